Context: an optimization exercise on an open-source flow, tuned for a short achievable clock period and few clock cycles. The choices shown serve that exercise and are no tape-out recipe.
RTL that was checked went through simulation tests only; none was proved equivalent to the original.
Runs are listed by start time; runs that overlapped did not see each other's results, and the first one shown may already differ from the original design.
The series may have gaps, and a smaller design here may also do less where the tests do not look.
Only the layout flow was run in run 1; the RTL was not checked for function there.

==> flow/design.v <==
module sirv_gnrl_dfflr_init # (
  parameter DW = 32,
  parameter rst_value = 0
) (
  input               lden, 
  input      [DW-1:0] dnxt,
  output     [DW-1:0] qout,
  input               clk,
  input               rst_n
);
reg [DW-1:0] qout_r;
always @(posedge clk or negedge rst_n)
begin : DFFLRS_PROC
  if (rst_n == 1'b0)
    qout_r <= rst_value;
  else if (lden == 1'b1)
    qout_r <=   dnxt;
end
assign qout = qout_r;
endmodule
module sirv_gnrl_dfflrs # (
  parameter DW = 32
) (
  input               lden, 
  input      [DW-1:0] dnxt,
  output     [DW-1:0] qout,
  input               clk,
  input               rst_n
);
reg [DW-1:0] qout_r;
always @(posedge clk or negedge rst_n)
begin : DFFLRS_PROC
  if (rst_n == 1'b0)
    qout_r <= {DW{1'b1}};
  else if (lden == 1'b1)
    qout_r <=   dnxt;
end
assign qout = qout_r;
endmodule
module sirv_gnrl_dfflr # (
  parameter DW = 32
) (
  input               lden, 
  input      [DW-1:0] dnxt,
  output     [DW-1:0] qout,
  input               clk,
  input               rst_n
);
reg [DW-1:0] qout_r;
always @(posedge clk or negedge rst_n)
begin : DFFLR_PROC
  if (rst_n == 1'b0)
    qout_r <= {DW{1'b0}};
  else if (lden == 1'b1)
    qout_r <=   dnxt;
end
assign qout = qout_r;
endmodule
module sirv_gnrl_dffl # (
  parameter DW = 32
) (
  input               lden, 
  input      [DW-1:0] dnxt,
  output     [DW-1:0] qout,
  input               clk 
);
reg [DW-1:0] qout_r;
always @(posedge clk)
begin : DFFL_PROC
  if (lden == 1'b1)
    qout_r <=   dnxt;
end
assign qout = qout_r;
endmodule
module sirv_gnrl_dffrs # (
  parameter DW = 32
) (
  input      [DW-1:0] dnxt,
  output     [DW-1:0] qout,
  input               clk,
  input               rst_n
);
reg [DW-1:0] qout_r;
always @(posedge clk or negedge rst_n)
begin : DFFRS_PROC
  if (rst_n == 1'b0)
    qout_r <= {DW{1'b1}};
  else                  
    qout_r <=   dnxt;
end
assign qout = qout_r;
endmodule
module sirv_gnrl_dffr # (
  parameter DW = 32
) (
  input      [DW-1:0] dnxt,
  output     [DW-1:0] qout,
  input               clk,
  input               rst_n
);
reg [DW-1:0] qout_r;
always @(posedge clk or negedge rst_n)
begin : DFFR_PROC
  if (rst_n == 1'b0)
    qout_r <= {DW{1'b0}};
  else                  
    qout_r <=   dnxt;
end
assign qout = qout_r;
endmodule
module sirv_gnrl_ltch # (
  parameter DW = 32
) (
  input               lden, 
  input      [DW-1:0] dnxt,
  output     [DW-1:0] qout
);
reg [DW-1:0] qout_r;
always @ * 
begin : LTCH_PROC
  if (lden == 1'b1)
    qout_r <= dnxt;
end
assign qout = qout_r;
endmodule
module booth_mul33 (
  input  [32:0] x,
  input  [32:0] y,
  output [65:0] p
);
  wire [34:0] ye = {y[32], y, 1'b0};
  wire b0_2 = ye[2], b0_1 = ye[1], b0_0 = ye[0];
  wire one0 = b0_1 ^ b0_0;
  wire two0 = (b0_2 & ~b0_1 & ~b0_0) | (~b0_2 & b0_1 & b0_0);
  wire neg0 = b0_2 & ~(b0_1 & b0_0);
  wire [33:0] sel0 = ({34{one0}} & {x[32], x}) | ({34{two0}} & {x, 1'b0});
  wire [33:0] sx0 = sel0 ^ {34{neg0}};
  wire b1_2 = ye[4], b1_1 = ye[3], b1_0 = ye[2];
  wire one1 = b1_1 ^ b1_0;
  wire two1 = (b1_2 & ~b1_1 & ~b1_0) | (~b1_2 & b1_1 & b1_0);
  wire neg1 = b1_2 & ~(b1_1 & b1_0);
  wire [33:0] sel1 = ({34{one1}} & {x[32], x}) | ({34{two1}} & {x, 1'b0});
  wire [33:0] sx1 = sel1 ^ {34{neg1}};
  wire b2_2 = ye[6], b2_1 = ye[5], b2_0 = ye[4];
  wire one2 = b2_1 ^ b2_0;
  wire two2 = (b2_2 & ~b2_1 & ~b2_0) | (~b2_2 & b2_1 & b2_0);
  wire neg2 = b2_2 & ~(b2_1 & b2_0);
  wire [33:0] sel2 = ({34{one2}} & {x[32], x}) | ({34{two2}} & {x, 1'b0});
  wire [33:0] sx2 = sel2 ^ {34{neg2}};
  wire b3_2 = ye[8], b3_1 = ye[7], b3_0 = ye[6];
  wire one3 = b3_1 ^ b3_0;
  wire two3 = (b3_2 & ~b3_1 & ~b3_0) | (~b3_2 & b3_1 & b3_0);
  wire neg3 = b3_2 & ~(b3_1 & b3_0);
  wire [33:0] sel3 = ({34{one3}} & {x[32], x}) | ({34{two3}} & {x, 1'b0});
  wire [33:0] sx3 = sel3 ^ {34{neg3}};
  wire b4_2 = ye[10], b4_1 = ye[9], b4_0 = ye[8];
  wire one4 = b4_1 ^ b4_0;
  wire two4 = (b4_2 & ~b4_1 & ~b4_0) | (~b4_2 & b4_1 & b4_0);
  wire neg4 = b4_2 & ~(b4_1 & b4_0);
  wire [33:0] sel4 = ({34{one4}} & {x[32], x}) | ({34{two4}} & {x, 1'b0});
  wire [33:0] sx4 = sel4 ^ {34{neg4}};
  wire b5_2 = ye[12], b5_1 = ye[11], b5_0 = ye[10];
  wire one5 = b5_1 ^ b5_0;
  wire two5 = (b5_2 & ~b5_1 & ~b5_0) | (~b5_2 & b5_1 & b5_0);
  wire neg5 = b5_2 & ~(b5_1 & b5_0);
  wire [33:0] sel5 = ({34{one5}} & {x[32], x}) | ({34{two5}} & {x, 1'b0});
  wire [33:0] sx5 = sel5 ^ {34{neg5}};
  wire b6_2 = ye[14], b6_1 = ye[13], b6_0 = ye[12];
  wire one6 = b6_1 ^ b6_0;
  wire two6 = (b6_2 & ~b6_1 & ~b6_0) | (~b6_2 & b6_1 & b6_0);
  wire neg6 = b6_2 & ~(b6_1 & b6_0);
  wire [33:0] sel6 = ({34{one6}} & {x[32], x}) | ({34{two6}} & {x, 1'b0});
  wire [33:0] sx6 = sel6 ^ {34{neg6}};
  wire b7_2 = ye[16], b7_1 = ye[15], b7_0 = ye[14];
  wire one7 = b7_1 ^ b7_0;
  wire two7 = (b7_2 & ~b7_1 & ~b7_0) | (~b7_2 & b7_1 & b7_0);
  wire neg7 = b7_2 & ~(b7_1 & b7_0);
  wire [33:0] sel7 = ({34{one7}} & {x[32], x}) | ({34{two7}} & {x, 1'b0});
  wire [33:0] sx7 = sel7 ^ {34{neg7}};
  wire b8_2 = ye[18], b8_1 = ye[17], b8_0 = ye[16];
  wire one8 = b8_1 ^ b8_0;
  wire two8 = (b8_2 & ~b8_1 & ~b8_0) | (~b8_2 & b8_1 & b8_0);
  wire neg8 = b8_2 & ~(b8_1 & b8_0);
  wire [33:0] sel8 = ({34{one8}} & {x[32], x}) | ({34{two8}} & {x, 1'b0});
  wire [33:0] sx8 = sel8 ^ {34{neg8}};
  wire b9_2 = ye[20], b9_1 = ye[19], b9_0 = ye[18];
  wire one9 = b9_1 ^ b9_0;
  wire two9 = (b9_2 & ~b9_1 & ~b9_0) | (~b9_2 & b9_1 & b9_0);
  wire neg9 = b9_2 & ~(b9_1 & b9_0);
  wire [33:0] sel9 = ({34{one9}} & {x[32], x}) | ({34{two9}} & {x, 1'b0});
  wire [33:0] sx9 = sel9 ^ {34{neg9}};
  wire b10_2 = ye[22], b10_1 = ye[21], b10_0 = ye[20];
  wire one10 = b10_1 ^ b10_0;
  wire two10 = (b10_2 & ~b10_1 & ~b10_0) | (~b10_2 & b10_1 & b10_0);
  wire neg10 = b10_2 & ~(b10_1 & b10_0);
  wire [33:0] sel10 = ({34{one10}} & {x[32], x}) | ({34{two10}} & {x, 1'b0});
  wire [33:0] sx10 = sel10 ^ {34{neg10}};
  wire b11_2 = ye[24], b11_1 = ye[23], b11_0 = ye[22];
  wire one11 = b11_1 ^ b11_0;
  wire two11 = (b11_2 & ~b11_1 & ~b11_0) | (~b11_2 & b11_1 & b11_0);
  wire neg11 = b11_2 & ~(b11_1 & b11_0);
  wire [33:0] sel11 = ({34{one11}} & {x[32], x}) | ({34{two11}} & {x, 1'b0});
  wire [33:0] sx11 = sel11 ^ {34{neg11}};
  wire b12_2 = ye[26], b12_1 = ye[25], b12_0 = ye[24];
  wire one12 = b12_1 ^ b12_0;
  wire two12 = (b12_2 & ~b12_1 & ~b12_0) | (~b12_2 & b12_1 & b12_0);
  wire neg12 = b12_2 & ~(b12_1 & b12_0);
  wire [33:0] sel12 = ({34{one12}} & {x[32], x}) | ({34{two12}} & {x, 1'b0});
  wire [33:0] sx12 = sel12 ^ {34{neg12}};
  wire b13_2 = ye[28], b13_1 = ye[27], b13_0 = ye[26];
  wire one13 = b13_1 ^ b13_0;
  wire two13 = (b13_2 & ~b13_1 & ~b13_0) | (~b13_2 & b13_1 & b13_0);
  wire neg13 = b13_2 & ~(b13_1 & b13_0);
  wire [33:0] sel13 = ({34{one13}} & {x[32], x}) | ({34{two13}} & {x, 1'b0});
  wire [33:0] sx13 = sel13 ^ {34{neg13}};
  wire b14_2 = ye[30], b14_1 = ye[29], b14_0 = ye[28];
  wire one14 = b14_1 ^ b14_0;
  wire two14 = (b14_2 & ~b14_1 & ~b14_0) | (~b14_2 & b14_1 & b14_0);
  wire neg14 = b14_2 & ~(b14_1 & b14_0);
  wire [33:0] sel14 = ({34{one14}} & {x[32], x}) | ({34{two14}} & {x, 1'b0});
  wire [33:0] sx14 = sel14 ^ {34{neg14}};
  wire b15_2 = ye[32], b15_1 = ye[31], b15_0 = ye[30];
  wire one15 = b15_1 ^ b15_0;
  wire two15 = (b15_2 & ~b15_1 & ~b15_0) | (~b15_2 & b15_1 & b15_0);
  wire neg15 = b15_2 & ~(b15_1 & b15_0);
  wire [33:0] sel15 = ({34{one15}} & {x[32], x}) | ({34{two15}} & {x, 1'b0});
  wire [33:0] sx15 = sel15 ^ {34{neg15}};
  wire b16_2 = ye[34], b16_1 = ye[33], b16_0 = ye[32];
  wire one16 = b16_1 ^ b16_0;
  wire two16 = (b16_2 & ~b16_1 & ~b16_0) | (~b16_2 & b16_1 & b16_0);
  wire neg16 = b16_2 & ~(b16_1 & b16_0);
  wire [33:0] sel16 = ({34{one16}} & {x[32], x}) | ({34{two16}} & {x, 1'b0});
  wire [33:0] sx16 = sel16 ^ {34{neg16}};
  wire mt1 = sx0[24] ^ sx1[22];
  wire mt2 = sx0[24] & sx1[22];
  wire mt3 = sx0[25] ^ sx1[23];
  wire mt4 = sx0[25] & sx1[23];
  wire mt5 = sx0[26] ^ sx1[24] ^ sx2[22];
  wire mt6 = (sx0[26] & sx1[24]) | (sx0[26] & sx2[22]) | (sx1[24] & sx2[22]);
  wire mt7 = sx3[20] ^ sx4[18];
  wire mt8 = sx3[20] & sx4[18];
  wire mt9 = sx0[27] ^ sx1[25] ^ sx2[23];
  wire mt10 = (sx0[27] & sx1[25]) | (sx0[27] & sx2[23]) | (sx1[25] & sx2[23]);
  wire mt11 = sx3[21] ^ sx4[19];
  wire mt12 = sx3[21] & sx4[19];
  wire mt13 = sx0[28] ^ sx1[26] ^ sx2[24];
  wire mt14 = (sx0[28] & sx1[26]) | (sx0[28] & sx2[24]) | (sx1[26] & sx2[24]);
  wire mt15 = sx3[22] ^ sx4[20] ^ sx5[18];
  wire mt16 = (sx3[22] & sx4[20]) | (sx3[22] & sx5[18]) | (sx4[20] & sx5[18]);
  wire mt17 = sx6[16] ^ sx7[14];
  wire mt18 = sx6[16] & sx7[14];
  wire mt19 = sx0[29] ^ sx1[27] ^ sx2[25];
  wire mt20 = (sx0[29] & sx1[27]) | (sx0[29] & sx2[25]) | (sx1[27] & sx2[25]);
  wire mt21 = sx3[23] ^ sx4[21] ^ sx5[19];
  wire mt22 = (sx3[23] & sx4[21]) | (sx3[23] & sx5[19]) | (sx4[21] & sx5[19]);
  wire mt23 = sx6[17] ^ sx7[15];
  wire mt24 = sx6[17] & sx7[15];
  wire mt25 = sx0[30] ^ sx1[28] ^ sx2[26];
  wire mt26 = (sx0[30] & sx1[28]) | (sx0[30] & sx2[26]) | (sx1[28] & sx2[26]);
  wire mt27 = sx3[24] ^ sx4[22] ^ sx5[20];
  wire mt28 = (sx3[24] & sx4[22]) | (sx3[24] & sx5[20]) | (sx4[22] & sx5[20]);
  wire mt29 = sx6[18] ^ sx7[16] ^ sx8[14];
  wire mt30 = (sx6[18] & sx7[16]) | (sx6[18] & sx8[14]) | (sx7[16] & sx8[14]);
  wire mt31 = sx9[12] ^ sx10[10];
  wire mt32 = sx9[12] & sx10[10];
  wire mt33 = sx0[31] ^ sx1[29] ^ sx2[27];
  wire mt34 = (sx0[31] & sx1[29]) | (sx0[31] & sx2[27]) | (sx1[29] & sx2[27]);
  wire mt35 = sx3[25] ^ sx4[23] ^ sx5[21];
  wire mt36 = (sx3[25] & sx4[23]) | (sx3[25] & sx5[21]) | (sx4[23] & sx5[21]);
  wire mt37 = sx6[19] ^ sx7[17] ^ sx8[15];
  wire mt38 = (sx6[19] & sx7[17]) | (sx6[19] & sx8[15]) | (sx7[17] & sx8[15]);
  wire mt39 = sx9[13] ^ sx10[11];
  wire mt40 = sx9[13] & sx10[11];
  wire mt41 = sx0[32] ^ sx1[30] ^ sx2[28];
  wire mt42 = (sx0[32] & sx1[30]) | (sx0[32] & sx2[28]) | (sx1[30] & sx2[28]);
  wire mt43 = sx3[26] ^ sx4[24] ^ sx5[22];
  wire mt44 = (sx3[26] & sx4[24]) | (sx3[26] & sx5[22]) | (sx4[24] & sx5[22]);
  wire mt45 = sx6[20] ^ sx7[18] ^ sx8[16];
  wire mt46 = (sx6[20] & sx7[18]) | (sx6[20] & sx8[16]) | (sx7[18] & sx8[16]);
  wire mt47 = sx9[14] ^ sx10[12] ^ sx11[10];
  wire mt48 = (sx9[14] & sx10[12]) | (sx9[14] & sx11[10]) | (sx10[12] & sx11[10]);
  wire mt49 = sx12[8] ^ sx13[6];
  wire mt50 = sx12[8] & sx13[6];
  wire mt51 = ~sx0[33] ^ sx1[31] ^ sx2[29];
  wire mt52 = (~sx0[33] & sx1[31]) | (~sx0[33] & sx2[29]) | (sx1[31] & sx2[29]);
  wire mt53 = sx3[27] ^ sx4[25] ^ sx5[23];
  wire mt54 = (sx3[27] & sx4[25]) | (sx3[27] & sx5[23]) | (sx4[25] & sx5[23]);
  wire mt55 = sx6[21] ^ sx7[19] ^ sx8[17];
  wire mt56 = (sx6[21] & sx7[19]) | (sx6[21] & sx8[17]) | (sx7[19] & sx8[17]);
  wire mt57 = sx9[15] ^ sx10[13] ^ sx11[11];
  wire mt58 = (sx9[15] & sx10[13]) | (sx9[15] & sx11[11]) | (sx10[13] & sx11[11]);
  wire mt59 = sx12[9] ^ sx13[7] ^ sx14[5];
  wire mt60 = (sx12[9] & sx13[7]) | (sx12[9] & sx14[5]) | (sx13[7] & sx14[5]);
  wire mt61 = sx1[32] ^ sx2[30] ^ sx3[28];
  wire mt62 = (sx1[32] & sx2[30]) | (sx1[32] & sx3[28]) | (sx2[30] & sx3[28]);
  wire mt63 = sx4[26] ^ sx5[24] ^ sx6[22];
  wire mt64 = (sx4[26] & sx5[24]) | (sx4[26] & sx6[22]) | (sx5[24] & sx6[22]);
  wire mt65 = sx7[20] ^ sx8[18] ^ sx9[16];
  wire mt66 = (sx7[20] & sx8[18]) | (sx7[20] & sx9[16]) | (sx8[18] & sx9[16]);
  wire mt67 = sx10[14] ^ sx11[12] ^ sx12[10];
  wire mt68 = (sx10[14] & sx11[12]) | (sx10[14] & sx12[10]) | (sx11[12] & sx12[10]);
  wire mt69 = sx13[8] ^ sx14[6];
  wire mt70 = sx13[8] & sx14[6];
  wire mt71 = ~sx1[33] ^ sx2[31] ^ sx3[29];
  wire mt72 = (~sx1[33] & sx2[31]) | (~sx1[33] & sx3[29]) | (sx2[31] & sx3[29]);
  wire mt73 = sx4[27] ^ sx5[25] ^ sx6[23];
  wire mt74 = (sx4[27] & sx5[25]) | (sx4[27] & sx6[23]) | (sx5[25] & sx6[23]);
  wire mt75 = sx7[21] ^ sx8[19] ^ sx9[17];
  wire mt76 = (sx7[21] & sx8[19]) | (sx7[21] & sx9[17]) | (sx8[19] & sx9[17]);
  wire mt77 = sx10[15] ^ sx11[13] ^ sx12[11];
  wire mt78 = (sx10[15] & sx11[13]) | (sx10[15] & sx12[11]) | (sx11[13] & sx12[11]);
  wire mt79 = sx2[32] ^ sx3[30] ^ sx4[28];
  wire mt80 = (sx2[32] & sx3[30]) | (sx2[32] & sx4[28]) | (sx3[30] & sx4[28]);
  wire mt81 = sx5[26] ^ sx6[24] ^ sx7[22];
  wire mt82 = (sx5[26] & sx6[24]) | (sx5[26] & sx7[22]) | (sx6[24] & sx7[22]);
  wire mt83 = sx8[20] ^ sx9[18] ^ sx10[16];
  wire mt84 = (sx8[20] & sx9[18]) | (sx8[20] & sx10[16]) | (sx9[18] & sx10[16]);
  wire mt85 = sx11[14] ^ sx12[12];
  wire mt86 = sx11[14] & sx12[12];
  wire mt87 = ~sx2[33] ^ sx3[31] ^ sx4[29];
  wire mt88 = (~sx2[33] & sx3[31]) | (~sx2[33] & sx4[29]) | (sx3[31] & sx4[29]);
  wire mt89 = sx5[27] ^ sx6[25] ^ sx7[23];
  wire mt90 = (sx5[27] & sx6[25]) | (sx5[27] & sx7[23]) | (sx6[25] & sx7[23]);
  wire mt91 = sx8[21] ^ sx9[19] ^ sx10[17];
  wire mt92 = (sx8[21] & sx9[19]) | (sx8[21] & sx10[17]) | (sx9[19] & sx10[17]);
  wire mt93 = sx3[32] ^ sx4[30] ^ sx5[28];
  wire mt94 = (sx3[32] & sx4[30]) | (sx3[32] & sx5[28]) | (sx4[30] & sx5[28]);
  wire mt95 = sx6[26] ^ sx7[24] ^ sx8[22];
  wire mt96 = (sx6[26] & sx7[24]) | (sx6[26] & sx8[22]) | (sx7[24] & sx8[22]);
  wire mt97 = sx9[20] ^ sx10[18];
  wire mt98 = sx9[20] & sx10[18];
  wire mt99 = ~sx3[33] ^ sx4[31] ^ sx5[29];
  wire mt100 = (~sx3[33] & sx4[31]) | (~sx3[33] & sx5[29]) | (sx4[31] & sx5[29]);
  wire mt101 = sx6[27] ^ sx7[25] ^ sx8[23];
  wire mt102 = (sx6[27] & sx7[25]) | (sx6[27] & sx8[23]) | (sx7[25] & sx8[23]);
  wire mt103 = sx4[32] ^ sx5[30] ^ sx6[28];
  wire mt104 = (sx4[32] & sx5[30]) | (sx4[32] & sx6[28]) | (sx5[30] & sx6[28]);
  wire mt105 = sx7[26] ^ sx8[24];
  wire mt106 = sx7[26] & sx8[24];
  wire mt107 = ~sx4[33] ^ sx5[31] ^ sx6[29];
  wire mt108 = (~sx4[33] & sx5[31]) | (~sx4[33] & sx6[29]) | (sx5[31] & sx6[29]);
  wire mt109 = sx5[32] ^ sx6[30];
  wire mt110 = sx5[32] & sx6[30];
  wire mt111 = sx0[16] ^ sx1[14];
  wire mt112 = sx0[16] & sx1[14];
  wire mt113 = sx0[17] ^ sx1[15];
  wire mt114 = sx0[17] & sx1[15];
  wire mt115 = sx0[18] ^ sx1[16] ^ sx2[14];
  wire mt116 = (sx0[18] & sx1[16]) | (sx0[18] & sx2[14]) | (sx1[16] & sx2[14]);
  wire mt117 = sx3[12] ^ sx4[10];
  wire mt118 = sx3[12] & sx4[10];
  wire mt119 = sx0[19] ^ sx1[17] ^ sx2[15];
  wire mt120 = (sx0[19] & sx1[17]) | (sx0[19] & sx2[15]) | (sx1[17] & sx2[15]);
  wire mt121 = sx3[13] ^ sx4[11];
  wire mt122 = sx3[13] & sx4[11];
  wire mt123 = sx0[20] ^ sx1[18] ^ sx2[16];
  wire mt124 = (sx0[20] & sx1[18]) | (sx0[20] & sx2[16]) | (sx1[18] & sx2[16]);
  wire mt125 = sx3[14] ^ sx4[12] ^ sx5[10];
  wire mt126 = (sx3[14] & sx4[12]) | (sx3[14] & sx5[10]) | (sx4[12] & sx5[10]);
  wire mt127 = sx6[8] ^ sx7[6];
  wire mt128 = sx6[8] & sx7[6];
  wire mt129 = sx0[21] ^ sx1[19] ^ sx2[17];
  wire mt130 = (sx0[21] & sx1[19]) | (sx0[21] & sx2[17]) | (sx1[19] & sx2[17]);
  wire mt131 = sx3[15] ^ sx4[13] ^ sx5[11];
  wire mt132 = (sx3[15] & sx4[13]) | (sx3[15] & sx5[11]) | (sx4[13] & sx5[11]);
  wire mt133 = sx6[9] ^ sx7[7];
  wire mt134 = sx6[9] & sx7[7];
  wire mt135 = sx0[22] ^ sx1[20] ^ sx2[18];
  wire mt136 = (sx0[22] & sx1[20]) | (sx0[22] & sx2[18]) | (sx1[20] & sx2[18]);
  wire mt137 = sx3[16] ^ sx4[14] ^ sx5[12];
  wire mt138 = (sx3[16] & sx4[14]) | (sx3[16] & sx5[12]) | (sx4[14] & sx5[12]);
  wire mt139 = sx6[10] ^ sx7[8] ^ sx8[6];
  wire mt140 = (sx6[10] & sx7[8]) | (sx6[10] & sx8[6]) | (sx7[8] & sx8[6]);
  wire mt141 = sx9[4] ^ sx10[2];
  wire mt142 = sx9[4] & sx10[2];
  wire mt143 = sx0[23] ^ sx1[21] ^ sx2[19];
  wire mt144 = (sx0[23] & sx1[21]) | (sx0[23] & sx2[19]) | (sx1[21] & sx2[19]);
  wire mt145 = sx3[17] ^ sx4[15] ^ sx5[13];
  wire mt146 = (sx3[17] & sx4[15]) | (sx3[17] & sx5[13]) | (sx4[15] & sx5[13]);
  wire mt147 = sx6[11] ^ sx7[9] ^ sx8[7];
  wire mt148 = (sx6[11] & sx7[9]) | (sx6[11] & sx8[7]) | (sx7[9] & sx8[7]);
  wire mt149 = sx9[5] ^ sx10[3];
  wire mt150 = sx9[5] & sx10[3];
  wire mt151 = mt1 ^ sx2[20] ^ sx3[18];
  wire mt152 = (mt1 & sx2[20]) | (mt1 & sx3[18]) | (sx2[20] & sx3[18]);
  wire mt153 = sx4[16] ^ sx5[14] ^ sx6[12];
  wire mt154 = (sx4[16] & sx5[14]) | (sx4[16] & sx6[12]) | (sx5[14] & sx6[12]);
  wire mt155 = sx7[10] ^ sx8[8] ^ sx9[6];
  wire mt156 = (sx7[10] & sx8[8]) | (sx7[10] & sx9[6]) | (sx8[8] & sx9[6]);
  wire mt157 = sx10[4] ^ sx11[2] ^ sx12[0];
  wire mt158 = (sx10[4] & sx11[2]) | (sx10[4] & sx12[0]) | (sx11[2] & sx12[0]);
  wire mt159 = mt2 ^ mt3 ^ sx2[21];
  wire mt160 = (mt2 & mt3) | (mt2 & sx2[21]) | (mt3 & sx2[21]);
  wire mt161 = sx3[19] ^ sx4[17] ^ sx5[15];
  wire mt162 = (sx3[19] & sx4[17]) | (sx3[19] & sx5[15]) | (sx4[17] & sx5[15]);
  wire mt163 = sx6[13] ^ sx7[11] ^ sx8[9];
  wire mt164 = (sx6[13] & sx7[11]) | (sx6[13] & sx8[9]) | (sx7[11] & sx8[9]);
  wire mt165 = sx9[7] ^ sx10[5] ^ sx11[3];
  wire mt166 = (sx9[7] & sx10[5]) | (sx9[7] & sx11[3]) | (sx10[5] & sx11[3]);
  wire mt167 = mt4 ^ mt5 ^ mt7;
  wire mt168 = (mt4 & mt5) | (mt4 & mt7) | (mt5 & mt7);
  wire mt169 = sx5[16] ^ sx6[14] ^ sx7[12];
  wire mt170 = (sx5[16] & sx6[14]) | (sx5[16] & sx7[12]) | (sx6[14] & sx7[12]);
  wire mt171 = sx8[10] ^ sx9[8] ^ sx10[6];
  wire mt172 = (sx8[10] & sx9[8]) | (sx8[10] & sx10[6]) | (sx9[8] & sx10[6]);
  wire mt173 = sx11[4] ^ sx12[2] ^ sx13[0];
  wire mt174 = (sx11[4] & sx12[2]) | (sx11[4] & sx13[0]) | (sx12[2] & sx13[0]);
  wire mt175 = mt6 ^ mt8 ^ mt9;
  wire mt176 = (mt6 & mt8) | (mt6 & mt9) | (mt8 & mt9);
  wire mt177 = mt11 ^ sx5[17] ^ sx6[15];
  wire mt178 = (mt11 & sx5[17]) | (mt11 & sx6[15]) | (sx5[17] & sx6[15]);
  wire mt179 = sx7[13] ^ sx8[11] ^ sx9[9];
  wire mt180 = (sx7[13] & sx8[11]) | (sx7[13] & sx9[9]) | (sx8[11] & sx9[9]);
  wire mt181 = sx10[7] ^ sx11[5] ^ sx12[3];
  wire mt182 = (sx10[7] & sx11[5]) | (sx10[7] & sx12[3]) | (sx11[5] & sx12[3]);
  wire mt183 = mt10 ^ mt12 ^ mt13;
  wire mt184 = (mt10 & mt12) | (mt10 & mt13) | (mt12 & mt13);
  wire mt185 = mt15 ^ mt17 ^ sx8[12];
  wire mt186 = (mt15 & mt17) | (mt15 & sx8[12]) | (mt17 & sx8[12]);
  wire mt187 = sx9[10] ^ sx10[8] ^ sx11[6];
  wire mt188 = (sx9[10] & sx10[8]) | (sx9[10] & sx11[6]) | (sx10[8] & sx11[6]);
  wire mt189 = sx12[4] ^ sx13[2] ^ sx14[0];
  wire mt190 = (sx12[4] & sx13[2]) | (sx12[4] & sx14[0]) | (sx13[2] & sx14[0]);
  wire mt191 = mt14 ^ mt16 ^ mt18;
  wire mt192 = (mt14 & mt16) | (mt14 & mt18) | (mt16 & mt18);
  wire mt193 = mt19 ^ mt21 ^ mt23;
  wire mt194 = (mt19 & mt21) | (mt19 & mt23) | (mt21 & mt23);
  wire mt195 = sx8[13] ^ sx9[11] ^ sx10[9];
  wire mt196 = (sx8[13] & sx9[11]) | (sx8[13] & sx10[9]) | (sx9[11] & sx10[9]);
  wire mt197 = sx11[7] ^ sx12[5] ^ sx13[3];
  wire mt198 = (sx11[7] & sx12[5]) | (sx11[7] & sx13[3]) | (sx12[5] & sx13[3]);
  wire mt199 = mt20 ^ mt22 ^ mt24;
  wire mt200 = (mt20 & mt22) | (mt20 & mt24) | (mt22 & mt24);
  wire mt201 = mt25 ^ mt27 ^ mt29;
  wire mt202 = (mt25 & mt27) | (mt25 & mt29) | (mt27 & mt29);
  wire mt203 = mt31 ^ sx11[8] ^ sx12[6];
  wire mt204 = (mt31 & sx11[8]) | (mt31 & sx12[6]) | (sx11[8] & sx12[6]);
  wire mt205 = sx13[4] ^ sx14[2] ^ sx15[0];
  wire mt206 = (sx13[4] & sx14[2]) | (sx13[4] & sx15[0]) | (sx14[2] & sx15[0]);
  wire mt207 = mt26 ^ mt28 ^ mt30;
  wire mt208 = (mt26 & mt28) | (mt26 & mt30) | (mt28 & mt30);
  wire mt209 = mt32 ^ mt33 ^ mt35;
  wire mt210 = (mt32 & mt33) | (mt32 & mt35) | (mt33 & mt35);
  wire mt211 = mt37 ^ mt39 ^ sx11[9];
  wire mt212 = (mt37 & mt39) | (mt37 & sx11[9]) | (mt39 & sx11[9]);
  wire mt213 = sx12[7] ^ sx13[5] ^ sx14[3];
  wire mt214 = (sx12[7] & sx13[5]) | (sx12[7] & sx14[3]) | (sx13[5] & sx14[3]);
  wire mt215 = mt34 ^ mt36 ^ mt38;
  wire mt216 = (mt34 & mt36) | (mt34 & mt38) | (mt36 & mt38);
  wire mt217 = mt40 ^ mt41 ^ mt43;
  wire mt218 = (mt40 & mt41) | (mt40 & mt43) | (mt41 & mt43);
  wire mt219 = mt45 ^ mt47 ^ mt49;
  wire mt220 = (mt45 & mt47) | (mt45 & mt49) | (mt47 & mt49);
  wire mt221 = sx14[4] ^ sx15[2] ^ sx16[0];
  wire mt222 = (sx14[4] & sx15[2]) | (sx14[4] & sx16[0]) | (sx15[2] & sx16[0]);
  wire mt223 = mt42 ^ mt44 ^ mt46;
  wire mt224 = (mt42 & mt44) | (mt42 & mt46) | (mt44 & mt46);
  wire mt225 = mt48 ^ mt50 ^ mt51;
  wire mt226 = (mt48 & mt50) | (mt48 & mt51) | (mt50 & mt51);
  wire mt227 = mt53 ^ mt55 ^ mt57;
  wire mt228 = (mt53 & mt55) | (mt53 & mt57) | (mt55 & mt57);
  wire mt229 = mt59 ^ sx15[3] ^ sx16[1];
  wire mt230 = (mt59 & sx15[3]) | (mt59 & sx16[1]) | (sx15[3] & sx16[1]);
  wire mt231 = mt52 ^ mt54 ^ mt56;
  wire mt232 = (mt52 & mt54) | (mt52 & mt56) | (mt54 & mt56);
  wire mt233 = mt58 ^ mt60 ^ mt61;
  wire mt234 = (mt58 & mt60) | (mt58 & mt61) | (mt60 & mt61);
  wire mt235 = mt63 ^ mt65 ^ mt67;
  wire mt236 = (mt63 & mt65) | (mt63 & mt67) | (mt65 & mt67);
  wire mt237 = mt69 ^ sx15[4] ^ sx16[2];
  wire mt238 = (mt69 & sx15[4]) | (mt69 & sx16[2]) | (sx15[4] & sx16[2]);
  wire mt239 = mt62 ^ mt64 ^ mt66;
  wire mt240 = (mt62 & mt64) | (mt62 & mt66) | (mt64 & mt66);
  wire mt241 = mt68 ^ mt70 ^ mt71;
  wire mt242 = (mt68 & mt70) | (mt68 & mt71) | (mt70 & mt71);
  wire mt243 = mt73 ^ mt75 ^ mt77;
  wire mt244 = (mt73 & mt75) | (mt73 & mt77) | (mt75 & mt77);
  wire mt245 = sx13[9] ^ sx14[7] ^ sx15[5];
  wire mt246 = (sx13[9] & sx14[7]) | (sx13[9] & sx15[5]) | (sx14[7] & sx15[5]);
  wire mt247 = mt72 ^ mt74 ^ mt76;
  wire mt248 = (mt72 & mt74) | (mt72 & mt76) | (mt74 & mt76);
  wire mt249 = mt78 ^ mt79 ^ mt81;
  wire mt250 = (mt78 & mt79) | (mt78 & mt81) | (mt79 & mt81);
  wire mt251 = mt83 ^ mt85 ^ sx13[10];
  wire mt252 = (mt83 & mt85) | (mt83 & sx13[10]) | (mt85 & sx13[10]);
  wire mt253 = sx14[8] ^ sx15[6] ^ sx16[4];
  wire mt254 = (sx14[8] & sx15[6]) | (sx14[8] & sx16[4]) | (sx15[6] & sx16[4]);
  wire mt255 = mt80 ^ mt82 ^ mt84;
  wire mt256 = (mt80 & mt82) | (mt80 & mt84) | (mt82 & mt84);
  wire mt257 = mt86 ^ mt87 ^ mt89;
  wire mt258 = (mt86 & mt87) | (mt86 & mt89) | (mt87 & mt89);
  wire mt259 = mt91 ^ sx11[15] ^ sx12[13];
  wire mt260 = (mt91 & sx11[15]) | (mt91 & sx12[13]) | (sx11[15] & sx12[13]);
  wire mt261 = sx13[11] ^ sx14[9] ^ sx15[7];
  wire mt262 = (sx13[11] & sx14[9]) | (sx13[11] & sx15[7]) | (sx14[9] & sx15[7]);
  wire mt263 = mt88 ^ mt90 ^ mt92;
  wire mt264 = (mt88 & mt90) | (mt88 & mt92) | (mt90 & mt92);
  wire mt265 = mt93 ^ mt95 ^ mt97;
  wire mt266 = (mt93 & mt95) | (mt93 & mt97) | (mt95 & mt97);
  wire mt267 = sx11[16] ^ sx12[14] ^ sx13[12];
  wire mt268 = (sx11[16] & sx12[14]) | (sx11[16] & sx13[12]) | (sx12[14] & sx13[12]);
  wire mt269 = sx14[10] ^ sx15[8] ^ sx16[6];
  wire mt270 = (sx14[10] & sx15[8]) | (sx14[10] & sx16[6]) | (sx15[8] & sx16[6]);
  wire mt271 = mt94 ^ mt96 ^ mt98;
  wire mt272 = (mt94 & mt96) | (mt94 & mt98) | (mt96 & mt98);
  wire mt273 = mt99 ^ mt101 ^ sx9[21];
  wire mt274 = (mt99 & mt101) | (mt99 & sx9[21]) | (mt101 & sx9[21]);
  wire mt275 = sx10[19] ^ sx11[17] ^ sx12[15];
  wire mt276 = (sx10[19] & sx11[17]) | (sx10[19] & sx12[15]) | (sx11[17] & sx12[15]);
  wire mt277 = sx13[13] ^ sx14[11] ^ sx15[9];
  wire mt278 = (sx13[13] & sx14[11]) | (sx13[13] & sx15[9]) | (sx14[11] & sx15[9]);
  wire mt279 = mt100 ^ mt102 ^ mt103;
  wire mt280 = (mt100 & mt102) | (mt100 & mt103) | (mt102 & mt103);
  wire mt281 = mt105 ^ sx9[22] ^ sx10[20];
  wire mt282 = (mt105 & sx9[22]) | (mt105 & sx10[20]) | (sx9[22] & sx10[20]);
  wire mt283 = sx11[18] ^ sx12[16] ^ sx13[14];
  wire mt284 = (sx11[18] & sx12[16]) | (sx11[18] & sx13[14]) | (sx12[16] & sx13[14]);
  wire mt285 = sx14[12] ^ sx15[10] ^ sx16[8];
  wire mt286 = (sx14[12] & sx15[10]) | (sx14[12] & sx16[8]) | (sx15[10] & sx16[8]);
  wire mt287 = mt104 ^ mt106 ^ mt107;
  wire mt288 = (mt104 & mt106) | (mt104 & mt107) | (mt106 & mt107);
  wire mt289 = sx7[27] ^ sx8[25] ^ sx9[23];
  wire mt290 = (sx7[27] & sx8[25]) | (sx7[27] & sx9[23]) | (sx8[25] & sx9[23]);
  wire mt291 = sx10[21] ^ sx11[19] ^ sx12[17];
  wire mt292 = (sx10[21] & sx11[19]) | (sx10[21] & sx12[17]) | (sx11[19] & sx12[17]);
  wire mt293 = sx13[15] ^ sx14[13] ^ sx15[11];
  wire mt294 = (sx13[15] & sx14[13]) | (sx13[15] & sx15[11]) | (sx14[13] & sx15[11]);
  wire mt295 = mt108 ^ mt109 ^ sx7[28];
  wire mt296 = (mt108 & mt109) | (mt108 & sx7[28]) | (mt109 & sx7[28]);
  wire mt297 = sx8[26] ^ sx9[24] ^ sx10[22];
  wire mt298 = (sx8[26] & sx9[24]) | (sx8[26] & sx10[22]) | (sx9[24] & sx10[22]);
  wire mt299 = sx11[20] ^ sx12[18] ^ sx13[16];
  wire mt300 = (sx11[20] & sx12[18]) | (sx11[20] & sx13[16]) | (sx12[18] & sx13[16]);
  wire mt301 = sx14[14] ^ sx15[12] ^ sx16[10];
  wire mt302 = (sx14[14] & sx15[12]) | (sx14[14] & sx16[10]) | (sx15[12] & sx16[10]);
  wire mt303 = mt110 ^ ~sx5[33] ^ sx6[31];
  wire mt304 = (mt110 & ~sx5[33]) | (mt110 & sx6[31]) | (~sx5[33] & sx6[31]);
  wire mt305 = sx7[29] ^ sx8[27] ^ sx9[25];
  wire mt306 = (sx7[29] & sx8[27]) | (sx7[29] & sx9[25]) | (sx8[27] & sx9[25]);
  wire mt307 = sx10[23] ^ sx11[21] ^ sx12[19];
  wire mt308 = (sx10[23] & sx11[21]) | (sx10[23] & sx12[19]) | (sx11[21] & sx12[19]);
  wire mt309 = sx13[17] ^ sx14[15] ^ sx15[13];
  wire mt310 = (sx13[17] & sx14[15]) | (sx13[17] & sx15[13]) | (sx14[15] & sx15[13]);
  wire mt311 = sx6[32] ^ sx7[30] ^ sx8[28];
  wire mt312 = (sx6[32] & sx7[30]) | (sx6[32] & sx8[28]) | (sx7[30] & sx8[28]);
  wire mt313 = sx9[26] ^ sx10[24] ^ sx11[22];
  wire mt314 = (sx9[26] & sx10[24]) | (sx9[26] & sx11[22]) | (sx10[24] & sx11[22]);
  wire mt315 = sx12[20] ^ sx13[18] ^ sx14[16];
  wire mt316 = (sx12[20] & sx13[18]) | (sx12[20] & sx14[16]) | (sx13[18] & sx14[16]);
  wire mt317 = sx15[14] ^ sx16[12];
  wire mt318 = sx15[14] & sx16[12];
  wire mt319 = ~sx6[33] ^ sx7[31] ^ sx8[29];
  wire mt320 = (~sx6[33] & sx7[31]) | (~sx6[33] & sx8[29]) | (sx7[31] & sx8[29]);
  wire mt321 = sx9[27] ^ sx10[25] ^ sx11[23];
  wire mt322 = (sx9[27] & sx10[25]) | (sx9[27] & sx11[23]) | (sx10[25] & sx11[23]);
  wire mt323 = sx12[21] ^ sx13[19] ^ sx14[17];
  wire mt324 = (sx12[21] & sx13[19]) | (sx12[21] & sx14[17]) | (sx13[19] & sx14[17]);
  wire mt325 = sx7[32] ^ sx8[30] ^ sx9[28];
  wire mt326 = (sx7[32] & sx8[30]) | (sx7[32] & sx9[28]) | (sx8[30] & sx9[28]);
  wire mt327 = sx10[26] ^ sx11[24] ^ sx12[22];
  wire mt328 = (sx10[26] & sx11[24]) | (sx10[26] & sx12[22]) | (sx11[24] & sx12[22]);
  wire mt329 = sx13[20] ^ sx14[18];
  wire mt330 = sx13[20] & sx14[18];
  wire mt331 = ~sx7[33] ^ sx8[31] ^ sx9[29];
  wire mt332 = (~sx7[33] & sx8[31]) | (~sx7[33] & sx9[29]) | (sx8[31] & sx9[29]);
  wire mt333 = sx10[27] ^ sx11[25] ^ sx12[23];
  wire mt334 = (sx10[27] & sx11[25]) | (sx10[27] & sx12[23]) | (sx11[25] & sx12[23]);
  wire mt335 = sx8[32] ^ sx9[30] ^ sx10[28];
  wire mt336 = (sx8[32] & sx9[30]) | (sx8[32] & sx10[28]) | (sx9[30] & sx10[28]);
  wire mt337 = sx11[26] ^ sx12[24];
  wire mt338 = sx11[26] & sx12[24];
  wire mt339 = ~sx8[33] ^ sx9[31] ^ sx10[29];
  wire mt340 = (~sx8[33] & sx9[31]) | (~sx8[33] & sx10[29]) | (sx9[31] & sx10[29]);
  wire mt341 = sx9[32] ^ sx10[30];
  wire mt342 = sx9[32] & sx10[30];
  wire mt343 = sx0[10] ^ sx1[8];
  wire mt344 = sx0[10] & sx1[8];
  wire mt345 = sx0[11] ^ sx1[9];
  wire mt346 = sx0[11] & sx1[9];
  wire mt347 = sx0[12] ^ sx1[10] ^ sx2[8];
  wire mt348 = (sx0[12] & sx1[10]) | (sx0[12] & sx2[8]) | (sx1[10] & sx2[8]);
  wire mt349 = sx3[6] ^ sx4[4];
  wire mt350 = sx3[6] & sx4[4];
  wire mt351 = sx0[13] ^ sx1[11] ^ sx2[9];
  wire mt352 = (sx0[13] & sx1[11]) | (sx0[13] & sx2[9]) | (sx1[11] & sx2[9]);
  wire mt353 = sx3[7] ^ sx4[5];
  wire mt354 = sx3[7] & sx4[5];
  wire mt355 = sx0[14] ^ sx1[12] ^ sx2[10];
  wire mt356 = (sx0[14] & sx1[12]) | (sx0[14] & sx2[10]) | (sx1[12] & sx2[10]);
  wire mt357 = sx3[8] ^ sx4[6] ^ sx5[4];
  wire mt358 = (sx3[8] & sx4[6]) | (sx3[8] & sx5[4]) | (sx4[6] & sx5[4]);
  wire mt359 = sx6[2] ^ sx7[0];
  wire mt360 = sx6[2] & sx7[0];
  wire mt361 = sx0[15] ^ sx1[13] ^ sx2[11];
  wire mt362 = (sx0[15] & sx1[13]) | (sx0[15] & sx2[11]) | (sx1[13] & sx2[11]);
  wire mt363 = sx3[9] ^ sx4[7] ^ sx5[5];
  wire mt364 = (sx3[9] & sx4[7]) | (sx3[9] & sx5[5]) | (sx4[7] & sx5[5]);
  wire mt365 = sx6[3] ^ sx7[1];
  wire mt366 = sx6[3] & sx7[1];
  wire mt367 = mt111 ^ sx2[12] ^ sx3[10];
  wire mt368 = (mt111 & sx2[12]) | (mt111 & sx3[10]) | (sx2[12] & sx3[10]);
  wire mt369 = sx4[8] ^ sx5[6] ^ sx6[4];
  wire mt370 = (sx4[8] & sx5[6]) | (sx4[8] & sx6[4]) | (sx5[6] & sx6[4]);
  wire mt371 = sx7[2] ^ sx8[0] ^ neg8;
  wire mt372 = (sx7[2] & sx8[0]) | (sx7[2] & neg8) | (sx8[0] & neg8);
  wire mt373 = mt112 ^ mt113 ^ sx2[13];
  wire mt374 = (mt112 & mt113) | (mt112 & sx2[13]) | (mt113 & sx2[13]);
  wire mt375 = sx3[11] ^ sx4[9] ^ sx5[7];
  wire mt376 = (sx3[11] & sx4[9]) | (sx3[11] & sx5[7]) | (sx4[9] & sx5[7]);
  wire mt377 = sx6[5] ^ sx7[3] ^ sx8[1];
  wire mt378 = (sx6[5] & sx7[3]) | (sx6[5] & sx8[1]) | (sx7[3] & sx8[1]);
  wire mt379 = mt114 ^ mt115 ^ mt117;
  wire mt380 = (mt114 & mt115) | (mt114 & mt117) | (mt115 & mt117);
  wire mt381 = sx5[8] ^ sx6[6] ^ sx7[4];
  wire mt382 = (sx5[8] & sx6[6]) | (sx5[8] & sx7[4]) | (sx6[6] & sx7[4]);
  wire mt383 = sx8[2] ^ sx9[0] ^ neg9;
  wire mt384 = (sx8[2] & sx9[0]) | (sx8[2] & neg9) | (sx9[0] & neg9);
  wire mt385 = mt116 ^ mt118 ^ mt119;
  wire mt386 = (mt116 & mt118) | (mt116 & mt119) | (mt118 & mt119);
  wire mt387 = mt121 ^ sx5[9] ^ sx6[7];
  wire mt388 = (mt121 & sx5[9]) | (mt121 & sx6[7]) | (sx5[9] & sx6[7]);
  wire mt389 = sx7[5] ^ sx8[3] ^ sx9[1];
  wire mt390 = (sx7[5] & sx8[3]) | (sx7[5] & sx9[1]) | (sx8[3] & sx9[1]);
  wire mt391 = mt120 ^ mt122 ^ mt123;
  wire mt392 = (mt120 & mt122) | (mt120 & mt123) | (mt122 & mt123);
  wire mt393 = mt125 ^ mt127 ^ sx8[4];
  wire mt394 = (mt125 & mt127) | (mt125 & sx8[4]) | (mt127 & sx8[4]);
  wire mt395 = sx9[2] ^ sx10[0] ^ neg10;
  wire mt396 = (sx9[2] & sx10[0]) | (sx9[2] & neg10) | (sx10[0] & neg10);
  wire mt397 = mt124 ^ mt126 ^ mt128;
  wire mt398 = (mt124 & mt126) | (mt124 & mt128) | (mt126 & mt128);
  wire mt399 = mt129 ^ mt131 ^ mt133;
  wire mt400 = (mt129 & mt131) | (mt129 & mt133) | (mt131 & mt133);
  wire mt401 = sx8[5] ^ sx9[3] ^ sx10[1];
  wire mt402 = (sx8[5] & sx9[3]) | (sx8[5] & sx10[1]) | (sx9[3] & sx10[1]);
  wire mt403 = mt130 ^ mt132 ^ mt134;
  wire mt404 = (mt130 & mt132) | (mt130 & mt134) | (mt132 & mt134);
  wire mt405 = mt135 ^ mt137 ^ mt139;
  wire mt406 = (mt135 & mt137) | (mt135 & mt139) | (mt137 & mt139);
  wire mt407 = mt141 ^ sx11[0] ^ neg11;
  wire mt408 = (mt141 & sx11[0]) | (mt141 & neg11) | (sx11[0] & neg11);
  wire mt409 = mt136 ^ mt138 ^ mt140;
  wire mt410 = (mt136 & mt138) | (mt136 & mt140) | (mt138 & mt140);
  wire mt411 = mt142 ^ mt143 ^ mt145;
  wire mt412 = (mt142 & mt143) | (mt142 & mt145) | (mt143 & mt145);
  wire mt413 = mt147 ^ mt149 ^ sx11[1];
  wire mt414 = (mt147 & mt149) | (mt147 & sx11[1]) | (mt149 & sx11[1]);
  wire mt415 = mt144 ^ mt146 ^ mt148;
  wire mt416 = (mt144 & mt146) | (mt144 & mt148) | (mt146 & mt148);
  wire mt417 = mt150 ^ mt151 ^ mt153;
  wire mt418 = (mt150 & mt151) | (mt150 & mt153) | (mt151 & mt153);
  wire mt419 = mt155 ^ mt157 ^ neg12;
  wire mt420 = (mt155 & mt157) | (mt155 & neg12) | (mt157 & neg12);
  wire mt421 = mt152 ^ mt154 ^ mt156;
  wire mt422 = (mt152 & mt154) | (mt152 & mt156) | (mt154 & mt156);
  wire mt423 = mt158 ^ mt159 ^ mt161;
  wire mt424 = (mt158 & mt159) | (mt158 & mt161) | (mt159 & mt161);
  wire mt425 = mt163 ^ mt165 ^ sx12[1];
  wire mt426 = (mt163 & mt165) | (mt163 & sx12[1]) | (mt165 & sx12[1]);
  wire mt427 = mt160 ^ mt162 ^ mt164;
  wire mt428 = (mt160 & mt162) | (mt160 & mt164) | (mt162 & mt164);
  wire mt429 = mt166 ^ mt167 ^ mt169;
  wire mt430 = (mt166 & mt167) | (mt166 & mt169) | (mt167 & mt169);
  wire mt431 = mt171 ^ mt173 ^ neg13;
  wire mt432 = (mt171 & mt173) | (mt171 & neg13) | (mt173 & neg13);
  wire mt433 = mt168 ^ mt170 ^ mt172;
  wire mt434 = (mt168 & mt170) | (mt168 & mt172) | (mt170 & mt172);
  wire mt435 = mt174 ^ mt175 ^ mt177;
  wire mt436 = (mt174 & mt175) | (mt174 & mt177) | (mt175 & mt177);
  wire mt437 = mt179 ^ mt181 ^ sx13[1];
  wire mt438 = (mt179 & mt181) | (mt179 & sx13[1]) | (mt181 & sx13[1]);
  wire mt439 = mt176 ^ mt178 ^ mt180;
  wire mt440 = (mt176 & mt178) | (mt176 & mt180) | (mt178 & mt180);
  wire mt441 = mt182 ^ mt183 ^ mt185;
  wire mt442 = (mt182 & mt183) | (mt182 & mt185) | (mt183 & mt185);
  wire mt443 = mt187 ^ mt189 ^ neg14;
  wire mt444 = (mt187 & mt189) | (mt187 & neg14) | (mt189 & neg14);
  wire mt445 = mt184 ^ mt186 ^ mt188;
  wire mt446 = (mt184 & mt186) | (mt184 & mt188) | (mt186 & mt188);
  wire mt447 = mt190 ^ mt191 ^ mt193;
  wire mt448 = (mt190 & mt191) | (mt190 & mt193) | (mt191 & mt193);
  wire mt449 = mt195 ^ mt197 ^ sx14[1];
  wire mt450 = (mt195 & mt197) | (mt195 & sx14[1]) | (mt197 & sx14[1]);
  wire mt451 = mt192 ^ mt194 ^ mt196;
  wire mt452 = (mt192 & mt194) | (mt192 & mt196) | (mt194 & mt196);
  wire mt453 = mt198 ^ mt199 ^ mt201;
  wire mt454 = (mt198 & mt199) | (mt198 & mt201) | (mt199 & mt201);
  wire mt455 = mt203 ^ mt205 ^ neg15;
  wire mt456 = (mt203 & mt205) | (mt203 & neg15) | (mt205 & neg15);
  wire mt457 = mt200 ^ mt202 ^ mt204;
  wire mt458 = (mt200 & mt202) | (mt200 & mt204) | (mt202 & mt204);
  wire mt459 = mt206 ^ mt207 ^ mt209;
  wire mt460 = (mt206 & mt207) | (mt206 & mt209) | (mt207 & mt209);
  wire mt461 = mt211 ^ mt213 ^ sx15[1];
  wire mt462 = (mt211 & mt213) | (mt211 & sx15[1]) | (mt213 & sx15[1]);
  wire mt463 = mt208 ^ mt210 ^ mt212;
  wire mt464 = (mt208 & mt210) | (mt208 & mt212) | (mt210 & mt212);
  wire mt465 = mt214 ^ mt215 ^ mt217;
  wire mt466 = (mt214 & mt215) | (mt214 & mt217) | (mt215 & mt217);
  wire mt467 = mt219 ^ mt221 ^ neg16;
  wire mt468 = (mt219 & mt221) | (mt219 & neg16) | (mt221 & neg16);
  wire mt469 = mt216 ^ mt218 ^ mt220;
  wire mt470 = (mt216 & mt218) | (mt216 & mt220) | (mt218 & mt220);
  wire mt471 = mt222 ^ mt223 ^ mt225;
  wire mt472 = (mt222 & mt223) | (mt222 & mt225) | (mt223 & mt225);
  wire mt473 = mt227 ^ mt229 ^ 1'b1;
  wire mt474 = (mt227 & mt229) | (mt227 & 1'b1) | (mt229 & 1'b1);
  wire mt475 = mt224 ^ mt226 ^ mt228;
  wire mt476 = (mt224 & mt226) | (mt224 & mt228) | (mt226 & mt228);
  wire mt477 = mt230 ^ mt231 ^ mt233;
  wire mt478 = (mt230 & mt231) | (mt230 & mt233) | (mt231 & mt233);
  wire mt479 = mt235 ^ mt237 ^ 1'b1;
  wire mt480 = (mt235 & mt237) | (mt235 & 1'b1) | (mt237 & 1'b1);
  wire mt481 = mt232 ^ mt234 ^ mt236;
  wire mt482 = (mt232 & mt234) | (mt232 & mt236) | (mt234 & mt236);
  wire mt483 = mt238 ^ mt239 ^ mt241;
  wire mt484 = (mt238 & mt239) | (mt238 & mt241) | (mt239 & mt241);
  wire mt485 = mt243 ^ mt245 ^ sx16[3];
  wire mt486 = (mt243 & mt245) | (mt243 & sx16[3]) | (mt245 & sx16[3]);
  wire mt487 = mt240 ^ mt242 ^ mt244;
  wire mt488 = (mt240 & mt242) | (mt240 & mt244) | (mt242 & mt244);
  wire mt489 = mt246 ^ mt247 ^ mt249;
  wire mt490 = (mt246 & mt247) | (mt246 & mt249) | (mt247 & mt249);
  wire mt491 = mt251 ^ mt253 ^ 1'b1;
  wire mt492 = (mt251 & mt253) | (mt251 & 1'b1) | (mt253 & 1'b1);
  wire mt493 = mt248 ^ mt250 ^ mt252;
  wire mt494 = (mt248 & mt250) | (mt248 & mt252) | (mt250 & mt252);
  wire mt495 = mt254 ^ mt255 ^ mt257;
  wire mt496 = (mt254 & mt255) | (mt254 & mt257) | (mt255 & mt257);
  wire mt497 = mt259 ^ mt261 ^ sx16[5];
  wire mt498 = (mt259 & mt261) | (mt259 & sx16[5]) | (mt261 & sx16[5]);
  wire mt499 = mt256 ^ mt258 ^ mt260;
  wire mt500 = (mt256 & mt258) | (mt256 & mt260) | (mt258 & mt260);
  wire mt501 = mt262 ^ mt263 ^ mt265;
  wire mt502 = (mt262 & mt263) | (mt262 & mt265) | (mt263 & mt265);
  wire mt503 = mt267 ^ mt269 ^ 1'b1;
  wire mt504 = (mt267 & mt269) | (mt267 & 1'b1) | (mt269 & 1'b1);
  wire mt505 = mt264 ^ mt266 ^ mt268;
  wire mt506 = (mt264 & mt266) | (mt264 & mt268) | (mt266 & mt268);
  wire mt507 = mt270 ^ mt271 ^ mt273;
  wire mt508 = (mt270 & mt271) | (mt270 & mt273) | (mt271 & mt273);
  wire mt509 = mt275 ^ mt277 ^ sx16[7];
  wire mt510 = (mt275 & mt277) | (mt275 & sx16[7]) | (mt277 & sx16[7]);
  wire mt511 = mt272 ^ mt274 ^ mt276;
  wire mt512 = (mt272 & mt274) | (mt272 & mt276) | (mt274 & mt276);
  wire mt513 = mt278 ^ mt279 ^ mt281;
  wire mt514 = (mt278 & mt279) | (mt278 & mt281) | (mt279 & mt281);
  wire mt515 = mt283 ^ mt285 ^ 1'b1;
  wire mt516 = (mt283 & mt285) | (mt283 & 1'b1) | (mt285 & 1'b1);
  wire mt517 = mt280 ^ mt282 ^ mt284;
  wire mt518 = (mt280 & mt282) | (mt280 & mt284) | (mt282 & mt284);
  wire mt519 = mt286 ^ mt287 ^ mt289;
  wire mt520 = (mt286 & mt287) | (mt286 & mt289) | (mt287 & mt289);
  wire mt521 = mt291 ^ mt293 ^ sx16[9];
  wire mt522 = (mt291 & mt293) | (mt291 & sx16[9]) | (mt293 & sx16[9]);
  wire mt523 = mt288 ^ mt290 ^ mt292;
  wire mt524 = (mt288 & mt290) | (mt288 & mt292) | (mt290 & mt292);
  wire mt525 = mt294 ^ mt295 ^ mt297;
  wire mt526 = (mt294 & mt295) | (mt294 & mt297) | (mt295 & mt297);
  wire mt527 = mt299 ^ mt301 ^ 1'b1;
  wire mt528 = (mt299 & mt301) | (mt299 & 1'b1) | (mt301 & 1'b1);
  wire mt529 = mt296 ^ mt298 ^ mt300;
  wire mt530 = (mt296 & mt298) | (mt296 & mt300) | (mt298 & mt300);
  wire mt531 = mt302 ^ mt303 ^ mt305;
  wire mt532 = (mt302 & mt303) | (mt302 & mt305) | (mt303 & mt305);
  wire mt533 = mt307 ^ mt309 ^ sx16[11];
  wire mt534 = (mt307 & mt309) | (mt307 & sx16[11]) | (mt309 & sx16[11]);
  wire mt535 = mt304 ^ mt306 ^ mt308;
  wire mt536 = (mt304 & mt306) | (mt304 & mt308) | (mt306 & mt308);
  wire mt537 = mt310 ^ mt311 ^ mt313;
  wire mt538 = (mt310 & mt311) | (mt310 & mt313) | (mt311 & mt313);
  wire mt539 = mt315 ^ mt317 ^ 1'b1;
  wire mt540 = (mt315 & mt317) | (mt315 & 1'b1) | (mt317 & 1'b1);
  wire mt541 = mt312 ^ mt314 ^ mt316;
  wire mt542 = (mt312 & mt314) | (mt312 & mt316) | (mt314 & mt316);
  wire mt543 = mt318 ^ mt319 ^ mt321;
  wire mt544 = (mt318 & mt319) | (mt318 & mt321) | (mt319 & mt321);
  wire mt545 = mt323 ^ sx15[15] ^ sx16[13];
  wire mt546 = (mt323 & sx15[15]) | (mt323 & sx16[13]) | (sx15[15] & sx16[13]);
  wire mt547 = mt320 ^ mt322 ^ mt324;
  wire mt548 = (mt320 & mt322) | (mt320 & mt324) | (mt322 & mt324);
  wire mt549 = mt325 ^ mt327 ^ mt329;
  wire mt550 = (mt325 & mt327) | (mt325 & mt329) | (mt327 & mt329);
  wire mt551 = sx15[16] ^ sx16[14] ^ 1'b1;
  wire mt552 = (sx15[16] & sx16[14]) | (sx15[16] & 1'b1) | (sx16[14] & 1'b1);
  wire mt553 = mt326 ^ mt328 ^ mt330;
  wire mt554 = (mt326 & mt328) | (mt326 & mt330) | (mt328 & mt330);
  wire mt555 = mt331 ^ mt333 ^ sx13[21];
  wire mt556 = (mt331 & mt333) | (mt331 & sx13[21]) | (mt333 & sx13[21]);
  wire mt557 = sx14[19] ^ sx15[17] ^ sx16[15];
  wire mt558 = (sx14[19] & sx15[17]) | (sx14[19] & sx16[15]) | (sx15[17] & sx16[15]);
  wire mt559 = mt332 ^ mt334 ^ mt335;
  wire mt560 = (mt332 & mt334) | (mt332 & mt335) | (mt334 & mt335);
  wire mt561 = mt337 ^ sx13[22] ^ sx14[20];
  wire mt562 = (mt337 & sx13[22]) | (mt337 & sx14[20]) | (sx13[22] & sx14[20]);
  wire mt563 = sx15[18] ^ sx16[16] ^ 1'b1;
  wire mt564 = (sx15[18] & sx16[16]) | (sx15[18] & 1'b1) | (sx16[16] & 1'b1);
  wire mt565 = mt336 ^ mt338 ^ mt339;
  wire mt566 = (mt336 & mt338) | (mt336 & mt339) | (mt338 & mt339);
  wire mt567 = sx11[27] ^ sx12[25] ^ sx13[23];
  wire mt568 = (sx11[27] & sx12[25]) | (sx11[27] & sx13[23]) | (sx12[25] & sx13[23]);
  wire mt569 = sx14[21] ^ sx15[19] ^ sx16[17];
  wire mt570 = (sx14[21] & sx15[19]) | (sx14[21] & sx16[17]) | (sx15[19] & sx16[17]);
  wire mt571 = mt340 ^ mt341 ^ sx11[28];
  wire mt572 = (mt340 & mt341) | (mt340 & sx11[28]) | (mt341 & sx11[28]);
  wire mt573 = sx12[26] ^ sx13[24] ^ sx14[22];
  wire mt574 = (sx12[26] & sx13[24]) | (sx12[26] & sx14[22]) | (sx13[24] & sx14[22]);
  wire mt575 = sx15[20] ^ sx16[18] ^ 1'b1;
  wire mt576 = (sx15[20] & sx16[18]) | (sx15[20] & 1'b1) | (sx16[18] & 1'b1);
  wire mt577 = mt342 ^ ~sx9[33] ^ sx10[31];
  wire mt578 = (mt342 & ~sx9[33]) | (mt342 & sx10[31]) | (~sx9[33] & sx10[31]);
  wire mt579 = sx11[29] ^ sx12[27] ^ sx13[25];
  wire mt580 = (sx11[29] & sx12[27]) | (sx11[29] & sx13[25]) | (sx12[27] & sx13[25]);
  wire mt581 = sx14[23] ^ sx15[21] ^ sx16[19];
  wire mt582 = (sx14[23] & sx15[21]) | (sx14[23] & sx16[19]) | (sx15[21] & sx16[19]);
  wire mt583 = sx10[32] ^ sx11[30] ^ sx12[28];
  wire mt584 = (sx10[32] & sx11[30]) | (sx10[32] & sx12[28]) | (sx11[30] & sx12[28]);
  wire mt585 = sx13[26] ^ sx14[24] ^ sx15[22];
  wire mt586 = (sx13[26] & sx14[24]) | (sx13[26] & sx15[22]) | (sx14[24] & sx15[22]);
  wire mt587 = sx16[20] ^ 1'b1;
  wire mt588 = sx16[20] & 1'b1;
  wire mt589 = ~sx10[33] ^ sx11[31] ^ sx12[29];
  wire mt590 = (~sx10[33] & sx11[31]) | (~sx10[33] & sx12[29]) | (sx11[31] & sx12[29]);
  wire mt591 = sx13[27] ^ sx14[25] ^ sx15[23];
  wire mt592 = (sx13[27] & sx14[25]) | (sx13[27] & sx15[23]) | (sx14[25] & sx15[23]);
  wire mt593 = sx11[32] ^ sx12[30] ^ sx13[28];
  wire mt594 = (sx11[32] & sx12[30]) | (sx11[32] & sx13[28]) | (sx12[30] & sx13[28]);
  wire mt595 = sx14[26] ^ sx15[24];
  wire mt596 = sx14[26] & sx15[24];
  wire mt597 = ~sx11[33] ^ sx12[31] ^ sx13[29];
  wire mt598 = (~sx11[33] & sx12[31]) | (~sx11[33] & sx13[29]) | (sx12[31] & sx13[29]);
  wire mt599 = sx12[32] ^ sx13[30];
  wire mt600 = sx12[32] & sx13[30];
  wire mt601 = sx0[6] ^ sx1[4];
  wire mt602 = sx0[6] & sx1[4];
  wire mt603 = sx0[7] ^ sx1[5];
  wire mt604 = sx0[7] & sx1[5];
  wire mt605 = sx0[8] ^ sx1[6] ^ sx2[4];
  wire mt606 = (sx0[8] & sx1[6]) | (sx0[8] & sx2[4]) | (sx1[6] & sx2[4]);
  wire mt607 = sx3[2] ^ sx4[0];
  wire mt608 = sx3[2] & sx4[0];
  wire mt609 = sx0[9] ^ sx1[7] ^ sx2[5];
  wire mt610 = (sx0[9] & sx1[7]) | (sx0[9] & sx2[5]) | (sx1[7] & sx2[5]);
  wire mt611 = sx3[3] ^ sx4[1];
  wire mt612 = sx3[3] & sx4[1];
  wire mt613 = mt343 ^ sx2[6] ^ sx3[4];
  wire mt614 = (mt343 & sx2[6]) | (mt343 & sx3[4]) | (sx2[6] & sx3[4]);
  wire mt615 = sx4[2] ^ sx5[0] ^ neg5;
  wire mt616 = (sx4[2] & sx5[0]) | (sx4[2] & neg5) | (sx5[0] & neg5);
  wire mt617 = mt344 ^ mt345 ^ sx2[7];
  wire mt618 = (mt344 & mt345) | (mt344 & sx2[7]) | (mt345 & sx2[7]);
  wire mt619 = sx3[5] ^ sx4[3] ^ sx5[1];
  wire mt620 = (sx3[5] & sx4[3]) | (sx3[5] & sx5[1]) | (sx4[3] & sx5[1]);
  wire mt621 = mt346 ^ mt347 ^ mt349;
  wire mt622 = (mt346 & mt347) | (mt346 & mt349) | (mt347 & mt349);
  wire mt623 = sx5[2] ^ sx6[0] ^ neg6;
  wire mt624 = (sx5[2] & sx6[0]) | (sx5[2] & neg6) | (sx6[0] & neg6);
  wire mt625 = mt348 ^ mt350 ^ mt351;
  wire mt626 = (mt348 & mt350) | (mt348 & mt351) | (mt350 & mt351);
  wire mt627 = mt353 ^ sx5[3] ^ sx6[1];
  wire mt628 = (mt353 & sx5[3]) | (mt353 & sx6[1]) | (sx5[3] & sx6[1]);
  wire mt629 = mt352 ^ mt354 ^ mt355;
  wire mt630 = (mt352 & mt354) | (mt352 & mt355) | (mt354 & mt355);
  wire mt631 = mt357 ^ mt359 ^ neg7;
  wire mt632 = (mt357 & mt359) | (mt357 & neg7) | (mt359 & neg7);
  wire mt633 = mt356 ^ mt358 ^ mt360;
  wire mt634 = (mt356 & mt358) | (mt356 & mt360) | (mt358 & mt360);
  wire mt635 = mt361 ^ mt363 ^ mt365;
  wire mt636 = (mt361 & mt363) | (mt361 & mt365) | (mt363 & mt365);
  wire mt637 = mt362 ^ mt364 ^ mt366;
  wire mt638 = (mt362 & mt364) | (mt362 & mt366) | (mt364 & mt366);
  wire mt639 = mt367 ^ mt369 ^ mt371;
  wire mt640 = (mt367 & mt369) | (mt367 & mt371) | (mt369 & mt371);
  wire mt641 = mt368 ^ mt370 ^ mt372;
  wire mt642 = (mt368 & mt370) | (mt368 & mt372) | (mt370 & mt372);
  wire mt643 = mt373 ^ mt375 ^ mt377;
  wire mt644 = (mt373 & mt375) | (mt373 & mt377) | (mt375 & mt377);
  wire mt645 = mt374 ^ mt376 ^ mt378;
  wire mt646 = (mt374 & mt376) | (mt374 & mt378) | (mt376 & mt378);
  wire mt647 = mt379 ^ mt381 ^ mt383;
  wire mt648 = (mt379 & mt381) | (mt379 & mt383) | (mt381 & mt383);
  wire mt649 = mt380 ^ mt382 ^ mt384;
  wire mt650 = (mt380 & mt382) | (mt380 & mt384) | (mt382 & mt384);
  wire mt651 = mt385 ^ mt387 ^ mt389;
  wire mt652 = (mt385 & mt387) | (mt385 & mt389) | (mt387 & mt389);
  wire mt653 = mt386 ^ mt388 ^ mt390;
  wire mt654 = (mt386 & mt388) | (mt386 & mt390) | (mt388 & mt390);
  wire mt655 = mt391 ^ mt393 ^ mt395;
  wire mt656 = (mt391 & mt393) | (mt391 & mt395) | (mt393 & mt395);
  wire mt657 = mt392 ^ mt394 ^ mt396;
  wire mt658 = (mt392 & mt394) | (mt392 & mt396) | (mt394 & mt396);
  wire mt659 = mt397 ^ mt399 ^ mt401;
  wire mt660 = (mt397 & mt399) | (mt397 & mt401) | (mt399 & mt401);
  wire mt661 = mt398 ^ mt400 ^ mt402;
  wire mt662 = (mt398 & mt400) | (mt398 & mt402) | (mt400 & mt402);
  wire mt663 = mt403 ^ mt405 ^ mt407;
  wire mt664 = (mt403 & mt405) | (mt403 & mt407) | (mt405 & mt407);
  wire mt665 = mt404 ^ mt406 ^ mt408;
  wire mt666 = (mt404 & mt406) | (mt404 & mt408) | (mt406 & mt408);
  wire mt667 = mt409 ^ mt411 ^ mt413;
  wire mt668 = (mt409 & mt411) | (mt409 & mt413) | (mt411 & mt413);
  wire mt669 = mt410 ^ mt412 ^ mt414;
  wire mt670 = (mt410 & mt412) | (mt410 & mt414) | (mt412 & mt414);
  wire mt671 = mt415 ^ mt417 ^ mt419;
  wire mt672 = (mt415 & mt417) | (mt415 & mt419) | (mt417 & mt419);
  wire mt673 = mt416 ^ mt418 ^ mt420;
  wire mt674 = (mt416 & mt418) | (mt416 & mt420) | (mt418 & mt420);
  wire mt675 = mt421 ^ mt423 ^ mt425;
  wire mt676 = (mt421 & mt423) | (mt421 & mt425) | (mt423 & mt425);
  wire mt677 = mt422 ^ mt424 ^ mt426;
  wire mt678 = (mt422 & mt424) | (mt422 & mt426) | (mt424 & mt426);
  wire mt679 = mt427 ^ mt429 ^ mt431;
  wire mt680 = (mt427 & mt429) | (mt427 & mt431) | (mt429 & mt431);
  wire mt681 = mt428 ^ mt430 ^ mt432;
  wire mt682 = (mt428 & mt430) | (mt428 & mt432) | (mt430 & mt432);
  wire mt683 = mt433 ^ mt435 ^ mt437;
  wire mt684 = (mt433 & mt435) | (mt433 & mt437) | (mt435 & mt437);
  wire mt685 = mt434 ^ mt436 ^ mt438;
  wire mt686 = (mt434 & mt436) | (mt434 & mt438) | (mt436 & mt438);
  wire mt687 = mt439 ^ mt441 ^ mt443;
  wire mt688 = (mt439 & mt441) | (mt439 & mt443) | (mt441 & mt443);
  wire mt689 = mt440 ^ mt442 ^ mt444;
  wire mt690 = (mt440 & mt442) | (mt440 & mt444) | (mt442 & mt444);
  wire mt691 = mt445 ^ mt447 ^ mt449;
  wire mt692 = (mt445 & mt447) | (mt445 & mt449) | (mt447 & mt449);
  wire mt693 = mt446 ^ mt448 ^ mt450;
  wire mt694 = (mt446 & mt448) | (mt446 & mt450) | (mt448 & mt450);
  wire mt695 = mt451 ^ mt453 ^ mt455;
  wire mt696 = (mt451 & mt453) | (mt451 & mt455) | (mt453 & mt455);
  wire mt697 = mt452 ^ mt454 ^ mt456;
  wire mt698 = (mt452 & mt454) | (mt452 & mt456) | (mt454 & mt456);
  wire mt699 = mt457 ^ mt459 ^ mt461;
  wire mt700 = (mt457 & mt459) | (mt457 & mt461) | (mt459 & mt461);
  wire mt701 = mt458 ^ mt460 ^ mt462;
  wire mt702 = (mt458 & mt460) | (mt458 & mt462) | (mt460 & mt462);
  wire mt703 = mt463 ^ mt465 ^ mt467;
  wire mt704 = (mt463 & mt465) | (mt463 & mt467) | (mt465 & mt467);
  wire mt705 = mt464 ^ mt466 ^ mt468;
  wire mt706 = (mt464 & mt466) | (mt464 & mt468) | (mt466 & mt468);
  wire mt707 = mt469 ^ mt471 ^ mt473;
  wire mt708 = (mt469 & mt471) | (mt469 & mt473) | (mt471 & mt473);
  wire mt709 = mt470 ^ mt472 ^ mt474;
  wire mt710 = (mt470 & mt472) | (mt470 & mt474) | (mt472 & mt474);
  wire mt711 = mt475 ^ mt477 ^ mt479;
  wire mt712 = (mt475 & mt477) | (mt475 & mt479) | (mt477 & mt479);
  wire mt713 = mt476 ^ mt478 ^ mt480;
  wire mt714 = (mt476 & mt478) | (mt476 & mt480) | (mt478 & mt480);
  wire mt715 = mt481 ^ mt483 ^ mt485;
  wire mt716 = (mt481 & mt483) | (mt481 & mt485) | (mt483 & mt485);
  wire mt717 = mt482 ^ mt484 ^ mt486;
  wire mt718 = (mt482 & mt484) | (mt482 & mt486) | (mt484 & mt486);
  wire mt719 = mt487 ^ mt489 ^ mt491;
  wire mt720 = (mt487 & mt489) | (mt487 & mt491) | (mt489 & mt491);
  wire mt721 = mt488 ^ mt490 ^ mt492;
  wire mt722 = (mt488 & mt490) | (mt488 & mt492) | (mt490 & mt492);
  wire mt723 = mt493 ^ mt495 ^ mt497;
  wire mt724 = (mt493 & mt495) | (mt493 & mt497) | (mt495 & mt497);
  wire mt725 = mt494 ^ mt496 ^ mt498;
  wire mt726 = (mt494 & mt496) | (mt494 & mt498) | (mt496 & mt498);
  wire mt727 = mt499 ^ mt501 ^ mt503;
  wire mt728 = (mt499 & mt501) | (mt499 & mt503) | (mt501 & mt503);
  wire mt729 = mt500 ^ mt502 ^ mt504;
  wire mt730 = (mt500 & mt502) | (mt500 & mt504) | (mt502 & mt504);
  wire mt731 = mt505 ^ mt507 ^ mt509;
  wire mt732 = (mt505 & mt507) | (mt505 & mt509) | (mt507 & mt509);
  wire mt733 = mt506 ^ mt508 ^ mt510;
  wire mt734 = (mt506 & mt508) | (mt506 & mt510) | (mt508 & mt510);
  wire mt735 = mt511 ^ mt513 ^ mt515;
  wire mt736 = (mt511 & mt513) | (mt511 & mt515) | (mt513 & mt515);
  wire mt737 = mt512 ^ mt514 ^ mt516;
  wire mt738 = (mt512 & mt514) | (mt512 & mt516) | (mt514 & mt516);
  wire mt739 = mt517 ^ mt519 ^ mt521;
  wire mt740 = (mt517 & mt519) | (mt517 & mt521) | (mt519 & mt521);
  wire mt741 = mt518 ^ mt520 ^ mt522;
  wire mt742 = (mt518 & mt520) | (mt518 & mt522) | (mt520 & mt522);
  wire mt743 = mt523 ^ mt525 ^ mt527;
  wire mt744 = (mt523 & mt525) | (mt523 & mt527) | (mt525 & mt527);
  wire mt745 = mt524 ^ mt526 ^ mt528;
  wire mt746 = (mt524 & mt526) | (mt524 & mt528) | (mt526 & mt528);
  wire mt747 = mt529 ^ mt531 ^ mt533;
  wire mt748 = (mt529 & mt531) | (mt529 & mt533) | (mt531 & mt533);
  wire mt749 = mt530 ^ mt532 ^ mt534;
  wire mt750 = (mt530 & mt532) | (mt530 & mt534) | (mt532 & mt534);
  wire mt751 = mt535 ^ mt537 ^ mt539;
  wire mt752 = (mt535 & mt537) | (mt535 & mt539) | (mt537 & mt539);
  wire mt753 = mt536 ^ mt538 ^ mt540;
  wire mt754 = (mt536 & mt538) | (mt536 & mt540) | (mt538 & mt540);
  wire mt755 = mt541 ^ mt543 ^ mt545;
  wire mt756 = (mt541 & mt543) | (mt541 & mt545) | (mt543 & mt545);
  wire mt757 = mt542 ^ mt544 ^ mt546;
  wire mt758 = (mt542 & mt544) | (mt542 & mt546) | (mt544 & mt546);
  wire mt759 = mt547 ^ mt549 ^ mt551;
  wire mt760 = (mt547 & mt549) | (mt547 & mt551) | (mt549 & mt551);
  wire mt761 = mt548 ^ mt550 ^ mt552;
  wire mt762 = (mt548 & mt550) | (mt548 & mt552) | (mt550 & mt552);
  wire mt763 = mt553 ^ mt555 ^ mt557;
  wire mt764 = (mt553 & mt555) | (mt553 & mt557) | (mt555 & mt557);
  wire mt765 = mt554 ^ mt556 ^ mt558;
  wire mt766 = (mt554 & mt556) | (mt554 & mt558) | (mt556 & mt558);
  wire mt767 = mt559 ^ mt561 ^ mt563;
  wire mt768 = (mt559 & mt561) | (mt559 & mt563) | (mt561 & mt563);
  wire mt769 = mt560 ^ mt562 ^ mt564;
  wire mt770 = (mt560 & mt562) | (mt560 & mt564) | (mt562 & mt564);
  wire mt771 = mt565 ^ mt567 ^ mt569;
  wire mt772 = (mt565 & mt567) | (mt565 & mt569) | (mt567 & mt569);
  wire mt773 = mt566 ^ mt568 ^ mt570;
  wire mt774 = (mt566 & mt568) | (mt566 & mt570) | (mt568 & mt570);
  wire mt775 = mt571 ^ mt573 ^ mt575;
  wire mt776 = (mt571 & mt573) | (mt571 & mt575) | (mt573 & mt575);
  wire mt777 = mt572 ^ mt574 ^ mt576;
  wire mt778 = (mt572 & mt574) | (mt572 & mt576) | (mt574 & mt576);
  wire mt779 = mt577 ^ mt579 ^ mt581;
  wire mt780 = (mt577 & mt579) | (mt577 & mt581) | (mt579 & mt581);
  wire mt781 = mt578 ^ mt580 ^ mt582;
  wire mt782 = (mt578 & mt580) | (mt578 & mt582) | (mt580 & mt582);
  wire mt783 = mt583 ^ mt585 ^ mt587;
  wire mt784 = (mt583 & mt585) | (mt583 & mt587) | (mt585 & mt587);
  wire mt785 = mt584 ^ mt586 ^ mt588;
  wire mt786 = (mt584 & mt586) | (mt584 & mt588) | (mt586 & mt588);
  wire mt787 = mt589 ^ mt591 ^ sx16[21];
  wire mt788 = (mt589 & mt591) | (mt589 & sx16[21]) | (mt591 & sx16[21]);
  wire mt789 = mt590 ^ mt592 ^ mt593;
  wire mt790 = (mt590 & mt592) | (mt590 & mt593) | (mt592 & mt593);
  wire mt791 = mt595 ^ sx16[22] ^ 1'b1;
  wire mt792 = (mt595 & sx16[22]) | (mt595 & 1'b1) | (sx16[22] & 1'b1);
  wire mt793 = mt594 ^ mt596 ^ mt597;
  wire mt794 = (mt594 & mt596) | (mt594 & mt597) | (mt596 & mt597);
  wire mt795 = sx14[27] ^ sx15[25] ^ sx16[23];
  wire mt796 = (sx14[27] & sx15[25]) | (sx14[27] & sx16[23]) | (sx15[25] & sx16[23]);
  wire mt797 = mt598 ^ mt599 ^ sx14[28];
  wire mt798 = (mt598 & mt599) | (mt598 & sx14[28]) | (mt599 & sx14[28]);
  wire mt799 = sx15[26] ^ sx16[24] ^ 1'b1;
  wire mt800 = (sx15[26] & sx16[24]) | (sx15[26] & 1'b1) | (sx16[24] & 1'b1);
  wire mt801 = mt600 ^ ~sx12[33] ^ sx13[31];
  wire mt802 = (mt600 & ~sx12[33]) | (mt600 & sx13[31]) | (~sx12[33] & sx13[31]);
  wire mt803 = sx14[29] ^ sx15[27] ^ sx16[25];
  wire mt804 = (sx14[29] & sx15[27]) | (sx14[29] & sx16[25]) | (sx15[27] & sx16[25]);
  wire mt805 = sx13[32] ^ sx14[30] ^ sx15[28];
  wire mt806 = (sx13[32] & sx14[30]) | (sx13[32] & sx15[28]) | (sx14[30] & sx15[28]);
  wire mt807 = sx16[26] ^ 1'b1;
  wire mt808 = sx16[26] & 1'b1;
  wire mt809 = ~sx13[33] ^ sx14[31] ^ sx15[29];
  wire mt810 = (~sx13[33] & sx14[31]) | (~sx13[33] & sx15[29]) | (sx14[31] & sx15[29]);
  wire mt811 = sx14[32] ^ sx15[30];
  wire mt812 = sx14[32] & sx15[30];
  wire mt813 = sx0[4] ^ sx1[2];
  wire mt814 = sx0[4] & sx1[2];
  wire mt815 = sx0[5] ^ sx1[3];
  wire mt816 = sx0[5] & sx1[3];
  wire mt817 = mt601 ^ sx2[2] ^ sx3[0];
  wire mt818 = (mt601 & sx2[2]) | (mt601 & sx3[0]) | (sx2[2] & sx3[0]);
  wire mt819 = mt602 ^ mt603 ^ sx2[3];
  wire mt820 = (mt602 & mt603) | (mt602 & sx2[3]) | (mt603 & sx2[3]);
  wire mt821 = mt604 ^ mt605 ^ mt607;
  wire mt822 = (mt604 & mt605) | (mt604 & mt607) | (mt605 & mt607);
  wire mt823 = mt606 ^ mt608 ^ mt609;
  wire mt824 = (mt606 & mt608) | (mt606 & mt609) | (mt608 & mt609);
  wire mt825 = mt610 ^ mt612 ^ mt613;
  wire mt826 = (mt610 & mt612) | (mt610 & mt613) | (mt612 & mt613);
  wire mt827 = mt614 ^ mt616 ^ mt617;
  wire mt828 = (mt614 & mt616) | (mt614 & mt617) | (mt616 & mt617);
  wire mt829 = mt618 ^ mt620 ^ mt621;
  wire mt830 = (mt618 & mt620) | (mt618 & mt621) | (mt620 & mt621);
  wire mt831 = mt622 ^ mt624 ^ mt625;
  wire mt832 = (mt622 & mt624) | (mt622 & mt625) | (mt624 & mt625);
  wire mt833 = mt626 ^ mt628 ^ mt629;
  wire mt834 = (mt626 & mt628) | (mt626 & mt629) | (mt628 & mt629);
  wire mt835 = mt630 ^ mt632 ^ mt633;
  wire mt836 = (mt630 & mt632) | (mt630 & mt633) | (mt632 & mt633);
  wire mt837 = mt634 ^ mt636 ^ mt637;
  wire mt838 = (mt634 & mt636) | (mt634 & mt637) | (mt636 & mt637);
  wire mt839 = mt638 ^ mt640 ^ mt641;
  wire mt840 = (mt638 & mt640) | (mt638 & mt641) | (mt640 & mt641);
  wire mt841 = mt642 ^ mt644 ^ mt645;
  wire mt842 = (mt642 & mt644) | (mt642 & mt645) | (mt644 & mt645);
  wire mt843 = mt646 ^ mt648 ^ mt649;
  wire mt844 = (mt646 & mt648) | (mt646 & mt649) | (mt648 & mt649);
  wire mt845 = mt650 ^ mt652 ^ mt653;
  wire mt846 = (mt650 & mt652) | (mt650 & mt653) | (mt652 & mt653);
  wire mt847 = mt654 ^ mt656 ^ mt657;
  wire mt848 = (mt654 & mt656) | (mt654 & mt657) | (mt656 & mt657);
  wire mt849 = mt658 ^ mt660 ^ mt661;
  wire mt850 = (mt658 & mt660) | (mt658 & mt661) | (mt660 & mt661);
  wire mt851 = mt662 ^ mt664 ^ mt665;
  wire mt852 = (mt662 & mt664) | (mt662 & mt665) | (mt664 & mt665);
  wire mt853 = mt666 ^ mt668 ^ mt669;
  wire mt854 = (mt666 & mt668) | (mt666 & mt669) | (mt668 & mt669);
  wire mt855 = mt670 ^ mt672 ^ mt673;
  wire mt856 = (mt670 & mt672) | (mt670 & mt673) | (mt672 & mt673);
  wire mt857 = mt674 ^ mt676 ^ mt677;
  wire mt858 = (mt674 & mt676) | (mt674 & mt677) | (mt676 & mt677);
  wire mt859 = mt678 ^ mt680 ^ mt681;
  wire mt860 = (mt678 & mt680) | (mt678 & mt681) | (mt680 & mt681);
  wire mt861 = mt682 ^ mt684 ^ mt685;
  wire mt862 = (mt682 & mt684) | (mt682 & mt685) | (mt684 & mt685);
  wire mt863 = mt686 ^ mt688 ^ mt689;
  wire mt864 = (mt686 & mt688) | (mt686 & mt689) | (mt688 & mt689);
  wire mt865 = mt690 ^ mt692 ^ mt693;
  wire mt866 = (mt690 & mt692) | (mt690 & mt693) | (mt692 & mt693);
  wire mt867 = mt694 ^ mt696 ^ mt697;
  wire mt868 = (mt694 & mt696) | (mt694 & mt697) | (mt696 & mt697);
  wire mt869 = mt698 ^ mt700 ^ mt701;
  wire mt870 = (mt698 & mt700) | (mt698 & mt701) | (mt700 & mt701);
  wire mt871 = mt702 ^ mt704 ^ mt705;
  wire mt872 = (mt702 & mt704) | (mt702 & mt705) | (mt704 & mt705);
  wire mt873 = mt706 ^ mt708 ^ mt709;
  wire mt874 = (mt706 & mt708) | (mt706 & mt709) | (mt708 & mt709);
  wire mt875 = mt710 ^ mt712 ^ mt713;
  wire mt876 = (mt710 & mt712) | (mt710 & mt713) | (mt712 & mt713);
  wire mt877 = mt714 ^ mt716 ^ mt717;
  wire mt878 = (mt714 & mt716) | (mt714 & mt717) | (mt716 & mt717);
  wire mt879 = mt718 ^ mt720 ^ mt721;
  wire mt880 = (mt718 & mt720) | (mt718 & mt721) | (mt720 & mt721);
  wire mt881 = mt722 ^ mt724 ^ mt725;
  wire mt882 = (mt722 & mt724) | (mt722 & mt725) | (mt724 & mt725);
  wire mt883 = mt726 ^ mt728 ^ mt729;
  wire mt884 = (mt726 & mt728) | (mt726 & mt729) | (mt728 & mt729);
  wire mt885 = mt730 ^ mt732 ^ mt733;
  wire mt886 = (mt730 & mt732) | (mt730 & mt733) | (mt732 & mt733);
  wire mt887 = mt734 ^ mt736 ^ mt737;
  wire mt888 = (mt734 & mt736) | (mt734 & mt737) | (mt736 & mt737);
  wire mt889 = mt738 ^ mt740 ^ mt741;
  wire mt890 = (mt738 & mt740) | (mt738 & mt741) | (mt740 & mt741);
  wire mt891 = mt742 ^ mt744 ^ mt745;
  wire mt892 = (mt742 & mt744) | (mt742 & mt745) | (mt744 & mt745);
  wire mt893 = mt746 ^ mt748 ^ mt749;
  wire mt894 = (mt746 & mt748) | (mt746 & mt749) | (mt748 & mt749);
  wire mt895 = mt750 ^ mt752 ^ mt753;
  wire mt896 = (mt750 & mt752) | (mt750 & mt753) | (mt752 & mt753);
  wire mt897 = mt754 ^ mt756 ^ mt757;
  wire mt898 = (mt754 & mt756) | (mt754 & mt757) | (mt756 & mt757);
  wire mt899 = mt758 ^ mt760 ^ mt761;
  wire mt900 = (mt758 & mt760) | (mt758 & mt761) | (mt760 & mt761);
  wire mt901 = mt762 ^ mt764 ^ mt765;
  wire mt902 = (mt762 & mt764) | (mt762 & mt765) | (mt764 & mt765);
  wire mt903 = mt766 ^ mt768 ^ mt769;
  wire mt904 = (mt766 & mt768) | (mt766 & mt769) | (mt768 & mt769);
  wire mt905 = mt770 ^ mt772 ^ mt773;
  wire mt906 = (mt770 & mt772) | (mt770 & mt773) | (mt772 & mt773);
  wire mt907 = mt774 ^ mt776 ^ mt777;
  wire mt908 = (mt774 & mt776) | (mt774 & mt777) | (mt776 & mt777);
  wire mt909 = mt778 ^ mt780 ^ mt781;
  wire mt910 = (mt778 & mt780) | (mt778 & mt781) | (mt780 & mt781);
  wire mt911 = mt782 ^ mt784 ^ mt785;
  wire mt912 = (mt782 & mt784) | (mt782 & mt785) | (mt784 & mt785);
  wire mt913 = mt786 ^ mt788 ^ mt789;
  wire mt914 = (mt786 & mt788) | (mt786 & mt789) | (mt788 & mt789);
  wire mt915 = mt790 ^ mt792 ^ mt793;
  wire mt916 = (mt790 & mt792) | (mt790 & mt793) | (mt792 & mt793);
  wire mt917 = mt794 ^ mt796 ^ mt797;
  wire mt918 = (mt794 & mt796) | (mt794 & mt797) | (mt796 & mt797);
  wire mt919 = mt798 ^ mt800 ^ mt801;
  wire mt920 = (mt798 & mt800) | (mt798 & mt801) | (mt800 & mt801);
  wire mt921 = mt802 ^ mt804 ^ mt805;
  wire mt922 = (mt802 & mt804) | (mt802 & mt805) | (mt804 & mt805);
  wire mt923 = mt806 ^ mt808 ^ mt809;
  wire mt924 = (mt806 & mt808) | (mt806 & mt809) | (mt808 & mt809);
  wire mt925 = mt810 ^ mt811 ^ sx16[28];
  wire mt926 = (mt810 & mt811) | (mt810 & sx16[28]) | (mt811 & sx16[28]);
  wire mt927 = mt812 ^ ~sx14[33] ^ sx15[31];
  wire mt928 = (mt812 & ~sx14[33]) | (mt812 & sx15[31]) | (~sx14[33] & sx15[31]);
  wire mt929 = sx15[32] ^ sx16[30];
  wire mt930 = sx15[32] & sx16[30];
  wire mt931 = sx0[2] ^ sx1[0];
  wire mt932 = sx0[2] & sx1[0];
  wire mt933 = sx0[3] ^ sx1[1];
  wire mt934 = sx0[3] & sx1[1];
  wire mt935 = mt813 ^ sx2[0] ^ neg2;
  wire mt936 = (mt813 & sx2[0]) | (mt813 & neg2) | (sx2[0] & neg2);
  wire mt937 = mt814 ^ mt815 ^ sx2[1];
  wire mt938 = (mt814 & mt815) | (mt814 & sx2[1]) | (mt815 & sx2[1]);
  wire mt939 = mt816 ^ mt817 ^ neg3;
  wire mt940 = (mt816 & mt817) | (mt816 & neg3) | (mt817 & neg3);
  wire mt941 = mt818 ^ mt819 ^ sx3[1];
  wire mt942 = (mt818 & mt819) | (mt818 & sx3[1]) | (mt819 & sx3[1]);
  wire mt943 = mt820 ^ mt821 ^ neg4;
  wire mt944 = (mt820 & mt821) | (mt820 & neg4) | (mt821 & neg4);
  wire mt945 = mt822 ^ mt823 ^ mt611;
  wire mt946 = (mt822 & mt823) | (mt822 & mt611) | (mt823 & mt611);
  wire mt947 = mt824 ^ mt825 ^ mt615;
  wire mt948 = (mt824 & mt825) | (mt824 & mt615) | (mt825 & mt615);
  wire mt949 = mt826 ^ mt827 ^ mt619;
  wire mt950 = (mt826 & mt827) | (mt826 & mt619) | (mt827 & mt619);
  wire mt951 = mt828 ^ mt829 ^ mt623;
  wire mt952 = (mt828 & mt829) | (mt828 & mt623) | (mt829 & mt623);
  wire mt953 = mt830 ^ mt831 ^ mt627;
  wire mt954 = (mt830 & mt831) | (mt830 & mt627) | (mt831 & mt627);
  wire mt955 = mt832 ^ mt833 ^ mt631;
  wire mt956 = (mt832 & mt833) | (mt832 & mt631) | (mt833 & mt631);
  wire mt957 = mt834 ^ mt835 ^ mt635;
  wire mt958 = (mt834 & mt835) | (mt834 & mt635) | (mt835 & mt635);
  wire mt959 = mt836 ^ mt837 ^ mt639;
  wire mt960 = (mt836 & mt837) | (mt836 & mt639) | (mt837 & mt639);
  wire mt961 = mt838 ^ mt839 ^ mt643;
  wire mt962 = (mt838 & mt839) | (mt838 & mt643) | (mt839 & mt643);
  wire mt963 = mt840 ^ mt841 ^ mt647;
  wire mt964 = (mt840 & mt841) | (mt840 & mt647) | (mt841 & mt647);
  wire mt965 = mt842 ^ mt843 ^ mt651;
  wire mt966 = (mt842 & mt843) | (mt842 & mt651) | (mt843 & mt651);
  wire mt967 = mt844 ^ mt845 ^ mt655;
  wire mt968 = (mt844 & mt845) | (mt844 & mt655) | (mt845 & mt655);
  wire mt969 = mt846 ^ mt847 ^ mt659;
  wire mt970 = (mt846 & mt847) | (mt846 & mt659) | (mt847 & mt659);
  wire mt971 = mt848 ^ mt849 ^ mt663;
  wire mt972 = (mt848 & mt849) | (mt848 & mt663) | (mt849 & mt663);
  wire mt973 = mt850 ^ mt851 ^ mt667;
  wire mt974 = (mt850 & mt851) | (mt850 & mt667) | (mt851 & mt667);
  wire mt975 = mt852 ^ mt853 ^ mt671;
  wire mt976 = (mt852 & mt853) | (mt852 & mt671) | (mt853 & mt671);
  wire mt977 = mt854 ^ mt855 ^ mt675;
  wire mt978 = (mt854 & mt855) | (mt854 & mt675) | (mt855 & mt675);
  wire mt979 = mt856 ^ mt857 ^ mt679;
  wire mt980 = (mt856 & mt857) | (mt856 & mt679) | (mt857 & mt679);
  wire mt981 = mt858 ^ mt859 ^ mt683;
  wire mt982 = (mt858 & mt859) | (mt858 & mt683) | (mt859 & mt683);
  wire mt983 = mt860 ^ mt861 ^ mt687;
  wire mt984 = (mt860 & mt861) | (mt860 & mt687) | (mt861 & mt687);
  wire mt985 = mt862 ^ mt863 ^ mt691;
  wire mt986 = (mt862 & mt863) | (mt862 & mt691) | (mt863 & mt691);
  wire mt987 = mt864 ^ mt865 ^ mt695;
  wire mt988 = (mt864 & mt865) | (mt864 & mt695) | (mt865 & mt695);
  wire mt989 = mt866 ^ mt867 ^ mt699;
  wire mt990 = (mt866 & mt867) | (mt866 & mt699) | (mt867 & mt699);
  wire mt991 = mt868 ^ mt869 ^ mt703;
  wire mt992 = (mt868 & mt869) | (mt868 & mt703) | (mt869 & mt703);
  wire mt993 = mt870 ^ mt871 ^ mt707;
  wire mt994 = (mt870 & mt871) | (mt870 & mt707) | (mt871 & mt707);
  wire mt995 = mt872 ^ mt873 ^ mt711;
  wire mt996 = (mt872 & mt873) | (mt872 & mt711) | (mt873 & mt711);
  wire mt997 = mt874 ^ mt875 ^ mt715;
  wire mt998 = (mt874 & mt875) | (mt874 & mt715) | (mt875 & mt715);
  wire mt999 = mt876 ^ mt877 ^ mt719;
  wire mt1000 = (mt876 & mt877) | (mt876 & mt719) | (mt877 & mt719);
  wire mt1001 = mt878 ^ mt879 ^ mt723;
  wire mt1002 = (mt878 & mt879) | (mt878 & mt723) | (mt879 & mt723);
  wire mt1003 = mt880 ^ mt881 ^ mt727;
  wire mt1004 = (mt880 & mt881) | (mt880 & mt727) | (mt881 & mt727);
  wire mt1005 = mt882 ^ mt883 ^ mt731;
  wire mt1006 = (mt882 & mt883) | (mt882 & mt731) | (mt883 & mt731);
  wire mt1007 = mt884 ^ mt885 ^ mt735;
  wire mt1008 = (mt884 & mt885) | (mt884 & mt735) | (mt885 & mt735);
  wire mt1009 = mt886 ^ mt887 ^ mt739;
  wire mt1010 = (mt886 & mt887) | (mt886 & mt739) | (mt887 & mt739);
  wire mt1011 = mt888 ^ mt889 ^ mt743;
  wire mt1012 = (mt888 & mt889) | (mt888 & mt743) | (mt889 & mt743);
  wire mt1013 = mt890 ^ mt891 ^ mt747;
  wire mt1014 = (mt890 & mt891) | (mt890 & mt747) | (mt891 & mt747);
  wire mt1015 = mt892 ^ mt893 ^ mt751;
  wire mt1016 = (mt892 & mt893) | (mt892 & mt751) | (mt893 & mt751);
  wire mt1017 = mt894 ^ mt895 ^ mt755;
  wire mt1018 = (mt894 & mt895) | (mt894 & mt755) | (mt895 & mt755);
  wire mt1019 = mt896 ^ mt897 ^ mt759;
  wire mt1020 = (mt896 & mt897) | (mt896 & mt759) | (mt897 & mt759);
  wire mt1021 = mt898 ^ mt899 ^ mt763;
  wire mt1022 = (mt898 & mt899) | (mt898 & mt763) | (mt899 & mt763);
  wire mt1023 = mt900 ^ mt901 ^ mt767;
  wire mt1024 = (mt900 & mt901) | (mt900 & mt767) | (mt901 & mt767);
  wire mt1025 = mt902 ^ mt903 ^ mt771;
  wire mt1026 = (mt902 & mt903) | (mt902 & mt771) | (mt903 & mt771);
  wire mt1027 = mt904 ^ mt905 ^ mt775;
  wire mt1028 = (mt904 & mt905) | (mt904 & mt775) | (mt905 & mt775);
  wire mt1029 = mt906 ^ mt907 ^ mt779;
  wire mt1030 = (mt906 & mt907) | (mt906 & mt779) | (mt907 & mt779);
  wire mt1031 = mt908 ^ mt909 ^ mt783;
  wire mt1032 = (mt908 & mt909) | (mt908 & mt783) | (mt909 & mt783);
  wire mt1033 = mt910 ^ mt911 ^ mt787;
  wire mt1034 = (mt910 & mt911) | (mt910 & mt787) | (mt911 & mt787);
  wire mt1035 = mt912 ^ mt913 ^ mt791;
  wire mt1036 = (mt912 & mt913) | (mt912 & mt791) | (mt913 & mt791);
  wire mt1037 = mt914 ^ mt915 ^ mt795;
  wire mt1038 = (mt914 & mt915) | (mt914 & mt795) | (mt915 & mt795);
  wire mt1039 = mt916 ^ mt917 ^ mt799;
  wire mt1040 = (mt916 & mt917) | (mt916 & mt799) | (mt917 & mt799);
  wire mt1041 = mt918 ^ mt919 ^ mt803;
  wire mt1042 = (mt918 & mt919) | (mt918 & mt803) | (mt919 & mt803);
  wire mt1043 = mt920 ^ mt921 ^ mt807;
  wire mt1044 = (mt920 & mt921) | (mt920 & mt807) | (mt921 & mt807);
  wire mt1045 = mt922 ^ mt923 ^ sx16[27];
  wire mt1046 = (mt922 & mt923) | (mt922 & sx16[27]) | (mt923 & sx16[27]);
  wire mt1047 = mt924 ^ mt925 ^ 1'b1;
  wire mt1048 = (mt924 & mt925) | (mt924 & 1'b1) | (mt925 & 1'b1);
  wire mt1049 = mt926 ^ mt927 ^ sx16[29];
  wire mt1050 = (mt926 & mt927) | (mt926 & sx16[29]) | (mt927 & sx16[29]);
  wire mt1051 = mt928 ^ mt929 ^ 1'b1;
  wire mt1052 = (mt928 & mt929) | (mt928 & 1'b1) | (mt929 & 1'b1);
  wire mt1053 = mt930 ^ ~sx15[33] ^ sx16[31];
  wire mt1054 = (mt930 & ~sx15[33]) | (mt930 & sx16[31]) | (~sx15[33] & sx16[31]);
  wire mt1055 = sx16[32] ^ 1'b1;
  wire mt1056 = sx16[32] & 1'b1;
  wire [65:0] r0 = {mt1056, mt1054, mt1052, mt1050, mt1048, mt1046, mt1044, mt1042, mt1040, mt1038, mt1036, mt1034, mt1032, mt1030, mt1028, mt1026, mt1024, mt1022, mt1020, mt1018, mt1016, mt1014, mt1012, mt1010, mt1008, mt1006, mt1004, mt1002, mt1000, mt998, mt996, mt994, mt992, mt990, mt988, mt986, mt984, mt982, mt980, mt978, mt976, mt974, mt972, mt970, mt968, mt966, mt964, mt962, mt960, mt958, mt956, mt954, mt952, mt950, mt948, mt946, mt944, mt942, mt940, mt938, mt936, mt934, mt932, mt931, sx0[1], sx0[0]};
  wire [65:0] r1 = {~sx16[33], mt1055, mt1053, mt1051, mt1049, mt1047, mt1045, mt1043, mt1041, mt1039, mt1037, mt1035, mt1033, mt1031, mt1029, mt1027, mt1025, mt1023, mt1021, mt1019, mt1017, mt1015, mt1013, mt1011, mt1009, mt1007, mt1005, mt1003, mt1001, mt999, mt997, mt995, mt993, mt991, mt989, mt987, mt985, mt983, mt981, mt979, mt977, mt975, mt973, mt971, mt969, mt967, mt965, mt963, mt961, mt959, mt957, mt955, mt953, mt951, mt949, mt947, mt945, mt943, mt941, mt939, mt937, mt935, mt933, neg1, 1'b0, neg0};
  assign p = r0 + r1;
endmodule
module div_fast (
  input  [31:0] a,
  input  [31:0] b,
  input         sgn,
  output        big,
  output [31:0] q,
  output [31:0] r
);
  wire sa = sgn & a[31];
  wire sb = sgn & b[31];
  wire sq = sa ^ sb;
  wire [32:0] bx = {sb, b};
  wire p1_1 = a[0] ^ ~bx[0];
  wire p1_2 = a[0] & ~bx[0];
  wire p1_3 = a[1] ^ ~bx[1];
  wire p1_4 = a[1] & ~bx[1];
  wire p1_5 = a[2] ^ ~bx[2];
  wire p1_6 = a[2] & ~bx[2];
  wire p1_7 = a[3] ^ ~bx[3];
  wire p1_8 = a[3] & ~bx[3];
  wire p1_9 = a[4] ^ ~bx[4];
  wire p1_10 = a[4] & ~bx[4];
  wire p1_11 = a[5] ^ ~bx[5];
  wire p1_12 = a[5] & ~bx[5];
  wire p1_13 = a[6] ^ ~bx[6];
  wire p1_14 = a[6] & ~bx[6];
  wire p1_15 = a[7] ^ ~bx[7];
  wire p1_16 = a[7] & ~bx[7];
  wire p1_17 = a[8] ^ ~bx[8];
  wire p1_18 = a[8] & ~bx[8];
  wire p1_19 = a[9] ^ ~bx[9];
  wire p1_20 = a[9] & ~bx[9];
  wire p1_21 = a[10] ^ ~bx[10];
  wire p1_22 = a[10] & ~bx[10];
  wire p1_23 = a[11] ^ ~bx[11];
  wire p1_24 = a[11] & ~bx[11];
  wire p1_25 = a[12] ^ ~bx[12];
  wire p1_26 = a[12] & ~bx[12];
  wire p1_27 = a[13] ^ ~bx[13];
  wire p1_28 = a[13] & ~bx[13];
  wire p1_29 = a[14] ^ ~bx[14];
  wire p1_30 = a[14] & ~bx[14];
  wire p1_31 = a[15] ^ ~bx[15];
  wire p1_32 = a[15] & ~bx[15];
  wire p1_33 = a[16] ^ ~bx[16];
  wire p1_34 = a[16] & ~bx[16];
  wire p1_35 = a[17] ^ ~bx[17];
  wire p1_36 = a[17] & ~bx[17];
  wire p1_37 = a[18] ^ ~bx[18];
  wire p1_38 = a[18] & ~bx[18];
  wire p1_39 = a[19] ^ ~bx[19];
  wire p1_40 = a[19] & ~bx[19];
  wire p1_41 = a[20] ^ ~bx[20];
  wire p1_42 = a[20] & ~bx[20];
  wire p1_43 = a[21] ^ ~bx[21];
  wire p1_44 = a[21] & ~bx[21];
  wire p1_45 = a[22] ^ ~bx[22];
  wire p1_46 = a[22] & ~bx[22];
  wire p1_47 = a[23] ^ ~bx[23];
  wire p1_48 = a[23] & ~bx[23];
  wire p1_49 = a[24] ^ ~bx[24];
  wire p1_50 = a[24] & ~bx[24];
  wire p1_51 = a[25] ^ ~bx[25];
  wire p1_52 = a[25] & ~bx[25];
  wire p1_53 = a[26] ^ ~bx[26];
  wire p1_54 = a[26] & ~bx[26];
  wire p1_55 = a[27] ^ ~bx[27];
  wire p1_56 = a[27] & ~bx[27];
  wire p1_57 = a[28] ^ ~bx[28];
  wire p1_58 = a[28] & ~bx[28];
  wire p1_59 = a[29] ^ ~bx[29];
  wire p1_60 = a[29] & ~bx[29];
  wire p1_61 = a[30] ^ ~bx[30];
  wire p1_62 = a[30] & ~bx[30];
  wire p1_63 = a[31] ^ ~bx[31];
  wire p1_64 = a[31] & ~bx[31];
  wire p1_65 = sa ^ ~bx[32];
  wire p1_66 = sa & ~bx[32];
  wire p1_67 = sa ^ ~bx[32];
  wire p1_68 = sa & ~bx[32];
  wire p1_69 = sa ^ ~bx[32];
  wire p1_70 = sa & ~bx[32];
  wire p1_71 = sa ^ ~bx[32];
  wire p1_72 = sa & ~bx[32];
  wire p1_73 = sa ^ ~bx[32];
  wire p1_74 = sa & ~bx[32];
  wire p1_75 = sa ^ ~bx[32];
  wire p1_76 = sa & ~bx[32];
  wire [37:0] p1_r0 = {p1_74, p1_72, p1_70, p1_68, p1_66, p1_64, p1_62, p1_60, p1_58, p1_56, p1_54, p1_52, p1_50, p1_48, p1_46, p1_44, p1_42, p1_40, p1_38, p1_36, p1_34, p1_32, p1_30, p1_28, p1_26, p1_24, p1_22, p1_20, p1_18, p1_16, p1_14, p1_12, p1_10, p1_8, p1_6, p1_4, p1_2, p1_1};
  wire [37:0] p1_r1 = {p1_75, p1_73, p1_71, p1_69, p1_67, p1_65, p1_63, p1_61, p1_59, p1_57, p1_55, p1_53, p1_51, p1_49, p1_47, p1_45, p1_43, p1_41, p1_39, p1_37, p1_35, p1_33, p1_31, p1_29, p1_27, p1_25, p1_23, p1_21, p1_19, p1_17, p1_15, p1_13, p1_11, p1_9, p1_7, p1_5, p1_3, 1'b1};
  wire [37:0] pv1 = p1_r0 + p1_r1;
  wire pz1 = ((p1_r0 ^ p1_r1) == {p1_r0[36:0] | p1_r1[36:0], 1'b0});
  wire pok1 = sa ? (pv1[37] | pz1) : ~pv1[37];
  wire p2_1 = a[1] ^ ~bx[0];
  wire p2_2 = a[1] & ~bx[0];
  wire p2_3 = a[2] ^ ~bx[1];
  wire p2_4 = a[2] & ~bx[1];
  wire p2_5 = a[3] ^ ~bx[2];
  wire p2_6 = a[3] & ~bx[2];
  wire p2_7 = a[4] ^ ~bx[3];
  wire p2_8 = a[4] & ~bx[3];
  wire p2_9 = a[5] ^ ~bx[4];
  wire p2_10 = a[5] & ~bx[4];
  wire p2_11 = a[6] ^ ~bx[5];
  wire p2_12 = a[6] & ~bx[5];
  wire p2_13 = a[7] ^ ~bx[6];
  wire p2_14 = a[7] & ~bx[6];
  wire p2_15 = a[8] ^ ~bx[7];
  wire p2_16 = a[8] & ~bx[7];
  wire p2_17 = a[9] ^ ~bx[8];
  wire p2_18 = a[9] & ~bx[8];
  wire p2_19 = a[10] ^ ~bx[9];
  wire p2_20 = a[10] & ~bx[9];
  wire p2_21 = a[11] ^ ~bx[10];
  wire p2_22 = a[11] & ~bx[10];
  wire p2_23 = a[12] ^ ~bx[11];
  wire p2_24 = a[12] & ~bx[11];
  wire p2_25 = a[13] ^ ~bx[12];
  wire p2_26 = a[13] & ~bx[12];
  wire p2_27 = a[14] ^ ~bx[13];
  wire p2_28 = a[14] & ~bx[13];
  wire p2_29 = a[15] ^ ~bx[14];
  wire p2_30 = a[15] & ~bx[14];
  wire p2_31 = a[16] ^ ~bx[15];
  wire p2_32 = a[16] & ~bx[15];
  wire p2_33 = a[17] ^ ~bx[16];
  wire p2_34 = a[17] & ~bx[16];
  wire p2_35 = a[18] ^ ~bx[17];
  wire p2_36 = a[18] & ~bx[17];
  wire p2_37 = a[19] ^ ~bx[18];
  wire p2_38 = a[19] & ~bx[18];
  wire p2_39 = a[20] ^ ~bx[19];
  wire p2_40 = a[20] & ~bx[19];
  wire p2_41 = a[21] ^ ~bx[20];
  wire p2_42 = a[21] & ~bx[20];
  wire p2_43 = a[22] ^ ~bx[21];
  wire p2_44 = a[22] & ~bx[21];
  wire p2_45 = a[23] ^ ~bx[22];
  wire p2_46 = a[23] & ~bx[22];
  wire p2_47 = a[24] ^ ~bx[23];
  wire p2_48 = a[24] & ~bx[23];
  wire p2_49 = a[25] ^ ~bx[24];
  wire p2_50 = a[25] & ~bx[24];
  wire p2_51 = a[26] ^ ~bx[25];
  wire p2_52 = a[26] & ~bx[25];
  wire p2_53 = a[27] ^ ~bx[26];
  wire p2_54 = a[27] & ~bx[26];
  wire p2_55 = a[28] ^ ~bx[27];
  wire p2_56 = a[28] & ~bx[27];
  wire p2_57 = a[29] ^ ~bx[28];
  wire p2_58 = a[29] & ~bx[28];
  wire p2_59 = a[30] ^ ~bx[29];
  wire p2_60 = a[30] & ~bx[29];
  wire p2_61 = a[31] ^ ~bx[30];
  wire p2_62 = a[31] & ~bx[30];
  wire p2_63 = sa ^ ~bx[31];
  wire p2_64 = sa & ~bx[31];
  wire p2_65 = sa ^ ~bx[32];
  wire p2_66 = sa & ~bx[32];
  wire p2_67 = sa ^ ~bx[32];
  wire p2_68 = sa & ~bx[32];
  wire p2_69 = sa ^ ~bx[32];
  wire p2_70 = sa & ~bx[32];
  wire p2_71 = sa ^ ~bx[32];
  wire p2_72 = sa & ~bx[32];
  wire p2_73 = sa ^ ~bx[32];
  wire p2_74 = sa & ~bx[32];
  wire [37:0] p2_r0 = {p2_72, p2_70, p2_68, p2_66, p2_64, p2_62, p2_60, p2_58, p2_56, p2_54, p2_52, p2_50, p2_48, p2_46, p2_44, p2_42, p2_40, p2_38, p2_36, p2_34, p2_32, p2_30, p2_28, p2_26, p2_24, p2_22, p2_20, p2_18, p2_16, p2_14, p2_12, p2_10, p2_8, p2_6, p2_4, p2_2, p2_1, a[0]};
  wire [37:0] p2_r1 = {p2_73, p2_71, p2_69, p2_67, p2_65, p2_63, p2_61, p2_59, p2_57, p2_55, p2_53, p2_51, p2_49, p2_47, p2_45, p2_43, p2_41, p2_39, p2_37, p2_35, p2_33, p2_31, p2_29, p2_27, p2_25, p2_23, p2_21, p2_19, p2_17, p2_15, p2_13, p2_11, p2_9, p2_7, p2_5, p2_3, 1'b1, 1'b0};
  wire [37:0] pv2 = p2_r0 + p2_r1;
  wire pz2 = ((p2_r0 ^ p2_r1) == {p2_r0[36:0] | p2_r1[36:0], 1'b0});
  wire pok2 = sa ? (pv2[37] | pz2) : ~pv2[37];
  wire p3_1 = a[2] ^ bx[2];
  wire p3_2 = a[2] & bx[2];
  wire p3_3 = a[3] ^ bx[3];
  wire p3_4 = a[3] & bx[3];
  wire p3_5 = a[4] ^ bx[4];
  wire p3_6 = a[4] & bx[4];
  wire p3_7 = a[5] ^ bx[5];
  wire p3_8 = a[5] & bx[5];
  wire p3_9 = a[6] ^ bx[6];
  wire p3_10 = a[6] & bx[6];
  wire p3_11 = a[7] ^ bx[7];
  wire p3_12 = a[7] & bx[7];
  wire p3_13 = a[8] ^ bx[8];
  wire p3_14 = a[8] & bx[8];
  wire p3_15 = a[9] ^ bx[9];
  wire p3_16 = a[9] & bx[9];
  wire p3_17 = a[10] ^ bx[10];
  wire p3_18 = a[10] & bx[10];
  wire p3_19 = a[11] ^ bx[11];
  wire p3_20 = a[11] & bx[11];
  wire p3_21 = a[12] ^ bx[12];
  wire p3_22 = a[12] & bx[12];
  wire p3_23 = a[13] ^ bx[13];
  wire p3_24 = a[13] & bx[13];
  wire p3_25 = a[14] ^ bx[14];
  wire p3_26 = a[14] & bx[14];
  wire p3_27 = a[15] ^ bx[15];
  wire p3_28 = a[15] & bx[15];
  wire p3_29 = a[16] ^ bx[16];
  wire p3_30 = a[16] & bx[16];
  wire p3_31 = a[17] ^ bx[17];
  wire p3_32 = a[17] & bx[17];
  wire p3_33 = a[18] ^ bx[18];
  wire p3_34 = a[18] & bx[18];
  wire p3_35 = a[19] ^ bx[19];
  wire p3_36 = a[19] & bx[19];
  wire p3_37 = a[20] ^ bx[20];
  wire p3_38 = a[20] & bx[20];
  wire p3_39 = a[21] ^ bx[21];
  wire p3_40 = a[21] & bx[21];
  wire p3_41 = a[22] ^ bx[22];
  wire p3_42 = a[22] & bx[22];
  wire p3_43 = a[23] ^ bx[23];
  wire p3_44 = a[23] & bx[23];
  wire p3_45 = a[24] ^ bx[24];
  wire p3_46 = a[24] & bx[24];
  wire p3_47 = a[25] ^ bx[25];
  wire p3_48 = a[25] & bx[25];
  wire p3_49 = a[26] ^ bx[26];
  wire p3_50 = a[26] & bx[26];
  wire p3_51 = a[27] ^ bx[27];
  wire p3_52 = a[27] & bx[27];
  wire p3_53 = a[28] ^ bx[28];
  wire p3_54 = a[28] & bx[28];
  wire p3_55 = a[29] ^ bx[29];
  wire p3_56 = a[29] & bx[29];
  wire p3_57 = a[30] ^ bx[30];
  wire p3_58 = a[30] & bx[30];
  wire p3_59 = a[31] ^ bx[31];
  wire p3_60 = a[31] & bx[31];
  wire p3_61 = sa ^ bx[32];
  wire p3_62 = sa & bx[32];
  wire p3_63 = sa ^ bx[32];
  wire p3_64 = sa & bx[32];
  wire p3_65 = sa ^ bx[32];
  wire p3_66 = sa & bx[32];
  wire p3_67 = sa ^ bx[32];
  wire p3_68 = sa & bx[32];
  wire p3_69 = sa ^ bx[32];
  wire p3_70 = sa & bx[32];
  wire p3_71 = sa ^ bx[32];
  wire p3_72 = sa & bx[32];
  wire p3_73 = p3_1 ^ ~bx[0];
  wire p3_74 = p3_1 & ~bx[0];
  wire p3_75 = p3_2 ^ p3_3 ^ ~bx[1];
  wire p3_76 = (p3_2 & p3_3) | (p3_2 & ~bx[1]) | (p3_3 & ~bx[1]);
  wire p3_77 = p3_4 ^ p3_5 ^ ~bx[2];
  wire p3_78 = (p3_4 & p3_5) | (p3_4 & ~bx[2]) | (p3_5 & ~bx[2]);
  wire p3_79 = p3_6 ^ p3_7 ^ ~bx[3];
  wire p3_80 = (p3_6 & p3_7) | (p3_6 & ~bx[3]) | (p3_7 & ~bx[3]);
  wire p3_81 = p3_8 ^ p3_9 ^ ~bx[4];
  wire p3_82 = (p3_8 & p3_9) | (p3_8 & ~bx[4]) | (p3_9 & ~bx[4]);
  wire p3_83 = p3_10 ^ p3_11 ^ ~bx[5];
  wire p3_84 = (p3_10 & p3_11) | (p3_10 & ~bx[5]) | (p3_11 & ~bx[5]);
  wire p3_85 = p3_12 ^ p3_13 ^ ~bx[6];
  wire p3_86 = (p3_12 & p3_13) | (p3_12 & ~bx[6]) | (p3_13 & ~bx[6]);
  wire p3_87 = p3_14 ^ p3_15 ^ ~bx[7];
  wire p3_88 = (p3_14 & p3_15) | (p3_14 & ~bx[7]) | (p3_15 & ~bx[7]);
  wire p3_89 = p3_16 ^ p3_17 ^ ~bx[8];
  wire p3_90 = (p3_16 & p3_17) | (p3_16 & ~bx[8]) | (p3_17 & ~bx[8]);
  wire p3_91 = p3_18 ^ p3_19 ^ ~bx[9];
  wire p3_92 = (p3_18 & p3_19) | (p3_18 & ~bx[9]) | (p3_19 & ~bx[9]);
  wire p3_93 = p3_20 ^ p3_21 ^ ~bx[10];
  wire p3_94 = (p3_20 & p3_21) | (p3_20 & ~bx[10]) | (p3_21 & ~bx[10]);
  wire p3_95 = p3_22 ^ p3_23 ^ ~bx[11];
  wire p3_96 = (p3_22 & p3_23) | (p3_22 & ~bx[11]) | (p3_23 & ~bx[11]);
  wire p3_97 = p3_24 ^ p3_25 ^ ~bx[12];
  wire p3_98 = (p3_24 & p3_25) | (p3_24 & ~bx[12]) | (p3_25 & ~bx[12]);
  wire p3_99 = p3_26 ^ p3_27 ^ ~bx[13];
  wire p3_100 = (p3_26 & p3_27) | (p3_26 & ~bx[13]) | (p3_27 & ~bx[13]);
  wire p3_101 = p3_28 ^ p3_29 ^ ~bx[14];
  wire p3_102 = (p3_28 & p3_29) | (p3_28 & ~bx[14]) | (p3_29 & ~bx[14]);
  wire p3_103 = p3_30 ^ p3_31 ^ ~bx[15];
  wire p3_104 = (p3_30 & p3_31) | (p3_30 & ~bx[15]) | (p3_31 & ~bx[15]);
  wire p3_105 = p3_32 ^ p3_33 ^ ~bx[16];
  wire p3_106 = (p3_32 & p3_33) | (p3_32 & ~bx[16]) | (p3_33 & ~bx[16]);
  wire p3_107 = p3_34 ^ p3_35 ^ ~bx[17];
  wire p3_108 = (p3_34 & p3_35) | (p3_34 & ~bx[17]) | (p3_35 & ~bx[17]);
  wire p3_109 = p3_36 ^ p3_37 ^ ~bx[18];
  wire p3_110 = (p3_36 & p3_37) | (p3_36 & ~bx[18]) | (p3_37 & ~bx[18]);
  wire p3_111 = p3_38 ^ p3_39 ^ ~bx[19];
  wire p3_112 = (p3_38 & p3_39) | (p3_38 & ~bx[19]) | (p3_39 & ~bx[19]);
  wire p3_113 = p3_40 ^ p3_41 ^ ~bx[20];
  wire p3_114 = (p3_40 & p3_41) | (p3_40 & ~bx[20]) | (p3_41 & ~bx[20]);
  wire p3_115 = p3_42 ^ p3_43 ^ ~bx[21];
  wire p3_116 = (p3_42 & p3_43) | (p3_42 & ~bx[21]) | (p3_43 & ~bx[21]);
  wire p3_117 = p3_44 ^ p3_45 ^ ~bx[22];
  wire p3_118 = (p3_44 & p3_45) | (p3_44 & ~bx[22]) | (p3_45 & ~bx[22]);
  wire p3_119 = p3_46 ^ p3_47 ^ ~bx[23];
  wire p3_120 = (p3_46 & p3_47) | (p3_46 & ~bx[23]) | (p3_47 & ~bx[23]);
  wire p3_121 = p3_48 ^ p3_49 ^ ~bx[24];
  wire p3_122 = (p3_48 & p3_49) | (p3_48 & ~bx[24]) | (p3_49 & ~bx[24]);
  wire p3_123 = p3_50 ^ p3_51 ^ ~bx[25];
  wire p3_124 = (p3_50 & p3_51) | (p3_50 & ~bx[25]) | (p3_51 & ~bx[25]);
  wire p3_125 = p3_52 ^ p3_53 ^ ~bx[26];
  wire p3_126 = (p3_52 & p3_53) | (p3_52 & ~bx[26]) | (p3_53 & ~bx[26]);
  wire p3_127 = p3_54 ^ p3_55 ^ ~bx[27];
  wire p3_128 = (p3_54 & p3_55) | (p3_54 & ~bx[27]) | (p3_55 & ~bx[27]);
  wire p3_129 = p3_56 ^ p3_57 ^ ~bx[28];
  wire p3_130 = (p3_56 & p3_57) | (p3_56 & ~bx[28]) | (p3_57 & ~bx[28]);
  wire p3_131 = p3_58 ^ p3_59 ^ ~bx[29];
  wire p3_132 = (p3_58 & p3_59) | (p3_58 & ~bx[29]) | (p3_59 & ~bx[29]);
  wire p3_133 = p3_60 ^ p3_61 ^ ~bx[30];
  wire p3_134 = (p3_60 & p3_61) | (p3_60 & ~bx[30]) | (p3_61 & ~bx[30]);
  wire p3_135 = p3_62 ^ p3_63 ^ ~bx[31];
  wire p3_136 = (p3_62 & p3_63) | (p3_62 & ~bx[31]) | (p3_63 & ~bx[31]);
  wire p3_137 = p3_64 ^ p3_65 ^ ~bx[32];
  wire p3_138 = (p3_64 & p3_65) | (p3_64 & ~bx[32]) | (p3_65 & ~bx[32]);
  wire p3_139 = p3_66 ^ p3_67 ^ ~bx[32];
  wire p3_140 = (p3_66 & p3_67) | (p3_66 & ~bx[32]) | (p3_67 & ~bx[32]);
  wire p3_141 = p3_68 ^ p3_69 ^ ~bx[32];
  wire p3_142 = (p3_68 & p3_69) | (p3_68 & ~bx[32]) | (p3_69 & ~bx[32]);
  wire p3_143 = p3_70 ^ p3_71 ^ ~bx[32];
  wire p3_144 = (p3_70 & p3_71) | (p3_70 & ~bx[32]) | (p3_71 & ~bx[32]);
  wire [37:0] p3_r0 = {p3_142, p3_140, p3_138, p3_136, p3_134, p3_132, p3_130, p3_128, p3_126, p3_124, p3_122, p3_120, p3_118, p3_116, p3_114, p3_112, p3_110, p3_108, p3_106, p3_104, p3_102, p3_100, p3_98, p3_96, p3_94, p3_92, p3_90, p3_88, p3_86, p3_84, p3_82, p3_80, p3_78, p3_76, p3_74, p3_73, a[1], a[0]};
  wire [37:0] p3_r1 = {p3_143, p3_141, p3_139, p3_137, p3_135, p3_133, p3_131, p3_129, p3_127, p3_125, p3_123, p3_121, p3_119, p3_117, p3_115, p3_113, p3_111, p3_109, p3_107, p3_105, p3_103, p3_101, p3_99, p3_97, p3_95, p3_93, p3_91, p3_89, p3_87, p3_85, p3_83, p3_81, p3_79, p3_77, p3_75, 1'b1, bx[1], bx[0]};
  wire [37:0] pv3 = p3_r0 + p3_r1;
  wire pz3 = ((p3_r0 ^ p3_r1) == {p3_r0[36:0] | p3_r1[36:0], 1'b0});
  wire pok3 = sa ? (pv3[37] | pz3) : ~pv3[37];
  wire p4_1 = a[2] ^ ~bx[0];
  wire p4_2 = a[2] & ~bx[0];
  wire p4_3 = a[3] ^ ~bx[1];
  wire p4_4 = a[3] & ~bx[1];
  wire p4_5 = a[4] ^ ~bx[2];
  wire p4_6 = a[4] & ~bx[2];
  wire p4_7 = a[5] ^ ~bx[3];
  wire p4_8 = a[5] & ~bx[3];
  wire p4_9 = a[6] ^ ~bx[4];
  wire p4_10 = a[6] & ~bx[4];
  wire p4_11 = a[7] ^ ~bx[5];
  wire p4_12 = a[7] & ~bx[5];
  wire p4_13 = a[8] ^ ~bx[6];
  wire p4_14 = a[8] & ~bx[6];
  wire p4_15 = a[9] ^ ~bx[7];
  wire p4_16 = a[9] & ~bx[7];
  wire p4_17 = a[10] ^ ~bx[8];
  wire p4_18 = a[10] & ~bx[8];
  wire p4_19 = a[11] ^ ~bx[9];
  wire p4_20 = a[11] & ~bx[9];
  wire p4_21 = a[12] ^ ~bx[10];
  wire p4_22 = a[12] & ~bx[10];
  wire p4_23 = a[13] ^ ~bx[11];
  wire p4_24 = a[13] & ~bx[11];
  wire p4_25 = a[14] ^ ~bx[12];
  wire p4_26 = a[14] & ~bx[12];
  wire p4_27 = a[15] ^ ~bx[13];
  wire p4_28 = a[15] & ~bx[13];
  wire p4_29 = a[16] ^ ~bx[14];
  wire p4_30 = a[16] & ~bx[14];
  wire p4_31 = a[17] ^ ~bx[15];
  wire p4_32 = a[17] & ~bx[15];
  wire p4_33 = a[18] ^ ~bx[16];
  wire p4_34 = a[18] & ~bx[16];
  wire p4_35 = a[19] ^ ~bx[17];
  wire p4_36 = a[19] & ~bx[17];
  wire p4_37 = a[20] ^ ~bx[18];
  wire p4_38 = a[20] & ~bx[18];
  wire p4_39 = a[21] ^ ~bx[19];
  wire p4_40 = a[21] & ~bx[19];
  wire p4_41 = a[22] ^ ~bx[20];
  wire p4_42 = a[22] & ~bx[20];
  wire p4_43 = a[23] ^ ~bx[21];
  wire p4_44 = a[23] & ~bx[21];
  wire p4_45 = a[24] ^ ~bx[22];
  wire p4_46 = a[24] & ~bx[22];
  wire p4_47 = a[25] ^ ~bx[23];
  wire p4_48 = a[25] & ~bx[23];
  wire p4_49 = a[26] ^ ~bx[24];
  wire p4_50 = a[26] & ~bx[24];
  wire p4_51 = a[27] ^ ~bx[25];
  wire p4_52 = a[27] & ~bx[25];
  wire p4_53 = a[28] ^ ~bx[26];
  wire p4_54 = a[28] & ~bx[26];
  wire p4_55 = a[29] ^ ~bx[27];
  wire p4_56 = a[29] & ~bx[27];
  wire p4_57 = a[30] ^ ~bx[28];
  wire p4_58 = a[30] & ~bx[28];
  wire p4_59 = a[31] ^ ~bx[29];
  wire p4_60 = a[31] & ~bx[29];
  wire p4_61 = sa ^ ~bx[30];
  wire p4_62 = sa & ~bx[30];
  wire p4_63 = sa ^ ~bx[31];
  wire p4_64 = sa & ~bx[31];
  wire p4_65 = sa ^ ~bx[32];
  wire p4_66 = sa & ~bx[32];
  wire p4_67 = sa ^ ~bx[32];
  wire p4_68 = sa & ~bx[32];
  wire p4_69 = sa ^ ~bx[32];
  wire p4_70 = sa & ~bx[32];
  wire p4_71 = sa ^ ~bx[32];
  wire p4_72 = sa & ~bx[32];
  wire [37:0] p4_r0 = {p4_70, p4_68, p4_66, p4_64, p4_62, p4_60, p4_58, p4_56, p4_54, p4_52, p4_50, p4_48, p4_46, p4_44, p4_42, p4_40, p4_38, p4_36, p4_34, p4_32, p4_30, p4_28, p4_26, p4_24, p4_22, p4_20, p4_18, p4_16, p4_14, p4_12, p4_10, p4_8, p4_6, p4_4, p4_2, p4_1, a[1], a[0]};
  wire [37:0] p4_r1 = {p4_71, p4_69, p4_67, p4_65, p4_63, p4_61, p4_59, p4_57, p4_55, p4_53, p4_51, p4_49, p4_47, p4_45, p4_43, p4_41, p4_39, p4_37, p4_35, p4_33, p4_31, p4_29, p4_27, p4_25, p4_23, p4_21, p4_19, p4_17, p4_15, p4_13, p4_11, p4_9, p4_7, p4_5, p4_3, 1'b1, 1'b0, 1'b0};
  wire [37:0] pv4 = p4_r0 + p4_r1;
  wire pz4 = ((p4_r0 ^ p4_r1) == {p4_r0[36:0] | p4_r1[36:0], 1'b0});
  wire pok4 = sa ? (pv4[37] | pz4) : ~pv4[37];
  wire p5_1 = a[2] ^ ~bx[2];
  wire p5_2 = a[2] & ~bx[2];
  wire p5_3 = a[3] ^ ~bx[3];
  wire p5_4 = a[3] & ~bx[3];
  wire p5_5 = a[4] ^ ~bx[4];
  wire p5_6 = a[4] & ~bx[4];
  wire p5_7 = a[5] ^ ~bx[5];
  wire p5_8 = a[5] & ~bx[5];
  wire p5_9 = a[6] ^ ~bx[6];
  wire p5_10 = a[6] & ~bx[6];
  wire p5_11 = a[7] ^ ~bx[7];
  wire p5_12 = a[7] & ~bx[7];
  wire p5_13 = a[8] ^ ~bx[8];
  wire p5_14 = a[8] & ~bx[8];
  wire p5_15 = a[9] ^ ~bx[9];
  wire p5_16 = a[9] & ~bx[9];
  wire p5_17 = a[10] ^ ~bx[10];
  wire p5_18 = a[10] & ~bx[10];
  wire p5_19 = a[11] ^ ~bx[11];
  wire p5_20 = a[11] & ~bx[11];
  wire p5_21 = a[12] ^ ~bx[12];
  wire p5_22 = a[12] & ~bx[12];
  wire p5_23 = a[13] ^ ~bx[13];
  wire p5_24 = a[13] & ~bx[13];
  wire p5_25 = a[14] ^ ~bx[14];
  wire p5_26 = a[14] & ~bx[14];
  wire p5_27 = a[15] ^ ~bx[15];
  wire p5_28 = a[15] & ~bx[15];
  wire p5_29 = a[16] ^ ~bx[16];
  wire p5_30 = a[16] & ~bx[16];
  wire p5_31 = a[17] ^ ~bx[17];
  wire p5_32 = a[17] & ~bx[17];
  wire p5_33 = a[18] ^ ~bx[18];
  wire p5_34 = a[18] & ~bx[18];
  wire p5_35 = a[19] ^ ~bx[19];
  wire p5_36 = a[19] & ~bx[19];
  wire p5_37 = a[20] ^ ~bx[20];
  wire p5_38 = a[20] & ~bx[20];
  wire p5_39 = a[21] ^ ~bx[21];
  wire p5_40 = a[21] & ~bx[21];
  wire p5_41 = a[22] ^ ~bx[22];
  wire p5_42 = a[22] & ~bx[22];
  wire p5_43 = a[23] ^ ~bx[23];
  wire p5_44 = a[23] & ~bx[23];
  wire p5_45 = a[24] ^ ~bx[24];
  wire p5_46 = a[24] & ~bx[24];
  wire p5_47 = a[25] ^ ~bx[25];
  wire p5_48 = a[25] & ~bx[25];
  wire p5_49 = a[26] ^ ~bx[26];
  wire p5_50 = a[26] & ~bx[26];
  wire p5_51 = a[27] ^ ~bx[27];
  wire p5_52 = a[27] & ~bx[27];
  wire p5_53 = a[28] ^ ~bx[28];
  wire p5_54 = a[28] & ~bx[28];
  wire p5_55 = a[29] ^ ~bx[29];
  wire p5_56 = a[29] & ~bx[29];
  wire p5_57 = a[30] ^ ~bx[30];
  wire p5_58 = a[30] & ~bx[30];
  wire p5_59 = a[31] ^ ~bx[31];
  wire p5_60 = a[31] & ~bx[31];
  wire p5_61 = sa ^ ~bx[32];
  wire p5_62 = sa & ~bx[32];
  wire p5_63 = sa ^ ~bx[32];
  wire p5_64 = sa & ~bx[32];
  wire p5_65 = sa ^ ~bx[32];
  wire p5_66 = sa & ~bx[32];
  wire p5_67 = sa ^ ~bx[32];
  wire p5_68 = sa & ~bx[32];
  wire p5_69 = sa ^ ~bx[32];
  wire p5_70 = sa & ~bx[32];
  wire p5_71 = sa ^ ~bx[32];
  wire p5_72 = sa & ~bx[32];
  wire p5_73 = a[0] ^ ~bx[0];
  wire p5_74 = a[0] & ~bx[0];
  wire p5_75 = a[1] ^ ~bx[1];
  wire p5_76 = a[1] & ~bx[1];
  wire p5_77 = p5_1 ^ ~bx[0] ^ 1'b1;
  wire p5_78 = (p5_1 & ~bx[0]) | (p5_1 & 1'b1) | (~bx[0] & 1'b1);
  wire p5_79 = p5_2 ^ p5_3 ^ ~bx[1];
  wire p5_80 = (p5_2 & p5_3) | (p5_2 & ~bx[1]) | (p5_3 & ~bx[1]);
  wire p5_81 = p5_4 ^ p5_5 ^ ~bx[2];
  wire p5_82 = (p5_4 & p5_5) | (p5_4 & ~bx[2]) | (p5_5 & ~bx[2]);
  wire p5_83 = p5_6 ^ p5_7 ^ ~bx[3];
  wire p5_84 = (p5_6 & p5_7) | (p5_6 & ~bx[3]) | (p5_7 & ~bx[3]);
  wire p5_85 = p5_8 ^ p5_9 ^ ~bx[4];
  wire p5_86 = (p5_8 & p5_9) | (p5_8 & ~bx[4]) | (p5_9 & ~bx[4]);
  wire p5_87 = p5_10 ^ p5_11 ^ ~bx[5];
  wire p5_88 = (p5_10 & p5_11) | (p5_10 & ~bx[5]) | (p5_11 & ~bx[5]);
  wire p5_89 = p5_12 ^ p5_13 ^ ~bx[6];
  wire p5_90 = (p5_12 & p5_13) | (p5_12 & ~bx[6]) | (p5_13 & ~bx[6]);
  wire p5_91 = p5_14 ^ p5_15 ^ ~bx[7];
  wire p5_92 = (p5_14 & p5_15) | (p5_14 & ~bx[7]) | (p5_15 & ~bx[7]);
  wire p5_93 = p5_16 ^ p5_17 ^ ~bx[8];
  wire p5_94 = (p5_16 & p5_17) | (p5_16 & ~bx[8]) | (p5_17 & ~bx[8]);
  wire p5_95 = p5_18 ^ p5_19 ^ ~bx[9];
  wire p5_96 = (p5_18 & p5_19) | (p5_18 & ~bx[9]) | (p5_19 & ~bx[9]);
  wire p5_97 = p5_20 ^ p5_21 ^ ~bx[10];
  wire p5_98 = (p5_20 & p5_21) | (p5_20 & ~bx[10]) | (p5_21 & ~bx[10]);
  wire p5_99 = p5_22 ^ p5_23 ^ ~bx[11];
  wire p5_100 = (p5_22 & p5_23) | (p5_22 & ~bx[11]) | (p5_23 & ~bx[11]);
  wire p5_101 = p5_24 ^ p5_25 ^ ~bx[12];
  wire p5_102 = (p5_24 & p5_25) | (p5_24 & ~bx[12]) | (p5_25 & ~bx[12]);
  wire p5_103 = p5_26 ^ p5_27 ^ ~bx[13];
  wire p5_104 = (p5_26 & p5_27) | (p5_26 & ~bx[13]) | (p5_27 & ~bx[13]);
  wire p5_105 = p5_28 ^ p5_29 ^ ~bx[14];
  wire p5_106 = (p5_28 & p5_29) | (p5_28 & ~bx[14]) | (p5_29 & ~bx[14]);
  wire p5_107 = p5_30 ^ p5_31 ^ ~bx[15];
  wire p5_108 = (p5_30 & p5_31) | (p5_30 & ~bx[15]) | (p5_31 & ~bx[15]);
  wire p5_109 = p5_32 ^ p5_33 ^ ~bx[16];
  wire p5_110 = (p5_32 & p5_33) | (p5_32 & ~bx[16]) | (p5_33 & ~bx[16]);
  wire p5_111 = p5_34 ^ p5_35 ^ ~bx[17];
  wire p5_112 = (p5_34 & p5_35) | (p5_34 & ~bx[17]) | (p5_35 & ~bx[17]);
  wire p5_113 = p5_36 ^ p5_37 ^ ~bx[18];
  wire p5_114 = (p5_36 & p5_37) | (p5_36 & ~bx[18]) | (p5_37 & ~bx[18]);
  wire p5_115 = p5_38 ^ p5_39 ^ ~bx[19];
  wire p5_116 = (p5_38 & p5_39) | (p5_38 & ~bx[19]) | (p5_39 & ~bx[19]);
  wire p5_117 = p5_40 ^ p5_41 ^ ~bx[20];
  wire p5_118 = (p5_40 & p5_41) | (p5_40 & ~bx[20]) | (p5_41 & ~bx[20]);
  wire p5_119 = p5_42 ^ p5_43 ^ ~bx[21];
  wire p5_120 = (p5_42 & p5_43) | (p5_42 & ~bx[21]) | (p5_43 & ~bx[21]);
  wire p5_121 = p5_44 ^ p5_45 ^ ~bx[22];
  wire p5_122 = (p5_44 & p5_45) | (p5_44 & ~bx[22]) | (p5_45 & ~bx[22]);
  wire p5_123 = p5_46 ^ p5_47 ^ ~bx[23];
  wire p5_124 = (p5_46 & p5_47) | (p5_46 & ~bx[23]) | (p5_47 & ~bx[23]);
  wire p5_125 = p5_48 ^ p5_49 ^ ~bx[24];
  wire p5_126 = (p5_48 & p5_49) | (p5_48 & ~bx[24]) | (p5_49 & ~bx[24]);
  wire p5_127 = p5_50 ^ p5_51 ^ ~bx[25];
  wire p5_128 = (p5_50 & p5_51) | (p5_50 & ~bx[25]) | (p5_51 & ~bx[25]);
  wire p5_129 = p5_52 ^ p5_53 ^ ~bx[26];
  wire p5_130 = (p5_52 & p5_53) | (p5_52 & ~bx[26]) | (p5_53 & ~bx[26]);
  wire p5_131 = p5_54 ^ p5_55 ^ ~bx[27];
  wire p5_132 = (p5_54 & p5_55) | (p5_54 & ~bx[27]) | (p5_55 & ~bx[27]);
  wire p5_133 = p5_56 ^ p5_57 ^ ~bx[28];
  wire p5_134 = (p5_56 & p5_57) | (p5_56 & ~bx[28]) | (p5_57 & ~bx[28]);
  wire p5_135 = p5_58 ^ p5_59 ^ ~bx[29];
  wire p5_136 = (p5_58 & p5_59) | (p5_58 & ~bx[29]) | (p5_59 & ~bx[29]);
  wire p5_137 = p5_60 ^ p5_61 ^ ~bx[30];
  wire p5_138 = (p5_60 & p5_61) | (p5_60 & ~bx[30]) | (p5_61 & ~bx[30]);
  wire p5_139 = p5_62 ^ p5_63 ^ ~bx[31];
  wire p5_140 = (p5_62 & p5_63) | (p5_62 & ~bx[31]) | (p5_63 & ~bx[31]);
  wire p5_141 = p5_64 ^ p5_65 ^ ~bx[32];
  wire p5_142 = (p5_64 & p5_65) | (p5_64 & ~bx[32]) | (p5_65 & ~bx[32]);
  wire p5_143 = p5_66 ^ p5_67 ^ ~bx[32];
  wire p5_144 = (p5_66 & p5_67) | (p5_66 & ~bx[32]) | (p5_67 & ~bx[32]);
  wire p5_145 = p5_68 ^ p5_69 ^ ~bx[32];
  wire p5_146 = (p5_68 & p5_69) | (p5_68 & ~bx[32]) | (p5_69 & ~bx[32]);
  wire p5_147 = p5_70 ^ p5_71 ^ ~bx[32];
  wire p5_148 = (p5_70 & p5_71) | (p5_70 & ~bx[32]) | (p5_71 & ~bx[32]);
  wire [37:0] p5_r0 = {p5_146, p5_144, p5_142, p5_140, p5_138, p5_136, p5_134, p5_132, p5_130, p5_128, p5_126, p5_124, p5_122, p5_120, p5_118, p5_116, p5_114, p5_112, p5_110, p5_108, p5_106, p5_104, p5_102, p5_100, p5_98, p5_96, p5_94, p5_92, p5_90, p5_88, p5_86, p5_84, p5_82, p5_80, p5_78, p5_76, p5_74, p5_73};
  wire [37:0] p5_r1 = {p5_147, p5_145, p5_143, p5_141, p5_139, p5_137, p5_135, p5_133, p5_131, p5_129, p5_127, p5_125, p5_123, p5_121, p5_119, p5_117, p5_115, p5_113, p5_111, p5_109, p5_107, p5_105, p5_103, p5_101, p5_99, p5_97, p5_95, p5_93, p5_91, p5_89, p5_87, p5_85, p5_83, p5_81, p5_79, p5_77, p5_75, 1'b1};
  wire [37:0] pv5 = p5_r0 + p5_r1;
  wire pz5 = ((p5_r0 ^ p5_r1) == {p5_r0[36:0] | p5_r1[36:0], 1'b0});
  wire pok5 = sa ? (pv5[37] | pz5) : ~pv5[37];
  wire p6_1 = a[3] ^ bx[2];
  wire p6_2 = a[3] & bx[2];
  wire p6_3 = a[4] ^ bx[3];
  wire p6_4 = a[4] & bx[3];
  wire p6_5 = a[5] ^ bx[4];
  wire p6_6 = a[5] & bx[4];
  wire p6_7 = a[6] ^ bx[5];
  wire p6_8 = a[6] & bx[5];
  wire p6_9 = a[7] ^ bx[6];
  wire p6_10 = a[7] & bx[6];
  wire p6_11 = a[8] ^ bx[7];
  wire p6_12 = a[8] & bx[7];
  wire p6_13 = a[9] ^ bx[8];
  wire p6_14 = a[9] & bx[8];
  wire p6_15 = a[10] ^ bx[9];
  wire p6_16 = a[10] & bx[9];
  wire p6_17 = a[11] ^ bx[10];
  wire p6_18 = a[11] & bx[10];
  wire p6_19 = a[12] ^ bx[11];
  wire p6_20 = a[12] & bx[11];
  wire p6_21 = a[13] ^ bx[12];
  wire p6_22 = a[13] & bx[12];
  wire p6_23 = a[14] ^ bx[13];
  wire p6_24 = a[14] & bx[13];
  wire p6_25 = a[15] ^ bx[14];
  wire p6_26 = a[15] & bx[14];
  wire p6_27 = a[16] ^ bx[15];
  wire p6_28 = a[16] & bx[15];
  wire p6_29 = a[17] ^ bx[16];
  wire p6_30 = a[17] & bx[16];
  wire p6_31 = a[18] ^ bx[17];
  wire p6_32 = a[18] & bx[17];
  wire p6_33 = a[19] ^ bx[18];
  wire p6_34 = a[19] & bx[18];
  wire p6_35 = a[20] ^ bx[19];
  wire p6_36 = a[20] & bx[19];
  wire p6_37 = a[21] ^ bx[20];
  wire p6_38 = a[21] & bx[20];
  wire p6_39 = a[22] ^ bx[21];
  wire p6_40 = a[22] & bx[21];
  wire p6_41 = a[23] ^ bx[22];
  wire p6_42 = a[23] & bx[22];
  wire p6_43 = a[24] ^ bx[23];
  wire p6_44 = a[24] & bx[23];
  wire p6_45 = a[25] ^ bx[24];
  wire p6_46 = a[25] & bx[24];
  wire p6_47 = a[26] ^ bx[25];
  wire p6_48 = a[26] & bx[25];
  wire p6_49 = a[27] ^ bx[26];
  wire p6_50 = a[27] & bx[26];
  wire p6_51 = a[28] ^ bx[27];
  wire p6_52 = a[28] & bx[27];
  wire p6_53 = a[29] ^ bx[28];
  wire p6_54 = a[29] & bx[28];
  wire p6_55 = a[30] ^ bx[29];
  wire p6_56 = a[30] & bx[29];
  wire p6_57 = a[31] ^ bx[30];
  wire p6_58 = a[31] & bx[30];
  wire p6_59 = sa ^ bx[31];
  wire p6_60 = sa & bx[31];
  wire p6_61 = sa ^ bx[32];
  wire p6_62 = sa & bx[32];
  wire p6_63 = sa ^ bx[32];
  wire p6_64 = sa & bx[32];
  wire p6_65 = sa ^ bx[32];
  wire p6_66 = sa & bx[32];
  wire p6_67 = sa ^ bx[32];
  wire p6_68 = sa & bx[32];
  wire p6_69 = sa ^ bx[32];
  wire p6_70 = sa & bx[32];
  wire p6_71 = p6_1 ^ ~bx[0];
  wire p6_72 = p6_1 & ~bx[0];
  wire p6_73 = p6_2 ^ p6_3 ^ ~bx[1];
  wire p6_74 = (p6_2 & p6_3) | (p6_2 & ~bx[1]) | (p6_3 & ~bx[1]);
  wire p6_75 = p6_4 ^ p6_5 ^ ~bx[2];
  wire p6_76 = (p6_4 & p6_5) | (p6_4 & ~bx[2]) | (p6_5 & ~bx[2]);
  wire p6_77 = p6_6 ^ p6_7 ^ ~bx[3];
  wire p6_78 = (p6_6 & p6_7) | (p6_6 & ~bx[3]) | (p6_7 & ~bx[3]);
  wire p6_79 = p6_8 ^ p6_9 ^ ~bx[4];
  wire p6_80 = (p6_8 & p6_9) | (p6_8 & ~bx[4]) | (p6_9 & ~bx[4]);
  wire p6_81 = p6_10 ^ p6_11 ^ ~bx[5];
  wire p6_82 = (p6_10 & p6_11) | (p6_10 & ~bx[5]) | (p6_11 & ~bx[5]);
  wire p6_83 = p6_12 ^ p6_13 ^ ~bx[6];
  wire p6_84 = (p6_12 & p6_13) | (p6_12 & ~bx[6]) | (p6_13 & ~bx[6]);
  wire p6_85 = p6_14 ^ p6_15 ^ ~bx[7];
  wire p6_86 = (p6_14 & p6_15) | (p6_14 & ~bx[7]) | (p6_15 & ~bx[7]);
  wire p6_87 = p6_16 ^ p6_17 ^ ~bx[8];
  wire p6_88 = (p6_16 & p6_17) | (p6_16 & ~bx[8]) | (p6_17 & ~bx[8]);
  wire p6_89 = p6_18 ^ p6_19 ^ ~bx[9];
  wire p6_90 = (p6_18 & p6_19) | (p6_18 & ~bx[9]) | (p6_19 & ~bx[9]);
  wire p6_91 = p6_20 ^ p6_21 ^ ~bx[10];
  wire p6_92 = (p6_20 & p6_21) | (p6_20 & ~bx[10]) | (p6_21 & ~bx[10]);
  wire p6_93 = p6_22 ^ p6_23 ^ ~bx[11];
  wire p6_94 = (p6_22 & p6_23) | (p6_22 & ~bx[11]) | (p6_23 & ~bx[11]);
  wire p6_95 = p6_24 ^ p6_25 ^ ~bx[12];
  wire p6_96 = (p6_24 & p6_25) | (p6_24 & ~bx[12]) | (p6_25 & ~bx[12]);
  wire p6_97 = p6_26 ^ p6_27 ^ ~bx[13];
  wire p6_98 = (p6_26 & p6_27) | (p6_26 & ~bx[13]) | (p6_27 & ~bx[13]);
  wire p6_99 = p6_28 ^ p6_29 ^ ~bx[14];
  wire p6_100 = (p6_28 & p6_29) | (p6_28 & ~bx[14]) | (p6_29 & ~bx[14]);
  wire p6_101 = p6_30 ^ p6_31 ^ ~bx[15];
  wire p6_102 = (p6_30 & p6_31) | (p6_30 & ~bx[15]) | (p6_31 & ~bx[15]);
  wire p6_103 = p6_32 ^ p6_33 ^ ~bx[16];
  wire p6_104 = (p6_32 & p6_33) | (p6_32 & ~bx[16]) | (p6_33 & ~bx[16]);
  wire p6_105 = p6_34 ^ p6_35 ^ ~bx[17];
  wire p6_106 = (p6_34 & p6_35) | (p6_34 & ~bx[17]) | (p6_35 & ~bx[17]);
  wire p6_107 = p6_36 ^ p6_37 ^ ~bx[18];
  wire p6_108 = (p6_36 & p6_37) | (p6_36 & ~bx[18]) | (p6_37 & ~bx[18]);
  wire p6_109 = p6_38 ^ p6_39 ^ ~bx[19];
  wire p6_110 = (p6_38 & p6_39) | (p6_38 & ~bx[19]) | (p6_39 & ~bx[19]);
  wire p6_111 = p6_40 ^ p6_41 ^ ~bx[20];
  wire p6_112 = (p6_40 & p6_41) | (p6_40 & ~bx[20]) | (p6_41 & ~bx[20]);
  wire p6_113 = p6_42 ^ p6_43 ^ ~bx[21];
  wire p6_114 = (p6_42 & p6_43) | (p6_42 & ~bx[21]) | (p6_43 & ~bx[21]);
  wire p6_115 = p6_44 ^ p6_45 ^ ~bx[22];
  wire p6_116 = (p6_44 & p6_45) | (p6_44 & ~bx[22]) | (p6_45 & ~bx[22]);
  wire p6_117 = p6_46 ^ p6_47 ^ ~bx[23];
  wire p6_118 = (p6_46 & p6_47) | (p6_46 & ~bx[23]) | (p6_47 & ~bx[23]);
  wire p6_119 = p6_48 ^ p6_49 ^ ~bx[24];
  wire p6_120 = (p6_48 & p6_49) | (p6_48 & ~bx[24]) | (p6_49 & ~bx[24]);
  wire p6_121 = p6_50 ^ p6_51 ^ ~bx[25];
  wire p6_122 = (p6_50 & p6_51) | (p6_50 & ~bx[25]) | (p6_51 & ~bx[25]);
  wire p6_123 = p6_52 ^ p6_53 ^ ~bx[26];
  wire p6_124 = (p6_52 & p6_53) | (p6_52 & ~bx[26]) | (p6_53 & ~bx[26]);
  wire p6_125 = p6_54 ^ p6_55 ^ ~bx[27];
  wire p6_126 = (p6_54 & p6_55) | (p6_54 & ~bx[27]) | (p6_55 & ~bx[27]);
  wire p6_127 = p6_56 ^ p6_57 ^ ~bx[28];
  wire p6_128 = (p6_56 & p6_57) | (p6_56 & ~bx[28]) | (p6_57 & ~bx[28]);
  wire p6_129 = p6_58 ^ p6_59 ^ ~bx[29];
  wire p6_130 = (p6_58 & p6_59) | (p6_58 & ~bx[29]) | (p6_59 & ~bx[29]);
  wire p6_131 = p6_60 ^ p6_61 ^ ~bx[30];
  wire p6_132 = (p6_60 & p6_61) | (p6_60 & ~bx[30]) | (p6_61 & ~bx[30]);
  wire p6_133 = p6_62 ^ p6_63 ^ ~bx[31];
  wire p6_134 = (p6_62 & p6_63) | (p6_62 & ~bx[31]) | (p6_63 & ~bx[31]);
  wire p6_135 = p6_64 ^ p6_65 ^ ~bx[32];
  wire p6_136 = (p6_64 & p6_65) | (p6_64 & ~bx[32]) | (p6_65 & ~bx[32]);
  wire p6_137 = p6_66 ^ p6_67 ^ ~bx[32];
  wire p6_138 = (p6_66 & p6_67) | (p6_66 & ~bx[32]) | (p6_67 & ~bx[32]);
  wire p6_139 = p6_68 ^ p6_69 ^ ~bx[32];
  wire p6_140 = (p6_68 & p6_69) | (p6_68 & ~bx[32]) | (p6_69 & ~bx[32]);
  wire [37:0] p6_r0 = {p6_138, p6_136, p6_134, p6_132, p6_130, p6_128, p6_126, p6_124, p6_122, p6_120, p6_118, p6_116, p6_114, p6_112, p6_110, p6_108, p6_106, p6_104, p6_102, p6_100, p6_98, p6_96, p6_94, p6_92, p6_90, p6_88, p6_86, p6_84, p6_82, p6_80, p6_78, p6_76, p6_74, p6_72, p6_71, a[2], a[1], a[0]};
  wire [37:0] p6_r1 = {p6_139, p6_137, p6_135, p6_133, p6_131, p6_129, p6_127, p6_125, p6_123, p6_121, p6_119, p6_117, p6_115, p6_113, p6_111, p6_109, p6_107, p6_105, p6_103, p6_101, p6_99, p6_97, p6_95, p6_93, p6_91, p6_89, p6_87, p6_85, p6_83, p6_81, p6_79, p6_77, p6_75, p6_73, 1'b1, bx[1], bx[0], 1'b0};
  wire [37:0] pv6 = p6_r0 + p6_r1;
  wire pz6 = ((p6_r0 ^ p6_r1) == {p6_r0[36:0] | p6_r1[36:0], 1'b0});
  wire pok6 = sa ? (pv6[37] | pz6) : ~pv6[37];
  wire p7_1 = a[3] ^ bx[3];
  wire p7_2 = a[3] & bx[3];
  wire p7_3 = a[4] ^ bx[4];
  wire p7_4 = a[4] & bx[4];
  wire p7_5 = a[5] ^ bx[5];
  wire p7_6 = a[5] & bx[5];
  wire p7_7 = a[6] ^ bx[6];
  wire p7_8 = a[6] & bx[6];
  wire p7_9 = a[7] ^ bx[7];
  wire p7_10 = a[7] & bx[7];
  wire p7_11 = a[8] ^ bx[8];
  wire p7_12 = a[8] & bx[8];
  wire p7_13 = a[9] ^ bx[9];
  wire p7_14 = a[9] & bx[9];
  wire p7_15 = a[10] ^ bx[10];
  wire p7_16 = a[10] & bx[10];
  wire p7_17 = a[11] ^ bx[11];
  wire p7_18 = a[11] & bx[11];
  wire p7_19 = a[12] ^ bx[12];
  wire p7_20 = a[12] & bx[12];
  wire p7_21 = a[13] ^ bx[13];
  wire p7_22 = a[13] & bx[13];
  wire p7_23 = a[14] ^ bx[14];
  wire p7_24 = a[14] & bx[14];
  wire p7_25 = a[15] ^ bx[15];
  wire p7_26 = a[15] & bx[15];
  wire p7_27 = a[16] ^ bx[16];
  wire p7_28 = a[16] & bx[16];
  wire p7_29 = a[17] ^ bx[17];
  wire p7_30 = a[17] & bx[17];
  wire p7_31 = a[18] ^ bx[18];
  wire p7_32 = a[18] & bx[18];
  wire p7_33 = a[19] ^ bx[19];
  wire p7_34 = a[19] & bx[19];
  wire p7_35 = a[20] ^ bx[20];
  wire p7_36 = a[20] & bx[20];
  wire p7_37 = a[21] ^ bx[21];
  wire p7_38 = a[21] & bx[21];
  wire p7_39 = a[22] ^ bx[22];
  wire p7_40 = a[22] & bx[22];
  wire p7_41 = a[23] ^ bx[23];
  wire p7_42 = a[23] & bx[23];
  wire p7_43 = a[24] ^ bx[24];
  wire p7_44 = a[24] & bx[24];
  wire p7_45 = a[25] ^ bx[25];
  wire p7_46 = a[25] & bx[25];
  wire p7_47 = a[26] ^ bx[26];
  wire p7_48 = a[26] & bx[26];
  wire p7_49 = a[27] ^ bx[27];
  wire p7_50 = a[27] & bx[27];
  wire p7_51 = a[28] ^ bx[28];
  wire p7_52 = a[28] & bx[28];
  wire p7_53 = a[29] ^ bx[29];
  wire p7_54 = a[29] & bx[29];
  wire p7_55 = a[30] ^ bx[30];
  wire p7_56 = a[30] & bx[30];
  wire p7_57 = a[31] ^ bx[31];
  wire p7_58 = a[31] & bx[31];
  wire p7_59 = sa ^ bx[32];
  wire p7_60 = sa & bx[32];
  wire p7_61 = sa ^ bx[32];
  wire p7_62 = sa & bx[32];
  wire p7_63 = sa ^ bx[32];
  wire p7_64 = sa & bx[32];
  wire p7_65 = sa ^ bx[32];
  wire p7_66 = sa & bx[32];
  wire p7_67 = sa ^ bx[32];
  wire p7_68 = sa & bx[32];
  wire p7_69 = sa ^ bx[32];
  wire p7_70 = sa & bx[32];
  wire p7_71 = p7_1 ^ ~bx[0];
  wire p7_72 = p7_1 & ~bx[0];
  wire p7_73 = p7_2 ^ p7_3 ^ ~bx[1];
  wire p7_74 = (p7_2 & p7_3) | (p7_2 & ~bx[1]) | (p7_3 & ~bx[1]);
  wire p7_75 = p7_4 ^ p7_5 ^ ~bx[2];
  wire p7_76 = (p7_4 & p7_5) | (p7_4 & ~bx[2]) | (p7_5 & ~bx[2]);
  wire p7_77 = p7_6 ^ p7_7 ^ ~bx[3];
  wire p7_78 = (p7_6 & p7_7) | (p7_6 & ~bx[3]) | (p7_7 & ~bx[3]);
  wire p7_79 = p7_8 ^ p7_9 ^ ~bx[4];
  wire p7_80 = (p7_8 & p7_9) | (p7_8 & ~bx[4]) | (p7_9 & ~bx[4]);
  wire p7_81 = p7_10 ^ p7_11 ^ ~bx[5];
  wire p7_82 = (p7_10 & p7_11) | (p7_10 & ~bx[5]) | (p7_11 & ~bx[5]);
  wire p7_83 = p7_12 ^ p7_13 ^ ~bx[6];
  wire p7_84 = (p7_12 & p7_13) | (p7_12 & ~bx[6]) | (p7_13 & ~bx[6]);
  wire p7_85 = p7_14 ^ p7_15 ^ ~bx[7];
  wire p7_86 = (p7_14 & p7_15) | (p7_14 & ~bx[7]) | (p7_15 & ~bx[7]);
  wire p7_87 = p7_16 ^ p7_17 ^ ~bx[8];
  wire p7_88 = (p7_16 & p7_17) | (p7_16 & ~bx[8]) | (p7_17 & ~bx[8]);
  wire p7_89 = p7_18 ^ p7_19 ^ ~bx[9];
  wire p7_90 = (p7_18 & p7_19) | (p7_18 & ~bx[9]) | (p7_19 & ~bx[9]);
  wire p7_91 = p7_20 ^ p7_21 ^ ~bx[10];
  wire p7_92 = (p7_20 & p7_21) | (p7_20 & ~bx[10]) | (p7_21 & ~bx[10]);
  wire p7_93 = p7_22 ^ p7_23 ^ ~bx[11];
  wire p7_94 = (p7_22 & p7_23) | (p7_22 & ~bx[11]) | (p7_23 & ~bx[11]);
  wire p7_95 = p7_24 ^ p7_25 ^ ~bx[12];
  wire p7_96 = (p7_24 & p7_25) | (p7_24 & ~bx[12]) | (p7_25 & ~bx[12]);
  wire p7_97 = p7_26 ^ p7_27 ^ ~bx[13];
  wire p7_98 = (p7_26 & p7_27) | (p7_26 & ~bx[13]) | (p7_27 & ~bx[13]);
  wire p7_99 = p7_28 ^ p7_29 ^ ~bx[14];
  wire p7_100 = (p7_28 & p7_29) | (p7_28 & ~bx[14]) | (p7_29 & ~bx[14]);
  wire p7_101 = p7_30 ^ p7_31 ^ ~bx[15];
  wire p7_102 = (p7_30 & p7_31) | (p7_30 & ~bx[15]) | (p7_31 & ~bx[15]);
  wire p7_103 = p7_32 ^ p7_33 ^ ~bx[16];
  wire p7_104 = (p7_32 & p7_33) | (p7_32 & ~bx[16]) | (p7_33 & ~bx[16]);
  wire p7_105 = p7_34 ^ p7_35 ^ ~bx[17];
  wire p7_106 = (p7_34 & p7_35) | (p7_34 & ~bx[17]) | (p7_35 & ~bx[17]);
  wire p7_107 = p7_36 ^ p7_37 ^ ~bx[18];
  wire p7_108 = (p7_36 & p7_37) | (p7_36 & ~bx[18]) | (p7_37 & ~bx[18]);
  wire p7_109 = p7_38 ^ p7_39 ^ ~bx[19];
  wire p7_110 = (p7_38 & p7_39) | (p7_38 & ~bx[19]) | (p7_39 & ~bx[19]);
  wire p7_111 = p7_40 ^ p7_41 ^ ~bx[20];
  wire p7_112 = (p7_40 & p7_41) | (p7_40 & ~bx[20]) | (p7_41 & ~bx[20]);
  wire p7_113 = p7_42 ^ p7_43 ^ ~bx[21];
  wire p7_114 = (p7_42 & p7_43) | (p7_42 & ~bx[21]) | (p7_43 & ~bx[21]);
  wire p7_115 = p7_44 ^ p7_45 ^ ~bx[22];
  wire p7_116 = (p7_44 & p7_45) | (p7_44 & ~bx[22]) | (p7_45 & ~bx[22]);
  wire p7_117 = p7_46 ^ p7_47 ^ ~bx[23];
  wire p7_118 = (p7_46 & p7_47) | (p7_46 & ~bx[23]) | (p7_47 & ~bx[23]);
  wire p7_119 = p7_48 ^ p7_49 ^ ~bx[24];
  wire p7_120 = (p7_48 & p7_49) | (p7_48 & ~bx[24]) | (p7_49 & ~bx[24]);
  wire p7_121 = p7_50 ^ p7_51 ^ ~bx[25];
  wire p7_122 = (p7_50 & p7_51) | (p7_50 & ~bx[25]) | (p7_51 & ~bx[25]);
  wire p7_123 = p7_52 ^ p7_53 ^ ~bx[26];
  wire p7_124 = (p7_52 & p7_53) | (p7_52 & ~bx[26]) | (p7_53 & ~bx[26]);
  wire p7_125 = p7_54 ^ p7_55 ^ ~bx[27];
  wire p7_126 = (p7_54 & p7_55) | (p7_54 & ~bx[27]) | (p7_55 & ~bx[27]);
  wire p7_127 = p7_56 ^ p7_57 ^ ~bx[28];
  wire p7_128 = (p7_56 & p7_57) | (p7_56 & ~bx[28]) | (p7_57 & ~bx[28]);
  wire p7_129 = p7_58 ^ p7_59 ^ ~bx[29];
  wire p7_130 = (p7_58 & p7_59) | (p7_58 & ~bx[29]) | (p7_59 & ~bx[29]);
  wire p7_131 = p7_60 ^ p7_61 ^ ~bx[30];
  wire p7_132 = (p7_60 & p7_61) | (p7_60 & ~bx[30]) | (p7_61 & ~bx[30]);
  wire p7_133 = p7_62 ^ p7_63 ^ ~bx[31];
  wire p7_134 = (p7_62 & p7_63) | (p7_62 & ~bx[31]) | (p7_63 & ~bx[31]);
  wire p7_135 = p7_64 ^ p7_65 ^ ~bx[32];
  wire p7_136 = (p7_64 & p7_65) | (p7_64 & ~bx[32]) | (p7_65 & ~bx[32]);
  wire p7_137 = p7_66 ^ p7_67 ^ ~bx[32];
  wire p7_138 = (p7_66 & p7_67) | (p7_66 & ~bx[32]) | (p7_67 & ~bx[32]);
  wire p7_139 = p7_68 ^ p7_69 ^ ~bx[32];
  wire p7_140 = (p7_68 & p7_69) | (p7_68 & ~bx[32]) | (p7_69 & ~bx[32]);
  wire [37:0] p7_r0 = {p7_138, p7_136, p7_134, p7_132, p7_130, p7_128, p7_126, p7_124, p7_122, p7_120, p7_118, p7_116, p7_114, p7_112, p7_110, p7_108, p7_106, p7_104, p7_102, p7_100, p7_98, p7_96, p7_94, p7_92, p7_90, p7_88, p7_86, p7_84, p7_82, p7_80, p7_78, p7_76, p7_74, p7_72, p7_71, a[2], a[1], a[0]};
  wire [37:0] p7_r1 = {p7_139, p7_137, p7_135, p7_133, p7_131, p7_129, p7_127, p7_125, p7_123, p7_121, p7_119, p7_117, p7_115, p7_113, p7_111, p7_109, p7_107, p7_105, p7_103, p7_101, p7_99, p7_97, p7_95, p7_93, p7_91, p7_89, p7_87, p7_85, p7_83, p7_81, p7_79, p7_77, p7_75, p7_73, 1'b1, bx[2], bx[1], bx[0]};
  wire [37:0] pv7 = p7_r0 + p7_r1;
  wire pz7 = ((p7_r0 ^ p7_r1) == {p7_r0[36:0] | p7_r1[36:0], 1'b0});
  wire pok7 = sa ? (pv7[37] | pz7) : ~pv7[37];
  wire p8_1 = a[3] ^ ~bx[0];
  wire p8_2 = a[3] & ~bx[0];
  wire p8_3 = a[4] ^ ~bx[1];
  wire p8_4 = a[4] & ~bx[1];
  wire p8_5 = a[5] ^ ~bx[2];
  wire p8_6 = a[5] & ~bx[2];
  wire p8_7 = a[6] ^ ~bx[3];
  wire p8_8 = a[6] & ~bx[3];
  wire p8_9 = a[7] ^ ~bx[4];
  wire p8_10 = a[7] & ~bx[4];
  wire p8_11 = a[8] ^ ~bx[5];
  wire p8_12 = a[8] & ~bx[5];
  wire p8_13 = a[9] ^ ~bx[6];
  wire p8_14 = a[9] & ~bx[6];
  wire p8_15 = a[10] ^ ~bx[7];
  wire p8_16 = a[10] & ~bx[7];
  wire p8_17 = a[11] ^ ~bx[8];
  wire p8_18 = a[11] & ~bx[8];
  wire p8_19 = a[12] ^ ~bx[9];
  wire p8_20 = a[12] & ~bx[9];
  wire p8_21 = a[13] ^ ~bx[10];
  wire p8_22 = a[13] & ~bx[10];
  wire p8_23 = a[14] ^ ~bx[11];
  wire p8_24 = a[14] & ~bx[11];
  wire p8_25 = a[15] ^ ~bx[12];
  wire p8_26 = a[15] & ~bx[12];
  wire p8_27 = a[16] ^ ~bx[13];
  wire p8_28 = a[16] & ~bx[13];
  wire p8_29 = a[17] ^ ~bx[14];
  wire p8_30 = a[17] & ~bx[14];
  wire p8_31 = a[18] ^ ~bx[15];
  wire p8_32 = a[18] & ~bx[15];
  wire p8_33 = a[19] ^ ~bx[16];
  wire p8_34 = a[19] & ~bx[16];
  wire p8_35 = a[20] ^ ~bx[17];
  wire p8_36 = a[20] & ~bx[17];
  wire p8_37 = a[21] ^ ~bx[18];
  wire p8_38 = a[21] & ~bx[18];
  wire p8_39 = a[22] ^ ~bx[19];
  wire p8_40 = a[22] & ~bx[19];
  wire p8_41 = a[23] ^ ~bx[20];
  wire p8_42 = a[23] & ~bx[20];
  wire p8_43 = a[24] ^ ~bx[21];
  wire p8_44 = a[24] & ~bx[21];
  wire p8_45 = a[25] ^ ~bx[22];
  wire p8_46 = a[25] & ~bx[22];
  wire p8_47 = a[26] ^ ~bx[23];
  wire p8_48 = a[26] & ~bx[23];
  wire p8_49 = a[27] ^ ~bx[24];
  wire p8_50 = a[27] & ~bx[24];
  wire p8_51 = a[28] ^ ~bx[25];
  wire p8_52 = a[28] & ~bx[25];
  wire p8_53 = a[29] ^ ~bx[26];
  wire p8_54 = a[29] & ~bx[26];
  wire p8_55 = a[30] ^ ~bx[27];
  wire p8_56 = a[30] & ~bx[27];
  wire p8_57 = a[31] ^ ~bx[28];
  wire p8_58 = a[31] & ~bx[28];
  wire p8_59 = sa ^ ~bx[29];
  wire p8_60 = sa & ~bx[29];
  wire p8_61 = sa ^ ~bx[30];
  wire p8_62 = sa & ~bx[30];
  wire p8_63 = sa ^ ~bx[31];
  wire p8_64 = sa & ~bx[31];
  wire p8_65 = sa ^ ~bx[32];
  wire p8_66 = sa & ~bx[32];
  wire p8_67 = sa ^ ~bx[32];
  wire p8_68 = sa & ~bx[32];
  wire p8_69 = sa ^ ~bx[32];
  wire p8_70 = sa & ~bx[32];
  wire [37:0] p8_r0 = {p8_68, p8_66, p8_64, p8_62, p8_60, p8_58, p8_56, p8_54, p8_52, p8_50, p8_48, p8_46, p8_44, p8_42, p8_40, p8_38, p8_36, p8_34, p8_32, p8_30, p8_28, p8_26, p8_24, p8_22, p8_20, p8_18, p8_16, p8_14, p8_12, p8_10, p8_8, p8_6, p8_4, p8_2, p8_1, a[2], a[1], a[0]};
  wire [37:0] p8_r1 = {p8_69, p8_67, p8_65, p8_63, p8_61, p8_59, p8_57, p8_55, p8_53, p8_51, p8_49, p8_47, p8_45, p8_43, p8_41, p8_39, p8_37, p8_35, p8_33, p8_31, p8_29, p8_27, p8_25, p8_23, p8_21, p8_19, p8_17, p8_15, p8_13, p8_11, p8_9, p8_7, p8_5, p8_3, 1'b1, 1'b0, 1'b0, 1'b0};
  wire [37:0] pv8 = p8_r0 + p8_r1;
  wire pz8 = ((p8_r0 ^ p8_r1) == {p8_r0[36:0] | p8_r1[36:0], 1'b0});
  wire pok8 = sa ? (pv8[37] | pz8) : ~pv8[37];
  wire p9_1 = a[3] ^ ~bx[3];
  wire p9_2 = a[3] & ~bx[3];
  wire p9_3 = a[4] ^ ~bx[4];
  wire p9_4 = a[4] & ~bx[4];
  wire p9_5 = a[5] ^ ~bx[5];
  wire p9_6 = a[5] & ~bx[5];
  wire p9_7 = a[6] ^ ~bx[6];
  wire p9_8 = a[6] & ~bx[6];
  wire p9_9 = a[7] ^ ~bx[7];
  wire p9_10 = a[7] & ~bx[7];
  wire p9_11 = a[8] ^ ~bx[8];
  wire p9_12 = a[8] & ~bx[8];
  wire p9_13 = a[9] ^ ~bx[9];
  wire p9_14 = a[9] & ~bx[9];
  wire p9_15 = a[10] ^ ~bx[10];
  wire p9_16 = a[10] & ~bx[10];
  wire p9_17 = a[11] ^ ~bx[11];
  wire p9_18 = a[11] & ~bx[11];
  wire p9_19 = a[12] ^ ~bx[12];
  wire p9_20 = a[12] & ~bx[12];
  wire p9_21 = a[13] ^ ~bx[13];
  wire p9_22 = a[13] & ~bx[13];
  wire p9_23 = a[14] ^ ~bx[14];
  wire p9_24 = a[14] & ~bx[14];
  wire p9_25 = a[15] ^ ~bx[15];
  wire p9_26 = a[15] & ~bx[15];
  wire p9_27 = a[16] ^ ~bx[16];
  wire p9_28 = a[16] & ~bx[16];
  wire p9_29 = a[17] ^ ~bx[17];
  wire p9_30 = a[17] & ~bx[17];
  wire p9_31 = a[18] ^ ~bx[18];
  wire p9_32 = a[18] & ~bx[18];
  wire p9_33 = a[19] ^ ~bx[19];
  wire p9_34 = a[19] & ~bx[19];
  wire p9_35 = a[20] ^ ~bx[20];
  wire p9_36 = a[20] & ~bx[20];
  wire p9_37 = a[21] ^ ~bx[21];
  wire p9_38 = a[21] & ~bx[21];
  wire p9_39 = a[22] ^ ~bx[22];
  wire p9_40 = a[22] & ~bx[22];
  wire p9_41 = a[23] ^ ~bx[23];
  wire p9_42 = a[23] & ~bx[23];
  wire p9_43 = a[24] ^ ~bx[24];
  wire p9_44 = a[24] & ~bx[24];
  wire p9_45 = a[25] ^ ~bx[25];
  wire p9_46 = a[25] & ~bx[25];
  wire p9_47 = a[26] ^ ~bx[26];
  wire p9_48 = a[26] & ~bx[26];
  wire p9_49 = a[27] ^ ~bx[27];
  wire p9_50 = a[27] & ~bx[27];
  wire p9_51 = a[28] ^ ~bx[28];
  wire p9_52 = a[28] & ~bx[28];
  wire p9_53 = a[29] ^ ~bx[29];
  wire p9_54 = a[29] & ~bx[29];
  wire p9_55 = a[30] ^ ~bx[30];
  wire p9_56 = a[30] & ~bx[30];
  wire p9_57 = a[31] ^ ~bx[31];
  wire p9_58 = a[31] & ~bx[31];
  wire p9_59 = sa ^ ~bx[32];
  wire p9_60 = sa & ~bx[32];
  wire p9_61 = sa ^ ~bx[32];
  wire p9_62 = sa & ~bx[32];
  wire p9_63 = sa ^ ~bx[32];
  wire p9_64 = sa & ~bx[32];
  wire p9_65 = sa ^ ~bx[32];
  wire p9_66 = sa & ~bx[32];
  wire p9_67 = sa ^ ~bx[32];
  wire p9_68 = sa & ~bx[32];
  wire p9_69 = sa ^ ~bx[32];
  wire p9_70 = sa & ~bx[32];
  wire p9_71 = a[0] ^ ~bx[0];
  wire p9_72 = a[0] & ~bx[0];
  wire p9_73 = a[1] ^ ~bx[1];
  wire p9_74 = a[1] & ~bx[1];
  wire p9_75 = a[2] ^ ~bx[2];
  wire p9_76 = a[2] & ~bx[2];
  wire p9_77 = p9_1 ^ ~bx[0] ^ 1'b1;
  wire p9_78 = (p9_1 & ~bx[0]) | (p9_1 & 1'b1) | (~bx[0] & 1'b1);
  wire p9_79 = p9_2 ^ p9_3 ^ ~bx[1];
  wire p9_80 = (p9_2 & p9_3) | (p9_2 & ~bx[1]) | (p9_3 & ~bx[1]);
  wire p9_81 = p9_4 ^ p9_5 ^ ~bx[2];
  wire p9_82 = (p9_4 & p9_5) | (p9_4 & ~bx[2]) | (p9_5 & ~bx[2]);
  wire p9_83 = p9_6 ^ p9_7 ^ ~bx[3];
  wire p9_84 = (p9_6 & p9_7) | (p9_6 & ~bx[3]) | (p9_7 & ~bx[3]);
  wire p9_85 = p9_8 ^ p9_9 ^ ~bx[4];
  wire p9_86 = (p9_8 & p9_9) | (p9_8 & ~bx[4]) | (p9_9 & ~bx[4]);
  wire p9_87 = p9_10 ^ p9_11 ^ ~bx[5];
  wire p9_88 = (p9_10 & p9_11) | (p9_10 & ~bx[5]) | (p9_11 & ~bx[5]);
  wire p9_89 = p9_12 ^ p9_13 ^ ~bx[6];
  wire p9_90 = (p9_12 & p9_13) | (p9_12 & ~bx[6]) | (p9_13 & ~bx[6]);
  wire p9_91 = p9_14 ^ p9_15 ^ ~bx[7];
  wire p9_92 = (p9_14 & p9_15) | (p9_14 & ~bx[7]) | (p9_15 & ~bx[7]);
  wire p9_93 = p9_16 ^ p9_17 ^ ~bx[8];
  wire p9_94 = (p9_16 & p9_17) | (p9_16 & ~bx[8]) | (p9_17 & ~bx[8]);
  wire p9_95 = p9_18 ^ p9_19 ^ ~bx[9];
  wire p9_96 = (p9_18 & p9_19) | (p9_18 & ~bx[9]) | (p9_19 & ~bx[9]);
  wire p9_97 = p9_20 ^ p9_21 ^ ~bx[10];
  wire p9_98 = (p9_20 & p9_21) | (p9_20 & ~bx[10]) | (p9_21 & ~bx[10]);
  wire p9_99 = p9_22 ^ p9_23 ^ ~bx[11];
  wire p9_100 = (p9_22 & p9_23) | (p9_22 & ~bx[11]) | (p9_23 & ~bx[11]);
  wire p9_101 = p9_24 ^ p9_25 ^ ~bx[12];
  wire p9_102 = (p9_24 & p9_25) | (p9_24 & ~bx[12]) | (p9_25 & ~bx[12]);
  wire p9_103 = p9_26 ^ p9_27 ^ ~bx[13];
  wire p9_104 = (p9_26 & p9_27) | (p9_26 & ~bx[13]) | (p9_27 & ~bx[13]);
  wire p9_105 = p9_28 ^ p9_29 ^ ~bx[14];
  wire p9_106 = (p9_28 & p9_29) | (p9_28 & ~bx[14]) | (p9_29 & ~bx[14]);
  wire p9_107 = p9_30 ^ p9_31 ^ ~bx[15];
  wire p9_108 = (p9_30 & p9_31) | (p9_30 & ~bx[15]) | (p9_31 & ~bx[15]);
  wire p9_109 = p9_32 ^ p9_33 ^ ~bx[16];
  wire p9_110 = (p9_32 & p9_33) | (p9_32 & ~bx[16]) | (p9_33 & ~bx[16]);
  wire p9_111 = p9_34 ^ p9_35 ^ ~bx[17];
  wire p9_112 = (p9_34 & p9_35) | (p9_34 & ~bx[17]) | (p9_35 & ~bx[17]);
  wire p9_113 = p9_36 ^ p9_37 ^ ~bx[18];
  wire p9_114 = (p9_36 & p9_37) | (p9_36 & ~bx[18]) | (p9_37 & ~bx[18]);
  wire p9_115 = p9_38 ^ p9_39 ^ ~bx[19];
  wire p9_116 = (p9_38 & p9_39) | (p9_38 & ~bx[19]) | (p9_39 & ~bx[19]);
  wire p9_117 = p9_40 ^ p9_41 ^ ~bx[20];
  wire p9_118 = (p9_40 & p9_41) | (p9_40 & ~bx[20]) | (p9_41 & ~bx[20]);
  wire p9_119 = p9_42 ^ p9_43 ^ ~bx[21];
  wire p9_120 = (p9_42 & p9_43) | (p9_42 & ~bx[21]) | (p9_43 & ~bx[21]);
  wire p9_121 = p9_44 ^ p9_45 ^ ~bx[22];
  wire p9_122 = (p9_44 & p9_45) | (p9_44 & ~bx[22]) | (p9_45 & ~bx[22]);
  wire p9_123 = p9_46 ^ p9_47 ^ ~bx[23];
  wire p9_124 = (p9_46 & p9_47) | (p9_46 & ~bx[23]) | (p9_47 & ~bx[23]);
  wire p9_125 = p9_48 ^ p9_49 ^ ~bx[24];
  wire p9_126 = (p9_48 & p9_49) | (p9_48 & ~bx[24]) | (p9_49 & ~bx[24]);
  wire p9_127 = p9_50 ^ p9_51 ^ ~bx[25];
  wire p9_128 = (p9_50 & p9_51) | (p9_50 & ~bx[25]) | (p9_51 & ~bx[25]);
  wire p9_129 = p9_52 ^ p9_53 ^ ~bx[26];
  wire p9_130 = (p9_52 & p9_53) | (p9_52 & ~bx[26]) | (p9_53 & ~bx[26]);
  wire p9_131 = p9_54 ^ p9_55 ^ ~bx[27];
  wire p9_132 = (p9_54 & p9_55) | (p9_54 & ~bx[27]) | (p9_55 & ~bx[27]);
  wire p9_133 = p9_56 ^ p9_57 ^ ~bx[28];
  wire p9_134 = (p9_56 & p9_57) | (p9_56 & ~bx[28]) | (p9_57 & ~bx[28]);
  wire p9_135 = p9_58 ^ p9_59 ^ ~bx[29];
  wire p9_136 = (p9_58 & p9_59) | (p9_58 & ~bx[29]) | (p9_59 & ~bx[29]);
  wire p9_137 = p9_60 ^ p9_61 ^ ~bx[30];
  wire p9_138 = (p9_60 & p9_61) | (p9_60 & ~bx[30]) | (p9_61 & ~bx[30]);
  wire p9_139 = p9_62 ^ p9_63 ^ ~bx[31];
  wire p9_140 = (p9_62 & p9_63) | (p9_62 & ~bx[31]) | (p9_63 & ~bx[31]);
  wire p9_141 = p9_64 ^ p9_65 ^ ~bx[32];
  wire p9_142 = (p9_64 & p9_65) | (p9_64 & ~bx[32]) | (p9_65 & ~bx[32]);
  wire p9_143 = p9_66 ^ p9_67 ^ ~bx[32];
  wire p9_144 = (p9_66 & p9_67) | (p9_66 & ~bx[32]) | (p9_67 & ~bx[32]);
  wire p9_145 = p9_68 ^ p9_69 ^ ~bx[32];
  wire p9_146 = (p9_68 & p9_69) | (p9_68 & ~bx[32]) | (p9_69 & ~bx[32]);
  wire [37:0] p9_r0 = {p9_144, p9_142, p9_140, p9_138, p9_136, p9_134, p9_132, p9_130, p9_128, p9_126, p9_124, p9_122, p9_120, p9_118, p9_116, p9_114, p9_112, p9_110, p9_108, p9_106, p9_104, p9_102, p9_100, p9_98, p9_96, p9_94, p9_92, p9_90, p9_88, p9_86, p9_84, p9_82, p9_80, p9_78, p9_76, p9_74, p9_72, p9_71};
  wire [37:0] p9_r1 = {p9_145, p9_143, p9_141, p9_139, p9_137, p9_135, p9_133, p9_131, p9_129, p9_127, p9_125, p9_123, p9_121, p9_119, p9_117, p9_115, p9_113, p9_111, p9_109, p9_107, p9_105, p9_103, p9_101, p9_99, p9_97, p9_95, p9_93, p9_91, p9_89, p9_87, p9_85, p9_83, p9_81, p9_79, p9_77, p9_75, p9_73, 1'b1};
  wire [37:0] pv9 = p9_r0 + p9_r1;
  wire pz9 = ((p9_r0 ^ p9_r1) == {p9_r0[36:0] | p9_r1[36:0], 1'b0});
  wire pok9 = sa ? (pv9[37] | pz9) : ~pv9[37];
  wire p10_1 = a[3] ^ ~bx[2];
  wire p10_2 = a[3] & ~bx[2];
  wire p10_3 = a[4] ^ ~bx[3];
  wire p10_4 = a[4] & ~bx[3];
  wire p10_5 = a[5] ^ ~bx[4];
  wire p10_6 = a[5] & ~bx[4];
  wire p10_7 = a[6] ^ ~bx[5];
  wire p10_8 = a[6] & ~bx[5];
  wire p10_9 = a[7] ^ ~bx[6];
  wire p10_10 = a[7] & ~bx[6];
  wire p10_11 = a[8] ^ ~bx[7];
  wire p10_12 = a[8] & ~bx[7];
  wire p10_13 = a[9] ^ ~bx[8];
  wire p10_14 = a[9] & ~bx[8];
  wire p10_15 = a[10] ^ ~bx[9];
  wire p10_16 = a[10] & ~bx[9];
  wire p10_17 = a[11] ^ ~bx[10];
  wire p10_18 = a[11] & ~bx[10];
  wire p10_19 = a[12] ^ ~bx[11];
  wire p10_20 = a[12] & ~bx[11];
  wire p10_21 = a[13] ^ ~bx[12];
  wire p10_22 = a[13] & ~bx[12];
  wire p10_23 = a[14] ^ ~bx[13];
  wire p10_24 = a[14] & ~bx[13];
  wire p10_25 = a[15] ^ ~bx[14];
  wire p10_26 = a[15] & ~bx[14];
  wire p10_27 = a[16] ^ ~bx[15];
  wire p10_28 = a[16] & ~bx[15];
  wire p10_29 = a[17] ^ ~bx[16];
  wire p10_30 = a[17] & ~bx[16];
  wire p10_31 = a[18] ^ ~bx[17];
  wire p10_32 = a[18] & ~bx[17];
  wire p10_33 = a[19] ^ ~bx[18];
  wire p10_34 = a[19] & ~bx[18];
  wire p10_35 = a[20] ^ ~bx[19];
  wire p10_36 = a[20] & ~bx[19];
  wire p10_37 = a[21] ^ ~bx[20];
  wire p10_38 = a[21] & ~bx[20];
  wire p10_39 = a[22] ^ ~bx[21];
  wire p10_40 = a[22] & ~bx[21];
  wire p10_41 = a[23] ^ ~bx[22];
  wire p10_42 = a[23] & ~bx[22];
  wire p10_43 = a[24] ^ ~bx[23];
  wire p10_44 = a[24] & ~bx[23];
  wire p10_45 = a[25] ^ ~bx[24];
  wire p10_46 = a[25] & ~bx[24];
  wire p10_47 = a[26] ^ ~bx[25];
  wire p10_48 = a[26] & ~bx[25];
  wire p10_49 = a[27] ^ ~bx[26];
  wire p10_50 = a[27] & ~bx[26];
  wire p10_51 = a[28] ^ ~bx[27];
  wire p10_52 = a[28] & ~bx[27];
  wire p10_53 = a[29] ^ ~bx[28];
  wire p10_54 = a[29] & ~bx[28];
  wire p10_55 = a[30] ^ ~bx[29];
  wire p10_56 = a[30] & ~bx[29];
  wire p10_57 = a[31] ^ ~bx[30];
  wire p10_58 = a[31] & ~bx[30];
  wire p10_59 = sa ^ ~bx[31];
  wire p10_60 = sa & ~bx[31];
  wire p10_61 = sa ^ ~bx[32];
  wire p10_62 = sa & ~bx[32];
  wire p10_63 = sa ^ ~bx[32];
  wire p10_64 = sa & ~bx[32];
  wire p10_65 = sa ^ ~bx[32];
  wire p10_66 = sa & ~bx[32];
  wire p10_67 = sa ^ ~bx[32];
  wire p10_68 = sa & ~bx[32];
  wire p10_69 = sa ^ ~bx[32];
  wire p10_70 = sa & ~bx[32];
  wire p10_71 = a[1] ^ ~bx[0];
  wire p10_72 = a[1] & ~bx[0];
  wire p10_73 = a[2] ^ ~bx[1];
  wire p10_74 = a[2] & ~bx[1];
  wire p10_75 = p10_1 ^ ~bx[0] ^ 1'b1;
  wire p10_76 = (p10_1 & ~bx[0]) | (p10_1 & 1'b1) | (~bx[0] & 1'b1);
  wire p10_77 = p10_2 ^ p10_3 ^ ~bx[1];
  wire p10_78 = (p10_2 & p10_3) | (p10_2 & ~bx[1]) | (p10_3 & ~bx[1]);
  wire p10_79 = p10_4 ^ p10_5 ^ ~bx[2];
  wire p10_80 = (p10_4 & p10_5) | (p10_4 & ~bx[2]) | (p10_5 & ~bx[2]);
  wire p10_81 = p10_6 ^ p10_7 ^ ~bx[3];
  wire p10_82 = (p10_6 & p10_7) | (p10_6 & ~bx[3]) | (p10_7 & ~bx[3]);
  wire p10_83 = p10_8 ^ p10_9 ^ ~bx[4];
  wire p10_84 = (p10_8 & p10_9) | (p10_8 & ~bx[4]) | (p10_9 & ~bx[4]);
  wire p10_85 = p10_10 ^ p10_11 ^ ~bx[5];
  wire p10_86 = (p10_10 & p10_11) | (p10_10 & ~bx[5]) | (p10_11 & ~bx[5]);
  wire p10_87 = p10_12 ^ p10_13 ^ ~bx[6];
  wire p10_88 = (p10_12 & p10_13) | (p10_12 & ~bx[6]) | (p10_13 & ~bx[6]);
  wire p10_89 = p10_14 ^ p10_15 ^ ~bx[7];
  wire p10_90 = (p10_14 & p10_15) | (p10_14 & ~bx[7]) | (p10_15 & ~bx[7]);
  wire p10_91 = p10_16 ^ p10_17 ^ ~bx[8];
  wire p10_92 = (p10_16 & p10_17) | (p10_16 & ~bx[8]) | (p10_17 & ~bx[8]);
  wire p10_93 = p10_18 ^ p10_19 ^ ~bx[9];
  wire p10_94 = (p10_18 & p10_19) | (p10_18 & ~bx[9]) | (p10_19 & ~bx[9]);
  wire p10_95 = p10_20 ^ p10_21 ^ ~bx[10];
  wire p10_96 = (p10_20 & p10_21) | (p10_20 & ~bx[10]) | (p10_21 & ~bx[10]);
  wire p10_97 = p10_22 ^ p10_23 ^ ~bx[11];
  wire p10_98 = (p10_22 & p10_23) | (p10_22 & ~bx[11]) | (p10_23 & ~bx[11]);
  wire p10_99 = p10_24 ^ p10_25 ^ ~bx[12];
  wire p10_100 = (p10_24 & p10_25) | (p10_24 & ~bx[12]) | (p10_25 & ~bx[12]);
  wire p10_101 = p10_26 ^ p10_27 ^ ~bx[13];
  wire p10_102 = (p10_26 & p10_27) | (p10_26 & ~bx[13]) | (p10_27 & ~bx[13]);
  wire p10_103 = p10_28 ^ p10_29 ^ ~bx[14];
  wire p10_104 = (p10_28 & p10_29) | (p10_28 & ~bx[14]) | (p10_29 & ~bx[14]);
  wire p10_105 = p10_30 ^ p10_31 ^ ~bx[15];
  wire p10_106 = (p10_30 & p10_31) | (p10_30 & ~bx[15]) | (p10_31 & ~bx[15]);
  wire p10_107 = p10_32 ^ p10_33 ^ ~bx[16];
  wire p10_108 = (p10_32 & p10_33) | (p10_32 & ~bx[16]) | (p10_33 & ~bx[16]);
  wire p10_109 = p10_34 ^ p10_35 ^ ~bx[17];
  wire p10_110 = (p10_34 & p10_35) | (p10_34 & ~bx[17]) | (p10_35 & ~bx[17]);
  wire p10_111 = p10_36 ^ p10_37 ^ ~bx[18];
  wire p10_112 = (p10_36 & p10_37) | (p10_36 & ~bx[18]) | (p10_37 & ~bx[18]);
  wire p10_113 = p10_38 ^ p10_39 ^ ~bx[19];
  wire p10_114 = (p10_38 & p10_39) | (p10_38 & ~bx[19]) | (p10_39 & ~bx[19]);
  wire p10_115 = p10_40 ^ p10_41 ^ ~bx[20];
  wire p10_116 = (p10_40 & p10_41) | (p10_40 & ~bx[20]) | (p10_41 & ~bx[20]);
  wire p10_117 = p10_42 ^ p10_43 ^ ~bx[21];
  wire p10_118 = (p10_42 & p10_43) | (p10_42 & ~bx[21]) | (p10_43 & ~bx[21]);
  wire p10_119 = p10_44 ^ p10_45 ^ ~bx[22];
  wire p10_120 = (p10_44 & p10_45) | (p10_44 & ~bx[22]) | (p10_45 & ~bx[22]);
  wire p10_121 = p10_46 ^ p10_47 ^ ~bx[23];
  wire p10_122 = (p10_46 & p10_47) | (p10_46 & ~bx[23]) | (p10_47 & ~bx[23]);
  wire p10_123 = p10_48 ^ p10_49 ^ ~bx[24];
  wire p10_124 = (p10_48 & p10_49) | (p10_48 & ~bx[24]) | (p10_49 & ~bx[24]);
  wire p10_125 = p10_50 ^ p10_51 ^ ~bx[25];
  wire p10_126 = (p10_50 & p10_51) | (p10_50 & ~bx[25]) | (p10_51 & ~bx[25]);
  wire p10_127 = p10_52 ^ p10_53 ^ ~bx[26];
  wire p10_128 = (p10_52 & p10_53) | (p10_52 & ~bx[26]) | (p10_53 & ~bx[26]);
  wire p10_129 = p10_54 ^ p10_55 ^ ~bx[27];
  wire p10_130 = (p10_54 & p10_55) | (p10_54 & ~bx[27]) | (p10_55 & ~bx[27]);
  wire p10_131 = p10_56 ^ p10_57 ^ ~bx[28];
  wire p10_132 = (p10_56 & p10_57) | (p10_56 & ~bx[28]) | (p10_57 & ~bx[28]);
  wire p10_133 = p10_58 ^ p10_59 ^ ~bx[29];
  wire p10_134 = (p10_58 & p10_59) | (p10_58 & ~bx[29]) | (p10_59 & ~bx[29]);
  wire p10_135 = p10_60 ^ p10_61 ^ ~bx[30];
  wire p10_136 = (p10_60 & p10_61) | (p10_60 & ~bx[30]) | (p10_61 & ~bx[30]);
  wire p10_137 = p10_62 ^ p10_63 ^ ~bx[31];
  wire p10_138 = (p10_62 & p10_63) | (p10_62 & ~bx[31]) | (p10_63 & ~bx[31]);
  wire p10_139 = p10_64 ^ p10_65 ^ ~bx[32];
  wire p10_140 = (p10_64 & p10_65) | (p10_64 & ~bx[32]) | (p10_65 & ~bx[32]);
  wire p10_141 = p10_66 ^ p10_67 ^ ~bx[32];
  wire p10_142 = (p10_66 & p10_67) | (p10_66 & ~bx[32]) | (p10_67 & ~bx[32]);
  wire p10_143 = p10_68 ^ p10_69 ^ ~bx[32];
  wire p10_144 = (p10_68 & p10_69) | (p10_68 & ~bx[32]) | (p10_69 & ~bx[32]);
  wire [37:0] p10_r0 = {p10_142, p10_140, p10_138, p10_136, p10_134, p10_132, p10_130, p10_128, p10_126, p10_124, p10_122, p10_120, p10_118, p10_116, p10_114, p10_112, p10_110, p10_108, p10_106, p10_104, p10_102, p10_100, p10_98, p10_96, p10_94, p10_92, p10_90, p10_88, p10_86, p10_84, p10_82, p10_80, p10_78, p10_76, p10_74, p10_72, p10_71, a[0]};
  wire [37:0] p10_r1 = {p10_143, p10_141, p10_139, p10_137, p10_135, p10_133, p10_131, p10_129, p10_127, p10_125, p10_123, p10_121, p10_119, p10_117, p10_115, p10_113, p10_111, p10_109, p10_107, p10_105, p10_103, p10_101, p10_99, p10_97, p10_95, p10_93, p10_91, p10_89, p10_87, p10_85, p10_83, p10_81, p10_79, p10_77, p10_75, p10_73, 1'b1, 1'b0};
  wire [37:0] pv10 = p10_r0 + p10_r1;
  wire pz10 = ((p10_r0 ^ p10_r1) == {p10_r0[36:0] | p10_r1[36:0], 1'b0});
  wire pok10 = sa ? (pv10[37] | pz10) : ~pv10[37];
  wire p11_1 = a[4] ^ bx[4];
  wire p11_2 = a[4] & bx[4];
  wire p11_3 = a[5] ^ bx[5];
  wire p11_4 = a[5] & bx[5];
  wire p11_5 = a[6] ^ bx[6];
  wire p11_6 = a[6] & bx[6];
  wire p11_7 = a[7] ^ bx[7];
  wire p11_8 = a[7] & bx[7];
  wire p11_9 = a[8] ^ bx[8];
  wire p11_10 = a[8] & bx[8];
  wire p11_11 = a[9] ^ bx[9];
  wire p11_12 = a[9] & bx[9];
  wire p11_13 = a[10] ^ bx[10];
  wire p11_14 = a[10] & bx[10];
  wire p11_15 = a[11] ^ bx[11];
  wire p11_16 = a[11] & bx[11];
  wire p11_17 = a[12] ^ bx[12];
  wire p11_18 = a[12] & bx[12];
  wire p11_19 = a[13] ^ bx[13];
  wire p11_20 = a[13] & bx[13];
  wire p11_21 = a[14] ^ bx[14];
  wire p11_22 = a[14] & bx[14];
  wire p11_23 = a[15] ^ bx[15];
  wire p11_24 = a[15] & bx[15];
  wire p11_25 = a[16] ^ bx[16];
  wire p11_26 = a[16] & bx[16];
  wire p11_27 = a[17] ^ bx[17];
  wire p11_28 = a[17] & bx[17];
  wire p11_29 = a[18] ^ bx[18];
  wire p11_30 = a[18] & bx[18];
  wire p11_31 = a[19] ^ bx[19];
  wire p11_32 = a[19] & bx[19];
  wire p11_33 = a[20] ^ bx[20];
  wire p11_34 = a[20] & bx[20];
  wire p11_35 = a[21] ^ bx[21];
  wire p11_36 = a[21] & bx[21];
  wire p11_37 = a[22] ^ bx[22];
  wire p11_38 = a[22] & bx[22];
  wire p11_39 = a[23] ^ bx[23];
  wire p11_40 = a[23] & bx[23];
  wire p11_41 = a[24] ^ bx[24];
  wire p11_42 = a[24] & bx[24];
  wire p11_43 = a[25] ^ bx[25];
  wire p11_44 = a[25] & bx[25];
  wire p11_45 = a[26] ^ bx[26];
  wire p11_46 = a[26] & bx[26];
  wire p11_47 = a[27] ^ bx[27];
  wire p11_48 = a[27] & bx[27];
  wire p11_49 = a[28] ^ bx[28];
  wire p11_50 = a[28] & bx[28];
  wire p11_51 = a[29] ^ bx[29];
  wire p11_52 = a[29] & bx[29];
  wire p11_53 = a[30] ^ bx[30];
  wire p11_54 = a[30] & bx[30];
  wire p11_55 = a[31] ^ bx[31];
  wire p11_56 = a[31] & bx[31];
  wire p11_57 = sa ^ bx[32];
  wire p11_58 = sa & bx[32];
  wire p11_59 = sa ^ bx[32];
  wire p11_60 = sa & bx[32];
  wire p11_61 = sa ^ bx[32];
  wire p11_62 = sa & bx[32];
  wire p11_63 = sa ^ bx[32];
  wire p11_64 = sa & bx[32];
  wire p11_65 = sa ^ bx[32];
  wire p11_66 = sa & bx[32];
  wire p11_67 = sa ^ bx[32];
  wire p11_68 = sa & bx[32];
  wire p11_69 = p11_1 ^ bx[2];
  wire p11_70 = p11_1 & bx[2];
  wire p11_71 = p11_2 ^ p11_3 ^ bx[3];
  wire p11_72 = (p11_2 & p11_3) | (p11_2 & bx[3]) | (p11_3 & bx[3]);
  wire p11_73 = p11_4 ^ p11_5 ^ bx[4];
  wire p11_74 = (p11_4 & p11_5) | (p11_4 & bx[4]) | (p11_5 & bx[4]);
  wire p11_75 = p11_6 ^ p11_7 ^ bx[5];
  wire p11_76 = (p11_6 & p11_7) | (p11_6 & bx[5]) | (p11_7 & bx[5]);
  wire p11_77 = p11_8 ^ p11_9 ^ bx[6];
  wire p11_78 = (p11_8 & p11_9) | (p11_8 & bx[6]) | (p11_9 & bx[6]);
  wire p11_79 = p11_10 ^ p11_11 ^ bx[7];
  wire p11_80 = (p11_10 & p11_11) | (p11_10 & bx[7]) | (p11_11 & bx[7]);
  wire p11_81 = p11_12 ^ p11_13 ^ bx[8];
  wire p11_82 = (p11_12 & p11_13) | (p11_12 & bx[8]) | (p11_13 & bx[8]);
  wire p11_83 = p11_14 ^ p11_15 ^ bx[9];
  wire p11_84 = (p11_14 & p11_15) | (p11_14 & bx[9]) | (p11_15 & bx[9]);
  wire p11_85 = p11_16 ^ p11_17 ^ bx[10];
  wire p11_86 = (p11_16 & p11_17) | (p11_16 & bx[10]) | (p11_17 & bx[10]);
  wire p11_87 = p11_18 ^ p11_19 ^ bx[11];
  wire p11_88 = (p11_18 & p11_19) | (p11_18 & bx[11]) | (p11_19 & bx[11]);
  wire p11_89 = p11_20 ^ p11_21 ^ bx[12];
  wire p11_90 = (p11_20 & p11_21) | (p11_20 & bx[12]) | (p11_21 & bx[12]);
  wire p11_91 = p11_22 ^ p11_23 ^ bx[13];
  wire p11_92 = (p11_22 & p11_23) | (p11_22 & bx[13]) | (p11_23 & bx[13]);
  wire p11_93 = p11_24 ^ p11_25 ^ bx[14];
  wire p11_94 = (p11_24 & p11_25) | (p11_24 & bx[14]) | (p11_25 & bx[14]);
  wire p11_95 = p11_26 ^ p11_27 ^ bx[15];
  wire p11_96 = (p11_26 & p11_27) | (p11_26 & bx[15]) | (p11_27 & bx[15]);
  wire p11_97 = p11_28 ^ p11_29 ^ bx[16];
  wire p11_98 = (p11_28 & p11_29) | (p11_28 & bx[16]) | (p11_29 & bx[16]);
  wire p11_99 = p11_30 ^ p11_31 ^ bx[17];
  wire p11_100 = (p11_30 & p11_31) | (p11_30 & bx[17]) | (p11_31 & bx[17]);
  wire p11_101 = p11_32 ^ p11_33 ^ bx[18];
  wire p11_102 = (p11_32 & p11_33) | (p11_32 & bx[18]) | (p11_33 & bx[18]);
  wire p11_103 = p11_34 ^ p11_35 ^ bx[19];
  wire p11_104 = (p11_34 & p11_35) | (p11_34 & bx[19]) | (p11_35 & bx[19]);
  wire p11_105 = p11_36 ^ p11_37 ^ bx[20];
  wire p11_106 = (p11_36 & p11_37) | (p11_36 & bx[20]) | (p11_37 & bx[20]);
  wire p11_107 = p11_38 ^ p11_39 ^ bx[21];
  wire p11_108 = (p11_38 & p11_39) | (p11_38 & bx[21]) | (p11_39 & bx[21]);
  wire p11_109 = p11_40 ^ p11_41 ^ bx[22];
  wire p11_110 = (p11_40 & p11_41) | (p11_40 & bx[22]) | (p11_41 & bx[22]);
  wire p11_111 = p11_42 ^ p11_43 ^ bx[23];
  wire p11_112 = (p11_42 & p11_43) | (p11_42 & bx[23]) | (p11_43 & bx[23]);
  wire p11_113 = p11_44 ^ p11_45 ^ bx[24];
  wire p11_114 = (p11_44 & p11_45) | (p11_44 & bx[24]) | (p11_45 & bx[24]);
  wire p11_115 = p11_46 ^ p11_47 ^ bx[25];
  wire p11_116 = (p11_46 & p11_47) | (p11_46 & bx[25]) | (p11_47 & bx[25]);
  wire p11_117 = p11_48 ^ p11_49 ^ bx[26];
  wire p11_118 = (p11_48 & p11_49) | (p11_48 & bx[26]) | (p11_49 & bx[26]);
  wire p11_119 = p11_50 ^ p11_51 ^ bx[27];
  wire p11_120 = (p11_50 & p11_51) | (p11_50 & bx[27]) | (p11_51 & bx[27]);
  wire p11_121 = p11_52 ^ p11_53 ^ bx[28];
  wire p11_122 = (p11_52 & p11_53) | (p11_52 & bx[28]) | (p11_53 & bx[28]);
  wire p11_123 = p11_54 ^ p11_55 ^ bx[29];
  wire p11_124 = (p11_54 & p11_55) | (p11_54 & bx[29]) | (p11_55 & bx[29]);
  wire p11_125 = p11_56 ^ p11_57 ^ bx[30];
  wire p11_126 = (p11_56 & p11_57) | (p11_56 & bx[30]) | (p11_57 & bx[30]);
  wire p11_127 = p11_58 ^ p11_59 ^ bx[31];
  wire p11_128 = (p11_58 & p11_59) | (p11_58 & bx[31]) | (p11_59 & bx[31]);
  wire p11_129 = p11_60 ^ p11_61 ^ bx[32];
  wire p11_130 = (p11_60 & p11_61) | (p11_60 & bx[32]) | (p11_61 & bx[32]);
  wire p11_131 = p11_62 ^ p11_63 ^ bx[32];
  wire p11_132 = (p11_62 & p11_63) | (p11_62 & bx[32]) | (p11_63 & bx[32]);
  wire p11_133 = p11_64 ^ p11_65 ^ bx[32];
  wire p11_134 = (p11_64 & p11_65) | (p11_64 & bx[32]) | (p11_65 & bx[32]);
  wire p11_135 = p11_66 ^ p11_67 ^ bx[32];
  wire p11_136 = (p11_66 & p11_67) | (p11_66 & bx[32]) | (p11_67 & bx[32]);
  wire p11_137 = a[2] ^ bx[2];
  wire p11_138 = a[2] & bx[2];
  wire p11_139 = a[3] ^ bx[3] ^ bx[1];
  wire p11_140 = (a[3] & bx[3]) | (a[3] & bx[1]) | (bx[3] & bx[1]);
  wire p11_141 = p11_69 ^ ~bx[0] ^ 1'b1;
  wire p11_142 = (p11_69 & ~bx[0]) | (p11_69 & 1'b1) | (~bx[0] & 1'b1);
  wire p11_143 = p11_70 ^ p11_71 ^ ~bx[1];
  wire p11_144 = (p11_70 & p11_71) | (p11_70 & ~bx[1]) | (p11_71 & ~bx[1]);
  wire p11_145 = p11_72 ^ p11_73 ^ ~bx[2];
  wire p11_146 = (p11_72 & p11_73) | (p11_72 & ~bx[2]) | (p11_73 & ~bx[2]);
  wire p11_147 = p11_74 ^ p11_75 ^ ~bx[3];
  wire p11_148 = (p11_74 & p11_75) | (p11_74 & ~bx[3]) | (p11_75 & ~bx[3]);
  wire p11_149 = p11_76 ^ p11_77 ^ ~bx[4];
  wire p11_150 = (p11_76 & p11_77) | (p11_76 & ~bx[4]) | (p11_77 & ~bx[4]);
  wire p11_151 = p11_78 ^ p11_79 ^ ~bx[5];
  wire p11_152 = (p11_78 & p11_79) | (p11_78 & ~bx[5]) | (p11_79 & ~bx[5]);
  wire p11_153 = p11_80 ^ p11_81 ^ ~bx[6];
  wire p11_154 = (p11_80 & p11_81) | (p11_80 & ~bx[6]) | (p11_81 & ~bx[6]);
  wire p11_155 = p11_82 ^ p11_83 ^ ~bx[7];
  wire p11_156 = (p11_82 & p11_83) | (p11_82 & ~bx[7]) | (p11_83 & ~bx[7]);
  wire p11_157 = p11_84 ^ p11_85 ^ ~bx[8];
  wire p11_158 = (p11_84 & p11_85) | (p11_84 & ~bx[8]) | (p11_85 & ~bx[8]);
  wire p11_159 = p11_86 ^ p11_87 ^ ~bx[9];
  wire p11_160 = (p11_86 & p11_87) | (p11_86 & ~bx[9]) | (p11_87 & ~bx[9]);
  wire p11_161 = p11_88 ^ p11_89 ^ ~bx[10];
  wire p11_162 = (p11_88 & p11_89) | (p11_88 & ~bx[10]) | (p11_89 & ~bx[10]);
  wire p11_163 = p11_90 ^ p11_91 ^ ~bx[11];
  wire p11_164 = (p11_90 & p11_91) | (p11_90 & ~bx[11]) | (p11_91 & ~bx[11]);
  wire p11_165 = p11_92 ^ p11_93 ^ ~bx[12];
  wire p11_166 = (p11_92 & p11_93) | (p11_92 & ~bx[12]) | (p11_93 & ~bx[12]);
  wire p11_167 = p11_94 ^ p11_95 ^ ~bx[13];
  wire p11_168 = (p11_94 & p11_95) | (p11_94 & ~bx[13]) | (p11_95 & ~bx[13]);
  wire p11_169 = p11_96 ^ p11_97 ^ ~bx[14];
  wire p11_170 = (p11_96 & p11_97) | (p11_96 & ~bx[14]) | (p11_97 & ~bx[14]);
  wire p11_171 = p11_98 ^ p11_99 ^ ~bx[15];
  wire p11_172 = (p11_98 & p11_99) | (p11_98 & ~bx[15]) | (p11_99 & ~bx[15]);
  wire p11_173 = p11_100 ^ p11_101 ^ ~bx[16];
  wire p11_174 = (p11_100 & p11_101) | (p11_100 & ~bx[16]) | (p11_101 & ~bx[16]);
  wire p11_175 = p11_102 ^ p11_103 ^ ~bx[17];
  wire p11_176 = (p11_102 & p11_103) | (p11_102 & ~bx[17]) | (p11_103 & ~bx[17]);
  wire p11_177 = p11_104 ^ p11_105 ^ ~bx[18];
  wire p11_178 = (p11_104 & p11_105) | (p11_104 & ~bx[18]) | (p11_105 & ~bx[18]);
  wire p11_179 = p11_106 ^ p11_107 ^ ~bx[19];
  wire p11_180 = (p11_106 & p11_107) | (p11_106 & ~bx[19]) | (p11_107 & ~bx[19]);
  wire p11_181 = p11_108 ^ p11_109 ^ ~bx[20];
  wire p11_182 = (p11_108 & p11_109) | (p11_108 & ~bx[20]) | (p11_109 & ~bx[20]);
  wire p11_183 = p11_110 ^ p11_111 ^ ~bx[21];
  wire p11_184 = (p11_110 & p11_111) | (p11_110 & ~bx[21]) | (p11_111 & ~bx[21]);
  wire p11_185 = p11_112 ^ p11_113 ^ ~bx[22];
  wire p11_186 = (p11_112 & p11_113) | (p11_112 & ~bx[22]) | (p11_113 & ~bx[22]);
  wire p11_187 = p11_114 ^ p11_115 ^ ~bx[23];
  wire p11_188 = (p11_114 & p11_115) | (p11_114 & ~bx[23]) | (p11_115 & ~bx[23]);
  wire p11_189 = p11_116 ^ p11_117 ^ ~bx[24];
  wire p11_190 = (p11_116 & p11_117) | (p11_116 & ~bx[24]) | (p11_117 & ~bx[24]);
  wire p11_191 = p11_118 ^ p11_119 ^ ~bx[25];
  wire p11_192 = (p11_118 & p11_119) | (p11_118 & ~bx[25]) | (p11_119 & ~bx[25]);
  wire p11_193 = p11_120 ^ p11_121 ^ ~bx[26];
  wire p11_194 = (p11_120 & p11_121) | (p11_120 & ~bx[26]) | (p11_121 & ~bx[26]);
  wire p11_195 = p11_122 ^ p11_123 ^ ~bx[27];
  wire p11_196 = (p11_122 & p11_123) | (p11_122 & ~bx[27]) | (p11_123 & ~bx[27]);
  wire p11_197 = p11_124 ^ p11_125 ^ ~bx[28];
  wire p11_198 = (p11_124 & p11_125) | (p11_124 & ~bx[28]) | (p11_125 & ~bx[28]);
  wire p11_199 = p11_126 ^ p11_127 ^ ~bx[29];
  wire p11_200 = (p11_126 & p11_127) | (p11_126 & ~bx[29]) | (p11_127 & ~bx[29]);
  wire p11_201 = p11_128 ^ p11_129 ^ ~bx[30];
  wire p11_202 = (p11_128 & p11_129) | (p11_128 & ~bx[30]) | (p11_129 & ~bx[30]);
  wire p11_203 = p11_130 ^ p11_131 ^ ~bx[31];
  wire p11_204 = (p11_130 & p11_131) | (p11_130 & ~bx[31]) | (p11_131 & ~bx[31]);
  wire p11_205 = p11_132 ^ p11_133 ^ ~bx[32];
  wire p11_206 = (p11_132 & p11_133) | (p11_132 & ~bx[32]) | (p11_133 & ~bx[32]);
  wire p11_207 = p11_134 ^ p11_135 ^ ~bx[32];
  wire p11_208 = (p11_134 & p11_135) | (p11_134 & ~bx[32]) | (p11_135 & ~bx[32]);
  wire [37:0] p11_r0 = {p11_206, p11_204, p11_202, p11_200, p11_198, p11_196, p11_194, p11_192, p11_190, p11_188, p11_186, p11_184, p11_182, p11_180, p11_178, p11_176, p11_174, p11_172, p11_170, p11_168, p11_166, p11_164, p11_162, p11_160, p11_158, p11_156, p11_154, p11_152, p11_150, p11_148, p11_146, p11_144, p11_142, p11_140, p11_138, p11_137, a[1], a[0]};
  wire [37:0] p11_r1 = {p11_207, p11_205, p11_203, p11_201, p11_199, p11_197, p11_195, p11_193, p11_191, p11_189, p11_187, p11_185, p11_183, p11_181, p11_179, p11_177, p11_175, p11_173, p11_171, p11_169, p11_167, p11_165, p11_163, p11_161, p11_159, p11_157, p11_155, p11_153, p11_151, p11_149, p11_147, p11_145, p11_143, p11_141, p11_139, bx[0], bx[1], bx[0]};
  wire [37:0] pv11 = p11_r0 + p11_r1;
  wire pz11 = ((p11_r0 ^ p11_r1) == {p11_r0[36:0] | p11_r1[36:0], 1'b0});
  wire pok11 = sa ? (pv11[37] | pz11) : ~pv11[37];
  wire p12_1 = a[4] ^ bx[2];
  wire p12_2 = a[4] & bx[2];
  wire p12_3 = a[5] ^ bx[3];
  wire p12_4 = a[5] & bx[3];
  wire p12_5 = a[6] ^ bx[4];
  wire p12_6 = a[6] & bx[4];
  wire p12_7 = a[7] ^ bx[5];
  wire p12_8 = a[7] & bx[5];
  wire p12_9 = a[8] ^ bx[6];
  wire p12_10 = a[8] & bx[6];
  wire p12_11 = a[9] ^ bx[7];
  wire p12_12 = a[9] & bx[7];
  wire p12_13 = a[10] ^ bx[8];
  wire p12_14 = a[10] & bx[8];
  wire p12_15 = a[11] ^ bx[9];
  wire p12_16 = a[11] & bx[9];
  wire p12_17 = a[12] ^ bx[10];
  wire p12_18 = a[12] & bx[10];
  wire p12_19 = a[13] ^ bx[11];
  wire p12_20 = a[13] & bx[11];
  wire p12_21 = a[14] ^ bx[12];
  wire p12_22 = a[14] & bx[12];
  wire p12_23 = a[15] ^ bx[13];
  wire p12_24 = a[15] & bx[13];
  wire p12_25 = a[16] ^ bx[14];
  wire p12_26 = a[16] & bx[14];
  wire p12_27 = a[17] ^ bx[15];
  wire p12_28 = a[17] & bx[15];
  wire p12_29 = a[18] ^ bx[16];
  wire p12_30 = a[18] & bx[16];
  wire p12_31 = a[19] ^ bx[17];
  wire p12_32 = a[19] & bx[17];
  wire p12_33 = a[20] ^ bx[18];
  wire p12_34 = a[20] & bx[18];
  wire p12_35 = a[21] ^ bx[19];
  wire p12_36 = a[21] & bx[19];
  wire p12_37 = a[22] ^ bx[20];
  wire p12_38 = a[22] & bx[20];
  wire p12_39 = a[23] ^ bx[21];
  wire p12_40 = a[23] & bx[21];
  wire p12_41 = a[24] ^ bx[22];
  wire p12_42 = a[24] & bx[22];
  wire p12_43 = a[25] ^ bx[23];
  wire p12_44 = a[25] & bx[23];
  wire p12_45 = a[26] ^ bx[24];
  wire p12_46 = a[26] & bx[24];
  wire p12_47 = a[27] ^ bx[25];
  wire p12_48 = a[27] & bx[25];
  wire p12_49 = a[28] ^ bx[26];
  wire p12_50 = a[28] & bx[26];
  wire p12_51 = a[29] ^ bx[27];
  wire p12_52 = a[29] & bx[27];
  wire p12_53 = a[30] ^ bx[28];
  wire p12_54 = a[30] & bx[28];
  wire p12_55 = a[31] ^ bx[29];
  wire p12_56 = a[31] & bx[29];
  wire p12_57 = sa ^ bx[30];
  wire p12_58 = sa & bx[30];
  wire p12_59 = sa ^ bx[31];
  wire p12_60 = sa & bx[31];
  wire p12_61 = sa ^ bx[32];
  wire p12_62 = sa & bx[32];
  wire p12_63 = sa ^ bx[32];
  wire p12_64 = sa & bx[32];
  wire p12_65 = sa ^ bx[32];
  wire p12_66 = sa & bx[32];
  wire p12_67 = sa ^ bx[32];
  wire p12_68 = sa & bx[32];
  wire p12_69 = p12_1 ^ ~bx[0];
  wire p12_70 = p12_1 & ~bx[0];
  wire p12_71 = p12_2 ^ p12_3 ^ ~bx[1];
  wire p12_72 = (p12_2 & p12_3) | (p12_2 & ~bx[1]) | (p12_3 & ~bx[1]);
  wire p12_73 = p12_4 ^ p12_5 ^ ~bx[2];
  wire p12_74 = (p12_4 & p12_5) | (p12_4 & ~bx[2]) | (p12_5 & ~bx[2]);
  wire p12_75 = p12_6 ^ p12_7 ^ ~bx[3];
  wire p12_76 = (p12_6 & p12_7) | (p12_6 & ~bx[3]) | (p12_7 & ~bx[3]);
  wire p12_77 = p12_8 ^ p12_9 ^ ~bx[4];
  wire p12_78 = (p12_8 & p12_9) | (p12_8 & ~bx[4]) | (p12_9 & ~bx[4]);
  wire p12_79 = p12_10 ^ p12_11 ^ ~bx[5];
  wire p12_80 = (p12_10 & p12_11) | (p12_10 & ~bx[5]) | (p12_11 & ~bx[5]);
  wire p12_81 = p12_12 ^ p12_13 ^ ~bx[6];
  wire p12_82 = (p12_12 & p12_13) | (p12_12 & ~bx[6]) | (p12_13 & ~bx[6]);
  wire p12_83 = p12_14 ^ p12_15 ^ ~bx[7];
  wire p12_84 = (p12_14 & p12_15) | (p12_14 & ~bx[7]) | (p12_15 & ~bx[7]);
  wire p12_85 = p12_16 ^ p12_17 ^ ~bx[8];
  wire p12_86 = (p12_16 & p12_17) | (p12_16 & ~bx[8]) | (p12_17 & ~bx[8]);
  wire p12_87 = p12_18 ^ p12_19 ^ ~bx[9];
  wire p12_88 = (p12_18 & p12_19) | (p12_18 & ~bx[9]) | (p12_19 & ~bx[9]);
  wire p12_89 = p12_20 ^ p12_21 ^ ~bx[10];
  wire p12_90 = (p12_20 & p12_21) | (p12_20 & ~bx[10]) | (p12_21 & ~bx[10]);
  wire p12_91 = p12_22 ^ p12_23 ^ ~bx[11];
  wire p12_92 = (p12_22 & p12_23) | (p12_22 & ~bx[11]) | (p12_23 & ~bx[11]);
  wire p12_93 = p12_24 ^ p12_25 ^ ~bx[12];
  wire p12_94 = (p12_24 & p12_25) | (p12_24 & ~bx[12]) | (p12_25 & ~bx[12]);
  wire p12_95 = p12_26 ^ p12_27 ^ ~bx[13];
  wire p12_96 = (p12_26 & p12_27) | (p12_26 & ~bx[13]) | (p12_27 & ~bx[13]);
  wire p12_97 = p12_28 ^ p12_29 ^ ~bx[14];
  wire p12_98 = (p12_28 & p12_29) | (p12_28 & ~bx[14]) | (p12_29 & ~bx[14]);
  wire p12_99 = p12_30 ^ p12_31 ^ ~bx[15];
  wire p12_100 = (p12_30 & p12_31) | (p12_30 & ~bx[15]) | (p12_31 & ~bx[15]);
  wire p12_101 = p12_32 ^ p12_33 ^ ~bx[16];
  wire p12_102 = (p12_32 & p12_33) | (p12_32 & ~bx[16]) | (p12_33 & ~bx[16]);
  wire p12_103 = p12_34 ^ p12_35 ^ ~bx[17];
  wire p12_104 = (p12_34 & p12_35) | (p12_34 & ~bx[17]) | (p12_35 & ~bx[17]);
  wire p12_105 = p12_36 ^ p12_37 ^ ~bx[18];
  wire p12_106 = (p12_36 & p12_37) | (p12_36 & ~bx[18]) | (p12_37 & ~bx[18]);
  wire p12_107 = p12_38 ^ p12_39 ^ ~bx[19];
  wire p12_108 = (p12_38 & p12_39) | (p12_38 & ~bx[19]) | (p12_39 & ~bx[19]);
  wire p12_109 = p12_40 ^ p12_41 ^ ~bx[20];
  wire p12_110 = (p12_40 & p12_41) | (p12_40 & ~bx[20]) | (p12_41 & ~bx[20]);
  wire p12_111 = p12_42 ^ p12_43 ^ ~bx[21];
  wire p12_112 = (p12_42 & p12_43) | (p12_42 & ~bx[21]) | (p12_43 & ~bx[21]);
  wire p12_113 = p12_44 ^ p12_45 ^ ~bx[22];
  wire p12_114 = (p12_44 & p12_45) | (p12_44 & ~bx[22]) | (p12_45 & ~bx[22]);
  wire p12_115 = p12_46 ^ p12_47 ^ ~bx[23];
  wire p12_116 = (p12_46 & p12_47) | (p12_46 & ~bx[23]) | (p12_47 & ~bx[23]);
  wire p12_117 = p12_48 ^ p12_49 ^ ~bx[24];
  wire p12_118 = (p12_48 & p12_49) | (p12_48 & ~bx[24]) | (p12_49 & ~bx[24]);
  wire p12_119 = p12_50 ^ p12_51 ^ ~bx[25];
  wire p12_120 = (p12_50 & p12_51) | (p12_50 & ~bx[25]) | (p12_51 & ~bx[25]);
  wire p12_121 = p12_52 ^ p12_53 ^ ~bx[26];
  wire p12_122 = (p12_52 & p12_53) | (p12_52 & ~bx[26]) | (p12_53 & ~bx[26]);
  wire p12_123 = p12_54 ^ p12_55 ^ ~bx[27];
  wire p12_124 = (p12_54 & p12_55) | (p12_54 & ~bx[27]) | (p12_55 & ~bx[27]);
  wire p12_125 = p12_56 ^ p12_57 ^ ~bx[28];
  wire p12_126 = (p12_56 & p12_57) | (p12_56 & ~bx[28]) | (p12_57 & ~bx[28]);
  wire p12_127 = p12_58 ^ p12_59 ^ ~bx[29];
  wire p12_128 = (p12_58 & p12_59) | (p12_58 & ~bx[29]) | (p12_59 & ~bx[29]);
  wire p12_129 = p12_60 ^ p12_61 ^ ~bx[30];
  wire p12_130 = (p12_60 & p12_61) | (p12_60 & ~bx[30]) | (p12_61 & ~bx[30]);
  wire p12_131 = p12_62 ^ p12_63 ^ ~bx[31];
  wire p12_132 = (p12_62 & p12_63) | (p12_62 & ~bx[31]) | (p12_63 & ~bx[31]);
  wire p12_133 = p12_64 ^ p12_65 ^ ~bx[32];
  wire p12_134 = (p12_64 & p12_65) | (p12_64 & ~bx[32]) | (p12_65 & ~bx[32]);
  wire p12_135 = p12_66 ^ p12_67 ^ ~bx[32];
  wire p12_136 = (p12_66 & p12_67) | (p12_66 & ~bx[32]) | (p12_67 & ~bx[32]);
  wire [37:0] p12_r0 = {p12_134, p12_132, p12_130, p12_128, p12_126, p12_124, p12_122, p12_120, p12_118, p12_116, p12_114, p12_112, p12_110, p12_108, p12_106, p12_104, p12_102, p12_100, p12_98, p12_96, p12_94, p12_92, p12_90, p12_88, p12_86, p12_84, p12_82, p12_80, p12_78, p12_76, p12_74, p12_72, p12_70, p12_69, a[3], a[2], a[1], a[0]};
  wire [37:0] p12_r1 = {p12_135, p12_133, p12_131, p12_129, p12_127, p12_125, p12_123, p12_121, p12_119, p12_117, p12_115, p12_113, p12_111, p12_109, p12_107, p12_105, p12_103, p12_101, p12_99, p12_97, p12_95, p12_93, p12_91, p12_89, p12_87, p12_85, p12_83, p12_81, p12_79, p12_77, p12_75, p12_73, p12_71, 1'b1, bx[1], bx[0], 1'b0, 1'b0};
  wire [37:0] pv12 = p12_r0 + p12_r1;
  wire pz12 = ((p12_r0 ^ p12_r1) == {p12_r0[36:0] | p12_r1[36:0], 1'b0});
  wire pok12 = sa ? (pv12[37] | pz12) : ~pv12[37];
  wire p13_1 = a[4] ^ ~bx[4];
  wire p13_2 = a[4] & ~bx[4];
  wire p13_3 = a[5] ^ ~bx[5];
  wire p13_4 = a[5] & ~bx[5];
  wire p13_5 = a[6] ^ ~bx[6];
  wire p13_6 = a[6] & ~bx[6];
  wire p13_7 = a[7] ^ ~bx[7];
  wire p13_8 = a[7] & ~bx[7];
  wire p13_9 = a[8] ^ ~bx[8];
  wire p13_10 = a[8] & ~bx[8];
  wire p13_11 = a[9] ^ ~bx[9];
  wire p13_12 = a[9] & ~bx[9];
  wire p13_13 = a[10] ^ ~bx[10];
  wire p13_14 = a[10] & ~bx[10];
  wire p13_15 = a[11] ^ ~bx[11];
  wire p13_16 = a[11] & ~bx[11];
  wire p13_17 = a[12] ^ ~bx[12];
  wire p13_18 = a[12] & ~bx[12];
  wire p13_19 = a[13] ^ ~bx[13];
  wire p13_20 = a[13] & ~bx[13];
  wire p13_21 = a[14] ^ ~bx[14];
  wire p13_22 = a[14] & ~bx[14];
  wire p13_23 = a[15] ^ ~bx[15];
  wire p13_24 = a[15] & ~bx[15];
  wire p13_25 = a[16] ^ ~bx[16];
  wire p13_26 = a[16] & ~bx[16];
  wire p13_27 = a[17] ^ ~bx[17];
  wire p13_28 = a[17] & ~bx[17];
  wire p13_29 = a[18] ^ ~bx[18];
  wire p13_30 = a[18] & ~bx[18];
  wire p13_31 = a[19] ^ ~bx[19];
  wire p13_32 = a[19] & ~bx[19];
  wire p13_33 = a[20] ^ ~bx[20];
  wire p13_34 = a[20] & ~bx[20];
  wire p13_35 = a[21] ^ ~bx[21];
  wire p13_36 = a[21] & ~bx[21];
  wire p13_37 = a[22] ^ ~bx[22];
  wire p13_38 = a[22] & ~bx[22];
  wire p13_39 = a[23] ^ ~bx[23];
  wire p13_40 = a[23] & ~bx[23];
  wire p13_41 = a[24] ^ ~bx[24];
  wire p13_42 = a[24] & ~bx[24];
  wire p13_43 = a[25] ^ ~bx[25];
  wire p13_44 = a[25] & ~bx[25];
  wire p13_45 = a[26] ^ ~bx[26];
  wire p13_46 = a[26] & ~bx[26];
  wire p13_47 = a[27] ^ ~bx[27];
  wire p13_48 = a[27] & ~bx[27];
  wire p13_49 = a[28] ^ ~bx[28];
  wire p13_50 = a[28] & ~bx[28];
  wire p13_51 = a[29] ^ ~bx[29];
  wire p13_52 = a[29] & ~bx[29];
  wire p13_53 = a[30] ^ ~bx[30];
  wire p13_54 = a[30] & ~bx[30];
  wire p13_55 = a[31] ^ ~bx[31];
  wire p13_56 = a[31] & ~bx[31];
  wire p13_57 = sa ^ ~bx[32];
  wire p13_58 = sa & ~bx[32];
  wire p13_59 = sa ^ ~bx[32];
  wire p13_60 = sa & ~bx[32];
  wire p13_61 = sa ^ ~bx[32];
  wire p13_62 = sa & ~bx[32];
  wire p13_63 = sa ^ ~bx[32];
  wire p13_64 = sa & ~bx[32];
  wire p13_65 = sa ^ ~bx[32];
  wire p13_66 = sa & ~bx[32];
  wire p13_67 = sa ^ ~bx[32];
  wire p13_68 = sa & ~bx[32];
  wire p13_69 = p13_1 ^ bx[2];
  wire p13_70 = p13_1 & bx[2];
  wire p13_71 = p13_2 ^ p13_3 ^ bx[3];
  wire p13_72 = (p13_2 & p13_3) | (p13_2 & bx[3]) | (p13_3 & bx[3]);
  wire p13_73 = p13_4 ^ p13_5 ^ bx[4];
  wire p13_74 = (p13_4 & p13_5) | (p13_4 & bx[4]) | (p13_5 & bx[4]);
  wire p13_75 = p13_6 ^ p13_7 ^ bx[5];
  wire p13_76 = (p13_6 & p13_7) | (p13_6 & bx[5]) | (p13_7 & bx[5]);
  wire p13_77 = p13_8 ^ p13_9 ^ bx[6];
  wire p13_78 = (p13_8 & p13_9) | (p13_8 & bx[6]) | (p13_9 & bx[6]);
  wire p13_79 = p13_10 ^ p13_11 ^ bx[7];
  wire p13_80 = (p13_10 & p13_11) | (p13_10 & bx[7]) | (p13_11 & bx[7]);
  wire p13_81 = p13_12 ^ p13_13 ^ bx[8];
  wire p13_82 = (p13_12 & p13_13) | (p13_12 & bx[8]) | (p13_13 & bx[8]);
  wire p13_83 = p13_14 ^ p13_15 ^ bx[9];
  wire p13_84 = (p13_14 & p13_15) | (p13_14 & bx[9]) | (p13_15 & bx[9]);
  wire p13_85 = p13_16 ^ p13_17 ^ bx[10];
  wire p13_86 = (p13_16 & p13_17) | (p13_16 & bx[10]) | (p13_17 & bx[10]);
  wire p13_87 = p13_18 ^ p13_19 ^ bx[11];
  wire p13_88 = (p13_18 & p13_19) | (p13_18 & bx[11]) | (p13_19 & bx[11]);
  wire p13_89 = p13_20 ^ p13_21 ^ bx[12];
  wire p13_90 = (p13_20 & p13_21) | (p13_20 & bx[12]) | (p13_21 & bx[12]);
  wire p13_91 = p13_22 ^ p13_23 ^ bx[13];
  wire p13_92 = (p13_22 & p13_23) | (p13_22 & bx[13]) | (p13_23 & bx[13]);
  wire p13_93 = p13_24 ^ p13_25 ^ bx[14];
  wire p13_94 = (p13_24 & p13_25) | (p13_24 & bx[14]) | (p13_25 & bx[14]);
  wire p13_95 = p13_26 ^ p13_27 ^ bx[15];
  wire p13_96 = (p13_26 & p13_27) | (p13_26 & bx[15]) | (p13_27 & bx[15]);
  wire p13_97 = p13_28 ^ p13_29 ^ bx[16];
  wire p13_98 = (p13_28 & p13_29) | (p13_28 & bx[16]) | (p13_29 & bx[16]);
  wire p13_99 = p13_30 ^ p13_31 ^ bx[17];
  wire p13_100 = (p13_30 & p13_31) | (p13_30 & bx[17]) | (p13_31 & bx[17]);
  wire p13_101 = p13_32 ^ p13_33 ^ bx[18];
  wire p13_102 = (p13_32 & p13_33) | (p13_32 & bx[18]) | (p13_33 & bx[18]);
  wire p13_103 = p13_34 ^ p13_35 ^ bx[19];
  wire p13_104 = (p13_34 & p13_35) | (p13_34 & bx[19]) | (p13_35 & bx[19]);
  wire p13_105 = p13_36 ^ p13_37 ^ bx[20];
  wire p13_106 = (p13_36 & p13_37) | (p13_36 & bx[20]) | (p13_37 & bx[20]);
  wire p13_107 = p13_38 ^ p13_39 ^ bx[21];
  wire p13_108 = (p13_38 & p13_39) | (p13_38 & bx[21]) | (p13_39 & bx[21]);
  wire p13_109 = p13_40 ^ p13_41 ^ bx[22];
  wire p13_110 = (p13_40 & p13_41) | (p13_40 & bx[22]) | (p13_41 & bx[22]);
  wire p13_111 = p13_42 ^ p13_43 ^ bx[23];
  wire p13_112 = (p13_42 & p13_43) | (p13_42 & bx[23]) | (p13_43 & bx[23]);
  wire p13_113 = p13_44 ^ p13_45 ^ bx[24];
  wire p13_114 = (p13_44 & p13_45) | (p13_44 & bx[24]) | (p13_45 & bx[24]);
  wire p13_115 = p13_46 ^ p13_47 ^ bx[25];
  wire p13_116 = (p13_46 & p13_47) | (p13_46 & bx[25]) | (p13_47 & bx[25]);
  wire p13_117 = p13_48 ^ p13_49 ^ bx[26];
  wire p13_118 = (p13_48 & p13_49) | (p13_48 & bx[26]) | (p13_49 & bx[26]);
  wire p13_119 = p13_50 ^ p13_51 ^ bx[27];
  wire p13_120 = (p13_50 & p13_51) | (p13_50 & bx[27]) | (p13_51 & bx[27]);
  wire p13_121 = p13_52 ^ p13_53 ^ bx[28];
  wire p13_122 = (p13_52 & p13_53) | (p13_52 & bx[28]) | (p13_53 & bx[28]);
  wire p13_123 = p13_54 ^ p13_55 ^ bx[29];
  wire p13_124 = (p13_54 & p13_55) | (p13_54 & bx[29]) | (p13_55 & bx[29]);
  wire p13_125 = p13_56 ^ p13_57 ^ bx[30];
  wire p13_126 = (p13_56 & p13_57) | (p13_56 & bx[30]) | (p13_57 & bx[30]);
  wire p13_127 = p13_58 ^ p13_59 ^ bx[31];
  wire p13_128 = (p13_58 & p13_59) | (p13_58 & bx[31]) | (p13_59 & bx[31]);
  wire p13_129 = p13_60 ^ p13_61 ^ bx[32];
  wire p13_130 = (p13_60 & p13_61) | (p13_60 & bx[32]) | (p13_61 & bx[32]);
  wire p13_131 = p13_62 ^ p13_63 ^ bx[32];
  wire p13_132 = (p13_62 & p13_63) | (p13_62 & bx[32]) | (p13_63 & bx[32]);
  wire p13_133 = p13_64 ^ p13_65 ^ bx[32];
  wire p13_134 = (p13_64 & p13_65) | (p13_64 & bx[32]) | (p13_65 & bx[32]);
  wire p13_135 = p13_66 ^ p13_67 ^ bx[32];
  wire p13_136 = (p13_66 & p13_67) | (p13_66 & bx[32]) | (p13_67 & bx[32]);
  wire p13_137 = a[0] ^ ~bx[0];
  wire p13_138 = a[0] & ~bx[0];
  wire p13_139 = a[1] ^ ~bx[1];
  wire p13_140 = a[1] & ~bx[1];
  wire p13_141 = a[2] ^ ~bx[2] ^ bx[0];
  wire p13_142 = (a[2] & ~bx[2]) | (a[2] & bx[0]) | (~bx[2] & bx[0]);
  wire p13_143 = a[3] ^ ~bx[3] ^ bx[1];
  wire p13_144 = (a[3] & ~bx[3]) | (a[3] & bx[1]) | (~bx[3] & bx[1]);
  wire p13_145 = p13_69 ^ ~bx[0] ^ 1'b1;
  wire p13_146 = (p13_69 & ~bx[0]) | (p13_69 & 1'b1) | (~bx[0] & 1'b1);
  wire p13_147 = p13_70 ^ p13_71 ^ ~bx[1];
  wire p13_148 = (p13_70 & p13_71) | (p13_70 & ~bx[1]) | (p13_71 & ~bx[1]);
  wire p13_149 = p13_72 ^ p13_73 ^ ~bx[2];
  wire p13_150 = (p13_72 & p13_73) | (p13_72 & ~bx[2]) | (p13_73 & ~bx[2]);
  wire p13_151 = p13_74 ^ p13_75 ^ ~bx[3];
  wire p13_152 = (p13_74 & p13_75) | (p13_74 & ~bx[3]) | (p13_75 & ~bx[3]);
  wire p13_153 = p13_76 ^ p13_77 ^ ~bx[4];
  wire p13_154 = (p13_76 & p13_77) | (p13_76 & ~bx[4]) | (p13_77 & ~bx[4]);
  wire p13_155 = p13_78 ^ p13_79 ^ ~bx[5];
  wire p13_156 = (p13_78 & p13_79) | (p13_78 & ~bx[5]) | (p13_79 & ~bx[5]);
  wire p13_157 = p13_80 ^ p13_81 ^ ~bx[6];
  wire p13_158 = (p13_80 & p13_81) | (p13_80 & ~bx[6]) | (p13_81 & ~bx[6]);
  wire p13_159 = p13_82 ^ p13_83 ^ ~bx[7];
  wire p13_160 = (p13_82 & p13_83) | (p13_82 & ~bx[7]) | (p13_83 & ~bx[7]);
  wire p13_161 = p13_84 ^ p13_85 ^ ~bx[8];
  wire p13_162 = (p13_84 & p13_85) | (p13_84 & ~bx[8]) | (p13_85 & ~bx[8]);
  wire p13_163 = p13_86 ^ p13_87 ^ ~bx[9];
  wire p13_164 = (p13_86 & p13_87) | (p13_86 & ~bx[9]) | (p13_87 & ~bx[9]);
  wire p13_165 = p13_88 ^ p13_89 ^ ~bx[10];
  wire p13_166 = (p13_88 & p13_89) | (p13_88 & ~bx[10]) | (p13_89 & ~bx[10]);
  wire p13_167 = p13_90 ^ p13_91 ^ ~bx[11];
  wire p13_168 = (p13_90 & p13_91) | (p13_90 & ~bx[11]) | (p13_91 & ~bx[11]);
  wire p13_169 = p13_92 ^ p13_93 ^ ~bx[12];
  wire p13_170 = (p13_92 & p13_93) | (p13_92 & ~bx[12]) | (p13_93 & ~bx[12]);
  wire p13_171 = p13_94 ^ p13_95 ^ ~bx[13];
  wire p13_172 = (p13_94 & p13_95) | (p13_94 & ~bx[13]) | (p13_95 & ~bx[13]);
  wire p13_173 = p13_96 ^ p13_97 ^ ~bx[14];
  wire p13_174 = (p13_96 & p13_97) | (p13_96 & ~bx[14]) | (p13_97 & ~bx[14]);
  wire p13_175 = p13_98 ^ p13_99 ^ ~bx[15];
  wire p13_176 = (p13_98 & p13_99) | (p13_98 & ~bx[15]) | (p13_99 & ~bx[15]);
  wire p13_177 = p13_100 ^ p13_101 ^ ~bx[16];
  wire p13_178 = (p13_100 & p13_101) | (p13_100 & ~bx[16]) | (p13_101 & ~bx[16]);
  wire p13_179 = p13_102 ^ p13_103 ^ ~bx[17];
  wire p13_180 = (p13_102 & p13_103) | (p13_102 & ~bx[17]) | (p13_103 & ~bx[17]);
  wire p13_181 = p13_104 ^ p13_105 ^ ~bx[18];
  wire p13_182 = (p13_104 & p13_105) | (p13_104 & ~bx[18]) | (p13_105 & ~bx[18]);
  wire p13_183 = p13_106 ^ p13_107 ^ ~bx[19];
  wire p13_184 = (p13_106 & p13_107) | (p13_106 & ~bx[19]) | (p13_107 & ~bx[19]);
  wire p13_185 = p13_108 ^ p13_109 ^ ~bx[20];
  wire p13_186 = (p13_108 & p13_109) | (p13_108 & ~bx[20]) | (p13_109 & ~bx[20]);
  wire p13_187 = p13_110 ^ p13_111 ^ ~bx[21];
  wire p13_188 = (p13_110 & p13_111) | (p13_110 & ~bx[21]) | (p13_111 & ~bx[21]);
  wire p13_189 = p13_112 ^ p13_113 ^ ~bx[22];
  wire p13_190 = (p13_112 & p13_113) | (p13_112 & ~bx[22]) | (p13_113 & ~bx[22]);
  wire p13_191 = p13_114 ^ p13_115 ^ ~bx[23];
  wire p13_192 = (p13_114 & p13_115) | (p13_114 & ~bx[23]) | (p13_115 & ~bx[23]);
  wire p13_193 = p13_116 ^ p13_117 ^ ~bx[24];
  wire p13_194 = (p13_116 & p13_117) | (p13_116 & ~bx[24]) | (p13_117 & ~bx[24]);
  wire p13_195 = p13_118 ^ p13_119 ^ ~bx[25];
  wire p13_196 = (p13_118 & p13_119) | (p13_118 & ~bx[25]) | (p13_119 & ~bx[25]);
  wire p13_197 = p13_120 ^ p13_121 ^ ~bx[26];
  wire p13_198 = (p13_120 & p13_121) | (p13_120 & ~bx[26]) | (p13_121 & ~bx[26]);
  wire p13_199 = p13_122 ^ p13_123 ^ ~bx[27];
  wire p13_200 = (p13_122 & p13_123) | (p13_122 & ~bx[27]) | (p13_123 & ~bx[27]);
  wire p13_201 = p13_124 ^ p13_125 ^ ~bx[28];
  wire p13_202 = (p13_124 & p13_125) | (p13_124 & ~bx[28]) | (p13_125 & ~bx[28]);
  wire p13_203 = p13_126 ^ p13_127 ^ ~bx[29];
  wire p13_204 = (p13_126 & p13_127) | (p13_126 & ~bx[29]) | (p13_127 & ~bx[29]);
  wire p13_205 = p13_128 ^ p13_129 ^ ~bx[30];
  wire p13_206 = (p13_128 & p13_129) | (p13_128 & ~bx[30]) | (p13_129 & ~bx[30]);
  wire p13_207 = p13_130 ^ p13_131 ^ ~bx[31];
  wire p13_208 = (p13_130 & p13_131) | (p13_130 & ~bx[31]) | (p13_131 & ~bx[31]);
  wire p13_209 = p13_132 ^ p13_133 ^ ~bx[32];
  wire p13_210 = (p13_132 & p13_133) | (p13_132 & ~bx[32]) | (p13_133 & ~bx[32]);
  wire p13_211 = p13_134 ^ p13_135 ^ ~bx[32];
  wire p13_212 = (p13_134 & p13_135) | (p13_134 & ~bx[32]) | (p13_135 & ~bx[32]);
  wire [37:0] p13_r0 = {p13_210, p13_208, p13_206, p13_204, p13_202, p13_200, p13_198, p13_196, p13_194, p13_192, p13_190, p13_188, p13_186, p13_184, p13_182, p13_180, p13_178, p13_176, p13_174, p13_172, p13_170, p13_168, p13_166, p13_164, p13_162, p13_160, p13_158, p13_156, p13_154, p13_152, p13_150, p13_148, p13_146, p13_144, p13_142, p13_140, p13_138, p13_137};
  wire [37:0] p13_r1 = {p13_211, p13_209, p13_207, p13_205, p13_203, p13_201, p13_199, p13_197, p13_195, p13_193, p13_191, p13_189, p13_187, p13_185, p13_183, p13_181, p13_179, p13_177, p13_175, p13_173, p13_171, p13_169, p13_167, p13_165, p13_163, p13_161, p13_159, p13_157, p13_155, p13_153, p13_151, p13_149, p13_147, p13_145, p13_143, p13_141, p13_139, 1'b1};
  wire [37:0] pv13 = p13_r0 + p13_r1;
  wire pz13 = ((p13_r0 ^ p13_r1) == {p13_r0[36:0] | p13_r1[36:0], 1'b0});
  wire pok13 = sa ? (pv13[37] | pz13) : ~pv13[37];
  wire p14_1 = a[4] ^ bx[3];
  wire p14_2 = a[4] & bx[3];
  wire p14_3 = a[5] ^ bx[4];
  wire p14_4 = a[5] & bx[4];
  wire p14_5 = a[6] ^ bx[5];
  wire p14_6 = a[6] & bx[5];
  wire p14_7 = a[7] ^ bx[6];
  wire p14_8 = a[7] & bx[6];
  wire p14_9 = a[8] ^ bx[7];
  wire p14_10 = a[8] & bx[7];
  wire p14_11 = a[9] ^ bx[8];
  wire p14_12 = a[9] & bx[8];
  wire p14_13 = a[10] ^ bx[9];
  wire p14_14 = a[10] & bx[9];
  wire p14_15 = a[11] ^ bx[10];
  wire p14_16 = a[11] & bx[10];
  wire p14_17 = a[12] ^ bx[11];
  wire p14_18 = a[12] & bx[11];
  wire p14_19 = a[13] ^ bx[12];
  wire p14_20 = a[13] & bx[12];
  wire p14_21 = a[14] ^ bx[13];
  wire p14_22 = a[14] & bx[13];
  wire p14_23 = a[15] ^ bx[14];
  wire p14_24 = a[15] & bx[14];
  wire p14_25 = a[16] ^ bx[15];
  wire p14_26 = a[16] & bx[15];
  wire p14_27 = a[17] ^ bx[16];
  wire p14_28 = a[17] & bx[16];
  wire p14_29 = a[18] ^ bx[17];
  wire p14_30 = a[18] & bx[17];
  wire p14_31 = a[19] ^ bx[18];
  wire p14_32 = a[19] & bx[18];
  wire p14_33 = a[20] ^ bx[19];
  wire p14_34 = a[20] & bx[19];
  wire p14_35 = a[21] ^ bx[20];
  wire p14_36 = a[21] & bx[20];
  wire p14_37 = a[22] ^ bx[21];
  wire p14_38 = a[22] & bx[21];
  wire p14_39 = a[23] ^ bx[22];
  wire p14_40 = a[23] & bx[22];
  wire p14_41 = a[24] ^ bx[23];
  wire p14_42 = a[24] & bx[23];
  wire p14_43 = a[25] ^ bx[24];
  wire p14_44 = a[25] & bx[24];
  wire p14_45 = a[26] ^ bx[25];
  wire p14_46 = a[26] & bx[25];
  wire p14_47 = a[27] ^ bx[26];
  wire p14_48 = a[27] & bx[26];
  wire p14_49 = a[28] ^ bx[27];
  wire p14_50 = a[28] & bx[27];
  wire p14_51 = a[29] ^ bx[28];
  wire p14_52 = a[29] & bx[28];
  wire p14_53 = a[30] ^ bx[29];
  wire p14_54 = a[30] & bx[29];
  wire p14_55 = a[31] ^ bx[30];
  wire p14_56 = a[31] & bx[30];
  wire p14_57 = sa ^ bx[31];
  wire p14_58 = sa & bx[31];
  wire p14_59 = sa ^ bx[32];
  wire p14_60 = sa & bx[32];
  wire p14_61 = sa ^ bx[32];
  wire p14_62 = sa & bx[32];
  wire p14_63 = sa ^ bx[32];
  wire p14_64 = sa & bx[32];
  wire p14_65 = sa ^ bx[32];
  wire p14_66 = sa & bx[32];
  wire p14_67 = sa ^ bx[32];
  wire p14_68 = sa & bx[32];
  wire p14_69 = p14_1 ^ ~bx[0];
  wire p14_70 = p14_1 & ~bx[0];
  wire p14_71 = p14_2 ^ p14_3 ^ ~bx[1];
  wire p14_72 = (p14_2 & p14_3) | (p14_2 & ~bx[1]) | (p14_3 & ~bx[1]);
  wire p14_73 = p14_4 ^ p14_5 ^ ~bx[2];
  wire p14_74 = (p14_4 & p14_5) | (p14_4 & ~bx[2]) | (p14_5 & ~bx[2]);
  wire p14_75 = p14_6 ^ p14_7 ^ ~bx[3];
  wire p14_76 = (p14_6 & p14_7) | (p14_6 & ~bx[3]) | (p14_7 & ~bx[3]);
  wire p14_77 = p14_8 ^ p14_9 ^ ~bx[4];
  wire p14_78 = (p14_8 & p14_9) | (p14_8 & ~bx[4]) | (p14_9 & ~bx[4]);
  wire p14_79 = p14_10 ^ p14_11 ^ ~bx[5];
  wire p14_80 = (p14_10 & p14_11) | (p14_10 & ~bx[5]) | (p14_11 & ~bx[5]);
  wire p14_81 = p14_12 ^ p14_13 ^ ~bx[6];
  wire p14_82 = (p14_12 & p14_13) | (p14_12 & ~bx[6]) | (p14_13 & ~bx[6]);
  wire p14_83 = p14_14 ^ p14_15 ^ ~bx[7];
  wire p14_84 = (p14_14 & p14_15) | (p14_14 & ~bx[7]) | (p14_15 & ~bx[7]);
  wire p14_85 = p14_16 ^ p14_17 ^ ~bx[8];
  wire p14_86 = (p14_16 & p14_17) | (p14_16 & ~bx[8]) | (p14_17 & ~bx[8]);
  wire p14_87 = p14_18 ^ p14_19 ^ ~bx[9];
  wire p14_88 = (p14_18 & p14_19) | (p14_18 & ~bx[9]) | (p14_19 & ~bx[9]);
  wire p14_89 = p14_20 ^ p14_21 ^ ~bx[10];
  wire p14_90 = (p14_20 & p14_21) | (p14_20 & ~bx[10]) | (p14_21 & ~bx[10]);
  wire p14_91 = p14_22 ^ p14_23 ^ ~bx[11];
  wire p14_92 = (p14_22 & p14_23) | (p14_22 & ~bx[11]) | (p14_23 & ~bx[11]);
  wire p14_93 = p14_24 ^ p14_25 ^ ~bx[12];
  wire p14_94 = (p14_24 & p14_25) | (p14_24 & ~bx[12]) | (p14_25 & ~bx[12]);
  wire p14_95 = p14_26 ^ p14_27 ^ ~bx[13];
  wire p14_96 = (p14_26 & p14_27) | (p14_26 & ~bx[13]) | (p14_27 & ~bx[13]);
  wire p14_97 = p14_28 ^ p14_29 ^ ~bx[14];
  wire p14_98 = (p14_28 & p14_29) | (p14_28 & ~bx[14]) | (p14_29 & ~bx[14]);
  wire p14_99 = p14_30 ^ p14_31 ^ ~bx[15];
  wire p14_100 = (p14_30 & p14_31) | (p14_30 & ~bx[15]) | (p14_31 & ~bx[15]);
  wire p14_101 = p14_32 ^ p14_33 ^ ~bx[16];
  wire p14_102 = (p14_32 & p14_33) | (p14_32 & ~bx[16]) | (p14_33 & ~bx[16]);
  wire p14_103 = p14_34 ^ p14_35 ^ ~bx[17];
  wire p14_104 = (p14_34 & p14_35) | (p14_34 & ~bx[17]) | (p14_35 & ~bx[17]);
  wire p14_105 = p14_36 ^ p14_37 ^ ~bx[18];
  wire p14_106 = (p14_36 & p14_37) | (p14_36 & ~bx[18]) | (p14_37 & ~bx[18]);
  wire p14_107 = p14_38 ^ p14_39 ^ ~bx[19];
  wire p14_108 = (p14_38 & p14_39) | (p14_38 & ~bx[19]) | (p14_39 & ~bx[19]);
  wire p14_109 = p14_40 ^ p14_41 ^ ~bx[20];
  wire p14_110 = (p14_40 & p14_41) | (p14_40 & ~bx[20]) | (p14_41 & ~bx[20]);
  wire p14_111 = p14_42 ^ p14_43 ^ ~bx[21];
  wire p14_112 = (p14_42 & p14_43) | (p14_42 & ~bx[21]) | (p14_43 & ~bx[21]);
  wire p14_113 = p14_44 ^ p14_45 ^ ~bx[22];
  wire p14_114 = (p14_44 & p14_45) | (p14_44 & ~bx[22]) | (p14_45 & ~bx[22]);
  wire p14_115 = p14_46 ^ p14_47 ^ ~bx[23];
  wire p14_116 = (p14_46 & p14_47) | (p14_46 & ~bx[23]) | (p14_47 & ~bx[23]);
  wire p14_117 = p14_48 ^ p14_49 ^ ~bx[24];
  wire p14_118 = (p14_48 & p14_49) | (p14_48 & ~bx[24]) | (p14_49 & ~bx[24]);
  wire p14_119 = p14_50 ^ p14_51 ^ ~bx[25];
  wire p14_120 = (p14_50 & p14_51) | (p14_50 & ~bx[25]) | (p14_51 & ~bx[25]);
  wire p14_121 = p14_52 ^ p14_53 ^ ~bx[26];
  wire p14_122 = (p14_52 & p14_53) | (p14_52 & ~bx[26]) | (p14_53 & ~bx[26]);
  wire p14_123 = p14_54 ^ p14_55 ^ ~bx[27];
  wire p14_124 = (p14_54 & p14_55) | (p14_54 & ~bx[27]) | (p14_55 & ~bx[27]);
  wire p14_125 = p14_56 ^ p14_57 ^ ~bx[28];
  wire p14_126 = (p14_56 & p14_57) | (p14_56 & ~bx[28]) | (p14_57 & ~bx[28]);
  wire p14_127 = p14_58 ^ p14_59 ^ ~bx[29];
  wire p14_128 = (p14_58 & p14_59) | (p14_58 & ~bx[29]) | (p14_59 & ~bx[29]);
  wire p14_129 = p14_60 ^ p14_61 ^ ~bx[30];
  wire p14_130 = (p14_60 & p14_61) | (p14_60 & ~bx[30]) | (p14_61 & ~bx[30]);
  wire p14_131 = p14_62 ^ p14_63 ^ ~bx[31];
  wire p14_132 = (p14_62 & p14_63) | (p14_62 & ~bx[31]) | (p14_63 & ~bx[31]);
  wire p14_133 = p14_64 ^ p14_65 ^ ~bx[32];
  wire p14_134 = (p14_64 & p14_65) | (p14_64 & ~bx[32]) | (p14_65 & ~bx[32]);
  wire p14_135 = p14_66 ^ p14_67 ^ ~bx[32];
  wire p14_136 = (p14_66 & p14_67) | (p14_66 & ~bx[32]) | (p14_67 & ~bx[32]);
  wire [37:0] p14_r0 = {p14_134, p14_132, p14_130, p14_128, p14_126, p14_124, p14_122, p14_120, p14_118, p14_116, p14_114, p14_112, p14_110, p14_108, p14_106, p14_104, p14_102, p14_100, p14_98, p14_96, p14_94, p14_92, p14_90, p14_88, p14_86, p14_84, p14_82, p14_80, p14_78, p14_76, p14_74, p14_72, p14_70, p14_69, a[3], a[2], a[1], a[0]};
  wire [37:0] p14_r1 = {p14_135, p14_133, p14_131, p14_129, p14_127, p14_125, p14_123, p14_121, p14_119, p14_117, p14_115, p14_113, p14_111, p14_109, p14_107, p14_105, p14_103, p14_101, p14_99, p14_97, p14_95, p14_93, p14_91, p14_89, p14_87, p14_85, p14_83, p14_81, p14_79, p14_77, p14_75, p14_73, p14_71, 1'b1, bx[2], bx[1], bx[0], 1'b0};
  wire [37:0] pv14 = p14_r0 + p14_r1;
  wire pz14 = ((p14_r0 ^ p14_r1) == {p14_r0[36:0] | p14_r1[36:0], 1'b0});
  wire pok14 = sa ? (pv14[37] | pz14) : ~pv14[37];
  wire p15_1 = a[4] ^ bx[4];
  wire p15_2 = a[4] & bx[4];
  wire p15_3 = a[5] ^ bx[5];
  wire p15_4 = a[5] & bx[5];
  wire p15_5 = a[6] ^ bx[6];
  wire p15_6 = a[6] & bx[6];
  wire p15_7 = a[7] ^ bx[7];
  wire p15_8 = a[7] & bx[7];
  wire p15_9 = a[8] ^ bx[8];
  wire p15_10 = a[8] & bx[8];
  wire p15_11 = a[9] ^ bx[9];
  wire p15_12 = a[9] & bx[9];
  wire p15_13 = a[10] ^ bx[10];
  wire p15_14 = a[10] & bx[10];
  wire p15_15 = a[11] ^ bx[11];
  wire p15_16 = a[11] & bx[11];
  wire p15_17 = a[12] ^ bx[12];
  wire p15_18 = a[12] & bx[12];
  wire p15_19 = a[13] ^ bx[13];
  wire p15_20 = a[13] & bx[13];
  wire p15_21 = a[14] ^ bx[14];
  wire p15_22 = a[14] & bx[14];
  wire p15_23 = a[15] ^ bx[15];
  wire p15_24 = a[15] & bx[15];
  wire p15_25 = a[16] ^ bx[16];
  wire p15_26 = a[16] & bx[16];
  wire p15_27 = a[17] ^ bx[17];
  wire p15_28 = a[17] & bx[17];
  wire p15_29 = a[18] ^ bx[18];
  wire p15_30 = a[18] & bx[18];
  wire p15_31 = a[19] ^ bx[19];
  wire p15_32 = a[19] & bx[19];
  wire p15_33 = a[20] ^ bx[20];
  wire p15_34 = a[20] & bx[20];
  wire p15_35 = a[21] ^ bx[21];
  wire p15_36 = a[21] & bx[21];
  wire p15_37 = a[22] ^ bx[22];
  wire p15_38 = a[22] & bx[22];
  wire p15_39 = a[23] ^ bx[23];
  wire p15_40 = a[23] & bx[23];
  wire p15_41 = a[24] ^ bx[24];
  wire p15_42 = a[24] & bx[24];
  wire p15_43 = a[25] ^ bx[25];
  wire p15_44 = a[25] & bx[25];
  wire p15_45 = a[26] ^ bx[26];
  wire p15_46 = a[26] & bx[26];
  wire p15_47 = a[27] ^ bx[27];
  wire p15_48 = a[27] & bx[27];
  wire p15_49 = a[28] ^ bx[28];
  wire p15_50 = a[28] & bx[28];
  wire p15_51 = a[29] ^ bx[29];
  wire p15_52 = a[29] & bx[29];
  wire p15_53 = a[30] ^ bx[30];
  wire p15_54 = a[30] & bx[30];
  wire p15_55 = a[31] ^ bx[31];
  wire p15_56 = a[31] & bx[31];
  wire p15_57 = sa ^ bx[32];
  wire p15_58 = sa & bx[32];
  wire p15_59 = sa ^ bx[32];
  wire p15_60 = sa & bx[32];
  wire p15_61 = sa ^ bx[32];
  wire p15_62 = sa & bx[32];
  wire p15_63 = sa ^ bx[32];
  wire p15_64 = sa & bx[32];
  wire p15_65 = sa ^ bx[32];
  wire p15_66 = sa & bx[32];
  wire p15_67 = sa ^ bx[32];
  wire p15_68 = sa & bx[32];
  wire p15_69 = p15_1 ^ ~bx[0];
  wire p15_70 = p15_1 & ~bx[0];
  wire p15_71 = p15_2 ^ p15_3 ^ ~bx[1];
  wire p15_72 = (p15_2 & p15_3) | (p15_2 & ~bx[1]) | (p15_3 & ~bx[1]);
  wire p15_73 = p15_4 ^ p15_5 ^ ~bx[2];
  wire p15_74 = (p15_4 & p15_5) | (p15_4 & ~bx[2]) | (p15_5 & ~bx[2]);
  wire p15_75 = p15_6 ^ p15_7 ^ ~bx[3];
  wire p15_76 = (p15_6 & p15_7) | (p15_6 & ~bx[3]) | (p15_7 & ~bx[3]);
  wire p15_77 = p15_8 ^ p15_9 ^ ~bx[4];
  wire p15_78 = (p15_8 & p15_9) | (p15_8 & ~bx[4]) | (p15_9 & ~bx[4]);
  wire p15_79 = p15_10 ^ p15_11 ^ ~bx[5];
  wire p15_80 = (p15_10 & p15_11) | (p15_10 & ~bx[5]) | (p15_11 & ~bx[5]);
  wire p15_81 = p15_12 ^ p15_13 ^ ~bx[6];
  wire p15_82 = (p15_12 & p15_13) | (p15_12 & ~bx[6]) | (p15_13 & ~bx[6]);
  wire p15_83 = p15_14 ^ p15_15 ^ ~bx[7];
  wire p15_84 = (p15_14 & p15_15) | (p15_14 & ~bx[7]) | (p15_15 & ~bx[7]);
  wire p15_85 = p15_16 ^ p15_17 ^ ~bx[8];
  wire p15_86 = (p15_16 & p15_17) | (p15_16 & ~bx[8]) | (p15_17 & ~bx[8]);
  wire p15_87 = p15_18 ^ p15_19 ^ ~bx[9];
  wire p15_88 = (p15_18 & p15_19) | (p15_18 & ~bx[9]) | (p15_19 & ~bx[9]);
  wire p15_89 = p15_20 ^ p15_21 ^ ~bx[10];
  wire p15_90 = (p15_20 & p15_21) | (p15_20 & ~bx[10]) | (p15_21 & ~bx[10]);
  wire p15_91 = p15_22 ^ p15_23 ^ ~bx[11];
  wire p15_92 = (p15_22 & p15_23) | (p15_22 & ~bx[11]) | (p15_23 & ~bx[11]);
  wire p15_93 = p15_24 ^ p15_25 ^ ~bx[12];
  wire p15_94 = (p15_24 & p15_25) | (p15_24 & ~bx[12]) | (p15_25 & ~bx[12]);
  wire p15_95 = p15_26 ^ p15_27 ^ ~bx[13];
  wire p15_96 = (p15_26 & p15_27) | (p15_26 & ~bx[13]) | (p15_27 & ~bx[13]);
  wire p15_97 = p15_28 ^ p15_29 ^ ~bx[14];
  wire p15_98 = (p15_28 & p15_29) | (p15_28 & ~bx[14]) | (p15_29 & ~bx[14]);
  wire p15_99 = p15_30 ^ p15_31 ^ ~bx[15];
  wire p15_100 = (p15_30 & p15_31) | (p15_30 & ~bx[15]) | (p15_31 & ~bx[15]);
  wire p15_101 = p15_32 ^ p15_33 ^ ~bx[16];
  wire p15_102 = (p15_32 & p15_33) | (p15_32 & ~bx[16]) | (p15_33 & ~bx[16]);
  wire p15_103 = p15_34 ^ p15_35 ^ ~bx[17];
  wire p15_104 = (p15_34 & p15_35) | (p15_34 & ~bx[17]) | (p15_35 & ~bx[17]);
  wire p15_105 = p15_36 ^ p15_37 ^ ~bx[18];
  wire p15_106 = (p15_36 & p15_37) | (p15_36 & ~bx[18]) | (p15_37 & ~bx[18]);
  wire p15_107 = p15_38 ^ p15_39 ^ ~bx[19];
  wire p15_108 = (p15_38 & p15_39) | (p15_38 & ~bx[19]) | (p15_39 & ~bx[19]);
  wire p15_109 = p15_40 ^ p15_41 ^ ~bx[20];
  wire p15_110 = (p15_40 & p15_41) | (p15_40 & ~bx[20]) | (p15_41 & ~bx[20]);
  wire p15_111 = p15_42 ^ p15_43 ^ ~bx[21];
  wire p15_112 = (p15_42 & p15_43) | (p15_42 & ~bx[21]) | (p15_43 & ~bx[21]);
  wire p15_113 = p15_44 ^ p15_45 ^ ~bx[22];
  wire p15_114 = (p15_44 & p15_45) | (p15_44 & ~bx[22]) | (p15_45 & ~bx[22]);
  wire p15_115 = p15_46 ^ p15_47 ^ ~bx[23];
  wire p15_116 = (p15_46 & p15_47) | (p15_46 & ~bx[23]) | (p15_47 & ~bx[23]);
  wire p15_117 = p15_48 ^ p15_49 ^ ~bx[24];
  wire p15_118 = (p15_48 & p15_49) | (p15_48 & ~bx[24]) | (p15_49 & ~bx[24]);
  wire p15_119 = p15_50 ^ p15_51 ^ ~bx[25];
  wire p15_120 = (p15_50 & p15_51) | (p15_50 & ~bx[25]) | (p15_51 & ~bx[25]);
  wire p15_121 = p15_52 ^ p15_53 ^ ~bx[26];
  wire p15_122 = (p15_52 & p15_53) | (p15_52 & ~bx[26]) | (p15_53 & ~bx[26]);
  wire p15_123 = p15_54 ^ p15_55 ^ ~bx[27];
  wire p15_124 = (p15_54 & p15_55) | (p15_54 & ~bx[27]) | (p15_55 & ~bx[27]);
  wire p15_125 = p15_56 ^ p15_57 ^ ~bx[28];
  wire p15_126 = (p15_56 & p15_57) | (p15_56 & ~bx[28]) | (p15_57 & ~bx[28]);
  wire p15_127 = p15_58 ^ p15_59 ^ ~bx[29];
  wire p15_128 = (p15_58 & p15_59) | (p15_58 & ~bx[29]) | (p15_59 & ~bx[29]);
  wire p15_129 = p15_60 ^ p15_61 ^ ~bx[30];
  wire p15_130 = (p15_60 & p15_61) | (p15_60 & ~bx[30]) | (p15_61 & ~bx[30]);
  wire p15_131 = p15_62 ^ p15_63 ^ ~bx[31];
  wire p15_132 = (p15_62 & p15_63) | (p15_62 & ~bx[31]) | (p15_63 & ~bx[31]);
  wire p15_133 = p15_64 ^ p15_65 ^ ~bx[32];
  wire p15_134 = (p15_64 & p15_65) | (p15_64 & ~bx[32]) | (p15_65 & ~bx[32]);
  wire p15_135 = p15_66 ^ p15_67 ^ ~bx[32];
  wire p15_136 = (p15_66 & p15_67) | (p15_66 & ~bx[32]) | (p15_67 & ~bx[32]);
  wire [37:0] p15_r0 = {p15_134, p15_132, p15_130, p15_128, p15_126, p15_124, p15_122, p15_120, p15_118, p15_116, p15_114, p15_112, p15_110, p15_108, p15_106, p15_104, p15_102, p15_100, p15_98, p15_96, p15_94, p15_92, p15_90, p15_88, p15_86, p15_84, p15_82, p15_80, p15_78, p15_76, p15_74, p15_72, p15_70, p15_69, a[3], a[2], a[1], a[0]};
  wire [37:0] p15_r1 = {p15_135, p15_133, p15_131, p15_129, p15_127, p15_125, p15_123, p15_121, p15_119, p15_117, p15_115, p15_113, p15_111, p15_109, p15_107, p15_105, p15_103, p15_101, p15_99, p15_97, p15_95, p15_93, p15_91, p15_89, p15_87, p15_85, p15_83, p15_81, p15_79, p15_77, p15_75, p15_73, p15_71, 1'b1, bx[3], bx[2], bx[1], bx[0]};
  wire [37:0] pv15 = p15_r0 + p15_r1;
  wire pz15 = ((p15_r0 ^ p15_r1) == {p15_r0[36:0] | p15_r1[36:0], 1'b0});
  wire pok15 = sa ? (pv15[37] | pz15) : ~pv15[37];
  wire p16_1 = a[4] ^ ~bx[0];
  wire p16_2 = a[4] & ~bx[0];
  wire p16_3 = a[5] ^ ~bx[1];
  wire p16_4 = a[5] & ~bx[1];
  wire p16_5 = a[6] ^ ~bx[2];
  wire p16_6 = a[6] & ~bx[2];
  wire p16_7 = a[7] ^ ~bx[3];
  wire p16_8 = a[7] & ~bx[3];
  wire p16_9 = a[8] ^ ~bx[4];
  wire p16_10 = a[8] & ~bx[4];
  wire p16_11 = a[9] ^ ~bx[5];
  wire p16_12 = a[9] & ~bx[5];
  wire p16_13 = a[10] ^ ~bx[6];
  wire p16_14 = a[10] & ~bx[6];
  wire p16_15 = a[11] ^ ~bx[7];
  wire p16_16 = a[11] & ~bx[7];
  wire p16_17 = a[12] ^ ~bx[8];
  wire p16_18 = a[12] & ~bx[8];
  wire p16_19 = a[13] ^ ~bx[9];
  wire p16_20 = a[13] & ~bx[9];
  wire p16_21 = a[14] ^ ~bx[10];
  wire p16_22 = a[14] & ~bx[10];
  wire p16_23 = a[15] ^ ~bx[11];
  wire p16_24 = a[15] & ~bx[11];
  wire p16_25 = a[16] ^ ~bx[12];
  wire p16_26 = a[16] & ~bx[12];
  wire p16_27 = a[17] ^ ~bx[13];
  wire p16_28 = a[17] & ~bx[13];
  wire p16_29 = a[18] ^ ~bx[14];
  wire p16_30 = a[18] & ~bx[14];
  wire p16_31 = a[19] ^ ~bx[15];
  wire p16_32 = a[19] & ~bx[15];
  wire p16_33 = a[20] ^ ~bx[16];
  wire p16_34 = a[20] & ~bx[16];
  wire p16_35 = a[21] ^ ~bx[17];
  wire p16_36 = a[21] & ~bx[17];
  wire p16_37 = a[22] ^ ~bx[18];
  wire p16_38 = a[22] & ~bx[18];
  wire p16_39 = a[23] ^ ~bx[19];
  wire p16_40 = a[23] & ~bx[19];
  wire p16_41 = a[24] ^ ~bx[20];
  wire p16_42 = a[24] & ~bx[20];
  wire p16_43 = a[25] ^ ~bx[21];
  wire p16_44 = a[25] & ~bx[21];
  wire p16_45 = a[26] ^ ~bx[22];
  wire p16_46 = a[26] & ~bx[22];
  wire p16_47 = a[27] ^ ~bx[23];
  wire p16_48 = a[27] & ~bx[23];
  wire p16_49 = a[28] ^ ~bx[24];
  wire p16_50 = a[28] & ~bx[24];
  wire p16_51 = a[29] ^ ~bx[25];
  wire p16_52 = a[29] & ~bx[25];
  wire p16_53 = a[30] ^ ~bx[26];
  wire p16_54 = a[30] & ~bx[26];
  wire p16_55 = a[31] ^ ~bx[27];
  wire p16_56 = a[31] & ~bx[27];
  wire p16_57 = sa ^ ~bx[28];
  wire p16_58 = sa & ~bx[28];
  wire p16_59 = sa ^ ~bx[29];
  wire p16_60 = sa & ~bx[29];
  wire p16_61 = sa ^ ~bx[30];
  wire p16_62 = sa & ~bx[30];
  wire p16_63 = sa ^ ~bx[31];
  wire p16_64 = sa & ~bx[31];
  wire p16_65 = sa ^ ~bx[32];
  wire p16_66 = sa & ~bx[32];
  wire p16_67 = sa ^ ~bx[32];
  wire p16_68 = sa & ~bx[32];
  wire [37:0] p16_r0 = {p16_66, p16_64, p16_62, p16_60, p16_58, p16_56, p16_54, p16_52, p16_50, p16_48, p16_46, p16_44, p16_42, p16_40, p16_38, p16_36, p16_34, p16_32, p16_30, p16_28, p16_26, p16_24, p16_22, p16_20, p16_18, p16_16, p16_14, p16_12, p16_10, p16_8, p16_6, p16_4, p16_2, p16_1, a[3], a[2], a[1], a[0]};
  wire [37:0] p16_r1 = {p16_67, p16_65, p16_63, p16_61, p16_59, p16_57, p16_55, p16_53, p16_51, p16_49, p16_47, p16_45, p16_43, p16_41, p16_39, p16_37, p16_35, p16_33, p16_31, p16_29, p16_27, p16_25, p16_23, p16_21, p16_19, p16_17, p16_15, p16_13, p16_11, p16_9, p16_7, p16_5, p16_3, 1'b1, 1'b0, 1'b0, 1'b0, 1'b0};
  wire [37:0] pv16 = p16_r0 + p16_r1;
  wire pz16 = ((p16_r0 ^ p16_r1) == {p16_r0[36:0] | p16_r1[36:0], 1'b0});
  wire pok16 = sa ? (pv16[37] | pz16) : ~pv16[37];
  wire [37:0] n1_r0 = {sa, sa, sa, sa, sa, sa, a[31], a[30], a[29], a[28], a[27], a[26], a[25], a[24], a[23], a[22], a[21], a[20], a[19], a[18], a[17], a[16], a[15], a[14], a[13], a[12], a[11], a[10], a[9], a[8], a[7], a[6], a[5], a[4], a[3], a[2], a[1], a[0]};
  wire [37:0] n1_r1 = {bx[32], bx[32], bx[32], bx[32], bx[32], bx[32], bx[31], bx[30], bx[29], bx[28], bx[27], bx[26], bx[25], bx[24], bx[23], bx[22], bx[21], bx[20], bx[19], bx[18], bx[17], bx[16], bx[15], bx[14], bx[13], bx[12], bx[11], bx[10], bx[9], bx[8], bx[7], bx[6], bx[5], bx[4], bx[3], bx[2], bx[1], bx[0]};
  wire [37:0] nv1 = n1_r0 + n1_r1;
  wire nz1 = ((n1_r0 ^ n1_r1) == {n1_r0[36:0] | n1_r1[36:0], 1'b0});
  wire nok1 = sa ? (nv1[37] | nz1) : ~nv1[37];
  wire [37:0] n2_r0 = {sa, sa, sa, sa, sa, sa, a[31], a[30], a[29], a[28], a[27], a[26], a[25], a[24], a[23], a[22], a[21], a[20], a[19], a[18], a[17], a[16], a[15], a[14], a[13], a[12], a[11], a[10], a[9], a[8], a[7], a[6], a[5], a[4], a[3], a[2], a[1], a[0]};
  wire [37:0] n2_r1 = {bx[32], bx[32], bx[32], bx[32], bx[32], bx[31], bx[30], bx[29], bx[28], bx[27], bx[26], bx[25], bx[24], bx[23], bx[22], bx[21], bx[20], bx[19], bx[18], bx[17], bx[16], bx[15], bx[14], bx[13], bx[12], bx[11], bx[10], bx[9], bx[8], bx[7], bx[6], bx[5], bx[4], bx[3], bx[2], bx[1], bx[0], 1'b0};
  wire [37:0] nv2 = n2_r0 + n2_r1;
  wire nz2 = ((n2_r0 ^ n2_r1) == {n2_r0[36:0] | n2_r1[36:0], 1'b0});
  wire nok2 = sa ? (nv2[37] | nz2) : ~nv2[37];
  wire n3_1 = a[0] ^ ~bx[0];
  wire n3_2 = a[0] & ~bx[0];
  wire n3_3 = a[1] ^ ~bx[1];
  wire n3_4 = a[1] & ~bx[1];
  wire n3_5 = a[2] ^ ~bx[2] ^ bx[0];
  wire n3_6 = (a[2] & ~bx[2]) | (a[2] & bx[0]) | (~bx[2] & bx[0]);
  wire n3_7 = a[3] ^ ~bx[3] ^ bx[1];
  wire n3_8 = (a[3] & ~bx[3]) | (a[3] & bx[1]) | (~bx[3] & bx[1]);
  wire n3_9 = a[4] ^ ~bx[4] ^ bx[2];
  wire n3_10 = (a[4] & ~bx[4]) | (a[4] & bx[2]) | (~bx[4] & bx[2]);
  wire n3_11 = a[5] ^ ~bx[5] ^ bx[3];
  wire n3_12 = (a[5] & ~bx[5]) | (a[5] & bx[3]) | (~bx[5] & bx[3]);
  wire n3_13 = a[6] ^ ~bx[6] ^ bx[4];
  wire n3_14 = (a[6] & ~bx[6]) | (a[6] & bx[4]) | (~bx[6] & bx[4]);
  wire n3_15 = a[7] ^ ~bx[7] ^ bx[5];
  wire n3_16 = (a[7] & ~bx[7]) | (a[7] & bx[5]) | (~bx[7] & bx[5]);
  wire n3_17 = a[8] ^ ~bx[8] ^ bx[6];
  wire n3_18 = (a[8] & ~bx[8]) | (a[8] & bx[6]) | (~bx[8] & bx[6]);
  wire n3_19 = a[9] ^ ~bx[9] ^ bx[7];
  wire n3_20 = (a[9] & ~bx[9]) | (a[9] & bx[7]) | (~bx[9] & bx[7]);
  wire n3_21 = a[10] ^ ~bx[10] ^ bx[8];
  wire n3_22 = (a[10] & ~bx[10]) | (a[10] & bx[8]) | (~bx[10] & bx[8]);
  wire n3_23 = a[11] ^ ~bx[11] ^ bx[9];
  wire n3_24 = (a[11] & ~bx[11]) | (a[11] & bx[9]) | (~bx[11] & bx[9]);
  wire n3_25 = a[12] ^ ~bx[12] ^ bx[10];
  wire n3_26 = (a[12] & ~bx[12]) | (a[12] & bx[10]) | (~bx[12] & bx[10]);
  wire n3_27 = a[13] ^ ~bx[13] ^ bx[11];
  wire n3_28 = (a[13] & ~bx[13]) | (a[13] & bx[11]) | (~bx[13] & bx[11]);
  wire n3_29 = a[14] ^ ~bx[14] ^ bx[12];
  wire n3_30 = (a[14] & ~bx[14]) | (a[14] & bx[12]) | (~bx[14] & bx[12]);
  wire n3_31 = a[15] ^ ~bx[15] ^ bx[13];
  wire n3_32 = (a[15] & ~bx[15]) | (a[15] & bx[13]) | (~bx[15] & bx[13]);
  wire n3_33 = a[16] ^ ~bx[16] ^ bx[14];
  wire n3_34 = (a[16] & ~bx[16]) | (a[16] & bx[14]) | (~bx[16] & bx[14]);
  wire n3_35 = a[17] ^ ~bx[17] ^ bx[15];
  wire n3_36 = (a[17] & ~bx[17]) | (a[17] & bx[15]) | (~bx[17] & bx[15]);
  wire n3_37 = a[18] ^ ~bx[18] ^ bx[16];
  wire n3_38 = (a[18] & ~bx[18]) | (a[18] & bx[16]) | (~bx[18] & bx[16]);
  wire n3_39 = a[19] ^ ~bx[19] ^ bx[17];
  wire n3_40 = (a[19] & ~bx[19]) | (a[19] & bx[17]) | (~bx[19] & bx[17]);
  wire n3_41 = a[20] ^ ~bx[20] ^ bx[18];
  wire n3_42 = (a[20] & ~bx[20]) | (a[20] & bx[18]) | (~bx[20] & bx[18]);
  wire n3_43 = a[21] ^ ~bx[21] ^ bx[19];
  wire n3_44 = (a[21] & ~bx[21]) | (a[21] & bx[19]) | (~bx[21] & bx[19]);
  wire n3_45 = a[22] ^ ~bx[22] ^ bx[20];
  wire n3_46 = (a[22] & ~bx[22]) | (a[22] & bx[20]) | (~bx[22] & bx[20]);
  wire n3_47 = a[23] ^ ~bx[23] ^ bx[21];
  wire n3_48 = (a[23] & ~bx[23]) | (a[23] & bx[21]) | (~bx[23] & bx[21]);
  wire n3_49 = a[24] ^ ~bx[24] ^ bx[22];
  wire n3_50 = (a[24] & ~bx[24]) | (a[24] & bx[22]) | (~bx[24] & bx[22]);
  wire n3_51 = a[25] ^ ~bx[25] ^ bx[23];
  wire n3_52 = (a[25] & ~bx[25]) | (a[25] & bx[23]) | (~bx[25] & bx[23]);
  wire n3_53 = a[26] ^ ~bx[26] ^ bx[24];
  wire n3_54 = (a[26] & ~bx[26]) | (a[26] & bx[24]) | (~bx[26] & bx[24]);
  wire n3_55 = a[27] ^ ~bx[27] ^ bx[25];
  wire n3_56 = (a[27] & ~bx[27]) | (a[27] & bx[25]) | (~bx[27] & bx[25]);
  wire n3_57 = a[28] ^ ~bx[28] ^ bx[26];
  wire n3_58 = (a[28] & ~bx[28]) | (a[28] & bx[26]) | (~bx[28] & bx[26]);
  wire n3_59 = a[29] ^ ~bx[29] ^ bx[27];
  wire n3_60 = (a[29] & ~bx[29]) | (a[29] & bx[27]) | (~bx[29] & bx[27]);
  wire n3_61 = a[30] ^ ~bx[30] ^ bx[28];
  wire n3_62 = (a[30] & ~bx[30]) | (a[30] & bx[28]) | (~bx[30] & bx[28]);
  wire n3_63 = a[31] ^ ~bx[31] ^ bx[29];
  wire n3_64 = (a[31] & ~bx[31]) | (a[31] & bx[29]) | (~bx[31] & bx[29]);
  wire n3_65 = sa ^ ~bx[32] ^ bx[30];
  wire n3_66 = (sa & ~bx[32]) | (sa & bx[30]) | (~bx[32] & bx[30]);
  wire n3_67 = sa ^ ~bx[32] ^ bx[31];
  wire n3_68 = (sa & ~bx[32]) | (sa & bx[31]) | (~bx[32] & bx[31]);
  wire n3_69 = sa ^ ~bx[32] ^ bx[32];
  wire n3_70 = (sa & ~bx[32]) | (sa & bx[32]) | (~bx[32] & bx[32]);
  wire n3_71 = sa ^ ~bx[32] ^ bx[32];
  wire n3_72 = (sa & ~bx[32]) | (sa & bx[32]) | (~bx[32] & bx[32]);
  wire n3_73 = sa ^ ~bx[32] ^ bx[32];
  wire n3_74 = (sa & ~bx[32]) | (sa & bx[32]) | (~bx[32] & bx[32]);
  wire n3_75 = sa ^ ~bx[32] ^ bx[32];
  wire n3_76 = (sa & ~bx[32]) | (sa & bx[32]) | (~bx[32] & bx[32]);
  wire [37:0] n3_r0 = {n3_74, n3_72, n3_70, n3_68, n3_66, n3_64, n3_62, n3_60, n3_58, n3_56, n3_54, n3_52, n3_50, n3_48, n3_46, n3_44, n3_42, n3_40, n3_38, n3_36, n3_34, n3_32, n3_30, n3_28, n3_26, n3_24, n3_22, n3_20, n3_18, n3_16, n3_14, n3_12, n3_10, n3_8, n3_6, n3_4, n3_2, n3_1};
  wire [37:0] n3_r1 = {n3_75, n3_73, n3_71, n3_69, n3_67, n3_65, n3_63, n3_61, n3_59, n3_57, n3_55, n3_53, n3_51, n3_49, n3_47, n3_45, n3_43, n3_41, n3_39, n3_37, n3_35, n3_33, n3_31, n3_29, n3_27, n3_25, n3_23, n3_21, n3_19, n3_17, n3_15, n3_13, n3_11, n3_9, n3_7, n3_5, n3_3, 1'b1};
  wire [37:0] nv3 = n3_r0 + n3_r1;
  wire nz3 = ((n3_r0 ^ n3_r1) == {n3_r0[36:0] | n3_r1[36:0], 1'b0});
  wire nok3 = sa ? (nv3[37] | nz3) : ~nv3[37];
  wire [37:0] n4_r0 = {sa, sa, sa, sa, sa, sa, a[31], a[30], a[29], a[28], a[27], a[26], a[25], a[24], a[23], a[22], a[21], a[20], a[19], a[18], a[17], a[16], a[15], a[14], a[13], a[12], a[11], a[10], a[9], a[8], a[7], a[6], a[5], a[4], a[3], a[2], a[1], a[0]};
  wire [37:0] n4_r1 = {bx[32], bx[32], bx[32], bx[32], bx[31], bx[30], bx[29], bx[28], bx[27], bx[26], bx[25], bx[24], bx[23], bx[22], bx[21], bx[20], bx[19], bx[18], bx[17], bx[16], bx[15], bx[14], bx[13], bx[12], bx[11], bx[10], bx[9], bx[8], bx[7], bx[6], bx[5], bx[4], bx[3], bx[2], bx[1], bx[0], 1'b0, 1'b0};
  wire [37:0] nv4 = n4_r0 + n4_r1;
  wire nz4 = ((n4_r0 ^ n4_r1) == {n4_r0[36:0] | n4_r1[36:0], 1'b0});
  wire nok4 = sa ? (nv4[37] | nz4) : ~nv4[37];
  wire n5_1 = a[2] ^ bx[2];
  wire n5_2 = a[2] & bx[2];
  wire n5_3 = a[3] ^ bx[3] ^ bx[1];
  wire n5_4 = (a[3] & bx[3]) | (a[3] & bx[1]) | (bx[3] & bx[1]);
  wire n5_5 = a[4] ^ bx[4] ^ bx[2];
  wire n5_6 = (a[4] & bx[4]) | (a[4] & bx[2]) | (bx[4] & bx[2]);
  wire n5_7 = a[5] ^ bx[5] ^ bx[3];
  wire n5_8 = (a[5] & bx[5]) | (a[5] & bx[3]) | (bx[5] & bx[3]);
  wire n5_9 = a[6] ^ bx[6] ^ bx[4];
  wire n5_10 = (a[6] & bx[6]) | (a[6] & bx[4]) | (bx[6] & bx[4]);
  wire n5_11 = a[7] ^ bx[7] ^ bx[5];
  wire n5_12 = (a[7] & bx[7]) | (a[7] & bx[5]) | (bx[7] & bx[5]);
  wire n5_13 = a[8] ^ bx[8] ^ bx[6];
  wire n5_14 = (a[8] & bx[8]) | (a[8] & bx[6]) | (bx[8] & bx[6]);
  wire n5_15 = a[9] ^ bx[9] ^ bx[7];
  wire n5_16 = (a[9] & bx[9]) | (a[9] & bx[7]) | (bx[9] & bx[7]);
  wire n5_17 = a[10] ^ bx[10] ^ bx[8];
  wire n5_18 = (a[10] & bx[10]) | (a[10] & bx[8]) | (bx[10] & bx[8]);
  wire n5_19 = a[11] ^ bx[11] ^ bx[9];
  wire n5_20 = (a[11] & bx[11]) | (a[11] & bx[9]) | (bx[11] & bx[9]);
  wire n5_21 = a[12] ^ bx[12] ^ bx[10];
  wire n5_22 = (a[12] & bx[12]) | (a[12] & bx[10]) | (bx[12] & bx[10]);
  wire n5_23 = a[13] ^ bx[13] ^ bx[11];
  wire n5_24 = (a[13] & bx[13]) | (a[13] & bx[11]) | (bx[13] & bx[11]);
  wire n5_25 = a[14] ^ bx[14] ^ bx[12];
  wire n5_26 = (a[14] & bx[14]) | (a[14] & bx[12]) | (bx[14] & bx[12]);
  wire n5_27 = a[15] ^ bx[15] ^ bx[13];
  wire n5_28 = (a[15] & bx[15]) | (a[15] & bx[13]) | (bx[15] & bx[13]);
  wire n5_29 = a[16] ^ bx[16] ^ bx[14];
  wire n5_30 = (a[16] & bx[16]) | (a[16] & bx[14]) | (bx[16] & bx[14]);
  wire n5_31 = a[17] ^ bx[17] ^ bx[15];
  wire n5_32 = (a[17] & bx[17]) | (a[17] & bx[15]) | (bx[17] & bx[15]);
  wire n5_33 = a[18] ^ bx[18] ^ bx[16];
  wire n5_34 = (a[18] & bx[18]) | (a[18] & bx[16]) | (bx[18] & bx[16]);
  wire n5_35 = a[19] ^ bx[19] ^ bx[17];
  wire n5_36 = (a[19] & bx[19]) | (a[19] & bx[17]) | (bx[19] & bx[17]);
  wire n5_37 = a[20] ^ bx[20] ^ bx[18];
  wire n5_38 = (a[20] & bx[20]) | (a[20] & bx[18]) | (bx[20] & bx[18]);
  wire n5_39 = a[21] ^ bx[21] ^ bx[19];
  wire n5_40 = (a[21] & bx[21]) | (a[21] & bx[19]) | (bx[21] & bx[19]);
  wire n5_41 = a[22] ^ bx[22] ^ bx[20];
  wire n5_42 = (a[22] & bx[22]) | (a[22] & bx[20]) | (bx[22] & bx[20]);
  wire n5_43 = a[23] ^ bx[23] ^ bx[21];
  wire n5_44 = (a[23] & bx[23]) | (a[23] & bx[21]) | (bx[23] & bx[21]);
  wire n5_45 = a[24] ^ bx[24] ^ bx[22];
  wire n5_46 = (a[24] & bx[24]) | (a[24] & bx[22]) | (bx[24] & bx[22]);
  wire n5_47 = a[25] ^ bx[25] ^ bx[23];
  wire n5_48 = (a[25] & bx[25]) | (a[25] & bx[23]) | (bx[25] & bx[23]);
  wire n5_49 = a[26] ^ bx[26] ^ bx[24];
  wire n5_50 = (a[26] & bx[26]) | (a[26] & bx[24]) | (bx[26] & bx[24]);
  wire n5_51 = a[27] ^ bx[27] ^ bx[25];
  wire n5_52 = (a[27] & bx[27]) | (a[27] & bx[25]) | (bx[27] & bx[25]);
  wire n5_53 = a[28] ^ bx[28] ^ bx[26];
  wire n5_54 = (a[28] & bx[28]) | (a[28] & bx[26]) | (bx[28] & bx[26]);
  wire n5_55 = a[29] ^ bx[29] ^ bx[27];
  wire n5_56 = (a[29] & bx[29]) | (a[29] & bx[27]) | (bx[29] & bx[27]);
  wire n5_57 = a[30] ^ bx[30] ^ bx[28];
  wire n5_58 = (a[30] & bx[30]) | (a[30] & bx[28]) | (bx[30] & bx[28]);
  wire n5_59 = a[31] ^ bx[31] ^ bx[29];
  wire n5_60 = (a[31] & bx[31]) | (a[31] & bx[29]) | (bx[31] & bx[29]);
  wire n5_61 = sa ^ bx[32] ^ bx[30];
  wire n5_62 = (sa & bx[32]) | (sa & bx[30]) | (bx[32] & bx[30]);
  wire n5_63 = sa ^ bx[32] ^ bx[31];
  wire n5_64 = (sa & bx[32]) | (sa & bx[31]) | (bx[32] & bx[31]);
  wire n5_65 = sa ^ bx[32] ^ bx[32];
  wire n5_66 = (sa & bx[32]) | (sa & bx[32]) | (bx[32] & bx[32]);
  wire n5_67 = sa ^ bx[32] ^ bx[32];
  wire n5_68 = (sa & bx[32]) | (sa & bx[32]) | (bx[32] & bx[32]);
  wire n5_69 = sa ^ bx[32] ^ bx[32];
  wire n5_70 = (sa & bx[32]) | (sa & bx[32]) | (bx[32] & bx[32]);
  wire n5_71 = sa ^ bx[32] ^ bx[32];
  wire n5_72 = (sa & bx[32]) | (sa & bx[32]) | (bx[32] & bx[32]);
  wire [37:0] n5_r0 = {n5_70, n5_68, n5_66, n5_64, n5_62, n5_60, n5_58, n5_56, n5_54, n5_52, n5_50, n5_48, n5_46, n5_44, n5_42, n5_40, n5_38, n5_36, n5_34, n5_32, n5_30, n5_28, n5_26, n5_24, n5_22, n5_20, n5_18, n5_16, n5_14, n5_12, n5_10, n5_8, n5_6, n5_4, n5_2, n5_1, a[1], a[0]};
  wire [37:0] n5_r1 = {n5_71, n5_69, n5_67, n5_65, n5_63, n5_61, n5_59, n5_57, n5_55, n5_53, n5_51, n5_49, n5_47, n5_45, n5_43, n5_41, n5_39, n5_37, n5_35, n5_33, n5_31, n5_29, n5_27, n5_25, n5_23, n5_21, n5_19, n5_17, n5_15, n5_13, n5_11, n5_9, n5_7, n5_5, n5_3, bx[0], bx[1], bx[0]};
  wire [37:0] nv5 = n5_r0 + n5_r1;
  wire nz5 = ((n5_r0 ^ n5_r1) == {n5_r0[36:0] | n5_r1[36:0], 1'b0});
  wire nok5 = sa ? (nv5[37] | nz5) : ~nv5[37];
  wire n6_1 = a[1] ^ ~bx[0];
  wire n6_2 = a[1] & ~bx[0];
  wire n6_3 = a[2] ^ ~bx[1];
  wire n6_4 = a[2] & ~bx[1];
  wire n6_5 = a[3] ^ ~bx[2] ^ bx[0];
  wire n6_6 = (a[3] & ~bx[2]) | (a[3] & bx[0]) | (~bx[2] & bx[0]);
  wire n6_7 = a[4] ^ ~bx[3] ^ bx[1];
  wire n6_8 = (a[4] & ~bx[3]) | (a[4] & bx[1]) | (~bx[3] & bx[1]);
  wire n6_9 = a[5] ^ ~bx[4] ^ bx[2];
  wire n6_10 = (a[5] & ~bx[4]) | (a[5] & bx[2]) | (~bx[4] & bx[2]);
  wire n6_11 = a[6] ^ ~bx[5] ^ bx[3];
  wire n6_12 = (a[6] & ~bx[5]) | (a[6] & bx[3]) | (~bx[5] & bx[3]);
  wire n6_13 = a[7] ^ ~bx[6] ^ bx[4];
  wire n6_14 = (a[7] & ~bx[6]) | (a[7] & bx[4]) | (~bx[6] & bx[4]);
  wire n6_15 = a[8] ^ ~bx[7] ^ bx[5];
  wire n6_16 = (a[8] & ~bx[7]) | (a[8] & bx[5]) | (~bx[7] & bx[5]);
  wire n6_17 = a[9] ^ ~bx[8] ^ bx[6];
  wire n6_18 = (a[9] & ~bx[8]) | (a[9] & bx[6]) | (~bx[8] & bx[6]);
  wire n6_19 = a[10] ^ ~bx[9] ^ bx[7];
  wire n6_20 = (a[10] & ~bx[9]) | (a[10] & bx[7]) | (~bx[9] & bx[7]);
  wire n6_21 = a[11] ^ ~bx[10] ^ bx[8];
  wire n6_22 = (a[11] & ~bx[10]) | (a[11] & bx[8]) | (~bx[10] & bx[8]);
  wire n6_23 = a[12] ^ ~bx[11] ^ bx[9];
  wire n6_24 = (a[12] & ~bx[11]) | (a[12] & bx[9]) | (~bx[11] & bx[9]);
  wire n6_25 = a[13] ^ ~bx[12] ^ bx[10];
  wire n6_26 = (a[13] & ~bx[12]) | (a[13] & bx[10]) | (~bx[12] & bx[10]);
  wire n6_27 = a[14] ^ ~bx[13] ^ bx[11];
  wire n6_28 = (a[14] & ~bx[13]) | (a[14] & bx[11]) | (~bx[13] & bx[11]);
  wire n6_29 = a[15] ^ ~bx[14] ^ bx[12];
  wire n6_30 = (a[15] & ~bx[14]) | (a[15] & bx[12]) | (~bx[14] & bx[12]);
  wire n6_31 = a[16] ^ ~bx[15] ^ bx[13];
  wire n6_32 = (a[16] & ~bx[15]) | (a[16] & bx[13]) | (~bx[15] & bx[13]);
  wire n6_33 = a[17] ^ ~bx[16] ^ bx[14];
  wire n6_34 = (a[17] & ~bx[16]) | (a[17] & bx[14]) | (~bx[16] & bx[14]);
  wire n6_35 = a[18] ^ ~bx[17] ^ bx[15];
  wire n6_36 = (a[18] & ~bx[17]) | (a[18] & bx[15]) | (~bx[17] & bx[15]);
  wire n6_37 = a[19] ^ ~bx[18] ^ bx[16];
  wire n6_38 = (a[19] & ~bx[18]) | (a[19] & bx[16]) | (~bx[18] & bx[16]);
  wire n6_39 = a[20] ^ ~bx[19] ^ bx[17];
  wire n6_40 = (a[20] & ~bx[19]) | (a[20] & bx[17]) | (~bx[19] & bx[17]);
  wire n6_41 = a[21] ^ ~bx[20] ^ bx[18];
  wire n6_42 = (a[21] & ~bx[20]) | (a[21] & bx[18]) | (~bx[20] & bx[18]);
  wire n6_43 = a[22] ^ ~bx[21] ^ bx[19];
  wire n6_44 = (a[22] & ~bx[21]) | (a[22] & bx[19]) | (~bx[21] & bx[19]);
  wire n6_45 = a[23] ^ ~bx[22] ^ bx[20];
  wire n6_46 = (a[23] & ~bx[22]) | (a[23] & bx[20]) | (~bx[22] & bx[20]);
  wire n6_47 = a[24] ^ ~bx[23] ^ bx[21];
  wire n6_48 = (a[24] & ~bx[23]) | (a[24] & bx[21]) | (~bx[23] & bx[21]);
  wire n6_49 = a[25] ^ ~bx[24] ^ bx[22];
  wire n6_50 = (a[25] & ~bx[24]) | (a[25] & bx[22]) | (~bx[24] & bx[22]);
  wire n6_51 = a[26] ^ ~bx[25] ^ bx[23];
  wire n6_52 = (a[26] & ~bx[25]) | (a[26] & bx[23]) | (~bx[25] & bx[23]);
  wire n6_53 = a[27] ^ ~bx[26] ^ bx[24];
  wire n6_54 = (a[27] & ~bx[26]) | (a[27] & bx[24]) | (~bx[26] & bx[24]);
  wire n6_55 = a[28] ^ ~bx[27] ^ bx[25];
  wire n6_56 = (a[28] & ~bx[27]) | (a[28] & bx[25]) | (~bx[27] & bx[25]);
  wire n6_57 = a[29] ^ ~bx[28] ^ bx[26];
  wire n6_58 = (a[29] & ~bx[28]) | (a[29] & bx[26]) | (~bx[28] & bx[26]);
  wire n6_59 = a[30] ^ ~bx[29] ^ bx[27];
  wire n6_60 = (a[30] & ~bx[29]) | (a[30] & bx[27]) | (~bx[29] & bx[27]);
  wire n6_61 = a[31] ^ ~bx[30] ^ bx[28];
  wire n6_62 = (a[31] & ~bx[30]) | (a[31] & bx[28]) | (~bx[30] & bx[28]);
  wire n6_63 = sa ^ ~bx[31] ^ bx[29];
  wire n6_64 = (sa & ~bx[31]) | (sa & bx[29]) | (~bx[31] & bx[29]);
  wire n6_65 = sa ^ ~bx[32] ^ bx[30];
  wire n6_66 = (sa & ~bx[32]) | (sa & bx[30]) | (~bx[32] & bx[30]);
  wire n6_67 = sa ^ ~bx[32] ^ bx[31];
  wire n6_68 = (sa & ~bx[32]) | (sa & bx[31]) | (~bx[32] & bx[31]);
  wire n6_69 = sa ^ ~bx[32] ^ bx[32];
  wire n6_70 = (sa & ~bx[32]) | (sa & bx[32]) | (~bx[32] & bx[32]);
  wire n6_71 = sa ^ ~bx[32] ^ bx[32];
  wire n6_72 = (sa & ~bx[32]) | (sa & bx[32]) | (~bx[32] & bx[32]);
  wire n6_73 = sa ^ ~bx[32] ^ bx[32];
  wire n6_74 = (sa & ~bx[32]) | (sa & bx[32]) | (~bx[32] & bx[32]);
  wire [37:0] n6_r0 = {n6_72, n6_70, n6_68, n6_66, n6_64, n6_62, n6_60, n6_58, n6_56, n6_54, n6_52, n6_50, n6_48, n6_46, n6_44, n6_42, n6_40, n6_38, n6_36, n6_34, n6_32, n6_30, n6_28, n6_26, n6_24, n6_22, n6_20, n6_18, n6_16, n6_14, n6_12, n6_10, n6_8, n6_6, n6_4, n6_2, n6_1, a[0]};
  wire [37:0] n6_r1 = {n6_73, n6_71, n6_69, n6_67, n6_65, n6_63, n6_61, n6_59, n6_57, n6_55, n6_53, n6_51, n6_49, n6_47, n6_45, n6_43, n6_41, n6_39, n6_37, n6_35, n6_33, n6_31, n6_29, n6_27, n6_25, n6_23, n6_21, n6_19, n6_17, n6_15, n6_13, n6_11, n6_9, n6_7, n6_5, n6_3, 1'b1, 1'b0};
  wire [37:0] nv6 = n6_r0 + n6_r1;
  wire nz6 = ((n6_r0 ^ n6_r1) == {n6_r0[36:0] | n6_r1[36:0], 1'b0});
  wire nok6 = sa ? (nv6[37] | nz6) : ~nv6[37];
  wire n7_1 = a[0] ^ ~bx[0];
  wire n7_2 = a[0] & ~bx[0];
  wire n7_3 = a[1] ^ ~bx[1];
  wire n7_4 = a[1] & ~bx[1];
  wire n7_5 = a[2] ^ ~bx[2];
  wire n7_6 = a[2] & ~bx[2];
  wire n7_7 = a[3] ^ ~bx[3] ^ bx[0];
  wire n7_8 = (a[3] & ~bx[3]) | (a[3] & bx[0]) | (~bx[3] & bx[0]);
  wire n7_9 = a[4] ^ ~bx[4] ^ bx[1];
  wire n7_10 = (a[4] & ~bx[4]) | (a[4] & bx[1]) | (~bx[4] & bx[1]);
  wire n7_11 = a[5] ^ ~bx[5] ^ bx[2];
  wire n7_12 = (a[5] & ~bx[5]) | (a[5] & bx[2]) | (~bx[5] & bx[2]);
  wire n7_13 = a[6] ^ ~bx[6] ^ bx[3];
  wire n7_14 = (a[6] & ~bx[6]) | (a[6] & bx[3]) | (~bx[6] & bx[3]);
  wire n7_15 = a[7] ^ ~bx[7] ^ bx[4];
  wire n7_16 = (a[7] & ~bx[7]) | (a[7] & bx[4]) | (~bx[7] & bx[4]);
  wire n7_17 = a[8] ^ ~bx[8] ^ bx[5];
  wire n7_18 = (a[8] & ~bx[8]) | (a[8] & bx[5]) | (~bx[8] & bx[5]);
  wire n7_19 = a[9] ^ ~bx[9] ^ bx[6];
  wire n7_20 = (a[9] & ~bx[9]) | (a[9] & bx[6]) | (~bx[9] & bx[6]);
  wire n7_21 = a[10] ^ ~bx[10] ^ bx[7];
  wire n7_22 = (a[10] & ~bx[10]) | (a[10] & bx[7]) | (~bx[10] & bx[7]);
  wire n7_23 = a[11] ^ ~bx[11] ^ bx[8];
  wire n7_24 = (a[11] & ~bx[11]) | (a[11] & bx[8]) | (~bx[11] & bx[8]);
  wire n7_25 = a[12] ^ ~bx[12] ^ bx[9];
  wire n7_26 = (a[12] & ~bx[12]) | (a[12] & bx[9]) | (~bx[12] & bx[9]);
  wire n7_27 = a[13] ^ ~bx[13] ^ bx[10];
  wire n7_28 = (a[13] & ~bx[13]) | (a[13] & bx[10]) | (~bx[13] & bx[10]);
  wire n7_29 = a[14] ^ ~bx[14] ^ bx[11];
  wire n7_30 = (a[14] & ~bx[14]) | (a[14] & bx[11]) | (~bx[14] & bx[11]);
  wire n7_31 = a[15] ^ ~bx[15] ^ bx[12];
  wire n7_32 = (a[15] & ~bx[15]) | (a[15] & bx[12]) | (~bx[15] & bx[12]);
  wire n7_33 = a[16] ^ ~bx[16] ^ bx[13];
  wire n7_34 = (a[16] & ~bx[16]) | (a[16] & bx[13]) | (~bx[16] & bx[13]);
  wire n7_35 = a[17] ^ ~bx[17] ^ bx[14];
  wire n7_36 = (a[17] & ~bx[17]) | (a[17] & bx[14]) | (~bx[17] & bx[14]);
  wire n7_37 = a[18] ^ ~bx[18] ^ bx[15];
  wire n7_38 = (a[18] & ~bx[18]) | (a[18] & bx[15]) | (~bx[18] & bx[15]);
  wire n7_39 = a[19] ^ ~bx[19] ^ bx[16];
  wire n7_40 = (a[19] & ~bx[19]) | (a[19] & bx[16]) | (~bx[19] & bx[16]);
  wire n7_41 = a[20] ^ ~bx[20] ^ bx[17];
  wire n7_42 = (a[20] & ~bx[20]) | (a[20] & bx[17]) | (~bx[20] & bx[17]);
  wire n7_43 = a[21] ^ ~bx[21] ^ bx[18];
  wire n7_44 = (a[21] & ~bx[21]) | (a[21] & bx[18]) | (~bx[21] & bx[18]);
  wire n7_45 = a[22] ^ ~bx[22] ^ bx[19];
  wire n7_46 = (a[22] & ~bx[22]) | (a[22] & bx[19]) | (~bx[22] & bx[19]);
  wire n7_47 = a[23] ^ ~bx[23] ^ bx[20];
  wire n7_48 = (a[23] & ~bx[23]) | (a[23] & bx[20]) | (~bx[23] & bx[20]);
  wire n7_49 = a[24] ^ ~bx[24] ^ bx[21];
  wire n7_50 = (a[24] & ~bx[24]) | (a[24] & bx[21]) | (~bx[24] & bx[21]);
  wire n7_51 = a[25] ^ ~bx[25] ^ bx[22];
  wire n7_52 = (a[25] & ~bx[25]) | (a[25] & bx[22]) | (~bx[25] & bx[22]);
  wire n7_53 = a[26] ^ ~bx[26] ^ bx[23];
  wire n7_54 = (a[26] & ~bx[26]) | (a[26] & bx[23]) | (~bx[26] & bx[23]);
  wire n7_55 = a[27] ^ ~bx[27] ^ bx[24];
  wire n7_56 = (a[27] & ~bx[27]) | (a[27] & bx[24]) | (~bx[27] & bx[24]);
  wire n7_57 = a[28] ^ ~bx[28] ^ bx[25];
  wire n7_58 = (a[28] & ~bx[28]) | (a[28] & bx[25]) | (~bx[28] & bx[25]);
  wire n7_59 = a[29] ^ ~bx[29] ^ bx[26];
  wire n7_60 = (a[29] & ~bx[29]) | (a[29] & bx[26]) | (~bx[29] & bx[26]);
  wire n7_61 = a[30] ^ ~bx[30] ^ bx[27];
  wire n7_62 = (a[30] & ~bx[30]) | (a[30] & bx[27]) | (~bx[30] & bx[27]);
  wire n7_63 = a[31] ^ ~bx[31] ^ bx[28];
  wire n7_64 = (a[31] & ~bx[31]) | (a[31] & bx[28]) | (~bx[31] & bx[28]);
  wire n7_65 = sa ^ ~bx[32] ^ bx[29];
  wire n7_66 = (sa & ~bx[32]) | (sa & bx[29]) | (~bx[32] & bx[29]);
  wire n7_67 = sa ^ ~bx[32] ^ bx[30];
  wire n7_68 = (sa & ~bx[32]) | (sa & bx[30]) | (~bx[32] & bx[30]);
  wire n7_69 = sa ^ ~bx[32] ^ bx[31];
  wire n7_70 = (sa & ~bx[32]) | (sa & bx[31]) | (~bx[32] & bx[31]);
  wire n7_71 = sa ^ ~bx[32] ^ bx[32];
  wire n7_72 = (sa & ~bx[32]) | (sa & bx[32]) | (~bx[32] & bx[32]);
  wire n7_73 = sa ^ ~bx[32] ^ bx[32];
  wire n7_74 = (sa & ~bx[32]) | (sa & bx[32]) | (~bx[32] & bx[32]);
  wire n7_75 = sa ^ ~bx[32] ^ bx[32];
  wire n7_76 = (sa & ~bx[32]) | (sa & bx[32]) | (~bx[32] & bx[32]);
  wire [37:0] n7_r0 = {n7_74, n7_72, n7_70, n7_68, n7_66, n7_64, n7_62, n7_60, n7_58, n7_56, n7_54, n7_52, n7_50, n7_48, n7_46, n7_44, n7_42, n7_40, n7_38, n7_36, n7_34, n7_32, n7_30, n7_28, n7_26, n7_24, n7_22, n7_20, n7_18, n7_16, n7_14, n7_12, n7_10, n7_8, n7_6, n7_4, n7_2, n7_1};
  wire [37:0] n7_r1 = {n7_75, n7_73, n7_71, n7_69, n7_67, n7_65, n7_63, n7_61, n7_59, n7_57, n7_55, n7_53, n7_51, n7_49, n7_47, n7_45, n7_43, n7_41, n7_39, n7_37, n7_35, n7_33, n7_31, n7_29, n7_27, n7_25, n7_23, n7_21, n7_19, n7_17, n7_15, n7_13, n7_11, n7_9, n7_7, n7_5, n7_3, 1'b1};
  wire [37:0] nv7 = n7_r0 + n7_r1;
  wire nz7 = ((n7_r0 ^ n7_r1) == {n7_r0[36:0] | n7_r1[36:0], 1'b0});
  wire nok7 = sa ? (nv7[37] | nz7) : ~nv7[37];
  wire [37:0] n8_r0 = {sa, sa, sa, sa, sa, sa, a[31], a[30], a[29], a[28], a[27], a[26], a[25], a[24], a[23], a[22], a[21], a[20], a[19], a[18], a[17], a[16], a[15], a[14], a[13], a[12], a[11], a[10], a[9], a[8], a[7], a[6], a[5], a[4], a[3], a[2], a[1], a[0]};
  wire [37:0] n8_r1 = {bx[32], bx[32], bx[32], bx[31], bx[30], bx[29], bx[28], bx[27], bx[26], bx[25], bx[24], bx[23], bx[22], bx[21], bx[20], bx[19], bx[18], bx[17], bx[16], bx[15], bx[14], bx[13], bx[12], bx[11], bx[10], bx[9], bx[8], bx[7], bx[6], bx[5], bx[4], bx[3], bx[2], bx[1], bx[0], 1'b0, 1'b0, 1'b0};
  wire [37:0] nv8 = n8_r0 + n8_r1;
  wire nz8 = ((n8_r0 ^ n8_r1) == {n8_r0[36:0] | n8_r1[36:0], 1'b0});
  wire nok8 = sa ? (nv8[37] | nz8) : ~nv8[37];
  wire n9_1 = a[3] ^ bx[3];
  wire n9_2 = a[3] & bx[3];
  wire n9_3 = a[4] ^ bx[4] ^ bx[1];
  wire n9_4 = (a[4] & bx[4]) | (a[4] & bx[1]) | (bx[4] & bx[1]);
  wire n9_5 = a[5] ^ bx[5] ^ bx[2];
  wire n9_6 = (a[5] & bx[5]) | (a[5] & bx[2]) | (bx[5] & bx[2]);
  wire n9_7 = a[6] ^ bx[6] ^ bx[3];
  wire n9_8 = (a[6] & bx[6]) | (a[6] & bx[3]) | (bx[6] & bx[3]);
  wire n9_9 = a[7] ^ bx[7] ^ bx[4];
  wire n9_10 = (a[7] & bx[7]) | (a[7] & bx[4]) | (bx[7] & bx[4]);
  wire n9_11 = a[8] ^ bx[8] ^ bx[5];
  wire n9_12 = (a[8] & bx[8]) | (a[8] & bx[5]) | (bx[8] & bx[5]);
  wire n9_13 = a[9] ^ bx[9] ^ bx[6];
  wire n9_14 = (a[9] & bx[9]) | (a[9] & bx[6]) | (bx[9] & bx[6]);
  wire n9_15 = a[10] ^ bx[10] ^ bx[7];
  wire n9_16 = (a[10] & bx[10]) | (a[10] & bx[7]) | (bx[10] & bx[7]);
  wire n9_17 = a[11] ^ bx[11] ^ bx[8];
  wire n9_18 = (a[11] & bx[11]) | (a[11] & bx[8]) | (bx[11] & bx[8]);
  wire n9_19 = a[12] ^ bx[12] ^ bx[9];
  wire n9_20 = (a[12] & bx[12]) | (a[12] & bx[9]) | (bx[12] & bx[9]);
  wire n9_21 = a[13] ^ bx[13] ^ bx[10];
  wire n9_22 = (a[13] & bx[13]) | (a[13] & bx[10]) | (bx[13] & bx[10]);
  wire n9_23 = a[14] ^ bx[14] ^ bx[11];
  wire n9_24 = (a[14] & bx[14]) | (a[14] & bx[11]) | (bx[14] & bx[11]);
  wire n9_25 = a[15] ^ bx[15] ^ bx[12];
  wire n9_26 = (a[15] & bx[15]) | (a[15] & bx[12]) | (bx[15] & bx[12]);
  wire n9_27 = a[16] ^ bx[16] ^ bx[13];
  wire n9_28 = (a[16] & bx[16]) | (a[16] & bx[13]) | (bx[16] & bx[13]);
  wire n9_29 = a[17] ^ bx[17] ^ bx[14];
  wire n9_30 = (a[17] & bx[17]) | (a[17] & bx[14]) | (bx[17] & bx[14]);
  wire n9_31 = a[18] ^ bx[18] ^ bx[15];
  wire n9_32 = (a[18] & bx[18]) | (a[18] & bx[15]) | (bx[18] & bx[15]);
  wire n9_33 = a[19] ^ bx[19] ^ bx[16];
  wire n9_34 = (a[19] & bx[19]) | (a[19] & bx[16]) | (bx[19] & bx[16]);
  wire n9_35 = a[20] ^ bx[20] ^ bx[17];
  wire n9_36 = (a[20] & bx[20]) | (a[20] & bx[17]) | (bx[20] & bx[17]);
  wire n9_37 = a[21] ^ bx[21] ^ bx[18];
  wire n9_38 = (a[21] & bx[21]) | (a[21] & bx[18]) | (bx[21] & bx[18]);
  wire n9_39 = a[22] ^ bx[22] ^ bx[19];
  wire n9_40 = (a[22] & bx[22]) | (a[22] & bx[19]) | (bx[22] & bx[19]);
  wire n9_41 = a[23] ^ bx[23] ^ bx[20];
  wire n9_42 = (a[23] & bx[23]) | (a[23] & bx[20]) | (bx[23] & bx[20]);
  wire n9_43 = a[24] ^ bx[24] ^ bx[21];
  wire n9_44 = (a[24] & bx[24]) | (a[24] & bx[21]) | (bx[24] & bx[21]);
  wire n9_45 = a[25] ^ bx[25] ^ bx[22];
  wire n9_46 = (a[25] & bx[25]) | (a[25] & bx[22]) | (bx[25] & bx[22]);
  wire n9_47 = a[26] ^ bx[26] ^ bx[23];
  wire n9_48 = (a[26] & bx[26]) | (a[26] & bx[23]) | (bx[26] & bx[23]);
  wire n9_49 = a[27] ^ bx[27] ^ bx[24];
  wire n9_50 = (a[27] & bx[27]) | (a[27] & bx[24]) | (bx[27] & bx[24]);
  wire n9_51 = a[28] ^ bx[28] ^ bx[25];
  wire n9_52 = (a[28] & bx[28]) | (a[28] & bx[25]) | (bx[28] & bx[25]);
  wire n9_53 = a[29] ^ bx[29] ^ bx[26];
  wire n9_54 = (a[29] & bx[29]) | (a[29] & bx[26]) | (bx[29] & bx[26]);
  wire n9_55 = a[30] ^ bx[30] ^ bx[27];
  wire n9_56 = (a[30] & bx[30]) | (a[30] & bx[27]) | (bx[30] & bx[27]);
  wire n9_57 = a[31] ^ bx[31] ^ bx[28];
  wire n9_58 = (a[31] & bx[31]) | (a[31] & bx[28]) | (bx[31] & bx[28]);
  wire n9_59 = sa ^ bx[32] ^ bx[29];
  wire n9_60 = (sa & bx[32]) | (sa & bx[29]) | (bx[32] & bx[29]);
  wire n9_61 = sa ^ bx[32] ^ bx[30];
  wire n9_62 = (sa & bx[32]) | (sa & bx[30]) | (bx[32] & bx[30]);
  wire n9_63 = sa ^ bx[32] ^ bx[31];
  wire n9_64 = (sa & bx[32]) | (sa & bx[31]) | (bx[32] & bx[31]);
  wire n9_65 = sa ^ bx[32] ^ bx[32];
  wire n9_66 = (sa & bx[32]) | (sa & bx[32]) | (bx[32] & bx[32]);
  wire n9_67 = sa ^ bx[32] ^ bx[32];
  wire n9_68 = (sa & bx[32]) | (sa & bx[32]) | (bx[32] & bx[32]);
  wire n9_69 = sa ^ bx[32] ^ bx[32];
  wire n9_70 = (sa & bx[32]) | (sa & bx[32]) | (bx[32] & bx[32]);
  wire [37:0] n9_r0 = {n9_68, n9_66, n9_64, n9_62, n9_60, n9_58, n9_56, n9_54, n9_52, n9_50, n9_48, n9_46, n9_44, n9_42, n9_40, n9_38, n9_36, n9_34, n9_32, n9_30, n9_28, n9_26, n9_24, n9_22, n9_20, n9_18, n9_16, n9_14, n9_12, n9_10, n9_8, n9_6, n9_4, n9_2, n9_1, a[2], a[1], a[0]};
  wire [37:0] n9_r1 = {n9_69, n9_67, n9_65, n9_63, n9_61, n9_59, n9_57, n9_55, n9_53, n9_51, n9_49, n9_47, n9_45, n9_43, n9_41, n9_39, n9_37, n9_35, n9_33, n9_31, n9_29, n9_27, n9_25, n9_23, n9_21, n9_19, n9_17, n9_15, n9_13, n9_11, n9_9, n9_7, n9_5, n9_3, bx[0], bx[2], bx[1], bx[0]};
  wire [37:0] nv9 = n9_r0 + n9_r1;
  wire nz9 = ((n9_r0 ^ n9_r1) == {n9_r0[36:0] | n9_r1[36:0], 1'b0});
  wire nok9 = sa ? (nv9[37] | nz9) : ~nv9[37];
  wire n10_1 = a[3] ^ bx[2];
  wire n10_2 = a[3] & bx[2];
  wire n10_3 = a[4] ^ bx[3] ^ bx[1];
  wire n10_4 = (a[4] & bx[3]) | (a[4] & bx[1]) | (bx[3] & bx[1]);
  wire n10_5 = a[5] ^ bx[4] ^ bx[2];
  wire n10_6 = (a[5] & bx[4]) | (a[5] & bx[2]) | (bx[4] & bx[2]);
  wire n10_7 = a[6] ^ bx[5] ^ bx[3];
  wire n10_8 = (a[6] & bx[5]) | (a[6] & bx[3]) | (bx[5] & bx[3]);
  wire n10_9 = a[7] ^ bx[6] ^ bx[4];
  wire n10_10 = (a[7] & bx[6]) | (a[7] & bx[4]) | (bx[6] & bx[4]);
  wire n10_11 = a[8] ^ bx[7] ^ bx[5];
  wire n10_12 = (a[8] & bx[7]) | (a[8] & bx[5]) | (bx[7] & bx[5]);
  wire n10_13 = a[9] ^ bx[8] ^ bx[6];
  wire n10_14 = (a[9] & bx[8]) | (a[9] & bx[6]) | (bx[8] & bx[6]);
  wire n10_15 = a[10] ^ bx[9] ^ bx[7];
  wire n10_16 = (a[10] & bx[9]) | (a[10] & bx[7]) | (bx[9] & bx[7]);
  wire n10_17 = a[11] ^ bx[10] ^ bx[8];
  wire n10_18 = (a[11] & bx[10]) | (a[11] & bx[8]) | (bx[10] & bx[8]);
  wire n10_19 = a[12] ^ bx[11] ^ bx[9];
  wire n10_20 = (a[12] & bx[11]) | (a[12] & bx[9]) | (bx[11] & bx[9]);
  wire n10_21 = a[13] ^ bx[12] ^ bx[10];
  wire n10_22 = (a[13] & bx[12]) | (a[13] & bx[10]) | (bx[12] & bx[10]);
  wire n10_23 = a[14] ^ bx[13] ^ bx[11];
  wire n10_24 = (a[14] & bx[13]) | (a[14] & bx[11]) | (bx[13] & bx[11]);
  wire n10_25 = a[15] ^ bx[14] ^ bx[12];
  wire n10_26 = (a[15] & bx[14]) | (a[15] & bx[12]) | (bx[14] & bx[12]);
  wire n10_27 = a[16] ^ bx[15] ^ bx[13];
  wire n10_28 = (a[16] & bx[15]) | (a[16] & bx[13]) | (bx[15] & bx[13]);
  wire n10_29 = a[17] ^ bx[16] ^ bx[14];
  wire n10_30 = (a[17] & bx[16]) | (a[17] & bx[14]) | (bx[16] & bx[14]);
  wire n10_31 = a[18] ^ bx[17] ^ bx[15];
  wire n10_32 = (a[18] & bx[17]) | (a[18] & bx[15]) | (bx[17] & bx[15]);
  wire n10_33 = a[19] ^ bx[18] ^ bx[16];
  wire n10_34 = (a[19] & bx[18]) | (a[19] & bx[16]) | (bx[18] & bx[16]);
  wire n10_35 = a[20] ^ bx[19] ^ bx[17];
  wire n10_36 = (a[20] & bx[19]) | (a[20] & bx[17]) | (bx[19] & bx[17]);
  wire n10_37 = a[21] ^ bx[20] ^ bx[18];
  wire n10_38 = (a[21] & bx[20]) | (a[21] & bx[18]) | (bx[20] & bx[18]);
  wire n10_39 = a[22] ^ bx[21] ^ bx[19];
  wire n10_40 = (a[22] & bx[21]) | (a[22] & bx[19]) | (bx[21] & bx[19]);
  wire n10_41 = a[23] ^ bx[22] ^ bx[20];
  wire n10_42 = (a[23] & bx[22]) | (a[23] & bx[20]) | (bx[22] & bx[20]);
  wire n10_43 = a[24] ^ bx[23] ^ bx[21];
  wire n10_44 = (a[24] & bx[23]) | (a[24] & bx[21]) | (bx[23] & bx[21]);
  wire n10_45 = a[25] ^ bx[24] ^ bx[22];
  wire n10_46 = (a[25] & bx[24]) | (a[25] & bx[22]) | (bx[24] & bx[22]);
  wire n10_47 = a[26] ^ bx[25] ^ bx[23];
  wire n10_48 = (a[26] & bx[25]) | (a[26] & bx[23]) | (bx[25] & bx[23]);
  wire n10_49 = a[27] ^ bx[26] ^ bx[24];
  wire n10_50 = (a[27] & bx[26]) | (a[27] & bx[24]) | (bx[26] & bx[24]);
  wire n10_51 = a[28] ^ bx[27] ^ bx[25];
  wire n10_52 = (a[28] & bx[27]) | (a[28] & bx[25]) | (bx[27] & bx[25]);
  wire n10_53 = a[29] ^ bx[28] ^ bx[26];
  wire n10_54 = (a[29] & bx[28]) | (a[29] & bx[26]) | (bx[28] & bx[26]);
  wire n10_55 = a[30] ^ bx[29] ^ bx[27];
  wire n10_56 = (a[30] & bx[29]) | (a[30] & bx[27]) | (bx[29] & bx[27]);
  wire n10_57 = a[31] ^ bx[30] ^ bx[28];
  wire n10_58 = (a[31] & bx[30]) | (a[31] & bx[28]) | (bx[30] & bx[28]);
  wire n10_59 = sa ^ bx[31] ^ bx[29];
  wire n10_60 = (sa & bx[31]) | (sa & bx[29]) | (bx[31] & bx[29]);
  wire n10_61 = sa ^ bx[32] ^ bx[30];
  wire n10_62 = (sa & bx[32]) | (sa & bx[30]) | (bx[32] & bx[30]);
  wire n10_63 = sa ^ bx[32] ^ bx[31];
  wire n10_64 = (sa & bx[32]) | (sa & bx[31]) | (bx[32] & bx[31]);
  wire n10_65 = sa ^ bx[32] ^ bx[32];
  wire n10_66 = (sa & bx[32]) | (sa & bx[32]) | (bx[32] & bx[32]);
  wire n10_67 = sa ^ bx[32] ^ bx[32];
  wire n10_68 = (sa & bx[32]) | (sa & bx[32]) | (bx[32] & bx[32]);
  wire n10_69 = sa ^ bx[32] ^ bx[32];
  wire n10_70 = (sa & bx[32]) | (sa & bx[32]) | (bx[32] & bx[32]);
  wire [37:0] n10_r0 = {n10_68, n10_66, n10_64, n10_62, n10_60, n10_58, n10_56, n10_54, n10_52, n10_50, n10_48, n10_46, n10_44, n10_42, n10_40, n10_38, n10_36, n10_34, n10_32, n10_30, n10_28, n10_26, n10_24, n10_22, n10_20, n10_18, n10_16, n10_14, n10_12, n10_10, n10_8, n10_6, n10_4, n10_2, n10_1, a[2], a[1], a[0]};
  wire [37:0] n10_r1 = {n10_69, n10_67, n10_65, n10_63, n10_61, n10_59, n10_57, n10_55, n10_53, n10_51, n10_49, n10_47, n10_45, n10_43, n10_41, n10_39, n10_37, n10_35, n10_33, n10_31, n10_29, n10_27, n10_25, n10_23, n10_21, n10_19, n10_17, n10_15, n10_13, n10_11, n10_9, n10_7, n10_5, n10_3, bx[0], bx[1], bx[0], 1'b0};
  wire [37:0] nv10 = n10_r0 + n10_r1;
  wire nz10 = ((n10_r0 ^ n10_r1) == {n10_r0[36:0] | n10_r1[36:0], 1'b0});
  wire nok10 = sa ? (nv10[37] | nz10) : ~nv10[37];
  wire n11_1 = a[2] ^ ~bx[2];
  wire n11_2 = a[2] & ~bx[2];
  wire n11_3 = a[3] ^ ~bx[3];
  wire n11_4 = a[3] & ~bx[3];
  wire n11_5 = a[4] ^ ~bx[4] ^ ~bx[2];
  wire n11_6 = (a[4] & ~bx[4]) | (a[4] & ~bx[2]) | (~bx[4] & ~bx[2]);
  wire n11_7 = a[5] ^ ~bx[5] ^ ~bx[3];
  wire n11_8 = (a[5] & ~bx[5]) | (a[5] & ~bx[3]) | (~bx[5] & ~bx[3]);
  wire n11_9 = a[6] ^ ~bx[6] ^ ~bx[4];
  wire n11_10 = (a[6] & ~bx[6]) | (a[6] & ~bx[4]) | (~bx[6] & ~bx[4]);
  wire n11_11 = a[7] ^ ~bx[7] ^ ~bx[5];
  wire n11_12 = (a[7] & ~bx[7]) | (a[7] & ~bx[5]) | (~bx[7] & ~bx[5]);
  wire n11_13 = a[8] ^ ~bx[8] ^ ~bx[6];
  wire n11_14 = (a[8] & ~bx[8]) | (a[8] & ~bx[6]) | (~bx[8] & ~bx[6]);
  wire n11_15 = a[9] ^ ~bx[9] ^ ~bx[7];
  wire n11_16 = (a[9] & ~bx[9]) | (a[9] & ~bx[7]) | (~bx[9] & ~bx[7]);
  wire n11_17 = a[10] ^ ~bx[10] ^ ~bx[8];
  wire n11_18 = (a[10] & ~bx[10]) | (a[10] & ~bx[8]) | (~bx[10] & ~bx[8]);
  wire n11_19 = a[11] ^ ~bx[11] ^ ~bx[9];
  wire n11_20 = (a[11] & ~bx[11]) | (a[11] & ~bx[9]) | (~bx[11] & ~bx[9]);
  wire n11_21 = a[12] ^ ~bx[12] ^ ~bx[10];
  wire n11_22 = (a[12] & ~bx[12]) | (a[12] & ~bx[10]) | (~bx[12] & ~bx[10]);
  wire n11_23 = a[13] ^ ~bx[13] ^ ~bx[11];
  wire n11_24 = (a[13] & ~bx[13]) | (a[13] & ~bx[11]) | (~bx[13] & ~bx[11]);
  wire n11_25 = a[14] ^ ~bx[14] ^ ~bx[12];
  wire n11_26 = (a[14] & ~bx[14]) | (a[14] & ~bx[12]) | (~bx[14] & ~bx[12]);
  wire n11_27 = a[15] ^ ~bx[15] ^ ~bx[13];
  wire n11_28 = (a[15] & ~bx[15]) | (a[15] & ~bx[13]) | (~bx[15] & ~bx[13]);
  wire n11_29 = a[16] ^ ~bx[16] ^ ~bx[14];
  wire n11_30 = (a[16] & ~bx[16]) | (a[16] & ~bx[14]) | (~bx[16] & ~bx[14]);
  wire n11_31 = a[17] ^ ~bx[17] ^ ~bx[15];
  wire n11_32 = (a[17] & ~bx[17]) | (a[17] & ~bx[15]) | (~bx[17] & ~bx[15]);
  wire n11_33 = a[18] ^ ~bx[18] ^ ~bx[16];
  wire n11_34 = (a[18] & ~bx[18]) | (a[18] & ~bx[16]) | (~bx[18] & ~bx[16]);
  wire n11_35 = a[19] ^ ~bx[19] ^ ~bx[17];
  wire n11_36 = (a[19] & ~bx[19]) | (a[19] & ~bx[17]) | (~bx[19] & ~bx[17]);
  wire n11_37 = a[20] ^ ~bx[20] ^ ~bx[18];
  wire n11_38 = (a[20] & ~bx[20]) | (a[20] & ~bx[18]) | (~bx[20] & ~bx[18]);
  wire n11_39 = a[21] ^ ~bx[21] ^ ~bx[19];
  wire n11_40 = (a[21] & ~bx[21]) | (a[21] & ~bx[19]) | (~bx[21] & ~bx[19]);
  wire n11_41 = a[22] ^ ~bx[22] ^ ~bx[20];
  wire n11_42 = (a[22] & ~bx[22]) | (a[22] & ~bx[20]) | (~bx[22] & ~bx[20]);
  wire n11_43 = a[23] ^ ~bx[23] ^ ~bx[21];
  wire n11_44 = (a[23] & ~bx[23]) | (a[23] & ~bx[21]) | (~bx[23] & ~bx[21]);
  wire n11_45 = a[24] ^ ~bx[24] ^ ~bx[22];
  wire n11_46 = (a[24] & ~bx[24]) | (a[24] & ~bx[22]) | (~bx[24] & ~bx[22]);
  wire n11_47 = a[25] ^ ~bx[25] ^ ~bx[23];
  wire n11_48 = (a[25] & ~bx[25]) | (a[25] & ~bx[23]) | (~bx[25] & ~bx[23]);
  wire n11_49 = a[26] ^ ~bx[26] ^ ~bx[24];
  wire n11_50 = (a[26] & ~bx[26]) | (a[26] & ~bx[24]) | (~bx[26] & ~bx[24]);
  wire n11_51 = a[27] ^ ~bx[27] ^ ~bx[25];
  wire n11_52 = (a[27] & ~bx[27]) | (a[27] & ~bx[25]) | (~bx[27] & ~bx[25]);
  wire n11_53 = a[28] ^ ~bx[28] ^ ~bx[26];
  wire n11_54 = (a[28] & ~bx[28]) | (a[28] & ~bx[26]) | (~bx[28] & ~bx[26]);
  wire n11_55 = a[29] ^ ~bx[29] ^ ~bx[27];
  wire n11_56 = (a[29] & ~bx[29]) | (a[29] & ~bx[27]) | (~bx[29] & ~bx[27]);
  wire n11_57 = a[30] ^ ~bx[30] ^ ~bx[28];
  wire n11_58 = (a[30] & ~bx[30]) | (a[30] & ~bx[28]) | (~bx[30] & ~bx[28]);
  wire n11_59 = a[31] ^ ~bx[31] ^ ~bx[29];
  wire n11_60 = (a[31] & ~bx[31]) | (a[31] & ~bx[29]) | (~bx[31] & ~bx[29]);
  wire n11_61 = sa ^ ~bx[32] ^ ~bx[30];
  wire n11_62 = (sa & ~bx[32]) | (sa & ~bx[30]) | (~bx[32] & ~bx[30]);
  wire n11_63 = sa ^ ~bx[32] ^ ~bx[31];
  wire n11_64 = (sa & ~bx[32]) | (sa & ~bx[31]) | (~bx[32] & ~bx[31]);
  wire n11_65 = sa ^ ~bx[32] ^ ~bx[32];
  wire n11_66 = (sa & ~bx[32]) | (sa & ~bx[32]) | (~bx[32] & ~bx[32]);
  wire n11_67 = sa ^ ~bx[32] ^ ~bx[32];
  wire n11_68 = (sa & ~bx[32]) | (sa & ~bx[32]) | (~bx[32] & ~bx[32]);
  wire n11_69 = sa ^ ~bx[32] ^ ~bx[32];
  wire n11_70 = (sa & ~bx[32]) | (sa & ~bx[32]) | (~bx[32] & ~bx[32]);
  wire n11_71 = sa ^ ~bx[32] ^ ~bx[32];
  wire n11_72 = (sa & ~bx[32]) | (sa & ~bx[32]) | (~bx[32] & ~bx[32]);
  wire n11_73 = a[0] ^ ~bx[0];
  wire n11_74 = a[0] & ~bx[0];
  wire n11_75 = a[1] ^ ~bx[1];
  wire n11_76 = a[1] & ~bx[1];
  wire n11_77 = n11_1 ^ ~bx[0] ^ 1'b1;
  wire n11_78 = (n11_1 & ~bx[0]) | (n11_1 & 1'b1) | (~bx[0] & 1'b1);
  wire n11_79 = n11_2 ^ n11_3 ^ ~bx[1];
  wire n11_80 = (n11_2 & n11_3) | (n11_2 & ~bx[1]) | (n11_3 & ~bx[1]);
  wire n11_81 = n11_4 ^ n11_5 ^ bx[0];
  wire n11_82 = (n11_4 & n11_5) | (n11_4 & bx[0]) | (n11_5 & bx[0]);
  wire n11_83 = n11_6 ^ n11_7 ^ bx[1];
  wire n11_84 = (n11_6 & n11_7) | (n11_6 & bx[1]) | (n11_7 & bx[1]);
  wire n11_85 = n11_8 ^ n11_9 ^ bx[2];
  wire n11_86 = (n11_8 & n11_9) | (n11_8 & bx[2]) | (n11_9 & bx[2]);
  wire n11_87 = n11_10 ^ n11_11 ^ bx[3];
  wire n11_88 = (n11_10 & n11_11) | (n11_10 & bx[3]) | (n11_11 & bx[3]);
  wire n11_89 = n11_12 ^ n11_13 ^ bx[4];
  wire n11_90 = (n11_12 & n11_13) | (n11_12 & bx[4]) | (n11_13 & bx[4]);
  wire n11_91 = n11_14 ^ n11_15 ^ bx[5];
  wire n11_92 = (n11_14 & n11_15) | (n11_14 & bx[5]) | (n11_15 & bx[5]);
  wire n11_93 = n11_16 ^ n11_17 ^ bx[6];
  wire n11_94 = (n11_16 & n11_17) | (n11_16 & bx[6]) | (n11_17 & bx[6]);
  wire n11_95 = n11_18 ^ n11_19 ^ bx[7];
  wire n11_96 = (n11_18 & n11_19) | (n11_18 & bx[7]) | (n11_19 & bx[7]);
  wire n11_97 = n11_20 ^ n11_21 ^ bx[8];
  wire n11_98 = (n11_20 & n11_21) | (n11_20 & bx[8]) | (n11_21 & bx[8]);
  wire n11_99 = n11_22 ^ n11_23 ^ bx[9];
  wire n11_100 = (n11_22 & n11_23) | (n11_22 & bx[9]) | (n11_23 & bx[9]);
  wire n11_101 = n11_24 ^ n11_25 ^ bx[10];
  wire n11_102 = (n11_24 & n11_25) | (n11_24 & bx[10]) | (n11_25 & bx[10]);
  wire n11_103 = n11_26 ^ n11_27 ^ bx[11];
  wire n11_104 = (n11_26 & n11_27) | (n11_26 & bx[11]) | (n11_27 & bx[11]);
  wire n11_105 = n11_28 ^ n11_29 ^ bx[12];
  wire n11_106 = (n11_28 & n11_29) | (n11_28 & bx[12]) | (n11_29 & bx[12]);
  wire n11_107 = n11_30 ^ n11_31 ^ bx[13];
  wire n11_108 = (n11_30 & n11_31) | (n11_30 & bx[13]) | (n11_31 & bx[13]);
  wire n11_109 = n11_32 ^ n11_33 ^ bx[14];
  wire n11_110 = (n11_32 & n11_33) | (n11_32 & bx[14]) | (n11_33 & bx[14]);
  wire n11_111 = n11_34 ^ n11_35 ^ bx[15];
  wire n11_112 = (n11_34 & n11_35) | (n11_34 & bx[15]) | (n11_35 & bx[15]);
  wire n11_113 = n11_36 ^ n11_37 ^ bx[16];
  wire n11_114 = (n11_36 & n11_37) | (n11_36 & bx[16]) | (n11_37 & bx[16]);
  wire n11_115 = n11_38 ^ n11_39 ^ bx[17];
  wire n11_116 = (n11_38 & n11_39) | (n11_38 & bx[17]) | (n11_39 & bx[17]);
  wire n11_117 = n11_40 ^ n11_41 ^ bx[18];
  wire n11_118 = (n11_40 & n11_41) | (n11_40 & bx[18]) | (n11_41 & bx[18]);
  wire n11_119 = n11_42 ^ n11_43 ^ bx[19];
  wire n11_120 = (n11_42 & n11_43) | (n11_42 & bx[19]) | (n11_43 & bx[19]);
  wire n11_121 = n11_44 ^ n11_45 ^ bx[20];
  wire n11_122 = (n11_44 & n11_45) | (n11_44 & bx[20]) | (n11_45 & bx[20]);
  wire n11_123 = n11_46 ^ n11_47 ^ bx[21];
  wire n11_124 = (n11_46 & n11_47) | (n11_46 & bx[21]) | (n11_47 & bx[21]);
  wire n11_125 = n11_48 ^ n11_49 ^ bx[22];
  wire n11_126 = (n11_48 & n11_49) | (n11_48 & bx[22]) | (n11_49 & bx[22]);
  wire n11_127 = n11_50 ^ n11_51 ^ bx[23];
  wire n11_128 = (n11_50 & n11_51) | (n11_50 & bx[23]) | (n11_51 & bx[23]);
  wire n11_129 = n11_52 ^ n11_53 ^ bx[24];
  wire n11_130 = (n11_52 & n11_53) | (n11_52 & bx[24]) | (n11_53 & bx[24]);
  wire n11_131 = n11_54 ^ n11_55 ^ bx[25];
  wire n11_132 = (n11_54 & n11_55) | (n11_54 & bx[25]) | (n11_55 & bx[25]);
  wire n11_133 = n11_56 ^ n11_57 ^ bx[26];
  wire n11_134 = (n11_56 & n11_57) | (n11_56 & bx[26]) | (n11_57 & bx[26]);
  wire n11_135 = n11_58 ^ n11_59 ^ bx[27];
  wire n11_136 = (n11_58 & n11_59) | (n11_58 & bx[27]) | (n11_59 & bx[27]);
  wire n11_137 = n11_60 ^ n11_61 ^ bx[28];
  wire n11_138 = (n11_60 & n11_61) | (n11_60 & bx[28]) | (n11_61 & bx[28]);
  wire n11_139 = n11_62 ^ n11_63 ^ bx[29];
  wire n11_140 = (n11_62 & n11_63) | (n11_62 & bx[29]) | (n11_63 & bx[29]);
  wire n11_141 = n11_64 ^ n11_65 ^ bx[30];
  wire n11_142 = (n11_64 & n11_65) | (n11_64 & bx[30]) | (n11_65 & bx[30]);
  wire n11_143 = n11_66 ^ n11_67 ^ bx[31];
  wire n11_144 = (n11_66 & n11_67) | (n11_66 & bx[31]) | (n11_67 & bx[31]);
  wire n11_145 = n11_68 ^ n11_69 ^ bx[32];
  wire n11_146 = (n11_68 & n11_69) | (n11_68 & bx[32]) | (n11_69 & bx[32]);
  wire n11_147 = n11_70 ^ n11_71 ^ bx[32];
  wire n11_148 = (n11_70 & n11_71) | (n11_70 & bx[32]) | (n11_71 & bx[32]);
  wire [37:0] n11_r0 = {n11_146, n11_144, n11_142, n11_140, n11_138, n11_136, n11_134, n11_132, n11_130, n11_128, n11_126, n11_124, n11_122, n11_120, n11_118, n11_116, n11_114, n11_112, n11_110, n11_108, n11_106, n11_104, n11_102, n11_100, n11_98, n11_96, n11_94, n11_92, n11_90, n11_88, n11_86, n11_84, n11_82, n11_80, n11_78, n11_76, n11_74, n11_73};
  wire [37:0] n11_r1 = {n11_147, n11_145, n11_143, n11_141, n11_139, n11_137, n11_135, n11_133, n11_131, n11_129, n11_127, n11_125, n11_123, n11_121, n11_119, n11_117, n11_115, n11_113, n11_111, n11_109, n11_107, n11_105, n11_103, n11_101, n11_99, n11_97, n11_95, n11_93, n11_91, n11_89, n11_87, n11_85, n11_83, n11_81, n11_79, n11_77, n11_75, 1'b1};
  wire [37:0] nv11 = n11_r0 + n11_r1;
  wire nz11 = ((n11_r0 ^ n11_r1) == {n11_r0[36:0] | n11_r1[36:0], 1'b0});
  wire nok11 = sa ? (nv11[37] | nz11) : ~nv11[37];
  wire n12_1 = a[2] ^ ~bx[0];
  wire n12_2 = a[2] & ~bx[0];
  wire n12_3 = a[3] ^ ~bx[1];
  wire n12_4 = a[3] & ~bx[1];
  wire n12_5 = a[4] ^ ~bx[2] ^ bx[0];
  wire n12_6 = (a[4] & ~bx[2]) | (a[4] & bx[0]) | (~bx[2] & bx[0]);
  wire n12_7 = a[5] ^ ~bx[3] ^ bx[1];
  wire n12_8 = (a[5] & ~bx[3]) | (a[5] & bx[1]) | (~bx[3] & bx[1]);
  wire n12_9 = a[6] ^ ~bx[4] ^ bx[2];
  wire n12_10 = (a[6] & ~bx[4]) | (a[6] & bx[2]) | (~bx[4] & bx[2]);
  wire n12_11 = a[7] ^ ~bx[5] ^ bx[3];
  wire n12_12 = (a[7] & ~bx[5]) | (a[7] & bx[3]) | (~bx[5] & bx[3]);
  wire n12_13 = a[8] ^ ~bx[6] ^ bx[4];
  wire n12_14 = (a[8] & ~bx[6]) | (a[8] & bx[4]) | (~bx[6] & bx[4]);
  wire n12_15 = a[9] ^ ~bx[7] ^ bx[5];
  wire n12_16 = (a[9] & ~bx[7]) | (a[9] & bx[5]) | (~bx[7] & bx[5]);
  wire n12_17 = a[10] ^ ~bx[8] ^ bx[6];
  wire n12_18 = (a[10] & ~bx[8]) | (a[10] & bx[6]) | (~bx[8] & bx[6]);
  wire n12_19 = a[11] ^ ~bx[9] ^ bx[7];
  wire n12_20 = (a[11] & ~bx[9]) | (a[11] & bx[7]) | (~bx[9] & bx[7]);
  wire n12_21 = a[12] ^ ~bx[10] ^ bx[8];
  wire n12_22 = (a[12] & ~bx[10]) | (a[12] & bx[8]) | (~bx[10] & bx[8]);
  wire n12_23 = a[13] ^ ~bx[11] ^ bx[9];
  wire n12_24 = (a[13] & ~bx[11]) | (a[13] & bx[9]) | (~bx[11] & bx[9]);
  wire n12_25 = a[14] ^ ~bx[12] ^ bx[10];
  wire n12_26 = (a[14] & ~bx[12]) | (a[14] & bx[10]) | (~bx[12] & bx[10]);
  wire n12_27 = a[15] ^ ~bx[13] ^ bx[11];
  wire n12_28 = (a[15] & ~bx[13]) | (a[15] & bx[11]) | (~bx[13] & bx[11]);
  wire n12_29 = a[16] ^ ~bx[14] ^ bx[12];
  wire n12_30 = (a[16] & ~bx[14]) | (a[16] & bx[12]) | (~bx[14] & bx[12]);
  wire n12_31 = a[17] ^ ~bx[15] ^ bx[13];
  wire n12_32 = (a[17] & ~bx[15]) | (a[17] & bx[13]) | (~bx[15] & bx[13]);
  wire n12_33 = a[18] ^ ~bx[16] ^ bx[14];
  wire n12_34 = (a[18] & ~bx[16]) | (a[18] & bx[14]) | (~bx[16] & bx[14]);
  wire n12_35 = a[19] ^ ~bx[17] ^ bx[15];
  wire n12_36 = (a[19] & ~bx[17]) | (a[19] & bx[15]) | (~bx[17] & bx[15]);
  wire n12_37 = a[20] ^ ~bx[18] ^ bx[16];
  wire n12_38 = (a[20] & ~bx[18]) | (a[20] & bx[16]) | (~bx[18] & bx[16]);
  wire n12_39 = a[21] ^ ~bx[19] ^ bx[17];
  wire n12_40 = (a[21] & ~bx[19]) | (a[21] & bx[17]) | (~bx[19] & bx[17]);
  wire n12_41 = a[22] ^ ~bx[20] ^ bx[18];
  wire n12_42 = (a[22] & ~bx[20]) | (a[22] & bx[18]) | (~bx[20] & bx[18]);
  wire n12_43 = a[23] ^ ~bx[21] ^ bx[19];
  wire n12_44 = (a[23] & ~bx[21]) | (a[23] & bx[19]) | (~bx[21] & bx[19]);
  wire n12_45 = a[24] ^ ~bx[22] ^ bx[20];
  wire n12_46 = (a[24] & ~bx[22]) | (a[24] & bx[20]) | (~bx[22] & bx[20]);
  wire n12_47 = a[25] ^ ~bx[23] ^ bx[21];
  wire n12_48 = (a[25] & ~bx[23]) | (a[25] & bx[21]) | (~bx[23] & bx[21]);
  wire n12_49 = a[26] ^ ~bx[24] ^ bx[22];
  wire n12_50 = (a[26] & ~bx[24]) | (a[26] & bx[22]) | (~bx[24] & bx[22]);
  wire n12_51 = a[27] ^ ~bx[25] ^ bx[23];
  wire n12_52 = (a[27] & ~bx[25]) | (a[27] & bx[23]) | (~bx[25] & bx[23]);
  wire n12_53 = a[28] ^ ~bx[26] ^ bx[24];
  wire n12_54 = (a[28] & ~bx[26]) | (a[28] & bx[24]) | (~bx[26] & bx[24]);
  wire n12_55 = a[29] ^ ~bx[27] ^ bx[25];
  wire n12_56 = (a[29] & ~bx[27]) | (a[29] & bx[25]) | (~bx[27] & bx[25]);
  wire n12_57 = a[30] ^ ~bx[28] ^ bx[26];
  wire n12_58 = (a[30] & ~bx[28]) | (a[30] & bx[26]) | (~bx[28] & bx[26]);
  wire n12_59 = a[31] ^ ~bx[29] ^ bx[27];
  wire n12_60 = (a[31] & ~bx[29]) | (a[31] & bx[27]) | (~bx[29] & bx[27]);
  wire n12_61 = sa ^ ~bx[30] ^ bx[28];
  wire n12_62 = (sa & ~bx[30]) | (sa & bx[28]) | (~bx[30] & bx[28]);
  wire n12_63 = sa ^ ~bx[31] ^ bx[29];
  wire n12_64 = (sa & ~bx[31]) | (sa & bx[29]) | (~bx[31] & bx[29]);
  wire n12_65 = sa ^ ~bx[32] ^ bx[30];
  wire n12_66 = (sa & ~bx[32]) | (sa & bx[30]) | (~bx[32] & bx[30]);
  wire n12_67 = sa ^ ~bx[32] ^ bx[31];
  wire n12_68 = (sa & ~bx[32]) | (sa & bx[31]) | (~bx[32] & bx[31]);
  wire n12_69 = sa ^ ~bx[32] ^ bx[32];
  wire n12_70 = (sa & ~bx[32]) | (sa & bx[32]) | (~bx[32] & bx[32]);
  wire n12_71 = sa ^ ~bx[32] ^ bx[32];
  wire n12_72 = (sa & ~bx[32]) | (sa & bx[32]) | (~bx[32] & bx[32]);
  wire [37:0] n12_r0 = {n12_70, n12_68, n12_66, n12_64, n12_62, n12_60, n12_58, n12_56, n12_54, n12_52, n12_50, n12_48, n12_46, n12_44, n12_42, n12_40, n12_38, n12_36, n12_34, n12_32, n12_30, n12_28, n12_26, n12_24, n12_22, n12_20, n12_18, n12_16, n12_14, n12_12, n12_10, n12_8, n12_6, n12_4, n12_2, n12_1, a[1], a[0]};
  wire [37:0] n12_r1 = {n12_71, n12_69, n12_67, n12_65, n12_63, n12_61, n12_59, n12_57, n12_55, n12_53, n12_51, n12_49, n12_47, n12_45, n12_43, n12_41, n12_39, n12_37, n12_35, n12_33, n12_31, n12_29, n12_27, n12_25, n12_23, n12_21, n12_19, n12_17, n12_15, n12_13, n12_11, n12_9, n12_7, n12_5, n12_3, 1'b1, 1'b0, 1'b0};
  wire [37:0] nv12 = n12_r0 + n12_r1;
  wire nz12 = ((n12_r0 ^ n12_r1) == {n12_r0[36:0] | n12_r1[36:0], 1'b0});
  wire nok12 = sa ? (nv12[37] | nz12) : ~nv12[37];
  wire n13_1 = a[2] ^ bx[2];
  wire n13_2 = a[2] & bx[2];
  wire n13_3 = a[3] ^ bx[3];
  wire n13_4 = a[3] & bx[3];
  wire n13_5 = a[4] ^ bx[4] ^ ~bx[2];
  wire n13_6 = (a[4] & bx[4]) | (a[4] & ~bx[2]) | (bx[4] & ~bx[2]);
  wire n13_7 = a[5] ^ bx[5] ^ ~bx[3];
  wire n13_8 = (a[5] & bx[5]) | (a[5] & ~bx[3]) | (bx[5] & ~bx[3]);
  wire n13_9 = a[6] ^ bx[6] ^ ~bx[4];
  wire n13_10 = (a[6] & bx[6]) | (a[6] & ~bx[4]) | (bx[6] & ~bx[4]);
  wire n13_11 = a[7] ^ bx[7] ^ ~bx[5];
  wire n13_12 = (a[7] & bx[7]) | (a[7] & ~bx[5]) | (bx[7] & ~bx[5]);
  wire n13_13 = a[8] ^ bx[8] ^ ~bx[6];
  wire n13_14 = (a[8] & bx[8]) | (a[8] & ~bx[6]) | (bx[8] & ~bx[6]);
  wire n13_15 = a[9] ^ bx[9] ^ ~bx[7];
  wire n13_16 = (a[9] & bx[9]) | (a[9] & ~bx[7]) | (bx[9] & ~bx[7]);
  wire n13_17 = a[10] ^ bx[10] ^ ~bx[8];
  wire n13_18 = (a[10] & bx[10]) | (a[10] & ~bx[8]) | (bx[10] & ~bx[8]);
  wire n13_19 = a[11] ^ bx[11] ^ ~bx[9];
  wire n13_20 = (a[11] & bx[11]) | (a[11] & ~bx[9]) | (bx[11] & ~bx[9]);
  wire n13_21 = a[12] ^ bx[12] ^ ~bx[10];
  wire n13_22 = (a[12] & bx[12]) | (a[12] & ~bx[10]) | (bx[12] & ~bx[10]);
  wire n13_23 = a[13] ^ bx[13] ^ ~bx[11];
  wire n13_24 = (a[13] & bx[13]) | (a[13] & ~bx[11]) | (bx[13] & ~bx[11]);
  wire n13_25 = a[14] ^ bx[14] ^ ~bx[12];
  wire n13_26 = (a[14] & bx[14]) | (a[14] & ~bx[12]) | (bx[14] & ~bx[12]);
  wire n13_27 = a[15] ^ bx[15] ^ ~bx[13];
  wire n13_28 = (a[15] & bx[15]) | (a[15] & ~bx[13]) | (bx[15] & ~bx[13]);
  wire n13_29 = a[16] ^ bx[16] ^ ~bx[14];
  wire n13_30 = (a[16] & bx[16]) | (a[16] & ~bx[14]) | (bx[16] & ~bx[14]);
  wire n13_31 = a[17] ^ bx[17] ^ ~bx[15];
  wire n13_32 = (a[17] & bx[17]) | (a[17] & ~bx[15]) | (bx[17] & ~bx[15]);
  wire n13_33 = a[18] ^ bx[18] ^ ~bx[16];
  wire n13_34 = (a[18] & bx[18]) | (a[18] & ~bx[16]) | (bx[18] & ~bx[16]);
  wire n13_35 = a[19] ^ bx[19] ^ ~bx[17];
  wire n13_36 = (a[19] & bx[19]) | (a[19] & ~bx[17]) | (bx[19] & ~bx[17]);
  wire n13_37 = a[20] ^ bx[20] ^ ~bx[18];
  wire n13_38 = (a[20] & bx[20]) | (a[20] & ~bx[18]) | (bx[20] & ~bx[18]);
  wire n13_39 = a[21] ^ bx[21] ^ ~bx[19];
  wire n13_40 = (a[21] & bx[21]) | (a[21] & ~bx[19]) | (bx[21] & ~bx[19]);
  wire n13_41 = a[22] ^ bx[22] ^ ~bx[20];
  wire n13_42 = (a[22] & bx[22]) | (a[22] & ~bx[20]) | (bx[22] & ~bx[20]);
  wire n13_43 = a[23] ^ bx[23] ^ ~bx[21];
  wire n13_44 = (a[23] & bx[23]) | (a[23] & ~bx[21]) | (bx[23] & ~bx[21]);
  wire n13_45 = a[24] ^ bx[24] ^ ~bx[22];
  wire n13_46 = (a[24] & bx[24]) | (a[24] & ~bx[22]) | (bx[24] & ~bx[22]);
  wire n13_47 = a[25] ^ bx[25] ^ ~bx[23];
  wire n13_48 = (a[25] & bx[25]) | (a[25] & ~bx[23]) | (bx[25] & ~bx[23]);
  wire n13_49 = a[26] ^ bx[26] ^ ~bx[24];
  wire n13_50 = (a[26] & bx[26]) | (a[26] & ~bx[24]) | (bx[26] & ~bx[24]);
  wire n13_51 = a[27] ^ bx[27] ^ ~bx[25];
  wire n13_52 = (a[27] & bx[27]) | (a[27] & ~bx[25]) | (bx[27] & ~bx[25]);
  wire n13_53 = a[28] ^ bx[28] ^ ~bx[26];
  wire n13_54 = (a[28] & bx[28]) | (a[28] & ~bx[26]) | (bx[28] & ~bx[26]);
  wire n13_55 = a[29] ^ bx[29] ^ ~bx[27];
  wire n13_56 = (a[29] & bx[29]) | (a[29] & ~bx[27]) | (bx[29] & ~bx[27]);
  wire n13_57 = a[30] ^ bx[30] ^ ~bx[28];
  wire n13_58 = (a[30] & bx[30]) | (a[30] & ~bx[28]) | (bx[30] & ~bx[28]);
  wire n13_59 = a[31] ^ bx[31] ^ ~bx[29];
  wire n13_60 = (a[31] & bx[31]) | (a[31] & ~bx[29]) | (bx[31] & ~bx[29]);
  wire n13_61 = sa ^ bx[32] ^ ~bx[30];
  wire n13_62 = (sa & bx[32]) | (sa & ~bx[30]) | (bx[32] & ~bx[30]);
  wire n13_63 = sa ^ bx[32] ^ ~bx[31];
  wire n13_64 = (sa & bx[32]) | (sa & ~bx[31]) | (bx[32] & ~bx[31]);
  wire n13_65 = sa ^ bx[32] ^ ~bx[32];
  wire n13_66 = (sa & bx[32]) | (sa & ~bx[32]) | (bx[32] & ~bx[32]);
  wire n13_67 = sa ^ bx[32] ^ ~bx[32];
  wire n13_68 = (sa & bx[32]) | (sa & ~bx[32]) | (bx[32] & ~bx[32]);
  wire n13_69 = sa ^ bx[32] ^ ~bx[32];
  wire n13_70 = (sa & bx[32]) | (sa & ~bx[32]) | (bx[32] & ~bx[32]);
  wire n13_71 = sa ^ bx[32] ^ ~bx[32];
  wire n13_72 = (sa & bx[32]) | (sa & ~bx[32]) | (bx[32] & ~bx[32]);
  wire n13_73 = n13_1 ^ ~bx[0];
  wire n13_74 = n13_1 & ~bx[0];
  wire n13_75 = n13_2 ^ n13_3 ^ ~bx[1];
  wire n13_76 = (n13_2 & n13_3) | (n13_2 & ~bx[1]) | (n13_3 & ~bx[1]);
  wire n13_77 = n13_4 ^ n13_5 ^ bx[0];
  wire n13_78 = (n13_4 & n13_5) | (n13_4 & bx[0]) | (n13_5 & bx[0]);
  wire n13_79 = n13_6 ^ n13_7 ^ bx[1];
  wire n13_80 = (n13_6 & n13_7) | (n13_6 & bx[1]) | (n13_7 & bx[1]);
  wire n13_81 = n13_8 ^ n13_9 ^ bx[2];
  wire n13_82 = (n13_8 & n13_9) | (n13_8 & bx[2]) | (n13_9 & bx[2]);
  wire n13_83 = n13_10 ^ n13_11 ^ bx[3];
  wire n13_84 = (n13_10 & n13_11) | (n13_10 & bx[3]) | (n13_11 & bx[3]);
  wire n13_85 = n13_12 ^ n13_13 ^ bx[4];
  wire n13_86 = (n13_12 & n13_13) | (n13_12 & bx[4]) | (n13_13 & bx[4]);
  wire n13_87 = n13_14 ^ n13_15 ^ bx[5];
  wire n13_88 = (n13_14 & n13_15) | (n13_14 & bx[5]) | (n13_15 & bx[5]);
  wire n13_89 = n13_16 ^ n13_17 ^ bx[6];
  wire n13_90 = (n13_16 & n13_17) | (n13_16 & bx[6]) | (n13_17 & bx[6]);
  wire n13_91 = n13_18 ^ n13_19 ^ bx[7];
  wire n13_92 = (n13_18 & n13_19) | (n13_18 & bx[7]) | (n13_19 & bx[7]);
  wire n13_93 = n13_20 ^ n13_21 ^ bx[8];
  wire n13_94 = (n13_20 & n13_21) | (n13_20 & bx[8]) | (n13_21 & bx[8]);
  wire n13_95 = n13_22 ^ n13_23 ^ bx[9];
  wire n13_96 = (n13_22 & n13_23) | (n13_22 & bx[9]) | (n13_23 & bx[9]);
  wire n13_97 = n13_24 ^ n13_25 ^ bx[10];
  wire n13_98 = (n13_24 & n13_25) | (n13_24 & bx[10]) | (n13_25 & bx[10]);
  wire n13_99 = n13_26 ^ n13_27 ^ bx[11];
  wire n13_100 = (n13_26 & n13_27) | (n13_26 & bx[11]) | (n13_27 & bx[11]);
  wire n13_101 = n13_28 ^ n13_29 ^ bx[12];
  wire n13_102 = (n13_28 & n13_29) | (n13_28 & bx[12]) | (n13_29 & bx[12]);
  wire n13_103 = n13_30 ^ n13_31 ^ bx[13];
  wire n13_104 = (n13_30 & n13_31) | (n13_30 & bx[13]) | (n13_31 & bx[13]);
  wire n13_105 = n13_32 ^ n13_33 ^ bx[14];
  wire n13_106 = (n13_32 & n13_33) | (n13_32 & bx[14]) | (n13_33 & bx[14]);
  wire n13_107 = n13_34 ^ n13_35 ^ bx[15];
  wire n13_108 = (n13_34 & n13_35) | (n13_34 & bx[15]) | (n13_35 & bx[15]);
  wire n13_109 = n13_36 ^ n13_37 ^ bx[16];
  wire n13_110 = (n13_36 & n13_37) | (n13_36 & bx[16]) | (n13_37 & bx[16]);
  wire n13_111 = n13_38 ^ n13_39 ^ bx[17];
  wire n13_112 = (n13_38 & n13_39) | (n13_38 & bx[17]) | (n13_39 & bx[17]);
  wire n13_113 = n13_40 ^ n13_41 ^ bx[18];
  wire n13_114 = (n13_40 & n13_41) | (n13_40 & bx[18]) | (n13_41 & bx[18]);
  wire n13_115 = n13_42 ^ n13_43 ^ bx[19];
  wire n13_116 = (n13_42 & n13_43) | (n13_42 & bx[19]) | (n13_43 & bx[19]);
  wire n13_117 = n13_44 ^ n13_45 ^ bx[20];
  wire n13_118 = (n13_44 & n13_45) | (n13_44 & bx[20]) | (n13_45 & bx[20]);
  wire n13_119 = n13_46 ^ n13_47 ^ bx[21];
  wire n13_120 = (n13_46 & n13_47) | (n13_46 & bx[21]) | (n13_47 & bx[21]);
  wire n13_121 = n13_48 ^ n13_49 ^ bx[22];
  wire n13_122 = (n13_48 & n13_49) | (n13_48 & bx[22]) | (n13_49 & bx[22]);
  wire n13_123 = n13_50 ^ n13_51 ^ bx[23];
  wire n13_124 = (n13_50 & n13_51) | (n13_50 & bx[23]) | (n13_51 & bx[23]);
  wire n13_125 = n13_52 ^ n13_53 ^ bx[24];
  wire n13_126 = (n13_52 & n13_53) | (n13_52 & bx[24]) | (n13_53 & bx[24]);
  wire n13_127 = n13_54 ^ n13_55 ^ bx[25];
  wire n13_128 = (n13_54 & n13_55) | (n13_54 & bx[25]) | (n13_55 & bx[25]);
  wire n13_129 = n13_56 ^ n13_57 ^ bx[26];
  wire n13_130 = (n13_56 & n13_57) | (n13_56 & bx[26]) | (n13_57 & bx[26]);
  wire n13_131 = n13_58 ^ n13_59 ^ bx[27];
  wire n13_132 = (n13_58 & n13_59) | (n13_58 & bx[27]) | (n13_59 & bx[27]);
  wire n13_133 = n13_60 ^ n13_61 ^ bx[28];
  wire n13_134 = (n13_60 & n13_61) | (n13_60 & bx[28]) | (n13_61 & bx[28]);
  wire n13_135 = n13_62 ^ n13_63 ^ bx[29];
  wire n13_136 = (n13_62 & n13_63) | (n13_62 & bx[29]) | (n13_63 & bx[29]);
  wire n13_137 = n13_64 ^ n13_65 ^ bx[30];
  wire n13_138 = (n13_64 & n13_65) | (n13_64 & bx[30]) | (n13_65 & bx[30]);
  wire n13_139 = n13_66 ^ n13_67 ^ bx[31];
  wire n13_140 = (n13_66 & n13_67) | (n13_66 & bx[31]) | (n13_67 & bx[31]);
  wire n13_141 = n13_68 ^ n13_69 ^ bx[32];
  wire n13_142 = (n13_68 & n13_69) | (n13_68 & bx[32]) | (n13_69 & bx[32]);
  wire n13_143 = n13_70 ^ n13_71 ^ bx[32];
  wire n13_144 = (n13_70 & n13_71) | (n13_70 & bx[32]) | (n13_71 & bx[32]);
  wire [37:0] n13_r0 = {n13_142, n13_140, n13_138, n13_136, n13_134, n13_132, n13_130, n13_128, n13_126, n13_124, n13_122, n13_120, n13_118, n13_116, n13_114, n13_112, n13_110, n13_108, n13_106, n13_104, n13_102, n13_100, n13_98, n13_96, n13_94, n13_92, n13_90, n13_88, n13_86, n13_84, n13_82, n13_80, n13_78, n13_76, n13_74, n13_73, a[1], a[0]};
  wire [37:0] n13_r1 = {n13_143, n13_141, n13_139, n13_137, n13_135, n13_133, n13_131, n13_129, n13_127, n13_125, n13_123, n13_121, n13_119, n13_117, n13_115, n13_113, n13_111, n13_109, n13_107, n13_105, n13_103, n13_101, n13_99, n13_97, n13_95, n13_93, n13_91, n13_89, n13_87, n13_85, n13_83, n13_81, n13_79, n13_77, n13_75, 1'b1, bx[1], bx[0]};
  wire [37:0] nv13 = n13_r0 + n13_r1;
  wire nz13 = ((n13_r0 ^ n13_r1) == {n13_r0[36:0] | n13_r1[36:0], 1'b0});
  wire nok13 = sa ? (nv13[37] | nz13) : ~nv13[37];
  wire n14_1 = a[1] ^ ~bx[0];
  wire n14_2 = a[1] & ~bx[0];
  wire n14_3 = a[2] ^ ~bx[1];
  wire n14_4 = a[2] & ~bx[1];
  wire n14_5 = a[3] ^ ~bx[2];
  wire n14_6 = a[3] & ~bx[2];
  wire n14_7 = a[4] ^ ~bx[3] ^ bx[0];
  wire n14_8 = (a[4] & ~bx[3]) | (a[4] & bx[0]) | (~bx[3] & bx[0]);
  wire n14_9 = a[5] ^ ~bx[4] ^ bx[1];
  wire n14_10 = (a[5] & ~bx[4]) | (a[5] & bx[1]) | (~bx[4] & bx[1]);
  wire n14_11 = a[6] ^ ~bx[5] ^ bx[2];
  wire n14_12 = (a[6] & ~bx[5]) | (a[6] & bx[2]) | (~bx[5] & bx[2]);
  wire n14_13 = a[7] ^ ~bx[6] ^ bx[3];
  wire n14_14 = (a[7] & ~bx[6]) | (a[7] & bx[3]) | (~bx[6] & bx[3]);
  wire n14_15 = a[8] ^ ~bx[7] ^ bx[4];
  wire n14_16 = (a[8] & ~bx[7]) | (a[8] & bx[4]) | (~bx[7] & bx[4]);
  wire n14_17 = a[9] ^ ~bx[8] ^ bx[5];
  wire n14_18 = (a[9] & ~bx[8]) | (a[9] & bx[5]) | (~bx[8] & bx[5]);
  wire n14_19 = a[10] ^ ~bx[9] ^ bx[6];
  wire n14_20 = (a[10] & ~bx[9]) | (a[10] & bx[6]) | (~bx[9] & bx[6]);
  wire n14_21 = a[11] ^ ~bx[10] ^ bx[7];
  wire n14_22 = (a[11] & ~bx[10]) | (a[11] & bx[7]) | (~bx[10] & bx[7]);
  wire n14_23 = a[12] ^ ~bx[11] ^ bx[8];
  wire n14_24 = (a[12] & ~bx[11]) | (a[12] & bx[8]) | (~bx[11] & bx[8]);
  wire n14_25 = a[13] ^ ~bx[12] ^ bx[9];
  wire n14_26 = (a[13] & ~bx[12]) | (a[13] & bx[9]) | (~bx[12] & bx[9]);
  wire n14_27 = a[14] ^ ~bx[13] ^ bx[10];
  wire n14_28 = (a[14] & ~bx[13]) | (a[14] & bx[10]) | (~bx[13] & bx[10]);
  wire n14_29 = a[15] ^ ~bx[14] ^ bx[11];
  wire n14_30 = (a[15] & ~bx[14]) | (a[15] & bx[11]) | (~bx[14] & bx[11]);
  wire n14_31 = a[16] ^ ~bx[15] ^ bx[12];
  wire n14_32 = (a[16] & ~bx[15]) | (a[16] & bx[12]) | (~bx[15] & bx[12]);
  wire n14_33 = a[17] ^ ~bx[16] ^ bx[13];
  wire n14_34 = (a[17] & ~bx[16]) | (a[17] & bx[13]) | (~bx[16] & bx[13]);
  wire n14_35 = a[18] ^ ~bx[17] ^ bx[14];
  wire n14_36 = (a[18] & ~bx[17]) | (a[18] & bx[14]) | (~bx[17] & bx[14]);
  wire n14_37 = a[19] ^ ~bx[18] ^ bx[15];
  wire n14_38 = (a[19] & ~bx[18]) | (a[19] & bx[15]) | (~bx[18] & bx[15]);
  wire n14_39 = a[20] ^ ~bx[19] ^ bx[16];
  wire n14_40 = (a[20] & ~bx[19]) | (a[20] & bx[16]) | (~bx[19] & bx[16]);
  wire n14_41 = a[21] ^ ~bx[20] ^ bx[17];
  wire n14_42 = (a[21] & ~bx[20]) | (a[21] & bx[17]) | (~bx[20] & bx[17]);
  wire n14_43 = a[22] ^ ~bx[21] ^ bx[18];
  wire n14_44 = (a[22] & ~bx[21]) | (a[22] & bx[18]) | (~bx[21] & bx[18]);
  wire n14_45 = a[23] ^ ~bx[22] ^ bx[19];
  wire n14_46 = (a[23] & ~bx[22]) | (a[23] & bx[19]) | (~bx[22] & bx[19]);
  wire n14_47 = a[24] ^ ~bx[23] ^ bx[20];
  wire n14_48 = (a[24] & ~bx[23]) | (a[24] & bx[20]) | (~bx[23] & bx[20]);
  wire n14_49 = a[25] ^ ~bx[24] ^ bx[21];
  wire n14_50 = (a[25] & ~bx[24]) | (a[25] & bx[21]) | (~bx[24] & bx[21]);
  wire n14_51 = a[26] ^ ~bx[25] ^ bx[22];
  wire n14_52 = (a[26] & ~bx[25]) | (a[26] & bx[22]) | (~bx[25] & bx[22]);
  wire n14_53 = a[27] ^ ~bx[26] ^ bx[23];
  wire n14_54 = (a[27] & ~bx[26]) | (a[27] & bx[23]) | (~bx[26] & bx[23]);
  wire n14_55 = a[28] ^ ~bx[27] ^ bx[24];
  wire n14_56 = (a[28] & ~bx[27]) | (a[28] & bx[24]) | (~bx[27] & bx[24]);
  wire n14_57 = a[29] ^ ~bx[28] ^ bx[25];
  wire n14_58 = (a[29] & ~bx[28]) | (a[29] & bx[25]) | (~bx[28] & bx[25]);
  wire n14_59 = a[30] ^ ~bx[29] ^ bx[26];
  wire n14_60 = (a[30] & ~bx[29]) | (a[30] & bx[26]) | (~bx[29] & bx[26]);
  wire n14_61 = a[31] ^ ~bx[30] ^ bx[27];
  wire n14_62 = (a[31] & ~bx[30]) | (a[31] & bx[27]) | (~bx[30] & bx[27]);
  wire n14_63 = sa ^ ~bx[31] ^ bx[28];
  wire n14_64 = (sa & ~bx[31]) | (sa & bx[28]) | (~bx[31] & bx[28]);
  wire n14_65 = sa ^ ~bx[32] ^ bx[29];
  wire n14_66 = (sa & ~bx[32]) | (sa & bx[29]) | (~bx[32] & bx[29]);
  wire n14_67 = sa ^ ~bx[32] ^ bx[30];
  wire n14_68 = (sa & ~bx[32]) | (sa & bx[30]) | (~bx[32] & bx[30]);
  wire n14_69 = sa ^ ~bx[32] ^ bx[31];
  wire n14_70 = (sa & ~bx[32]) | (sa & bx[31]) | (~bx[32] & bx[31]);
  wire n14_71 = sa ^ ~bx[32] ^ bx[32];
  wire n14_72 = (sa & ~bx[32]) | (sa & bx[32]) | (~bx[32] & bx[32]);
  wire n14_73 = sa ^ ~bx[32] ^ bx[32];
  wire n14_74 = (sa & ~bx[32]) | (sa & bx[32]) | (~bx[32] & bx[32]);
  wire [37:0] n14_r0 = {n14_72, n14_70, n14_68, n14_66, n14_64, n14_62, n14_60, n14_58, n14_56, n14_54, n14_52, n14_50, n14_48, n14_46, n14_44, n14_42, n14_40, n14_38, n14_36, n14_34, n14_32, n14_30, n14_28, n14_26, n14_24, n14_22, n14_20, n14_18, n14_16, n14_14, n14_12, n14_10, n14_8, n14_6, n14_4, n14_2, n14_1, a[0]};
  wire [37:0] n14_r1 = {n14_73, n14_71, n14_69, n14_67, n14_65, n14_63, n14_61, n14_59, n14_57, n14_55, n14_53, n14_51, n14_49, n14_47, n14_45, n14_43, n14_41, n14_39, n14_37, n14_35, n14_33, n14_31, n14_29, n14_27, n14_25, n14_23, n14_21, n14_19, n14_17, n14_15, n14_13, n14_11, n14_9, n14_7, n14_5, n14_3, 1'b1, 1'b0};
  wire [37:0] nv14 = n14_r0 + n14_r1;
  wire nz14 = ((n14_r0 ^ n14_r1) == {n14_r0[36:0] | n14_r1[36:0], 1'b0});
  wire nok14 = sa ? (nv14[37] | nz14) : ~nv14[37];
  wire n15_1 = a[0] ^ ~bx[0];
  wire n15_2 = a[0] & ~bx[0];
  wire n15_3 = a[1] ^ ~bx[1];
  wire n15_4 = a[1] & ~bx[1];
  wire n15_5 = a[2] ^ ~bx[2];
  wire n15_6 = a[2] & ~bx[2];
  wire n15_7 = a[3] ^ ~bx[3];
  wire n15_8 = a[3] & ~bx[3];
  wire n15_9 = a[4] ^ ~bx[4] ^ bx[0];
  wire n15_10 = (a[4] & ~bx[4]) | (a[4] & bx[0]) | (~bx[4] & bx[0]);
  wire n15_11 = a[5] ^ ~bx[5] ^ bx[1];
  wire n15_12 = (a[5] & ~bx[5]) | (a[5] & bx[1]) | (~bx[5] & bx[1]);
  wire n15_13 = a[6] ^ ~bx[6] ^ bx[2];
  wire n15_14 = (a[6] & ~bx[6]) | (a[6] & bx[2]) | (~bx[6] & bx[2]);
  wire n15_15 = a[7] ^ ~bx[7] ^ bx[3];
  wire n15_16 = (a[7] & ~bx[7]) | (a[7] & bx[3]) | (~bx[7] & bx[3]);
  wire n15_17 = a[8] ^ ~bx[8] ^ bx[4];
  wire n15_18 = (a[8] & ~bx[8]) | (a[8] & bx[4]) | (~bx[8] & bx[4]);
  wire n15_19 = a[9] ^ ~bx[9] ^ bx[5];
  wire n15_20 = (a[9] & ~bx[9]) | (a[9] & bx[5]) | (~bx[9] & bx[5]);
  wire n15_21 = a[10] ^ ~bx[10] ^ bx[6];
  wire n15_22 = (a[10] & ~bx[10]) | (a[10] & bx[6]) | (~bx[10] & bx[6]);
  wire n15_23 = a[11] ^ ~bx[11] ^ bx[7];
  wire n15_24 = (a[11] & ~bx[11]) | (a[11] & bx[7]) | (~bx[11] & bx[7]);
  wire n15_25 = a[12] ^ ~bx[12] ^ bx[8];
  wire n15_26 = (a[12] & ~bx[12]) | (a[12] & bx[8]) | (~bx[12] & bx[8]);
  wire n15_27 = a[13] ^ ~bx[13] ^ bx[9];
  wire n15_28 = (a[13] & ~bx[13]) | (a[13] & bx[9]) | (~bx[13] & bx[9]);
  wire n15_29 = a[14] ^ ~bx[14] ^ bx[10];
  wire n15_30 = (a[14] & ~bx[14]) | (a[14] & bx[10]) | (~bx[14] & bx[10]);
  wire n15_31 = a[15] ^ ~bx[15] ^ bx[11];
  wire n15_32 = (a[15] & ~bx[15]) | (a[15] & bx[11]) | (~bx[15] & bx[11]);
  wire n15_33 = a[16] ^ ~bx[16] ^ bx[12];
  wire n15_34 = (a[16] & ~bx[16]) | (a[16] & bx[12]) | (~bx[16] & bx[12]);
  wire n15_35 = a[17] ^ ~bx[17] ^ bx[13];
  wire n15_36 = (a[17] & ~bx[17]) | (a[17] & bx[13]) | (~bx[17] & bx[13]);
  wire n15_37 = a[18] ^ ~bx[18] ^ bx[14];
  wire n15_38 = (a[18] & ~bx[18]) | (a[18] & bx[14]) | (~bx[18] & bx[14]);
  wire n15_39 = a[19] ^ ~bx[19] ^ bx[15];
  wire n15_40 = (a[19] & ~bx[19]) | (a[19] & bx[15]) | (~bx[19] & bx[15]);
  wire n15_41 = a[20] ^ ~bx[20] ^ bx[16];
  wire n15_42 = (a[20] & ~bx[20]) | (a[20] & bx[16]) | (~bx[20] & bx[16]);
  wire n15_43 = a[21] ^ ~bx[21] ^ bx[17];
  wire n15_44 = (a[21] & ~bx[21]) | (a[21] & bx[17]) | (~bx[21] & bx[17]);
  wire n15_45 = a[22] ^ ~bx[22] ^ bx[18];
  wire n15_46 = (a[22] & ~bx[22]) | (a[22] & bx[18]) | (~bx[22] & bx[18]);
  wire n15_47 = a[23] ^ ~bx[23] ^ bx[19];
  wire n15_48 = (a[23] & ~bx[23]) | (a[23] & bx[19]) | (~bx[23] & bx[19]);
  wire n15_49 = a[24] ^ ~bx[24] ^ bx[20];
  wire n15_50 = (a[24] & ~bx[24]) | (a[24] & bx[20]) | (~bx[24] & bx[20]);
  wire n15_51 = a[25] ^ ~bx[25] ^ bx[21];
  wire n15_52 = (a[25] & ~bx[25]) | (a[25] & bx[21]) | (~bx[25] & bx[21]);
  wire n15_53 = a[26] ^ ~bx[26] ^ bx[22];
  wire n15_54 = (a[26] & ~bx[26]) | (a[26] & bx[22]) | (~bx[26] & bx[22]);
  wire n15_55 = a[27] ^ ~bx[27] ^ bx[23];
  wire n15_56 = (a[27] & ~bx[27]) | (a[27] & bx[23]) | (~bx[27] & bx[23]);
  wire n15_57 = a[28] ^ ~bx[28] ^ bx[24];
  wire n15_58 = (a[28] & ~bx[28]) | (a[28] & bx[24]) | (~bx[28] & bx[24]);
  wire n15_59 = a[29] ^ ~bx[29] ^ bx[25];
  wire n15_60 = (a[29] & ~bx[29]) | (a[29] & bx[25]) | (~bx[29] & bx[25]);
  wire n15_61 = a[30] ^ ~bx[30] ^ bx[26];
  wire n15_62 = (a[30] & ~bx[30]) | (a[30] & bx[26]) | (~bx[30] & bx[26]);
  wire n15_63 = a[31] ^ ~bx[31] ^ bx[27];
  wire n15_64 = (a[31] & ~bx[31]) | (a[31] & bx[27]) | (~bx[31] & bx[27]);
  wire n15_65 = sa ^ ~bx[32] ^ bx[28];
  wire n15_66 = (sa & ~bx[32]) | (sa & bx[28]) | (~bx[32] & bx[28]);
  wire n15_67 = sa ^ ~bx[32] ^ bx[29];
  wire n15_68 = (sa & ~bx[32]) | (sa & bx[29]) | (~bx[32] & bx[29]);
  wire n15_69 = sa ^ ~bx[32] ^ bx[30];
  wire n15_70 = (sa & ~bx[32]) | (sa & bx[30]) | (~bx[32] & bx[30]);
  wire n15_71 = sa ^ ~bx[32] ^ bx[31];
  wire n15_72 = (sa & ~bx[32]) | (sa & bx[31]) | (~bx[32] & bx[31]);
  wire n15_73 = sa ^ ~bx[32] ^ bx[32];
  wire n15_74 = (sa & ~bx[32]) | (sa & bx[32]) | (~bx[32] & bx[32]);
  wire n15_75 = sa ^ ~bx[32] ^ bx[32];
  wire n15_76 = (sa & ~bx[32]) | (sa & bx[32]) | (~bx[32] & bx[32]);
  wire [37:0] n15_r0 = {n15_74, n15_72, n15_70, n15_68, n15_66, n15_64, n15_62, n15_60, n15_58, n15_56, n15_54, n15_52, n15_50, n15_48, n15_46, n15_44, n15_42, n15_40, n15_38, n15_36, n15_34, n15_32, n15_30, n15_28, n15_26, n15_24, n15_22, n15_20, n15_18, n15_16, n15_14, n15_12, n15_10, n15_8, n15_6, n15_4, n15_2, n15_1};
  wire [37:0] n15_r1 = {n15_75, n15_73, n15_71, n15_69, n15_67, n15_65, n15_63, n15_61, n15_59, n15_57, n15_55, n15_53, n15_51, n15_49, n15_47, n15_45, n15_43, n15_41, n15_39, n15_37, n15_35, n15_33, n15_31, n15_29, n15_27, n15_25, n15_23, n15_21, n15_19, n15_17, n15_15, n15_13, n15_11, n15_9, n15_7, n15_5, n15_3, 1'b1};
  wire [37:0] nv15 = n15_r0 + n15_r1;
  wire nz15 = ((n15_r0 ^ n15_r1) == {n15_r0[36:0] | n15_r1[36:0], 1'b0});
  wire nok15 = sa ? (nv15[37] | nz15) : ~nv15[37];
  wire [37:0] n16_r0 = {sa, sa, sa, sa, sa, sa, a[31], a[30], a[29], a[28], a[27], a[26], a[25], a[24], a[23], a[22], a[21], a[20], a[19], a[18], a[17], a[16], a[15], a[14], a[13], a[12], a[11], a[10], a[9], a[8], a[7], a[6], a[5], a[4], a[3], a[2], a[1], a[0]};
  wire [37:0] n16_r1 = {bx[32], bx[32], bx[31], bx[30], bx[29], bx[28], bx[27], bx[26], bx[25], bx[24], bx[23], bx[22], bx[21], bx[20], bx[19], bx[18], bx[17], bx[16], bx[15], bx[14], bx[13], bx[12], bx[11], bx[10], bx[9], bx[8], bx[7], bx[6], bx[5], bx[4], bx[3], bx[2], bx[1], bx[0], 1'b0, 1'b0, 1'b0, 1'b0};
  wire [37:0] nv16 = n16_r0 + n16_r1;
  wire nz16 = ((n16_r0 ^ n16_r1) == {n16_r0[36:0] | n16_r1[36:0], 1'b0});
  wire nok16 = sa ? (nv16[37] | nz16) : ~nv16[37];
  wire [16:0] ok;
  assign ok[0] = 1'b1;
  assign ok[1] = sq ? nok1 : pok1;
  assign ok[2] = sq ? nok2 : pok2;
  assign ok[3] = sq ? nok3 : pok3;
  assign ok[4] = sq ? nok4 : pok4;
  assign ok[5] = sq ? nok5 : pok5;
  assign ok[6] = sq ? nok6 : pok6;
  assign ok[7] = sq ? nok7 : pok7;
  assign ok[8] = sq ? nok8 : pok8;
  assign ok[9] = sq ? nok9 : pok9;
  assign ok[10] = sq ? nok10 : pok10;
  assign ok[11] = sq ? nok11 : pok11;
  assign ok[12] = sq ? nok12 : pok12;
  assign ok[13] = sq ? nok13 : pok13;
  assign ok[14] = sq ? nok14 : pok14;
  assign ok[15] = sq ? nok15 : pok15;
  assign ok[16] = sq ? nok16 : pok16;
  assign big = ok[16];
  wire [15:0] sel;
  assign sel[0] = ~ok[1];
  assign sel[1] = ok[1] & ~ok[2];
  assign sel[2] = ok[2] & ~ok[3];
  assign sel[3] = ok[3] & ~ok[4];
  assign sel[4] = ok[4] & ~ok[5];
  assign sel[5] = ok[5] & ~ok[6];
  assign sel[6] = ok[6] & ~ok[7];
  assign sel[7] = ok[7] & ~ok[8];
  assign sel[8] = ok[8] & ~ok[9];
  assign sel[9] = ok[9] & ~ok[10];
  assign sel[10] = ok[10] & ~ok[11];
  assign sel[11] = ok[11] & ~ok[12];
  assign sel[12] = ok[12] & ~ok[13];
  assign sel[13] = ok[13] & ~ok[14];
  assign sel[14] = ok[14] & ~ok[15];
  assign sel[15] = ok[15] & ~ok[16];
  assign r = ({32{sel[0]}} & a)
           | ({32{sel[1]}} & (sq ? nv1[31:0] : pv1[31:0]))
           | ({32{sel[2]}} & (sq ? nv2[31:0] : pv2[31:0]))
           | ({32{sel[3]}} & (sq ? nv3[31:0] : pv3[31:0]))
           | ({32{sel[4]}} & (sq ? nv4[31:0] : pv4[31:0]))
           | ({32{sel[5]}} & (sq ? nv5[31:0] : pv5[31:0]))
           | ({32{sel[6]}} & (sq ? nv6[31:0] : pv6[31:0]))
           | ({32{sel[7]}} & (sq ? nv7[31:0] : pv7[31:0]))
           | ({32{sel[8]}} & (sq ? nv8[31:0] : pv8[31:0]))
           | ({32{sel[9]}} & (sq ? nv9[31:0] : pv9[31:0]))
           | ({32{sel[10]}} & (sq ? nv10[31:0] : pv10[31:0]))
           | ({32{sel[11]}} & (sq ? nv11[31:0] : pv11[31:0]))
           | ({32{sel[12]}} & (sq ? nv12[31:0] : pv12[31:0]))
           | ({32{sel[13]}} & (sq ? nv13[31:0] : pv13[31:0]))
           | ({32{sel[14]}} & (sq ? nv14[31:0] : pv14[31:0]))
           | ({32{sel[15]}} & (sq ? nv15[31:0] : pv15[31:0]));
  wire [31:0] qp = ({32{sel[1]}} & 32'd1)
            | ({32{sel[2]}} & 32'd2)
            | ({32{sel[3]}} & 32'd3)
            | ({32{sel[4]}} & 32'd4)
            | ({32{sel[5]}} & 32'd5)
            | ({32{sel[6]}} & 32'd6)
            | ({32{sel[7]}} & 32'd7)
            | ({32{sel[8]}} & 32'd8)
            | ({32{sel[9]}} & 32'd9)
            | ({32{sel[10]}} & 32'd10)
            | ({32{sel[11]}} & 32'd11)
            | ({32{sel[12]}} & 32'd12)
            | ({32{sel[13]}} & 32'd13)
            | ({32{sel[14]}} & 32'd14)
            | ({32{sel[15]}} & 32'd15);
  wire [31:0] qn = ({32{sel[1]}} & 32'hffffffff)
            | ({32{sel[2]}} & 32'hfffffffe)
            | ({32{sel[3]}} & 32'hfffffffd)
            | ({32{sel[4]}} & 32'hfffffffc)
            | ({32{sel[5]}} & 32'hfffffffb)
            | ({32{sel[6]}} & 32'hfffffffa)
            | ({32{sel[7]}} & 32'hfffffff9)
            | ({32{sel[8]}} & 32'hfffffff8)
            | ({32{sel[9]}} & 32'hfffffff7)
            | ({32{sel[10]}} & 32'hfffffff6)
            | ({32{sel[11]}} & 32'hfffffff5)
            | ({32{sel[12]}} & 32'hfffffff4)
            | ({32{sel[13]}} & 32'hfffffff3)
            | ({32{sel[14]}} & 32'hfffffff2)
            | ({32{sel[15]}} & 32'hfffffff1);
  assign q = sq ? qn : qp;
endmodule
module e203_muldiv_top (
  input         clk,
  input         rst_n,
  input         i_valid,
  output        i_ready,
  input  [2:0]  i_op,      
  input  [31:0] i_rs1,
  input  [31:0] i_rs2,
  output        o_valid,
  input         o_ready,
  output [31:0] o_wdat
);
  localparam SK   = 4;                     
  localparam SC   = 2;                     
  localparam SW   = SK * SC;               
  localparam NWIN = (32 + SW - 1) / SW;    
  localparam DW   = NWIN * SW;             
  localparam NM   = (1 << SK) - 1;         
  wire is_div = i_op[2];
  wire is_rem = i_op[1];
  wire mul_sa = (i_op[1:0] != 2'b11);
  wire mul_sb = ~i_op[1];
  wire [65:0] prod;
  booth_mul33 u_mul (
    .x ({mul_sa & i_rs1[31], i_rs1}),
    .y ({mul_sb & i_rs2[31], i_rs2}),
    .p (prod)
  );
  wire div_s  = ~i_op[0];
  wire sa     = div_s & i_rs1[31];
  wire sb     = div_s & i_rs2[31];
  wire sq     = sa ^ sb;
  wire b_zero = (i_rs2 == 32'd0);
  wire        f_big;
  wire [31:0] f_q;
  wire [31:0] f_r;
  div_fast u_fast (
    .a   (i_rs1),
    .b   (i_rs2),
    .sgn (div_s),
    .big (f_big),
    .q   (f_q),
    .r   (f_r)
  );
  wire fast_ok = b_zero | ~f_big;
  wire [31:0] am = sa ? (32'd0 - i_rs1) : i_rs1;
  wire [31:0] bm = sb ? (32'd0 - i_rs2) : i_rs2;
  reg  [NWIN-1:0] win_need;
  reg  [3:0]      start_w;
  reg  [31:0]     start_p;    
  reg  [DW-1:0]   start_d;    
  integer w;
  always @* begin
    win_need = {NWIN{1'b0}};
    for (w = 1; w < NWIN; w = w + 1)
      win_need[w] = ((am >> (SW * w)) >= bm);
    start_w = 4'd0;
    for (w = 1; w < NWIN; w = w + 1)
      if (win_need[w]) start_w = w;
    start_p = 32'd0;
    start_d = {DW{1'b0}};
    for (w = 0; w < NWIN; w = w + 1)
      if (start_w == w) begin
        start_p = ({{DW{1'b0}}, am} >> (SW * (w + 1)));
        start_d = ({{DW{1'b0}}, am} << (DW - SW * (w + 1)));
      end
  end
  reg            busy;
  reg [3:0]      s_w;
  reg [31:0]     s_p;
  reg [DW-1:0]   s_d;
  reg [31:0]     s_q;
  reg [(32+SK)*NM-1:0] s_mul;    
  reg [(32+SK)*NM-1:0] mul_nxt;
  integer jm;
  always @* begin
    for (jm = 1; jm <= NM; jm = jm + 1)
      mul_nxt[(32+SK)*(jm-1) +: (32+SK)] = jm * {{SK{1'b0}}, bm};
  end
  reg [31:0]   n_p;
  reg [DW-1:0] n_d;
  reg [31:0]   n_q;
  reg [31+SK:0] pp;
  reg [32+SK:0] df;
  reg [SK-1:0]  dig;
  reg [31:0]    rem;
  integer c, j;
  always @* begin
    n_p = s_p;
    n_d = s_d;
    n_q = s_q;
    for (c = 0; c < SC; c = c + 1) begin
      pp  = {n_p, n_d[DW-1 -: SK]};
      n_d = n_d << SK;
      dig = {SK{1'b0}};
      rem = pp[31:0];
      for (j = 1; j <= NM; j = j + 1) begin
        df = {1'b0, pp} - {1'b0, s_mul[(32+SK)*(j-1) +: (32+SK)]};
        if (!df[32+SK]) begin
          dig = j;
          rem = df[31:0];
        end
      end
      n_p = rem;
      n_q = {n_q[31-SK:0], dig};
    end
  end
  wire last = (s_w == 4'd0);
  wire [31:0] sres = is_rem ? (sa ? (32'd0 - n_p) : n_p)
                            : (sq ? (32'd0 - n_q) : n_q);
  always @(posedge clk or negedge rst_n) begin
    if (!rst_n) busy <= 1'b0;
    else if (~i_valid) busy <= 1'b0;
    else if (~busy) busy <= is_div & ~fast_ok;
    else if (last & o_ready) busy <= 1'b0;
  end
  always @(posedge clk) begin
    if (~busy) begin
      s_w   <= start_w;
      s_p   <= start_p;
      s_d   <= start_d;
      s_q   <= 32'd0;
      s_mul <= mul_nxt;
    end else if (~last) begin
      s_w   <= s_w - 4'd1;
      s_p   <= n_p;
      s_d   <= n_d;
      s_q   <= n_q;
    end
  end
  assign o_valid = i_valid & (busy ? last : (~is_div | fast_ok));
  assign i_ready = o_valid & o_ready;
  wire en_slow = busy;
  wire en_lo   = ~busy & ~is_div & (i_op[1:0] == 2'b00);
  wire en_hi   = ~busy & ~is_div & (i_op[1:0] != 2'b00);
  wire en_r    = ~busy & is_div & ~b_zero & is_rem;
  wire en_q    = ~busy & is_div & ~b_zero & ~is_rem;
  wire en_z    = ~busy & is_div & b_zero;
  assign o_wdat = ({32{en_slow}} & sres)
                | ({32{en_lo}}   & prod[31:0])
                | ({32{en_hi}}   & prod[63:32])
                | ({32{en_r}}    & f_r)
                | ({32{en_q}}    & f_q)
                | ({32{en_z}}    & (is_rem ? i_rs1 : 32'hffffffff));
endmodule
==> flow/run.sh <==
#!/bin/bash
# synth_recipe.tcl (not shown) runs the flow's synth.tcl, then flattens the netlist and writes it again
# the make line also repeats each setting of config.mk as NAME=value (left out here)
make -C /OpenROAD-flow-scripts/flow DESIGN_CONFIG=/design/flow/config.mk WORK_HOME=/design/flow/orfs CLKGATE_MAP_FILE= SYNTH_SCRIPT=/design/flow/synth_recipe.tcl finish
==> flow/config.mk <==
export PLATFORM = sky130hd
export DESIGN_NAME = e203_muldiv_top
export DESIGN_NICKNAME = e203_muldiv_top
export VERILOG_FILES = /design/flow/design.v
export SDC_FILE = /design/flow/constraint.sdc
export NUM_CORES = 4
export LEC_CHECK = 0
export CAP_MARGIN = 20
export CORE_MARGIN = 2
export CORE_UTILIZATION = 40
export PLACE_DENSITY = 0.6
export SETUP_SLACK_MARGIN = 3
export SLEW_MARGIN = 20
==> flow/constraint.sdc <==
create_clock -name core_clock -period 12.0 [get_ports {clk}]
set_input_delay 2.4000 -clock core_clock [delete_from_list [all_inputs] [get_ports {clk}]]
set_output_delay 2.4000 -clock core_clock [all_outputs]
set_load 0.01 [all_outputs]
==> results of run 1 <==
stage by stage:
step	TNS (ns)	hold WS [ns]	worst slack, ns	area (sq um)
after detailed placement	-99.93	0.467	-3.80	298000
after CTS	-54.33	0.476	-2.32	305000
after floorplan	-6.75	0.444	-0.602	209000
after global placement	-104.15	0.451	-3.99	298000
worst max path at each step:
stage / startpoint / endpoint / slack (ns)
4_1_cts: s_d[28]$_DFFE_PP_ / o_wdat[31] / -2.32
3_5_place_dp: s_d[28]$_DFFE_PP_ / o_wdat[31] / -3.80
3_3_place_gp: s_d[28]$_DFFE_PP_ / o_wdat[31] / -3.99
2_1_floorplan: i_rs2[5] / o_wdat[28] / -0.60
synth_stat cells (83+ instances only):
library cell  count
a211o_1          98
a211oi_1        315
a21o_1          710
a21oi_1        1930
a221oi_1         83
a22oi_1         541
a31o_2           93
a31oi_1         247
and2_1          120
and3_1          197
buf_1            94
clkbuf_1        757
edfxtp_1        331
fa_1           1479
ha_1           3660
inv_1          3066
mux2i_1          85
nand2_1        1385
nand2b_1        368
nand3_1         444
nand4_1         332
nor2_1         1569
nor2b_1         238
nor3_1          497
nor4_1          213
o211ai_1        215
o21a_1          353
o21ai_0        1428
o21bai_1        240
o22ai_1         138
o31ai_1         152
or2_2            92
or3_1           195
xnor2_1        1858
xor2_1         1500
timing repair:
item                       in CTS
setup endpoints to repair     227
resized for setup             955
gates cloned                    1
buffers inserted              185
pin swaps                     284
cell families after synthesis:
| group | count (synthesis) | share of synthesized area (%) |
|---|---|---|
| and+or+nand+nor | 5868 | 13.7 |
| muxes | 121 | 0.602 |
| adders and majority gates | 5139 | 36.1 |
| AOI/OAI and AO/OA | 7433 | 23.3 |
| xor gates and xnor gates | 3358 | 14.1 |
| other | 1 | 0.00180 |
| buffers and inverters | 3949 | 7.12 |
| DFF | 356 | 5.01 |
==> summary.md, run 1 <==
| Metric | Value |
|---|---|
| Status | aborted with a tool error |
| Stop stage | global routing (5_1_grt) |
| Err | [ERROR GRT-0116] Global routing finished with congestion. Check the congestion regions in the DRC Viewer. |
| Cells after Synth | between 20000 and 30000 |
| Largest net degree at the start of global routing | 131 |
| Synth warn | 1 |
| Ys flop type | edfxtp_1 |
| CTS Buffer Depth | 3 |
| Largest area contributor in the netlist | ha_1 |
| Std-Cell Rows | 265 |
| I/O pins | around 110 |
| PortBufs | 104 |
| Asr flop ratio synth | less than 1% |
| DP Wirelength | around 1400000 um |
| Area share of the largest cell type after synthesis | 21.9% |
| Initial Utilization | between 40% and 50% |
| Mapped Avg Cell Area | 7.96 sq um |
| GP Congestion | 1.29 |
| Sequential area share after synthesis | under 10% |
| Root Buffer | clkbuf_16 |
| Synth Cell Area | around 0.21 sq mm |
| Top cells by area, synth | ha_1 22%, fa_1 14%, xnor2_1 7.8% |
| Synth cell types | ~120 |
| Yosys reg bits | approximately 360 |
| H-tree levels | 2 |
| Placed cells | about 43000 |
| Die H | 726 um |
| Hold-fix buffers at CTS | 0 |
| CTS Buf Count | 45 |
| Clock Sinks | 356 |
| Die W | just over 700 um |
| Post-synth EDFFs | 331 |
--- run 2: outline of the changes from run 1 ---
flow/design.v: 4696 -> 2780 lines; modules unchanged: 8
  div_fast: edited, 3258 -> 1274 lines, shown in part
  e203_muldiv_top: edited, 145 -> 139 lines
  div_slow_step: new, 40 lines
  out_sel: new, 34 lines
==> module div_fast, changes in run 2, first 22 of 2887 lines <==
@@ -84,13 +84,11 @@
   wire p1_72 = sa & ~bx[32];
   wire p1_73 = sa ^ ~bx[32];
   wire p1_74 = sa & ~bx[32];
-  wire p1_75 = sa ^ ~bx[32];
-  wire p1_76 = sa & ~bx[32];
-  wire [37:0] p1_r0 = {p1_74, p1_72, p1_70, p1_68, p1_66, p1_64, p1_62, p1_60, p1_58, p1_56, p1_54, p1_52, p1_50, p1_48, p1_46, p1_44, p1_42, p1_40, p1_38, p1_36, p1_34, p1_32, p1_30, p1_28, p1_26, p1_24, p1_22, p1_20, p1_18, p1_16, p1_14, p1_12, p1_10, p1_8, p1_6, p1_4, p1_2, p1_1};
-  wire [37:0] p1_r1 = {p1_75, p1_73, p1_71, p1_69, p1_67, p1_65, p1_63, p1_61, p1_59, p1_57, p1_55, p1_53, p1_51, p1_49, p1_47, p1_45, p1_43, p1_41, p1_39, p1_37, p1_35, p1_33, p1_31, p1_29, p1_27, p1_25, p1_23, p1_21, p1_19, p1_17, p1_15, p1_13, p1_11, p1_9, p1_7, p1_5, p1_3, 1'b1};
-  wire [37:0] pv1 = p1_r0 + p1_r1;
-  wire pz1 = ((p1_r0 ^ p1_r1) == {p1_r0[36:0] | p1_r1[36:0], 1'b0});
-  wire pok1 = sa ? (pv1[37] | pz1) : ~pv1[37];
+  wire [36:0] p1_r0 = {p1_72, p1_70, p1_68, p1_66, p1_64, p1_62, p1_60, p1_58, p1_56, p1_54, p1_52, p1_50, p1_48, p1_46, p1_44, p1_42, p1_40, p1_38, p1_36, p1_34, p1_32, p1_30, p1_28, p1_26, p1_24, p1_22, p1_20, p1_18, p1_16, p1_14, p1_12, p1_10, p1_8, p1_6, p1_4, p1_2, p1_1};
+  wire [36:0] p1_r1 = {p1_73, p1_71, p1_69, p1_67, p1_65, p1_63, p1_61, p1_59, p1_57, p1_55, p1_53, p1_51, p1_49, p1_47, p1_45, p1_43, p1_41, p1_39, p1_37, p1_35, p1_33, p1_31, p1_29, p1_27, p1_25, p1_23, p1_21, p1_19, p1_17, p1_15, p1_13, p1_11, p1_9, p1_7, p1_5, p1_3, 1'b1};
+  wire [36:0] pv1 = p1_r0 + p1_r1;
+  wire pz1 = ((p1_r0 ^ p1_r1) == {p1_r0[35:0] | p1_r1[35:0], 1'b0});
+  wire pok1 = sa ? (pv1[36] | pz1) : ~pv1[36];
   wire p2_1 = a[1] ^ ~bx[0];
   wire p2_2 = a[1] & ~bx[0];
   wire p2_3 = a[2] ^ ~bx[1];
@@ -163,13 +161,11 @@
   wire p2_70 = sa & ~bx[32];
   wire p2_71 = sa ^ ~bx[32];
==> module e203_muldiv_top as of run 2 <==
module e203_muldiv_top (
  input         clk,
  input         rst_n,
  input         i_valid,
  output        i_ready,
  input  [2:0]  i_op,      
  input  [31:0] i_rs1,
  input  [31:0] i_rs2,
  output        o_valid,
  input         o_ready,
  output [31:0] o_wdat
);
  localparam DG   = 3;                     
  localparam WB   = 2 * DG;                
  localparam NWIN = (32 + WB - 1) / WB;    
  localparam DW   = NWIN * WB;             
  wire is_div = i_op[2];
  wire is_rem = i_op[1];
  wire mul_sa = (i_op[1:0] != 2'b11);
  wire mul_sb = ~i_op[1];
  wire [65:0] prod;
  booth_mul33 u_mul (
    .x ({mul_sa & i_rs1[31], i_rs1}),
    .y ({mul_sb & i_rs2[31], i_rs2}),
    .p (prod)
  );
  wire div_s  = ~i_op[0];
  wire sa     = div_s & i_rs1[31];
  wire sb     = div_s & i_rs2[31];
  wire sq     = sa ^ sb;
  wire b_zero = (i_rs2 == 32'd0);
  wire        f_big;
  wire [31:0] f_q;
  wire [31:0] f_r;
  div_fast u_fast (
    .a   (i_rs1),
    .b   (i_rs2),
    .sgn (div_s),
    .big (f_big),
    .q   (f_q),
    .r   (f_r)
  );
  wire fast_ok = b_zero | ~f_big;
  wire [31:0] am = sa ? (32'd0 - i_rs1) : i_rs1;
  wire [31:0] bm = sb ? (32'd0 - i_rs2) : i_rs2;
  reg  [NWIN-1:0] win_need;
  reg  [2:0]      start_w;
  reg  [31:0]     start_p;
  reg  [DW-1:0]   start_d;
  integer w;
  always @* begin
    win_need = {NWIN{1'b0}};
    for (w = 1; w < NWIN; w = w + 1)
      win_need[w] = ((am >> (WB * w)) >= bm);
    start_w = 3'd0;
    for (w = 1; w < NWIN; w = w + 1)
      if (win_need[w]) start_w = w;
    start_p = 32'd0;
    start_d = {DW{1'b0}};
    for (w = 0; w < NWIN; w = w + 1)
      if (start_w == w) begin
        start_p = ({{DW{1'b0}}, am} >> (WB * (w + 1)));
        start_d = ({{DW{1'b0}}, am} << (DW - WB * (w + 1)));
      end
  end
  reg           busy;
  reg [2:0]     s_w;
  reg [31:0]    s_p;     
  reg [DW-1:0]  s_d;     
  reg [31:0]    s_q;     
  reg [31:0]    s_b1;    
  reg [33:0]    s_b3;    
  wire [31:0]   n_p;
  wire [DW-1:0] n_d;
  wire [31:0]   n_q;
  div_slow_step #(.DG(DG), .DW(DW)) u_step (
    .p   (s_p),
    .d   (s_d),
    .q   (s_q),
    .b1  (s_b1),
    .b3  (s_b3),
    .n_p (n_p),
    .n_d (n_d),
    .n_q (n_q)
  );
  reg  done;
  wire last = (s_w == 3'd0);
  wire [31:0] sres = is_rem ? (sa ? (32'd0 - s_p) : s_p)
                            : (sq ? (32'd0 - s_q) : s_q);
  always @(posedge clk or negedge rst_n) begin
    if (!rst_n) begin
      busy <= 1'b0;
      done <= 1'b0;
    end else if (~i_valid) begin
      busy <= 1'b0;
      done <= 1'b0;
    end else if (~busy) begin
      busy <= is_div & ~fast_ok;
      done <= 1'b0;
    end else if (~done) begin
      done <= last;
    end else if (o_ready) begin
      busy <= 1'b0;
      done <= 1'b0;
    end
  end
  always @(posedge clk) begin
    if (~busy) begin
      s_w  <= start_w;
      s_p  <= start_p;
      s_d  <= start_d;
      s_q  <= 32'd0;
      s_b1 <= bm;
      s_b3 <= {2'b00, bm} + {1'b0, bm, 1'b0};
    end else if (~done) begin
      s_w  <= s_w - 3'd1;
      s_p  <= n_p;
      s_d  <= n_d;
      s_q  <= n_q;
    end
  end
  out_sel u_out (
    .busy    (busy),
    .done    (done),
    .i_valid (i_valid),
    .o_ready (o_ready),
    .i_op    (i_op),
    .b_zero  (b_zero),
    .f_big   (f_big),
    .sres    (sres),
    .prod    (prod[63:0]),
    .f_q     (f_q),
    .f_r     (f_r),
    .a       (i_rs1),
    .o_valid (o_valid),
    .i_ready (i_ready),
    .o_wdat  (o_wdat)
  );
endmodule
==> module div_slow_step as of run 2 <==
module div_slow_step #(
  parameter DG = 3,
  parameter DW = 36
) (
  input      [31:0]   p,
  input      [DW-1:0] d,
  input      [31:0]   q,
  input      [31:0]   b1,
  input      [33:0]   b3,
  output reg [31:0]   n_p,
  output reg [DW-1:0] n_d,
  output reg [31:0]   n_q
);
  wire [33:0] m1 = {2'b00, b1};
  wire [33:0] m2 = {1'b0, b1, 1'b0};
  reg  [33:0] pp;
  reg  [34:0] d1, d2, d3;
  integer c;
  always @* begin
    n_p = p;
    n_d = d;
    n_q = q;
    for (c = 0; c < DG; c = c + 1) begin
      pp  = {n_p, n_d[DW-1 -: 2]};
      n_d = n_d << 2;
      d1 = {1'b0, pp} - {1'b0, m1};
      d2 = {1'b0, pp} - {1'b0, m2};
      d3 = {1'b0, pp} - {1'b0, b3};
      if (!d3[34]) begin
        n_p = d3[31:0]; n_q = {n_q[29:0], 2'd3};
      end else if (!d2[34]) begin
        n_p = d2[31:0]; n_q = {n_q[29:0], 2'd2};
      end else if (!d1[34]) begin
        n_p = d1[31:0]; n_q = {n_q[29:0], 2'd1};
      end else begin
        n_p = pp[31:0]; n_q = {n_q[29:0], 2'd0};
      end
    end
  end
endmodule
==> module out_sel as of run 2 <==
module out_sel (
  input         busy,
  input         done,
  input         i_valid,
  input         o_ready,
  input  [2:0]  i_op,
  input         b_zero,
  input         f_big,
  input  [31:0] sres,
  input  [63:0] prod,
  input  [31:0] f_q,
  input  [31:0] f_r,
  input  [31:0] a,
  output        o_valid,
  output        i_ready,
  output [31:0] o_wdat
);
  wire is_div = i_op[2];
  wire is_rem = i_op[1];
  assign o_valid = i_valid & (busy ? done : (~is_div | b_zero | ~f_big));
  assign i_ready = o_valid & o_ready;
  wire en_slow = busy;
  wire en_lo   = ~busy & ~is_div & (i_op[1:0] == 2'b00);
  wire en_hi   = ~busy & ~is_div & (i_op[1:0] != 2'b00);
  wire en_r    = ~busy & is_div & ~b_zero & is_rem;
  wire en_q    = ~busy & is_div & ~b_zero & ~is_rem;
  wire en_z    = ~busy & is_div & b_zero;
  assign o_wdat = ({32{en_slow}} & sres)
                | ({32{en_lo}}   & prod[31:0])
                | ({32{en_hi}}   & prod[63:32])
                | ({32{en_r}}    & f_r)
                | ({32{en_q}}    & f_q)
                | ({32{en_z}}    & (is_rem ? a : 32'hffffffff));
endmodule
--- a/flow/config.mk
+++ b/flow/config.mk
@@ -11,3 +11,5 @@
 export PLACE_DENSITY = 0.6
 export SETUP_SLACK_MARGIN = 3
 export SLEW_MARGIN = 20
+export SYNTH_HIERARCHICAL = 1
+export SYNTH_MINIMUM_KEEP_SIZE = 0
==> run 2 against run 1 <==
Net effect:
- the run now finishes clean
- area after synthesis down 48%
- synthesized cell count decreased by 48%
==> summary.md, run 2 <==
| Metric | Value |
|---|---|
| Final min period | ~12 ns |
| GRT overflow | 0 |
| Crit-path max cell delay | around 0.57 ns |
| CP bufs+invs | 8 |
| I/O pins | 105 (unchanged) |
| Layout Skew | 0.0150 ns |
| Root Buffer | clkbuf_16 (unchanged) |
| Worst-Skew Late Latency | approximately 0.49 ns |
| First-pass GRT wire length | approximately 840000 um |
| Final critical-path setup slack | 0.419 ns |
| Drt initial violations | between 10000 and 15000 |
| Synth Cell Area | 0.109 sq mm (was 0.209 sq mm) |
| CTS Buf Count | 17 (was 45) |
| Final Hold Vio Count | 0 |
| Worst-Margin Slew | between 1 and 1.5 ns |
| CTS Buffer Depth | 2 (was 3) |
| Max FFs per register | 36 |
| Delay-heaviest family, CP | adder cells |
| Hold/Removal Path Class | flop to flop |
| Crit-path max FO | 6 |
| Max Slew Vio Count | 0 |
| Clock Sinks | 170 (was 356) |
| Commonest non-fill, non-tap cell in the layout | buf_4 |
| Largest regs | s_d (36), s_b3 (34) |
| Fraction of layout cells with a size suffix above 1 | 23.1% |
| Mapped Avg Cell Area | 7.97 sq um (was 7.96 sq um) |
| Synth warn | 8 (was 1) |
| Vias per cell | approximately 6 |
| Status | complete, no violations (was aborted with a tool error) |
| Final Cycle Share | between 90% and 100% |
| Critical Path AT | around 9.2 ns |
| FILL cells | roughly 27000 |
| Layout Nets | around 18000 |
| Initial antenna violation count | 45 |
| Fmax | about 0.086 GHz |
| Drt pass-1 iters | 9 |
| Routed len/inst | ~32 um |
| Worst endpoint required time | between 9 and 10 ns |
| PortBufs | 104 (unchanged) |
| Most frequent cells in the layout | 2093 x buf_4, 1604 x ha_1, 1501 x inv_1 |
| Die H | 526 um (was 726 um) |
| CP dominant cell by count | fa_2 |
| Startpoint Class | input port |
| Area of the core | ~0.27 sq mm |
| Hold WS | 0.533 ns |
| Max-cap violations | 0 |
| Slew headroom | around 14% |
| Clock-pin slew on the worst setup and hold paths | about 0.080 ns |
| Vias in the first global route | around 110k |
| DP Wirelength | 519000 um (was 1410000 um) |
| GP Congestion | 1.11 (was 1.29) |
| Post-Route WL | just over 600000 um |
| Std-Cell Rows | 191 (was 265) |
| Element type at the critical path end | primary output |
| Placed cells | 18700 (was 42500) |
| Fin cells | between 15000 and 20000 |
| Top reg by flops | s_d |
| Antenna Nets Post-Route | 0 |
| DRC Markers | 0 |
| Area grow syn2layout | 26.5% |
| Cells after Synth | 13700 (was 26200) |
| H-tree levels | 4 (was 2) |
| Layout Utilization | 50.9% |
| Die W | 526 um (was 726 um) |
| Setup violators final | 0 |
| Largest net degree at the start of global routing | between 90 and 100 |
| Total GRT Usage | 42.6% |
| Via count | between 100k and 150k |
| Initial Utilization | 40.2% (was 40.1%) |
| RSZ-0062 raised after global routing | true |
| Area of the die | about 0.28 sq mm |
| CTS tree | built |
| Setup CP Type | input port to primary output |
| Setup WS pre-CTS | -0.463 ns (was -3.80 ns) |
| CP max stage cell | fa_1 |
[run 2: worst reg2reg max path: cells and delay by family (launching register included)]
family	cells	cell delay, ns
buf+inv	12	1.90
fa+ha+maj	4	0.92
simple gates	6	1.05
compound gates	29	6.18
flops	1	0.48
[run 2: final cells by class]
| class | instances | area [sq um] | area share (%) |
|---|---|---|---|
| tap | 3570 | 4470 | 3.24 |
| timing repair buffer | 2506 | 22200 | 16.1 |
| clock inverter | 14 | 138 | 0.0998 |
| sequential | 170 | 4780 | 3.47 |
| antenna | 21 | 52.6 | 0.0381 |
| inverter | 1591 | 6060 | 4.40 |
| clock buffer | 18 | 429 | 0.311 |
| multi-input combinational | 11100 | 99800 | 72.4 |
[run 2: worst paths after layout]
check	startpoint	end	slack, ns	depth (start not counted)
worst min-delay path	s_d[10]$_DFFE_PP_	s_d[16]$_DFFE_PP_	0.53	2
worst min register to register	s_d[10]$_DFFE_PP_	s_d[16]$_DFFE_PP_	0.53	2
min in group asynchronous	rst_n	busy$_DFF_PN0_	2.07	1
max in group asynchronous	rst_n	busy$_DFF_PN0_	9.80	1
worst max register to register	s_b3[0]$_DFFE_PN_	s_p[6]$_DFFE_PP_	1.21	51
worst max-delay path	i_rs2[1]	o_wdat[24]	0.42	29
[run 2: what timing repair did]
item | CTS | global route
setup buffers | 116 | 143
pin swaps | 261 | 309
cloned | 5 | 8
hold buffers | 0 | 0
setup endpoints to repair | 78 | 86
gates resized for setup | 520 | 723
[run 2: metal layers]
metal / global-route usage, % / part of all wire, % / vias up
li1: - / - / 51200
met1: 59.6 / 43 / 57400
met2: 60.6 / 40 / 6408
met3: 10.2 / 11 / 1213
met4: 20.3 / 5.9 / 20
met5: 0 / 0.021 / -
[run 2: metrics by stage]
step,TNS [ns],instance area [sq um]
4_1_cts,0,133000
3_5_place_dp,-5.64,130000
3_3_place_gp,-11.13,130000
6_report,0,138000
5_1_grt,0,138000
2_1_floorplan,0,111000
Testbench counts for the RTL of run 2, summed over its fixed seeds: cycles 3,691.
Power of run 2 is not shown: default switching activity piles up to over one toggle a cycle in this logic, so the estimate is an artifact.
## Run 3: large edit since run 2, in outline
flow/design.v: 2780 -> 4780 lines; modules unchanged: 11
  div_fast: edited, 1274 -> 3274 lines, shown in part
==> module div_fast, changes in run 3, first 22 of 2858 lines <==
@@ -84,11 +84,13 @@
   wire p1_72 = sa & ~bx[32];
   wire p1_73 = sa ^ ~bx[32];
   wire p1_74 = sa & ~bx[32];
-  wire [36:0] p1_r0 = {p1_72, p1_70, p1_68, p1_66, p1_64, p1_62, p1_60, p1_58, p1_56, p1_54, p1_52, p1_50, p1_48, p1_46, p1_44, p1_42, p1_40, p1_38, p1_36, p1_34, p1_32, p1_30, p1_28, p1_26, p1_24, p1_22, p1_20, p1_18, p1_16, p1_14, p1_12, p1_10, p1_8, p1_6, p1_4, p1_2, p1_1};
-  wire [36:0] p1_r1 = {p1_73, p1_71, p1_69, p1_67, p1_65, p1_63, p1_61, p1_59, p1_57, p1_55, p1_53, p1_51, p1_49, p1_47, p1_45, p1_43, p1_41, p1_39, p1_37, p1_35, p1_33, p1_31, p1_29, p1_27, p1_25, p1_23, p1_21, p1_19, p1_17, p1_15, p1_13, p1_11, p1_9, p1_7, p1_5, p1_3, 1'b1};
-  wire [36:0] pv1 = p1_r0 + p1_r1;
-  wire pz1 = ((p1_r0 ^ p1_r1) == {p1_r0[35:0] | p1_r1[35:0], 1'b0});
-  wire pok1 = sa ? (pv1[36] | pz1) : ~pv1[36];
+  wire p1_75 = sa ^ ~bx[32];
+  wire p1_76 = sa & ~bx[32];
+  wire [37:0] p1_r0 = {p1_74, p1_72, p1_70, p1_68, p1_66, p1_64, p1_62, p1_60, p1_58, p1_56, p1_54, p1_52, p1_50, p1_48, p1_46, p1_44, p1_42, p1_40, p1_38, p1_36, p1_34, p1_32, p1_30, p1_28, p1_26, p1_24, p1_22, p1_20, p1_18, p1_16, p1_14, p1_12, p1_10, p1_8, p1_6, p1_4, p1_2, p1_1};
+  wire [37:0] p1_r1 = {p1_75, p1_73, p1_71, p1_69, p1_67, p1_65, p1_63, p1_61, p1_59, p1_57, p1_55, p1_53, p1_51, p1_49, p1_47, p1_45, p1_43, p1_41, p1_39, p1_37, p1_35, p1_33, p1_31, p1_29, p1_27, p1_25, p1_23, p1_21, p1_19, p1_17, p1_15, p1_13, p1_11, p1_9, p1_7, p1_5, p1_3, 1'b1};
+  wire [37:0] pv1 = p1_r0 + p1_r1;
+  wire pz1 = ((p1_r0 ^ p1_r1) == {p1_r0[36:0] | p1_r1[36:0], 1'b0});
+  wire pok1 = sa ? (pv1[37] | pz1) : ~pv1[37];
   wire p2_1 = a[1] ^ ~bx[0];
   wire p2_2 = a[1] & ~bx[0];
   wire p2_3 = a[2] ^ ~bx[1];
@@ -161,11 +163,13 @@
   wire p2_70 = sa & ~bx[32];
   wire p2_71 = sa ^ ~bx[32];
--- a/flow/config.mk
+++ b/flow/config.mk
@@ -7,7 +7,7 @@
 export LEC_CHECK = 0
 export CAP_MARGIN = 20
 export CORE_MARGIN = 2
-export CORE_UTILIZATION = 40
+export CORE_UTILIZATION = 35
 export PLACE_DENSITY = 0.6
 export SETUP_SLACK_MARGIN = 3
 export SLEW_MARGIN = 20
==> run 3 against run 2 <==
Net effect:
- the layout now fails its checks (negative setup slack)
- area after synthesis is 50% higher
- flip-flop and latch count stayed put
- critical path depth did not move
- cell area up 61%
- critical path type unchanged
- highest routed layer unchanged
==> summary.md, run 3 <==
| Metric | Value |
|---|---|
| Max Slew Vio Count | 0 (unchanged) |
| Root Buffer | clkbuf_16 (unchanged) |
| Drt pass-1 iters | 8 (was 9) |
| Layout Nets | 29000 (was 18000) |
| I/O pins | 105 (unchanged) |
| Status | failed layout checks (was complete, no violations) |
| Synth Cell Area | 0.164 sq mm (was 0.109 sq mm) |
| Via count | 188000 (was 116000) |
| First-pass GRT wire length | 1560000 um (was 844000 um) |
| Largest net degree at the start of global routing | 90 (was 95) |
| Startpoint Class | input port (unchanged) |
| Total GRT Usage | 48.5% (was 42.6%) |
| Largest regs | s_d (36), s_b3 (34) (unchanged) |
| Final critical-path setup slack | -0.0841 ns (was 0.419 ns) |
| Top reg by flops | s_d (unchanged) |
| Fraction of layout cells with a size suffix above 1 | 28.1% (was 23.1%) |
| PortBufs | 104 (unchanged) |
| Cells after Synth | 20400 (was 13700) |
| Initial antenna violation count | 150 (was 45) |
| DP Wirelength | 1040000 um (was 519000 um) |
| Worst-Margin Slew | 1.36 ns (was 1.28 ns) |
| Die W | 688 um (was 526 um) |
| Drt initial violations | 24600 (was 14300) |
| DRC Markers | 0 (unchanged) |
| Multi-input gate area | 0.151 sq mm (was 0.0998 sq mm) |
| Final Cycle Share | 101% (was 96.5%) |
| Fmax | 0.0828 GHz (was 0.0863 GHz) |
| Area grow syn2layout | 36.2% (was 26.5%) |
| Commonest non-fill, non-tap cell in the layout | buf_4 (unchanged) |
| Element type at the critical path end | primary output (unchanged) |
| Layout Skew | 0.0200 ns (was 0.0150 ns) |
| Post-Route WL | 1200000 um (was 615000 um) |
| Area of the die | 0.473 sq mm (was 0.277 sq mm) |
| Final Hold Vio Count | 0 (unchanged) |
| Die H | 688 um (was 526 um) |
| CP max stage cell | fa_2 (was fa_1) |
| Max-cap violations | 0 (unchanged) |
| Slew headroom | 8.65% (was 14.0%) |
| Worst-Skew Late Latency | 0.51 ns (was 0.49 ns) |
| CTS tree | built (unchanged) |
| Crit-path max cell delay | 0.63 ns (was 0.57 ns) |
| Placed Area | 0.212 sq mm (was 0.130 sq mm) |
| Area of the core | 0.466 sq mm (was 0.271 sq mm) |
| Hold-fix buffers at CTS | 0 (unchanged) |
| Critical Path AT | 9.68 ns (was 9.18 ns) |
| Setup CP Type | input port to primary output (unchanged) |
| Final Instance Area | 0.223 sq mm (was 0.138 sq mm) |
| Reg area | 0.00478 sq mm (unchanged) |
| Max FFs per register | 36 (unchanged) |
| Clock Sinks | 170 (unchanged) |
| FILL cells | 46300 (was 26700) |
| CTS Buf Count | 17 (unchanged) |
| Std-Cell Rows | 251 (was 191) |
| Worst endpoint required time | 9.60 ns (about the same) |
| GP Congestion | 1.17 (was 1.11) |
| Vias per cell | 6.02 (was 6.12) |
| Clock-pin slew on the worst setup and hold paths | 0.08 ns (about the same) |
| RSZ-0062 raised after global routing | true (unchanged) |
| GRT overflow | 0 (unchanged) |
| Mapped Avg Cell Area | 8.01 sq um (was 7.97 sq um) |
| Initial Utilization | 35.1% (was 40.2%) |
| H-tree levels | 4 (unchanged) |
| Crit-path max FO | 4 (was 6) |
| Vias in the first global route | 177000 (was 111000) |
| Layout Utilization | 47.7% (was 50.9%) |
| Routed len/inst | 38.4 um (was 32.4 um) |
| Violated checks | negative setup slack |
| Antenna Nets Post-Route | 0 (unchanged) |
| CTS Buffer Depth | 2 (unchanged) |
| Final min period | 12.08 ns (was 11.58 ns) |
| Most frequent cells in the layout | 4947 x buf_4, 2609 x ha_1, 2468 x inv_1 (was 2093 x buf_4, 1604 x ha_1, 1501 x inv_1) |
| Synth warn | 8 (unchanged) |
| Setup violators final | 6 (was 0) |
| Hold/Removal Path Class | flop to flop (unchanged) |
run 3: repair_timing:
| item | CTS | global route |
|---|---|---|
| pin swaps | 209 | 264 |
| gates cloned | 2 | 13 |
| setup buffers | 102 | 218 |
| resized for setup | 718 | 736 |
| setup endpoints to repair | 76 | 93 |
| endpoints found under the hold margin | 0 | 0 |
run 3: final cells by class:
| class | count | share of cell area, % |
|---|---|---|
| antenna | 74 | 0.0832 |
| clock buffer | 17 | 0.191 |
| clock inverter | 15 | 0.0680 |
| inverter | 2593 | 4.47 |
| multi-input combinational | 16600 | 68.0 |
| sequential | 170 | 2.15 |
| tap | 6198 | 3.48 |
| timing repair buffer | 5568 | 21.5 |
run 3: worst paths after layout:
kind | to | cells after the start | slack [ns] | start
setup / recovery | o_wdat[31] | 29 | -0.08 | i_rs2[26]
hold / removal | s_d[6]$_DFFE_PP_ | 2 | 0.53 | s_d[0]$_DFFE_PP_
setup reg to reg | s_p[1]$_DFFE_PP_ | 43 | 2.15 | s_b3[0]$_DFFE_PN_
hold reg to reg | s_d[6]$_DFFE_PP_ | 2 | 0.53 | s_d[0]$_DFFE_PP_
max in group asynchronous | busy$_DFF_PN0_ | 1 | 9.60 | rst_n
min in group asynchronous | busy$_DFF_PN0_ | 1 | 2.15 | rst_n
run 3: stage by stage:
stage	setup WS (ns)	hold slack [ns]	cells	setup TNS [ns]
after floorplan	1.15	0.484	20400	0
after CTS	0.209	0.540	30900	0
after global placement	-2.05	0.512	30700	-39.73
final	-0.0841	0.535	31200	-0.271
after global routing	-0.0365	0.553	31100	-0.0891
after detailed placement	-1.86	0.522	30700	-36.87
run 3: critical path: cells and delay by family:
| kind | cells | cell delay (ns) |
|---|---|---|
| AND/OR/NAND/NOR | 6 | 1.86 |
| AO/OA/AOI/OAI | 6 | 1.79 |
| buffers and inverters | 11 | 1.74 |
| adder cells (fa/ha/maj) | 4 | 1.48 |
| XOR/XNOR | 1 | 0.19 |
| multiplexers | 1 | 0.19 |
run 3: layer usage:
metal | GRT usage (%) | wire length, um | vias up
li1 | - | - | 79400
met1 | 60.8 | 464000 | 93300
met2 | 69.1 | 478000 | 12000
met3 | 13.2 | 130000 | 2942
met4 | 40.0 | 124000 | 60
met5 | 0.388 | 705 | -
Testbench counts for the RTL of run 3, summed over its fixed seeds: cycles 3,607.
Power of run 3 is left out for the same reason.
==> run 4: too many edits to list; what changed since run 3 <==
flow/design.v: 4780 -> 2794 lines; modules unchanged: 10
  div_fast: edited, 3274 -> 1274 lines, shown in part
  e203_muldiv_top: edited, 139 -> 153 lines
==> module div_fast, changes in run 4, first 22 of 2858 lines <==
@@ -84,13 +84,11 @@
   wire p1_72 = sa & ~bx[32];
   wire p1_73 = sa ^ ~bx[32];
   wire p1_74 = sa & ~bx[32];
-  wire p1_75 = sa ^ ~bx[32];
-  wire p1_76 = sa & ~bx[32];
-  wire [37:0] p1_r0 = {p1_74, p1_72, p1_70, p1_68, p1_66, p1_64, p1_62, p1_60, p1_58, p1_56, p1_54, p1_52, p1_50, p1_48, p1_46, p1_44, p1_42, p1_40, p1_38, p1_36, p1_34, p1_32, p1_30, p1_28, p1_26, p1_24, p1_22, p1_20, p1_18, p1_16, p1_14, p1_12, p1_10, p1_8, p1_6, p1_4, p1_2, p1_1};
-  wire [37:0] p1_r1 = {p1_75, p1_73, p1_71, p1_69, p1_67, p1_65, p1_63, p1_61, p1_59, p1_57, p1_55, p1_53, p1_51, p1_49, p1_47, p1_45, p1_43, p1_41, p1_39, p1_37, p1_35, p1_33, p1_31, p1_29, p1_27, p1_25, p1_23, p1_21, p1_19, p1_17, p1_15, p1_13, p1_11, p1_9, p1_7, p1_5, p1_3, 1'b1};
-  wire [37:0] pv1 = p1_r0 + p1_r1;
-  wire pz1 = ((p1_r0 ^ p1_r1) == {p1_r0[36:0] | p1_r1[36:0], 1'b0});
-  wire pok1 = sa ? (pv1[37] | pz1) : ~pv1[37];
+  wire [36:0] p1_r0 = {p1_72, p1_70, p1_68, p1_66, p1_64, p1_62, p1_60, p1_58, p1_56, p1_54, p1_52, p1_50, p1_48, p1_46, p1_44, p1_42, p1_40, p1_38, p1_36, p1_34, p1_32, p1_30, p1_28, p1_26, p1_24, p1_22, p1_20, p1_18, p1_16, p1_14, p1_12, p1_10, p1_8, p1_6, p1_4, p1_2, p1_1};
+  wire [36:0] p1_r1 = {p1_73, p1_71, p1_69, p1_67, p1_65, p1_63, p1_61, p1_59, p1_57, p1_55, p1_53, p1_51, p1_49, p1_47, p1_45, p1_43, p1_41, p1_39, p1_37, p1_35, p1_33, p1_31, p1_29, p1_27, p1_25, p1_23, p1_21, p1_19, p1_17, p1_15, p1_13, p1_11, p1_9, p1_7, p1_5, p1_3, 1'b1};
+  wire [36:0] pv1 = p1_r0 + p1_r1;
+  wire pz1 = ((p1_r0 ^ p1_r1) == {p1_r0[35:0] | p1_r1[35:0], 1'b0});
+  wire pok1 = sa ? (pv1[36] | pz1) : ~pv1[36];
   wire p2_1 = a[1] ^ ~bx[0];
   wire p2_2 = a[1] & ~bx[0];
   wire p2_3 = a[2] ^ ~bx[1];
@@ -163,13 +161,11 @@
   wire p2_70 = sa & ~bx[32];
   wire p2_71 = sa ^ ~bx[32];
==> module e203_muldiv_top, changes in run 4 <==
@@ -12,8 +12,9 @@
 );
   localparam DG   = 3;                     
   localparam WB   = 2 * DG;                
-  localparam NWIN = (32 + WB - 1) / WB;    
-  localparam DW   = NWIN * WB;             
+  localparam LB   = 2;                     
+  localparam NWIN = (32 - LB + WB - 1) / WB;   
+  localparam DW   = LB + NWIN * WB;        
   wire is_div = i_op[2];
   wire is_rem = i_op[1];
   wire mul_sa = (i_op[1:0] != 2'b11);
@@ -51,7 +52,7 @@
   always @* begin
     win_need = {NWIN{1'b0}};
     for (w = 1; w < NWIN; w = w + 1)
-      win_need[w] = ((am >> (WB * w)) >= bm);
+      win_need[w] = ((am >> (LB + WB * w)) >= bm);
     start_w = 3'd0;
     for (w = 1; w < NWIN; w = w + 1)
       if (win_need[w]) start_w = w;
@@ -59,8 +60,8 @@
     start_d = {DW{1'b0}};
     for (w = 0; w < NWIN; w = w + 1)
       if (start_w == w) begin
-        start_p = ({{DW{1'b0}}, am} >> (WB * (w + 1)));
-        start_d = ({{DW{1'b0}}, am} << (DW - WB * (w + 1)));
+        start_p = ({{DW{1'b0}}, am} >> (LB + WB * (w + 1)));
+        start_d = ({{DW{1'b0}}, am} << (DW - LB - WB * (w + 1)));
       end
   end
   reg           busy;
@@ -85,8 +86,21 @@
   );
   reg  done;
   wire last = (s_w == 3'd0);
-  wire [31:0] sres = is_rem ? (sa ? (32'd0 - s_p) : s_p)
-                            : (sq ? (32'd0 - s_q) : s_q);
+  wire [31:0]   l_p;
+  wire [DW-1:0] l_d;
+  wire [31:0]   l_q;
+  div_slow_step #(.DG(LB / 2), .DW(DW)) u_last (
+    .p   (s_p),
+    .d   (s_d),
+    .q   (s_q),
+    .b1  (s_b1),
+    .b3  (s_b3),
+    .n_p (l_p),
+    .n_d (l_d),
+    .n_q (l_q)
+  );
+  wire [31:0] sres = is_rem ? (sa ? (32'd0 - l_p) : l_p)
+                            : (sq ? (32'd0 - l_q) : l_q);
   always @(posedge clk or negedge rst_n) begin
     if (!rst_n) begin
       busy <= 1'b0;
--- a/flow/config.mk
+++ b/flow/config.mk
@@ -7,7 +7,7 @@
 export LEC_CHECK = 0
 export CAP_MARGIN = 20
 export CORE_MARGIN = 2
-export CORE_UTILIZATION = 35
+export CORE_UTILIZATION = 40
 export PLACE_DENSITY = 0.6
 export SETUP_SLACK_MARGIN = 3
 export SLEW_MARGIN = 20
==> run 4 against run 3 <==
Net effect:
- now clean on timing, DRC and antenna
- die area fell by 39%
- clock-buffer cell count increased by 2
- utilization increased by 0.33 points
- register-to-register slack worse by 0.89 ns
- maximum frequency is 3.3% higher
- sequential share of layout area up 1.2 points
- critical path depth unchanged
- via count down 37%
- non-clock buffer count is 3609 lower
- critical endpoint is now o_wdat[25]
==> summary.md, run 4 <==
| Metric | Value |
|---|---|
| Status | complete, no violations (was failed layout checks) |
| Startpoint Class | input port (unchanged) |
| Setup CP Type | input port to primary output (unchanged) |
| H-tree levels | 4 (unchanged) |
| FILL cells | 28300 (was 46300) |
| Hold/Removal Path Class | flop to flop (unchanged) |
| Die W | 538 um (was 688 um) |
| Post-route setup TNS | 0 ns (was -0.271 ns) |
| Die H | 538 um (was 688 um) |
| Max FFs per register | 34 (was 36) |
| Vias in the first global route | 112000 (was 177000) |
| Max Slew Vio Count | 0 (unchanged) |
| Synth Cell Area | 0.114 sq mm (was 0.164 sq mm) |
| Fraction of layout cells with a size suffix above 1 | 17.9% (was 28.1%) |
| Final critical-path setup slack | 0.297 ns (was -0.0841 ns) |
| Met3 WL | 58900 um (was 130000 um) |
| Hold wc startpoint | s_d[5]$_DFFE_PP_ (was s_d[0]$_DFFE_PP_) |
| CTS Buf Count | 17 (unchanged) |
| Vias per cell | 6.10 (was 6.02) |
| Via count | 118000 (was 188000) |
| Crit-path max FO | 8 (was 4) |
| Largest regs | s_b3 (34), s_d (32), s_p (32) (was s_d (36), s_b3 (34)) |
| Layout Nets | 18300 (was 29000) |
| RR Startpoint | s_p[14]$_DFFE_PP_ (was s_b3[0]$_DFFE_PN_) |
| Worst reg2reg endpoint | s_p[27]$_SDFFCE_PN0P_ (was s_p[1]$_DFFE_PP_) |
| RSZ-0062 raised after global routing | true (unchanged) |
| Top reg by flops | s_b3 (was s_d) |
| Mapped Avg Cell Area | 7.88 sq um (was 8.01 sq um) |
| Root Buffer | clkbuf_16 (unchanged) |
| Reg2Reg Depth | 44 (was 43) |
| Hold Crit Depth | 2 (unchanged) |
| Commonest non-fill, non-tap cell in the layout | ha_1 (was buf_4) |
| Drt pass-1 iters | 9 (was 8) |
| Final min period | 11.70 ns (was 12.08 ns) |
| Worst-Skew Late Latency | 0.45 ns (was 0.51 ns) |
| GP Congestion | 1.09 (was 1.17) |
| Largest net degree at the start of global routing | 109 (was 90) |
| Std-Cell Rows | 196 (was 251) |
| CP max stage cell | ha_2 (was fa_2) |
| Total GRT Usage | 37.8% (was 48.5%) |
| Antenna Nets Post-Route | 0 (unchanged) |
| Post-Route WL | 574000 um (was 1200000 um) |
| Element type at the critical path end | primary output (unchanged) |
| Synth warn | 9 (was 8) |
| GRT overflow | 0 (unchanged) |
| WHS Endpoint | s_d[11]$_DFFE_PP_ (was s_d[6]$_DFFE_PP_) |
| Clock Sinks | 164 (was 170) |
| Most frequent cells in the layout | 1743 x ha_1, 1640 x buf_4, 1605 x inv_1 (was 4947 x buf_4, 2609 x ha_1, 2468 x inv_1) |
| Area grow syn2layout | 19.8% (was 36.2%) |
| Setup violators final | 0 (was 6) |
| Setup WS pre-CTS | -0.605 ns (was -1.86 ns) |
| Cells after Synth | 14500 (was 20400) |
| Initial antenna violation count | 23 (was 150) |
| Area of the core | 0.284 sq mm (was 0.466 sq mm) |
| Uppermost routed layer | met5 (unchanged) |
| DP Wirelength | 483000 um (was 1040000 um) |
| Slew headroom | 21.5% (was 8.65%) |
| Drt initial violations | 14800 (was 24600) |
| Critical Path AT | 9.30 ns (was 9.68 ns) |
| Clock-pin slew on the worst setup and hold paths | 0.08 ns (about the same) |
| Max-cap violations | 0 (unchanged) |
| PortBufs | 104 (unchanged) |
| I/O pins | 105 (unchanged) |
| Layout Skew | 0.0135 ns (was 0.0200 ns) |
| Worst-Margin Slew | 1.17 ns (was 1.36 ns) |
| Routed len/inst | 29.6 um (was 38.4 um) |
| DRC Markers | 0 (unchanged) |
| Final Cycle Share | 97.5% (was 101%) |
| Area of the die | 0.290 sq mm (was 0.473 sq mm) |
| CTS Buffer Depth | 2 (unchanged) |
| Crit-path max cell delay | 0.49 ns (was 0.63 ns) |
| Final Hold Vio Count | 0 (unchanged) |
| CP dominant cell by count | buf_4 |
| Flop2flop setup slack | 1.26 ns (was 2.15 ns) |
| Worst endpoint required time | 9.60 ns (about the same) |
| Fmax | 0.0855 GHz (was 0.0828 GHz) |
| Initial Utilization | 40.1% (was 35.1%) |
| CTS tree | built (unchanged) |
| DR WL met2 | 235000 um (was 478000 um) |
| First-pass GRT wire length | 802000 um (was 1560000 um) |
| Met1 WL | 232000 um (was 464000 um) |
run 4: worst max path at each step:
stage,start,endpoint,cells past startpoint
floorplan,i_op[1],o_wdat[28],27
global placement,i_rs2[6],o_wdat[25],31
detailed placement,i_rs2[6],o_wdat[25],31
CTS,s_b1[16]$_DFFE_PN_,s_p[3]$_DFFE_PP_,47
global route,i_rs2[6],o_wdat[25],31
finish,i_rs2[2],o_wdat[25],29
run 4: final cells by class:
type	instances	area, sq um	area share, %
repair buffers	1959	16900	12.4
clock buffers	19	433	0.317
clock inverters	13	173	0.126
flip-flops and latches	164	4620	3.38
diodes	12	30.0	0.0220
inverters	1666	6310	4.61
multi-input cells	11800	104000	75.7
well taps	3762	4710	3.44
run 4: timing repair:
item / in CTS / in global routing
setup endpoints to repair: 68 / 82
cloned: 5 / 3
resized for setup: 473 / 427
setup buffers: 83 / 112
pin swaps: 231 / 195
hold buffers: 0 / 0
run 4: per-layer routing:
layer | track usage (%) | vias up
met5 | 0 | -
met4 | 25.5 | 12
met3 | 7.25 | 1255
met2 | 55.2 | 6710
met1 | 50.2 | 57600
li1 | - | 52800
run 4: critical path, delay by kind of cell:
| kind | cells | cell delay [ns] |
|---|---|---|
| multiplexers | 1 | 0.07 |
| buffers and inverters | 13 | 2.44 |
| AND/OR/NAND/NOR | 3 | 0.98 |
| AO/OA/AOI/OAI | 10 | 2.60 |
| adder cells (fa/ha/maj) | 2 | 0.78 |
run 4: metrics by stage:
step,hold WS (ns),area [sq um],cells,util (%)
after floorplan,0.465,116000,14500,-
after global placement,0.504,131000,19200,46.0
after detailed placement,0.512,131000,19200,46.0
after CTS,0.529,134000,19300,47.1
after global routing,0.549,137000,19400,48.1
final,0.529,137000,19400,48.1
Testbench counts for the RTL of run 4, summed over its fixed seeds: cycles 3,663.
Power of run 4 is left out for the same reason.

-- what the ideal ports hide --
How much do the figures lean on ideal ports? The routed layouts below were timed once more, with nothing changed but the port constraints. Step 1: set_driving_cell puts a clkbuf_16 on clk and a buf_2 on each other input, an assumption about the parent block. Step 2, shift: input delay + t, output delay - t, t = (earliest + latest rising clock arrival at the registers) / 2. This alone moves slack from input paths to output paths. a / b / c = ideal / step 1 / step 2; a / b = the first two.
run | t (ns) | setup slack, ns | slew at the worst register clock pin (ns) | pins driven straight from the clock port
run 2 | 0.561 | 0.419 / 0.336 / 0.336 | 0.08 / 0.08 | 1
run 3 | 0.555 | -0.084 / -0.215 / -0.215 | 0.08 / 0.08 | 1
run 4 | 0.501 | 0.297 / 0.254 / 0.254 | 0.08 / 0.08 | 1
The setup slack of run 3, which loses most, moves by -0.131 ns with the drivers and by -0.131 ns with both steps.
